Context: an optimization exercise on an open-source flow, tuned for small area, a short achievable clock period and few clock cycles per item. The choices shown serve that exercise and are no tape-out recipe.
Function was checked by simulation only, so behaviour that the tests miss may differ from the original.
The runs stand in the order in which they began. Some may have run side by side, so a run need not build on the results above it, and the first need not be the original design.
Not every run is shown, and edits may drop behaviour that the tests do not exercise.

`design/flow/design.v`:
```
module controller(input clk,rst,start,co,
		    output reg done, zx,initx,ldx, zt,initt,ldt, zr,initr,ldr, zc,ldc,enc, s);
	reg [2:0] ps, ns;
	parameter [2:0]
	Idle = 0, Initialization = 1, Begin = 2, Mult1 = 3, Mult2 = 4, Add=5;
	always@(ps,co,start)begin
		ns = Idle;
		case(ps)
			Idle:
				ns = (start)? Initialization : Idle;
			Initialization:
				ns = (start)? Initialization : Begin;
			Begin:
				ns = Mult1;
			Mult1:
				ns = Mult2;
			Mult2:
				ns = Add;
			Add:
				ns = (co)? Idle : Mult1;
		endcase
	end
	always@(ps,co,start)begin
	done = 1'b0; zx = 1'b0; initx = 1'b0; ldx = 1'b0; zt = 1'b0; initt = 1'b0; ldt = 1'b0; 
	zr = 1'b0; initr = 1'b0; ldr = 1'b0;  zc = 1'b0; ldc = 1'b0; enc = 1'b0; s = 1'b0;
		case(ps)
			Idle:begin
				zx = 1'b1;
				zt = 1'b1;
				zc = 1'b1;
				done = 1'b1;
			end
			Initialization: begin
				ldx = 1'b1;
			end
			Begin:begin
				initr = 1'b1;
				initt = 1'b1;
			end
			Mult1:begin
				s = 1'b0;
				ldt = 1'b1;
			end
			Mult2:begin
				s = 1'b1;
				ldt = 1'b1;
			end
			Add:begin
				enc =1'b1;
				ldr = 1'b1;
			end
		endcase
	end
	always@(posedge clk,posedge rst)begin
		if(rst == 1'b1)
			ps <= Idle;
		else
			ps <= ns;
	end
endmodule
module counter (input clk,rst,zero,ld,enb, input [2:0] in ,output reg [3:0] out, output  co);
	always@(posedge clk, posedge rst)begin
		if(rst == 1'b1)
			out <= 0;
		else
			if(zero == 1'b1)
				out <= 0;
			else if(ld == 1'b1)
				out <= in;
			else if(enb == 1'b1)
				out <= out + 1'b1;
	end
	assign co = (out >= 4'b1000)? 1'b1: 1'b0;
endmodule 
module LUT (input [3:0] adr, output [15:0] data);
reg [15:0] datat;
	always @(adr) begin
		case(adr)
			0: datat = 16'hFFFF;
			1: datat = 16'h8000; 
			2: datat = 16'h5555; 
			3: datat = 16'h4000; 
			4: datat = 16'h3333; 
			5: datat = 16'h2AAA; 
			6: datat = 16'h2492; 
			7: datat = 16'h2000; 
			default: datat = 16'h2000;
		endcase
	end
assign data = datat;
endmodule
module adder(input [17:0] a,b, output [17:0] s);
assign s = a+b;
endmodule
module multiplier(input [15:0] a,b, output [15:0] c);
wire [31:0]temp;
	assign temp = a*b;
	assign c = temp[31:16];
endmodule
module mux2to1(input [15:0] a,b, input s, output [15:0] y);
	assign y = (~s)? a:b;
endmodule 
module register (input clk,rst,zero,init,ld, input [15:0] r_in, output reg [15:0] r_out);
	always@(posedge clk, posedge rst)begin
		if(rst == 1'b1)
			r_out <= 0;
		else
			if(zero == 1'b1)
				r_out <= 0;
			else if (init == 1'b1)
				r_out <= 16'hFFFF;
			else if(ld == 1'b1)
				r_out <= r_in;
	end
 endmodule
module register18 (input clk,rst,zero,init,ld, input [17:0] r_in, output reg [17:0] r_out);
	always@(posedge clk, posedge rst)begin
		if(rst == 1'b1)
			r_out <= 0;
		else
			if(zero == 1'b1)
				r_out <= 0;
			else if (init == 1'b1)
				r_out <= 16'hFFFF;
			else if(ld == 1'b1)
				r_out <= r_in;
	end
 endmodule
module datapath(input clk,rst, zx,initx,ldx, zt,initt,ldt, zr,initr,ldr, zc,ldc,enc, s,
		 input [15:0] x, output co,output [17:0]result);
	wire [15:0] xptwo;
	wire [2:0] c_in = 0;
	wire [15:0] data,m_out,temp_in,ymux;
	wire [15:0] xptwor,temp_out, xr;
	wire [17:0] res_in;
	wire [3:0] adr;
	register regx(clk,rst,zx,initx,ldx,x,xr);
	counter count(clk,rst,zc,ldc,enc,c_in,adr,co);
	LUT lut(adr,data);
	mux2to1 mux(xr,data,s,m_out);
	multiplier mult(m_out,temp_out,temp_in);
	register rtemp(clk,rst,zt,initt,ldt,temp_in,temp_out);
	adder add(result,{2'b00,temp_out},res_in);
	register18 rres(clk,rst,zr,initr,ldr,res_in,result);
endmodule
module exponential(input clk,rst,start, input [15:0] _x, output done, output[1:0] intpart, output [15:0]fracpart);
	wire co,zx,initx,ldx,zt,initt,ldt,zr,initr,ldr,zc,ldc,enc,s;
	controller control(clk,rst,start,co,done, zx,initx,ldx, 
			  zt,initt,ldt, zr,initr,ldr, zc,ldc,enc, s);
	datapath dP(clk,rst, zx,initx,ldx, zt,initt,ldt,
		    zr,initr,ldr, zc,ldc,enc, s,_x,co,{intpart,fracpart});
endmodule
```
`design/flow/run.sh`:
```
#!/bin/bash
# synth_recipe.tcl (not shown) runs the flow's synth.tcl, then flattens the netlist and writes it again
# the make line also repeats each setting of config.mk as NAME=value (left out here)
make -C /OpenROAD-flow-scripts/flow DESIGN_CONFIG=/design/flow/config.mk WORK_HOME=/design/flow/orfs CLKGATE_MAP_FILE= SYNTH_SCRIPT=/design/flow/synth_recipe.tcl finish
```
`design/flow/config.mk`:
```
export PLATFORM = sky130hd
export DESIGN_NAME = exponential
export DESIGN_NICKNAME = exponential
export VERILOG_FILES = /design/flow/design.v
export SDC_FILE = /design/flow/constraint.sdc
export NUM_CORES = 4
export LEC_CHECK = 0
export CAP_MARGIN = 20
export CORE_MARGIN = 2
export CORE_UTILIZATION = 40
export PLACE_DENSITY = 0.6
export SLEW_MARGIN = 20
```
`design/flow/constraint.sdc`:
```
create_clock -name core_clock -period 9.0 [get_ports {clk}]
set_input_delay 1.8000 -clock core_clock [delete_from_list [all_inputs] [get_ports {clk}]]
set_output_delay 1.8000 -clock core_clock [all_outputs]
set_load 0.01 [all_outputs]
```
==> summary.md, run 1 <==
| Metric | Value |
|---|---|
| Crit share post-route | 0.9201 |
| Clock Pin Slew Worst Setup and Hold Paths | 0.06 ns |
| Post-Syn Area | 0.01155 sq mm |
| CTS root buf | clkbuf_16 |
| CTS tree | yes |
| Largest family of logic cells by synthesized area | adder cells |
| Clk Latency, worst-skew pair | 0.33 ns |
| Iter 0 DRT Violations | 502 |
| Synth Area in Compound Gates | 0.1116 |
| Primary flip-flop cell chosen by synthesis mapping | dfrtp_1 |
| Register area | 0.001426 sq mm |
| Initial antenna violation count | 0 |
| DRC viols | 0 |
| Final ANT Viol Nets | 0 |
| RePlAce Congestion | 0.8445 |
| Row count | 62 |
| Max Clock Skew | 0.005712 ns |
| Critical Path AT | 8.46 ns |
| Die Width | 173.9 um |
| Worst min path class | reg -> reg |
| Yosys top cell area share | 0.3363 |
| Mapped Cells | 1312 |
| Relative slew slack | 0.3788 |
| Placeable Area | 0.02855 sq mm |
| Inserted Diodes | 0 |
| Post-cts resize count | 0 |
| WL final | 29230 um |
| Cell with the most instances after synthesis | inv_1 |
| # Max-Cap Violations | 0 |
| Distinct cells, synth | 59 |
| Via Count | 8884 |
| Global-route wire length before repair | 49810 um |
| Via density | 5.204 |
| # setup viols final | 0 |
| YS warnings | 5 |
| FILL cells | 2881 |
| DP Wirelength | 22180 um |
| H-Tree Depth | 3 |
| Buffers on Ports | 37 |
| Worst path required time | 9.18 ns |
| Number of synthesized register bits | 57 |
| Synth top area cells | fa_1 34%, ha_1 13%, dfrtp_1 12% |
| Synthesized area per cell | 8.801 sq um |
| DRT Pass-1 Iters | 5 |
| Share of cells above drive strength 1 | 0.04233 |
| Sequential element share of the synthesized area | 0.1235 |
| FMAX | 120.8 MHz |
| WS Path Type | reg -> reg |
| Fin crit period | 8.281 ns |
| Adder-cell share of the synthesized area | 0.4685 |
| Synth top cells by count | 242 x inv_1, 200 x nand2_1, 194 x fa_1, 122 x ha_1, 115 x and2_1 |
| Deepest clock path buffer count | 2 |
| Vias in the first global route | 9483 |
| Die Y | 173.9 um |
| Largest net degree at the start of global routing | 58 |
| Unrepaired setup endpoints after global routing | false |
| Number of enable flip-flop cells after synthesis | 0 |
| Slew @ Worst Pin | 0.9217 ns |
| Fin. max-slew vios | 0 |
| Clock sinks | 57 |
| Synth-to-layout area growth | 9.058% |
| Crit-path max FO | 22 |
| Hold_buf cts | 0 |
| Count of final hold-check violations | 0 |
| Wire per inst | 17.12 um |
| CP Launch Type | flip-flop |
| CP endpoint kind | flip-flop |
| Status | timing/DRC/antenna clean |
| Ports | 38 |
| Post-Layout Cell Count | 1707 |
| Post-CTS Setup Inserts | 0 |
| Area of the multi-input gates | 0.009030 sq mm |
| Mux cell area share after synthesis | 0.003576 |
| Synth async-reset ratio | 1.000 |
| Remaining global-route overflow | 0 |
| GRT Overall Usage | 0.2066 |
| Nets | 1653 |
| Starting Density | 0.4045 |
| Placed cell count | 1691 |
| Post-synthesis xor/xnor area fraction | 0.01820 |
| Yosys top cell by area | fa_1 |
| Inserted Clock Buffers | 9 |
| Simple-Gate Fraction of Synth Area | 0.1773 |
| Die area | 0.03024 sq mm |
| Fin Setup TNS | 0 ns |
-- layer usage --
metal  GRT usage  part of all wire  vias up
met2      0.3576              0.50      178
met5           0                 0        -
met4     0.04167             0.015        0
li1            -                 -     4153
met3     0.01662             0.037       28
met1      0.2854              0.45     4525
-- critical path, stage by stage, from the launching register on --
cell and delay, ns:
dfrtp_1 0.55, or3b_1 0.77, buf_4 0.30, nor3_1 0.24, a21o_1 0.57, nand2_1 0.17, fa_1 0.54, fa_1 0.52
inv_1 0.06, fa_1 0.55, fa_1 0.42, fa_1 0.50, inv_1 0.05, fa_1 0.49, inv_1 0.05, ha_1 0.33
a2111oi_0 0.43, o21a_1 0.20, o211ai_1 0.15, o22ai_1 0.35, or3_4 0.23, a21boi_2 0.06, or3_1 0.33, a21oi_1 0.18
a211oi_2 0.06
-- cell families after synthesis --
kind of cell / count (synthesis)
xor+xnor: 24
flops: 57
compound gates: 193
buf+inv: 297
simple gates: 421
fa+ha+maj: 316
mux: 4
-- stage by stage --
stage	area [sq um]	worst slack, ns	hold slack [ns]	utilization
6_report	12590	0.7191	0.4785	0.4411
5_1_grt	12590	0.2446	0.5150	0.4411
4_1_cts	12590	0.7849	0.4874	0.4411
3_5_place_dp	12310	0.8027	0.4716	0.4312
3_3_place_gp	12310	0.9988	0.4651	0.4312
2_1_floorplan	11550	1.763	0.4659	-
-- layout make-up --
cell class,count,area share
Tap cell,384,0.03815
Clock inverter,7,0.004372
Clock buffer,9,0.01788
Sequential cell,57,0.1133
Timing Repair Buffer,50,0.03716
Inverter,242,0.07213
Multi-Input combinational cell,958,0.7170
-- sequential cells by signal, indices dropped and copies added (netlist names) --
signal,count
dP.count.out,4
dP.regx.r_out,16
dP.rtemp.r_out,16
control.ps,3
dP.rres.r_out,18
-- path summary, 6_finish.rpt --
path | cells after the start | end | start | slack (ns)
setup reg to reg | 24 | dP.rtemp.r_out[13]$_DFFE_PP0P_ | control.ps[1]$_DFF_PP0_ | 0.72
hold reg to reg | 1 | dP.rres.r_out[17]$_DFFE_PP0P_ | dP.rres.r_out[17]$_DFFE_PP0P_ | 0.48
hold / removal | 1 | dP.rres.r_out[17]$_DFFE_PP0P_ | dP.rres.r_out[17]$_DFFE_PP0P_ | 0.48
max in group asynchronous | 3 | dP.rtemp.r_out[1]$_DFFE_PP0P_ | rst | 6.50
min in group asynchronous | 3 | dP.rres.r_out[3]$_DFFE_PP0P_ | rst | 2.01
setup / recovery | 24 | dP.rtemp.r_out[13]$_DFFE_PP0P_ | control.ps[1]$_DFF_PP0_ | 0.72
-- placed cells by master, fill, tap and decap left out, types with 6 or more instances in the layout --
master / n
a21o_1: 13
nor2_1: 35
a211oi_1: 7
nand4_1: 7
or3_1: 7
clkbuf_16: 9
nand2b_1: 6
a21oi_1: 55
a22o_1: 16
nand2_1: 200
o21a_1: 11
clkdlybuf4s50_1: 37
buf_4: 13
and2_1: 115
dfrtp_1: 57
nor3_1: 15
xnor2_1: 14
o21ai_0: 33
o211ai_1: 11
xor2_1: 10
nor2b_1: 6
nand3_1: 12
ha_1: 122
inv_1: 241
fa_1: 194
or2_2: 6
Testbench counts, summed over its fixed seeds: cycles 36,006, items 1,200.
Power of run 1 is left out: the tool's default activity adds up to more than one toggle a clock period on the data nets, which glitch-free logic cannot reach.
==> inputs of run 2 (changes only) <==
==> design/flow/design.v (replaced) <==
module exponential(input clk, rst, start, input [15:0] _x, output done,
                   output [1:0] intpart, output [15:0] fracpart);
	reg [3:0] st;           
	reg [15:0] xr, t;
	reg [17:0] r;
	wire cst   = (st == 4'd3) | (st == 4'd6) | (st == 4'd8) | (st == 4'd10);
	wire sh1   = (st == 4'd1);
	wire sh2   = (st == 4'd4);
	wire sh3   = (st == 4'd11) | (st == 4'd12);
	wire term  = (st != 4'd0) & ~cst;    
	reg [15:0] c;
	always @(*) begin
		case (st)
			4'd3:    c = 16'h5555;
			4'd6:    c = 16'h3333;
			4'd8:    c = 16'h2AAA;
			default: c = 16'h2492;
		endcase
	end
	wire [15:0] b = cst ? c : xr;
	wire [31:0] p = t * b;
	wire [15:0] tn = sh1 ? {1'b0,   p[31:17]} :
	                 sh2 ? {2'b00,  p[31:18]} :
	                 sh3 ? {3'b000, p[31:19]} : p[31:16];
	wire idle = (st == 4'd0);
	wire go = idle & start;
	wire [15:0] t1 = (_x[15:1] == 15'd0) ? 16'd0 : _x - 16'd2;
	always @(posedge clk or posedge rst) begin
		if (rst)
			st <= 4'd0;
		else if (go)
			st <= 4'd1;
		else if (st == 4'd12)
			st <= 4'd0;
		else if (!idle)
			st <= st + 4'd1;
	end
	always @(posedge clk) begin
		if (go) begin
			xr <= _x;
			t  <= t1;
			r  <= 18'h0FFFF;
		end else if (!idle) begin
			t <= tn;
			if (term)
				r <= r + {2'b00, t};
		end
	end
	assign done = idle;
	assign {intpart, fracpart} = r + {2'b00, t};
endmodule
==> run 2 against run 1 <==
Maximum frequency is 3.4% lower. Routed wire length grew 5.5%. First-iteration DRC count up 40%. Global-route usage increased by 0.40 points. Sequential cell count is 3 lower. Largest cell class unchanged. Sequential share of layout area down 0.14 points.
==> summary.md, run 2 <==
| Metric | Value |
|---|---|
| RePlAce Congestion | 0.9105 |
| Number of enable flip-flop cells after synthesis | 32 |
| Vias in the first global route | 9659 |
| Synth-to-layout area growth | 8.181% |
| Clk Latency, worst-skew pair | 0.30 ns |
| Yosys top cell by area | fa_1 |
| Post-Layout Inst Area | 0.01271 sq mm |
| Fin crit period | 8.570 ns |
| H-Tree Depth | 2 |
| Clock Pin Slew Worst Setup and Hold Paths | 0.07 ns |
| CTS tree | yes |
| Starting Density | 0.4081 |
| Largest delay share family, worst path | adder cells |
| Post-Syn Area | 0.01175 sq mm |
| YS warnings | 1 |
| WL final | 30840 um |
| FMAX | 116.7 MHz |
| Die Y | 175.4 um |
| Commonest cells after routing, fill and taps aside | 255 x inv_1, 207 x nand2_1, 194 x fa_1 |
| Count of final hold-check violations | 0 |
| GRT Overall Usage | 0.2106 |
| Yosys top cell area share | 0.3307 |
| Remaining global-route overflow | 0 |
| Sequential element share of the synthesized area | 0.1210 |
| Via Count | 9242 |
| Deepest clock path buffer count | 2 |
| Die Width | 175.4 um |
| Nets | 1698 |
| Slowest CP cell | fa_1 |
| WS Path Type | reg -> reg |
| Ports | 38 |
| Relative slew slack | 0.3129 |
| Crit share post-route | 0.9522 |
| Share of cells above drive strength 1 | 0.03666 |
| Max Clock Skew | 0.004416 ns |
| DRT Pass-1 Iters | 5 |
| DP Wirelength | 23630 um |
| CP Launch Type | flip-flop |
| Largest Register | r |
| Worst min path class | reg -> reg |
| Unrepaired setup endpoints after global routing | false |
| Row count | 62 |
| Worst path required time | 9.05 ns |
| Number of synthesized register bits | 54 |
| FILL cells | 2849 |
| Status | timing/DRC/antenna clean |
| Post-Layout Cell Count | 1750 |
| Primary flip-flop cell chosen by synthesis mapping | edfxtp_1 |
| Post-CTS Setup Inserts | 0 |
| Global-route wire length before repair | 51230 um |
| Wire per inst | 17.62 um |
| Largest net degree at the start of global routing | 39 |
| Iter 0 DRT Violations | 702 |
| Critical path's most frequent cell | fa_1 |
| Fin Setup TNS | 0 ns |
| # Max-Cap Violations | 0 |
| Crit-path max FO | 16 |
| Placed cell count | 1740 |
| Inserted Clock Buffers | 5 |
| Final ANT Viol Nets | 0 |
| Mapped Cells | 1346 |
| Max reg flops | 18 |
| DRC viols | 0 |
| Cell with the most instances after synthesis | inv_1 |
| Placeable Area | 0.02878 sq mm |
| Critical Path AT | 8.62 ns |
| Commonest non-fill, non-tap cell in the layout | inv_1 |
| CTS root buf | clkbuf_16 |
| Critical path's largest stage delay | 0.52 ns |
| Synth top area cells | fa_1 33%, ha_1 13%, edfxtp_1 8.2% |
| CP endpoint kind | flip-flop |
| Placed cell areas | 0.01255 sq mm |
| Via density | 5.281 |
| Synth top cells by count | 255 x inv_1, 207 x nand2_1, 194 x fa_1, 122 x ha_1, 114 x and2_1 |
| CP bufs+invs | 5 |
| Hold_buf cts | 0 |
| Initial antenna violation count | 2 |
| Distinct cells, synth | 66 |
| Buffers on Ports | 37 |
| Biggest regs | r (18), t (16), xr (16) |
| # setup viols final | 0 |
| Clock sinks | 54 |
| Slew @ Worst Pin | 1.031 ns |
| Synth async-reset ratio | 0.07407 |
| Synthesized area per cell | 8.726 sq um |
| Fin. max-slew vios | 0 |
| Die area | 0.03075 sq mm |
run 2: cell types whose count changed in the layout (fill, tap and decap cells not counted), sizes merged, moves of 7 or more:
cell | before | now
a21oi | 58 | 50
a22o | 16 | 1
dfrtp | 57 | 4
dfxtp | 0 | 18
edfxtp | 0 | 32
inv | 244 | 258
nor2 | 36 | 52
o21ai | 37 | 54
o221ai | 1 | 8
xnor2 | 14 | 25
xor2 | 10 | 17
run 2: per-stage QoR:
stage	hold WS (ns)	setup slack, ns	utilization
floorplan	0.4492	1.053	-
global placement	0.4633	0.5623	0.4360
detailed placement	0.4740	0.3411	0.4360
CTS	0.4892	0.2912	0.4411
global route	0.5043	0.03677	0.4413
finish	0.4866	0.4303	0.4415
run 2: logic make-up (layout without fill, tap and decap cells):
family | after synthesis | count (layout) | synth area share
AO/OA/AOI/OAI | 197 | 197 | 0.1123
other | 0 | 2 | 0
multiplexers | 3 | 3 | 0.002557
adder cells (fa/ha/maj) | 316 | 316 | 0.4606
AND/OR/NAND/NOR | 431 | 431 | 0.1725
buffers and inverters | 303 | 321 | 0.09907
flip-flops | 54 | 54 | 0.1210
XOR/XNOR | 42 | 42 | 0.03196
run 2: final cells by class:
type / instances / area [sq um] / area share
Antenna cell: 2 / 5.005 / 0.0003939
Clock buffer: 5 / 125.1 / 0.009847
Clock inverter: 3 / 20.02 / 0.001576
Inverter: 257 / 964.7 / 0.07592
Multi-Input combinational cell: 989 / 9176 / 0.7222
Sequential cell: 54 / 1421 / 0.1119
Tap cell: 384 / 480.5 / 0.03781
Timing Repair Buffer: 56 / 513.0 / 0.04037
run 2: metal layers:
metal,wire length (um),up-vias,GRT usage
met5,0,-,0
li1,-,4292,-
met3,1859,41,0.02381
met2,14670,296,0.3529
met1,13630,4613,0.2915
met4,684,0,0.05243
run 2: what timing repair did:
item,in CTS,in global routing
endpoints found under the setup margin,0,14
gates resized for setup,0,2
endpoints found under the hold margin,0,0
run 2: worst paths after layout:
kind                                       to  depth (start not counted)          startpoint  slack, ns
max                            t[4]$_DFFE_PP_                         26   st[0]$_DFFE_PP0P_       0.43
min                        r[17]$_SDFFE_PP0P_                          1  r[17]$_SDFFE_PP0P_       0.49
max reg2reg                    t[4]$_DFFE_PP_                         26   st[0]$_DFFE_PP0P_       0.43
min reg2reg                r[17]$_SDFFE_PP0P_                          1  r[17]$_SDFFE_PP0P_       0.49
max in group asynchronous   st[1]$_DFFE_PP0P_                          2                 rst       7.15
min in group asynchronous   st[3]$_DFFE_PP0P_                          2                 rst       1.70
run 2: worst reg2reg max path: stages (launching register included):
cell,delay (ns)
dfrtp_1,0.44
inv_1,0.15
ha_1,0.36
inv_1,0.23
nor3_1,0.48
a21o_2,0.44
nand2_1,0.14
fa_1,0.50
fa_1,0.51
fa_1,0.52
inv_1,0.06
fa_1,0.49
fa_1,0.50
inv_1,0.05
fa_1,0.48
inv_1,0.06
ha_1,0.31
a211oi_1,0.21
o21ai_0,0.14
a211o_1,0.28
a311o_2,0.35
a311o_2,0.52
a21o_1,0.25
a21oi_2,0.18
xor2_2,0.25
o21ai_1,0.09
a221o_1,0.36
Testbench counts for the RTL of run 2, summed over its fixed seeds: cycles 15,606, items 1,200.
Power of run 2 is left out for the same reason.
==> inputs of run 3 (changes only) <==
==> design/flow/design.v (replaced) <==
module exponential(input clk, rst, start, input [15:0] _x, output done,
                   output [1:0] intpart, output [15:0] fracpart);
	reg [3:0] st;           
	reg idle;               
	reg sh1, sh2, term;     
	reg [15:0] b, t;
	reg [17:0] r;
	wire go = idle & start;
	wire [3:0] nst = go ? 4'd1 : (idle | st == 4'd9) ? 4'd0 : st + 4'd1;
	always @(posedge clk or posedge rst) begin
		if (rst) begin
			st   <= 4'd0;
			idle <= 1'b1;
		end else begin
			st   <= nst;
			idle <= (nst == 4'd0);
		end
	end
	always @(posedge clk) begin
		sh1  <= (nst == 4'd1);                                
		sh2  <= (nst == 4'd4);                                
		term <= (nst == 4'd1) | (nst == 4'd2) | (nst == 4'd4) |
		        (nst == 4'd5) | (nst == 4'd7) | (nst == 4'd9);  
	end
	reg [15:0] bn;
	always @(*) begin
		case (nst)
			4'd3:    bn = 16'h5555;
			4'd6:    bn = 16'h3333;
			4'd8:    bn = 16'h2AAA;
			default: bn = _x;
		endcase
	end
	wire [31:0] p = t * b;
	wire [15:0] tn = sh1 ? {1'b0,  p[31:17]} :
	                 sh2 ? {2'b00, p[31:18]} : p[31:16];
	wire [15:0] t1 = (_x[15:1] == 15'd0) ? 16'd0 : _x - 16'd2;
	wire [22:0] p7 = t[6:0] * 16'h2492;
	wire [3:0]  t7 = p7[19:16];
	reg t8;                 
	always @(*) begin
		case (t7)
			4'd9:    t8 = b >= 16'd58255;
			4'd10:   t8 = b >= 16'd52429;
			4'd11:   t8 = b >= 16'd47663;
			4'd12:   t8 = b >= 16'd43691;
			4'd13:   t8 = b >= 16'd40330;
			4'd14:   t8 = b >= 16'd37450;
			4'd15:   t8 = b >= 16'd34953;
			default: t8 = 1'b0;
		endcase
	end
	wire [15:0] addb = idle ? {12'd0, t7} : t;
	wire [17:0] sum  = r + {2'b00, addb} + {17'd0, idle & t8};
	always @(posedge clk) begin
		if (go) begin
			b <= bn;
			t <= t1;
			r <= 18'h0FFFF;
		end else if (!idle) begin
			b <= bn;
			t <= tn;
			if (term)
				r <= sum;
		end
	end
	assign done = idle;
	assign {intpart, fracpart} = sum;
endmodule
==> run 3 against run 2 <==
Maximum frequency down 1.2%. Critical path depth shrank 2. Sequential share of layout area down 0.078 points. Final cell count grew 4.3%. Count of clock-buffer cells in the layout increased by 5. Routed wire length rose by 5.1%. Synthesized cell count increased by 5.2%. Worst hold slack worse by 0.011 ns. Clock skew is 0.0038 ns higher. Register-to-register slack gained 0.95 ns. Non-clock buffer count stayed put.
==> summary.md, run 3 <==
| Metric | Value |
|---|---|
| Crit share post-route | 0.9638 |
| Clock Pin Slew Worst Setup and Hold Paths | 0.06 ns |
| Placed cell areas | 0.01325 sq mm |
| CP endpoint kind | output port |
| Unrepaired setup endpoints after global routing | false |
| Wire per inst | 17.74 um |
| CTS root buf | clkbuf_16 |
| FILL cells | 3043 |
| Starting Density | 0.4068 |
| DRC viols | 0 |
| H-Tree Depth | 3 |
| Post-Layout Inst Area | 0.01357 sq mm |
| Pre-CTS setup slack | 0.3696 ns |
| Hold_buf cts | 0 |
| Max reg flops | 18 |
| Layout Utilization | 0.4425 |
| Synth async-reset ratio | 0.08621 |
| Final ANT Viol Nets | 0 |
| Number of enable flip-flop cells after synthesis | 32 |
| Synth top area cells | fa_1 31%, ha_1 14%, inv_1 7.9% |
| Relative slew slack | 0.2601 |
| Cell with the most instances after synthesis | inv_1 |
| Buffers on Ports | 37 |
| Simple-Gate Fraction of Synth Area | 0.1823 |
| Crit-path max FO | 5 |
| Via density | 5.350 |
| Final worst setup slack | 0.3259 ns |
| Largest family of logic cells by synthesized area | adder cells |
| DRT Pass-1 Iters | 7 |
| RePlAce Congestion | 0.8888 |
| Ports | 38 |
| Count of final hold-check violations | 0 |
| YS warnings | 1 |
| Inserted Diodes | 0 |
| Distinct cells, synth | 75 |
| Inserted Clock Buffers | 9 |
| Fin crit period | 8.674 ns |
| Initial antenna violation count | 5 |
| Largest Register | r |
| Register area | 0.001508 sq mm |
| Status | timing/DRC/antenna clean |
| Yosys top cell by area | fa_1 |
| Die area | 0.03262 sq mm |
| Row count | 64 |
| Area of the multi-input gates | 0.009774 sq mm |
| Iter 0 DRT Violations | 584 |
| Largest net degree at the start of global routing | 33 |
| Commonest non-fill, non-tap cell in the layout | inv_1 |
| Slew @ Worst Pin | 1.110 ns |
| Mux cell area share after synthesis | 0.004313 |
| Critical Path AT | 6.87 ns |
| CP Launch Type | flip-flop |
| Synthesized area per cell | 8.811 sq um |
| Die Width | 180.6 um |
| DP Wirelength | 24810 um |
| GRT Overall Usage | 0.2078 |
| HP Start | r[7]$_SDFFE_PP1P_ |
| Die Y | 180.6 um |
| FMAX | 115.3 MHz |
| Adder-cell share of the synthesized area | 0.4529 |
| Biggest regs | r (18), b (16), t (16) |
| Synth Area in Compound Gates | 0.1089 |
| Synth top cells by count | 261 x inv_1, 199 x nand2_1, 196 x fa_1, 138 x ha_1, 117 x and2_1 |
| Global-route wire length before repair | 54020 um |
| Clk Latency, worst-skew pair | 0.33 ns |
| WS Path Type | reg -> out |
| Remaining global-route overflow | 0 |
| Number of synthesized register bits | 58 |
| Sequential element share of the synthesized area | 0.1209 |
| # Max-Cap Violations | 0 |
| Worst path required time | 7.20 ns |
| Mapped Cells | 1416 |
| Vias in the first global route | 10231 |
| Nets | 1778 |
| Placeable Area | 0.03067 sq mm |
| Worst R2R Start | b[5]$_DFFE_PP_ |
| Worst min path class | reg -> reg |
| Yosys top cell area share | 0.3145 |
| # setup viols final | 0 |
| Max Clock Skew | 0.008247 ns |
| Clock sinks | 58 |
| Share of cells above drive strength 1 | 0.04476 |
| Post-synthesis xor/xnor area fraction | 0.03430 |
| Post-Syn Area | 0.01248 sq mm |
| Fin. max-slew vios | 0 |
| Synth-to-layout area growth | 8.786% |
| Deepest clock path buffer count | 2 |
| Commonest cells after routing, fill and taps aside | 261 x inv_1, 199 x nand2_1, 196 x fa_1 |
| Critical path startpoint | t[6]$_DFFE_PP_ |
| Via Count | 9769 |
| WL final | 32400 um |
| Fin Setup TNS | 0 ns |
| Primary flip-flop cell chosen by synthesis mapping | edfxtp_1 |
| CTS tree | yes |
==> run 3: worst paths after layout <==
path | slack [ns] | end | depth (start not counted)
max in group asynchronous | 7.11 | idle$_DFF_PP1_ | 2
worst min-delay path | 0.48 | r[7]$_SDFFE_PP1P_ | 1
worst max register to register | 1.38 | t[1]$_DFFE_PP_ | 20
worst max-delay path | 0.33 | fracpart[10] | 24
worst min register to register | 0.48 | r[7]$_SDFFE_PP1P_ | 1
min in group asynchronous | 1.66 | st[2]$_DFF_PP0_ | 2
==> run 3: worst max-delay path, stage by stage (launching register included) <==
cell and delay (ns):
edfxtp_1 0.40, ha_1 0.29, ha_1 0.34, fa_1 0.43, ha_1 0.38, a21o_1 0.23, a21o_2 0.24, o21ai_1 0.17
a31oi_2 0.09, a211oi_4 0.30, a41o_1 0.21, a22oi_1 0.10, a2111oi_2 0.44, a41oi_1 0.10, fa_1 0.43, fa_1 0.42
nor2b_1 0.13, o21ai_1 0.08, a21boi_1 0.20, o21ai_1 0.12, a21oi_2 0.27, a2111oi_0 0.14, nor3_1 0.24, xor2_1 0.23
clkdlybuf4s50_1 0.57
==> run 3: cells by family (layout without fill, tap and decap cells) <==
family,count (synthesis),count (layout)
AO/OA/AOI/OAI,191,191
buffers and inverters,320,334
adder cells (fa/ha/maj),334,334
flip-flops,58,58
XOR/XNOR,48,48
AND/OR/NAND/NOR,460,460
multiplexers,5,5
==> run 3: final cells by class <==
| class | count | share of cell area |
|---|---|---|
| clock buffer | 10 | 0.01844 |
| clock inverter | 6 | 0.003503 |
| inverter | 262 | 0.07246 |
| multi-input combinational | 1038 | 0.7202 |
| sequential | 58 | 0.1111 |
| tap | 396 | 0.03651 |
| timing repair buffer | 56 | 0.03780 |
==> run 3: routing by layer <==
| metal | up-vias | global-route usage | part of all wire |
|---|---|---|---|
| met1 | 4882 | 0.2811 | 0.44 |
| met3 | 54 | 0.03153 | 0.062 |
| met4 | 8 | 0.05581 | 0.023 |
| met2 | 299 | 0.3478 | 0.47 |
| met5 | - | 0 | 0.0016 |
| li1 | 4526 | - | - |
==> run 3: stage by stage <==
step,std cells,hold WS [ns]
after global placement,1808,0.4531
final,1826,0.4757
after detailed placement,1808,0.4584
after global routing,1826,0.4949
after floorplan,1416,0.4432
after CTS,1826,0.4741
==> run 3: timing repair <==
item / CTS / global route
pin swaps: 1 / 0
setup buffers: 2 / 0
endpoints found under the setup margin: 1 / 3
gates resized for setup: 0 / 2
Testbench counts for the RTL of run 3, summed over its fixed seeds: cycles 12,006, items 1,200.
Power of run 3 is left out for the same reason.
==> inputs of run 4 (changes only) <==
--- a/design/flow/design.v
+++ b/design/flow/design.v
@@ -1,2 +1,428 @@
+module mul16(input [15:0] a, input [15:0] b, output [15:0] hi);
+	wire s1 = (a[0] & b[13]) ^ (a[1] & b[12]);
+	wire c2 = (a[0] & b[13]) & (a[1] & b[12]);
+	wire s3 = (a[0] & b[14]) ^ (a[1] & b[13]) ^ (a[2] & b[12]);
+	wire c4 = ((a[0] & b[14]) & (a[1] & b[13])) | ((a[0] & b[14]) & (a[2] & b[12])) | ((a[1] & b[13]) & (a[2] & b[12]));
+	wire s5 = (a[3] & b[11]) ^ (a[4] & b[10]);
+	wire c6 = (a[3] & b[11]) & (a[4] & b[10]);
+	wire s7 = (a[0] & b[15]) ^ (a[1] & b[14]) ^ (a[2] & b[13]);
+	wire c8 = ((a[0] & b[15]) & (a[1] & b[14])) | ((a[0] & b[15]) & (a[2] & b[13])) | ((a[1] & b[14]) & (a[2] & b[13]));
+	wire s9 = (a[3] & b[12]) ^ (a[4] & b[11]) ^ (a[5] & b[10]);
+	wire c10 = ((a[3] & b[12]) & (a[4] & b[11])) | ((a[3] & b[12]) & (a[5] & b[10])) | ((a[4] & b[11]) & (a[5] & b[10]));
+	wire s11 = (a[6] & b[9]) ^ (a[7] & b[8]);
+	wire c12 = (a[6] & b[9]) & (a[7] & b[8]);
+	wire s13 = (a[1] & b[15]) ^ (a[2] & b[14]) ^ (a[3] & b[13]);
+	wire c14 = ((a[1] & b[15]) & (a[2] & b[14])) | ((a[1] & b[15]) & (a[3] & b[13])) | ((a[2] & b[14]) & (a[3] & b[13]));
+	wire s15 = (a[4] & b[12]) ^ (a[5] & b[11]) ^ (a[6] & b[10]);
+	wire c16 = ((a[4] & b[12]) & (a[5] & b[11])) | ((a[4] & b[12]) & (a[6] & b[10])) | ((a[5] & b[11]) & (a[6] & b[10]));
+	wire s17 = (a[7] & b[9]) ^ (a[8] & b[8]);
+	wire c18 = (a[7] & b[9]) & (a[8] & b[8]);
+	wire s19 = (a[2] & b[15]) ^ (a[3] & b[14]) ^ (a[4] & b[13]);
+	wire c20 = ((a[2] & b[15]) & (a[3] & b[14])) | ((a[2] & b[15]) & (a[4] & b[13])) | ((a[3] & b[14]) & (a[4] & b[13]));
+	wire s21 = (a[5] & b[12]) ^ (a[6] & b[11]) ^ (a[7] & b[10]);
+	wire c22 = ((a[5] & b[12]) & (a[6] & b[11])) | ((a[5] & b[12]) & (a[7] & b[10])) | ((a[6] & b[11]) & (a[7] & b[10]));
+	wire s23 = (a[3] & b[15]) ^ (a[4] & b[14]) ^ (a[5] & b[13]);
+	wire c24 = ((a[3] & b[15]) & (a[4] & b[14])) | ((a[3] & b[15]) & (a[5] & b[13])) | ((a[4] & b[14]) & (a[5] & b[13]));
+	wire s25 = (a[0] & b[9]) ^ (a[1] & b[8]);
+	wire c26 = (a[0] & b[9]) & (a[1] & b[8]);
+	wire s27 = (a[0] & b[10]) ^ (a[1] & b[9]) ^ (a[2] & b[8]);
+	wire c28 = ((a[0] & b[10]) & (a[1] & b[9])) | ((a[0] & b[10]) & (a[2] & b[8])) | ((a[1] & b[9]) & (a[2] & b[8]));
+	wire s29 = (a[3] & b[7]) ^ (a[4] & b[6]);
+	wire c30 = (a[3] & b[7]) & (a[4] & b[6]);
+	wire s31 = (a[0] & b[11]) ^ (a[1] & b[10]) ^ (a[2] & b[9]);
+	wire c32 = ((a[0] & b[11]) & (a[1] & b[10])) | ((a[0] & b[11]) & (a[2] & b[9])) | ((a[1] & b[10]) & (a[2] & b[9]));
+	wire s33 = (a[3] & b[8]) ^ (a[4] & b[7]) ^ (a[5] & b[6]);
+	wire c34 = ((a[3] & b[8]) & (a[4] & b[7])) | ((a[3] & b[8]) & (a[5] & b[6])) | ((a[4] & b[7]) & (a[5] & b[6]));
+	wire s35 = (a[6] & b[5]) ^ (a[7] & b[4]);
+	wire c36 = (a[6] & b[5]) & (a[7] & b[4]);
+	wire s37 = (a[0] & b[12]) ^ (a[1] & b[11]) ^ (a[2] & b[10]);
+	wire c38 = ((a[0] & b[12]) & (a[1] & b[11])) | ((a[0] & b[12]) & (a[2] & b[10])) | ((a[1] & b[11]) & (a[2] & b[10]));
+	wire s39 = (a[3] & b[9]) ^ (a[4] & b[8]) ^ (a[5] & b[7]);
+	wire c40 = ((a[3] & b[9]) & (a[4] & b[8])) | ((a[3] & b[9]) & (a[5] & b[7])) | ((a[4] & b[8]) & (a[5] & b[7]));
+	wire s41 = (a[6] & b[6]) ^ (a[7] & b[5]) ^ (a[8] & b[4]);
+	wire c42 = ((a[6] & b[6]) & (a[7] & b[5])) | ((a[6] & b[6]) & (a[8] & b[4])) | ((a[7] & b[5]) & (a[8] & b[4]));
+	wire s43 = (a[9] & b[3]) ^ (a[10] & b[2]);
+	wire c44 = (a[9] & b[3]) & (a[10] & b[2]);
+	wire s45 = s1 ^ (a[2] & b[11]) ^ (a[3] & b[10]);
+	wire c46 = (s1 & (a[2] & b[11])) | (s1 & (a[3] & b[10])) | ((a[2] & b[11]) & (a[3] & b[10]));
+	wire s47 = (a[4] & b[9]) ^ (a[5] & b[8]) ^ (a[6] & b[7]);
+	wire c48 = ((a[4] & b[9]) & (a[5] & b[8])) | ((a[4] & b[9]) & (a[6] & b[7])) | ((a[5] & b[8]) & (a[6] & b[7]));
+	wire s49 = (a[7] & b[6]) ^ (a[8] & b[5]) ^ (a[9] & b[4]);
+	wire c50 = ((a[7] & b[6]) & (a[8] & b[5])) | ((a[7] & b[6]) & (a[9] & b[4])) | ((a[8] & b[5]) & (a[9] & b[4]));
+	wire s51 = (a[10] & b[3]) ^ (a[11] & b[2]) ^ (a[12] & b[1]);
+	wire c52 = ((a[10] & b[3]) & (a[11] & b[2])) | ((a[10] & b[3]) & (a[12] & b[1])) | ((a[11] & b[2]) & (a[12] & b[1]));
+	wire s53 = c2 ^ s3 ^ s5;
+	wire c54 = (c2 & s3) | (c2 & s5) | (s3 & s5);
+	wire s55 = (a[5] & b[9]) ^ (a[6] & b[8]) ^ (a[7] & b[7]);
+	wire c56 = ((a[5] & b[9]) & (a[6] & b[8])) | ((a[5] & b[9]) & (a[7] & b[7])) | ((a[6] & b[8]) & (a[7] & b[7]));
+	wire s57 = (a[8] & b[6]) ^ (a[9] & b[5]) ^ (a[10] & b[4]);
+	wire c58 = ((a[8] & b[6]) & (a[9] & b[5])) | ((a[8] & b[6]) & (a[10] & b[4])) | ((a[9] & b[5]) & (a[10] & b[4]));
+	wire s59 = (a[11] & b[3]) ^ (a[12] & b[2]) ^ (a[13] & b[1]);
+	wire c60 = ((a[11] & b[3]) & (a[12] & b[2])) | ((a[11] & b[3]) & (a[13] & b[1])) | ((a[12] & b[2]) & (a[13] & b[1]));
+	wire s61 = c4 ^ c6 ^ s7;
+	wire c62 = (c4 & c6) | (c4 & s7) | (c6 & s7);
+	wire s63 = s9 ^ s11 ^ (a[8] & b[7]);
+	wire c64 = (s9 & s11) | (s9 & (a[8] & b[7])) | (s11 & (a[8] & b[7]));
+	wire s65 = (a[9] & b[6]) ^ (a[10] & b[5]) ^ (a[11] & b[4]);
+	wire c66 = ((a[9] & b[6]) & (a[10] & b[5])) | ((a[9] & b[6]) & (a[11] & b[4])) | ((a[10] & b[5]) & (a[11] & b[4]));
+	wire s67 = (a[12] & b[3]) ^ (a[13] & b[2]) ^ (a[14] & b[1]);
+	wire c68 = ((a[12] & b[3]) & (a[13] & b[2])) | ((a[12] & b[3]) & (a[14] & b[1])) | ((a[13] & b[2]) & (a[14] & b[1]));
+	wire s69 = c8 ^ c10 ^ c12;
+	wire c70 = (c8 & c10) | (c8 & c12) | (c10 & c12);
+	wire s71 = s13 ^ s15 ^ s17;
+	wire c72 = (s13 & s15) | (s13 & s17) | (s15 & s17);
+	wire s73 = (a[9] & b[7]) ^ (a[10] & b[6]) ^ (a[11] & b[5]);
+	wire c74 = ((a[9] & b[7]) & (a[10] & b[6])) | ((a[9] & b[7]) & (a[11] & b[5])) | ((a[10] & b[6]) & (a[11] & b[5]));
+	wire s75 = (a[12] & b[4]) ^ (a[13] & b[3]) ^ (a[14] & b[2]);
+	wire c76 = ((a[12] & b[4]) & (a[13] & b[3])) | ((a[12] & b[4]) & (a[14] & b[2])) | ((a[13] & b[3]) & (a[14] & b[2]));
+	wire s77 = c14 ^ c16 ^ c18;
+	wire c78 = (c14 & c16) | (c14 & c18) | (c16 & c18);
+	wire s79 = s19 ^ s21 ^ (a[8] & b[9]);
+	wire c80 = (s19 & s21) | (s19 & (a[8] & b[9])) | (s21 & (a[8] & b[9]));
+	wire s81 = (a[9] & b[8]) ^ (a[10] & b[7]) ^ (a[11] & b[6]);
+	wire c82 = ((a[9] & b[8]) & (a[10] & b[7])) | ((a[9] & b[8]) & (a[11] & b[6])) | ((a[10] & b[7]) & (a[11] & b[6]));
+	wire s83 = (a[12] & b[5]) ^ (a[13] & b[4]) ^ (a[14] & b[3]);
+	wire c84 = ((a[12] & b[5]) & (a[13] & b[4])) | ((a[12] & b[5]) & (a[14] & b[3])) | ((a[13] & b[4]) & (a[14] & b[3]));
+	wire s85 = c20 ^ c22 ^ s23;
+	wire c86 = (c20 & c22) | (c20 & s23) | (c22 & s23);
+	wire s87 = (a[6] & b[12]) ^ (a[7] & b[11]) ^ (a[8] & b[10]);
+	wire c88 = ((a[6] & b[12]) & (a[7] & b[11])) | ((a[6] & b[12]) & (a[8] & b[10])) | ((a[7] & b[11]) & (a[8] & b[10]));
+	wire s89 = (a[9] & b[9]) ^ (a[10] & b[8]) ^ (a[11] & b[7]);
+	wire c90 = ((a[9] & b[9]) & (a[10] & b[8])) | ((a[9] & b[9]) & (a[11] & b[7])) | ((a[10] & b[8]) & (a[11] & b[7]));
+	wire s91 = (a[12] & b[6]) ^ (a[13] & b[5]) ^ (a[14] & b[4]);
+	wire c92 = ((a[12] & b[6]) & (a[13] & b[5])) | ((a[12] & b[6]) & (a[14] & b[4])) | ((a[13] & b[5]) & (a[14] & b[4]));
+	wire s93 = c24 ^ (a[4] & b[15]) ^ (a[5] & b[14]);
+	wire c94 = (c24 & (a[4] & b[15])) | (c24 & (a[5] & b[14])) | ((a[4] & b[15]) & (a[5] & b[14]));
+	wire s95 = (a[6] & b[13]) ^ (a[7] & b[12]) ^ (a[8] & b[11]);
+	wire c96 = ((a[6] & b[13]) & (a[7] & b[12])) | ((a[6] & b[13]) & (a[8] & b[11])) | ((a[7] & b[12]) & (a[8] & b[11]));
+	wire s97 = (a[9] & b[10]) ^ (a[10] & b[9]) ^ (a[11] & b[8]);
+	wire c98 = ((a[9] & b[10]) & (a[10] & b[9])) | ((a[9] & b[10]) & (a[11] & b[8])) | ((a[10] & b[9]) & (a[11] & b[8]));
+	wire s99 = (a[12] & b[7]) ^ (a[13] & b[6]) ^ (a[14] & b[5]);
+	wire c100 = ((a[12] & b[7]) & (a[13] & b[6])) | ((a[12] & b[7]) & (a[14] & b[5])) | ((a[13] & b[6]) & (a[14] & b[5]));
+	wire s101 = (a[5] & b[15]) ^ (a[6] & b[14]) ^ (a[7] & b[13]);
+	wire c102 = ((a[5] & b[15]) & (a[6] & b[14])) | ((a[5] & b[15]) & (a[7] & b[13])) | ((a[6] & b[14]) & (a[7] & b[13]));
+	wire s103 = (a[8] & b[12]) ^ (a[9] & b[11]) ^ (a[10] & b[10]);
+	wire c104 = ((a[8] & b[12]) & (a[9] & b[11])) | ((a[8] & b[12]) & (a[10] & b[10])) | ((a[9] & b[11]) & (a[10] & b[10]));
+	wire s105 = (a[11] & b[9]) ^ (a[12] & b[8]) ^ (a[13] & b[7]);
+	wire c106 = ((a[11] & b[9]) & (a[12] & b[8])) | ((a[11] & b[9]) & (a[13] & b[7])) | ((a[12] & b[8]) & (a[13] & b[7]));
+	wire s107 = (a[6] & b[15]) ^ (a[7] & b[14]) ^ (a[8] & b[13]);
+	wire c108 = ((a[6] & b[15]) & (a[7] & b[14])) | ((a[6] & b[15]) & (a[8] & b[13])) | ((a[7] & b[14]) & (a[8] & b[13]));
+	wire s109 = (a[9] & b[12]) ^ (a[10] & b[11]) ^ (a[11] & b[10]);
+	wire c110 = ((a[9] & b[12]) & (a[10] & b[11])) | ((a[9] & b[12]) & (a[11] & b[10])) | ((a[10] & b[11]) & (a[11] & b[10]));
+	wire s111 = (a[7] & b[15]) ^ (a[8] & b[14]) ^ (a[9] & b[13]);
+	wire c112 = ((a[7] & b[15]) & (a[8] & b[14])) | ((a[7] & b[15]) & (a[9] & b[13])) | ((a[8] & b[14]) & (a[9] & b[13]));
+	wire s113 = (a[0] & b[6]) ^ (a[1] & b[5]);
+	wire c114 = (a[0] & b[6]) & (a[1] & b[5]);
+	wire s115 = (a[0] & b[7]) ^ (a[1] & b[6]) ^ (a[2] & b[5]);
+	wire c116 = ((a[0] & b[7]) & (a[1] & b[6])) | ((a[0] & b[7]) & (a[2] & b[5])) | ((a[1] & b[6]) & (a[2] & b[5]));
+	wire s117 = (a[3] & b[4]) ^ (a[4] & b[3]);
+	wire c118 = (a[3] & b[4]) & (a[4] & b[3]);
+	wire s119 = (a[0] & b[8]) ^ (a[1] & b[7]) ^ (a[2] & b[6]);
+	wire c120 = ((a[0] & b[8]) & (a[1] & b[7])) | ((a[0] & b[8]) & (a[2] & b[6])) | ((a[1] & b[7]) & (a[2] & b[6]));
+	wire s121 = (a[3] & b[5]) ^ (a[4] & b[4]) ^ (a[5] & b[3]);
+	wire c122 = ((a[3] & b[5]) & (a[4] & b[4])) | ((a[3] & b[5]) & (a[5] & b[3])) | ((a[4] & b[4]) & (a[5] & b[3]));
+	wire s123 = (a[6] & b[2]) ^ (a[7] & b[1]);
+	wire c124 = (a[6] & b[2]) & (a[7] & b[1]);
+	wire s125 = s25 ^ (a[2] & b[7]) ^ (a[3] & b[6]);
+	wire c126 = (s25 & (a[2] & b[7])) | (s25 & (a[3] & b[6])) | ((a[2] & b[7]) & (a[3] & b[6]));
+	wire s127 = (a[4] & b[5]) ^ (a[5] & b[4]) ^ (a[6] & b[3]);
+	wire c128 = ((a[4] & b[5]) & (a[5] & b[4])) | ((a[4] & b[5]) & (a[6] & b[3])) | ((a[5] & b[4]) & (a[6] & b[3]));
+	wire s129 = (a[7] & b[2]) ^ (a[8] & b[1]) ^ (a[9] & b[0]);
+	wire c130 = ((a[7] & b[2]) & (a[8] & b[1])) | ((a[7] & b[2]) & (a[9] & b[0])) | ((a[8] & b[1]) & (a[9] & b[0]));
+	wire s131 = c26 ^ s27 ^ s29;
+	wire c132 = (c26 & s27) | (c26 & s29) | (s27 & s29);
+	wire s133 = (a[5] & b[5]) ^ (a[6] & b[4]) ^ (a[7] & b[3]);
+	wire c134 = ((a[5] & b[5]) & (a[6] & b[4])) | ((a[5] & b[5]) & (a[7] & b[3])) | ((a[6] & b[4]) & (a[7] & b[3]));
+	wire s135 = (a[8] & b[2]) ^ (a[9] & b[1]) ^ (a[10] & b[0]);
+	wire c136 = ((a[8] & b[2]) & (a[9] & b[1])) | ((a[8] & b[2]) & (a[10] & b[0])) | ((a[9] & b[1]) & (a[10] & b[0]));
+	wire s137 = c28 ^ c30 ^ s31;
+	wire c138 = (c28 & c30) | (c28 & s31) | (c30 & s31);
+	wire s139 = s33 ^ s35 ^ (a[8] & b[3]);
+	wire c140 = (s33 & s35) | (s33 & (a[8] & b[3])) | (s35 & (a[8] & b[3]));
+	wire s141 = (a[9] & b[2]) ^ (a[10] & b[1]) ^ (a[11] & b[0]);
+	wire c142 = ((a[9] & b[2]) & (a[10] & b[1])) | ((a[9] & b[2]) & (a[11] & b[0])) | ((a[10] & b[1]) & (a[11] & b[0]));
+	wire s143 = c32 ^ c34 ^ c36;
+	wire c144 = (c32 & c34) | (c32 & c36) | (c34 & c36);
+	wire s145 = s37 ^ s39 ^ s41;
+	wire c146 = (s37 & s39) | (s37 & s41) | (s39 & s41);
+	wire s147 = s43 ^ (a[11] & b[1]) ^ (a[12] & b[0]);
+	wire c148 = (s43 & (a[11] & b[1])) | (s43 & (a[12] & b[0])) | ((a[11] & b[1]) & (a[12] & b[0]));
+	wire s149 = c38 ^ c40 ^ c42;
+	wire c150 = (c38 & c40) | (c38 & c42) | (c40 & c42);
+	wire s151 = c44 ^ s45 ^ s47;
+	wire c152 = (c44 & s45) | (c44 & s47) | (s45 & s47);
+	wire s153 = s49 ^ s51 ^ (a[13] & b[0]);
+	wire c154 = (s49 & s51) | (s49 & (a[13] & b[0])) | (s51 & (a[13] & b[0]));
+	wire s155 = c46 ^ c48 ^ c50;
+	wire c156 = (c46 & c48) | (c46 & c50) | (c48 & c50);
+	wire s157 = c52 ^ s53 ^ s55;
+	wire c158 = (c52 & s53) | (c52 & s55) | (s53 & s55);
+	wire s159 = s57 ^ s59 ^ (a[14] & b[0]);
+	wire c160 = (s57 & s59) | (s57 & (a[14] & b[0])) | (s59 & (a[14] & b[0]));
+	wire s161 = c54 ^ c56 ^ c58;
+	wire c162 = (c54 & c56) | (c54 & c58) | (c56 & c58);
+	wire s163 = c60 ^ s61 ^ s63;
+	wire c164 = (c60 & s61) | (c60 & s63) | (s61 & s63);
+	wire s165 = s65 ^ s67 ^ (a[15] & b[0]);
+	wire c166 = (s65 & s67) | (s65 & (a[15] & b[0])) | (s67 & (a[15] & b[0]));
+	wire s167 = c62 ^ c64 ^ c66;
+	wire c168 = (c62 & c64) | (c62 & c66) | (c64 & c66);
+	wire s169 = c68 ^ s69 ^ s71;
+	wire c170 = (c68 & s69) | (c68 & s71) | (s69 & s71);
+	wire s171 = s73 ^ s75 ^ (a[15] & b[1]);
+	wire c172 = (s73 & s75) | (s73 & (a[15] & b[1])) | (s75 & (a[15] & b[1]));
+	wire s173 = c70 ^ c72 ^ c74;
+	wire c174 = (c70 & c72) | (c70 & c74) | (c72 & c74);
+	wire s175 = c76 ^ s77 ^ s79;
+	wire c176 = (c76 & s77) | (c76 & s79) | (s77 & s79);
+	wire s177 = s81 ^ s83 ^ (a[15] & b[2]);
+	wire c178 = (s81 & s83) | (s81 & (a[15] & b[2])) | (s83 & (a[15] & b[2]));
+	wire s179 = c78 ^ c80 ^ c82;
+	wire c180 = (c78 & c80) | (c78 & c82) | (c80 & c82);
+	wire s181 = c84 ^ s85 ^ s87;
+	wire c182 = (c84 & s85) | (c84 & s87) | (s85 & s87);
+	wire s183 = s89 ^ s91 ^ (a[15] & b[3]);
+	wire c184 = (s89 & s91) | (s89 & (a[15] & b[3])) | (s91 & (a[15] & b[3]));
+	wire s185 = c86 ^ c88 ^ c90;
+	wire c186 = (c86 & c88) | (c86 & c90) | (c88 & c90);
+	wire s187 = c92 ^ s93 ^ s95;
+	wire c188 = (c92 & s93) | (c92 & s95) | (s93 & s95);
+	wire s189 = s97 ^ s99 ^ (a[15] & b[4]);
+	wire c190 = (s97 & s99) | (s97 & (a[15] & b[4])) | (s99 & (a[15] & b[4]));
+	wire s191 = c94 ^ c96 ^ c98;
+	wire c192 = (c94 & c96) | (c94 & c98) | (c96 & c98);
+	wire s193 = c100 ^ s101 ^ s103;
+	wire c194 = (c100 & s101) | (c100 & s103) | (s101 & s103);
+	wire s195 = s105 ^ (a[14] & b[6]) ^ (a[15] & b[5]);
+	wire c196 = (s105 & (a[14] & b[6])) | (s105 & (a[15] & b[5])) | ((a[14] & b[6]) & (a[15] & b[5]));
+	wire s197 = c102 ^ c104 ^ c106;
+	wire c198 = (c102 & c104) | (c102 & c106) | (c104 & c106);
+	wire s199 = s107 ^ s109 ^ (a[12] & b[9]);
+	wire c200 = (s107 & s109) | (s107 & (a[12] & b[9])) | (s109 & (a[12] & b[9]));
+	wire s201 = (a[13] & b[8]) ^ (a[14] & b[7]) ^ (a[15] & b[6]);
+	wire c202 = ((a[13] & b[8]) & (a[14] & b[7])) | ((a[13] & b[8]) & (a[15] & b[6])) | ((a[14] & b[7]) & (a[15] & b[6]));
+	wire s203 = c108 ^ c110 ^ s111;
+	wire c204 = (c108 & c110) | (c108 & s111) | (c110 & s111);
+	wire s205 = (a[10] & b[12]) ^ (a[11] & b[11]) ^ (a[12] & b[10]);
+	wire c206 = ((a[10] & b[12]) & (a[11] & b[11])) | ((a[10] & b[12]) & (a[12] & b[10])) | ((a[11] & b[11]) & (a[12] & b[10]));
+	wire s207 = (a[13] & b[9]) ^ (a[14] & b[8]) ^ (a[15] & b[7]);
+	wire c208 = ((a[13] & b[9]) & (a[14] & b[8])) | ((a[13] & b[9]) & (a[15] & b[7])) | ((a[14] & b[8]) & (a[15] & b[7]));
+	wire s209 = c112 ^ (a[8] & b[15]) ^ (a[9] & b[14]);
+	wire c210 = (c112 & (a[8] & b[15])) | (c112 & (a[9] & b[14])) | ((a[8] & b[15]) & (a[9] & b[14]));
+	wire s211 = (a[10] & b[13]) ^ (a[11] & b[12]) ^ (a[12] & b[11]);
+	wire c212 = ((a[10] & b[13]) & (a[11] & b[12])) | ((a[10] & b[13]) & (a[12] & b[11])) | ((a[11] & b[12]) & (a[12] & b[11]));
+	wire s213 = (a[13] & b[10]) ^ (a[14] & b[9]) ^ (a[15] & b[8]);
+	wire c214 = ((a[13] & b[10]) & (a[14] & b[9])) | ((a[13] & b[10]) & (a[15] & b[8])) | ((a[14] & b[9]) & (a[15] & b[8]));
+	wire s215 = (a[9] & b[15]) ^ (a[10] & b[14]) ^ (a[11] & b[13]);
+	wire c216 = ((a[9] & b[15]) & (a[10] & b[14])) | ((a[9] & b[15]) & (a[11] & b[13])) | ((a[10] & b[14]) & (a[11] & b[13]));
+	wire s217 = (a[12] & b[12]) ^ (a[13] & b[11]) ^ (a[14] & b[10]);
+	wire c218 = ((a[12] & b[12]) & (a[13] & b[11])) | ((a[12] & b[12]) & (a[14] & b[10])) | ((a[13] & b[11]) & (a[14] & b[10]));
+	wire s219 = (a[10] & b[15]) ^ (a[11] & b[14]) ^ (a[12] & b[13]);
+	wire c220 = ((a[10] & b[15]) & (a[11] & b[14])) | ((a[10] & b[15]) & (a[12] & b[13])) | ((a[11] & b[14]) & (a[12] & b[13]));
+	wire s221 = (a[0] & b[4]) ^ (a[1] & b[3]);
+	wire c222 = (a[0] & b[4]) & (a[1] & b[3]);
+	wire s223 = (a[0] & b[5]) ^ (a[1] & b[4]) ^ (a[2] & b[3]);
+	wire c224 = ((a[0] & b[5]) & (a[1] & b[4])) | ((a[0] & b[5]) & (a[2] & b[3])) | ((a[1] & b[4]) & (a[2] & b[3]));
+	wire s225 = (a[3] & b[2]) ^ (a[4] & b[1]);
+	wire c226 = (a[3] & b[2]) & (a[4] & b[1]);
+	wire s227 = s113 ^ (a[2] & b[4]) ^ (a[3] & b[3]);
+	wire c228 = (s113 & (a[2] & b[4])) | (s113 & (a[3] & b[3])) | ((a[2] & b[4]) & (a[3] & b[3]));
+	wire s229 = (a[4] & b[2]) ^ (a[5] & b[1]) ^ (a[6] & b[0]);
+	wire c230 = ((a[4] & b[2]) & (a[5] & b[1])) | ((a[4] & b[2]) & (a[6] & b[0])) | ((a[5] & b[1]) & (a[6] & b[0]));
+	wire s231 = c114 ^ s115 ^ s117;
+	wire c232 = (c114 & s115) | (c114 & s117) | (s115 & s117);
+	wire s233 = (a[5] & b[2]) ^ (a[6] & b[1]) ^ (a[7] & b[0]);
+	wire c234 = ((a[5] & b[2]) & (a[6] & b[1])) | ((a[5] & b[2]) & (a[7] & b[0])) | ((a[6] & b[1]) & (a[7] & b[0]));
+	wire s235 = c116 ^ c118 ^ s119;
+	wire c236 = (c116 & c118) | (c116 & s119) | (c118 & s119);
+	wire s237 = s121 ^ s123 ^ (a[8] & b[0]);
+	wire c238 = (s121 & s123) | (s121 & (a[8] & b[0])) | (s123 & (a[8] & b[0]));
+	wire s239 = c120 ^ c122 ^ c124;
+	wire c240 = (c120 & c122) | (c120 & c124) | (c122 & c124);
+	wire s241 = s125 ^ s127 ^ s129;
+	wire c242 = (s125 & s127) | (s125 & s129) | (s127 & s129);
+	wire s243 = c126 ^ c128 ^ c130;
+	wire c244 = (c126 & c128) | (c126 & c130) | (c128 & c130);
+	wire s245 = s131 ^ s133 ^ s135;
+	wire c246 = (s131 & s133) | (s131 & s135) | (s133 & s135);
+	wire s247 = c132 ^ c134 ^ c136;
+	wire c248 = (c132 & c134) | (c132 & c136) | (c134 & c136);
+	wire s249 = s137 ^ s139 ^ s141;
+	wire c250 = (s137 & s139) | (s137 & s141) | (s139 & s141);
+	wire s251 = c138 ^ c140 ^ c142;
+	wire c252 = (c138 & c140) | (c138 & c142) | (c140 & c142);
+	wire s253 = s143 ^ s145 ^ s147;
+	wire c254 = (s143 & s145) | (s143 & s147) | (s145 & s147);
+	wire s255 = c144 ^ c146 ^ c148;
+	wire c256 = (c144 & c146) | (c144 & c148) | (c146 & c148);
+	wire s257 = s149 ^ s151 ^ s153;
+	wire c258 = (s149 & s151) | (s149 & s153) | (s151 & s153);
+	wire s259 = c150 ^ c152 ^ c154;
+	wire c260 = (c150 & c152) | (c150 & c154) | (c152 & c154);
+	wire s261 = s155 ^ s157 ^ s159;
+	wire c262 = (s155 & s157) | (s155 & s159) | (s157 & s159);
+	wire s263 = c156 ^ c158 ^ c160;
+	wire c264 = (c156 & c158) | (c156 & c160) | (c158 & c160);
+	wire s265 = s161 ^ s163 ^ s165;
+	wire c266 = (s161 & s163) | (s161 & s165) | (s163 & s165);
+	wire s267 = c162 ^ c164 ^ c166;
+	wire c268 = (c162 & c164) | (c162 & c166) | (c164 & c166);
+	wire s269 = s167 ^ s169 ^ s171;
+	wire c270 = (s167 & s169) | (s167 & s171) | (s169 & s171);
+	wire s271 = c168 ^ c170 ^ c172;
+	wire c272 = (c168 & c170) | (c168 & c172) | (c170 & c172);
+	wire s273 = s173 ^ s175 ^ s177;
+	wire c274 = (s173 & s175) | (s173 & s177) | (s175 & s177);
+	wire s275 = c174 ^ c176 ^ c178;
+	wire c276 = (c174 & c176) | (c174 & c178) | (c176 & c178);
+	wire s277 = s179 ^ s181 ^ s183;
+	wire c278 = (s179 & s181) | (s179 & s183) | (s181 & s183);
+	wire s279 = c180 ^ c182 ^ c184;
+	wire c280 = (c180 & c182) | (c180 & c184) | (c182 & c184);
+	wire s281 = s185 ^ s187 ^ s189;
+	wire c282 = (s185 & s187) | (s185 & s189) | (s187 & s189);
+	wire s283 = c186 ^ c188 ^ c190;
+	wire c284 = (c186 & c188) | (c186 & c190) | (c188 & c190);
+	wire s285 = s191 ^ s193 ^ s195;
+	wire c286 = (s191 & s193) | (s191 & s195) | (s193 & s195);
+	wire s287 = c192 ^ c194 ^ c196;
+	wire c288 = (c192 & c194) | (c192 & c196) | (c194 & c196);
+	wire s289 = s197 ^ s199 ^ s201;
+	wire c290 = (s197 & s199) | (s197 & s201) | (s199 & s201);
+	wire s291 = c198 ^ c200 ^ c202;
+	wire c292 = (c198 & c200) | (c198 & c202) | (c200 & c202);
+	wire s293 = s203 ^ s205 ^ s207;
+	wire c294 = (s203 & s205) | (s203 & s207) | (s205 & s207);
+	wire s295 = c204 ^ c206 ^ c208;
+	wire c296 = (c204 & c206) | (c204 & c208) | (c206 & c208);
+	wire s297 = s209 ^ s211 ^ s213;
+	wire c298 = (s209 & s211) | (s209 & s213) | (s211 & s213);
+	wire s299 = c210 ^ c212 ^ c214;
+	wire c300 = (c210 & c212) | (c210 & c214) | (c212 & c214);
+	wire s301 = s215 ^ s217 ^ (a[15] & b[9]);
+	wire c302 = (s215 & s217) | (s215 & (a[15] & b[9])) | (s217 & (a[15] & b[9]));
+	wire s303 = c216 ^ c218 ^ s219;
+	wire c304 = (c216 & c218) | (c216 & s219) | (c218 & s219);
+	wire s305 = (a[13] & b[12]) ^ (a[14] & b[11]) ^ (a[15] & b[10]);
+	wire c306 = ((a[13] & b[12]) & (a[14] & b[11])) | ((a[13] & b[12]) & (a[15] & b[10])) | ((a[14] & b[11]) & (a[15] & b[10]));
+	wire s307 = c220 ^ (a[11] & b[15]) ^ (a[12] & b[14]);
+	wire c308 = (c220 & (a[11] & b[15])) | (c220 & (a[12] & b[14])) | ((a[11] & b[15]) & (a[12] & b[14]));
+	wire s309 = (a[13] & b[13]) ^ (a[14] & b[12]) ^ (a[15] & b[11]);
+	wire c310 = ((a[13] & b[13]) & (a[14] & b[12])) | ((a[13] & b[13]) & (a[15] & b[11])) | ((a[14] & b[12]) & (a[15] & b[11]));
+	wire s311 = (a[12] & b[15]) ^ (a[13] & b[14]) ^ (a[14] & b[13]);
+	wire c312 = ((a[12] & b[15]) & (a[13] & b[14])) | ((a[12] & b[15]) & (a[14] & b[13])) | ((a[13] & b[14]) & (a[14] & b[13]));
+	wire s313 = (a[0] & b[3]) ^ (a[1] & b[2]);
+	wire c314 = (a[0] & b[3]) & (a[1] & b[2]);
+	wire s315 = s221 ^ (a[2] & b[2]) ^ (a[3] & b[1]);
+	wire c316 = (s221 & (a[2] & b[2])) | (s221 & (a[3] & b[1])) | ((a[2] & b[2]) & (a[3] & b[1]));
+	wire s317 = c222 ^ s223 ^ s225;
+	wire c318 = (c222 & s223) | (c222 & s225) | (s223 & s225);
+	wire s319 = c224 ^ c226 ^ s227;
+	wire c320 = (c224 & c226) | (c224 & s227) | (c226 & s227);
+	wire s321 = c228 ^ c230 ^ s231;
+	wire c322 = (c228 & c230) | (c228 & s231) | (c230 & s231);
+	wire s323 = c232 ^ c234 ^ s235;
+	wire c324 = (c232 & c234) | (c232 & s235) | (c234 & s235);
+	wire s325 = c236 ^ c238 ^ s239;
+	wire c326 = (c236 & c238) | (c236 & s239) | (c238 & s239);
+	wire s327 = c240 ^ c242 ^ s243;
+	wire c328 = (c240 & c242) | (c240 & s243) | (c242 & s243);
+	wire s329 = c244 ^ c246 ^ s247;
+	wire c330 = (c244 & c246) | (c244 & s247) | (c246 & s247);
+	wire s331 = c248 ^ c250 ^ s251;
+	wire c332 = (c248 & c250) | (c248 & s251) | (c250 & s251);
+	wire s333 = c252 ^ c254 ^ s255;
+	wire c334 = (c252 & c254) | (c252 & s255) | (c254 & s255);
+	wire s335 = c256 ^ c258 ^ s259;
+	wire c336 = (c256 & c258) | (c256 & s259) | (c258 & s259);
+	wire s337 = c260 ^ c262 ^ s263;
+	wire c338 = (c260 & c262) | (c260 & s263) | (c262 & s263);
+	wire s339 = c264 ^ c266 ^ s267;
+	wire c340 = (c264 & c266) | (c264 & s267) | (c266 & s267);
+	wire s341 = c268 ^ c270 ^ s271;
+	wire c342 = (c268 & c270) | (c268 & s271) | (c270 & s271);
+	wire s343 = c272 ^ c274 ^ s275;
+	wire c344 = (c272 & c274) | (c272 & s275) | (c274 & s275);
+	wire s345 = c276 ^ c278 ^ s279;
+	wire c346 = (c276 & c278) | (c276 & s279) | (c278 & s279);
+	wire s347 = c280 ^ c282 ^ s283;
+	wire c348 = (c280 & c282) | (c280 & s283) | (c282 & s283);
+	wire s349 = c284 ^ c286 ^ s287;
+	wire c350 = (c284 & c286) | (c284 & s287) | (c286 & s287);
+	wire s351 = c288 ^ c290 ^ s291;
+	wire c352 = (c288 & c290) | (c288 & s291) | (c290 & s291);
+	wire s353 = c292 ^ c294 ^ s295;
+	wire c354 = (c292 & c294) | (c292 & s295) | (c294 & s295);
+	wire s355 = c296 ^ c298 ^ s299;
+	wire c356 = (c296 & c298) | (c296 & s299) | (c298 & s299);
+	wire s357 = c300 ^ c302 ^ s303;
+	wire c358 = (c300 & c302) | (c300 & s303) | (c302 & s303);
+	wire s359 = c304 ^ c306 ^ s307;
+	wire c360 = (c304 & c306) | (c304 & s307) | (c306 & s307);
+	wire s361 = c308 ^ c310 ^ s311;
+	wire c362 = (c308 & c310) | (c308 & s311) | (c310 & s311);
+	wire s363 = c312 ^ (a[13] & b[15]) ^ (a[14] & b[14]);
+	wire c364 = (c312 & (a[13] & b[15])) | (c312 & (a[14] & b[14])) | ((a[13] & b[15]) & (a[14] & b[14]));
+	wire s365 = (a[0] & b[2]) ^ (a[1] & b[1]);
+	wire c366 = (a[0] & b[2]) & (a[1] & b[1]);
+	wire s367 = s313 ^ (a[2] & b[1]) ^ (a[3] & b[0]);
+	wire c368 = (s313 & (a[2] & b[1])) | (s313 & (a[3] & b[0])) | ((a[2] & b[1]) & (a[3] & b[0]));
+	wire s369 = c314 ^ s315 ^ (a[4] & b[0]);
+	wire c370 = (c314 & s315) | (c314 & (a[4] & b[0])) | (s315 & (a[4] & b[0]));
+	wire s371 = c316 ^ s317 ^ (a[5] & b[0]);
+	wire c372 = (c316 & s317) | (c316 & (a[5] & b[0])) | (s317 & (a[5] & b[0]));
+	wire s373 = c318 ^ s319 ^ s229;
+	wire c374 = (c318 & s319) | (c318 & s229) | (s319 & s229);
+	wire s375 = c320 ^ s321 ^ s233;
+	wire c376 = (c320 & s321) | (c320 & s233) | (s321 & s233);
+	wire s377 = c322 ^ s323 ^ s237;
+	wire c378 = (c322 & s323) | (c322 & s237) | (s323 & s237);
+	wire s379 = c324 ^ s325 ^ s241;
+	wire c380 = (c324 & s325) | (c324 & s241) | (s325 & s241);
+	wire s381 = c326 ^ s327 ^ s245;
+	wire c382 = (c326 & s327) | (c326 & s245) | (s327 & s245);
+	wire s383 = c328 ^ s329 ^ s249;
+	wire c384 = (c328 & s329) | (c328 & s249) | (s329 & s249);
+	wire s385 = c330 ^ s331 ^ s253;
+	wire c386 = (c330 & s331) | (c330 & s253) | (s331 & s253);
+	wire s387 = c332 ^ s333 ^ s257;
+	wire c388 = (c332 & s333) | (c332 & s257) | (s333 & s257);
+	wire s389 = c334 ^ s335 ^ s261;
+	wire c390 = (c334 & s335) | (c334 & s261) | (s335 & s261);
+	wire s391 = c336 ^ s337 ^ s265;
+	wire c392 = (c336 & s337) | (c336 & s265) | (s337 & s265);
+	wire s393 = c338 ^ s339 ^ s269;
+	wire c394 = (c338 & s339) | (c338 & s269) | (s339 & s269);
+	wire s395 = c340 ^ s341 ^ s273;
+	wire c396 = (c340 & s341) | (c340 & s273) | (s341 & s273);
+	wire s397 = c342 ^ s343 ^ s277;
+	wire c398 = (c342 & s343) | (c342 & s277) | (s343 & s277);
+	wire s399 = c344 ^ s345 ^ s281;
+	wire c400 = (c344 & s345) | (c344 & s281) | (s345 & s281);
+	wire s401 = c346 ^ s347 ^ s285;
+	wire c402 = (c346 & s347) | (c346 & s285) | (s347 & s285);
+	wire s403 = c348 ^ s349 ^ s289;
+	wire c404 = (c348 & s349) | (c348 & s289) | (s349 & s289);
+	wire s405 = c350 ^ s351 ^ s293;
+	wire c406 = (c350 & s351) | (c350 & s293) | (s351 & s293);
+	wire s407 = c352 ^ s353 ^ s297;
+	wire c408 = (c352 & s353) | (c352 & s297) | (s353 & s297);
+	wire s409 = c354 ^ s355 ^ s301;
+	wire c410 = (c354 & s355) | (c354 & s301) | (s355 & s301);
+	wire s411 = c356 ^ s357 ^ s305;
+	wire c412 = (c356 & s357) | (c356 & s305) | (s357 & s305);
+	wire s413 = c358 ^ s359 ^ s309;
+	wire c414 = (c358 & s359) | (c358 & s309) | (s359 & s309);
+	wire s415 = c360 ^ s361 ^ (a[15] & b[12]);
+	wire c416 = (c360 & s361) | (c360 & (a[15] & b[12])) | (s361 & (a[15] & b[12]));
+	wire s417 = c362 ^ s363 ^ (a[15] & b[13]);
+	wire c418 = (c362 & s363) | (c362 & (a[15] & b[13])) | (s363 & (a[15] & b[13]));
+	wire s419 = c364 ^ (a[14] & b[15]) ^ (a[15] & b[14]);
+	wire c420 = (c364 & (a[14] & b[15])) | (c364 & (a[15] & b[14])) | ((a[14] & b[15]) & (a[15] & b[14]));
+	wire [31:0] ra = {1'b0, c420, c418, c416, c414, c412, c410, c408, c406, c404, c402, c400, c398, c396, c394, c392, c390, c388, c386, c384, c382, c380, c378, c376, c374, c372, c370, c368, c366, s365, (a[0] & b[1]), (a[0] & b[0])};
+	wire [31:0] rb = {1'b0, (a[15] & b[15]), s419, s417, s415, s413, s411, s409, s407, s405, s403, s401, s399, s397, s395, s393, s391, s389, s387, s385, s383, s381, s379, s377, s375, s373, s371, s369, s367, (a[2] & b[0]), (a[1] & b[0]), 1'b0};
+	wire [31:0] p = ra + rb;
+	assign hi = p[31:16];
+endmodule
 module exponential(input clk, rst, start, input [15:0] _x, output done,
                    output [1:0] intpart, output [15:0] fracpart);
@@ -32,10 +458,26 @@
 		endcase
 	end
-	wire [31:0] p = t * b;
-	wire [15:0] tn = sh1 ? {1'b0,  p[31:17]} :
-	                 sh2 ? {2'b00, p[31:18]} : p[31:16];
+	wire [15:0] ph;                      
+	mul16 mul(.a(t), .b(b), .hi(ph));
+	wire [15:0] tn = sh1 ? {1'b0,  ph[15:1]} :
+	                 sh2 ? {2'b00, ph[15:2]} : ph;
 	wire [15:0] t1 = (_x[15:1] == 15'd0) ? 16'd0 : _x - 16'd2;
-	wire [22:0] p7 = t[6:0] * 16'h2492;
-	wire [3:0]  t7 = p7[19:16];
+	wire [6:0] u6 = t[6:0];
+	reg [3:0] t7;
+	always @(*) begin
+		if (u6 >= 7'd85) t7 = 4'd12;
+		else if (u6 >= 7'd78) t7 = 4'd11;
+		else if (u6 >= 7'd71) t7 = 4'd10;
+		else if (u6 >= 7'd64) t7 = 4'd9;
+		else if (u6 >= 7'd57) t7 = 4'd8;
+		else if (u6 >= 7'd50) t7 = 4'd7;
+		else if (u6 >= 7'd43) t7 = 4'd6;
+		else if (u6 >= 7'd36) t7 = 4'd5;
+		else if (u6 >= 7'd29) t7 = 4'd4;
+		else if (u6 >= 7'd22) t7 = 4'd3;
+		else if (u6 >= 7'd15) t7 = 4'd2;
+		else if (u6 >= 7'd8) t7 = 4'd1;
+		else t7 = 4'd0;
+	end
 	reg t8;                 
 	always @(*) begin
@@ -51,6 +493,4 @@
 		endcase
 	end
-	wire [15:0] addb = idle ? {12'd0, t7} : t;
-	wire [17:0] sum  = r + {2'b00, addb} + {17'd0, idle & t8};
 	always @(posedge clk) begin
 		if (go) begin
@@ -62,8 +502,10 @@
 			t <= tn;
 			if (term)
-				r <= sum;
+				r <= r + {2'b00, t};
 		end
 	end
+	wire [4:0]  lo = {1'b0, r[3:0]} + {1'b0, t7} + {4'd0, t8};
+	wire [13:0] hi = lo[4] ? r[17:4] + 14'd1 : r[17:4];
 	assign done = idle;
-	assign {intpart, fracpart} = sum;
+	assign {intpart, fracpart} = {hi, lo[3:0]};
 endmodule
==> run 4 against run 3 <==
Clock skew about the same. Routed wire length down 5.0%. Count of clock-buffer cells in the layout up 5. Setup slack better by 1.4 ns. First-iteration DRC count down 23%. Maximum frequency up 19%. Synthesized cell count down 7.7%. Non-clock buffer count down 2. Via count down 8.6%. Critical path type unchanged. Critical endpoint is now fracpart[15].
==> summary.md, run 4 <==
| Metric | Value |
|---|---|
| Status | timing/DRC/antenna clean |
| Largest net degree at the start of global routing | 33 |
| Placed cell areas | 0.01219 sq mm |
| Synth top area cells | fa_1 34%, and2_1 8.5%, edfxtp_1 8.4% |
| Wire per inst | 18.22 um |
| WL final | 30770 um |
| Relative slew slack | 0.2860 |
| Deepest clock path buffer count | 2 |
| Via Count | 8927 |
| Placeable Area | 0.02801 sq mm |
| Layout Utilization | 0.4460 |
| YS warnings | 1 |
| Distinct cells, synth | 67 |
| Mapped Cells | 1307 |
| Die Width | 173.3 um |
| # setup viols final | 0 |
| H-Tree Depth | 3 |
| Crit-path max FO | 27 |
| CP endpoint kind | output port |
| Fin Setup TNS | 0 ns |
| Nets | 1590 |
| CTS tree | yes |
| Via density | 5.285 |
| Biggest regs | r (18), b (16), t (16) |
| Slew @ Worst Pin | 1.064 ns |
| Synth top cells by count | 208 x inv_1, 197 x fa_1, 174 x nand2_1, 155 x and2_1, 68 x ha_1 |
| DRT Pass-1 Iters | 5 |
| Post-Syn Area | 0.01147 sq mm |
| Commonest cells after routing, fill and taps aside | 208 x inv_1, 197 x fa_1, 174 x nand2_1 |
| Worst min path class | reg -> reg |
| Unrepaired setup endpoints after global routing | false |
| Synthesized area per cell | 8.777 sq um |
| Initial antenna violation count | 0 |
| GRT Overall Usage | 0.2128 |
| Critical Path AT | 5.50 ns |
| Primary flip-flop cell chosen by synthesis mapping | edfxtp_1 |
| Sequential element share of the synthesized area | 0.1314 |
| DP Wirelength | 23420 um |
| Global-route wire length before repair | 50940 um |
| DRC viols | 0 |
| Max reg flops | 18 |
| Buffers on Ports | 37 |
| Fin. max-slew vios | 0 |
| Largest Register | r |
| Yosys top cell area share | 0.3438 |
| Cell with the most instances after synthesis | inv_1 |
| Share of cells above drive strength 1 | 0.03509 |
| RePlAce Congestion | 0.8790 |
| Count of final hold-check violations | 0 |
| Post-Layout Inst Area | 0.01249 sq mm |
| Ports | 38 |
| Hold_buf cts | 0 |
| Vias in the first global route | 9411 |
| Iter 0 DRT Violations | 451 |
| Commonest non-fill, non-tap cell in the layout | inv_1 |
| # Max-Cap Violations | 0 |
| CTS root buf | clkbuf_16 |
| Worst path required time | 7.20 ns |
| Final ANT Viol Nets | 0 |
| WS Path Type | reg -> out |
| CP Launch Type | flip-flop |
| Synth-to-layout area growth | 8.911% |
| Clk Latency, worst-skew pair | 0.32 ns |
| Starting Density | 0.4095 |
| Die area | 0.03005 sq mm |
| Remaining global-route overflow | 0 |
| Post-CTS Setup Inserts | 0 |
| Inserted Diodes | 0 |
| Clock sinks | 58 |
| Post-cts resize count | 0 |
| Clock Pin Slew Worst Setup and Hold Paths | 0.05 ns |
| Die Y | 173.3 um |
| Max Clock Skew | 0.007922 ns |
| Number of synthesized register bits | 58 |
| Crit share post-route | 0.8116 |
| Synth async-reset ratio | 0.08621 |
| Row count | 61 |
| Yosys top cell by area | fa_1 |
| Fin crit period | 7.304 ns |
| FMAX | 136.9 MHz |
| Number of enable flip-flop cells after synthesis | 32 |
| Inserted Clock Buffers | 9 |
run 4: cell count changes in the layout (fill, tap and decap cells not counted), moves of 6 or more:
cell	previous run	this run
a31oi_1	10	2
and2_1	117	155
ha_1	138	68
inv_1	261	208
nand2_1	199	174
nand3_1	11	21
nor2b_1	19	6
o21a_1	2	10
o21ai_0	15	23
o21ai_1	20	5
o22a_1	13	1
xnor2_1	29	35
run 4: area by class of cell:
cell class,count,area [sq um]
clock inverters,1,5.005
clock buffers,15,289.0
fillers,2789,15520
multi-input cells,975,8940
flip-flops and latches,58,1508
inverters,208,780.7
repair buffers,54,498.0
well taps,378,473.0
run 4: critical path, stage by stage (launching register included):
cell	delay [ns]
edfxtp_1	1.00
nand3_1	0.19
nor2_1	0.18
or2_2	0.19
a21oi_1	0.06
o21a_1	0.25
nand2b_1	0.17
a22oi_1	0.20
o311ai_1	0.13
fa_1	0.42
fa_1	0.42
a21o_1	0.20
a21oi_1	0.41
nor2_1	0.14
and2_1	0.22
nor2b_1	0.18
nand3_1	0.11
xnor2_1	0.12
clkdlybuf4s50_1	0.57
run 4: through the flow:
| step | worst slack [ns] | std cells | hold WS, ns |
|---|---|---|---|
| after floorplan | 2.566 | 1307 | 0.4722 |
| after global placement | 2.149 | 1673 | 0.4945 |
| after detailed placement | 2.106 | 1673 | 0.5017 |
| after CTS | 1.730 | 1689 | 0.5162 |
| after global routing | 1.339 | 1689 | 0.5471 |
| final | 1.696 | 1689 | 0.5092 |
run 4: cell families after synthesis:
| kind of cell | share of synthesized area |
|---|---|
| and+or+nand+nor | 0.2057 |
| buffers and inverters | 0.08988 |
| adders and majority gates | 0.4180 |
| AOI/OAI and AO/OA | 0.1101 |
| DFF | 0.1314 |
| xor gates and xnor gates | 0.04047 |
| muxes | 0.004472 |
run 4: metal layers:
layer  global-route usage  vias to the layer above  part of all wire
met3              0.02939                       59             0.051
met4              0.06250                        0             0.027
met2               0.3450                      245              0.46
met1               0.2973                     4478              0.46
li1                     -                     4145                 -
met5                    0                        -                 0
run 4: final timing paths:
| check | cells past startpoint | to | slack (ns) | start |
|---|---|---|---|---|
| min in group asynchronous | 2 | st[3]$_DFF_PP0_ | 1.70 | rst |
| max in group asynchronous | 2 | idle$_DFF_PP1_ | 7.07 | rst |
| setup / recovery | 18 | fracpart[15] | 1.70 | t[5]$_DFFE_PP_ |
| hold / removal | 1 | r[16]$_SDFFE_PP0P_ | 0.51 | r[16]$_SDFFE_PP0P_ |
| setup reg to reg | 21 | t[8]$_DFFE_PP_ | 2.10 | b[13]$_DFFE_PP_ |
| hold reg to reg | 1 | r[16]$_SDFFE_PP0P_ | 0.51 | r[16]$_SDFFE_PP0P_ |
Testbench counts for the RTL of run 4, summed over its fixed seeds: cycles 12,006, items 1,200.
Power of run 4 is left out for the same reason.
==> inputs of run 5 (changes only) <==
==> design/flow/design.v (replaced) <==
module mul16(input [15:0] a, input [15:0] b, input [17:0] b3, output [15:0] hi);
	wire [16:0] b2 = {b, 1'b0};
	wire d0_1 = a[1:0] == 2'd1;
	wire d0_2 = a[1:0] == 2'd2;
	wire d0_3 = a[1:0] == 2'd3;
	wire pp1 = (d0_1 & b[0]) | (d0_2 & b2[0]) | (d0_3 & b3[0]);
	wire pp2 = (d0_1 & b[1]) | (d0_2 & b2[1]) | (d0_3 & b3[1]);
	wire pp3 = (d0_1 & b[2]) | (d0_2 & b2[2]) | (d0_3 & b3[2]);
	wire pp4 = (d0_1 & b[3]) | (d0_2 & b2[3]) | (d0_3 & b3[3]);
	wire pp5 = (d0_1 & b[4]) | (d0_2 & b2[4]) | (d0_3 & b3[4]);
	wire pp6 = (d0_1 & b[5]) | (d0_2 & b2[5]) | (d0_3 & b3[5]);
	wire pp7 = (d0_1 & b[6]) | (d0_2 & b2[6]) | (d0_3 & b3[6]);
	wire pp8 = (d0_1 & b[7]) | (d0_2 & b2[7]) | (d0_3 & b3[7]);
	wire pp9 = (d0_1 & b[8]) | (d0_2 & b2[8]) | (d0_3 & b3[8]);
	wire pp10 = (d0_1 & b[9]) | (d0_2 & b2[9]) | (d0_3 & b3[9]);
	wire pp11 = (d0_1 & b[10]) | (d0_2 & b2[10]) | (d0_3 & b3[10]);
	wire pp12 = (d0_1 & b[11]) | (d0_2 & b2[11]) | (d0_3 & b3[11]);
	wire pp13 = (d0_1 & b[12]) | (d0_2 & b2[12]) | (d0_3 & b3[12]);
	wire pp14 = (d0_1 & b[13]) | (d0_2 & b2[13]) | (d0_3 & b3[13]);
	wire pp15 = (d0_1 & b[14]) | (d0_2 & b2[14]) | (d0_3 & b3[14]);
	wire pp16 = (d0_1 & b[15]) | (d0_2 & b2[15]) | (d0_3 & b3[15]);
	wire pp17 = (d0_2 & b2[16]) | (d0_3 & b3[16]);
	wire pp18 = (d0_3 & b3[17]);
	wire d1_1 = a[3:2] == 2'd1;
	wire d1_2 = a[3:2] == 2'd2;
	wire d1_3 = a[3:2] == 2'd3;
	wire pp19 = (d1_1 & b[0]) | (d1_2 & b2[0]) | (d1_3 & b3[0]);
	wire pp20 = (d1_1 & b[1]) | (d1_2 & b2[1]) | (d1_3 & b3[1]);
	wire pp21 = (d1_1 & b[2]) | (d1_2 & b2[2]) | (d1_3 & b3[2]);
	wire pp22 = (d1_1 & b[3]) | (d1_2 & b2[3]) | (d1_3 & b3[3]);
	wire pp23 = (d1_1 & b[4]) | (d1_2 & b2[4]) | (d1_3 & b3[4]);
	wire pp24 = (d1_1 & b[5]) | (d1_2 & b2[5]) | (d1_3 & b3[5]);
	wire pp25 = (d1_1 & b[6]) | (d1_2 & b2[6]) | (d1_3 & b3[6]);
	wire pp26 = (d1_1 & b[7]) | (d1_2 & b2[7]) | (d1_3 & b3[7]);
	wire pp27 = (d1_1 & b[8]) | (d1_2 & b2[8]) | (d1_3 & b3[8]);
	wire pp28 = (d1_1 & b[9]) | (d1_2 & b2[9]) | (d1_3 & b3[9]);
	wire pp29 = (d1_1 & b[10]) | (d1_2 & b2[10]) | (d1_3 & b3[10]);
	wire pp30 = (d1_1 & b[11]) | (d1_2 & b2[11]) | (d1_3 & b3[11]);
	wire pp31 = (d1_1 & b[12]) | (d1_2 & b2[12]) | (d1_3 & b3[12]);
	wire pp32 = (d1_1 & b[13]) | (d1_2 & b2[13]) | (d1_3 & b3[13]);
	wire pp33 = (d1_1 & b[14]) | (d1_2 & b2[14]) | (d1_3 & b3[14]);
	wire pp34 = (d1_1 & b[15]) | (d1_2 & b2[15]) | (d1_3 & b3[15]);
	wire pp35 = (d1_2 & b2[16]) | (d1_3 & b3[16]);
	wire pp36 = (d1_3 & b3[17]);
	wire d2_1 = a[5:4] == 2'd1;
	wire d2_2 = a[5:4] == 2'd2;
	wire d2_3 = a[5:4] == 2'd3;
	wire pp37 = (d2_1 & b[0]) | (d2_2 & b2[0]) | (d2_3 & b3[0]);
	wire pp38 = (d2_1 & b[1]) | (d2_2 & b2[1]) | (d2_3 & b3[1]);
	wire pp39 = (d2_1 & b[2]) | (d2_2 & b2[2]) | (d2_3 & b3[2]);
	wire pp40 = (d2_1 & b[3]) | (d2_2 & b2[3]) | (d2_3 & b3[3]);
	wire pp41 = (d2_1 & b[4]) | (d2_2 & b2[4]) | (d2_3 & b3[4]);
	wire pp42 = (d2_1 & b[5]) | (d2_2 & b2[5]) | (d2_3 & b3[5]);
	wire pp43 = (d2_1 & b[6]) | (d2_2 & b2[6]) | (d2_3 & b3[6]);
	wire pp44 = (d2_1 & b[7]) | (d2_2 & b2[7]) | (d2_3 & b3[7]);
	wire pp45 = (d2_1 & b[8]) | (d2_2 & b2[8]) | (d2_3 & b3[8]);
	wire pp46 = (d2_1 & b[9]) | (d2_2 & b2[9]) | (d2_3 & b3[9]);
	wire pp47 = (d2_1 & b[10]) | (d2_2 & b2[10]) | (d2_3 & b3[10]);
	wire pp48 = (d2_1 & b[11]) | (d2_2 & b2[11]) | (d2_3 & b3[11]);
	wire pp49 = (d2_1 & b[12]) | (d2_2 & b2[12]) | (d2_3 & b3[12]);
	wire pp50 = (d2_1 & b[13]) | (d2_2 & b2[13]) | (d2_3 & b3[13]);
	wire pp51 = (d2_1 & b[14]) | (d2_2 & b2[14]) | (d2_3 & b3[14]);
	wire pp52 = (d2_1 & b[15]) | (d2_2 & b2[15]) | (d2_3 & b3[15]);
	wire pp53 = (d2_2 & b2[16]) | (d2_3 & b3[16]);
	wire pp54 = (d2_3 & b3[17]);
	wire d3_1 = a[7:6] == 2'd1;
	wire d3_2 = a[7:6] == 2'd2;
	wire d3_3 = a[7:6] == 2'd3;
	wire pp55 = (d3_1 & b[0]) | (d3_2 & b2[0]) | (d3_3 & b3[0]);
	wire pp56 = (d3_1 & b[1]) | (d3_2 & b2[1]) | (d3_3 & b3[1]);
	wire pp57 = (d3_1 & b[2]) | (d3_2 & b2[2]) | (d3_3 & b3[2]);
	wire pp58 = (d3_1 & b[3]) | (d3_2 & b2[3]) | (d3_3 & b3[3]);
	wire pp59 = (d3_1 & b[4]) | (d3_2 & b2[4]) | (d3_3 & b3[4]);
	wire pp60 = (d3_1 & b[5]) | (d3_2 & b2[5]) | (d3_3 & b3[5]);
	wire pp61 = (d3_1 & b[6]) | (d3_2 & b2[6]) | (d3_3 & b3[6]);
	wire pp62 = (d3_1 & b[7]) | (d3_2 & b2[7]) | (d3_3 & b3[7]);
	wire pp63 = (d3_1 & b[8]) | (d3_2 & b2[8]) | (d3_3 & b3[8]);
	wire pp64 = (d3_1 & b[9]) | (d3_2 & b2[9]) | (d3_3 & b3[9]);
	wire pp65 = (d3_1 & b[10]) | (d3_2 & b2[10]) | (d3_3 & b3[10]);
	wire pp66 = (d3_1 & b[11]) | (d3_2 & b2[11]) | (d3_3 & b3[11]);
	wire pp67 = (d3_1 & b[12]) | (d3_2 & b2[12]) | (d3_3 & b3[12]);
	wire pp68 = (d3_1 & b[13]) | (d3_2 & b2[13]) | (d3_3 & b3[13]);
	wire pp69 = (d3_1 & b[14]) | (d3_2 & b2[14]) | (d3_3 & b3[14]);
	wire pp70 = (d3_1 & b[15]) | (d3_2 & b2[15]) | (d3_3 & b3[15]);
	wire pp71 = (d3_2 & b2[16]) | (d3_3 & b3[16]);
	wire pp72 = (d3_3 & b3[17]);
	wire d4_1 = a[9:8] == 2'd1;
	wire d4_2 = a[9:8] == 2'd2;
	wire d4_3 = a[9:8] == 2'd3;
	wire pp73 = (d4_1 & b[0]) | (d4_2 & b2[0]) | (d4_3 & b3[0]);
	wire pp74 = (d4_1 & b[1]) | (d4_2 & b2[1]) | (d4_3 & b3[1]);
	wire pp75 = (d4_1 & b[2]) | (d4_2 & b2[2]) | (d4_3 & b3[2]);
	wire pp76 = (d4_1 & b[3]) | (d4_2 & b2[3]) | (d4_3 & b3[3]);
	wire pp77 = (d4_1 & b[4]) | (d4_2 & b2[4]) | (d4_3 & b3[4]);
	wire pp78 = (d4_1 & b[5]) | (d4_2 & b2[5]) | (d4_3 & b3[5]);
	wire pp79 = (d4_1 & b[6]) | (d4_2 & b2[6]) | (d4_3 & b3[6]);
	wire pp80 = (d4_1 & b[7]) | (d4_2 & b2[7]) | (d4_3 & b3[7]);
	wire pp81 = (d4_1 & b[8]) | (d4_2 & b2[8]) | (d4_3 & b3[8]);
	wire pp82 = (d4_1 & b[9]) | (d4_2 & b2[9]) | (d4_3 & b3[9]);
	wire pp83 = (d4_1 & b[10]) | (d4_2 & b2[10]) | (d4_3 & b3[10]);
	wire pp84 = (d4_1 & b[11]) | (d4_2 & b2[11]) | (d4_3 & b3[11]);
	wire pp85 = (d4_1 & b[12]) | (d4_2 & b2[12]) | (d4_3 & b3[12]);
	wire pp86 = (d4_1 & b[13]) | (d4_2 & b2[13]) | (d4_3 & b3[13]);
	wire pp87 = (d4_1 & b[14]) | (d4_2 & b2[14]) | (d4_3 & b3[14]);
	wire pp88 = (d4_1 & b[15]) | (d4_2 & b2[15]) | (d4_3 & b3[15]);
	wire pp89 = (d4_2 & b2[16]) | (d4_3 & b3[16]);
	wire pp90 = (d4_3 & b3[17]);
	wire d5_1 = a[11:10] == 2'd1;
	wire d5_2 = a[11:10] == 2'd2;
	wire d5_3 = a[11:10] == 2'd3;
	wire pp91 = (d5_1 & b[0]) | (d5_2 & b2[0]) | (d5_3 & b3[0]);
	wire pp92 = (d5_1 & b[1]) | (d5_2 & b2[1]) | (d5_3 & b3[1]);
	wire pp93 = (d5_1 & b[2]) | (d5_2 & b2[2]) | (d5_3 & b3[2]);
	wire pp94 = (d5_1 & b[3]) | (d5_2 & b2[3]) | (d5_3 & b3[3]);
	wire pp95 = (d5_1 & b[4]) | (d5_2 & b2[4]) | (d5_3 & b3[4]);
	wire pp96 = (d5_1 & b[5]) | (d5_2 & b2[5]) | (d5_3 & b3[5]);
	wire pp97 = (d5_1 & b[6]) | (d5_2 & b2[6]) | (d5_3 & b3[6]);
	wire pp98 = (d5_1 & b[7]) | (d5_2 & b2[7]) | (d5_3 & b3[7]);
	wire pp99 = (d5_1 & b[8]) | (d5_2 & b2[8]) | (d5_3 & b3[8]);
	wire pp100 = (d5_1 & b[9]) | (d5_2 & b2[9]) | (d5_3 & b3[9]);
	wire pp101 = (d5_1 & b[10]) | (d5_2 & b2[10]) | (d5_3 & b3[10]);
	wire pp102 = (d5_1 & b[11]) | (d5_2 & b2[11]) | (d5_3 & b3[11]);
	wire pp103 = (d5_1 & b[12]) | (d5_2 & b2[12]) | (d5_3 & b3[12]);
	wire pp104 = (d5_1 & b[13]) | (d5_2 & b2[13]) | (d5_3 & b3[13]);
	wire pp105 = (d5_1 & b[14]) | (d5_2 & b2[14]) | (d5_3 & b3[14]);
	wire pp106 = (d5_1 & b[15]) | (d5_2 & b2[15]) | (d5_3 & b3[15]);
	wire pp107 = (d5_2 & b2[16]) | (d5_3 & b3[16]);
	wire pp108 = (d5_3 & b3[17]);
	wire d6_1 = a[13:12] == 2'd1;
	wire d6_2 = a[13:12] == 2'd2;
	wire d6_3 = a[13:12] == 2'd3;
	wire pp109 = (d6_1 & b[0]) | (d6_2 & b2[0]) | (d6_3 & b3[0]);
	wire pp110 = (d6_1 & b[1]) | (d6_2 & b2[1]) | (d6_3 & b3[1]);
	wire pp111 = (d6_1 & b[2]) | (d6_2 & b2[2]) | (d6_3 & b3[2]);
	wire pp112 = (d6_1 & b[3]) | (d6_2 & b2[3]) | (d6_3 & b3[3]);
	wire pp113 = (d6_1 & b[4]) | (d6_2 & b2[4]) | (d6_3 & b3[4]);
	wire pp114 = (d6_1 & b[5]) | (d6_2 & b2[5]) | (d6_3 & b3[5]);
	wire pp115 = (d6_1 & b[6]) | (d6_2 & b2[6]) | (d6_3 & b3[6]);
	wire pp116 = (d6_1 & b[7]) | (d6_2 & b2[7]) | (d6_3 & b3[7]);
	wire pp117 = (d6_1 & b[8]) | (d6_2 & b2[8]) | (d6_3 & b3[8]);
	wire pp118 = (d6_1 & b[9]) | (d6_2 & b2[9]) | (d6_3 & b3[9]);
	wire pp119 = (d6_1 & b[10]) | (d6_2 & b2[10]) | (d6_3 & b3[10]);
	wire pp120 = (d6_1 & b[11]) | (d6_2 & b2[11]) | (d6_3 & b3[11]);
	wire pp121 = (d6_1 & b[12]) | (d6_2 & b2[12]) | (d6_3 & b3[12]);
	wire pp122 = (d6_1 & b[13]) | (d6_2 & b2[13]) | (d6_3 & b3[13]);
	wire pp123 = (d6_1 & b[14]) | (d6_2 & b2[14]) | (d6_3 & b3[14]);
	wire pp124 = (d6_1 & b[15]) | (d6_2 & b2[15]) | (d6_3 & b3[15]);
	wire pp125 = (d6_2 & b2[16]) | (d6_3 & b3[16]);
	wire pp126 = (d6_3 & b3[17]);
	wire d7_1 = a[15:14] == 2'd1;
	wire d7_2 = a[15:14] == 2'd2;
	wire d7_3 = a[15:14] == 2'd3;
	wire pp127 = (d7_1 & b[0]) | (d7_2 & b2[0]) | (d7_3 & b3[0]);
	wire pp128 = (d7_1 & b[1]) | (d7_2 & b2[1]) | (d7_3 & b3[1]);
	wire pp129 = (d7_1 & b[2]) | (d7_2 & b2[2]) | (d7_3 & b3[2]);
	wire pp130 = (d7_1 & b[3]) | (d7_2 & b2[3]) | (d7_3 & b3[3]);
	wire pp131 = (d7_1 & b[4]) | (d7_2 & b2[4]) | (d7_3 & b3[4]);
	wire pp132 = (d7_1 & b[5]) | (d7_2 & b2[5]) | (d7_3 & b3[5]);
	wire pp133 = (d7_1 & b[6]) | (d7_2 & b2[6]) | (d7_3 & b3[6]);
	wire pp134 = (d7_1 & b[7]) | (d7_2 & b2[7]) | (d7_3 & b3[7]);
	wire pp135 = (d7_1 & b[8]) | (d7_2 & b2[8]) | (d7_3 & b3[8]);
	wire pp136 = (d7_1 & b[9]) | (d7_2 & b2[9]) | (d7_3 & b3[9]);
	wire pp137 = (d7_1 & b[10]) | (d7_2 & b2[10]) | (d7_3 & b3[10]);
	wire pp138 = (d7_1 & b[11]) | (d7_2 & b2[11]) | (d7_3 & b3[11]);
	wire pp139 = (d7_1 & b[12]) | (d7_2 & b2[12]) | (d7_3 & b3[12]);
	wire pp140 = (d7_1 & b[13]) | (d7_2 & b2[13]) | (d7_3 & b3[13]);
	wire pp141 = (d7_1 & b[14]) | (d7_2 & b2[14]) | (d7_3 & b3[14]);
	wire pp142 = (d7_1 & b[15]) | (d7_2 & b2[15]) | (d7_3 & b3[15]);
	wire pp143 = (d7_2 & b2[16]) | (d7_3 & b3[16]);
	wire pp144 = (d7_3 & b3[17]);
	wire s145 = pp13 ^ pp29;
	wire c146 = pp13 & pp29;
	wire s147 = pp14 ^ pp30 ^ pp46;
	wire c148 = (pp14 & pp30) | (pp14 & pp46) | (pp30 & pp46);
	wire s149 = pp15 ^ pp31 ^ pp47;
	wire c150 = (pp15 & pp31) | (pp15 & pp47) | (pp31 & pp47);
	wire s151 = pp63 ^ pp79;
	wire c152 = pp63 & pp79;
	wire s153 = pp16 ^ pp32 ^ pp48;
	wire c154 = (pp16 & pp32) | (pp16 & pp48) | (pp32 & pp48);
	wire s155 = pp64 ^ pp80 ^ pp96;
	wire c156 = (pp64 & pp80) | (pp64 & pp96) | (pp80 & pp96);
	wire s157 = pp17 ^ pp33 ^ pp49;
	wire c158 = (pp17 & pp33) | (pp17 & pp49) | (pp33 & pp49);
	wire s159 = pp65 ^ pp81 ^ pp97;
	wire c160 = (pp65 & pp81) | (pp65 & pp97) | (pp81 & pp97);
	wire s161 = pp18 ^ pp34 ^ pp50;
	wire c162 = (pp18 & pp34) | (pp18 & pp50) | (pp34 & pp50);
	wire s163 = pp66 ^ pp82 ^ pp98;
	wire c164 = (pp66 & pp82) | (pp66 & pp98) | (pp82 & pp98);
	wire s165 = pp35 ^ pp51 ^ pp67;
	wire c166 = (pp35 & pp51) | (pp35 & pp67) | (pp51 & pp67);
	wire s167 = pp83 ^ pp99;
	wire c168 = pp83 & pp99;
	wire s169 = pp36 ^ pp52 ^ pp68;
	wire c170 = (pp36 & pp52) | (pp36 & pp68) | (pp52 & pp68);
	wire s171 = pp84 ^ pp100;
	wire c172 = pp84 & pp100;
	wire s173 = pp53 ^ pp69 ^ pp85;
	wire c174 = (pp53 & pp69) | (pp53 & pp85) | (pp69 & pp85);
	wire s175 = pp54 ^ pp70;
	wire c176 = pp54 & pp70;
	wire s177 = pp9 ^ pp25;
	wire c178 = pp9 & pp25;
	wire s179 = pp10 ^ pp26 ^ pp42;
	wire c180 = (pp10 & pp26) | (pp10 & pp42) | (pp26 & pp42);
	wire s181 = pp11 ^ pp27 ^ pp43;
	wire c182 = (pp11 & pp27) | (pp11 & pp43) | (pp27 & pp43);
	wire s183 = pp59 ^ pp75;
	wire c184 = pp59 & pp75;
	wire s185 = pp12 ^ pp28 ^ pp44;
	wire c186 = (pp12 & pp28) | (pp12 & pp44) | (pp28 & pp44);
	wire s187 = pp60 ^ pp76 ^ pp92;
	wire c188 = (pp60 & pp76) | (pp60 & pp92) | (pp76 & pp92);
	wire s189 = s145 ^ pp45 ^ pp61;
	wire c190 = (s145 & pp45) | (s145 & pp61) | (pp45 & pp61);
	wire s191 = pp77 ^ pp93 ^ pp109;
	wire c192 = (pp77 & pp93) | (pp77 & pp109) | (pp93 & pp109);
	wire s193 = c146 ^ s147 ^ pp62;
	wire c194 = (c146 & s147) | (c146 & pp62) | (s147 & pp62);
	wire s195 = pp78 ^ pp94 ^ pp110;
	wire c196 = (pp78 & pp94) | (pp78 & pp110) | (pp94 & pp110);
	wire s197 = c148 ^ s149 ^ s151;
	wire c198 = (c148 & s149) | (c148 & s151) | (s149 & s151);
	wire s199 = pp95 ^ pp111 ^ pp127;
	wire c200 = (pp95 & pp111) | (pp95 & pp127) | (pp111 & pp127);
	wire s201 = c150 ^ c152 ^ s153;
	wire c202 = (c150 & c152) | (c150 & s153) | (c152 & s153);
	wire s203 = s155 ^ pp112 ^ pp128;
	wire c204 = (s155 & pp112) | (s155 & pp128) | (pp112 & pp128);
	wire s205 = c154 ^ c156 ^ s157;
	wire c206 = (c154 & c156) | (c154 & s157) | (c156 & s157);
	wire s207 = s159 ^ pp113 ^ pp129;
	wire c208 = (s159 & pp113) | (s159 & pp129) | (pp113 & pp129);
	wire s209 = c158 ^ c160 ^ s161;
	wire c210 = (c158 & c160) | (c158 & s161) | (c160 & s161);
	wire s211 = s163 ^ pp114 ^ pp130;
	wire c212 = (s163 & pp114) | (s163 & pp130) | (pp114 & pp130);
	wire s213 = c162 ^ c164 ^ s165;
	wire c214 = (c162 & c164) | (c162 & s165) | (c164 & s165);
	wire s215 = s167 ^ pp115 ^ pp131;
	wire c216 = (s167 & pp115) | (s167 & pp131) | (pp115 & pp131);
	wire s217 = c166 ^ c168 ^ s169;
	wire c218 = (c166 & c168) | (c166 & s169) | (c168 & s169);
	wire s219 = s171 ^ pp116 ^ pp132;
	wire c220 = (s171 & pp116) | (s171 & pp132) | (pp116 & pp132);
	wire s221 = c170 ^ c172 ^ s173;
	wire c222 = (c170 & c172) | (c170 & s173) | (c172 & s173);
	wire s223 = pp101 ^ pp117 ^ pp133;
	wire c224 = (pp101 & pp117) | (pp101 & pp133) | (pp117 & pp133);
	wire s225 = c174 ^ s175 ^ pp86;
	wire c226 = (c174 & s175) | (c174 & pp86) | (s175 & pp86);
	wire s227 = pp102 ^ pp118 ^ pp134;
	wire c228 = (pp102 & pp118) | (pp102 & pp134) | (pp118 & pp134);
	wire s229 = c176 ^ pp71 ^ pp87;
	wire c230 = (c176 & pp71) | (c176 & pp87) | (pp71 & pp87);
	wire s231 = pp103 ^ pp119 ^ pp135;
	wire c232 = (pp103 & pp119) | (pp103 & pp135) | (pp119 & pp135);
	wire s233 = pp72 ^ pp88 ^ pp104;
	wire c234 = (pp72 & pp88) | (pp72 & pp104) | (pp88 & pp104);
	wire s235 = pp120 ^ pp136;
	wire c236 = pp120 & pp136;
	wire s237 = pp89 ^ pp105 ^ pp121;
	wire c238 = (pp89 & pp105) | (pp89 & pp121) | (pp105 & pp121);
	wire s239 = pp90 ^ pp106;
	wire c240 = pp90 & pp106;
	wire s241 = pp7 ^ pp23;
	wire c242 = pp7 & pp23;
	wire s243 = pp8 ^ pp24 ^ pp40;
	wire c244 = (pp8 & pp24) | (pp8 & pp40) | (pp24 & pp40);
	wire s245 = s177 ^ pp41 ^ pp57;
	wire c246 = (s177 & pp41) | (s177 & pp57) | (pp41 & pp57);
	wire s247 = c178 ^ s179 ^ pp58;
	wire c248 = (c178 & s179) | (c178 & pp58) | (s179 & pp58);
	wire s249 = c180 ^ s181 ^ s183;
	wire c250 = (c180 & s181) | (c180 & s183) | (s181 & s183);
	wire s251 = c182 ^ c184 ^ s185;
	wire c252 = (c182 & c184) | (c182 & s185) | (c184 & s185);
	wire s253 = c186 ^ c188 ^ s189;
	wire c254 = (c186 & c188) | (c186 & s189) | (c188 & s189);
	wire s255 = c190 ^ c192 ^ s193;
	wire c256 = (c190 & c192) | (c190 & s193) | (c192 & s193);
	wire s257 = c194 ^ c196 ^ s197;
	wire c258 = (c194 & c196) | (c194 & s197) | (c196 & s197);
	wire s259 = c198 ^ c200 ^ s201;
	wire c260 = (c198 & c200) | (c198 & s201) | (c200 & s201);
	wire s261 = c202 ^ c204 ^ s205;
	wire c262 = (c202 & c204) | (c202 & s205) | (c204 & s205);
	wire s263 = c206 ^ c208 ^ s209;
	wire c264 = (c206 & c208) | (c206 & s209) | (c208 & s209);
	wire s265 = c210 ^ c212 ^ s213;
	wire c266 = (c210 & c212) | (c210 & s213) | (c212 & s213);
	wire s267 = c214 ^ c216 ^ s217;
	wire c268 = (c214 & c216) | (c214 & s217) | (c216 & s217);
	wire s269 = c218 ^ c220 ^ s221;
	wire c270 = (c218 & c220) | (c218 & s221) | (c220 & s221);
	wire s271 = c222 ^ c224 ^ s225;
	wire c272 = (c222 & c224) | (c222 & s225) | (c224 & s225);
	wire s273 = c226 ^ c228 ^ s229;
	wire c274 = (c226 & c228) | (c226 & s229) | (c228 & s229);
	wire s275 = c230 ^ c232 ^ s233;
	wire c276 = (c230 & c232) | (c230 & s233) | (c232 & s233);
	wire s277 = c234 ^ c236 ^ s237;
	wire c278 = (c234 & c236) | (c234 & s237) | (c236 & s237);
	wire s279 = c238 ^ s239 ^ pp122;
	wire c280 = (c238 & s239) | (c238 & pp122) | (s239 & pp122);
	wire s281 = c240 ^ pp107 ^ pp123;
	wire c282 = (c240 & pp107) | (c240 & pp123) | (pp107 & pp123);
	wire s283 = pp108 ^ pp124;
	wire c284 = pp108 & pp124;
	wire s285 = pp5 ^ pp21;
	wire c286 = pp5 & pp21;
	wire s287 = pp6 ^ pp22 ^ pp38;
	wire c288 = (pp6 & pp22) | (pp6 & pp38) | (pp22 & pp38);
	wire s289 = s241 ^ pp39 ^ pp55;
	wire c290 = (s241 & pp39) | (s241 & pp55) | (pp39 & pp55);
	wire s291 = c242 ^ s243 ^ pp56;
	wire c292 = (c242 & s243) | (c242 & pp56) | (s243 & pp56);
	wire s293 = c244 ^ s245 ^ pp73;
	wire c294 = (c244 & s245) | (c244 & pp73) | (s245 & pp73);
	wire s295 = c246 ^ s247 ^ pp74;
	wire c296 = (c246 & s247) | (c246 & pp74) | (s247 & pp74);
	wire s297 = c248 ^ s249 ^ pp91;
	wire c298 = (c248 & s249) | (c248 & pp91) | (s249 & pp91);
	wire s299 = c250 ^ s251 ^ s187;
	wire c300 = (c250 & s251) | (c250 & s187) | (s251 & s187);
	wire s301 = c252 ^ s253 ^ s191;
	wire c302 = (c252 & s253) | (c252 & s191) | (s253 & s191);
	wire s303 = c254 ^ s255 ^ s195;
	wire c304 = (c254 & s255) | (c254 & s195) | (s255 & s195);
	wire s305 = c256 ^ s257 ^ s199;
	wire c306 = (c256 & s257) | (c256 & s199) | (s257 & s199);
	wire s307 = c258 ^ s259 ^ s203;
	wire c308 = (c258 & s259) | (c258 & s203) | (s259 & s203);
	wire s309 = c260 ^ s261 ^ s207;
	wire c310 = (c260 & s261) | (c260 & s207) | (s261 & s207);
	wire s311 = c262 ^ s263 ^ s211;
	wire c312 = (c262 & s263) | (c262 & s211) | (s263 & s211);
	wire s313 = c264 ^ s265 ^ s215;
	wire c314 = (c264 & s265) | (c264 & s215) | (s265 & s215);
	wire s315 = c266 ^ s267 ^ s219;
	wire c316 = (c266 & s267) | (c266 & s219) | (s267 & s219);
	wire s317 = c268 ^ s269 ^ s223;
	wire c318 = (c268 & s269) | (c268 & s223) | (s269 & s223);
	wire s319 = c270 ^ s271 ^ s227;
	wire c320 = (c270 & s271) | (c270 & s227) | (s271 & s227);
	wire s321 = c272 ^ s273 ^ s231;
	wire c322 = (c272 & s273) | (c272 & s231) | (s273 & s231);
	wire s323 = c274 ^ s275 ^ s235;
	wire c324 = (c274 & s275) | (c274 & s235) | (s275 & s235);
	wire s325 = c276 ^ s277 ^ pp137;
	wire c326 = (c276 & s277) | (c276 & pp137) | (s277 & pp137);
	wire s327 = c278 ^ s279 ^ pp138;
	wire c328 = (c278 & s279) | (c278 & pp138) | (s279 & pp138);
	wire s329 = c280 ^ s281 ^ pp139;
	wire c330 = (c280 & s281) | (c280 & pp139) | (s281 & pp139);
	wire s331 = c282 ^ s283 ^ pp140;
	wire c332 = (c282 & s283) | (c282 & pp140) | (s283 & pp140);
	wire s333 = c284 ^ pp125 ^ pp141;
	wire c334 = (c284 & pp125) | (c284 & pp141) | (pp125 & pp141);
	wire s335 = pp126 ^ pp142;
	wire c336 = pp126 & pp142;
	wire [31:0] ra = {pp144, c336, c334, c332, c330, c328, c326, c324, c322, c320, c318, c316, c314, c312, c310, c308, c306, c304, c302, c300, c298, c296, c294, c292, c290, c288, c286, s285, pp4, pp3, pp2, pp1};
	wire [31:0] rb = {1'b0, pp143, s335, s333, s331, s329, s327, s325, s323, s321, s319, s317, s315, s313, s311, s309, s307, s305, s303, s301, s299, s297, s295, s293, s291, s289, s287, pp37, pp20, pp19, 1'b0, 1'b0};
	wire [31:0] p = ra + rb;
	assign hi = p[31:16];
endmodule
module exponential(input clk, rst, start, input [15:0] _x, output done,
                   output [1:0] intpart, output [15:0] fracpart);
	reg [3:0] st;           
	reg idle;               
	reg sh1, sh2, term;     
	reg [15:0] b, t;
	reg [17:0] b3;          
	reg [17:0] r;
	wire go = idle & start;
	wire [3:0] nst = go ? 4'd1 : (idle | st == 4'd9) ? 4'd0 : st + 4'd1;
	always @(posedge clk or posedge rst) begin
		if (rst) begin
			st   <= 4'd0;
			idle <= 1'b1;
		end else begin
			st   <= nst;
			idle <= (nst == 4'd0);
		end
	end
	always @(posedge clk) begin
		sh1  <= (nst == 4'd1);                                
		sh2  <= (nst == 4'd4);                                
		term <= (nst == 4'd1) | (nst == 4'd2) | (nst == 4'd4) |
		        (nst == 4'd5) | (nst == 4'd7) | (nst == 4'd9);  
	end
	reg [15:0] bn;
	always @(*) begin
		case (nst)
			4'd3:    bn = 16'h5555;
			4'd6:    bn = 16'h3333;
			4'd8:    bn = 16'h2AAA;
			default: bn = _x;
		endcase
	end
	reg [17:0] bn3;
	always @(*) begin
		case (nst)
			4'd3:    bn3 = 18'h0FFFF;    
			4'd6:    bn3 = 18'h09999;    
			4'd8:    bn3 = 18'h07FFE;    
			default: bn3 = {2'b00, _x} + {1'b0, _x, 1'b0};
		endcase
	end
	always @(posedge clk)
		b3 <= bn3;
	wire [15:0] ph;                      
	mul16 mul(.a(t), .b(b), .b3(b3), .hi(ph));
	wire [15:0] tn = sh1 ? {1'b0,  ph[15:1]} :
	                 sh2 ? {2'b00, ph[15:2]} : ph;
	wire [15:0] t1 = (_x[15:1] == 15'd0) ? 16'd0 : _x - 16'd2;
	wire [6:0] u6 = t[6:0];
	reg [3:0] t7;
	always @(*) begin
		if (u6 >= 7'd85) t7 = 4'd12;
		else if (u6 >= 7'd78) t7 = 4'd11;
		else if (u6 >= 7'd71) t7 = 4'd10;
		else if (u6 >= 7'd64) t7 = 4'd9;
		else if (u6 >= 7'd57) t7 = 4'd8;
		else if (u6 >= 7'd50) t7 = 4'd7;
		else if (u6 >= 7'd43) t7 = 4'd6;
		else if (u6 >= 7'd36) t7 = 4'd5;
		else if (u6 >= 7'd29) t7 = 4'd4;
		else if (u6 >= 7'd22) t7 = 4'd3;
		else if (u6 >= 7'd15) t7 = 4'd2;
		else if (u6 >= 7'd8) t7 = 4'd1;
		else t7 = 4'd0;
	end
	reg t8;                 
	always @(*) begin
		case (t7)
			4'd9:    t8 = b >= 16'd58255;
			4'd10:   t8 = b >= 16'd52429;
			4'd11:   t8 = b >= 16'd47663;
			4'd12:   t8 = b >= 16'd43691;
			4'd13:   t8 = b >= 16'd40330;
			4'd14:   t8 = b >= 16'd37450;
			4'd15:   t8 = b >= 16'd34953;
			default: t8 = 1'b0;
		endcase
	end
	always @(posedge clk) begin
		if (go) begin
			b <= bn;
			t <= t1;
			r <= 18'h0FFFF;
		end else if (!idle) begin
			b <= bn;
			t <= tn;
			if (term)
				r <= r + {2'b00, t};
		end
	end
	wire [4:0]  lo = {1'b0, r[3:0]} + {1'b0, t7} + {4'd0, t8};
	wire [13:0] hi = lo[4] ? r[17:4] + 14'd1 : r[17:4];
	assign done = idle;
	assign {intpart, fracpart} = {hi, lo[3:0]};
endmodule
==> run 5 against run 4 <==
Worst hold slack improved by 0.028 ns. Critical endpoint is now intpart[0]. Global-route usage rose by 3.2 points. Highest routed layer unchanged. Critical path type unchanged. Critical path depth down 2. Utilization down 0.074 points. Maximum frequency grew 6.2%. Still clean.
==> summary.md, run 5 <==
| Metric | Value |
|---|---|
| Slew @ Worst Pin | 1.120 ns |
| Die Y | 175.6 um |
| Sequential element share of the synthesized area | 0.1586 |
| Via Count | 10503 |
| Mapped Cells | 1394 |
| CP bufs+invs | 2 |
| Vias in the first global route | 10239 |
| DRT Pass-1 Iters | 5 |
| Number of enable flip-flop cells after synthesis | 32 |
| Global-route wire length before repair | 58570 um |
| Die Width | 175.6 um |
| Layout Utilization | 0.4453 |
| DP Wirelength | 27050 um |
| Synth top area cells | fa_1 15%, ha_1 9.9%, mux2_2 9.1% |
| CTS tree | yes |
| CTS root buf | clkbuf_16 |
| Row count | 62 |
| Final ANT Viol Nets | 0 |
| Synth async-reset ratio | 0.06579 |
| Worst min path class | reg -> reg |
| Largest delay share family, worst path | compound AO/OA/AOI/OAI gates |
| Iter 0 DRT Violations | 1110 |
| DRC viols | 0 |
| Post-CTS Setup Inserts | 0 |
| Placeable Area | 0.02886 sq mm |
| Fin Setup TNS | 0 ns |
| # Max-Cap Violations | 0 |
| Remaining global-route overflow | 0 |
| Number of synthesized register bits | 76 |
| Critical Path AT | 5.08 ns |
| Commonest cells after routing, fill and taps aside | 166 x inv_1, 112 x nand2_1, 95 x mux2_2 |
| Fin crit period | 6.880 ns |
| Starting Density | 0.4081 |
| Worst path required time | 7.20 ns |
| Synth top cells by count | 166 x inv_1, 112 x nand2_1, 95 x mux2_2, 93 x ha_1, 87 x fa_1 |
| WL final | 37260 um |
| Cell Chain, Critical Path | buf_4, and3_1, o41ai_1, a21oi_1, o21ai_0, o31ai_1, fa_1, fa_1, a21o_1, a21oi_1, nor2b_1, nand3_1, nor2_1, nand4_1, xnor2_1, clkdlybuf4s50_1 |
| Post-Syn Area | 0.01178 sq mm |
| Via density | 5.921 |
| Crit share post-route | 0.7644 |
| Post-cts resize count | 0 |
| Slowest CP cell | o41ai_1 |
| Count of final hold-check violations | 0 |
| RePlAce Congestion | 0.9338 |
| GRT Overall Usage | 0.2448 |
| Ports | 38 |
| Cell with the most instances after synthesis | inv_1 |
| Inserted Clock Buffers | 9 |
| Hold_buf cts | 0 |
| Max Clock Skew | 0.007654 ns |
| Share of cells above drive strength 1 | 0.1180 |
| Distinct cells, synth | 76 |
| Buffers on Ports | 37 |
| Yosys top cell by area | fa_1 |
| Inserted Diodes | 0 |
| # setup viols final | 0 |
| Primary flip-flop cell chosen by synthesis mapping | dfxtp_1 |
| CP Launch Type | flip-flop |
| Wire per inst | 21.01 um |
| FMAX | 145.4 MHz |
| Relative slew slack | 0.2533 |
| Nets | 1584 |
| Synthesized area per cell | 8.448 sq um |
| Clk Latency, worst-skew pair | 0.35 ns |
| Clock Pin Slew Worst Setup and Hold Paths | 0.06 ns |
| Fin. max-slew vios | 0 |
| WS Path Type | reg -> out |
| Deepest clock path buffer count | 2 |
| Die area | 0.03083 sq mm |
| Largest net degree at the start of global routing | 43 |
| Initial antenna violation count | 0 |
| H-Tree Depth | 3 |
| Crit-path max FO | 42 |
| Status | timing/DRC/antenna clean |
| Commonest non-fill, non-tap cell in the layout | inv_1 |
| Yosys top cell area share | 0.1479 |
| CP endpoint kind | output port |
| Synth-to-layout area growth | 9.116% |
| Critical path's largest stage delay | 0.62 ns |
| Biggest regs | b3 (18), r (18) |
| Clock sinks | 76 |
| Unrepaired setup endpoints after global routing | false |
| YS warnings | 1 |
-- run 5: cell types whose count changed after synthesis, moves of 54 or more --
cell,delta
mux2_2,+94
nand2_1,-62
o21ai_0,+54
a22o_1,+63
and2_1,-152
fa_1,-110
-- run 5: logic make-up (layout without fill, tap and decap cells) --
group	count (synthesis)	count (layout)	share of synthesized area
muxes	127	127	0.1180
adders and majority gates	180	180	0.2467
DFF	76	76	0.1586
AOI/OAI and AO/OA	361	361	0.2120
buffers and inverters	258	254	0.08287
xor gates and xnor gates	68	68	0.05057
and+or+nand+nor	324	324	0.1312
-- run 5: metrics by stage --
step,setup slack (ns),std cells,hold WS [ns],area [sq um]
floorplan,3.078,1394,0.4763,11780
global placement,2.336,1757,0.5233,12530
detailed placement,2.287,1757,0.5266,12530
CTS,2.055,1773,0.5482,12840
global route,1.604,1774,0.5620,12850
finish,2.120,1774,0.5373,12850
-- run 5: final cells by class --
cell class / instances / area, sq um
clock inverters: 5 / 58.81
multi-input cells: 1060 / 8932
fillers: 2921 / 16010
well taps: 384 / 480.5
flip-flops and latches: 76 / 1868
clock buffers: 11 / 254.0
repair buffers: 72 / 633.1
inverters: 166 / 623.1
-- run 5: worst paths after layout --
path,start,end,slack (ns),depth (start not counted)
max,t[1]$_DFFE_PP_,intpart[0],2.12,16
min,r[17]$_SDFFE_PP0P_,r[17]$_SDFFE_PP0P_,0.54,2
max reg2reg,t[9]$_DFFE_PP_,t[12]$_DFFE_PP_,2.19,21
min reg2reg,r[17]$_SDFFE_PP0P_,r[17]$_SDFFE_PP0P_,0.54,2
max in group asynchronous,rst,idle$_DFF_PP1_,7.13,2
min in group asynchronous,rst,st[0]$_DFF_PP0_,1.64,2
-- run 5: routing by layer --
metal  up-vias  routed length [um]  global-route usage
met5         -                   0                   0
met4         0                1421             0.09504
met3        84                3113             0.05152
met2       431               16510              0.3829
met1      5118               16210              0.3314
li1       4870                   -                   -
-- run 5: worst register-to-register path: stages (launching register included) --
cell      delay (ns)
edfxtp_1        0.81
nor2b_1         0.76
buf_4           0.32
a22oi_1         0.13
fa_1            0.58
inv_1           0.07
fa_1            0.45
fa_1            0.51
inv_1           0.05
fa_1            0.49
inv_1           0.04
ha_1            0.36
a211oi_2        0.26
o211ai_1        0.14
a221oi_2        0.28
nand2_1         0.12
o211ai_2        0.23
a21oi_1         0.13
nor2_2          0.17
xnor2_1         0.12
a222oi_1        0.38
o211ai_1        0.14
Testbench counts for the RTL of run 5, summed over its fixed seeds: cycles 12,006, items 1,200.
Power of run 5 is left out for the same reason.
==> inputs of run 6 (changes only) <==
==> design/flow/design.v: back to that of run 4 <==
--- a/design/flow/config.mk
+++ b/design/flow/config.mk
@@ -10,3 +10,4 @@
 export CORE_UTILIZATION = 40
 export PLACE_DENSITY = 0.6
+export SETUP_SLACK_MARGIN = 3
 export SLEW_MARGIN = 20
==> run 6 against run 5 <==
Register-to-register slack improved by 0.51 ns. Still clean on timing, DRC and antenna. Routed wire length fell by 13%. Clock skew rose by 0.0024 ns. Maximum frequency up 9.2%. Non-clock buffer count grew 77. Via count shrank 10%.
==> summary.md, run 6 <==
| Metric | Value |
|---|---|
| Max Clock Skew | 0.01002 ns |
| Count of final hold-check violations | 0 |
| Number of synthesized register bits | 58 |
| Fin. max-slew vios | 0 |
| Post-Syn Area | 0.01147 sq mm |
| Via density | 5.277 |
| Clk Latency, worst-skew pair | 0.32 ns |
| Largest net degree at the start of global routing | 33 |
| Nets | 1685 |
| FILL cells | 2705 |
| Critical path startpoint | t[2]$_DFFE_PP_ |
| Fin crit period | 6.302 ns |
| Synth top area cells | fa_1 34%, and2_1 8.5%, edfxtp_1 8.4% |
| Wire per inst | 18.14 um |
| # Max-Cap Violations | 0 |
| Critical Path AT | 6.37 ns |
| Min-Delay Endpoint | r[3]$_SDFFE_PP1P_ |
| Final ANT Viol Nets | 0 |
| Synthesized area per cell | 8.777 sq um |
| FMAX | 158.7 MHz |
| DP Wirelength | 22480 um |
| Inserted Clock Buffers | 9 |
| DRT Pass-1 Iters | 6 |
| Largest Register | r |
| Worst Reg-to-Reg Cells | 24 |
| Global-route wire length before repair | 52100 um |
| CTS root buf | clkbuf_16 |
| Yosys top cell area share | 0.3438 |
| Synth async-reset ratio | 0.08621 |
| Fin Setup TNS | 0 ns |
| Commonest cells after routing, fill and taps aside | 202 x inv_1, 185 x fa_1, 171 x nand2_1 |
| YS warnings | 1 |
| Remaining global-route overflow | 0 |
| WL final | 32370 um |
| Slew @ Worst Pin | 1.051 ns |
| Die area | 0.03005 sq mm |
| HP Start | r[3]$_SDFFE_PP1P_ |
| Clock sinks | 58 |
| Commonest non-fill, non-tap cell in the layout | inv_1 |
| Inserted Diodes | 0 |
| Synth-to-layout area growth | 19.26% |
| Worst min path class | reg -> reg |
| Via Count | 9414 |
| Share of cells above drive strength 1 | 0.1607 |
| Biggest regs | r (18), b (16), t (16) |
| Relative slew slack | 0.2948 |
| Placeable Area | 0.02801 sq mm |
| Die Y | 173.3 um |
| Crit share post-route | 0.7002 |
| Primary flip-flop cell chosen by synthesis mapping | edfxtp_1 |
| Ports | 38 |
| Hold depth | 2 |
| Synth top cells by count | 208 x inv_1, 197 x fa_1, 174 x nand2_1, 155 x and2_1, 68 x ha_1 |
| Buffers on Ports | 37 |
| WS Path Type | reg -> reg |
| CTS tree | yes |
| Number of enable flip-flop cells after synthesis | 32 |
| CP endpoint kind | flip-flop |
| Mapped Cells | 1307 |
| Row count | 61 |
| Worst r2r dst | t[12]$_DFFE_PP_ |
| Starting Density | 0.4095 |
| Unrepaired setup endpoints after global routing | true |
| Iter 0 DRT Violations | 633 |
| # setup viols final | 0 |
| GRT Overall Usage | 0.2190 |
| Hold_buf cts | 0 |
| Worst path required time | 9.06 ns |
| CP Launch Type | flip-flop |
| Initial antenna violation count | 0 |
| Hold_ws | 0.5344 ns |
| Clock Pin Slew Worst Setup and Hold Paths | 0.05 ns |
| Distinct cells, synth | 67 |
| Crit-path max FO | 13 |
| H-Tree Depth | 3 |
| Vias in the first global route | 9808 |
| Status | timing/DRC/antenna clean |
| Yosys top cell by area | fa_1 |
| RePlAce Congestion | 0.8505 |
| Worst R2R Start | t[2]$_DFFE_PP_ |
| Max reg flops | 18 |
| Die Width | 173.3 um |
| Deepest clock path buffer count | 2 |
| DRC viols | 0 |
| Cell with the most instances after synthesis | inv_1 |
| Sequential element share of the synthesized area | 0.1314 |
| R2R Setup Slk | 2.70 ns |
-- run 6: cell families (layout without fill, tap and decap cells) --
kind of cell               count (synthesis)  after routing  synth area share
AOI/OAI and AO/OA                        184            184            0.1101
xor gates and xnor gates                  53             53           0.04047
adders and majority gates                265            265            0.4180
buffers and inverters                    274            373           0.08988
DFF                                       58             58            0.1314
muxes                                      5              5          0.004472
and+or+nand+nor                          468            468            0.2057
-- run 6: cell type report --
class	instances	area (sq um)	area share
clock buffers	16	271.5	0.01985
inverters	208	780.7	0.05707
multi-input cells	975	9413	0.6880
flip-flops and latches	58	1508	0.1102
well taps	378	473.0	0.03457
repair buffers	149	1235	0.09027
-- run 6: routing by layer --
| metal | GRT usage | wire length [um] | vias to the layer above |
|---|---|---|---|
| li1 | - | - | 4326 |
| met1 | 0.2945 | 14060 | 4753 |
| met2 | 0.3707 | 15660 | 281 |
| met3 | 0.03509 | 1892 | 54 |
| met4 | 0.05261 | 753 | 0 |
| met5 | 0 | 0 | - |
-- run 6: timing repair --
| item | in CTS | in global routing |
|---|---|---|
| endpoints found under the setup margin | 31 | 30 |
| pin swaps | 34 | 57 |
| setup buffers | 74 | 27 |
| resized for setup | 68 | 87 |
-- run 6: metrics by stage --
step	area (sq um)	std cells	setup slack (ns)	utilization
after floorplan	11580	1307	3.002	-
after global placement	12190	1667	2.388	0.4353
after detailed placement	12190	1667	2.240	0.4353
after CTS	13240	1757	2.705	0.4726
after global routing	13680	1784	2.538	0.4884
final	13680	1784	2.698	0.4884
-- run 6: worst max-delay path, cell delays in order, from the launching register on --
cell,delay (ns)
edfxtp_1,0.46
buf_6,0.17
buf_8,0.14
and2_4,0.16
fa_1,0.48
inv_1,0.05
fa_2,0.51
inv_1,0.05
fa_2,0.38
inv_2,0.06
fa_1,0.41
inv_2,0.07
fa_1,0.41
ha_1,0.30
a21o_1,0.18
or4_4,0.52
a211oi_4,0.33
nor3_4,0.12
buf_4,0.15
buf_4,0.12
a211o_1,0.30
nand2_1,0.11
xnor2_2,0.10
o2bb2ai_1,0.14
a221o_1,0.31
-- run 6: worst max-delay path by stage --
| stage | endpoint | depth (start not counted) |
|---|---|---|
| 2_1_floorplan | t[8]$_DFFE_PP_ | 23 |
| 3_3_place_gp | fracpart[15] | 18 |
| 3_5_place_dp | fracpart[15] | 18 |
| 4_1_cts | t[7]$_DFFE_PP_ | 21 |
| 5_1_grt | t[12]$_DFFE_PP_ | 25 |
| 6_report | t[12]$_DFFE_PP_ | 24 |
Testbench counts for the RTL of run 6, summed over its fixed seeds: cycles 12,006, items 1,200.
Power of run 6 is left out for the same reason.
==> inputs of run 7 (changes only) <==
==> design/flow/design.v: back to that of run 5 <==
==> run 7 against run 6 <==
Count of clock-buffer cells in the layout decreased by 5. Die area increased by 2.6%. Critical path depth decreased by 4. Sequential share of layout area increased by 2.5 points. Cell area increased by 0.89%. Critical endpoint is now fracpart[10].
==> summary.md, run 7 <==
| Metric | Value |
|---|---|
| Status | timing/DRC/antenna clean |
| Starting Density | 0.4081 |
| Row count | 62 |
| Fin. max-slew vios | 0 |
| Nets | 1642 |
| H-Tree Depth | 3 |
| Share of cells above drive strength 1 | 0.1858 |
| Post-synthesis xor/xnor area fraction | 0.05057 |
| Largest net degree at the start of global routing | 33 |
| Hold_buf cts | 0 |
| Cell with the most instances after synthesis | inv_1 |
| YS warnings | 1 |
| Distinct cells, synth | 76 |
| RePlAce Congestion | 0.9338 |
| Register area | 0.001869 sq mm |
| Inserted Clock Buffers | 9 |
| Metal2 WL | 17510 um |
| Inserted Diodes | 0 |
| Sequential element share of the synthesized area | 0.1586 |
| Count of final hold-check violations | 0 |
| DR WL met3 | 3938 um |
| Unrepaired setup endpoints after global routing | true |
| Simple-Gate Fraction of Synth Area | 0.1312 |
| Global-route wire length before repair | 61330 um |
| Post-Syn Area | 0.01178 sq mm |
| Number of enable flip-flop cells after synthesis | 32 |
| Synth top cells by count | 166 x inv_1, 112 x nand2_1, 95 x mux2_2, 93 x ha_1, 87 x fa_1 |
| FILL cells | 2819 |
| # setup viols final | 0 |
| DRC viols | 0 |
| Synth async-reset ratio | 0.06579 |
| Final worst setup slack | 3.118 ns |
| Cell Chain, Critical Path | buf_8, a21o_1, a21oi_1, nor2_1, nor2_1, nand2_1, o21ai_0, nand2_1, a21oi_2, o21ai_2, o31ai_2, fa_2, fa_2, a21o_1, a21oi_4, nor2b_4, nand3_2, nor2_2, xor2_1, clkdlybuf4s50_1 |
| Via Count | 10884 |
| WS Path Type | reg -> out |
| CTS tree | yes |
| Clock Pin Slew Worst Setup and Hold Paths | 0.06 ns |
| CTS root buf | clkbuf_16 |
| Worst path required time | 7.20 ns |
| Ports | 38 |
| M1 WL | 16540 um |
| Crit-path max FO | 29 |
| Die area | 0.03083 sq mm |
| Critical Path AT | 4.08 ns |
| Placeable Area | 0.02886 sq mm |
| Crit share post-route | 0.6535 |
| Yosys top cell area share | 0.1479 |
| Vias in the first global route | 10622 |
| Deepest clock path buffer count | 2 |
| Slowest CP cell | clkdlybuf4s50_1 |
| Iter 0 DRT Violations | 995 |
| Mapped Cells | 1394 |
| Clock sinks | 76 |
| # Max-Cap Violations | 0 |
| CP endpoint kind | output port |
| Commonest cells after routing, fill and taps aside | 162 x inv_1, 112 x nand2_1, 95 x mux2_2 |
| Die Y | 175.6 um |
| Adder-cell share of the synthesized area | 0.2467 |
| Remaining global-route overflow | 0 |
| Number of synthesized register bits | 76 |
| Commonest non-fill, non-tap cell in the layout | inv_1 |
| Synthesized area per cell | 8.448 sq um |
| Relative slew slack | 0.3587 |
| Biggest regs | b3 (18), r (18) |
| FMAX | 170.0 MHz |
| CP Launch Type | flip-flop |
| Final ANT Viol Nets | 0 |
| Largest family of logic cells by synthesized area | adder cells |
| Fin crit period | 5.882 ns |
| Synth Area in Compound Gates | 0.2120 |
| GRT Overall Usage | 0.2584 |
| Initial antenna violation count | 0 |
| Synth-to-layout area growth | 17.20% |
| Clk Latency, worst-skew pair | 0.35 ns |
| Mux cell area share after synthesis | 0.1180 |
| WL final | 39930 um |
| Pre-CTS setup slack | 2.287 ns |
| Hold_ws | 0.5365 ns |
| Via density | 5.941 |
| Area of the multi-input gates | 0.009141 sq mm |
| Fin Setup TNS | 0 ns |
| Synth top area cells | fa_1 15%, ha_1 9.9%, mux2_2 9.1% |
| Wire per inst | 21.80 um |
| Max Clock Skew | 0.009112 ns |
| DP Wirelength | 27050 um |
| Buffers on Ports | 37 |
| Critical path's largest stage delay | 0.55 ns |
| Primary flip-flop cell chosen by synthesis mapping | dfxtp_1 |
| DRT Pass-1 Iters | 6 |
| Uppermost layer routed | met4 |
| Slew @ Worst Pin | 0.9546 ns |
| Yosys top cell by area | fa_1 |
| Worst min path class | reg -> reg |
| Die Width | 175.6 um |
run 7: area by class of cell:
class                           count  share of cell area
Tap cell                          384             0.03481
Multi-Input combinational cell   1060              0.6623
Clock buffer                       11             0.01840
Inverter                          166             0.04623
Sequential cell                    76              0.1354
Clock inverter                      5            0.004261
Timing Repair Buffer              130             0.09854
run 7: metrics by stage:
stage	std cells	cell area [sq um]	utilization
floorplan	1394	11780	-
global placement	1757	12530	0.4342
detailed placement	1757	12530	0.4342
CTS	1812	13370	0.4634
global route	1832	13800	0.4783
finish	1832	13800	0.4783
run 7: path summary, 6_finish.rpt:
check | slack (ns) | from | depth (start not counted) | to
max in group asynchronous | 7.13 | rst | 2 | idle$_DFF_PP1_
hold / removal | 0.54 | r[17]$_SDFFE_PP0P_ | 2 | r[17]$_SDFFE_PP0P_
hold reg to reg | 0.54 | r[17]$_SDFFE_PP0P_ | 2 | r[17]$_SDFFE_PP0P_
setup reg to reg | 3.17 | b3[16]$_DFF_P_ | 19 | t[12]$_DFFE_PP_
setup / recovery | 3.12 | t[2]$_DFFE_PP_ | 20 | fracpart[10]
min in group asynchronous | 1.64 | rst | 2 | st[0]$_DFF_PP0_
run 7: logic make-up (layout without fill, tap and decap cells):
group / after synthesis / after routing
adders and majority gates: 180 / 180
xor gates and xnor gates: 68 / 68
muxes: 127 / 127
and+or+nand+nor: 324 / 324
DFF: 76 / 76
AOI/OAI and AO/OA: 361 / 361
buffers and inverters: 258 / 312
run 7: what timing repair did:
| item | in CTS | in global routing |
|---|---|---|
| pin swaps | 9 | 13 |
| setup endpoints to repair | 30 | 30 |
| buffers inserted | 36 | 17 |
| gates cloned | 3 | 3 |
| gates resized for setup | 38 | 64 |
run 7: per-layer routing:
metal  global-route usage  up-vias
li1                     -     4983
met5                    0        -
met1               0.3379     5298
met3              0.07143      111
met4               0.1198        0
met2               0.3965      492
run 7: worst max-delay path, delay by kind of cell (launching register included):
kind,cells,cell delay (ns)
AOI/OAI and AO/OA,8,1.11
xor gates and xnor gates,1,0.15
adders and majority gates,2,0.47
buffers and inverters,2,0.76
DFF,1,0.40
and+or+nand+nor,7,0.82
Testbench counts for the RTL of run 7, summed over its fixed seeds: cycles 12,006, items 1,200.
Power of run 7 is left out for the same reason.
==> inputs of run 8 (changes only) <==
--- a/design/flow/config.mk
+++ b/design/flow/config.mk
@@ -8,6 +8,6 @@
 export CAP_MARGIN = 20
 export CORE_MARGIN = 2
-export CORE_UTILIZATION = 40
-export PLACE_DENSITY = 0.6
+export CORE_UTILIZATION = 65
+export PLACE_DENSITY = 0.85
 export SETUP_SLACK_MARGIN = 3
 export SLEW_MARGIN = 20
==> run 8 against run 7 <==
Still clean on timing, DRC and antenna. Worst hold slack gained 0.010 ns. Global-route usage up 12 points. Final cell count is 8.5% lower. Sequential cell count is the same. Cell area decreased by 1.0%. Routed wire length up 0.10%. Critical path depth rose by 1. Die area fell by 38%. Setup slack lost 0.55 ns. Register-to-register slack worse by 0.60 ns. Synthesized cell count did not move. Area after synthesis unchanged.
==> summary.md, run 8 <==
| Metric | Value |
|---|---|
| Status | timing/DRC/antenna clean |
| Row count | 49 |
| CP bufs+invs | 4 |
| R2R Setup Slk | 2.57 ns |
| DRT Pass-1 Iters | 7 |
| Critical path's most frequent cell | fa_1 |
| Global-route wire length before repair | 58640 um |
| Inserted Diodes | 0 |
| Synth top area cells | fa_1 15%, ha_1 9.9%, mux2_2 9.1% |
| Initial antenna violation count | 2 |
| Crit share post-route | 0.7146 |
| Clock Pin Slew Worst Setup and Hold Paths | 0.07 ns |
| Remaining global-route overflow | 0 |
| Largest delay share family, worst path | adder cells |
| Nets | 1642 |
| FILL cells | 1117 |
| CP endpoint kind | flip-flop |
| Buffers on Ports | 37 |
| Slowest CP cell | edfxtp_1 |
| Mux cell area share after synthesis | 0.1180 |
| Simple-Gate Fraction of Synth Area | 0.1312 |
| Largest net degree at the start of global routing | 35 |
| Inserted Clock Buffers | 9 |
| Mapped Cells | 1394 |
| Deepest clock path buffer count | 2 |
| Vias in the first global route | 11222 |
| Synth top cells by count | 166 x inv_1, 112 x nand2_1, 95 x mux2_2, 93 x ha_1, 87 x fa_1 |
| Yosys top cell area share | 0.1479 |
| CTS root buf | clkbuf_16 |
| Clk Latency, worst-skew pair | 0.35 ns |
| Synth-to-layout area growth | 15.98% |
| YS warnings | 1 |
| Yosys top cell by area | fa_1 |
| Worst path required time | 9.08 ns |
| Distinct cells, synth | 76 |
| FMAX | 155.5 MHz |
| WS Path Type | reg -> reg |
| DRC viols | 0 |
| Hold depth | 2 |
| Min-Delay Endpoint | r[17]$_SDFFE_PP0P_ |
| Via density | 7.008 |
| Adder-cell share of the synthesized area | 0.2467 |
| H-Tree Depth | 3 |
| Starting Density | 0.6601 |
| Synth async-reset ratio | 0.06579 |
| Worst R2R Start | b[13]$_DFFE_PP_ |
| Sequential element share of the synthesized area | 0.1586 |
| Unrepaired setup endpoints after global routing | true |
| Relative slew slack | 0.3972 |
| Cell with the most instances after synthesis | inv_1 |
| HP Start | r[17]$_SDFFE_PP0P_ |
| Synthesized area per cell | 8.448 sq um |
| Final ANT Viol Nets | 0 |
| Primary flip-flop cell chosen by synthesis mapping | dfxtp_1 |
| Number of synthesized register bits | 76 |
| Register area | 0.001868 sq mm |
| Largest family of logic cells by synthesized area | adder cells |
| Die area | 0.01921 sq mm |
| Post-synthesis xor/xnor area fraction | 0.05057 |
| Worst r2r dst | t[12]$_DFFE_PP_ |
| Cell Chain, Critical Path | mux2_2, a22oi_1, fa_1, fa_1, inv_1, fa_1, inv_1, fa_1, inv_1, ha_1, nand3_2, nor4_4, o2111ai_2, a21oi_2, buf_6, o211ai_4, a21oi_2, nor2_2, xnor2_2, a222oi_1, o211ai_1 |
| Share of cells above drive strength 1 | 0.2023 |
| Area of the multi-input gates | 0.009316 sq mm |
| Max Clock Skew | 0.01255 ns |
| Hold_buf cts | 0 |
| Iter 0 DRT Violations | 1895 |
| Placeable Area | 0.01784 sq mm |
| Count of final hold-check violations | 0 |
| Critical Path AT | 6.52 ns |
| Post-Syn Area | 0.01178 sq mm |
| CP Launch Type | flip-flop |
| DP Wirelength | 24360 um |
| RePlAce Congestion | 1.008 |
| Critical path's largest stage delay | 0.65 ns |
| Fin. max-slew vios | 0 |
| Die Y | 138.6 um |
| Commonest non-fill, non-tap cell in the layout | inv_1 |
| GRT Overall Usage | 0.3799 |
| Biggest regs | b3 (18), r (18) |
| Commonest cells after routing, fill and taps aside | 162 x inv_1, 109 x nand2_1, 94 x mux2_2 |
| Number of enable flip-flop cells after synthesis | 32 |
| Fin Setup TNS | 0 ns |
| Ports | 38 |
| Crit-path max FO | 11 |
| Die Width | 138.6 um |
| Via Count | 11753 |
| Fin crit period | 6.431 ns |
| # setup viols final | 0 |
| Synth Area in Compound Gates | 0.2120 |
| CTS tree | yes |
| WL final | 39970 um |
| # Max-Cap Violations | 0 |
| Worst Reg-to-Reg Cells | 21 |
| Worst min path class | reg -> reg |
| Slew @ Worst Pin | 0.8972 ns |
| Clock sinks | 76 |
| Wire per inst | 23.83 um |
run 8: changes by cell type in the layout (fill, tap and decap cells not counted), moves of 4 or more:
cell / delta
buf_2: +4
buf_4: +10
xnor2_2: +5
buf_6: -5
a21oi_1: -4
buf_12: -4
xnor2_1: -5
run 8: repair_timing:
item                                    4_1_cts  5_1_grt
setup buffers                                37       23
gates cloned                                  5        1
resized for setup                            48      100
pin swaps                                     6       36
endpoints found under the setup margin       30       30
run 8: logic make-up after synthesis:
logic type / count (synthesis)
fa+ha+maj: 180
flops: 76
simple gates: 324
buf+inv: 258
compound gates: 361
mux: 127
xor+xnor: 68
run 8: worst max path at each step:
stage | start | to | slack [ns] | cells after the start
2_1_floorplan | t[1]$_DFFE_PP_ | t[14]$_DFFE_PP_ | 3.08 | 22
3_3_place_gp | t[4]$_DFFE_PP_ | t[13]$_DFFE_PP_ | 2.33 | 21
5_1_grt | t[5]$_DFFE_PP_ | t[12]$_DFFE_PP_ | 2.46 | 23
6_report | b[13]$_DFFE_PP_ | t[12]$_DFFE_PP_ | 2.57 | 21
3_5_place_dp | t[3]$_DFFE_PP_ | t[12]$_DFFE_PP_ | 2.26 | 21
4_1_cts | t[2]$_DFFE_PP_ | fracpart[11] | 2.95 | 23
run 8: layer usage:
metal	vias up	GRT usage	routed length (um)
li1	4986	-	-
met1	5409	0.4800	13780
met2	1038	0.6019	17370
met3	320	0.09669	5710
met4	0	0.2035	3106
met5	-	0	0
run 8: cell type report:
cell class / count / share of cell area
clock inverters: 6 / 0.003664
clock buffers: 10 / 0.01832
well taps: 229 / 0.02098
multi-input cells: 1060 / 0.6821
flip-flops and latches: 76 / 0.1368
repair inverters: 1 / 0.0005497
repair buffers: 129 / 0.09170
inverters: 166 / 0.04590
run 8: stage by stage:
step                      setup slack, ns  cell area, sq um  std cells  hold WS, ns  utilization
after floorplan                     3.078             11780       1394       0.4763            -
after global placement              2.330             12280       1595       0.5290       0.6885
after detailed placement            2.255             12280       1595       0.5303       0.6885
after CTS                           2.954             13140       1653       0.5504       0.7366
after global routing                2.461             13660       1677       0.5884       0.7656
final                               2.569             13660       1677       0.5469       0.7656
run 8: worst register-to-register path, stage by stage, from the launching register on:
cell and delay, ns:
edfxtp_1 0.65, mux2_2 0.38, a22oi_1 0.50, fa_1 0.58
fa_1 0.51, inv_1 0.05, fa_1 0.49, inv_1 0.06
fa_1 0.50, inv_1 0.05, ha_1 0.36, nand3_2 0.14
nor4_4 0.32, o2111ai_2 0.17, a21oi_2 0.15, buf_6 0.16
o211ai_4 0.11, a21oi_2 0.25, nor2_2 0.09, xnor2_2 0.17
a222oi_1 0.33, o211ai_1 0.15
Power of run 8 is left out for the same reason.
==> inputs of run 9 (changes only) <==
--- a/design/flow/config.mk
+++ b/design/flow/config.mk
@@ -8,6 +8,6 @@
 export CAP_MARGIN = 20
 export CORE_MARGIN = 2
-export CORE_UTILIZATION = 65
-export PLACE_DENSITY = 0.85
-export SETUP_SLACK_MARGIN = 3
+export CORE_UTILIZATION = 40
+export PLACE_DENSITY = 0.6
+export SETUP_SLACK_MARGIN = 4
 export SLEW_MARGIN = 20
==> run 9 against run 8 <==
Sequential share of layout area down 0.81 points. Highest routed layer unchanged. Via count down 5.5%. Largest cell class unchanged. Critical endpoint is now t[10]$_DFFE_PP_. Worst hold slack worse by 0.0091 ns.
==> summary.md, run 9 <==
| Metric | Value |
|---|---|
| Status | timing/DRC/antenna clean |
| CP bufs+invs | 5 |
| # setup viols final | 0 |
| CTS tree | yes |
| Nets | 1684 |
| Row count | 62 |
| YS warnings | 1 |
| Placeable Area | 0.02886 sq mm |
| Synth top cells by count | 166 x inv_1, 112 x nand2_1, 95 x mux2_2, 93 x ha_1, 87 x fa_1 |
| Fin. max-slew vios | 0 |
| HP Start | r[17]$_SDFFE_PP0P_ |
| DP Wirelength | 26460 um |
| Post-Syn Area | 0.01178 sq mm |
| Wire per inst | 21.12 um |
| Max Clock Skew | 0.006193 ns |
| Hold depth | 2 |
| Clock sinks | 76 |
| Count of final hold-check violations | 0 |
| Worst path required time | 9.06 ns |
| Cell with the most instances after synthesis | inv_1 |
| Clk Latency, worst-skew pair | 0.34 ns |
| CP Launch Type | flip-flop |
| Number of synthesized register bits | 76 |
| Synth top area cells | fa_1 15%, ha_1 9.9%, mux2_2 9.1% |
| GRT Overall Usage | 0.2599 |
| Slew @ Worst Pin | 0.8338 ns |
| RePlAce Congestion | 0.8953 |
| Crit-path max FO | 6 |
| Yosys top cell by area | fa_1 |
| Buffers on Ports | 37 |
| Deepest clock path buffer count | 2 |
| Largest delay share family, worst path | adder cells |
| Commonest cells after routing, fill and taps aside | 154 x inv_1, 106 x nand2_1, 91 x mux2_2 |
| H-Tree Depth | 3 |
| Min-Delay Endpoint | r[17]$_SDFFE_PP0P_ |
| WS Path Type | reg -> reg |
| Critical path's largest stage delay | 0.52 ns |
| Critical Path AT | 5.83 ns |
| Fin Setup TNS | 0 ns |
| Clock Pin Slew Worst Setup and Hold Paths | 0.06 ns |
| Sequential element share of the synthesized area | 0.1586 |
| Fin crit period | 5.769 ns |
| Primary flip-flop cell chosen by synthesis mapping | dfxtp_1 |
| FMAX | 173.3 MHz |
| Starting Density | 0.4081 |
| Worst min path class | reg -> reg |
| Critical path's most frequent cell | fa_1 |
| Worst Reg-to-Reg Cells | 22 |
| Hold_buf cts | 0 |
| Global-route wire length before repair | 62330 um |
| Synth async-reset ratio | 0.06579 |
| Slowest CP cell | fa_2 |
| Largest net degree at the start of global routing | 35 |
| WL final | 39580 um |
| Relative slew slack | 0.4398 |
| Worst R2R Start | t[3]$_DFFE_PP_ |
| Via density | 5.928 |
| Via Count | 11110 |
| Ports | 38 |
| Inserted Diodes | 0 |
| Vias in the first global route | 10963 |
| Final ANT Viol Nets | 0 |
| Unrepaired setup endpoints after global routing | true |
| Initial antenna violation count | 0 |
| Synthesized area per cell | 8.448 sq um |
| Commonest non-fill, non-tap cell in the layout | inv_1 |
| DRT Pass-1 Iters | 5 |
| Distinct cells, synth | 76 |
| Synth-to-layout area growth | 23.29% |
| R2R Setup Slk | 3.23 ns |
| DRC viols | 0 |
| Biggest regs | b3 (18), r (18) |
| Mapped Cells | 1394 |
| Worst r2r dst | t[10]$_DFFE_PP_ |
| Yosys top cell area share | 0.1479 |
| CP endpoint kind | flip-flop |
| Die area | 0.03083 sq mm |
| Share of cells above drive strength 1 | 0.2577 |
| Die Width | 175.6 um |
| Die Y | 175.6 um |
| Crit share post-route | 0.6410 |
| CTS root buf | clkbuf_16 |
| Number of enable flip-flop cells after synthesis | 32 |
| Cell Chain, Critical Path | buf_6, buf_8, mux2_4, a22oi_2, fa_2, fa_1, inv_1, fa_1, inv_1, fa_1, inv_2, ha_4, a211oi_2, o211ai_1, a221oi_2, nand2_2, o211ai_4, a21boi_4, nor4_2, nor3_2, xnor2_1, o221ai_1 |
| Remaining global-route overflow | 0 |
| Inserted Clock Buffers | 9 |
| Iter 0 DRT Violations | 874 |
| FILL cells | 2734 |
| # Max-Cap Violations | 0 |
run 9: cell count changes in the layout (fill, tap and decap cells not counted), moves of 5 or more:
cell / change
buf_6: +27
clkinvlp_4: +6
inv_1: -8
ha_4: +5
inv_2: +6
buf_2: +10
buf_4: +14
clkdlybuf4s50_1: -6
run 9: worst max path at each step:
stage	endpoint	from	cells after the start	slack [ns]
floorplan	t[13]$_DFFE_PP_	t[5]$_DFFE_PP_	23	3.60
global placement	intpart[0]	t[2]$_DFFE_PP_	15	2.30
detailed placement	intpart[0]	t[2]$_DFFE_PP_	15	2.19
CTS	intpart[0]	t[1]$_DFFE_PP_	22	3.30
global route	fracpart[15]	t[2]$_DFFE_PP_	23	3.03
finish	t[10]$_DFFE_PP_	t[3]$_DFFE_PP_	22	3.23
run 9: worst reg2reg max path: stages, from the launching register on:
cell and delay (ns):
edfxtp_1 0.37, buf_6 0.15, buf_8 0.13, mux2_4 0.29, a22oi_2 0.18, fa_2 0.52, fa_1 0.51, inv_1 0.05
fa_1 0.50, inv_1 0.05, fa_1 0.49, inv_2 0.05, ha_4 0.23, a211oi_2 0.21, o211ai_1 0.13, a221oi_2 0.29
nand2_2 0.15, o211ai_4 0.32, a21boi_4 0.13, nor4_2 0.22, nor3_2 0.10, xnor2_1 0.28, o221ai_1 0.16
run 9: area by class of cell:
class,instances,area [sq um],share of cell area
Clock buffer,10,229.0,0.01577
Timing Repair Buffer,170,1629,0.1122
Multi-Input combinational cell,1060,9615,0.6623
Timing Repair inverter,2,15.01,0.001034
Inverter,166,634.4,0.04369
Sequential cell,76,1868,0.1287
Tap cell,384,480.5,0.03309
Clock inverter,6,47.55,0.003275
run 9: timing repair:
action,4_1_cts,5_1_grt
setup endpoints to repair,34,38
cloned,6,0
buffers inserted,90,15
resized for setup,175,47
pin swaps,61,45
run 9: cells by family (layout without fill, tap and decap cells):
group	after synthesis	in the layout	share of synthesized area
flip-flops	76	76	0.1586
XOR/XNOR	68	68	0.05057
adder cells (fa/ha/maj)	180	180	0.2467
AND/OR/NAND/NOR	324	324	0.1312
AO/OA/AOI/OAI	361	361	0.2120
multiplexers	127	127	0.1180
buffers and inverters	258	354	0.08287
run 9: metal layers:
metal	vias up	global-route usage	share of wire
li1	5072	-	-
met1	5397	0.3499	0.42
met2	536	0.4067	0.44
met3	105	0.06797	0.10
met4	0	0.08506	0.032
met5	-	0	0
run 9: per-stage QoR:
step | hold WS [ns] | instances | area (sq um) | util | setup slack [ns]
3_3_place_gp | 0.5213 | 1747 | 12650 | 0.4385 | 2.298
3_5_place_dp | 0.5257 | 1747 | 12650 | 0.4385 | 2.193
2_1_floorplan | 0.4763 | 1394 | 12100 | - | 3.599
6_report | 0.5379 | 1874 | 14520 | 0.5031 | 3.231
5_1_grt | 0.5943 | 1874 | 14520 | 0.5031 | 3.035
4_1_cts | 0.5449 | 1859 | 14260 | 0.4941 | 3.296
Power of run 9 is left out for the same reason.
==> inputs of run 10 (changes only) <==
--- a/design/flow/design.v
+++ b/design/flow/design.v
@@ -171,192 +171,192 @@
 	wire s145 = pp13 ^ pp29;
 	wire c146 = pp13 & pp29;
-	wire s147 = pp14 ^ pp30 ^ pp46;
-	wire c148 = (pp14 & pp30) | (pp14 & pp46) | (pp30 & pp46);
-	wire s149 = pp15 ^ pp31 ^ pp47;
-	wire c150 = (pp15 & pp31) | (pp15 & pp47) | (pp31 & pp47);
+	wire s147, c148;
+	fa us147(pp14, pp30, pp46, s147, c148);
+	wire s149, c150;
+	fa us149(pp15, pp31, pp47, s149, c150);
 	wire s151 = pp63 ^ pp79;
 	wire c152 = pp63 & pp79;
-	wire s153 = pp16 ^ pp32 ^ pp48;
-	wire c154 = (pp16 & pp32) | (pp16 & pp48) | (pp32 & pp48);
-	wire s155 = pp64 ^ pp80 ^ pp96;
-	wire c156 = (pp64 & pp80) | (pp64 & pp96) | (pp80 & pp96);
-	wire s157 = pp17 ^ pp33 ^ pp49;
-	wire c158 = (pp17 & pp33) | (pp17 & pp49) | (pp33 & pp49);
-	wire s159 = pp65 ^ pp81 ^ pp97;
-	wire c160 = (pp65 & pp81) | (pp65 & pp97) | (pp81 & pp97);
-	wire s161 = pp18 ^ pp34 ^ pp50;
-	wire c162 = (pp18 & pp34) | (pp18 & pp50) | (pp34 & pp50);
-	wire s163 = pp66 ^ pp82 ^ pp98;
-	wire c164 = (pp66 & pp82) | (pp66 & pp98) | (pp82 & pp98);
-	wire s165 = pp35 ^ pp51 ^ pp67;
-	wire c166 = (pp35 & pp51) | (pp35 & pp67) | (pp51 & pp67);
+	wire s153, c154;
+	fa us153(pp16, pp32, pp48, s153, c154);
+	wire s155, c156;
+	fa us155(pp64, pp80, pp96, s155, c156);
+	wire s157, c158;
+	fa us157(pp17, pp33, pp49, s157, c158);
+	wire s159, c160;
+	fa us159(pp65, pp81, pp97, s159, c160);
+	wire s161, c162;
+	fa us161(pp18, pp34, pp50, s161, c162);
+	wire s163, c164;
+	fa us163(pp66, pp82, pp98, s163, c164);
+	wire s165, c166;
+	fa us165(pp35, pp51, pp67, s165, c166);
 	wire s167 = pp83 ^ pp99;
 	wire c168 = pp83 & pp99;
-	wire s169 = pp36 ^ pp52 ^ pp68;
-	wire c170 = (pp36 & pp52) | (pp36 & pp68) | (pp52 & pp68);
+	wire s169, c170;
+	fa us169(pp36, pp52, pp68, s169, c170);
 	wire s171 = pp84 ^ pp100;
 	wire c172 = pp84 & pp100;
-	wire s173 = pp53 ^ pp69 ^ pp85;
-	wire c174 = (pp53 & pp69) | (pp53 & pp85) | (pp69 & pp85);
+	wire s173, c174;
+	fa us173(pp53, pp69, pp85, s173, c174);
 	wire s175 = pp54 ^ pp70;
 	wire c176 = pp54 & pp70;
 	wire s177 = pp9 ^ pp25;
 	wire c178 = pp9 & pp25;
-	wire s179 = pp10 ^ pp26 ^ pp42;
-	wire c180 = (pp10 & pp26) | (pp10 & pp42) | (pp26 & pp42);
-	wire s181 = pp11 ^ pp27 ^ pp43;
-	wire c182 = (pp11 & pp27) | (pp11 & pp43) | (pp27 & pp43);
+	wire s179, c180;
+	fa us179(pp10, pp26, pp42, s179, c180);
+	wire s181, c182;
+	fa us181(pp11, pp27, pp43, s181, c182);
 	wire s183 = pp59 ^ pp75;
 	wire c184 = pp59 & pp75;
-	wire s185 = pp12 ^ pp28 ^ pp44;
-	wire c186 = (pp12 & pp28) | (pp12 & pp44) | (pp28 & pp44);
-	wire s187 = pp60 ^ pp76 ^ pp92;
-	wire c188 = (pp60 & pp76) | (pp60 & pp92) | (pp76 & pp92);
-	wire s189 = s145 ^ pp45 ^ pp61;
-	wire c190 = (s145 & pp45) | (s145 & pp61) | (pp45 & pp61);
-	wire s191 = pp77 ^ pp93 ^ pp109;
-	wire c192 = (pp77 & pp93) | (pp77 & pp109) | (pp93 & pp109);
-	wire s193 = c146 ^ s147 ^ pp62;
-	wire c194 = (c146 & s147) | (c146 & pp62) | (s147 & pp62);
-	wire s195 = pp78 ^ pp94 ^ pp110;
-	wire c196 = (pp78 & pp94) | (pp78 & pp110) | (pp94 & pp110);
-	wire s197 = c148 ^ s149 ^ s151;
-	wire c198 = (c148 & s149) | (c148 & s151) | (s149 & s151);
-	wire s199 = pp95 ^ pp111 ^ pp127;
-	wire c200 = (pp95 & pp111) | (pp95 & pp127) | (pp111 & pp127);
-	wire s201 = c150 ^ c152 ^ s153;
-	wire c202 = (c150 & c152) | (c150 & s153) | (c152 & s153);
-	wire s203 = s155 ^ pp112 ^ pp128;
-	wire c204 = (s155 & pp112) | (s155 & pp128) | (pp112 & pp128);
-	wire s205 = c154 ^ c156 ^ s157;
-	wire c206 = (c154 & c156) | (c154 & s157) | (c156 & s157);
-	wire s207 = s159 ^ pp113 ^ pp129;
-	wire c208 = (s159 & pp113) | (s159 & pp129) | (pp113 & pp129);
-	wire s209 = c158 ^ c160 ^ s161;
-	wire c210 = (c158 & c160) | (c158 & s161) | (c160 & s161);
-	wire s211 = s163 ^ pp114 ^ pp130;
-	wire c212 = (s163 & pp114) | (s163 & pp130) | (pp114 & pp130);
-	wire s213 = c162 ^ c164 ^ s165;
-	wire c214 = (c162 & c164) | (c162 & s165) | (c164 & s165);
-	wire s215 = s167 ^ pp115 ^ pp131;
-	wire c216 = (s167 & pp115) | (s167 & pp131) | (pp115 & pp131);
-	wire s217 = c166 ^ c168 ^ s169;
-	wire c218 = (c166 & c168) | (c166 & s169) | (c168 & s169);
-	wire s219 = s171 ^ pp116 ^ pp132;
-	wire c220 = (s171 & pp116) | (s171 & pp132) | (pp116 & pp132);
-	wire s221 = c170 ^ c172 ^ s173;
-	wire c222 = (c170 & c172) | (c170 & s173) | (c172 & s173);
-	wire s223 = pp101 ^ pp117 ^ pp133;
-	wire c224 = (pp101 & pp117) | (pp101 & pp133) | (pp117 & pp133);
-	wire s225 = c174 ^ s175 ^ pp86;
-	wire c226 = (c174 & s175) | (c174 & pp86) | (s175 & pp86);
-	wire s227 = pp102 ^ pp118 ^ pp134;
-	wire c228 = (pp102 & pp118) | (pp102 & pp134) | (pp118 & pp134);
-	wire s229 = c176 ^ pp71 ^ pp87;
-	wire c230 = (c176 & pp71) | (c176 & pp87) | (pp71 & pp87);
-	wire s231 = pp103 ^ pp119 ^ pp135;
-	wire c232 = (pp103 & pp119) | (pp103 & pp135) | (pp119 & pp135);
-	wire s233 = pp72 ^ pp88 ^ pp104;
-	wire c234 = (pp72 & pp88) | (pp72 & pp104) | (pp88 & pp104);
+	wire s185, c186;
+	fa us185(pp12, pp28, pp44, s185, c186);
+	wire s187, c188;
+	fa us187(pp60, pp76, pp92, s187, c188);
+	wire s189, c190;
+	fa us189(s145, pp45, pp61, s189, c190);
+	wire s191, c192;
+	fa us191(pp77, pp93, pp109, s191, c192);
+	wire s193, c194;
+	fa us193(c146, s147, pp62, s193, c194);
+	wire s195, c196;
+	fa us195(pp78, pp94, pp110, s195, c196);
+	wire s197, c198;
+	fa us197(c148, s149, s151, s197, c198);
+	wire s199, c200;
+	fa us199(pp95, pp111, pp127, s199, c200);
+	wire s201, c202;
+	fa us201(c150, c152, s153, s201, c202);
+	wire s203, c204;
+	fa us203(s155, pp112, pp128, s203, c204);
+	wire s205, c206;
+	fa us205(c154, c156, s157, s205, c206);
+	wire s207, c208;
+	fa us207(s159, pp113, pp129, s207, c208);
+	wire s209, c210;
+	fa us209(c158, c160, s161, s209, c210);
+	wire s211, c212;
+	fa us211(s163, pp114, pp130, s211, c212);
+	wire s213, c214;
+	fa us213(c162, c164, s165, s213, c214);
+	wire s215, c216;
+	fa us215(s167, pp115, pp131, s215, c216);
+	wire s217, c218;
+	fa us217(c166, c168, s169, s217, c218);
+	wire s219, c220;
+	fa us219(s171, pp116, pp132, s219, c220);
+	wire s221, c222;
+	fa us221(c170, c172, s173, s221, c222);
+	wire s223, c224;
+	fa us223(pp101, pp117, pp133, s223, c224);
+	wire s225, c226;
+	fa us225(c174, s175, pp86, s225, c226);
+	wire s227, c228;
+	fa us227(pp102, pp118, pp134, s227, c228);
+	wire s229, c230;
+	fa us229(c176, pp71, pp87, s229, c230);
+	wire s231, c232;
+	fa us231(pp103, pp119, pp135, s231, c232);
+	wire s233, c234;
+	fa us233(pp72, pp88, pp104, s233, c234);
 	wire s235 = pp120 ^ pp136;
 	wire c236 = pp120 & pp136;
-	wire s237 = pp89 ^ pp105 ^ pp121;
-	wire c238 = (pp89 & pp105) | (pp89 & pp121) | (pp105 & pp121);
+	wire s237, c238;
+	fa us237(pp89, pp105, pp121, s237, c238);
 	wire s239 = pp90 ^ pp106;
 	wire c240 = pp90 & pp106;
 	wire s241 = pp7 ^ pp23;
 	wire c242 = pp7 & pp23;
-	wire s243 = pp8 ^ pp24 ^ pp40;
-	wire c244 = (pp8 & pp24) | (pp8 & pp40) | (pp24 & pp40);
-	wire s245 = s177 ^ pp41 ^ pp57;
-	wire c246 = (s177 & pp41) | (s177 & pp57) | (pp41 & pp57);
-	wire s247 = c178 ^ s179 ^ pp58;
-	wire c248 = (c178 & s179) | (c178 & pp58) | (s179 & pp58);
-	wire s249 = c180 ^ s181 ^ s183;
-	wire c250 = (c180 & s181) | (c180 & s183) | (s181 & s183);
-	wire s251 = c182 ^ c184 ^ s185;
-	wire c252 = (c182 & c184) | (c182 & s185) | (c184 & s185);
-	wire s253 = c186 ^ c188 ^ s189;
-	wire c254 = (c186 & c188) | (c186 & s189) | (c188 & s189);
-	wire s255 = c190 ^ c192 ^ s193;
-	wire c256 = (c190 & c192) | (c190 & s193) | (c192 & s193);
-	wire s257 = c194 ^ c196 ^ s197;
-	wire c258 = (c194 & c196) | (c194 & s197) | (c196 & s197);
-	wire s259 = c198 ^ c200 ^ s201;
-	wire c260 = (c198 & c200) | (c198 & s201) | (c200 & s201);
-	wire s261 = c202 ^ c204 ^ s205;
-	wire c262 = (c202 & c204) | (c202 & s205) | (c204 & s205);
-	wire s263 = c206 ^ c208 ^ s209;
-	wire c264 = (c206 & c208) | (c206 & s209) | (c208 & s209);
-	wire s265 = c210 ^ c212 ^ s213;
-	wire c266 = (c210 & c212) | (c210 & s213) | (c212 & s213);
-	wire s267 = c214 ^ c216 ^ s217;
-	wire c268 = (c214 & c216) | (c214 & s217) | (c216 & s217);
-	wire s269 = c218 ^ c220 ^ s221;
-	wire c270 = (c218 & c220) | (c218 & s221) | (c220 & s221);
-	wire s271 = c222 ^ c224 ^ s225;
-	wire c272 = (c222 & c224) | (c222 & s225) | (c224 & s225);
-	wire s273 = c226 ^ c228 ^ s229;
-	wire c274 = (c226 & c228) | (c226 & s229) | (c228 & s229);
-	wire s275 = c230 ^ c232 ^ s233;
-	wire c276 = (c230 & c232) | (c230 & s233) | (c232 & s233);
-	wire s277 = c234 ^ c236 ^ s237;
-	wire c278 = (c234 & c236) | (c234 & s237) | (c236 & s237);
-	wire s279 = c238 ^ s239 ^ pp122;
-	wire c280 = (c238 & s239) | (c238 & pp122) | (s239 & pp122);
-	wire s281 = c240 ^ pp107 ^ pp123;
-	wire c282 = (c240 & pp107) | (c240 & pp123) | (pp107 & pp123);
+	wire s243, c244;
+	fa us243(pp8, pp24, pp40, s243, c244);
+	wire s245, c246;
+	fa us245(s177, pp41, pp57, s245, c246);
+	wire s247, c248;
+	fa us247(c178, s179, pp58, s247, c248);
+	wire s249, c250;
+	fa us249(c180, s181, s183, s249, c250);
+	wire s251, c252;
+	fa us251(c182, c184, s185, s251, c252);
+	wire s253, c254;
+	fa us253(c186, c188, s189, s253, c254);
+	wire s255, c256;
+	fa us255(c190, c192, s193, s255, c256);
+	wire s257, c258;
+	fa us257(c194, c196, s197, s257, c258);
+	wire s259, c260;
+	fa us259(c198, c200, s201, s259, c260);
+	wire s261, c262;
+	fa us261(c202, c204, s205, s261, c262);
+	wire s263, c264;
+	fa us263(c206, c208, s209, s263, c264);
+	wire s265, c266;
+	fa us265(c210, c212, s213, s265, c266);
+	wire s267, c268;
+	fa us267(c214, c216, s217, s267, c268);
+	wire s269, c270;
+	fa us269(c218, c220, s221, s269, c270);
+	wire s271, c272;
+	fa us271(c222, c224, s225, s271, c272);
+	wire s273, c274;
+	fa us273(c226, c228, s229, s273, c274);
+	wire s275, c276;
+	fa us275(c230, c232, s233, s275, c276);
+	wire s277, c278;
+	fa us277(c234, c236, s237, s277, c278);
+	wire s279, c280;
+	fa us279(c238, s239, pp122, s279, c280);
+	wire s281, c282;
+	fa us281(c240, pp107, pp123, s281, c282);
 	wire s283 = pp108 ^ pp124;
 	wire c284 = pp108 & pp124;
 	wire s285 = pp5 ^ pp21;
 	wire c286 = pp5 & pp21;
-	wire s287 = pp6 ^ pp22 ^ pp38;
-	wire c288 = (pp6 & pp22) | (pp6 & pp38) | (pp22 & pp38);
-	wire s289 = s241 ^ pp39 ^ pp55;
-	wire c290 = (s241 & pp39) | (s241 & pp55) | (pp39 & pp55);
-	wire s291 = c242 ^ s243 ^ pp56;
-	wire c292 = (c242 & s243) | (c242 & pp56) | (s243 & pp56);
-	wire s293 = c244 ^ s245 ^ pp73;
-	wire c294 = (c244 & s245) | (c244 & pp73) | (s245 & pp73);
-	wire s295 = c246 ^ s247 ^ pp74;
-	wire c296 = (c246 & s247) | (c246 & pp74) | (s247 & pp74);
-	wire s297 = c248 ^ s249 ^ pp91;
-	wire c298 = (c248 & s249) | (c248 & pp91) | (s249 & pp91);
-	wire s299 = c250 ^ s251 ^ s187;
-	wire c300 = (c250 & s251) | (c250 & s187) | (s251 & s187);
-	wire s301 = c252 ^ s253 ^ s191;
-	wire c302 = (c252 & s253) | (c252 & s191) | (s253 & s191);
-	wire s303 = c254 ^ s255 ^ s195;
-	wire c304 = (c254 & s255) | (c254 & s195) | (s255 & s195);
-	wire s305 = c256 ^ s257 ^ s199;
-	wire c306 = (c256 & s257) | (c256 & s199) | (s257 & s199);
-	wire s307 = c258 ^ s259 ^ s203;
-	wire c308 = (c258 & s259) | (c258 & s203) | (s259 & s203);
-	wire s309 = c260 ^ s261 ^ s207;
-	wire c310 = (c260 & s261) | (c260 & s207) | (s261 & s207);
-	wire s311 = c262 ^ s263 ^ s211;
-	wire c312 = (c262 & s263) | (c262 & s211) | (s263 & s211);
-	wire s313 = c264 ^ s265 ^ s215;
-	wire c314 = (c264 & s265) | (c264 & s215) | (s265 & s215);
-	wire s315 = c266 ^ s267 ^ s219;
-	wire c316 = (c266 & s267) | (c266 & s219) | (s267 & s219);
-	wire s317 = c268 ^ s269 ^ s223;
-	wire c318 = (c268 & s269) | (c268 & s223) | (s269 & s223);
-	wire s319 = c270 ^ s271 ^ s227;
-	wire c320 = (c270 & s271) | (c270 & s227) | (s271 & s227);
-	wire s321 = c272 ^ s273 ^ s231;
-	wire c322 = (c272 & s273) | (c272 & s231) | (s273 & s231);
-	wire s323 = c274 ^ s275 ^ s235;
-	wire c324 = (c274 & s275) | (c274 & s235) | (s275 & s235);
-	wire s325 = c276 ^ s277 ^ pp137;
-	wire c326 = (c276 & s277) | (c276 & pp137) | (s277 & pp137);
-	wire s327 = c278 ^ s279 ^ pp138;
-	wire c328 = (c278 & s279) | (c278 & pp138) | (s279 & pp138);
-	wire s329 = c280 ^ s281 ^ pp139;
-	wire c330 = (c280 & s281) | (c280 & pp139) | (s281 & pp139);
-	wire s331 = c282 ^ s283 ^ pp140;
-	wire c332 = (c282 & s283) | (c282 & pp140) | (s283 & pp140);
-	wire s333 = c284 ^ pp125 ^ pp141;
-	wire c334 = (c284 & pp125) | (c284 & pp141) | (pp125 & pp141);
+	wire s287, c288;
+	fa us287(pp6, pp22, pp38, s287, c288);
+	wire s289, c290;
+	fa us289(s241, pp39, pp55, s289, c290);
+	wire s291, c292;
+	fa us291(c242, s243, pp56, s291, c292);
+	wire s293, c294;
+	fa us293(c244, s245, pp73, s293, c294);
+	wire s295, c296;
+	fa us295(c246, s247, pp74, s295, c296);
+	wire s297, c298;
+	fa us297(c248, s249, pp91, s297, c298);
+	wire s299, c300;
+	fa us299(c250, s251, s187, s299, c300);
+	wire s301, c302;
+	fa us301(c252, s253, s191, s301, c302);
+	wire s303, c304;
+	fa us303(c254, s255, s195, s303, c304);
+	wire s305, c306;
+	fa us305(c256, s257, s199, s305, c306);
+	wire s307, c308;
+	fa us307(c258, s259, s203, s307, c308);
+	wire s309, c310;
+	fa us309(c260, s261, s207, s309, c310);
+	wire s311, c312;
+	fa us311(c262, s263, s211, s311, c312);
+	wire s313, c314;
+	fa us313(c264, s265, s215, s313, c314);
+	wire s315, c316;
+	fa us315(c266, s267, s219, s315, c316);
+	wire s317, c318;
+	fa us317(c268, s269, s223, s317, c318);
+	wire s319, c320;
+	fa us319(c270, s271, s227, s319, c320);
+	wire s321, c322;
+	fa us321(c272, s273, s231, s321, c322);
+	wire s323, c324;
+	fa us323(c274, s275, s235, s323, c324);
+	wire s325, c326;
+	fa us325(c276, s277, pp137, s325, c326);
+	wire s327, c328;
+	fa us327(c278, s279, pp138, s327, c328);
+	wire s329, c330;
+	fa us329(c280, s281, pp139, s329, c330);
+	wire s331, c332;
+	fa us331(c282, s283, pp140, s331, c332);
+	wire s333, c334;
+	fa us333(c284, pp125, pp141, s333, c334);
 	wire s335 = pp126 ^ pp142;
 	wire c336 = pp126 & pp142;
@@ -366,4 +366,8 @@
 	assign hi = p[31:16];
 endmodule
+module fa(input a, b, c, output s, co);
+	assign s = a ^ b ^ c;
+	assign co = (a & b) | (a & c) | (b & c);
+endmodule
 module exponential(input clk, rst, start, input [15:0] _x, output done,
                    output [1:0] intpart, output [15:0] fracpart);
@@ -440,10 +444,9 @@
 			4'd11:   t8 = b >= 16'd47663;
 			4'd12:   t8 = b >= 16'd43691;
-			4'd13:   t8 = b >= 16'd40330;
-			4'd14:   t8 = b >= 16'd37450;
-			4'd15:   t8 = b >= 16'd34953;
 			default: t8 = 1'b0;
 		endcase
 	end
+	wire [15:0] addb = idle ? {12'd0, t7} : t;
+	wire [17:0] sum  = r + {2'b00, addb} + {17'd0, idle & t8};
 	always @(posedge clk) begin
 		if (go) begin
@@ -455,10 +458,8 @@
 			t <= tn;
 			if (term)
-				r <= r + {2'b00, t};
+				r <= sum;
 		end
 	end
-	wire [4:0]  lo = {1'b0, r[3:0]} + {1'b0, t7} + {4'd0, t8};
-	wire [13:0] hi = lo[4] ? r[17:4] + 14'd1 : r[17:4];
 	assign done = idle;
-	assign {intpart, fracpart} = {hi, lo[3:0]};
+	assign {intpart, fracpart} = sum;
 endmodule
--- a/design/flow/config.mk
+++ b/design/flow/config.mk
@@ -10,4 +10,6 @@
 export CORE_UTILIZATION = 40
 export PLACE_DENSITY = 0.6
-export SETUP_SLACK_MARGIN = 4
+export SETUP_SLACK_MARGIN = 3
 export SLEW_MARGIN = 20
+export SYNTH_HIERARCHICAL = 1
+export SYNTH_MINIMUM_KEEP_SIZE = 0
==> run 10 against run 9 <==
Setup slack worse by 0.61 ns. Synthesized cell count down 12%. Utilization down 2.6 points. Sequential cell count unchanged. Die area down 2.1%. First-iteration DRC count down 11%. Count of clock-buffer cells in the layout up 6. Critical path depth down 3. Register-to-register slack worse by 0.19 ns. Critical endpoint is now intpart[0]. Highest routed layer unchanged.
==> summary.md, run 10 <==
| Metric | Value |
|---|---|
| H-Tree Depth | 3 |
| WS Path Type | reg -> out |
| # Max-Cap Violations | 0 |
| Max Clock Skew | 0.007016 ns |
| Crit-path max FO | 4 |
| Clk Latency, worst-skew pair | 0.35 ns |
| Pre-CTS setup slack | 2.033 ns |
| Fin crit period | 6.377 ns |
| YS warnings | 7 |
| Synth-to-layout area growth | 18.13% |
| Global-route wire length before repair | 57240 um |
| Via density | 6.170 |
| Distinct cells, synth | 79 |
| Post-synthesis xor/xnor area fraction | 0.04258 |
| Status | timing/DRC/antenna clean |
| Critical path startpoint | t[1]$_DFFE_PP_ |
| Synth top cells by count | 120 x a22o_1, 119 x mux2_2, 88 x ha_1, 86 x fa_1, 77 x a21oi_1 |
| Via Count | 10280 |
| Wire per inst | 22.49 um |
| Slew @ Worst Pin | 1.012 ns |
| Clock sinks | 76 |
| DP Wirelength | 25650 um |
| CP Launch Type | flip-flop |
| CTS root buf | clkbuf_16 |
| FILL cells | 2748 |
| Synthesized area per cell | 9.419 sq um |
| Commonest non-fill, non-tap cell in the layout | a22o_1 |
| DRC viols | 0 |
| Iter 0 DRT Violations | 776 |
| Adder-cell share of the synthesized area | 0.2450 |
| Simple-Gate Fraction of Synth Area | 0.1149 |
| Relative slew slack | 0.3254 |
| Worst Reg-to-Reg Cells | 22 |
| CTS tree | yes |
| Row count | 62 |
| Post-Syn Area | 0.01152 sq mm |
| CP endpoint kind | output port |
| Worst R2R Start | t[4]$_DFFE_PP_ |
| Synth Area in Compound Gates | 0.2469 |
| Die Y | 173.7 um |
| Hold_buf cts | 0 |
| Worst path required time | 7.20 ns |
| Die area | 0.03017 sq mm |
| Synth top area cells | fa_1 15%, mux2_2 12%, ha_1 9.6% |
| Number of enable flip-flop cells after synthesis | 32 |
| Count of final hold-check violations | 0 |
| Worst min path class | reg -> reg |
| Critical Path AT | 4.58 ns |
| Starting Density | 0.4035 |
| Cell with the most instances after synthesis | a22o_1 |
| Largest family of logic cells by synthesized area | compound AO/OA/AOI/OAI gates |
| Initial antenna violation count | 0 |
| # setup viols final | 0 |
| Number of synthesized register bits | 76 |
| Final ANT Viol Nets | 0 |
| Nets | 1470 |
| RePlAce Congestion | 0.8845 |
| Biggest regs | b3 (18), r (18) |
| Clock Pin Slew Worst Setup and Hold Paths | 0.06 ns |
| DRT Pass-1 Iters | 5 |
| Unrepaired setup endpoints after global routing | true |
| Worst r2r dst | t[13]$_DFFE_PP_ |
| Placeable Area | 0.02855 sq mm |
| Inserted Diodes | 0 |
| Inserted Clock Buffers | 9 |
| Share of cells above drive strength 1 | 0.2621 |
| Mapped Cells | 1223 |
| Deepest clock path buffer count | 2 |
| Hold depth | 1 |
| Hold_ws | 0.4731 ns |
| Ports | 38 |
| Buffers on Ports | 37 |
| R2R Setup Slk | 3.04 ns |
| Remaining global-route overflow | 0 |
| Largest net degree at the start of global routing | 33 |
| Yosys top cell area share | 0.1495 |
| Fin. max-slew vios | 0 |
| Final worst setup slack | 2.623 ns |
| Crit path capture | intpart[0] |
| Commonest cells after routing, fill and taps aside | 120 x a22o_1, 119 x mux2_2, 79 x fa_1 |
| Yosys top cell by area | fa_1 |
| Crit share post-route | 0.7085 |
| Synth async-reset ratio | 0.06579 |
| WL final | 37460 um |
| FMAX | 156.8 MHz |
| Die Width | 173.7 um |
| Primary flip-flop cell chosen by synthesis mapping | dfxtp_1 |
| Vias in the first global route | 9989 |
| GRT Overall Usage | 0.2397 |
| Sequential element share of the synthesized area | 0.1622 |
| Fin Setup TNS | 0 ns |
| Mux cell area share after synthesis | 0.1442 |
## run 10: changes by cell type in the layout (fill, tap and decap cells not counted), moves of 10 or more
cell / before / now
buf_4: 89 / 77
nor3_1: 21 / 10
o22ai_1: 4 / 14
mux2_2: 91 / 119
o22a_1: 1 / 15
inv_1: 154 / 34
nor2_1: 61 / 46
buf_6: 32 / 8
nand2_1: 106 / 55
a22o_1: 63 / 120
a22oi_1: 28 / 0
nor2b_1: 23 / 37
## run 10: worst min path at each step
stage / from / to / slack [ns]
6_report: r[4]$_SDFFE_PP1P_ / r[4]$_SDFFE_PP1P_ / 0.47
4_1_cts: r[4]$_SDFFE_PP1P_ / r[4]$_SDFFE_PP1P_ / 0.48
3_5_place_dp: r[4]$_SDFFE_PP1P_ / r[4]$_SDFFE_PP1P_ / 0.46
3_3_place_gp: r[9]$_SDFFE_PP1P_ / r[9]$_SDFFE_PP1P_ / 0.45
2_1_floorplan: r[10]$_SDFFE_PP1P_ / r[10]$_SDFFE_PP1P_ / 0.44
5_1_grt: r[15]$_SDFFE_PP1P_ / r[15]$_SDFFE_PP1P_ / 0.50
## run 10: metrics by stage
step | utilization | std cells | cell area [sq um]
global route | 0.4767 | 1666 | 13610
detailed placement | 0.4254 | 1578 | 12140
floorplan | - | 1223 | 11520
finish | 0.4767 | 1666 | 13610
CTS | 0.4535 | 1633 | 12940
global placement | 0.4254 | 1578 | 12140
## run 10: Yosys stat by module, one instance, submodules excluded
module / cell area, sq um / flip-flops and latches / cells inside
exponential: 5391 / 76 / 589
mul16: 4467 / 0 / 551
fa: 20.02 / 0 / 1
## run 10: cells by family (layout without fill, tap and decap cells)
group                      Yosys count  after routing
DFF                                 76             76
buffers and inverters              121            180
AOI/OAI and AO/OA                  400            400
xor gates and xnor gates            56             56
and+or+nand+nor                    245            245
adders and majority gates          174            174
muxes                              151            151
## run 10: layer usage
metal | routed length, um | part of all wire | GRT usage
met2 | 17770 | 0.47 | 0.3977
met4 | 1117 | 0.030 | 0.07528
met1 | 16180 | 0.43 | 0.3222
met5 | 0 | 0 | 0
met3 | 2400 | 0.064 | 0.03618
## run 10: area by class of cell
type,count,area [sq um],share of cell area
Clock buffer,16,314.1,0.02308
Inverter,35,131.4,0.009654
Multi-Input combinational cell,1026,9662,0.7100
Tap cell,384,480.5,0.03531
Sequential cell,76,1868,0.1373
Timing Repair Buffer,129,1152,0.08468
## run 10: repair_timing
action / in CTS / in global routing
setup buffers: 37 / 33
cloned: 2 / 0
gates resized for setup: 59 / 105
pin swaps: 21 / 49
endpoints found under the setup margin: 33 / 29
## run 10: critical path, cell delays in order, from the launching register on
cell and delay (ns):
edfxtp_1 0.43, buf_12 0.16, or3_4 0.38, a21oi_2 0.15
nor4b_2 0.06, a311oi_2 0.30, nand2_1 0.14, o221ai_2 0.17
o22ai_2 0.12, fa_2 0.41, fa_2 0.41, a211oi_4 0.29
o21ai_2 0.11, a31oi_2 0.24, o31a_1 0.22, buf_6 0.12
nand2b_4 0.12, a31oi_4 0.08, xor2_1 0.17, buf_2 0.14
Testbench counts for the RTL of run 10, summed over its fixed seeds: cycles 12,006, items 1,200.
Power of run 10 is left out for the same reason.
==> inputs of run 11 (changes only) <==
--- a/design/flow/design.v
+++ b/design/flow/design.v
@@ -444,9 +444,10 @@
 			4'd11:   t8 = b >= 16'd47663;
 			4'd12:   t8 = b >= 16'd43691;
+			4'd13:   t8 = b >= 16'd40330;
+			4'd14:   t8 = b >= 16'd37450;
+			4'd15:   t8 = b >= 16'd34953;
 			default: t8 = 1'b0;
 		endcase
 	end
-	wire [15:0] addb = idle ? {12'd0, t7} : t;
-	wire [17:0] sum  = r + {2'b00, addb} + {17'd0, idle & t8};
 	always @(posedge clk) begin
 		if (go) begin
@@ -458,8 +459,10 @@
 			t <= tn;
 			if (term)
-				r <= sum;
+				r <= r + {2'b00, t};
 		end
 	end
+	wire [4:0]  lo = {1'b0, r[3:0]} + {1'b0, t7} + {4'd0, t8};
+	wire [13:0] hi = lo[4] ? r[17:4] + 14'd1 : r[17:4];
 	assign done = idle;
-	assign {intpart, fracpart} = sum;
+	assign {intpart, fracpart} = {hi, lo[3:0]};
 endmodule
==> run 11 against run 10 <==
Synthesized cell count grew 3.6%. Sequential cell count is the same. Worst hold slack gained 0.015 ns. Global-route usage grew 0.77 points. Count of clock-buffer cells in the layout shrank 6. Die area grew 1.6%. Largest cell class unchanged. Utilization shrank 1.0 points. Sequential share of layout area grew 0.19 points.
==> summary.md, run 11 <==
| Metric | Value |
|---|---|
| CTS tree | yes |
| Clock sinks | 76 |
| Worst min path class | reg -> reg |
| Synth-to-layout area growth | 14.59% |
| Global-route wire length before repair | 59330 um |
| Die Width | 175.1 um |
| Mapped Cells | 1267 |
| Critical path startpoint | t[1]$_DFFE_PP_ |
| Clock Pin Slew Worst Setup and Hold Paths | 0.08 ns |
| Synth async-reset ratio | 0.06579 |
| Pre-CTS setup slack | 2.438 ns |
| Synth Area in Compound Gates | 0.2372 |
| Layout Utilization | 0.4662 |
| Crit path capture | t[8]$_DFFE_PP_ |
| Synthesized area per cell | 9.242 sq um |
| Ports | 38 |
| Buffers on Ports | 37 |
| Cell with the most instances after synthesis | a22o_1 |
| CP endpoint kind | flip-flop |
| Commonest non-fill, non-tap cell in the layout | a22o_1 |
| Inserted Clock Buffers | 9 |
| Fin crit period | 5.919 ns |
| Die area | 0.03066 sq mm |
| Unrepaired setup endpoints after global routing | true |
| Worst Reg-to-Reg Cells | 20 |
| Vias in the first global route | 10177 |
| Via density | 6.226 |
| Synth top area cells | fa_1 15%, mux2_2 11%, ha_1 9.9% |
| Worst R2R Start | t[1]$_DFFE_PP_ |
| DRC viols | 0 |
| Final ANT Viol Nets | 0 |
| Fin. max-slew vios | 0 |
| WL final | 38590 um |
| WS Path Type | reg -> reg |
| Clk Latency, worst-skew pair | 0.36 ns |
| Biggest regs | b3 (18), r (18) |
| Inserted Diodes | 0 |
| Worst path required time | 9.19 ns |
| Largest family of logic cells by synthesized area | adder cells |
| Iter 0 DRT Violations | 973 |
| Worst r2r dst | t[8]$_DFFE_PP_ |
| Deepest clock path buffer count | 2 |
| FMAX | 168.9 MHz |
| Starting Density | 0.4069 |
| CP Launch Type | flip-flop |
| Critical Path AT | 6.10 ns |
| CTS root buf | clkbuf_16 |
| Synth top cells by count | 120 x a22o_1, 119 x mux2_2, 93 x ha_1, 88 x a21oi_1, 87 x fa_1 |
| Wire per inst | 22.78 um |
| Max Clock Skew | 0.01886 ns |
| Number of enable flip-flop cells after synthesis | 32 |
| Yosys top cell by area | fa_1 |
| Primary flip-flop cell chosen by synthesis mapping | dfxtp_1 |
| Crit-path max FO | 18 |
| Largest net degree at the start of global routing | 33 |
| Hold_buf cts | 0 |
| Yosys top cell area share | 0.1487 |
| Via Count | 10547 |
| Simple-Gate Fraction of Synth Area | 0.1228 |
| Post-synthesis xor/xnor area fraction | 0.04862 |
| DP Wirelength | 27240 um |
| Post-Syn Area | 0.01171 sq mm |
| Final worst setup slack | 3.081 ns |
| # Max-Cap Violations | 0 |
| Adder-cell share of the synthesized area | 0.2481 |
| RePlAce Congestion | 0.8693 |
| Sequential element share of the synthesized area | 0.1595 |
| Placeable Area | 0.02878 sq mm |
| R2R Setup Slk | 3.08 ns |
| YS warnings | 7 |
| H-Tree Depth | 3 |
| Relative slew slack | 0.3156 |
| Commonest cells after routing, fill and taps aside | 120 x a22o_1, 119 x mux2_2, 86 x ha_1 |
| Row count | 62 |
| Mux cell area share after synthesis | 0.1419 |
| Number of synthesized register bits | 76 |
| Distinct cells, synth | 80 |
| Slew @ Worst Pin | 1.025 ns |
| Share of cells above drive strength 1 | 0.2046 |
| DRT Pass-1 Iters | 5 |
| Fin Setup TNS | 0 ns |
| Status | timing/DRC/antenna clean |
| # setup viols final | 0 |
| Hold_ws | 0.4881 ns |
| Count of final hold-check violations | 0 |
| GRT Overall Usage | 0.2474 |
| Crit share post-route | 0.6577 |
| Nets | 1504 |
| Remaining global-route overflow | 0 |
| Die Y | 175.1 um |
| Initial antenna violation count | 0 |
==> run 11: cell count changes after synthesis, moves of 5 or more <==
cell     delta
nor2b_1     -9
nor2_1     +12
xor2_1      +5
nor3_1      +8
a21oi_1    +11
nand2_1    +15
o22a_1     -13
nand3_1    +10
ha_1        +5
==> run 11: worst min path at each step <==
stage / start / cells after the start / to
2_1_floorplan: r[17]$_SDFFE_PP0P_ / 1 / r[17]$_SDFFE_PP0P_
3_3_place_gp: r[17]$_SDFFE_PP0P_ / 2 / r[17]$_SDFFE_PP0P_
3_5_place_dp: r[17]$_SDFFE_PP0P_ / 2 / r[17]$_SDFFE_PP0P_
4_1_cts: r[17]$_SDFFE_PP0P_ / 2 / r[17]$_SDFFE_PP0P_
5_1_grt: r[17]$_SDFFE_PP0P_ / 2 / r[17]$_SDFFE_PP0P_
6_report: r[17]$_SDFFE_PP0P_ / 2 / r[17]$_SDFFE_PP0P_
==> run 11: layout make-up <==
class	instances	area, sq um
Timing Repair Buffer	109	1003
Clock buffer	10	250.2
Inverter	38	142.6
Multi-Input combinational cell	1071	9575
Tap cell	384	480.5
Sequential cell	76	1868
Fill cell	2787	15360
Clock inverter	6	97.59
==> run 11: critical path, stage by stage, from the launching register on <==
cell and delay, ns:
edfxtp_1 0.56, buf_4 0.32, nor2b_4 0.08, buf_4 0.16, a22o_1 0.26, fa_1 0.57
fa_1 0.43, fa_1 0.52, fa_1 0.46, ha_4 0.30, nand4_1 0.16, nor4_1 0.34
o211ai_1 0.21, a21o_1 0.26, nand2_1 0.12, a21oi_1 0.10, xnor2_1 0.34, mux2i_1 0.12
nor2_1 0.12, a21oi_1 0.08, o22ai_1 0.24
==> run 11: kinds of logic (layout without fill, tap and decap cells) <==
family                     count (synthesis)  count (layout)
AOI/OAI and AO/OA                        398             398
buffers and inverters                    120             163
DFF                                       76              76
xor gates and xnor gates                  65              65
adders and majority gates                180             180
and+or+nand+nor                          277             277
muxes                                    151             151
==> run 11: Yosys stat by module (local to each module, per instance) <==
module / flip-flops and latches / times used / area (sq um) / cells inside
fa: 0 / 83 / 20.02 / 1
exponential: 76 / 1 / 5582 / 633
mul16: 0 / 1 / 4467 / 551
==> run 11: timing repair <==
item / CTS / global route
gates resized for setup: 26 / 67
cloned: 0 / 1
pin swaps: 1 / 20
endpoints found under the setup margin: 28 / 27
buffers inserted: 22 / 21
==> run 11: metal layers <==
metal / share of wire / track usage
met1: 0.43 / 0.3313
met3: 0.057 / 0.02785
met2: 0.46 / 0.4006
met5: 0 / 0
met4: 0.052 / 0.1132
==> run 11: through the flow <==
stage	cells	cell area, sq um
after CTS	1672	13010
final	1694	13420
after global placement	1634	12420
after floorplan	1267	11710
after global routing	1694	13420
after detailed placement	1634	12420
Testbench counts for the RTL of run 11, summed over its fixed seeds: cycles 12,006, items 1,200.
Power of run 11 is left out for the same reason.
==> inputs of run 12 (changes only) <==
--- a/design/flow/config.mk
+++ b/design/flow/config.mk
@@ -6,4 +6,5 @@
 export NUM_CORES = 4
 export LEC_CHECK = 0
+export ABC_AREA = 1
 export CAP_MARGIN = 20
 export CORE_MARGIN = 2
==> run 12 against run 11 <==
Still clean on timing, DRC and antenna. Sequential share of layout area rose by 0.60 points. Utilization shrank 0.57 points. Count of clock-buffer cells in the layout stayed put. Cell area is 4.1% lower. First-iteration DRC count up 52%. Critical path depth rose by 3. Synthesized cell count is 26% higher. Register-to-register slack improved by 0.14 ns.
==> summary.md, run 12 <==
| Metric | Value |
|---|---|
| Status | timing/DRC/antenna clean |
| Fin. max-slew vios | 0 |
| Pre-CTS setup slack | 2.666 ns |
| Clk Latency, worst-skew pair | 0.34 ns |
| Die area | 0.02986 sq mm |
| Synth top cells by count | 404 x nand2_1, 195 x inv_1, 122 x nor2_1, 119 x o221ai_1, 104 x o21ai_0 |
| FMAX | 173.0 MHz |
| DP Wirelength | 32220 um |
| Clock sinks | 76 |
| Hold_ws | 0.5279 ns |
| Remaining global-route overflow | 0 |
| Crit share post-route | 0.6424 |
| Worst Reg-to-Reg Cells | 23 |
| Fin Setup TNS | 0 ns |
| # Max-Cap Violations | 0 |
| H-Tree Depth | 3 |
| Slew @ Worst Pin | 0.8740 ns |
| Deepest clock path buffer count | 2 |
| Via density | 5.920 |
| Register area | 0.001868 sq mm |
| Crit-path max FO | 14 |
| Count of final hold-check violations | 0 |
| Synthesized area per cell | 7.159 sq um |
| Global-route wire length before repair | 64040 um |
| Final ANT Viol Nets | 0 |
| Synth async-reset ratio | 0.06579 |
| Iter 0 DRT Violations | 1482 |
| Unrepaired setup endpoints after global routing | true |
| Worst R2R Start | t[1]$_DFFE_PP_ |
| Cell with the most instances after synthesis | nand2_1 |
| DRT Pass-1 Iters | 6 |
| Fin crit period | 5.782 ns |
| Min-Delay Endpoint | r[17]$_SDFFE_PP0P_ |
| Nets | 1842 |
| Synth-to-layout area growth | 12.88% |
| WL final | 41390 um |
| RePlAce Congestion | 0.9447 |
| YS warnings | 7 |
| Ports | 38 |
| Inserted Clock Buffers | 9 |
| Hold depth | 2 |
| Layout Utilization | 0.4605 |
| Primary flip-flop cell chosen by synthesis mapping | dfxtp_1 |
| Commonest cells after routing, fill and taps aside | 391 x nand2_1, 193 x inv_1, 118 x o221ai_1 |
| Final worst setup slack | 3.218 ns |
| Number of synthesized register bits | 76 |
| Die Width | 172.8 um |
| WS Path Type | reg -> reg |
| DRC viols | 0 |
| Largest net degree at the start of global routing | 33 |
| GRT Overall Usage | 0.2712 |
| Buffers on Ports | 37 |
| Biggest regs | b3 (18), r (18) |
| Via Count | 11994 |
| Synth top area cells | fa_1 15%, nand2_1 13%, ha_1 10% |
| CTS root buf | clkbuf_16 |
| Area of the multi-input gates | 0.008653 sq mm |
| Number of enable flip-flop cells after synthesis | 32 |
| Share of cells above drive strength 1 | 0.07767 |
| R2R Setup Slk | 3.22 ns |
| Initial antenna violation count | 0 |
| Worst r2r dst | t[12]$_DFFE_PP_ |
| Worst min path class | reg -> reg |
| CP endpoint kind | flip-flop |
| Vias in the first global route | 11280 |
| Row count | 61 |
| Worst path required time | 9.05 ns |
| Wire per inst | 20.43 um |
| Relative slew slack | 0.4159 |
| Distinct cells, synth | 48 |
| Max Clock Skew | 0.007981 ns |
| Sequential element share of the synthesized area | 0.1639 |
| Placeable Area | 0.02793 sq mm |
| Starting Density | 0.4080 |
| Inserted Diodes | 0 |
| Commonest non-fill, non-tap cell in the layout | nand2_1 |
| Yosys top cell by area | fa_1 |
| CTS tree | yes |
| # setup viols final | 0 |
| FILL cells | 2888 |
| Clock Pin Slew Worst Setup and Hold Paths | 0.06 ns |
| Critical Path AT | 5.83 ns |
| HP Start | r[17]$_SDFFE_PP0P_ |
| Post-Syn Area | 0.01140 sq mm |
| CP Launch Type | flip-flop |
| Die Y | 172.8 um |
| Mapped Cells | 1592 |
| Yosys top cell area share | 0.1528 |
run 12: changes by cell type after synthesis, moves of 34 or more:
cell / change
a22o_1: -120
inv_1: +157
mux2_2: -119
nand2_1: +332
nand3_1: +41
nor2_1: +61
o21ai_0: +36
o221ai_1: +118
xnor2_1: -34
run 12: worst max-delay path by stage:
stage / slack, ns / from / cells after the start / end
finish: 3.22 / t[1]$_DFFE_PP_ / 23 / t[12]$_DFFE_PP_
global route: 2.93 / b[12]$_DFFE_PP_ / 19 / t[12]$_DFFE_PP_
CTS: 2.95 / t[8]$_DFFE_PP_ / 20 / t[9]$_DFFE_PP_
detailed placement: 2.67 / t[1]$_DFFE_PP_ / 20 / t[9]$_DFFE_PP_
global placement: 2.71 / t[1]$_DFFE_PP_ / 20 / t[9]$_DFFE_PP_
floorplan: 4.10 / t[1]$_DFFE_PP_ / 20 / t[8]$_DFFE_PP_
run 12: routing by layer:
| layer | up-vias | track usage | routed length, um |
|---|---|---|---|
| li1 | 5583 | - | - |
| met1 | 5616 | 0.3645 | 17400 |
| met2 | 659 | 0.4243 | 18370 |
| met3 | 136 | 0.04661 | 3518 |
| met4 | 0 | 0.1275 | 2101 |
| met5 | - | 0 | 0 |
run 12: through the flow:
step,instance area [sq um],cells
detailed placement,12070,1958
CTS,12660,2009
finish,12860,2026
global route,12860,2026
global placement,12060,1958
floorplan,11400,1592
run 12: kinds of logic (layout without fill, tap and decap cells):
family	count (synthesis)	count (layout)	synth area share
and+or+nand+nor	651	651	0.2379
DFF	76	76	0.1639
AOI/OAI and AO/OA	386	386	0.2234
buffers and inverters	253	309	0.08453
xor gates and xnor gates	46	46	0.03535
adders and majority gates	180	180	0.2549
run 12: critical path: stages, from the launching register on:
cell and delay (ns):
edfxtp_1 0.37, buf_4 0.20, buf_4 0.15, inv_1 0.06, nor2_1 0.05, inv_2 0.25
o221ai_1 0.22, fa_1 0.50, fa_1 0.56, fa_1 0.43, fa_1 0.49, ha_1 0.38
nand2_1 0.14, nor2_1 0.14, inv_1 0.09, nor2_1 0.25, and3_1 0.20, nand2_1 0.07
nand3_1 0.07, nand2_1 0.14, nand2_1 0.08, o21ai_0 0.08, o21ai_0 0.36, o21ai_0 0.19
run 12: per-module statistics from Yosys, one instance, submodules excluded:
module       flip-flops and latches  cells inside
exponential                      76           771
mul16                             0           738
fa                                0             1
run 12: layout make-up:
type,instances,share of cell area
Timing Repair Buffer,94,0.06244
Sequential cell,76,0.1452
Inverter,199,0.05826
Multi-Input combinational cell,1263,0.6726
Clock buffer,10,0.01945
Tap cell,378,0.03676
Clock inverter,6,0.005252
run 12: what timing repair did:
item | 4_1_cts | 5_1_grt
setup buffers | 35 | 17
pin swaps | 0 | 2
resized for setup | 9 | 29
endpoints found under the hold margin | 0 | 0
endpoints found under the setup margin | 10 | 15
hold buffers | 0 | 0
Power of run 12 is left out for the same reason.
==> inputs of run 13 (changes only) <==
--- a/design/flow/design.v
+++ b/design/flow/design.v
@@ -1,2 +1,82 @@
+module add18(input [17:0] a, input [17:0] b, output [17:0] s);
+	wire [17:0] p = a ^ b;
+	wire [17:0] g = a & b;
+	wire G1 = g[1] | (p[1] & g[0]);
+	wire P1 = p[1] & p[0];
+	wire G2 = g[3] | (p[3] & g[2]);
+	wire P2 = p[3] & p[2];
+	wire G3 = g[5] | (p[5] & g[4]);
+	wire P3 = p[5] & p[4];
+	wire G4 = g[7] | (p[7] & g[6]);
+	wire P4 = p[7] & p[6];
+	wire G5 = g[9] | (p[9] & g[8]);
+	wire P5 = p[9] & p[8];
+	wire G6 = g[11] | (p[11] & g[10]);
+	wire P6 = p[11] & p[10];
+	wire G7 = g[13] | (p[13] & g[12]);
+	wire P7 = p[13] & p[12];
+	wire G8 = g[15] | (p[15] & g[14]);
+	wire P8 = p[15] & p[14];
+	wire G9 = g[17] | (p[17] & g[16]);
+	wire P9 = p[17] & p[16];
+	wire G10 = G2 | (P2 & G1);
+	wire P10 = P2 & P1;
+	wire G11 = G4 | (P4 & G3);
+	wire P11 = P4 & P3;
+	wire G12 = G6 | (P6 & G5);
+	wire P12 = P6 & P5;
+	wire G13 = G8 | (P8 & G7);
+	wire P13 = P8 & P7;
+	wire G14 = G11 | (P11 & G10);
+	wire P14 = P11 & P10;
+	wire G15 = G13 | (P13 & G12);
+	wire P15 = P13 & P12;
+	wire G16 = G15 | (P15 & G14);
+	wire P16 = P15 & P14;
+	wire G17 = G12 | (P12 & G14);
+	wire P17 = P12 & P14;
+	wire G18 = G3 | (P3 & G10);
+	wire P18 = P3 & P10;
+	wire G19 = G5 | (P5 & G14);
+	wire P19 = P5 & P14;
+	wire G20 = G7 | (P7 & G17);
+	wire P20 = P7 & P17;
+	wire G21 = G9 | (P9 & G16);
+	wire P21 = P9 & P16;
+	wire G22 = g[2] | (p[2] & G1);
+	wire P22 = p[2] & P1;
+	wire G23 = g[4] | (p[4] & G10);
+	wire P23 = p[4] & P10;
+	wire G24 = g[6] | (p[6] & G18);
+	wire P24 = p[6] & P18;
+	wire G25 = g[8] | (p[8] & G14);
+	wire P25 = p[8] & P14;
+	wire G26 = g[10] | (p[10] & G19);
+	wire P26 = p[10] & P19;
+	wire G27 = g[12] | (p[12] & G17);
+	wire P27 = p[12] & P17;
+	wire G28 = g[14] | (p[14] & G20);
+	wire P28 = p[14] & P20;
+	wire G29 = g[16] | (p[16] & G16);
+	wire P29 = p[16] & P16;
+	assign s[0] = p[0];
+	assign s[1] = p[1] ^ g[0];
+	assign s[2] = p[2] ^ G1;
+	assign s[3] = p[3] ^ G22;
+	assign s[4] = p[4] ^ G10;
+	assign s[5] = p[5] ^ G23;
+	assign s[6] = p[6] ^ G18;
+	assign s[7] = p[7] ^ G24;
+	assign s[8] = p[8] ^ G14;
+	assign s[9] = p[9] ^ G25;
+	assign s[10] = p[10] ^ G19;
+	assign s[11] = p[11] ^ G26;
+	assign s[12] = p[12] ^ G17;
+	assign s[13] = p[13] ^ G27;
+	assign s[14] = p[14] ^ G20;
+	assign s[15] = p[15] ^ G28;
+	assign s[16] = p[16] ^ G16;
+	assign s[17] = p[17] ^ G29;
+endmodule
 module mul16(input [15:0] a, input [15:0] b, input [17:0] b3, output [15:0] hi);
 	wire [16:0] b2 = {b, 1'b0};
@@ -404,4 +484,6 @@
 		endcase
 	end
+	wire [17:0] x3;                      
+	add18 ax3(.a({2'b00, _x}), .b({1'b0, _x, 1'b0}), .s(x3));
 	reg [17:0] bn3;
 	always @(*) begin
@@ -410,5 +492,5 @@
 			4'd6:    bn3 = 18'h09999;    
 			4'd8:    bn3 = 18'h07FFE;    
-			default: bn3 = {2'b00, _x} + {1'b0, _x, 1'b0};
+			default: bn3 = x3;
 		endcase
 	end
@@ -419,5 +501,20 @@
 	wire [15:0] tn = sh1 ? {1'b0,  ph[15:1]} :
 	                 sh2 ? {2'b00, ph[15:2]} : ph;
-	wire [15:0] t1 = (_x[15:1] == 15'd0) ? 16'd0 : _x - 16'd2;
+	wire [15:0] t1;
+	assign t1[0] = ~g_dec[16].z & _x[0];
+	genvar k;
+	generate
+		for (k = 1; k <= 16; k = k + 1) begin : g_dec
+			wire z;
+			if (k == 1) begin : g_first
+				assign z = 1'b1;
+			end else begin : g_next
+				assign z = g_dec[k-1].z & ~_x[k-1];
+			end
+		end
+		for (k = 1; k <= 15; k = k + 1) begin : g_t1
+			assign t1[k] = ~g_dec[16].z & (_x[k] ^ g_dec[k].z);
+		end
+	endgenerate
 	wire [6:0] u6 = t[6:0];
 	reg [3:0] t7;
@@ -450,4 +547,6 @@
 		endcase
 	end
+	wire [17:0] racc;                    
+	add18 aacc(.a(r), .b({2'b00, t}), .s(racc));
 	always @(posedge clk) begin
 		if (go) begin
@@ -459,5 +558,5 @@
 			t <= tn;
 			if (term)
-				r <= r + {2'b00, t};
+				r <= racc;
 		end
 	end
==> run 13 against run 12 <==
Area after synthesis shrank 2.4%. Critical path depth shrank 3. Count of clock-buffer cells in the layout is the same. Non-clock buffer count shrank 21. Critical path type unchanged. Critical endpoint is now t[7]$_DFFE_PP_. Largest cell class unchanged.
==> summary.md, run 13 <==
| Metric | Value |
|---|---|
| Status | timing/DRC/antenna clean |
| Share of cells above drive strength 1 | 0.07304 |
| Crit share post-route | 0.6546 |
| Global-route wire length before repair | 58550 um |
| Primary flip-flop cell chosen by synthesis mapping | dfxtp_1 |
| Critical Path AT | 5.93 ns |
| DRC viols | 0 |
| Clk Latency, worst-skew pair | 0.34 ns |
| Inserted Diodes | 0 |
| Number of synthesized register bits | 76 |
| Slew @ Worst Pin | 1.119 ns |
| Ports | 38 |
| # setup viols final | 0 |
| Hold_buf cts | 0 |
| Synthesized area per cell | 7.399 sq um |
| Row count | 61 |
| Clock sinks | 76 |
| Yosys top cell by area | fa_1 |
| Starting Density | 0.4039 |
| GRT Overall Usage | 0.2614 |
| Synth top cells by count | 389 x nand2_1, 206 x inv_1, 118 x o221ai_1, 113 x nor2_1, 103 x fa_1 |
| DRT Pass-1 Iters | 8 |
| Largest net degree at the start of global routing | 33 |
| Synth top area cells | fa_1 19%, nand2_1 13%, ha_1 10% |
| WL final | 37450 um |
| Buffers on Ports | 37 |
| CP endpoint kind | flip-flop |
| Placed cell count | 1879 |
| Hold_ws | 0.5449 ns |
| Die Width | 170.8 um |
| Distinct cells, synth | 48 |
| Fin. max-slew vios | 0 |
| Deepest clock path buffer count | 2 |
| Mapped Cells | 1504 |
| Post-Layout Cell Count | 1925 |
| Count of final hold-check violations | 0 |
| Unrepaired setup endpoints after global routing | true |
| Nets | 1753 |
| Wire per inst | 19.45 um |
| CP Launch Type | flip-flop |
| YS warnings | 7 |
| Crit-path max FO | 18 |
| Post-Syn Area | 0.01113 sq mm |
| Initial antenna violation count | 1 |
| Fin Setup TNS | 0 ns |
| Commonest non-fill, non-tap cell in the layout | nand2_1 |
| R2R Setup Slk | 3.11 ns |
| Placeable Area | 0.02755 sq mm |
| Sequential element share of the synthesized area | 0.1679 |
| # Max-Cap Violations | 0 |
| Worst path required time | 9.04 ns |
| Commonest cells after routing, fill and taps aside | 383 x nand2_1, 203 x inv_1, 118 x o221ai_1 |
| Die Y | 170.8 um |
| Remaining global-route overflow | 0 |
| Final ANT Viol Nets | 0 |
| Synth-to-layout area growth | 11.65% |
| Via Count | 11134 |
| DP Wirelength | 29340 um |
| Pre-CTS setup slack | 2.893 ns |
| Iter 0 DRT Violations | 1229 |
| Synth async-reset ratio | 0.06579 |
| Cell with the most instances after synthesis | nand2_1 |
| Die area | 0.02917 sq mm |
| Max Clock Skew | 0.007439 ns |
| H-Tree Depth | 3 |
| RePlAce Congestion | 0.9659 |
| Vias in the first global route | 10587 |
| WS Path Type | reg -> reg |
| Relative slew slack | 0.2488 |
| Biggest regs | b3 (18), r (18) |
| Clock Pin Slew Worst Setup and Hold Paths | 0.06 ns |
| Number of enable flip-flop cells after synthesis | 32 |
| Inserted Clock Buffers | 9 |
| CTS tree | yes |
| Fin crit period | 5.891 ns |
| CTS root buf | clkbuf_16 |
| Yosys top cell area share | 0.1853 |
| Final worst setup slack | 3.109 ns |
| Via density | 5.784 |
| FMAX | 169.8 MHz |
| Worst min path class | reg -> reg |
-- run 13: changes by cell type after synthesis, moves of 8 or more --
cell	before	now
o21ai_0	104	55
nand3_1	68	47
a21oi_1	90	71
fa_1	87	103
nand2_1	404	389
xor2_1	37	24
inv_1	195	206
nor2_1	122	113
nand2_2	3	11
o22ai_1	15	23
-- run 13: Yosys stat by module (local to each module, per instance) --
module       cells  flip-flops and latches
exponential    501                      76
mul16          738                       0
add18           91                       0
fa               1                       0
-- run 13: worst paths after layout --
kind / startpoint / endpoint / cells past startpoint
max: t[5]$_DFFE_PP_ / t[7]$_DFFE_PP_ / 20
min: r[17]$_SDFFE_PP0P_ / r[17]$_SDFFE_PP0P_ / 2
max reg2reg: t[5]$_DFFE_PP_ / t[7]$_DFFE_PP_ / 20
min reg2reg: r[17]$_SDFFE_PP0P_ / r[17]$_SDFFE_PP0P_ / 2
max in group asynchronous: rst / idle$_DFF_PP1_ / 2
min in group asynchronous: rst / st[3]$_DFF_PP0_ / 2
-- run 13: critical path, cell delays in order (launching register included) --
cell and delay [ns]:
edfxtp_1 0.44, buf_4 0.17, nand2_1 0.46, o221ai_1 0.46, fa_1 0.48, fa_1 0.43
fa_1 0.60, fa_1 0.43, ha_1 0.37, a21oi_1 0.29, inv_1 0.07, nor2_1 0.20
o21ai_0 0.18, a211oi_1 0.30, nand2_1 0.08, nand2_1 0.06, nand2_1 0.15, nand2_1 0.11
nand2_1 0.05, a21oi_1 0.13, o22ai_1 0.10
-- run 13: area by class of cell --
class | instances | area (sq um)
clock buffer | 10 | 229.0
clock inverter | 6 | 62.56
fill | 2826 | 15130
inverter | 215 | 807.0
multi-input combinational | 1167 | 8343
sequential | 76 | 1868
tap | 378 | 473.0
timing repair buffer | 73 | 641.9
-- run 13: per-layer routing --
metal  vias up  part of all wire  global-route usage  wire (um)
met1      5285              0.42              0.3542      15790
met4         0             0.050              0.1282       1861
met2       570              0.44              0.4068      16590
met3       109             0.086             0.04048       3206
met5         -                 0                   0          0
li1       5170                 -                   -          -
-- run 13: kinds of logic (layout without fill, tap and decap cells) --
family | Yosys count | after routing | share of synthesized area
AOI/OAI and AO/OA | 319 | 319 | 0.1976
xor gates and xnor gates | 38 | 38 | 0.02991
adders and majority gates | 192 | 192 | 0.2854
buffers and inverters | 266 | 304 | 0.09096
DFF | 76 | 76 | 0.1679
other | 1 | 6 | 0.0003370
and+or+nand+nor | 612 | 612 | 0.2280
-- run 13: metrics by stage --
stage	area, sq um	utilization
2_1_floorplan	11150	-
3_3_place_gp	11830	0.4294
3_5_place_dp	11830	0.4294
4_1_cts	12280	0.4455
5_1_grt	12420	0.4509
6_report	12420	0.4509
-- run 13: what timing repair did --
item                                   CTS  global route
buffers inserted                        17            13
cloned                                   0             0
resized for setup                        8            26
pin swaps                                2             4
setup endpoints to repair                9            23
endpoints found under the hold margin    0             0
Testbench counts for the RTL of run 13, summed over its fixed seeds: cycles 12,006, items 1,200.
Power of run 13 is left out for the same reason.
==> inputs of run 14 (changes only) <==
--- a/design/flow/design.v
+++ b/design/flow/design.v
@@ -454,5 +454,6 @@
 	reg [3:0] st;           
 	reg idle;               
-	reg sh1, sh2, term;     
+	reg sh0, sh1, sh2;      
+	reg term;               
 	reg [15:0] b, t;
 	reg [17:0] b3;          
@@ -464,12 +465,16 @@
 			st   <= 4'd0;
 			idle <= 1'b1;
+			sh0  <= 1'b0;
+			sh1  <= 1'b0;
+			sh2  <= 1'b0;
 		end else begin
 			st   <= nst;
 			idle <= (nst == 4'd0);
+			sh0  <= (nst != 4'd0) & (nst != 4'd1) & (nst != 4'd4);
+			sh1  <= (nst == 4'd1);                                
+			sh2  <= (nst == 4'd4);                                
 		end
 	end
 	always @(posedge clk) begin
-		sh1  <= (nst == 4'd1);                                
-		sh2  <= (nst == 4'd4);                                
 		term <= (nst == 4'd1) | (nst == 4'd2) | (nst == 4'd4) |
 		        (nst == 4'd5) | (nst == 4'd7) | (nst == 4'd9);  
@@ -499,6 +504,6 @@
 	wire [15:0] ph;                      
 	mul16 mul(.a(t), .b(b), .b3(b3), .hi(ph));
-	wire [15:0] tn = sh1 ? {1'b0,  ph[15:1]} :
-	                 sh2 ? {2'b00, ph[15:2]} : ph;
+	wire [15:0] tn = ({16{sh0}} & ph) | ({16{sh1}} & {1'b0, ph[15:1]}) |
+	                 ({16{sh2}} & {2'b00, ph[15:2]}) | ({16{idle}} & t1);
 	wire [15:0] t1;
 	assign t1[0] = ~g_dec[16].z & _x[0];
@@ -550,14 +555,12 @@
 	add18 aacc(.a(r), .b({2'b00, t}), .s(racc));
 	always @(posedge clk) begin
-		if (go) begin
-			b <= bn;
-			t <= t1;
-			r <= 18'h0FFFF;
-		end else if (!idle) begin
+		if (go | !idle) begin
 			b <= bn;
 			t <= tn;
-			if (term)
-				r <= racc;
 		end
+		if (go)
+			r <= 18'h0FFFF;
+		else if (term)
+			r <= racc;
 	end
 	wire [4:0]  lo = {1'b0, r[3:0]} + {1'b0, t7} + {4'd0, t8};
==> run 14 against run 13 <==
Still clean. Worst hold slack got worse by 0.033 ns. Setup slack improved by 0.11 ns. Critical path depth rose by 3. Count of clock-buffer cells in the layout did not move. First-iteration DRC count fell by 0.24%. Utilization barely moved. Die area rose by 0.15%. Routed wire length rose by 3.4%. Via count rose by 0.96%. Area after synthesis rose by 0.16%.
==> summary.md, run 14 <==
| Metric | Value |
|---|---|
| Status | timing/DRC/antenna clean |
| Register area | 0.001903 sq mm |
| R2R Setup Slk | 3.28 ns |
| Clk Latency, worst-skew pair | 0.34 ns |
| CP Launch Type | flip-flop |
| RePlAce Congestion | 0.9754 |
| Hold_ws | 0.5121 ns |
| HP Start | r[3]$_SDFFE_PP1P_ |
| Ports | 38 |
| Final ANT Viol Nets | 0 |
| Crit-path max FO | 12 |
| Post-Syn Area | 0.01115 sq mm |
| Commonest cells after routing, fill and taps aside | 420 x nand2_1, 200 x inv_1, 118 x o221ai_1 |
| Starting Density | 0.4034 |
| Initial antenna violation count | 0 |
| Largest net degree at the start of global routing | 33 |
| Worst Reg-to-Reg Cells | 18 |
| Primary flip-flop cell chosen by synthesis mapping | dfxtp_1 |
| Number of enable flip-flop cells after synthesis | 32 |
| Nets | 1760 |
| YS warnings | 7 |
| Vias in the first global route | 10714 |
| Share of cells above drive strength 1 | 0.06885 |
| CTS root buf | clkbuf_16 |
| Via Count | 11241 |
| Critical Path AT | 3.98 ns |
| Iter 0 DRT Violations | 1226 |
| Layout Utilization | 0.4507 |
| Worst R2R Start | t[10]$_DFFE_PP_ |
| Clock Pin Slew Worst Setup and Hold Paths | 0.06 ns |
| H-Tree Depth | 3 |
| Inserted Diodes | 0 |
| Wire per inst | 20.05 um |
| Max Clock Skew | 0.01178 ns |
| Deepest clock path buffer count | 2 |
| Buffers on Ports | 37 |
| WS Path Type | reg -> out |
| DRC viols | 0 |
| DP Wirelength | 30500 um |
| Worst path required time | 7.20 ns |
| # Max-Cap Violations | 0 |
| Fin Setup TNS | 0 ns |
| Clock sinks | 77 |
| Yosys top cell area share | 0.1850 |
| Area of the multi-input gates | 0.008330 sq mm |
| Relative slew slack | 0.3930 |
| Via density | 5.818 |
| WL final | 38730 um |
| Synth-to-layout area growth | 11.73% |
| Synth top area cells | fa_1 19%, nand2_1 14%, ha_1 10% |
| Synth async-reset ratio | 0.1039 |
| Synth top cells by count | 428 x nand2_1, 202 x inv_1, 118 x o221ai_1, 115 x nor2_1, 103 x fa_1 |
| Count of final hold-check violations | 0 |
| Distinct cells, synth | 48 |
| FMAX | 172.9 MHz |
| Cell with the most instances after synthesis | nand2_1 |
| Worst min path class | reg -> reg |
| # setup viols final | 0 |
| Unrepaired setup endpoints after global routing | true |
| Crit share post-route | 0.6426 |
| FILL cells | 2884 |
| Die Y | 170.9 um |
| DRT Pass-1 Iters | 5 |
| Die Width | 170.9 um |
| Row count | 61 |
| Slew @ Worst Pin | 0.9083 ns |
| Fin. max-slew vios | 0 |
| Number of synthesized register bits | 77 |
| GRT Overall Usage | 0.2706 |
| Sequential element share of the synthesized area | 0.1707 |
| Commonest non-fill, non-tap cell in the layout | nand2_1 |
| Placeable Area | 0.02763 sq mm |
| Remaining global-route overflow | 0 |
| Min-Delay Endpoint | r[3]$_SDFFE_PP1P_ |
| Worst r2r dst | t[9]$_DFFE_PP_ |
| Biggest regs | b3 (18), r (18) |
| Die area | 0.02922 sq mm |
| Inserted Clock Buffers | 9 |
| Synthesized area per cell | 7.386 sq um |
| CTS tree | yes |
| Mapped Cells | 1509 |
| Hold depth | 2 |
| Fin crit period | 5.783 ns |
| Global-route wire length before repair | 60510 um |
| CP endpoint kind | output port |
| Yosys top cell by area | fa_1 |
-- run 14: cell count changes after synthesis, moves of 4 or more --
cell,change
nand2_1,+39
a21oi_1,-23
o22ai_1,-15
o2111ai_1,+14
nand3_1,+13
o21ai_0,-7
o21ai_1,-6
o22a_1,-6
nor2_2,-5
o211ai_1,+5
inv_1,-4
xnor2_1,+4
-- run 14: how the worst max path moves through the flow --
stage / startpoint / end / slack [ns] / cells after the start
5_1_grt: t[4]$_DFFE_PP_ / intpart[0] / 2.89 / 22
6_report: b[9]$_DFFE_PP_ / fracpart[15] / 3.22 / 23
3_5_place_dp: t[6]$_DFFE_PP_ / intpart[0] / 3.01 / 24
3_3_place_gp: t[3]$_DFFE_PP_ / intpart[0] / 3.03 / 27
4_1_cts: t[0]$_DFFE_PP_ / intpart[0] / 2.89 / 23
2_1_floorplan: t[3]$_DFFE_PP_ / intpart[0] / 3.93 / 28
-- run 14: timing repair --
item / 4_1_cts / 5_1_grt
gates cloned: 0 / 0
resized for setup: 12 / 21
buffers inserted: 30 / 0
pin swaps: 2 / 6
setup endpoints to repair: 7 / 15
hold buffers: 0 / 0
-- run 14: area by class of cell --
cell class | instances | area share
timing repair buffer | 75 | 0.05315
multi-input combinational | 1177 | 0.6689
clock inverter | 6 | 0.005727
sequential | 77 | 0.1528
tap | 378 | 0.03798
inverter | 209 | 0.06300
clock buffer | 10 | 0.01839
-- run 14: metal layers --
| metal | vias up | GRT usage | wire length (um) |
|---|---|---|---|
| met5 | - | 0 | 0 |
| met4 | 0 | 0.1268 | 1965 |
| met3 | 102 | 0.05367 | 3422 |
| met2 | 621 | 0.4079 | 16650 |
| met1 | 5350 | 0.3729 | 16690 |
| li1 | 5168 | - | - |
-- run 14: critical path, cell delays in order, from the launching register on --
cell           delay (ns)
edfxtp_1             0.74
nand2_1              0.14
a21oi_1              0.19
inv_1                0.07
o21ai_0              0.08
nand2_1              0.06
nand2_1              0.06
nand3_1              0.07
nand2_1              0.07
inv_1                0.04
nor2_1               0.08
nor2_1               0.05
fa_1                 0.36
inv_1                0.09
fa_1                 0.21
nand3_1              0.08
and2_4               0.18
nor2_2               0.15
nand4_1              0.16
inv_1                0.10
nand3_2              0.10
nor2_1               0.13
xor2_1               0.14
dlygate4sd2_1        0.28
-- run 14: metrics by stage --
stage | instance area (sq um) | cells | worst slack, ns
after CTS | 12410 | 1932 | 2.894
after detailed placement | 11870 | 1886 | 3.012
after floorplan | 11160 | 1514 | 3.927
after global routing | 12450 | 1932 | 2.891
final | 12450 | 1932 | 3.217
after global placement | 11870 | 1886 | 3.028
-- run 14: cell families (layout without fill, tap and decap cells) --
group,Yosys count,count (layout),synth area share
flops,77,77,0.1707
xor+xnor,39,39,0.03065
buf+inv,260,300,0.08857
compound gates,280,280,0.1817
simple gates,660,660,0.2430
other cells,1,6,0.0003365
fa+ha+maj,192,192,0.2849
-- run 14: modules after synthesis (local to each module, per instance) --
module	cell area (sq um)	flip-flops and latches	copies in the design
fa	20.02	0	83
exponential	4121	77	1
add18	695.7	0	2
mul16	3971	0	1
Testbench counts for the RTL of run 14, summed over its fixed seeds: cycles 12,006, items 1,200.
Power of run 14 is left out for the same reason.
==> inputs of run 15 (changes only) <==
--- a/design/flow/design.v
+++ b/design/flow/design.v
@@ -1,82 +1,2 @@
-module add18(input [17:0] a, input [17:0] b, output [17:0] s);
-	wire [17:0] p = a ^ b;
-	wire [17:0] g = a & b;
-	wire G1 = g[1] | (p[1] & g[0]);
-	wire P1 = p[1] & p[0];
-	wire G2 = g[3] | (p[3] & g[2]);
-	wire P2 = p[3] & p[2];
-	wire G3 = g[5] | (p[5] & g[4]);
-	wire P3 = p[5] & p[4];
-	wire G4 = g[7] | (p[7] & g[6]);
-	wire P4 = p[7] & p[6];
-	wire G5 = g[9] | (p[9] & g[8]);
-	wire P5 = p[9] & p[8];
-	wire G6 = g[11] | (p[11] & g[10]);
-	wire P6 = p[11] & p[10];
-	wire G7 = g[13] | (p[13] & g[12]);
-	wire P7 = p[13] & p[12];
-	wire G8 = g[15] | (p[15] & g[14]);
-	wire P8 = p[15] & p[14];
-	wire G9 = g[17] | (p[17] & g[16]);
-	wire P9 = p[17] & p[16];
-	wire G10 = G2 | (P2 & G1);
-	wire P10 = P2 & P1;
-	wire G11 = G4 | (P4 & G3);
-	wire P11 = P4 & P3;
-	wire G12 = G6 | (P6 & G5);
-	wire P12 = P6 & P5;
-	wire G13 = G8 | (P8 & G7);
-	wire P13 = P8 & P7;
-	wire G14 = G11 | (P11 & G10);
-	wire P14 = P11 & P10;
-	wire G15 = G13 | (P13 & G12);
-	wire P15 = P13 & P12;
-	wire G16 = G15 | (P15 & G14);
-	wire P16 = P15 & P14;
-	wire G17 = G12 | (P12 & G14);
-	wire P17 = P12 & P14;
-	wire G18 = G3 | (P3 & G10);
-	wire P18 = P3 & P10;
-	wire G19 = G5 | (P5 & G14);
-	wire P19 = P5 & P14;
-	wire G20 = G7 | (P7 & G17);
-	wire P20 = P7 & P17;
-	wire G21 = G9 | (P9 & G16);
-	wire P21 = P9 & P16;
-	wire G22 = g[2] | (p[2] & G1);
-	wire P22 = p[2] & P1;
-	wire G23 = g[4] | (p[4] & G10);
-	wire P23 = p[4] & P10;
-	wire G24 = g[6] | (p[6] & G18);
-	wire P24 = p[6] & P18;
-	wire G25 = g[8] | (p[8] & G14);
-	wire P25 = p[8] & P14;
-	wire G26 = g[10] | (p[10] & G19);
-	wire P26 = p[10] & P19;
-	wire G27 = g[12] | (p[12] & G17);
-	wire P27 = p[12] & P17;
-	wire G28 = g[14] | (p[14] & G20);
-	wire P28 = p[14] & P20;
-	wire G29 = g[16] | (p[16] & G16);
-	wire P29 = p[16] & P16;
-	assign s[0] = p[0];
-	assign s[1] = p[1] ^ g[0];
-	assign s[2] = p[2] ^ G1;
-	assign s[3] = p[3] ^ G22;
-	assign s[4] = p[4] ^ G10;
-	assign s[5] = p[5] ^ G23;
-	assign s[6] = p[6] ^ G18;
-	assign s[7] = p[7] ^ G24;
-	assign s[8] = p[8] ^ G14;
-	assign s[9] = p[9] ^ G25;
-	assign s[10] = p[10] ^ G19;
-	assign s[11] = p[11] ^ G26;
-	assign s[12] = p[12] ^ G17;
-	assign s[13] = p[13] ^ G27;
-	assign s[14] = p[14] ^ G20;
-	assign s[15] = p[15] ^ G28;
-	assign s[16] = p[16] ^ G16;
-	assign s[17] = p[17] ^ G29;
-endmodule
 module mul16(input [15:0] a, input [15:0] b, input [17:0] b3, output [15:0] hi);
 	wire [16:0] b2 = {b, 1'b0};
@@ -443,6 +363,121 @@
 	wire [31:0] ra = {pp144, c336, c334, c332, c330, c328, c326, c324, c322, c320, c318, c316, c314, c312, c310, c308, c306, c304, c302, c300, c298, c296, c294, c292, c290, c288, c286, s285, pp4, pp3, pp2, pp1};
 	wire [31:0] rb = {1'b0, pp143, s335, s333, s331, s329, s327, s325, s323, s321, s319, s317, s315, s313, s311, s309, s307, s305, s303, s301, s299, s297, s295, s293, s291, s289, s287, pp37, pp20, pp19, 1'b0, 1'b0};
-	wire [31:0] p = ra + rb;
-	assign hi = p[31:16];
+	wire [31:0] pp_ = ra ^ rb;
+	wire [31:0] gg_ = ra & rb;
+	wire G1 = gg_[1] | (pp_[1] & gg_[0]);
+	wire P1 = pp_[1] & pp_[0];
+	wire G2 = gg_[3] | (pp_[3] & gg_[2]);
+	wire P2 = pp_[3] & pp_[2];
+	wire G3 = gg_[5] | (pp_[5] & gg_[4]);
+	wire P3 = pp_[5] & pp_[4];
+	wire G4 = gg_[7] | (pp_[7] & gg_[6]);
+	wire P4 = pp_[7] & pp_[6];
+	wire G5 = gg_[9] | (pp_[9] & gg_[8]);
+	wire P5 = pp_[9] & pp_[8];
+	wire G6 = gg_[11] | (pp_[11] & gg_[10]);
+	wire P6 = pp_[11] & pp_[10];
+	wire G7 = gg_[13] | (pp_[13] & gg_[12]);
+	wire P7 = pp_[13] & pp_[12];
+	wire G8 = gg_[15] | (pp_[15] & gg_[14]);
+	wire P8 = pp_[15] & pp_[14];
+	wire G9 = gg_[17] | (pp_[17] & gg_[16]);
+	wire P9 = pp_[17] & pp_[16];
+	wire G10 = gg_[19] | (pp_[19] & gg_[18]);
+	wire P10 = pp_[19] & pp_[18];
+	wire G11 = gg_[21] | (pp_[21] & gg_[20]);
+	wire P11 = pp_[21] & pp_[20];
+	wire G12 = gg_[23] | (pp_[23] & gg_[22]);
+	wire P12 = pp_[23] & pp_[22];
+	wire G13 = gg_[25] | (pp_[25] & gg_[24]);
+	wire P13 = pp_[25] & pp_[24];
+	wire G14 = gg_[27] | (pp_[27] & gg_[26]);
+	wire P14 = pp_[27] & pp_[26];
+	wire G15 = gg_[29] | (pp_[29] & gg_[28]);
+	wire P15 = pp_[29] & pp_[28];
+	wire G16 = gg_[31] | (pp_[31] & gg_[30]);
+	wire P16 = pp_[31] & pp_[30];
+	wire G17 = G2 | (P2 & G1);
+	wire P17 = P2 & P1;
+	wire G18 = G4 | (P4 & G3);
+	wire P18 = P4 & P3;
+	wire G19 = G6 | (P6 & G5);
+	wire P19 = P6 & P5;
+	wire G20 = G8 | (P8 & G7);
+	wire P20 = P8 & P7;
+	wire G21 = G10 | (P10 & G9);
+	wire P21 = P10 & P9;
+	wire G22 = G12 | (P12 & G11);
+	wire P22 = P12 & P11;
+	wire G23 = G14 | (P14 & G13);
+	wire P23 = P14 & P13;
+	wire G24 = G16 | (P16 & G15);
+	wire P24 = P16 & P15;
+	wire G25 = G18 | (P18 & G17);
+	wire P25 = P18 & P17;
+	wire G26 = G20 | (P20 & G19);
+	wire P26 = P20 & P19;
+	wire G27 = G22 | (P22 & G21);
+	wire P27 = P22 & P21;
+	wire G28 = G24 | (P24 & G23);
+	wire P28 = P24 & P23;
+	wire G29 = G26 | (P26 & G25);
+	wire P29 = P26 & P25;
+	wire G30 = G28 | (P28 & G27);
+	wire P30 = P28 & P27;
+	wire G31 = G30 | (P30 & G29);
+	wire P31 = P30 & P29;
+	wire G32 = G27 | (P27 & G29);
+	wire P32 = P27 & P29;
+	wire G33 = G19 | (P19 & G25);
+	wire P33 = P19 & P25;
+	wire G34 = G21 | (P21 & G29);
+	wire P34 = P21 & P29;
+	wire G35 = G23 | (P23 & G32);
+	wire P35 = P23 & P32;
+	wire G36 = G3 | (P3 & G17);
+	wire P36 = P3 & P17;
+	wire G37 = G5 | (P5 & G25);
+	wire P37 = P5 & P25;
+	wire G38 = G7 | (P7 & G33);
+	wire P38 = P7 & P33;
+	wire G39 = G9 | (P9 & G29);
+	wire P39 = P9 & P29;
+	wire G40 = G11 | (P11 & G34);
+	wire P40 = P11 & P34;
+	wire G41 = G13 | (P13 & G32);
+	wire P41 = P13 & P32;
+	wire G42 = G15 | (P15 & G35);
+	wire P42 = P15 & P35;
+	wire G43 = gg_[2] | (pp_[2] & G1);
+	wire P43 = pp_[2] & P1;
+	wire G44 = gg_[4] | (pp_[4] & G17);
+	wire P44 = pp_[4] & P17;
+	wire G45 = gg_[6] | (pp_[6] & G36);
+	wire P45 = pp_[6] & P36;
+	wire G46 = gg_[8] | (pp_[8] & G25);
+	wire P46 = pp_[8] & P25;
+	wire G47 = gg_[10] | (pp_[10] & G37);
+	wire P47 = pp_[10] & P37;
+	wire G48 = gg_[12] | (pp_[12] & G33);
+	wire P48 = pp_[12] & P33;
+	wire G49 = gg_[14] | (pp_[14] & G38);
+	wire P49 = pp_[14] & P38;
+	wire G50 = gg_[16] | (pp_[16] & G29);
+	wire P50 = pp_[16] & P29;
+	wire G51 = gg_[18] | (pp_[18] & G39);
+	wire P51 = pp_[18] & P39;
+	wire G52 = gg_[20] | (pp_[20] & G34);
+	wire P52 = pp_[20] & P34;
+	wire G53 = gg_[22] | (pp_[22] & G40);
+	wire P53 = pp_[22] & P40;
+	wire G54 = gg_[24] | (pp_[24] & G32);
+	wire P54 = pp_[24] & P32;
+	wire G55 = gg_[26] | (pp_[26] & G41);
+	wire P55 = pp_[26] & P41;
+	wire G56 = gg_[28] | (pp_[28] & G35);
+	wire P56 = pp_[28] & P35;
+	wire G57 = gg_[30] | (pp_[30] & G42);
+	wire P57 = pp_[30] & P42;
+	assign hi = pp_[31:16] ^ {G57, G42, G56, G35, G55, G41, G54, G32, G53, G40, G52, G34, G51, G39, G50, G29};
 endmodule
 module fa(input a, b, c, output s, co);
@@ -489,6 +524,67 @@
 		endcase
 	end
-	wire [17:0] x3;                      
-	add18 ax3(.a({2'b00, _x}), .b({1'b0, _x, 1'b0}), .s(x3));
+	wire [17:0] x3_a = {2'b00, _x};
+	wire [17:0] x3_b = {1'b0, _x, 1'b0};
+	wire [17:0] x3_p = x3_a ^ x3_b;
+	wire [17:0] x3_g = x3_a & x3_b;
+	wire x3_G1 = x3_g[1] | (x3_p[1] & x3_g[0]);
+	wire x3_P1 = x3_p[1] & x3_p[0];
+	wire x3_G2 = x3_g[3] | (x3_p[3] & x3_g[2]);
+	wire x3_P2 = x3_p[3] & x3_p[2];
+	wire x3_G3 = x3_g[5] | (x3_p[5] & x3_g[4]);
+	wire x3_P3 = x3_p[5] & x3_p[4];
+	wire x3_G4 = x3_g[7] | (x3_p[7] & x3_g[6]);
+	wire x3_P4 = x3_p[7] & x3_p[6];
+	wire x3_G5 = x3_g[9] | (x3_p[9] & x3_g[8]);
+	wire x3_P5 = x3_p[9] & x3_p[8];
+	wire x3_G6 = x3_g[11] | (x3_p[11] & x3_g[10]);
+	wire x3_P6 = x3_p[11] & x3_p[10];
+	wire x3_G7 = x3_g[13] | (x3_p[13] & x3_g[12]);
+	wire x3_P7 = x3_p[13] & x3_p[12];
+	wire x3_G8 = x3_g[15] | (x3_p[15] & x3_g[14]);
+	wire x3_P8 = x3_p[15] & x3_p[14];
+	wire x3_G9 = x3_g[17] | (x3_p[17] & x3_g[16]);
+	wire x3_P9 = x3_p[17] & x3_p[16];
+	wire x3_G10 = x3_G2 | (x3_P2 & x3_G1);
+	wire x3_P10 = x3_P2 & x3_P1;
+	wire x3_G11 = x3_G4 | (x3_P4 & x3_G3);
+	wire x3_P11 = x3_P4 & x3_P3;
+	wire x3_G12 = x3_G6 | (x3_P6 & x3_G5);
+	wire x3_P12 = x3_P6 & x3_P5;
+	wire x3_G13 = x3_G8 | (x3_P8 & x3_G7);
+	wire x3_P13 = x3_P8 & x3_P7;
+	wire x3_G14 = x3_G11 | (x3_P11 & x3_G10);
+	wire x3_P14 = x3_P11 & x3_P10;
+	wire x3_G15 = x3_G13 | (x3_P13 & x3_G12);
+	wire x3_P15 = x3_P13 & x3_P12;
+	wire x3_G16 = x3_G15 | (x3_P15 & x3_G14);
+	wire x3_P16 = x3_P15 & x3_P14;
+	wire x3_G17 = x3_G12 | (x3_P12 & x3_G14);
+	wire x3_P17 = x3_P12 & x3_P14;
+	wire x3_G18 = x3_G3 | (x3_P3 & x3_G10);
+	wire x3_P18 = x3_P3 & x3_P10;
+	wire x3_G19 = x3_G5 | (x3_P5 & x3_G14);
+	wire x3_P19 = x3_P5 & x3_P14;
+	wire x3_G20 = x3_G7 | (x3_P7 & x3_G17);
+	wire x3_P20 = x3_P7 & x3_P17;
+	wire x3_G21 = x3_G9 | (x3_P9 & x3_G16);
+	wire x3_P21 = x3_P9 & x3_P16;
+	wire x3_G22 = x3_g[2] | (x3_p[2] & x3_G1);
+	wire x3_P22 = x3_p[2] & x3_P1;
+	wire x3_G23 = x3_g[4] | (x3_p[4] & x3_G10);
+	wire x3_P23 = x3_p[4] & x3_P10;
+	wire x3_G24 = x3_g[6] | (x3_p[6] & x3_G18);
+	wire x3_P24 = x3_p[6] & x3_P18;
+	wire x3_G25 = x3_g[8] | (x3_p[8] & x3_G14);
+	wire x3_P25 = x3_p[8] & x3_P14;
+	wire x3_G26 = x3_g[10] | (x3_p[10] & x3_G19);
+	wire x3_P26 = x3_p[10] & x3_P19;
+	wire x3_G27 = x3_g[12] | (x3_p[12] & x3_G17);
+	wire x3_P27 = x3_p[12] & x3_P17;
+	wire x3_G28 = x3_g[14] | (x3_p[14] & x3_G20);
+	wire x3_P28 = x3_p[14] & x3_P20;
+	wire x3_G29 = x3_g[16] | (x3_p[16] & x3_G16);
+	wire x3_P29 = x3_p[16] & x3_P16;
+	wire [17:0] x3 = x3_p ^ {x3_G29, x3_G16, x3_G28, x3_G20, x3_G27, x3_G17, x3_G26, x3_G19, x3_G25, x3_G14, x3_G24, x3_G18, x3_G23, x3_G10, x3_G22, x3_G1, x3_g[0], 1'b0};
 	reg [17:0] bn3;
 	always @(*) begin
@@ -552,6 +648,67 @@
 		endcase
 	end
-	wire [17:0] racc;                    
-	add18 aacc(.a(r), .b({2'b00, t}), .s(racc));
+	wire [17:0] ra_a = r;
+	wire [17:0] ra_b = {2'b00, t};
+	wire [17:0] ra_p = ra_a ^ ra_b;
+	wire [17:0] ra_g = ra_a & ra_b;
+	wire ra_G1 = ra_g[1] | (ra_p[1] & ra_g[0]);
+	wire ra_P1 = ra_p[1] & ra_p[0];
+	wire ra_G2 = ra_g[3] | (ra_p[3] & ra_g[2]);
+	wire ra_P2 = ra_p[3] & ra_p[2];
+	wire ra_G3 = ra_g[5] | (ra_p[5] & ra_g[4]);
+	wire ra_P3 = ra_p[5] & ra_p[4];
+	wire ra_G4 = ra_g[7] | (ra_p[7] & ra_g[6]);
+	wire ra_P4 = ra_p[7] & ra_p[6];
+	wire ra_G5 = ra_g[9] | (ra_p[9] & ra_g[8]);
+	wire ra_P5 = ra_p[9] & ra_p[8];
+	wire ra_G6 = ra_g[11] | (ra_p[11] & ra_g[10]);
+	wire ra_P6 = ra_p[11] & ra_p[10];
+	wire ra_G7 = ra_g[13] | (ra_p[13] & ra_g[12]);
+	wire ra_P7 = ra_p[13] & ra_p[12];
+	wire ra_G8 = ra_g[15] | (ra_p[15] & ra_g[14]);
+	wire ra_P8 = ra_p[15] & ra_p[14];
+	wire ra_G9 = ra_g[17] | (ra_p[17] & ra_g[16]);
+	wire ra_P9 = ra_p[17] & ra_p[16];
+	wire ra_G10 = ra_G2 | (ra_P2 & ra_G1);
+	wire ra_P10 = ra_P2 & ra_P1;
+	wire ra_G11 = ra_G4 | (ra_P4 & ra_G3);
+	wire ra_P11 = ra_P4 & ra_P3;
+	wire ra_G12 = ra_G6 | (ra_P6 & ra_G5);
+	wire ra_P12 = ra_P6 & ra_P5;
+	wire ra_G13 = ra_G8 | (ra_P8 & ra_G7);
+	wire ra_P13 = ra_P8 & ra_P7;
+	wire ra_G14 = ra_G11 | (ra_P11 & ra_G10);
+	wire ra_P14 = ra_P11 & ra_P10;
+	wire ra_G15 = ra_G13 | (ra_P13 & ra_G12);
+	wire ra_P15 = ra_P13 & ra_P12;
+	wire ra_G16 = ra_G15 | (ra_P15 & ra_G14);
+	wire ra_P16 = ra_P15 & ra_P14;
+	wire ra_G17 = ra_G12 | (ra_P12 & ra_G14);
+	wire ra_P17 = ra_P12 & ra_P14;
+	wire ra_G18 = ra_G3 | (ra_P3 & ra_G10);
+	wire ra_P18 = ra_P3 & ra_P10;
+	wire ra_G19 = ra_G5 | (ra_P5 & ra_G14);
+	wire ra_P19 = ra_P5 & ra_P14;
+	wire ra_G20 = ra_G7 | (ra_P7 & ra_G17);
+	wire ra_P20 = ra_P7 & ra_P17;
+	wire ra_G21 = ra_G9 | (ra_P9 & ra_G16);
+	wire ra_P21 = ra_P9 & ra_P16;
+	wire ra_G22 = ra_g[2] | (ra_p[2] & ra_G1);
+	wire ra_P22 = ra_p[2] & ra_P1;
+	wire ra_G23 = ra_g[4] | (ra_p[4] & ra_G10);
+	wire ra_P23 = ra_p[4] & ra_P10;
+	wire ra_G24 = ra_g[6] | (ra_p[6] & ra_G18);
+	wire ra_P24 = ra_p[6] & ra_P18;
+	wire ra_G25 = ra_g[8] | (ra_p[8] & ra_G14);
+	wire ra_P25 = ra_p[8] & ra_P14;
+	wire ra_G26 = ra_g[10] | (ra_p[10] & ra_G19);
+	wire ra_P26 = ra_p[10] & ra_P19;
+	wire ra_G27 = ra_g[12] | (ra_p[12] & ra_G17);
+	wire ra_P27 = ra_p[12] & ra_P17;
+	wire ra_G28 = ra_g[14] | (ra_p[14] & ra_G20);
+	wire ra_P28 = ra_p[14] & ra_P20;
+	wire ra_G29 = ra_g[16] | (ra_p[16] & ra_G16);
+	wire ra_P29 = ra_p[16] & ra_P16;
+	wire [17:0] racc = ra_p ^ {ra_G29, ra_G16, ra_G28, ra_G20, ra_G27, ra_G17, ra_G26, ra_G19, ra_G25, ra_G14, ra_G24, ra_G18, ra_G23, ra_G10, ra_G22, ra_G1, ra_g[0], 1'b0};
 	always @(posedge clk) begin
 		if (go | !idle) begin
==> run 15 against run 14 <==
Synthesized cell count shrank 20%. Die area fell by 10%. Critical path depth increased by 3. Utilization grew 3.1 points. First-iteration DRC count is 31% lower. Setup slack got worse by 0.20 ns. Sequential cell count unchanged. Final cell count fell by 17%. Largest cell class unchanged.
==> summary.md, run 15 <==
| Metric | Value |
|---|---|
| Status | timing/DRC/antenna clean |
| Global-route wire length before repair | 51050 um |
| Synth top cells by count | 302 x nand2_1, 124 x inv_1, 118 x o221ai_1, 108 x fa_1, 90 x ha_1 |
| CP bufs+invs | 3 |
| Row count | 57 |
| Crit path depth | 26 |
| Die Width | 162.1 um |
| Relative slew slack | 0.4565 |
| Critical Path AT | 4.19 ns |
| WS Path Type | reg -> out |
| Fin. max-slew vios | 0 |
| Yosys top cell by area | fa_1 |
| Critical path's most frequent cell | nand2_1 |
| Placed cell count | 1528 |
| Crit path capture | intpart[1] |
| Post-Layout Cell Count | 1612 |
| Distinct cells, synth | 49 |
| Sequential element share of the synthesized area | 0.1904 |
| Final ANT Viol Nets | 0 |
| Yosys top cell area share | 0.2164 |
| DP Wirelength | 23860 um |
| Via density | 5.857 |
| Post-Syn Area | 0.009993 sq mm |
| GRT Overall Usage | 0.2482 |
| Fin crit period | 5.987 ns |
| Fin Setup TNS | 0 ns |
| Worst path required time | 7.20 ns |
| Remaining global-route overflow | 0 |
| YS warnings | 7 |
| Clock sinks | 77 |
| Inserted Diodes | 0 |
| WL final | 32510 um |
| Primary flip-flop cell chosen by synthesis mapping | dfxtp_1 |
| Hold_buf cts | 0 |
| Iter 0 DRT Violations | 847 |
| Via Count | 9442 |
| Worst min path class | reg -> reg |
| Layout Utilization | 0.4818 |
| Critical path startpoint | t[4]$_DFFE_PP_ |
| CP Launch Type | flip-flop |
| H-Tree Depth | 3 |
| RePlAce Congestion | 0.9256 |
| Unrepaired setup endpoints after global routing | true |
| Largest net degree at the start of global routing | 33 |
| CTS root buf | clkbuf_16 |
| CTS tree | yes |
| Synth async-reset ratio | 0.1039 |
| Die Y | 162.1 um |
| Ports | 38 |
| Buffers on Ports | 37 |
| # Max-Cap Violations | 0 |
| Vias in the first global route | 9384 |
| Placeable Area | 0.02439 sq mm |
| Starting Density | 0.4097 |
| Largest delay share family, worst path | simple AND/OR/NAND/NOR gates |
| Number of enable flip-flop cells after synthesis | 32 |
| Clk Latency, worst-skew pair | 0.35 ns |
| Share of cells above drive strength 1 | 0.1498 |
| FMAX | 167.0 MHz |
| Deepest clock path buffer count | 2 |
| Slowest CP cell | edfxtp_1 |
| Synthesized area per cell | 8.293 sq um |
| Critical path's largest stage delay | 0.55 ns |
| Mapped Cells | 1205 |
| R2R Setup Slk | 3.17 ns |
| Slew @ Worst Pin | 0.8152 ns |
| Number of synthesized register bits | 77 |
| Worst r2r dst | t[13]$_DFFE_PP_ |
| Biggest regs | b3 (18), r (18) |
| Inserted Clock Buffers | 9 |
| Synth-to-layout area growth | 17.60% |
| Crit-path max FO | 6 |
| Clock Pin Slew Worst Setup and Hold Paths | 0.06 ns |
| Worst R2R Start | t[0]$_DFFE_PP_ |
| Synth top area cells | fa_1 22%, nand2_1 11%, ha_1 11% |
| Post-Layout Inst Area | 0.01175 sq mm |
| # setup viols final | 0 |
| Cell with the most instances after synthesis | nand2_1 |
| Commonest cells after routing, fill and taps aside | 286 x nand2_1, 119 x inv_1, 108 x o221ai_1 |
| Count of final hold-check violations | 0 |
| CP endpoint kind | output port |
| Nets | 1500 |
| Commonest non-fill, non-tap cell in the layout | nand2_1 |
| Crit share post-route | 0.6652 |
| Max Clock Skew | 0.008863 ns |
| DRT Pass-1 Iters | 6 |
| DRC viols | 0 |
| Worst Reg-to-Reg Cells | 25 |
| Placed cell areas | 0.01066 sq mm |
| Die area | 0.02626 sq mm |
| Wire per inst | 20.17 um |
| Initial antenna violation count | 0 |
-- run 15: layer usage --
metal,GRT usage,vias up,part of all wire
met4,0.08689,0,0.027
li1,-,4376,-
met5,0,-,0
met1,0.3377,4594,0.43
met3,0.04290,65,0.071
met2,0.3998,407,0.47
-- run 15: layout make-up --
type / instances / area [sq um]
clock inverter: 7 / 96.34
clock buffer: 9 / 225.2
sequential: 77 / 1903
tap: 324 / 405.4
fill: 2415 / 12640
inverter: 136 / 516.7
timing repair buffer: 117 / 994.7
multi-input combinational: 942 / 7611
-- run 15: modules after synthesis (local to each module, per instance) --
module / flops+latches / cells inside / times used / cell area, sq um
exponential: 77 / 614 / 1 / 5186
mul16: 0 / 508 / 1 / 3146
fa: 0 / 1 / 83 / 20.02
-- run 15: repair_timing --
item / 4_1_cts / 5_1_grt
endpoints found under the setup margin: 22 / 21
resized for setup: 26 / 54
hold endpoints to repair: 0 / 0
buffers inserted: 52 / 16
pin swaps: 5 / 15
cloned: 0 / 0
-- run 15: cells by family after synthesis --
logic type,synth area share
simple gates,0.1868
compound gates,0.1929
fa+ha+maj,0.3290
buf+inv,0.07087
flops,0.1904
xor+xnor,0.02880
mux,0.001127
-- run 15: worst min-delay path by stage --
stage,start,endpoint,cells past startpoint
3_3_place_gp,r[17]$_SDFFE_PP0P_,r[17]$_SDFFE_PP0P_,2
5_1_grt,r[17]$_SDFFE_PP0P_,r[17]$_SDFFE_PP0P_,2
4_1_cts,r[17]$_SDFFE_PP0P_,r[17]$_SDFFE_PP0P_,2
3_5_place_dp,r[17]$_SDFFE_PP0P_,r[17]$_SDFFE_PP0P_,2
6_report,r[17]$_SDFFE_PP0P_,r[17]$_SDFFE_PP0P_,2
2_1_floorplan,r[17]$_SDFFE_PP0P_,r[17]$_SDFFE_PP0P_,2
-- run 15: tightest hold or removal path: stages, from the launching register on --
cell and delay (ns):
dfxtp_1 0.30, inv_1 0.09, a21oi_1 0.07
-- run 15: metrics by stage --
stage               hold WS (ns)  worst slack, ns
floorplan                 0.4619            3.589
global placement          0.4805            2.659
detailed placement        0.4847            2.572
CTS                       0.4956            2.975
global route              0.5242            2.742
finish                    0.4945            3.013
Testbench counts for the RTL of run 15, summed over its fixed seeds: cycles 12,006, items 1,200.
Power of run 15 is left out for the same reason.
==> inputs of run 16 (changes only) <==
--- a/design/flow/design.v
+++ b/design/flow/design.v
@@ -363,121 +363,6 @@
 	wire [31:0] ra = {pp144, c336, c334, c332, c330, c328, c326, c324, c322, c320, c318, c316, c314, c312, c310, c308, c306, c304, c302, c300, c298, c296, c294, c292, c290, c288, c286, s285, pp4, pp3, pp2, pp1};
 	wire [31:0] rb = {1'b0, pp143, s335, s333, s331, s329, s327, s325, s323, s321, s319, s317, s315, s313, s311, s309, s307, s305, s303, s301, s299, s297, s295, s293, s291, s289, s287, pp37, pp20, pp19, 1'b0, 1'b0};
-	wire [31:0] pp_ = ra ^ rb;
-	wire [31:0] gg_ = ra & rb;
-	wire G1 = gg_[1] | (pp_[1] & gg_[0]);
-	wire P1 = pp_[1] & pp_[0];
-	wire G2 = gg_[3] | (pp_[3] & gg_[2]);
-	wire P2 = pp_[3] & pp_[2];
-	wire G3 = gg_[5] | (pp_[5] & gg_[4]);
-	wire P3 = pp_[5] & pp_[4];
-	wire G4 = gg_[7] | (pp_[7] & gg_[6]);
-	wire P4 = pp_[7] & pp_[6];
-	wire G5 = gg_[9] | (pp_[9] & gg_[8]);
-	wire P5 = pp_[9] & pp_[8];
-	wire G6 = gg_[11] | (pp_[11] & gg_[10]);
-	wire P6 = pp_[11] & pp_[10];
-	wire G7 = gg_[13] | (pp_[13] & gg_[12]);
-	wire P7 = pp_[13] & pp_[12];
-	wire G8 = gg_[15] | (pp_[15] & gg_[14]);
-	wire P8 = pp_[15] & pp_[14];
-	wire G9 = gg_[17] | (pp_[17] & gg_[16]);
-	wire P9 = pp_[17] & pp_[16];
-	wire G10 = gg_[19] | (pp_[19] & gg_[18]);
-	wire P10 = pp_[19] & pp_[18];
-	wire G11 = gg_[21] | (pp_[21] & gg_[20]);
-	wire P11 = pp_[21] & pp_[20];
-	wire G12 = gg_[23] | (pp_[23] & gg_[22]);
-	wire P12 = pp_[23] & pp_[22];
-	wire G13 = gg_[25] | (pp_[25] & gg_[24]);
-	wire P13 = pp_[25] & pp_[24];
-	wire G14 = gg_[27] | (pp_[27] & gg_[26]);
-	wire P14 = pp_[27] & pp_[26];
-	wire G15 = gg_[29] | (pp_[29] & gg_[28]);
-	wire P15 = pp_[29] & pp_[28];
-	wire G16 = gg_[31] | (pp_[31] & gg_[30]);
-	wire P16 = pp_[31] & pp_[30];
-	wire G17 = G2 | (P2 & G1);
-	wire P17 = P2 & P1;
-	wire G18 = G4 | (P4 & G3);
-	wire P18 = P4 & P3;
-	wire G19 = G6 | (P6 & G5);
-	wire P19 = P6 & P5;
-	wire G20 = G8 | (P8 & G7);
-	wire P20 = P8 & P7;
-	wire G21 = G10 | (P10 & G9);
-	wire P21 = P10 & P9;
-	wire G22 = G12 | (P12 & G11);
-	wire P22 = P12 & P11;
-	wire G23 = G14 | (P14 & G13);
-	wire P23 = P14 & P13;
-	wire G24 = G16 | (P16 & G15);
-	wire P24 = P16 & P15;
-	wire G25 = G18 | (P18 & G17);
-	wire P25 = P18 & P17;
-	wire G26 = G20 | (P20 & G19);
-	wire P26 = P20 & P19;
-	wire G27 = G22 | (P22 & G21);
-	wire P27 = P22 & P21;
-	wire G28 = G24 | (P24 & G23);
-	wire P28 = P24 & P23;
-	wire G29 = G26 | (P26 & G25);
-	wire P29 = P26 & P25;
-	wire G30 = G28 | (P28 & G27);
-	wire P30 = P28 & P27;
-	wire G31 = G30 | (P30 & G29);
-	wire P31 = P30 & P29;
-	wire G32 = G27 | (P27 & G29);
-	wire P32 = P27 & P29;
-	wire G33 = G19 | (P19 & G25);
-	wire P33 = P19 & P25;
-	wire G34 = G21 | (P21 & G29);
-	wire P34 = P21 & P29;
-	wire G35 = G23 | (P23 & G32);
-	wire P35 = P23 & P32;
-	wire G36 = G3 | (P3 & G17);
-	wire P36 = P3 & P17;
-	wire G37 = G5 | (P5 & G25);
-	wire P37 = P5 & P25;
-	wire G38 = G7 | (P7 & G33);
-	wire P38 = P7 & P33;
-	wire G39 = G9 | (P9 & G29);
-	wire P39 = P9 & P29;
-	wire G40 = G11 | (P11 & G34);
-	wire P40 = P11 & P34;
-	wire G41 = G13 | (P13 & G32);
-	wire P41 = P13 & P32;
-	wire G42 = G15 | (P15 & G35);
-	wire P42 = P15 & P35;
-	wire G43 = gg_[2] | (pp_[2] & G1);
-	wire P43 = pp_[2] & P1;
-	wire G44 = gg_[4] | (pp_[4] & G17);
-	wire P44 = pp_[4] & P17;
-	wire G45 = gg_[6] | (pp_[6] & G36);
-	wire P45 = pp_[6] & P36;
-	wire G46 = gg_[8] | (pp_[8] & G25);
-	wire P46 = pp_[8] & P25;
-	wire G47 = gg_[10] | (pp_[10] & G37);
-	wire P47 = pp_[10] & P37;
-	wire G48 = gg_[12] | (pp_[12] & G33);
-	wire P48 = pp_[12] & P33;
-	wire G49 = gg_[14] | (pp_[14] & G38);
-	wire P49 = pp_[14] & P38;
-	wire G50 = gg_[16] | (pp_[16] & G29);
-	wire P50 = pp_[16] & P29;
-	wire G51 = gg_[18] | (pp_[18] & G39);
-	wire P51 = pp_[18] & P39;
-	wire G52 = gg_[20] | (pp_[20] & G34);
-	wire P52 = pp_[20] & P34;
-	wire G53 = gg_[22] | (pp_[22] & G40);
-	wire P53 = pp_[22] & P40;
-	wire G54 = gg_[24] | (pp_[24] & G32);
-	wire P54 = pp_[24] & P32;
-	wire G55 = gg_[26] | (pp_[26] & G41);
-	wire P55 = pp_[26] & P41;
-	wire G56 = gg_[28] | (pp_[28] & G35);
-	wire P56 = pp_[28] & P35;
-	wire G57 = gg_[30] | (pp_[30] & G42);
-	wire P57 = pp_[30] & P42;
-	assign hi = pp_[31:16] ^ {G57, G42, G56, G35, G55, G41, G54, G32, G53, G40, G52, G34, G51, G39, G50, G29};
+	wire [31:0] p = ra + rb;
+	assign hi = p[31:16];
 endmodule
 module fa(input a, b, c, output s, co);
==> run 16 against run 15 <==
Highest routed layer unchanged. Non-clock buffer count fell by 38. Largest cell class unchanged. Final cell count up 13%. Worst hold slack gained 0.0012 ns. Cell area rose by 3.6%. Setup slack improved by 0.25 ns. Utilization is 2.7 points lower. Die area is 8.2% higher. Count of clock-buffer cells in the layout did not move. Critical path type is now reg -> reg. Area after synthesis grew 8.4%.
==> summary.md, run 16 <==
| Metric | Value |
|---|---|
| Status | timing/DRC/antenna clean |
| Commonest non-fill, non-tap cell in the layout | nand2_1 |
| Buffers on Ports | 37 |
| Count of final hold-check violations | 0 |
| Share of cells above drive strength 1 | 0.08684 |
| Clock Pin Slew Worst Setup and Hold Paths | 0.07 ns |
| Critical Path AT | 5.77 ns |
| Wire per inst | 20.84 um |
| Yosys top cell area share | 0.1849 |
| Number of synthesized register bits | 77 |
| Yosys top cell by area | fa_1 |
| Fin Setup TNS | 0 ns |
| Via density | 6.032 |
| Cell Chain, Critical Path | buf_4, buf_4, nand2_2, o221ai_1, fa_1, fa_1, fa_1, fa_1, ha_1, a21oi_1, o21ai_0, a21oi_1, nor2_1, nor3_1, nand2_1, nand2_1, nand2_1, nand2_1, o2111ai_1 |
| Inserted Clock Buffers | 9 |
| Synth-to-layout area growth | 12.47% |
| Ports | 38 |
| Post-Syn Area | 0.01083 sq mm |
| Critical path's largest stage delay | 0.58 ns |
| # setup viols final | 0 |
| CP bufs+invs | 2 |
| Iter 0 DRT Violations | 1386 |
| Final ANT Viol Nets | 0 |
| FMAX | 174.3 MHz |
| Biggest regs | b3 (18), r (18) |
| Remaining global-route overflow | 0 |
| Synth top area cells | fa_1 18%, nand2_1 13%, ha_1 11% |
| Fin crit period | 5.738 ns |
| Via Count | 10948 |
| Fin. max-slew vios | 0 |
| Relative slew slack | 0.4335 |
| DRC viols | 0 |
| RePlAce Congestion | 0.9665 |
| Simple-Gate Fraction of Synth Area | 0.2275 |
| # Max-Cap Violations | 0 |
| Crit-path max FO | 18 |
| Nets | 1679 |
| DRT Pass-1 Iters | 6 |
| R2R Setup Slk | 3.26 ns |
| Post-synthesis xor/xnor area fraction | 0.02265 |
| Worst min path class | reg -> reg |
| Synth async-reset ratio | 0.1039 |
| CTS root buf | clkbuf_16 |
| Vias in the first global route | 10477 |
| Min-Delay Endpoint | r[17]$_SDFFE_PP0P_ |
| Hold_ws | 0.4957 ns |
| Hold_buf cts | 0 |
| Global-route wire length before repair | 59220 um |
| WL final | 37820 um |
| Primary flip-flop cell chosen by synthesis mapping | dfxtp_1 |
| GRT Overall Usage | 0.2671 |
| Worst R2R Start | t[5]$_DFFE_PP_ |
| Adder-cell share of the synthesized area | 0.2900 |
| Max Clock Skew | 0.009614 ns |
| Largest family of logic cells by synthesized area | adder cells |
| Placeable Area | 0.02680 sq mm |
| Largest net degree at the start of global routing | 33 |
| Post-Layout Inst Area | 0.01218 sq mm |
| CTS tree | yes |
| Sequential element share of the synthesized area | 0.1757 |
| HP Start | r[17]$_SDFFE_PP0P_ |
| Die area | 0.02841 sq mm |
| H-Tree Depth | 3 |
| CP Launch Type | flip-flop |
| Inserted Diodes | 0 |
| Commonest cells after routing, fill and taps aside | 375 x nand2_1, 156 x inv_1, 118 x o221ai_1 |
| Number of enable flip-flop cells after synthesis | 32 |
| Worst r2r dst | t[9]$_DFFE_PP_ |
| Synth Area in Compound Gates | 0.2059 |
| Die Y | 168.5 um |
| Critical path startpoint | t[5]$_DFFE_PP_ |
| FILL cells | 2681 |
| Distinct cells, synth | 49 |
| Hold depth | 2 |
| Slowest CP cell | fa_1 |
| Placed cell areas | 0.01148 sq mm |
| Clock sinks | 77 |
| Synthesized area per cell | 7.578 sq um |
| Starting Density | 0.4041 |
| Synth top cells by count | 387 x nand2_1, 163 x inv_1, 118 x o221ai_1, 100 x fa_1, 97 x nor2_1 |
| Worst Reg-to-Reg Cells | 19 |
| Unrepaired setup endpoints after global routing | true |
| Deepest clock path buffer count | 2 |
| WS Path Type | reg -> reg |
| Die Width | 168.5 um |
| YS warnings | 7 |
| Clk Latency, worst-skew pair | 0.35 ns |
| Mapped Cells | 1429 |
| Worst path required time | 9.04 ns |
| Mux cell area share after synthesis | 0.001040 |
| Row count | 60 |
| Initial antenna violation count | 1 |
| Slew @ Worst Pin | 0.8476 ns |
| Crit share post-route | 0.6376 |
| CP endpoint kind | flip-flop |
| Largest delay share family, worst path | adder cells |
| DP Wirelength | 29720 um |
| Cell with the most instances after synthesis | nand2_1 |
## run 16: cell types whose count changed after synthesis, sizes merged, moves of 8 or more
cell   before  now
a21oi      44   64
inv       134  169
nand3      37   56
fa        108  100
nor3       10   22
nor2       71  105
nand2     310  393
o21ai      50   68
## run 16: cell families (layout without fill, tap and decap cells)
| kind of cell | Yosys count | after routing |
|---|---|---|
| AOI/OAI and AO/OA | 318 | 318 |
| xor gates and xnor gates | 28 | 28 |
| adders and majority gates | 191 | 191 |
| buffers and inverters | 220 | 265 |
| DFF | 77 | 77 |
| muxes | 1 | 1 |
| and+or+nand+nor | 594 | 594 |
## run 16: layer usage
metal  global-route usage  share of wire  vias up
li1                     -              -     5036
met1               0.3605           0.42     5178
met4               0.1049          0.042        0
met3              0.07201           0.10      104
met2               0.4085           0.44      630
met5                    0              0        -
## run 16: per-stage QoR
| step | setup slack, ns | instances | utilization |
|---|---|---|---|
| floorplan | 3.866 | 1429 | - |
| global placement | 3.040 | 1764 | 0.4284 |
| detailed placement | 2.993 | 1764 | 0.4285 |
| CTS | 3.028 | 1800 | 0.4461 |
| global route | 2.967 | 1815 | 0.4544 |
| finish | 3.262 | 1815 | 0.4544 |
## run 16: worst max path at each step
| stage | end | slack (ns) | cells after the start |
|---|---|---|---|
| 3_5_place_dp | intpart[1] | 2.99 | 28 |
| 5_1_grt | intpart[1] | 2.97 | 28 |
| 2_1_floorplan | intpart[1] | 3.87 | 27 |
| 3_3_place_gp | intpart[1] | 3.04 | 29 |
| 6_report | t[9]$_DFFE_PP_ | 3.26 | 19 |
| 4_1_cts | intpart[0] | 3.03 | 24 |
## run 16: layout make-up
cell class / count / area [sq um] / area share
clock buffer: 9 / 225.2 / 0.01849
inverter: 170 / 638.1 / 0.05239
multi-input combinational: 1132 / 8217 / 0.6746
tap: 341 / 426.7 / 0.03503
clock inverter: 7 / 86.33 / 0.007089
sequential: 77 / 1903 / 0.1563
timing repair buffer: 79 / 683.2 / 0.05609
## run 16: repair_timing
item                                    4_1_cts  5_1_grt
endpoints found under the setup margin        4       15
setup buffers                                20       15
pin swaps                                     1       12
gates resized for setup                       6       46
endpoints found under the hold margin         0        0
## run 16: Yosys stat by module (local to each module, per instance)
module,copies in the design,cells inside,area (sq um),flip-flops and latches
exponential,1,608,5196,77
fa,83,1,20.02,0
mul16,1,738,3971,0
## run 16: tightest hold or removal path, delay by kind of cell, from the launching register on
family | cells | cell delay, ns
flip-flops | 1 | 0.30
buffers and inverters | 1 | 0.08
AO/OA/AOI/OAI | 1 | 0.07
Testbench counts for the RTL of run 16, summed over its fixed seeds: cycles 12,006, items 1,200.
Power of run 16 is left out for the same reason.
==> inputs of run 17 (changes only) <==
==> design/flow/design.v: back to that of run 15 <==
--- a/design/flow/config.mk
+++ b/design/flow/config.mk
@@ -7,10 +7,10 @@
 export LEC_CHECK = 0
 export ABC_AREA = 1
-export CAP_MARGIN = 20
+export CAP_MARGIN = 0
 export CORE_MARGIN = 2
 export CORE_UTILIZATION = 40
 export PLACE_DENSITY = 0.6
 export SETUP_SLACK_MARGIN = 3
-export SLEW_MARGIN = 20
+export SLEW_MARGIN = 0
 export SYNTH_HIERARCHICAL = 1
 export SYNTH_MINIMUM_KEEP_SIZE = 0
==> run 17 against run 16 <==
Final cell count is 11% lower. Critical path depth is 7 higher. Synthesized cell count is 16% lower.
==> summary.md, run 17 <==
| Metric | Value |
|---|---|
| Status | timing/DRC/antenna clean |
| GRT Overall Usage | 0.2482 |
| H-Tree Depth | 3 |
| DRT Pass-1 Iters | 6 |
| DRC viols | 0 |
| Crit-path max FO | 6 |
| Placed cell areas | 0.01066 sq mm |
| Synth async-reset ratio | 0.1039 |
| Critical path's most frequent cell | nand2_1 |
| Deepest clock path buffer count | 2 |
| Worst path required time | 7.20 ns |
| Fin Setup TNS | 0 ns |
| FMAX | 167.0 MHz |
| Die Width | 162.1 um |
| Initial antenna violation count | 0 |
| Count of final hold-check violations | 0 |
| DP Wirelength | 23860 um |
| Iter 0 DRT Violations | 847 |
| Worst Reg-to-Reg Cells | 25 |
| Relative slew slack | 0.4565 |
| CTS tree | yes |
| Unrepaired setup endpoints after global routing | true |
| Clock sinks | 77 |
| Fin. max-slew vios | 0 |
| Pre-CTS setup slack | 2.572 ns |
| Largest delay share family, worst path | simple AND/OR/NAND/NOR gates |
| Starting Density | 0.4097 |
| Commonest cells after routing, fill and taps aside | 286 x nand2_1, 119 x inv_1, 108 x o221ai_1 |
| Yosys top cell by area | fa_1 |
| HP Start | r[17]$_SDFFE_PP0P_ |
| Post-Layout Inst Area | 0.01175 sq mm |
| Critical path's largest stage delay | 0.55 ns |
| Synthesized area per cell | 8.293 sq um |
| Inserted Diodes | 0 |
| Global-route wire length before repair | 51050 um |
| Post-Syn Area | 0.009993 sq mm |
| Worst min path class | reg -> reg |
| Crit share post-route | 0.6652 |
| Remaining global-route overflow | 0 |
| Placeable Area | 0.02439 sq mm |
| Via density | 5.857 |
| Synth-to-layout area growth | 17.60% |
| Number of synthesized register bits | 77 |
| RePlAce Congestion | 0.9256 |
| Clock Pin Slew Worst Setup and Hold Paths | 0.06 ns |
| Mapped Cells | 1205 |
| Synth top area cells | fa_1 22%, nand2_1 11%, ha_1 11% |
| Slew @ Worst Pin | 0.8152 ns |
| R2R Setup Slk | 3.17 ns |
| Buffers on Ports | 37 |
| Ports | 38 |
| Worst r2r dst | t[13]$_DFFE_PP_ |
| CTS root buf | clkbuf_16 |
| Cell with the most instances after synthesis | nand2_1 |
| Biggest regs | b3 (18), r (18) |
| Vias in the first global route | 9384 |
| CP endpoint kind | output port |
| WS Path Type | reg -> out |
| Inserted Clock Buffers | 9 |
| Primary flip-flop cell chosen by synthesis mapping | dfxtp_1 |
| Worst R2R Start | t[0]$_DFFE_PP_ |
| Wire per inst | 20.17 um |
| Min-Delay Endpoint | r[17]$_SDFFE_PP0P_ |
| Hold_buf cts | 0 |
| # Max-Cap Violations | 0 |
| Largest net degree at the start of global routing | 33 |
| Sequential element share of the synthesized area | 0.1904 |
| Fin crit period | 5.987 ns |
| Critical Path AT | 4.19 ns |
| Row count | 57 |
| Final worst setup slack | 3.013 ns |
| Slowest CP cell | edfxtp_1 |
| # setup viols final | 0 |
| Synth top cells by count | 302 x nand2_1, 124 x inv_1, 118 x o221ai_1, 108 x fa_1, 90 x ha_1 |
| Number of enable flip-flop cells after synthesis | 32 |
| Clk Latency, worst-skew pair | 0.35 ns |
| Die Y | 162.1 um |
| Distinct cells, synth | 49 |
| WL final | 32510 um |
| Via Count | 9442 |
| Max Clock Skew | 0.008863 ns |
| Die area | 0.02626 sq mm |
| Nets | 1500 |
| Commonest non-fill, non-tap cell in the layout | nand2_1 |
| YS warnings | 7 |
| CP bufs+invs | 3 |
| Share of cells above drive strength 1 | 0.1498 |
| Hold depth | 2 |
| Final ANT Viol Nets | 0 |
| Yosys top cell area share | 0.2164 |
| CP Launch Type | flip-flop |
## run 17: changes by cell type in the layout (fill, tap and decap cells not counted), sizes merged, moves of 4 or more
cell / previous run / this run
nand2: 393 / 310
buf: 43 / 82
inv: 174 / 135
nor2: 105 / 71
a21oi: 64 / 44
nand3: 56 / 37
o21ai: 68 / 50
nor3: 22 / 10
fa: 100 / 108
o21bai: 5 / 1
xnor2: 8 / 12
## run 17: final cells by class
cell class              instances  area (sq um)
fillers                      2415         12640
multi-input cells             942          7611
flip-flops and latches         77          1903
repair buffers                117         994.7
inverters                     136         516.7
well taps                     324         405.4
clock buffers                   9         225.2
clock inverters                 7         96.34
## run 17: worst max-delay path by stage
stage,to,start,depth (start not counted)
after detailed placement,intpart[1],b[13]$_DFFE_PP_,20
after global placement,intpart[1],b[13]$_DFFE_PP_,20
after global routing,intpart[1],t[4]$_DFFE_PP_,25
after CTS,intpart[1],t[3]$_DFFE_PP_,29
after floorplan,intpart[1],t[6]$_DFFE_PP_,24
final,intpart[1],t[4]$_DFFE_PP_,26
## run 17: timing repair
item	in CTS	in global routing
pin swaps	5	15
endpoints found under the hold margin	0	0
setup buffers	52	16
gates resized for setup	26	54
endpoints found under the setup margin	22	21
## run 17: routing by layer
layer | global-route usage | vias to the layer above | routed length, um
met2 | 0.3998 | 407 | 15220
met1 | 0.3377 | 4594 | 14070
met5 | 0 | - | 0
li1 | - | 4376 | -
met4 | 0.08689 | 0 | 894
met3 | 0.04290 | 65 | 2320
## run 17: logic make-up after synthesis
kind of cell             after synthesis  share of synthesized area
buffers and inverters                186                    0.07087
flip-flops                            77                     0.1904
adder cells (fa/ha/maj)              198                     0.3290
XOR/XNOR                              32                    0.02880
AND/OR/NAND/NOR                      445                     0.1868
multiplexers                           1                   0.001127
AO/OA/AOI/OAI                        266                     0.1929
## run 17: through the flow
step	hold WS, ns	utilization	cells
after floorplan	0.4619	-	1205
after global placement	0.4805	0.4372	1528
after detailed placement	0.4847	0.4372	1528
after CTS	0.4956	0.4683	1596
after global routing	0.5242	0.4818	1612
final	0.4945	0.4818	1612
## run 17: Yosys stat by module, one instance, submodules excluded
module,flops+latches,copies in the design,cell area [sq um],cells inside
exponential,77,1,5186,614
mul16,0,1,3146,508
fa,0,83,20.02,1
## run 17: tightest hold or removal path, stage by stage, from the launching register on
cell     delay [ns]
dfxtp_1        0.30
inv_1          0.09
a21oi_1        0.07
Testbench counts for the RTL of run 17, summed over its fixed seeds: cycles 12,006, items 1,200.
Power of run 17 is left out for the same reason.
==> inputs of run 18 (changes only) <==
--- a/design/flow/config.mk
+++ b/design/flow/config.mk
@@ -7,10 +7,10 @@
 export LEC_CHECK = 0
 export ABC_AREA = 1
-export CAP_MARGIN = 0
+export CAP_MARGIN = 20
 export CORE_MARGIN = 2
 export CORE_UTILIZATION = 40
 export PLACE_DENSITY = 0.6
-export SETUP_SLACK_MARGIN = 3
-export SLEW_MARGIN = 0
+export SETUP_SLACK_MARGIN = 3.5
+export SLEW_MARGIN = 20
 export SYNTH_HIERARCHICAL = 1
 export SYNTH_MINIMUM_KEEP_SIZE = 0
==> run 18 against run 17 <==
Critical path type is now reg -> reg. Setup slack better by 0.19 ns. Still clean on timing, DRC and antenna. Via count rose by 1.1%. Maximum frequency grew 3.3%. First-iteration DRC count increased by 1.5%. Highest routed layer unchanged. Utilization grew 1.1 points.
==> summary.md, run 18 <==
| Metric | Value |
|---|---|
| Biggest regs | b3 (18), r (18) |
| Critical path's most frequent cell | buf_6 |
| Largest delay share family, worst path | adder cells |
| Hold depth | 2 |
| Final ANT Viol Nets | 0 |
| Crit share post-route | 0.6437 |
| Hold_ws | 0.4924 ns |
| Simple-Gate Fraction of Synth Area | 0.1868 |
| Synth async-reset ratio | 0.1039 |
| Yosys top cell area share | 0.2164 |
| H-Tree Depth | 3 |
| Mapped Cells | 1205 |
| Mux cell area share after synthesis | 0.001127 |
| Die area | 0.02626 sq mm |
| CTS root buf | clkbuf_16 |
| Via Count | 9550 |
| Slowest CP cell | fa_1 |
| Commonest non-fill, non-tap cell in the layout | nand2_1 |
| DRC viols | 0 |
| Clock sinks | 77 |
| Clk Latency, worst-skew pair | 0.35 ns |
| Layout Utilization | 0.4926 |
| Distinct cells, synth | 49 |
| Final worst setup slack | 3.207 ns |
| Vias in the first global route | 9667 |
| Commonest cells after routing, fill and taps aside | 280 x nand2_1, 117 x inv_1, 109 x o221ai_1 |
| YS warnings | 7 |
| R2R Setup Slk | 3.21 ns |
| Critical path's largest stage delay | 0.53 ns |
| Yosys top cell by area | fa_1 |
| CTS tree | yes |
| Buffers on Ports | 37 |
| Worst Reg-to-Reg Cells | 28 |
| DRT Pass-1 Iters | 5 |
| Starting Density | 0.4097 |
| # Max-Cap Violations | 0 |
| Sequential element share of the synthesized area | 0.1904 |
| Unrepaired setup endpoints after global routing | true |
| Status | timing/DRC/antenna clean |
| Pre-CTS setup slack | 2.572 ns |
| WL final | 32920 um |
| Fin. max-slew vios | 0 |
| RePlAce Congestion | 0.9256 |
| Synth-to-layout area growth | 20.23% |
| Inserted Diodes | 0 |
| Die Width | 162.1 um |
| Worst min path class | reg -> reg |
| Fin Setup TNS | 0 ns |
| DP Wirelength | 23860 um |
| Synthesized area per cell | 8.293 sq um |
| Synth top area cells | fa_1 22%, nand2_1 11%, ha_1 11% |
| Adder-cell share of the synthesized area | 0.3290 |
| Hold_buf cts | 0 |
| Number of synthesized register bits | 77 |
| Inserted Clock Buffers | 9 |
| Max Clock Skew | 0.007707 ns |
| Crit path depth | 28 |
| Global-route wire length before repair | 52180 um |
| Synth Area in Compound Gates | 0.1929 |
| Clock Pin Slew Worst Setup and Hold Paths | 0.06 ns |
| Iter 0 DRT Violations | 860 |
| CP endpoint kind | flip-flop |
| Post-synthesis xor/xnor area fraction | 0.02880 |
| Crit-path max FO | 6 |
| Count of final hold-check violations | 0 |
| Largest family of logic cells by synthesized area | adder cells |
| Initial antenna violation count | 0 |
| Wire per inst | 20.26 um |
| Cell with the most instances after synthesis | nand2_1 |
| Largest net degree at the start of global routing | 33 |
| Via density | 5.877 |
| Ports | 38 |
| Synth top cells by count | 302 x nand2_1, 124 x inv_1, 118 x o221ai_1, 108 x fa_1, 90 x ha_1 |
| GRT Overall Usage | 0.2542 |
| Critical Path AT | 5.86 ns |
| Nets | 1513 |
| Die Y | 162.1 um |
| Number of enable flip-flop cells after synthesis | 32 |
| Share of cells above drive strength 1 | 0.1899 |
| Fin crit period | 5.793 ns |
| Primary flip-flop cell chosen by synthesis mapping | dfxtp_1 |
| WS Path Type | reg -> reg |
| # setup viols final | 0 |
| CP bufs+invs | 9 |
| Placeable Area | 0.02439 sq mm |
| Slew @ Worst Pin | 0.8086 ns |
| Worst path required time | 9.07 ns |
| Row count | 57 |
| Relative slew slack | 0.4609 |
| Deepest clock path buffer count | 2 |
| FMAX | 172.6 MHz |
| Remaining global-route overflow | 0 |
| Post-Syn Area | 0.009993 sq mm |
| CP Launch Type | flip-flop |
## run 18: cell counts after synthesis
No cell type changed its count.
## run 18: per-module statistics from Yosys, one instance, submodules excluded
module       flip-flops and latches  cells inside  area (sq um)  times used
exponential                      77           614          5186           1
mul16                             0           508          3146           1
fa                                0             1         20.02          83
## run 18: worst paths after layout
check / start / endpoint
max in group asynchronous: rst / idle$_DFF_PP1_
min in group asynchronous: rst / st[1]$_DFF_PP0_
max: t[3]$_DFFE_PP_ / t[12]$_DFFE_PP_
min reg2reg: r[17]$_SDFFE_PP0P_ / r[17]$_SDFFE_PP0P_
min: r[17]$_SDFFE_PP0P_ / r[17]$_SDFFE_PP0P_
max reg2reg: t[3]$_DFFE_PP_ / t[12]$_DFFE_PP_
## run 18: logic make-up after synthesis
logic type | count (synthesis)
AND/OR/NAND/NOR | 445
AO/OA/AOI/OAI | 266
adder cells (fa/ha/maj) | 198
buffers and inverters | 186
flip-flops | 77
XOR/XNOR | 32
multiplexers | 1
## run 18: area by class of cell
cell class | instances | area, sq um
clock buffers | 9 | 225.2
clock inverters | 7 | 96.34
fillers | 2357 | 12380
inverters | 136 | 519.2
multi-input cells | 942 | 7797
flip-flops and latches | 77 | 1903
well taps | 324 | 405.4
repair buffers | 130 | 1069
## run 18: routing by layer
metal | vias up | global-route usage | share of wire
li1 | 4400 | - | -
met1 | 4648 | 0.3404 | 0.42
met2 | 427 | 0.4126 | 0.47
met3 | 75 | 0.04239 | 0.076
met4 | 0 | 0.09895 | 0.033
met5 | - | 0 | 0
## run 18: per-stage QoR
step	area (sq um)	instances
4_1_cts	11770	1609
3_3_place_gp	10660	1528
2_1_floorplan	9993	1205
6_report	12020	1625
5_1_grt	12020	1625
3_5_place_dp	10660	1528
## run 18: worst min-delay path, delay by kind of cell (launching register included)
family,cells,cell delay [ns]
buf+inv,1,0.09
flops,1,0.30
compound gates,1,0.07
## run 18: timing repair
item | 4_1_cts | 5_1_grt
gates resized for setup | 123 | 41
gates cloned | 0 | 1
setup buffers | 65 | 15
setup endpoints to repair | 32 | 31
pin swaps | 33 | 16
Power of run 18 is left out for the same reason.
==> inputs of run 19 (changes only) <==
--- a/design/flow/design.v
+++ b/design/flow/design.v
@@ -635,17 +635,5 @@
 		else t7 = 4'd0;
 	end
-	reg t8;                 
-	always @(*) begin
-		case (t7)
-			4'd9:    t8 = b >= 16'd58255;
-			4'd10:   t8 = b >= 16'd52429;
-			4'd11:   t8 = b >= 16'd47663;
-			4'd12:   t8 = b >= 16'd43691;
-			4'd13:   t8 = b >= 16'd40330;
-			4'd14:   t8 = b >= 16'd37450;
-			4'd15:   t8 = b >= 16'd34953;
-			default: t8 = 1'b0;
-		endcase
-	end
+	wire t8 = b >= 16'd62481;
 	wire [17:0] ra_a = r;
 	wire [17:0] ra_b = {2'b00, t};
@@ -714,6 +702,7 @@
 		if (go | !idle) begin
 			b <= bn;
-			t <= tn;
+			t[6:0] <= tn[6:0];
 		end
+		t[15:7] <= tn[15:7];         
 		if (go)
 			r <= 18'h0FFFF;
==> run 19 against run 18 <==
Critical path type unchanged. Highest routed layer unchanged. Sequential share of layout area down 0.26 points. Maximum frequency up 7.8%. Routed wire length down 3.4%. Cell area down 3.1%. Synthesized cell count down 2.9%. Die area down 1.6%. Global-route usage down 1.3 points.
==> summary.md, run 19 <==
| Metric | Value |
|---|---|
| Max Clock Skew | 0.008034 ns |
| Remaining global-route overflow | 0 |
| Iter 0 DRT Violations | 720 |
| Commonest cells after routing, fill and taps aside | 273 x nand2_1, 115 x inv_1, 108 x o221ai_1 |
| Inserted Diodes | 0 |
| Die area | 0.02584 sq mm |
| Biggest regs | b3 (18), r (18) |
| Synth top cells by count | 292 x nand2_1, 118 x inv_1, 118 x o221ai_1, 108 x fa_1, 90 x ha_1 |
| Critical path's most frequent cell | nand2_2 |
| Die Y | 160.7 um |
| FMAX | 186.1 MHz |
| CP endpoint kind | flip-flop |
| Commonest non-fill, non-tap cell in the layout | nand2_1 |
| Worst r2r dst | t[5]$_DFFE_PP_ |
| H-Tree Depth | 3 |
| Clock sinks | 77 |
| Row count | 57 |
| Cell with the most instances after synthesis | nand2_1 |
| Crit share post-route | 0.5970 |
| Initial antenna violation count | 0 |
| RePlAce Congestion | 0.8985 |
| Relative slew slack | 0.4496 |
| Share of cells above drive strength 1 | 0.1698 |
| Yosys top cell area share | 0.2200 |
| Wire per inst | 20.29 um |
| Crit-path max FO | 8 |
| Number of enable flip-flop cells after synthesis | 23 |
| Primary flip-flop cell chosen by synthesis mapping | dfxtp_1 |
| Critical path startpoint | t[3]$_DFFE_PP_ |
| Fin. max-slew vios | 0 |
| Starting Density | 0.4053 |
| Placeable Area | 0.02425 sq mm |
| Critical Path AT | 5.45 ns |
| Number of synthesized register bits | 77 |
| Slowest CP cell | fa_2 |
| Hold_buf cts | 0 |
| DRT Pass-1 Iters | 5 |
| Area of the multi-input gates | 0.007729 sq mm |
| # Max-Cap Violations | 0 |
| Vias in the first global route | 8951 |
| Inserted Clock Buffers | 9 |
| Global-route wire length before repair | 48590 um |
| Largest net degree at the start of global routing | 24 |
| Clock Pin Slew Worst Setup and Hold Paths | 0.06 ns |
| R2R Setup Slk | 3.63 ns |
| CTS root buf | clkbuf_16 |
| Worst min path class | reg -> reg |
| Sequential element share of the synthesized area | 0.1845 |
| DP Wirelength | 22780 um |
| CTS tree | yes |
| Via Count | 9214 |
| Placed cell areas | 0.01046 sq mm |
| Synth async-reset ratio | 0.1039 |
| Die Width | 160.7 um |
| Post-Syn Area | 0.009827 sq mm |
| Synthesized area per cell | 8.399 sq um |
| Worst R2R Start | t[3]$_DFFE_PP_ |
| Final ANT Viol Nets | 0 |
| Fin crit period | 5.373 ns |
| Nets | 1455 |
| Unrepaired setup endpoints after global routing | true |
| WS Path Type | reg -> reg |
| Clk Latency, worst-skew pair | 0.35 ns |
| Via density | 5.880 |
| Worst Reg-to-Reg Cells | 25 |
| Post-Layout Inst Area | 0.01164 sq mm |
| Worst path required time | 9.08 ns |
| Register area | 0.001814 sq mm |
| YS warnings | 7 |
| Status | timing/DRC/antenna clean |
| Yosys top cell by area | fa_1 |
| Slew @ Worst Pin | 0.8236 ns |
| CP Launch Type | flip-flop |
| DRC viols | 0 |
| GRT Overall Usage | 0.2409 |
| Critical path's largest stage delay | 0.56 ns |
| Distinct cells, synth | 51 |
| Fin Setup TNS | 0 ns |
| Mapped Cells | 1170 |
| Buffers on Ports | 37 |
| Synth top area cells | fa_1 22%, ha_1 11%, nand2_1 11% |
| WL final | 31790 um |
| Ports | 38 |
| # setup viols final | 0 |
| Synth-to-layout area growth | 18.47% |
| FILL cells | 2359 |
| Deepest clock path buffer count | 2 |
| Count of final hold-check violations | 0 |
| Crit path capture | t[5]$_DFFE_PP_ |
## run 19: cell types whose count changed in the layout (fill, tap and decap cells not counted), moves of 8 or more
cell and delta:
buf_4 -15, a21oi_1 -13, buf_6 -11, o21ai_0 -11
buf_2 -9, clkdlybuf4s50_1 +9, edfxtp_1 -9, dfxtp_1 +8
nor2_1 -8
## run 19: critical path: cells and delay by family, from the launching register on
kind | cells | cell delay [ns]
AOI/OAI and AO/OA | 3 | 0.24
xor gates and xnor gates | 1 | 0.18
adders and majority gates | 6 | 2.61
buffers and inverters | 4 | 0.51
DFF | 1 | 0.50
and+or+nand+nor | 11 | 1.03
## run 19: what timing repair did
action	CTS	global route
buffers inserted	36	27
hold endpoints to repair	0	0
setup endpoints to repair	28	28
gates resized for setup	20	82
cloned	0	1
pin swaps	1	19
## run 19: how the worst min path moves through the flow
| stage | from | to | slack (ns) | cells past startpoint |
|---|---|---|---|---|
| finish | r[17]$_SDFFE_PP0P_ | r[17]$_SDFFE_PP0P_ | 0.50 | 2 |
| CTS | r[17]$_SDFFE_PP0P_ | r[17]$_SDFFE_PP0P_ | 0.51 | 2 |
| floorplan | r[17]$_SDFFE_PP0P_ | r[17]$_SDFFE_PP0P_ | 0.46 | 2 |
| global placement | r[17]$_SDFFE_PP0P_ | r[17]$_SDFFE_PP0P_ | 0.48 | 2 |
| global route | r[0]$_SDFFE_PP1P_ | r[0]$_SDFFE_PP1P_ | 0.55 | 2 |
| detailed placement | r[17]$_SDFFE_PP0P_ | r[17]$_SDFFE_PP0P_ | 0.50 | 2 |
## run 19: logic make-up after synthesis
logic type / count (synthesis) / share of synthesized area
compound gates: 254 / 0.1937
xor+xnor: 32 / 0.02928
fa+ha+maj: 198 / 0.3346
buf+inv: 182 / 0.07041
flops: 77 / 0.1845
simple gates: 427 / 0.1875
## run 19: metrics by stage
stage	utilization	std cells	hold slack [ns]	setup WS (ns)
after global routing	0.4801	1567	0.5481	3.443
after detailed placement	0.4314	1487	0.4953	3.225
after floorplan	-	1170	0.4618	3.936
after CTS	0.4555	1539	0.5057	3.442
final	0.4801	1567	0.5007	3.627
after global placement	0.4314	1487	0.4777	3.187
## run 19: layout make-up
cell class              count  area share
inverters                 131     0.04331
clock inverters             7    0.003332
flip-flops and latches     77      0.1558
clock buffers               9     0.01934
well taps                 324     0.03482
multi-input cells         911      0.6638
repair buffers            108     0.07953
## run 19: per-module statistics from Yosys (local to each module, per instance)
| module | copies in the design | cells inside | flops+latches | cell area (sq um) |
|---|---|---|---|---|
| exponential | 1 | 579 | 77 | 5020 |
| mul16 | 1 | 508 | 0 | 3146 |
| fa | 83 | 1 | 0 | 20.02 |
## run 19: layer usage
layer,GRT usage,part of all wire,routed length [um]
met3,0.06095,0.083,2638
met4,0.08929,0.040,1282
met5,0,0,0
met1,0.3176,0.41,12970
met2,0.3840,0.47,14900
Testbench counts for the RTL of run 19, summed over its fixed seeds: cycles 12,006, items 1,200.
Power of run 19 is left out for the same reason.
==> inputs of run 20 (changes only) <==
--- a/design/flow/design.v
+++ b/design/flow/design.v
@@ -636,8 +636,10 @@
 	end
 	wire t8 = b >= 16'd62481;
-	wire [17:0] ra_a = r;
-	wire [17:0] ra_b = {2'b00, t};
-	wire [17:0] ra_p = ra_a ^ ra_b;
-	wire [17:0] ra_g = ra_a & ra_b;
+	wire [15:0] addb = idle ? {12'd0, t7} : t;
+	wire cin = idle & t8;
+	wire [18:0] ra_a = {r, cin};
+	wire [18:0] ra_b = {2'b00, addb, cin};
+	wire [18:0] ra_p = ra_a ^ ra_b;
+	wire [18:0] ra_g = ra_a & ra_b;
 	wire ra_G1 = ra_g[1] | (ra_p[1] & ra_g[0]);
 	wire ra_P1 = ra_p[1] & ra_p[0];
@@ -698,5 +700,8 @@
 	wire ra_G29 = ra_g[16] | (ra_p[16] & ra_G16);
 	wire ra_P29 = ra_p[16] & ra_P16;
-	wire [17:0] racc = ra_p ^ {ra_G29, ra_G16, ra_G28, ra_G20, ra_G27, ra_G17, ra_G26, ra_G19, ra_G25, ra_G14, ra_G24, ra_G18, ra_G23, ra_G10, ra_G22, ra_G1, ra_g[0], 1'b0};
+	wire ra_G30 = ra_g[18] | (ra_p[18] & ra_G21);
+	wire ra_P30 = ra_p[18] & ra_P21;
+	wire [18:0] rs0 = ra_p ^ {ra_G21, ra_G29, ra_G16, ra_G28, ra_G20, ra_G27, ra_G17, ra_G26, ra_G19, ra_G25, ra_G14, ra_G24, ra_G18, ra_G23, ra_G10, ra_G22, ra_G1, ra_g[0], 1'b0};
+	wire [17:0] racc = rs0[18:1];
 	always @(posedge clk) begin
 		if (go | !idle) begin
@@ -710,7 +715,5 @@
 			r <= racc;
 	end
-	wire [4:0]  lo = {1'b0, r[3:0]} + {1'b0, t7} + {4'd0, t8};
-	wire [13:0] hi = lo[4] ? r[17:4] + 14'd1 : r[17:4];
 	assign done = idle;
-	assign {intpart, fracpart} = {hi, lo[3:0]};
+	assign {intpart, fracpart} = racc;
 endmodule
==> run 20 against run 19 <==
Highest routed layer unchanged. Non-clock buffer count grew 6. Register-to-register slack lost 0.11 ns. Setup slack lost 0.13 ns. Maximum frequency shrank 2.4%. Global-route usage grew 1.2 points. Clock skew is essentially flat. Sequential cell count is the same. Utilization grew 0.63 points. Worst hold slack lost 0.018 ns. Sequential share of layout area grew 0.28 points.
==> summary.md, run 20 <==
| Metric | Value |
|---|---|
| Status | timing/DRC/antenna clean |
| Primary flip-flop cell chosen by synthesis mapping | dfxtp_1 |
| Post-synthesis xor/xnor area fraction | 0.02275 |
| Simple-Gate Fraction of Synth Area | 0.1890 |
| Synth top area cells | fa_1 22%, nand2_1 11%, ha_1 11% |
| Unrepaired setup endpoints after global routing | true |
| Fin crit period | 5.506 ns |
| Post-Layout Cell Count | 1565 |
| Commonest cells after routing, fill and taps aside | 273 x nand2_1, 120 x inv_1, 105 x o221ai_1 |
| Inserted Clock Buffers | 9 |
| Nets | 1452 |
| Max Clock Skew | 0.008287 ns |
| Yosys top cell by area | fa_1 |
| Largest family of logic cells by synthesized area | adder cells |
| Commonest non-fill, non-tap cell in the layout | nand2_1 |
| Deepest clock path buffer count | 2 |
| Synth top cells by count | 289 x nand2_1, 130 x inv_1, 119 x o221ai_1, 107 x fa_1, 85 x ha_1 |
| Synth async-reset ratio | 0.1039 |
| Slew @ Worst Pin | 0.7509 ns |
| Count of final hold-check violations | 0 |
| Synthesized area per cell | 8.262 sq um |
| Vias in the first global route | 8838 |
| DRT Pass-1 Iters | 6 |
| Buffers on Ports | 37 |
| YS warnings | 7 |
| Remaining global-route overflow | 0 |
| Placeable Area | 0.02354 sq mm |
| WS Path Type | reg -> out |
| Worst path required time | 7.20 ns |
| CTS root buf | clkbuf_16 |
| Share of cells above drive strength 1 | 0.1742 |
| Via density | 5.847 |
| Biggest regs | b3 (18), r (18) |
| Distinct cells, synth | 51 |
| Adder-cell share of the synthesized area | 0.3330 |
| Wire per inst | 20.88 um |
| GRT Overall Usage | 0.2529 |
| Fin Setup TNS | 0 ns |
| Row count | 56 |
| Synth-to-layout area growth | 18.98% |
| Via Count | 9150 |
| Mux cell area share after synthesis | 0 |
| Number of enable flip-flop cells after synthesis | 23 |
| Placed cell count | 1476 |
| Cell with the most instances after synthesis | nand2_1 |
| FMAX | 181.6 MHz |
| Starting Density | 0.4089 |
| Grt met1 use | 0.3350 |
| DRC viols | 0 |
| Met2 Usage GRT | 0.3966 |
| Number of synthesized register bits | 77 |
| Fin. max-slew vios | 0 |
| Synth Area in Compound Gates | 0.1893 |
| Mapped Cells | 1165 |
| Worst Reg-to-Reg Cells | 25 |
| DP Wirelength | 23790 um |
| R2R Setup Slk | 3.52 ns |
| # setup viols final | 0 |
| Largest net degree at the start of global routing | 24 |
| Worst min path class | reg -> reg |
| Sequential element share of the synthesized area | 0.1884 |
| Clock Pin Slew Worst Setup and Hold Paths | 0.06 ns |
| Die Width | 159.1 um |
| Crit-path max FO | 5 |
| Initial antenna violation count | 0 |
| CP Launch Type | flip-flop |
| WL final | 32680 um |
| Inserted Diodes | 0 |
| RePlAce Congestion | 0.9709 |
| Die area | 0.02532 sq mm |
| Die Y | 159.1 um |
| CP endpoint kind | output port |
| Ports | 38 |
| H-Tree Depth | 3 |
| Yosys top cell area share | 0.2225 |
| Global-route wire length before repair | 50450 um |
| Crit share post-route | 0.6117 |
| Hold_buf cts | 0 |
| # Max-Cap Violations | 0 |
| Grt met3 use | 0.06200 |
| Grt peak-use layer | met2 |
| Clk Latency, worst-skew pair | 0.34 ns |
| Clock sinks | 77 |
| Post-Syn Area | 0.009625 sq mm |
| Iter 0 DRT Violations | 960 |
| Relative slew slack | 0.4982 |
| Hold depth | 2 |
| Critical Path AT | 3.71 ns |
| CTS tree | yes |
| Final ANT Viol Nets | 0 |
==> run 20: cell count changes after synthesis, sizes merged, moves of 6 or more <==
cell     delta
nor2       +12
o2111ai     -8
inv         +7
o211ai      -8
a21oi      +14
a21o        -8
xor2        -6
==> run 20: layout make-up <==
type / count / area (sq um)
Fill cell: 2316 / 12090
Clock inverter: 7 / 55.05
Inverter: 139 / 546.8
Clock buffer: 9 / 225.2
Multi-Input combinational cell: 899 / 7451
Timing Repair Buffer: 114 / 953.4
Tap cell: 319 / 399.1
Sequential cell: 77 / 1817
Timing Repair inverter: 1 / 5.005
==> run 20: logic make-up after synthesis <==
group           Yosys count
flops                    77
compound gates          251
buf+inv                 189
fa+ha+maj               192
simple gates            431
xor+xnor                 25
==> run 20: worst max-delay path, cell delays in order (launching register included) <==
cell	delay [ns]
edfxtp_1	0.41
buf_4	0.18
inv_2	0.10
nand2_1	0.10
o31ai_2	0.24
nand2_1	0.08
nand2_1	0.06
nand2_1	0.05
nand2_1	0.06
nand2_1	0.05
nand2_1	0.07
nand2_2	0.06
fa_2	0.40
nand3_2	0.08
nand3_2	0.10
nand2_2	0.10
a21oi_1	0.06
or2_4	0.24
a31o_2	0.22
fa_2	0.40
xor2_2	0.16
clkbuf_2	0.16
==> run 20: final timing paths <==
path,end,from
hold reg to reg,r[10]$_SDFFE_PP1P_,r[10]$_SDFFE_PP1P_
max in group asynchronous,idle$_DFF_PP1_,rst
min in group asynchronous,st[0]$_DFF_PP0_,rst
setup reg to reg,t[8]$_DFF_P_,t[6]$_DFFE_PP_
setup / recovery,fracpart[14],t[2]$_DFFE_PP_
hold / removal,r[10]$_SDFFE_PP1P_,r[10]$_SDFFE_PP1P_
==> run 20: per-layer routing <==
| metal | vias up | wire length [um] | share of wire |
|---|---|---|---|
| met5 | - | 0 | 0 |
| met4 | 0 | 1730 | 0.053 |
| met3 | 110 | 2897 | 0.089 |
| met2 | 499 | 14720 | 0.45 |
| met1 | 4366 | 13330 | 0.41 |
| li1 | 4175 | - | - |
==> run 20: repair_timing <==
action                                  CTS  global route
cloned                                    0             1
endpoints found under the setup margin   31            31
gates resized for setup                  64            62
setup buffers                            48            24
pin swaps                                 7            17
==> run 20: Yosys stat by module, one instance, submodules excluded <==
module       area (sq um)  cells
fa                  20.02      1
exponential          4818    574
mul16                3146    508
==> run 20: metrics by stage <==
stage	utilization	hold WS, ns	setup slack [ns]	cell area (sq um)
floorplan	-	0.4445	3.838	9625
global placement	0.4340	0.4614	2.843	10220
detailed placement	0.4341	0.4647	2.920	10220
CTS	0.4702	0.4843	3.363	11070
global route	0.4864	0.5047	3.238	11450
finish	0.4864	0.4829	3.494	11450
Testbench counts for the RTL of run 20, summed over its fixed seeds: cycles 12,006, items 1,200.
Power of run 20 is left out for the same reason.
==> inputs of run 21 (changes only) <==
--- a/design/flow/design.v
+++ b/design/flow/design.v
@@ -494,4 +494,5 @@
 	reg [17:0] b3;          
 	reg [17:0] r;
+	reg [6:0] u6;            
 	wire go = idle & start;
 	wire [3:0] nst = go ? 4'd1 : (idle | st == 4'd9) ? 4'd0 : st + 4'd1;
@@ -618,5 +619,4 @@
 		end
 	endgenerate
-	wire [6:0] u6 = t[6:0];
 	reg [3:0] t7;
 	always @(*) begin
@@ -636,10 +636,8 @@
 	end
 	wire t8 = b >= 16'd62481;
-	wire [15:0] addb = idle ? {12'd0, t7} : t;
-	wire cin = idle & t8;
-	wire [18:0] ra_a = {r, cin};
-	wire [18:0] ra_b = {2'b00, addb, cin};
-	wire [18:0] ra_p = ra_a ^ ra_b;
-	wire [18:0] ra_g = ra_a & ra_b;
+	wire [17:0] ra_a = r;
+	wire [17:0] ra_b = {2'b00, t};
+	wire [17:0] ra_p = ra_a ^ ra_b;
+	wire [17:0] ra_g = ra_a & ra_b;
 	wire ra_G1 = ra_g[1] | (ra_p[1] & ra_g[0]);
 	wire ra_P1 = ra_p[1] & ra_p[0];
@@ -700,14 +698,11 @@
 	wire ra_G29 = ra_g[16] | (ra_p[16] & ra_G16);
 	wire ra_P29 = ra_p[16] & ra_P16;
-	wire ra_G30 = ra_g[18] | (ra_p[18] & ra_G21);
-	wire ra_P30 = ra_p[18] & ra_P21;
-	wire [18:0] rs0 = ra_p ^ {ra_G21, ra_G29, ra_G16, ra_G28, ra_G20, ra_G27, ra_G17, ra_G26, ra_G19, ra_G25, ra_G14, ra_G24, ra_G18, ra_G23, ra_G10, ra_G22, ra_G1, ra_g[0], 1'b0};
-	wire [17:0] racc = rs0[18:1];
+	wire [17:0] racc = ra_p ^ {ra_G29, ra_G16, ra_G28, ra_G20, ra_G27, ra_G17, ra_G26, ra_G19, ra_G25, ra_G14, ra_G24, ra_G18, ra_G23, ra_G10, ra_G22, ra_G1, ra_g[0], 1'b0};
 	always @(posedge clk) begin
-		if (go | !idle) begin
+		if (go | !idle)
 			b <= bn;
-			t[6:0] <= tn[6:0];
-		end
-		t[15:7] <= tn[15:7];         
+		t <= tn;                     
+		if (st == 4'd9)
+			u6 <= tn[6:0];           
 		if (go)
 			r <= 18'h0FFFF;
@@ -715,5 +710,7 @@
 			r <= racc;
 	end
+	wire [4:0]  lo = {1'b0, r[3:0]} + {1'b0, t7} + {4'd0, t8};
+	wire [13:0] hi = lo[4] ? r[17:4] + 14'd1 : r[17:4];
 	assign done = idle;
-	assign {intpart, fracpart} = racc;
+	assign {intpart, fracpart} = {hi, lo[3:0]};
 endmodule
==> run 21 against run 20 <==
Die area grew 2.7%. Still clean. Non-clock buffer count down 15. Final cell count grew 0.19%. Cell area grew 1.1%. Critical path depth is 4 higher. Utilization decreased by 1.1 points. Global-route usage decreased by 1.1 points. Worst hold slack better by 0.0094 ns. Setup slack gained 0.16 ns. Sequential cell count is 7 higher. Highest routed layer unchanged. Synthesized cell count is 1.0% higher. Clock skew is 0.00090 ns higher.
==> summary.md, run 21 <==
| Metric | Value |
|---|---|
| Status | timing/DRC/antenna clean |
| Mapped Cells | 1177 |
| Iter 0 DRT Violations | 871 |
| Die area | 0.02600 sq mm |
| Sequential element share of the synthesized area | 0.1975 |
| DRT Pass-1 Iters | 5 |
| Crit path depth | 25 |
| YS warnings | 7 |
| GRT Overall Usage | 0.2422 |
| Commonest non-fill, non-tap cell in the layout | nand2_1 |
| R2R Setup Slk | 3.65 ns |
| Largest net degree at the start of global routing | 20 |
| Worst r2r dst | u6[4]$_DFFE_PP_ |
| Clock sinks | 84 |
| Initial antenna violation count | 0 |
| Row count | 57 |
| CTS root buf | clkbuf_16 |
| CP Launch Type | flip-flop |
| H-Tree Depth | 3 |
| Distinct cells, synth | 51 |
| Die Width | 161.2 um |
| Remaining global-route overflow | 0 |
| WS Path Type | reg -> reg |
| Vias in the first global route | 8891 |
| Fin. max-slew vios | 0 |
| Fin crit period | 5.348 ns |
| CP bufs+invs | 4 |
| Yosys top cell by area | fa_1 |
| Synthesized area per cell | 8.403 sq um |
| Unrepaired setup endpoints after global routing | true |
| CP endpoint kind | flip-flop |
| Crit path capture | u6[4]$_DFFE_PP_ |
| Number of enable flip-flop cells after synthesis | 23 |
| Inserted Diodes | 0 |
| Die Y | 161.2 um |
| Commonest cells after routing, fill and taps aside | 256 x nand2_1, 122 x inv_1, 113 x o221ai_1 |
| Crit share post-route | 0.5942 |
| Synth top area cells | fa_1 22%, ha_1 11%, dfxtp_1 11% |
| Placeable Area | 0.02432 sq mm |
| Slew @ Worst Pin | 0.8159 ns |
| Crit-path max FO | 7 |
| Yosys top cell area share | 0.2186 |
| Wire per inst | 20.38 um |
| CTS tree | yes |
| Clk Latency, worst-skew pair | 0.35 ns |
| Synth async-reset ratio | 0.09524 |
| Inserted Clock Buffers | 9 |
| FILL cells | 2337 |
| Critical path startpoint | t[4]$_DFF_P_ |
| Ports | 38 |
| Critical path's most frequent cell | nand2_1 |
| Max Clock Skew | 0.009187 ns |
| WL final | 31960 um |
| # Max-Cap Violations | 0 |
| Primary flip-flop cell chosen by synthesis mapping | dfxtp_1 |
| Global-route wire length before repair | 48890 um |
| Worst R2R Start | t[4]$_DFF_P_ |
| Deepest clock path buffer count | 2 |
| Via density | 5.825 |
| Via Count | 9134 |
| Cell with the most instances after synthesis | nand2_1 |
| DRC viols | 0 |
| Count of final hold-check violations | 0 |
| Critical Path AT | 5.44 ns |
| Largest delay share family, worst path | adder cells |
| Post-Syn Area | 0.009891 sq mm |
| Worst min path class | reg -> reg |
| Starting Density | 0.4067 |
| Biggest regs | b3 (18), r (18) |
| Worst Reg-to-Reg Cells | 25 |
| Slowest CP cell | fa_2 |
| Share of cells above drive strength 1 | 0.1447 |
| Nets | 1456 |
| DP Wirelength | 23310 um |
| Final ANT Viol Nets | 0 |
| Critical path's largest stage delay | 0.56 ns |
| Clock Pin Slew Worst Setup and Hold Paths | 0.07 ns |
| Worst path required time | 9.09 ns |
| Synth top cells by count | 268 x nand2_1, 132 x inv_1, 119 x o221ai_1, 108 x fa_1, 90 x ha_1 |
| Fin Setup TNS | 0 ns |
| Buffers on Ports | 37 |
| Number of synthesized register bits | 84 |
| RePlAce Congestion | 0.9284 |
| Synth-to-layout area growth | 17.03% |
| FMAX | 187.0 MHz |
| # setup viols final | 0 |
| Relative slew slack | 0.4548 |
-- run 21: cell types whose count changed after synthesis, sizes merged, moves of 5 or more --
| cell | change |
|---|---|
| o21ai | +12 |
| nand2 | -28 |
| or2 | -5 |
| ha | +5 |
| nor2 | -13 |
| dfxtp | +7 |
| xor2 | +5 |
| a21o | +6 |
| o211ai | +6 |
-- run 21: modules after synthesis, one instance, submodules excluded --
module	cells inside	copies in the design	area (sq um)
mul16	508	1	3146
exponential	586	1	5084
fa	1	83	20.02
-- run 21: per-stage QoR --
step                      instances  area, sq um  worst slack (ns)  hold WS [ns]  utilization
after global routing           1568        11570             3.426        0.5650       0.4759
after CTS                      1526        10950             3.519        0.4930       0.4502
after global placement         1498        10550             3.230        0.4779       0.4338
final                          1568        11570             3.652        0.4922       0.4759
after detailed placement       1498        10550             3.200        0.4849       0.4338
after floorplan                1177         9891             3.963        0.4637            -
-- run 21: cell families after synthesis --
family                   synth area share
AND/OR/NAND/NOR                    0.1700
AO/OA/AOI/OAI                      0.1999
adder cells (fa/ha/maj)            0.3324
buffers and inverters             0.07274
flip-flops                         0.1975
XOR/XNOR                          0.02745
-- run 21: cell type report --
| class | count | area, sq um | share of cell area |
|---|---|---|---|
| multi-input combinational | 904 | 7512 | 0.6490 |
| sequential | 84 | 1973 | 0.1705 |
| timing repair buffer | 99 | 855.8 | 0.07394 |
| inverter | 141 | 551.8 | 0.04767 |
| tap | 324 | 405.4 | 0.03502 |
| clock buffer | 10 | 229.0 | 0.01978 |
| clock inverter | 6 | 47.55 | 0.004108 |
-- run 21: worst min-delay path, cell delays in order (launching register included) --
cell,delay (ns)
dfxtp_1,0.30
inv_1,0.09
a21oi_1,0.06
-- run 21: timing repair --
action / CTS / global route
hold buffers: 0 / 0
resized for setup: 23 / 82
pin swaps: 1 / 11
buffers inserted: 12 / 40
gates cloned: 0 / 2
endpoints found under the setup margin: 31 / 34
-- run 21: metal layers --
layer  GRT usage  wire length [um]  up-vias
met2      0.3941             14920      470
met1      0.3187             13290     4337
met3     0.05419              2674       86
met5           0                 0        -
met4     0.08482              1071        0
li1            -                 -     4241
-- run 21: how the worst min path moves through the flow --
| stage | startpoint | depth (start not counted) | to |
|---|---|---|---|
| floorplan | r[17]$_SDFFE_PP0P_ | 2 | r[17]$_SDFFE_PP0P_ |
| global placement | r[17]$_SDFFE_PP0P_ | 2 | r[17]$_SDFFE_PP0P_ |
| detailed placement | r[17]$_SDFFE_PP0P_ | 2 | r[17]$_SDFFE_PP0P_ |
| CTS | r[17]$_SDFFE_PP0P_ | 2 | r[17]$_SDFFE_PP0P_ |
| global route | r[17]$_SDFFE_PP0P_ | 2 | r[17]$_SDFFE_PP0P_ |
| finish | r[17]$_SDFFE_PP0P_ | 2 | r[17]$_SDFFE_PP0P_ |
Testbench counts for the RTL of run 21, summed over its fixed seeds: cycles 12,006, items 1,200.
Power of run 21 is left out for the same reason.
==> inputs of run 22 (changes only) <==
--- a/design/flow/design.v
+++ b/design/flow/design.v
@@ -635,9 +635,11 @@
 		else t7 = 4'd0;
 	end
-	wire t8 = b >= 16'd62481;
-	wire [17:0] ra_a = r;
-	wire [17:0] ra_b = {2'b00, t};
-	wire [17:0] ra_p = ra_a ^ ra_b;
-	wire [17:0] ra_g = ra_a & ra_b;
+	reg t8;
+	wire [15:0] addb = idle ? {12'd0, t7} : t;
+	wire cin = idle & t8;
+	wire [18:0] ra_a = {r, cin};
+	wire [18:0] ra_b = {2'b00, addb, cin};
+	wire [18:0] ra_p = ra_a ^ ra_b;
+	wire [18:0] ra_g = ra_a & ra_b;
 	wire ra_G1 = ra_g[1] | (ra_p[1] & ra_g[0]);
 	wire ra_P1 = ra_p[1] & ra_p[0];
@@ -698,11 +700,15 @@
 	wire ra_G29 = ra_g[16] | (ra_p[16] & ra_G16);
 	wire ra_P29 = ra_p[16] & ra_P16;
-	wire [17:0] racc = ra_p ^ {ra_G29, ra_G16, ra_G28, ra_G20, ra_G27, ra_G17, ra_G26, ra_G19, ra_G25, ra_G14, ra_G24, ra_G18, ra_G23, ra_G10, ra_G22, ra_G1, ra_g[0], 1'b0};
+	wire ra_G30 = ra_g[18] | (ra_p[18] & ra_G21);
+	wire ra_P30 = ra_p[18] & ra_P21;
+	wire [18:0] rs0 = ra_p ^ {ra_G21, ra_G29, ra_G16, ra_G28, ra_G20, ra_G27, ra_G17, ra_G26, ra_G19, ra_G25, ra_G14, ra_G24, ra_G18, ra_G23, ra_G10, ra_G22, ra_G1, ra_g[0], 1'b0};
+	wire [17:0] racc = rs0[18:1];
 	always @(posedge clk) begin
-		if (go | !idle)
-			b <= bn;
+		b <= bn;
 		t <= tn;                     
-		if (st == 4'd9)
+		if (st == 4'd9) begin        
 			u6 <= tn[6:0];           
+			t8 <= b >= 16'd62481;    
+		end
 		if (go)
 			r <= 18'h0FFFF;
@@ -710,7 +716,5 @@
 			r <= racc;
 	end
-	wire [4:0]  lo = {1'b0, r[3:0]} + {1'b0, t7} + {4'd0, t8};
-	wire [13:0] hi = lo[4] ? r[17:4] + 14'd1 : r[17:4];
 	assign done = idle;
-	assign {intpart, fracpart} = {hi, lo[3:0]};
+	assign {intpart, fracpart} = racc;
 endmodule
==> run 22 against run 21 <==
Clock skew rose by 0.00078 ns. Highest routed layer unchanged. Worst hold slack got worse by 0.015 ns. Via count fell by 2.6%. Critical path type is now reg -> out.
==> summary.md, run 22 <==
| Metric | Value |
|---|---|
| Buffers on Ports | 37 |
| Biggest regs | b3 (18), r (18), t (16) |
| Primary flip-flop cell chosen by synthesis mapping | dfxtp_1 |
| Via Count | 8900 |
| Post-Syn Area | 0.009668 sq mm |
| Synth top area cells | fa_1 22%, dfxtp_1 14%, nand2_1 12% |
| Yosys top cell area share | 0.2216 |
| Critical Path AT | 3.56 ns |
| Fin. max-slew vios | 0 |
| Unrepaired setup endpoints after global routing | true |
| Clk Latency, worst-skew pair | 0.34 ns |
| Die Width | 159.5 um |
| DP Wirelength | 23750 um |
| Pre-CTS setup slack | 3.140 ns |
| Placed cell areas | 0.01026 sq mm |
| # setup viols final | 0 |
| RePlAce Congestion | 0.9216 |
| Final worst setup slack | 3.642 ns |
| GRT Overall Usage | 0.2405 |
| Synth top cells by count | 313 x nand2_1, 126 x inv_1, 118 x o221ai_1, 107 x fa_1, 85 x ha_1 |
| Yosys top cell by area | fa_1 |
| Clock Pin Slew Worst Setup and Hold Paths | 0.06 ns |
| Fin crit period | 5.358 ns |
| Mapped Cells | 1173 |
| Fin Setup TNS | 0 ns |
| CTS tree | yes |
| Via density | 5.863 |
| Slew @ Worst Pin | 0.7790 ns |
| Relative slew slack | 0.4800 |
| Synthesized area per cell | 8.242 sq um |
| Iter 0 DRT Violations | 874 |
| Global-route wire length before repair | 48470 um |
| Crit-path max FO | 4 |
| Crit share post-route | 0.5953 |
| Max Clock Skew | 0.009968 ns |
| Die Y | 159.5 um |
| Distinct cells, synth | 54 |
| Deepest clock path buffer count | 2 |
| FILL cells | 2355 |
| # Max-Cap Violations | 0 |
| Met2 Usage GRT | 0.3932 |
| Inserted Diodes | 0 |
| Final ANT Viol Nets | 0 |
| Number of enable flip-flop cells after synthesis | 8 |
| DRT Pass-1 Iters | 5 |
| Sequential element share of the synthesized area | 0.1865 |
| FMAX | 186.7 MHz |
| Clock sinks | 84 |
| Commonest cells after routing, fill and taps aside | 299 x nand2_1, 123 x inv_1, 112 x o221ai_1 |
| YS warnings | 7 |
| Worst min path class | reg -> reg |
| Vias in the first global route | 8654 |
| Grt met3 use | 0.04402 |
| Inserted Clock Buffers | 9 |
| Worst path required time | 7.20 ns |
| Post-Layout Inst Area | 0.01092 sq mm |
| Number of synthesized register bits | 84 |
| Synth async-reset ratio | 0.09524 |
| Synth-to-layout area growth | 12.99% |
| CTS root buf | clkbuf_16 |
| Placeable Area | 0.02361 sq mm |
| WS Path Type | reg -> out |
| Count of final hold-check violations | 0 |
| WL final | 30920 um |
| Grt peak-use layer | met2 |
| Starting Density | 0.4094 |
| Grt met1 use | 0.3128 |
| Share of cells above drive strength 1 | 0.1201 |
| DRC viols | 0 |
| CP endpoint kind | output port |
| Commonest non-fill, non-tap cell in the layout | nand2_1 |
| CP Launch Type | flip-flop |
| Row count | 56 |
| Remaining global-route overflow | 0 |
| Nets | 1405 |
| Die area | 0.02543 sq mm |
| Status | timing/DRC/antenna clean |
| H-Tree Depth | 3 |
| Wire per inst | 20.37 um |
| Ports | 38 |
| Cell with the most instances after synthesis | nand2_1 |
| Initial antenna violation count | 0 |
| Hold_ws | 0.4776 ns |
| Largest net degree at the start of global routing | 21 |
| Hold_buf cts | 0 |
-- run 22: per-module statistics from Yosys, one instance, submodules excluded --
module,times used,cells inside,area (sq um)
exponential,1,582,4861
mul16,1,508,3146
fa,83,1,20.02
-- run 22: routing by layer --
metal	vias up	routed length, um
met5	-	0
met3	93	2370
met1	4246	12830
met4	0	1369
met2	476	14350
li1	4085	-
-- run 22: area by class of cell --
cell class | count | area, sq um | area share
Clock buffer | 12 | 236.5 | 0.02165
Clock inverter | 4 | 25.02 | 0.002291
Inverter | 138 | 539.3 | 0.04936
Multi-Input combinational cell | 900 | 7336 | 0.6715
Sequential cell | 84 | 1821 | 0.1666
Tap cell | 319 | 399.1 | 0.03654
Timing Repair Buffer | 61 | 568.0 | 0.05200
-- run 22: timing repair --
item	4_1_cts	5_1_grt
pin swaps	3	15
buffers inserted	5	13
gates resized for setup	21	77
endpoints found under the setup margin	32	38
-- run 22: critical path: stages (launching register included) --
cell and delay, ns:
edfxtp_1 0.50, nor2_4 0.18, inv_2 0.07, a21oi_2 0.09
nand2_1 0.06, nand2_1 0.05, nand2_1 0.05, nand2_1 0.07
nand2_1 0.05, nand2_1 0.06, nand2_1 0.05, nand2_1 0.06
nand2_1 0.07, fa_2 0.36, nand3_2 0.10, nand3_2 0.09
nand2_2 0.10, buf_6 0.10, nand2_4 0.05, a31o_4 0.24
fa_2 0.41, xor2_2 0.24, buf_2 0.17
-- run 22: kinds of logic after synthesis --
family,share of synthesized area
adders and majority gates,0.3316
AOI/OAI and AO/OA,0.1847
xor gates and xnor gates,0.02174
buffers and inverters,0.07804
DFF,0.1865
and+or+nand+nor,0.1975
-- run 22: path summary, 6_finish.rpt --
path	slack [ns]	from	depth (start not counted)	end
max in group asynchronous	7.00	rst	2	idle$_DFF_PP1_
worst min-delay path	0.48	r[6]$_SDFFE_PP1P_	2	r[6]$_SDFFE_PP1P_
worst min register to register	0.48	r[6]$_SDFFE_PP1P_	2	r[6]$_SDFFE_PP1P_
min in group asynchronous	1.70	rst	2	st[2]$_DFF_PP0_
worst max-delay path	3.64	u6[6]$_DFFE_PP_	22	fracpart[10]
worst max register to register	3.70	t[5]$_DFF_P_	19	u6[5]$_DFFE_PP_
-- run 22: per-stage QoR --
stage | cells | utilization
after floorplan | 1173 | -
final | 1518 | 0.4626
after detailed placement | 1484 | 0.4347
after global routing | 1518 | 0.4626
after global placement | 1484 | 0.4347
after CTS | 1505 | 0.4484
Testbench counts for the RTL of run 22, summed over its fixed seeds: cycles 12,006, items 1,200.
Power of run 22 is left out for the same reason.
==> inputs of run 23 (changes only) <==
--- a/design/flow/design.v
+++ b/design/flow/design.v
@@ -636,10 +636,8 @@
 	end
 	reg t8;
-	wire [15:0] addb = idle ? {12'd0, t7} : t;
-	wire cin = idle & t8;
-	wire [18:0] ra_a = {r, cin};
-	wire [18:0] ra_b = {2'b00, addb, cin};
-	wire [18:0] ra_p = ra_a ^ ra_b;
-	wire [18:0] ra_g = ra_a & ra_b;
+	wire [17:0] ra_a = r;
+	wire [17:0] ra_b = {2'b00, t};
+	wire [17:0] ra_p = ra_a ^ ra_b;
+	wire [17:0] ra_g = ra_a & ra_b;
 	wire ra_G1 = ra_g[1] | (ra_p[1] & ra_g[0]);
 	wire ra_P1 = ra_p[1] & ra_p[0];
@@ -700,8 +698,5 @@
 	wire ra_G29 = ra_g[16] | (ra_p[16] & ra_G16);
 	wire ra_P29 = ra_p[16] & ra_P16;
-	wire ra_G30 = ra_g[18] | (ra_p[18] & ra_G21);
-	wire ra_P30 = ra_p[18] & ra_P21;
-	wire [18:0] rs0 = ra_p ^ {ra_G21, ra_G29, ra_G16, ra_G28, ra_G20, ra_G27, ra_G17, ra_G26, ra_G19, ra_G25, ra_G14, ra_G24, ra_G18, ra_G23, ra_G10, ra_G22, ra_G1, ra_g[0], 1'b0};
-	wire [17:0] racc = rs0[18:1];
+	wire [17:0] racc = ra_p ^ {ra_G29, ra_G16, ra_G28, ra_G20, ra_G27, ra_G17, ra_G26, ra_G19, ra_G25, ra_G14, ra_G24, ra_G18, ra_G23, ra_G10, ra_G22, ra_G1, ra_g[0], 1'b0};
 	always @(posedge clk) begin
 		b <= bn;
@@ -716,5 +711,7 @@
 			r <= racc;
 	end
+	wire [4:0]  lo = {1'b0, r[3:0]} + {1'b0, t7} + {4'd0, t8};
+	wire [13:0] hi = lo[4] ? r[17:4] + 14'd1 : r[17:4];
 	assign done = idle;
-	assign {intpart, fracpart} = racc;
+	assign {intpart, fracpart} = {hi, lo[3:0]};
 endmodule
==> run 23 against run 22 <==
Clock skew hardly changed. Critical endpoint is now intpart[0]. Synthesized cell count up 0.68%. Setup slack better by 0.078 ns. Worst hold slack better by 0.034 ns. Final cell count rose by 2.0%. Non-clock buffer count is 15 higher. First-iteration DRC count shrank 15%.
==> summary.md, run 23 <==
| Metric | Value |
|---|---|
| Worst path required time | 7.20 ns |
| Inserted Diodes | 0 |
| Max Clock Skew | 0.009815 ns |
| Cell with the most instances after synthesis | nand2_1 |
| Via Count | 9175 |
| Remaining global-route overflow | 0 |
| Die area | 0.02589 sq mm |
| Nets | 1437 |
| # Max-Cap Violations | 0 |
| Die Y | 160.9 um |
| Crit-path max FO | 5 |
| WS Path Type | reg -> out |
| Status | timing/DRC/antenna clean |
| Synth async-reset ratio | 0.09524 |
| Largest net degree at the start of global routing | 21 |
| Commonest cells after routing, fill and taps aside | 270 x nand2_1, 111 x inv_1, 109 x o221ai_1 |
| Commonest non-fill, non-tap cell in the layout | nand2_1 |
| Slew @ Worst Pin | 0.7647 ns |
| Wire per inst | 20.16 um |
| Fin Setup TNS | 0 ns |
| Placeable Area | 0.02425 sq mm |
| CP Launch Type | flip-flop |
| Fin. max-slew vios | 0 |
| Hold depth | 2 |
| Worst min path class | reg -> reg |
| CTS tree | yes |
| YS warnings | 7 |
| Ports | 38 |
| Crit path capture | intpart[0] |
| Iter 0 DRT Violations | 744 |
| Deepest clock path buffer count | 2 |
| Distinct cells, synth | 54 |
| Sequential element share of the synthesized area | 0.1831 |
| Inserted Clock Buffers | 9 |
| Layout Utilization | 0.4710 |
| Worst Reg-to-Reg Cells | 21 |
| Row count | 57 |
| Via density | 5.923 |
| Yosys top cell by area | fa_1 |
| Number of enable flip-flop cells after synthesis | 8 |
| GRT Overall Usage | 0.2397 |
| Clk Latency, worst-skew pair | 0.35 ns |
| Critical path startpoint | u6[6]$_DFFE_PP_ |
| Synth top area cells | fa_1 22%, dfxtp_1 14%, ha_1 11% |
| H-Tree Depth | 3 |
| Final ANT Viol Nets | 0 |
| Number of synthesized register bits | 84 |
| Synthesized area per cell | 8.339 sq um |
| Share of cells above drive strength 1 | 0.1371 |
| CTS root buf | clkbuf_16 |
| DRC viols | 0 |
| DP Wirelength | 23190 um |
| Starting Density | 0.4061 |
| Die Width | 160.9 um |
| Relative slew slack | 0.4890 |
| Worst r2r dst | u6[6]$_DFFE_PP_ |
| Primary flip-flop cell chosen by synthesis mapping | dfxtp_1 |
| Vias in the first global route | 8867 |
| Yosys top cell area share | 0.2195 |
| Hold_ws | 0.5114 ns |
| Initial antenna violation count | 0 |
| Post-Syn Area | 0.009848 sq mm |
| Count of final hold-check violations | 0 |
| Synth top cells by count | 283 x nand2_1, 122 x inv_1, 118 x o221ai_1, 108 x fa_1, 90 x ha_1 |
| Worst R2R Start | b[4]$_DFF_P_ |
| Mapped Cells | 1181 |
| Synth-to-layout area growth | 15.97% |
| Clock Pin Slew Worst Setup and Hold Paths | 0.06 ns |
| DRT Pass-1 Iters | 7 |
| RePlAce Congestion | 0.8957 |
| FMAX | 189.4 MHz |
| Critical Path AT | 3.48 ns |
| Unrepaired setup endpoints after global routing | true |
| Clock sinks | 84 |
| Crit share post-route | 0.5866 |
| Fin crit period | 5.280 ns |
| Biggest regs | b3 (18), r (18), t (16) |
| CP endpoint kind | output port |
| Buffers on Ports | 37 |
| # setup viols final | 0 |
| WL final | 31220 um |
| Global-route wire length before repair | 48870 um |
| R2R Setup Slk | 3.76 ns |
==> run 23: cell count changes in the layout (fill, tap and decap cells not counted), sizes merged, moves of 6 or more <==
cell           previous run  this run
buf                      27        39
nand3                    35        43
nand2                   329       295
o211ai                    3        10
clkdlybuf4s50            24        32
o21ai                    39        51
o2111ai                  14         8
inv                     135       125
a21oi                    37        43
==> run 23: Yosys stat by module (local to each module, per instance) <==
module,flops+latches,copies in the design,area [sq um],cells inside
fa,0,83,20.02,1
exponential,84,1,5041,590
mul16,0,1,3146,508
==> run 23: worst min-delay path by stage <==
stage / startpoint / to / slack [ns]
6_report: r[17]$_SDFFE_PP0P_ / r[17]$_SDFFE_PP0P_ / 0.51
5_1_grt: r[17]$_SDFFE_PP0P_ / r[17]$_SDFFE_PP0P_ / 0.54
2_1_floorplan: r[17]$_SDFFE_PP0P_ / r[17]$_SDFFE_PP0P_ / 0.46
3_3_place_gp: r[17]$_SDFFE_PP0P_ / r[17]$_SDFFE_PP0P_ / 0.48
3_5_place_dp: r[17]$_SDFFE_PP0P_ / r[17]$_SDFFE_PP0P_ / 0.50
4_1_cts: r[17]$_SDFFE_PP0P_ / r[17]$_SDFFE_PP0P_ / 0.51
==> run 23: metrics by stage <==
step | std cells | setup WS, ns | instance area, sq um
2_1_floorplan | 1181 | 3.879 | 9848
5_1_grt | 1549 | 3.427 | 11420
3_5_place_dp | 1503 | 3.190 | 10510
4_1_cts | 1521 | 3.519 | 10960
6_report | 1549 | 3.720 | 11420
3_3_place_gp | 1503 | 3.289 | 10510
==> run 23: layout make-up <==
| class | instances | area (sq um) |
|---|---|---|
| inverters | 131 | 529.3 |
| flip-flops and latches | 84 | 1857 |
| clock buffers | 11 | 254.0 |
| fillers | 2413 | 12830 |
| clock inverters | 5 | 105.1 |
| well taps | 324 | 405.4 |
| repair buffers | 76 | 693.2 |
| multi-input cells | 918 | 7577 |
==> run 23: cell families (layout without fill, tap and decap cells) <==
| logic type | Yosys count | count (layout) | share of synthesized area |
|---|---|---|---|
| simple gates | 424 | 425 | 0.1893 |
| compound gates | 265 | 265 | 0.1969 |
| fa+ha+maj | 198 | 198 | 0.3339 |
| buf+inv | 180 | 223 | 0.06988 |
| flops | 84 | 84 | 0.1831 |
| xor+xnor | 29 | 29 | 0.02579 |
| mux | 1 | 1 | 0.001143 |
==> run 23: per-layer routing <==
layer,global-route usage,wire (um)
met4,0.07549,950
met5,0,0
met1,0.3173,12740
met2,0.3958,15070
met3,0.04752,2469
==> run 23: worst max-delay path, stage by stage, from the launching register on <==
cell and delay (ns):
edfxtp_1 0.54, nor2_4 0.19, nand2_1 0.08, nand2_1 0.07
nand2_1 0.05, nand2_1 0.05, nand2_1 0.04, nand2_1 0.06
nand2_1 0.04, nand2_1 0.05, a21oi_1 0.07, fa_2 0.35
fa_2 0.35, nand3_1 0.09, nand2_2 0.12, and3_4 0.21
nand4_1 0.08, xor2_1 0.14, clkdlybuf4s50_1 0.55
==> run 23: repair_timing <==
action,in CTS,in global routing
pin swaps,1,5
setup buffers,2,26
resized for setup,30,73
endpoints found under the setup margin,30,29
hold buffers,0,0
cloned,0,2
Testbench counts for the RTL of run 23, summed over its fixed seeds: cycles 12,006, items 1,200.
Power of run 23 is left out for the same reason.
==> inputs of run 24 (changes only) <==
--- a/design/flow/design.v
+++ b/design/flow/design.v
@@ -494,5 +494,6 @@
 	reg [17:0] b3;          
 	reg [17:0] r;
-	reg [6:0] u6;            
+	reg fin;                
+	reg [6:0] u6h;          
 	wire go = idle & start;
 	wire [3:0] nst = go ? 4'd1 : (idle | st == 4'd9) ? 4'd0 : st + 4'd1;
@@ -619,4 +620,5 @@
 		end
 	endgenerate
+	wire [6:0] u6 = fin ? t[6:0] : u6h;
 	reg [3:0] t7;
 	always @(*) begin
@@ -636,8 +638,10 @@
 	end
 	reg t8;
-	wire [17:0] ra_a = r;
-	wire [17:0] ra_b = {2'b00, t};
-	wire [17:0] ra_p = ra_a ^ ra_b;
-	wire [17:0] ra_g = ra_a & ra_b;
+	wire [15:0] addb = idle ? {12'd0, t7} : t;
+	wire cin = idle & t8;
+	wire [18:0] ra_a = {r, cin};
+	wire [18:0] ra_b = {2'b00, addb, cin};
+	wire [18:0] ra_p = ra_a ^ ra_b;
+	wire [18:0] ra_g = ra_a & ra_b;
 	wire ra_G1 = ra_g[1] | (ra_p[1] & ra_g[0]);
 	wire ra_P1 = ra_p[1] & ra_p[0];
@@ -698,12 +702,16 @@
 	wire ra_G29 = ra_g[16] | (ra_p[16] & ra_G16);
 	wire ra_P29 = ra_p[16] & ra_P16;
-	wire [17:0] racc = ra_p ^ {ra_G29, ra_G16, ra_G28, ra_G20, ra_G27, ra_G17, ra_G26, ra_G19, ra_G25, ra_G14, ra_G24, ra_G18, ra_G23, ra_G10, ra_G22, ra_G1, ra_g[0], 1'b0};
+	wire ra_G30 = ra_g[18] | (ra_p[18] & ra_G21);
+	wire ra_P30 = ra_p[18] & ra_P21;
+	wire [18:0] rs0 = ra_p ^ {ra_G21, ra_G29, ra_G16, ra_G28, ra_G20, ra_G27, ra_G17, ra_G26, ra_G19, ra_G25, ra_G14, ra_G24, ra_G18, ra_G23, ra_G10, ra_G22, ra_G1, ra_g[0], 1'b0};
+	wire [17:0] racc = rs0[18:1];
 	always @(posedge clk) begin
 		b <= bn;
 		t <= tn;                     
-		if (st == 4'd9) begin        
-			u6 <= tn[6:0];           
+		fin <= (st == 4'd9);         
+		if (st == 4'd9)
 			t8 <= b >= 16'd62481;    
-		end
+		if (fin)
+			u6h <= t[6:0];           
 		if (go)
 			r <= 18'h0FFFF;
@@ -711,7 +719,5 @@
 			r <= racc;
 	end
-	wire [4:0]  lo = {1'b0, r[3:0]} + {1'b0, t7} + {4'd0, t8};
-	wire [13:0] hi = lo[4] ? r[17:4] + 14'd1 : r[17:4];
 	assign done = idle;
-	assign {intpart, fracpart} = {hi, lo[3:0]};
+	assign {intpart, fracpart} = racc;
 endmodule
--- a/design/flow/config.mk
+++ b/design/flow/config.mk
@@ -11,5 +11,5 @@
 export CORE_UTILIZATION = 40
 export PLACE_DENSITY = 0.6
-export SETUP_SLACK_MARGIN = 3.5
+export SETUP_SLACK_MARGIN = 4
 export SLEW_MARGIN = 20
 export SYNTH_HIERARCHICAL = 1
==> run 24 against run 23 <==
Largest cell class unchanged. Setup slack lost 0.21 ns. Global-route usage grew 2.0 points. Still clean. Sequential cell count grew 1. Register-to-register slack is essentially flat. Maximum frequency shrank 3.7%. Utilization grew 3.1 points. Area after synthesis shrank 2.2%. Die area shrank 2.1%. Sequential share of layout area shrank 0.80 points. Routed wire length grew 7.0%. Final cell count grew 1.5%. Synthesized cell count grew 1.0%.
==> summary.md, run 24 <==
| Metric | Value |
|---|---|
| DP Wirelength | 23930 um |
| Area of the multi-input gates | 0.007875 sq mm |
| Share of cells above drive strength 1 | 0.2380 |
| Cell Chain, Critical Path | buf_12, o21ai_4, nand2_1, a21oi_2, nor2_1, nand2_1, nand2_1, nand2_1, nand2_1, nand2_1, nand2_2, fa_2, nand2_2, nand2_1, o21a_1, nand2_1, nand3_2, nand3_2, o21bai_4, a31o_4, fa_2, xor2_2, buf_2 |
| Post-Layout Inst Area | 0.01181 sq mm |
| Commonest cells after routing, fill and taps aside | 265 x nand2_1, 110 x inv_1, 110 x o221ai_1 |
| Clock sinks | 85 |
| Sequential element share of the synthesized area | 0.1820 |
| Die area | 0.02534 sq mm |
| Nets | 1458 |
| Max Clock Skew | 0.009808 ns |
| Register area | 0.001826 sq mm |
| Critical path's largest stage delay | 0.40 ns |
| H-Tree Depth | 3 |
| DRT Pass-1 Iters | 6 |
| Crit-path max FO | 7 |
| Critical path startpoint | fin$_DFF_P_ |
| Yosys top cell by area | fa_1 |
| Largest net degree at the start of global routing | 22 |
| Number of synthesized register bits | 85 |
| WL final | 33420 um |
| Die Y | 159.2 um |
| Primary flip-flop cell chosen by synthesis mapping | dfxtp_1 |
| Mapped Cells | 1193 |
| Critical path's most frequent cell | nand2_1 |
| Via Count | 9323 |
| Placed cell areas | 0.01025 sq mm |
| Pre-CTS setup slack | 2.952 ns |
| FMAX | 182.3 MHz |
| HP Start | r[2]$_SDFFE_PP1P_ |
| Buffers on Ports | 37 |
| Commonest non-fill, non-tap cell in the layout | nand2_1 |
| Synth top cells by count | 308 x nand2_1, 129 x inv_1, 119 x o221ai_1, 107 x fa_1, 85 x ha_1 |
| # setup viols final | 0 |
| GRT Overall Usage | 0.2594 |
| Final ANT Viol Nets | 0 |
| Critical Path AT | 3.68 ns |
| Synth top area cells | fa_1 22%, dfxtp_1 16%, nand2_1 12% |
| DRC viols | 0 |
| # Max-Cap Violations | 0 |
| Placeable Area | 0.02354 sq mm |
| Clock Pin Slew Worst Setup and Hold Paths | 0.07 ns |
| Die Width | 159.2 um |
| Fin Setup TNS | 0 ns |
| CP Launch Type | flip-flop |
| Status | timing/DRC/antenna clean |
| YS warnings | 7 |
| Slowest CP cell | dfxtp_4 |
| Worst R2R Start | b[11]$_DFF_P_ |
| Row count | 56 |
| Via density | 5.931 |
| Ports | 38 |
| Crit share post-route | 0.6094 |
| Post-Syn Area | 0.009633 sq mm |
| Distinct cells, synth | 51 |
| Cell with the most instances after synthesis | nand2_1 |
| Deepest clock path buffer count | 2 |
| Number of enable flip-flop cells after synthesis | 1 |
| Starting Density | 0.4092 |
| RePlAce Congestion | 0.9112 |
| Initial antenna violation count | 1 |
| Relative slew slack | 0.4557 |
| Wire per inst | 21.26 um |
| Clk Latency, worst-skew pair | 0.34 ns |
| Worst path required time | 7.20 ns |
| Vias in the first global route | 9217 |
| Fin. max-slew vios | 0 |
| Synth async-reset ratio | 0.09412 |
| WS Path Type | reg -> out |
| Iter 0 DRT Violations | 1231 |
| Count of final hold-check violations | 0 |
| Global-route wire length before repair | 52110 um |
| CTS root buf | clkbuf_16 |
| Biggest regs | b3 (18), r (18), t (16) |
| Remaining global-route overflow | 0 |
| CTS tree | yes |
| R2R Setup Slk | 3.76 ns |
| CP endpoint kind | output port |
| Synthesized area per cell | 8.075 sq um |
| Fin crit period | 5.485 ns |
| Yosys top cell area share | 0.2224 |
| Final worst setup slack | 3.515 ns |
| Inserted Clock Buffers | 9 |
| Unrepaired setup endpoints after global routing | true |
| Worst min path class | reg -> reg |
| Slew @ Worst Pin | 0.8144 ns |
| FILL cells | 2231 |
| Synth-to-layout area growth | 22.60% |
## run 24: cells by family after synthesis
kind of cell	after synthesis	synth area share
buffers and inverters	192	0.07819
flip-flops	85	0.1820
AO/OA/AOI/OAI	252	0.1931
adder cells (fa/ha/maj)	192	0.3328
XOR/XNOR	25	0.02273
AND/OR/NAND/NOR	447	0.1912
## run 24: path summary, 6_finish.rpt
check	endpoint	depth (start not counted)
worst max register to register	t[8]$_DFF_P_	23
worst max-delay path	fracpart[14]	23
min in group asynchronous	sh2$_DFF_PP0_	2
max in group asynchronous	idle$_DFF_PP1_	2
worst min register to register	r[2]$_SDFFE_PP1P_	2
worst min-delay path	r[2]$_SDFFE_PP1P_	2
## run 24: worst max-delay path, delay by kind of cell, from the launching register on
| kind | cells | cell delay [ns] |
|---|---|---|
| buffers and inverters | 2 | 0.28 |
| and+or+nand+nor | 13 | 0.98 |
| DFF | 1 | 0.40 |
| AOI/OAI and AO/OA | 5 | 0.78 |
| xor gates and xnor gates | 1 | 0.15 |
| adders and majority gates | 2 | 0.75 |
## run 24: through the flow
| stage | utilization | cells | hold slack (ns) |
|---|---|---|---|
| 6_report | 0.5016 | 1572 | 0.4784 |
| 3_3_place_gp | 0.4356 | 1505 | 0.4626 |
| 3_5_place_dp | 0.4356 | 1505 | 0.4661 |
| 5_1_grt | 0.5015 | 1571 | 0.5169 |
| 4_1_cts | 0.4826 | 1551 | 0.4836 |
| 2_1_floorplan | - | 1193 | 0.4475 |
## run 24: modules after synthesis, one instance, submodules excluded
module       times used  cells  flip-flops and latches  cell area [sq um]
mul16                 1    508                       0               3146
fa                   83      1                       0              20.02
exponential           1    602                      85               4826
## run 24: what timing repair did
| item | CTS | global route |
|---|---|---|
| cloned | 1 | 0 |
| hold buffers | 0 | 0 |
| setup buffers | 29 | 20 |
| setup endpoints to repair | 34 | 33 |
| pin swaps | 28 | 40 |
| resized for setup | 231 | 85 |
## run 24: area by class of cell
| cell class | count | share of cell area |
|---|---|---|
| well taps | 319 | 0.03380 |
| flip-flops and latches | 85 | 0.1546 |
| clock inverters | 6 | 0.004026 |
| inverters | 141 | 0.04873 |
| repair buffers | 93 | 0.07162 |
| clock buffers | 10 | 0.02024 |
| diodes | 1 | 0.0002119 |
| multi-input cells | 917 | 0.6668 |
## run 24: per-layer routing
metal,routed length (um),track usage
met1,13770,0.3436
met2,15670,0.4223
met3,2775,0.05262
met4,1212,0.09174
met5,0,0
Testbench counts for the RTL of run 24, summed over its fixed seeds: cycles 12,006, items 1,200.
Power of run 24 is left out for the same reason.
==> inputs of run 25 (changes only) <==
--- a/design/flow/config.mk
+++ b/design/flow/config.mk
@@ -11,5 +11,5 @@
 export CORE_UTILIZATION = 40
 export PLACE_DENSITY = 0.6
-export SETUP_SLACK_MARGIN = 4
+export SETUP_SLACK_MARGIN = 3.5
 export SLEW_MARGIN = 20
 export SYNTH_HIERARCHICAL = 1
==> run 25 against run 24 <==
Still clean. Count of clock-buffer cells in the layout stayed put. Via count shrank 2.4%. First-iteration DRC count down 11%. Non-clock buffer count down 23. Sequential cell count stayed put. Critical path type unchanged.
==> summary.md, run 25 <==
| Metric | Value |
|---|---|
| Status | timing/DRC/antenna clean |
| Worst Reg-to-Reg Cells | 23 |
| WL final | 31460 um |
| Worst min path class | reg -> reg |
| Share of cells above drive strength 1 | 0.1676 |
| Clock Pin Slew Worst Setup and Hold Paths | 0.07 ns |
| Slew @ Worst Pin | 0.7721 ns |
| CTS root buf | clkbuf_16 |
| Clock sinks | 85 |
| Critical Path AT | 3.75 ns |
| Fin crit period | 5.545 ns |
| GRT Overall Usage | 0.2437 |
| Fin. max-slew vios | 0 |
| Fin Setup TNS | 0 ns |
| DRT Pass-1 Iters | 6 |
| Synth top area cells | fa_1 22%, dfxtp_1 16%, nand2_1 12% |
| Wire per inst | 20.32 um |
| Inserted Clock Buffers | 9 |
| CP Launch Type | flip-flop |
| Biggest regs | b3 (18), r (18), t (16) |
| YS warnings | 7 |
| Synth top cells by count | 308 x nand2_1, 129 x inv_1, 119 x o221ai_1, 107 x fa_1, 85 x ha_1 |
| Via density | 5.877 |
| Number of enable flip-flop cells after synthesis | 1 |
| Via Count | 9097 |
| FILL cells | 2307 |
| Post-Syn Area | 0.009633 sq mm |
| CP endpoint kind | output port |
| Yosys top cell area share | 0.2224 |
| DRC viols | 0 |
| CTS tree | yes |
| Placeable Area | 0.02354 sq mm |
| Initial antenna violation count | 1 |
| Crit-path max FO | 6 |
| Ports | 38 |
| Die Width | 159.2 um |
| WS Path Type | reg -> out |
| Hold_buf cts | 0 |
| Global-route wire length before repair | 49150 um |
| Synth-to-layout area growth | 16.92% |
| Nets | 1435 |
| Distinct cells, synth | 51 |
| # Max-Cap Violations | 0 |
| Synth async-reset ratio | 0.09412 |
| Commonest cells after routing, fill and taps aside | 281 x nand2_1, 124 x inv_1, 112 x o221ai_1 |
| Starting Density | 0.4092 |
| Row count | 56 |
| Final ANT Viol Nets | 0 |
| Vias in the first global route | 8765 |
| Yosys top cell by area | fa_1 |
| Relative slew slack | 0.4847 |
| H-Tree Depth | 3 |
| Hold depth | 2 |
| Inserted Diodes | 0 |
| Area of the multi-input gates | 0.007601 sq mm |
| Unrepaired setup endpoints after global routing | true |
| Number of synthesized register bits | 85 |
| Mapped Cells | 1193 |
| Remaining global-route overflow | 0 |
| RePlAce Congestion | 0.9054 |
| FMAX | 180.3 MHz |
| Worst path required time | 7.20 ns |
| Register area | 0.001784 sq mm |
| Clk Latency, worst-skew pair | 0.35 ns |
| Commonest non-fill, non-tap cell in the layout | nand2_1 |
| Count of final hold-check violations | 0 |
| Die Y | 159.2 um |
| Crit share post-route | 0.6161 |
| Sequential element share of the synthesized area | 0.1820 |
| Buffers on Ports | 37 |
| Deepest clock path buffer count | 2 |
| DP Wirelength | 23440 um |
| Iter 0 DRT Violations | 1101 |
| Synthesized area per cell | 8.075 sq um |
| # setup viols final | 0 |
| Max Clock Skew | 0.005775 ns |
| Largest net degree at the start of global routing | 21 |
| Die area | 0.02534 sq mm |
| Primary flip-flop cell chosen by synthesis mapping | dfxtp_1 |
| Cell with the most instances after synthesis | nand2_1 |
run 25: cell count changes in the layout (fill, tap and decap cells not counted), sizes merged:
cell,before,now
nand2,321,320
clkbuf,11,17
clkdlybuf4s15,0,1
buf,70,36
clkdlybuf4s50,18,24
clkinv,6,3
dlygate4sd2,3,1
inv,133,140
diode,1,0
bufinv,0,2
clkinvlp,8,3
run 25: cells by family after synthesis:
family          Yosys count  synth area share
fa+ha+maj               192            0.3328
compound gates          252            0.1931
xor+xnor                 25           0.02273
buf+inv                 192           0.07819
simple gates            447            0.1912
flops                    85            0.1820
run 25: timing repair:
action / 4_1_cts / 5_1_grt
buffers inserted: 9 / 16
hold endpoints to repair: 0 / 0
pin swaps: 6 / 44
setup endpoints to repair: 30 / 31
cloned: 1 / 0
resized for setup: 57 / 119
run 25: per-layer routing:
layer / vias up / track usage / share of wire / routed length [um]
met5: - / 0 / 0 / 0
met4: 0 / 0.07479 / 0.033 / 1036
met3: 94 / 0.04428 / 0.077 / 2432
met2: 469 / 0.4040 / 0.46 / 14620
met1: 4380 / 0.3244 / 0.43 / 13370
li1: 4154 / - / - / -
run 25: cell type report:
| class | instances | area share |
|---|---|---|
| Clock inverter | 6 | 0.008331 |
| Sequential cell | 85 | 0.1584 |
| Clock buffer | 10 | 0.02122 |
| Timing Repair inverter | 1 | 0.0004443 |
| Inverter | 141 | 0.04843 |
| Timing Repair Buffer | 70 | 0.05288 |
| Multi-Input combinational cell | 916 | 0.6749 |
| Tap cell | 319 | 0.03544 |
run 25: worst paths after layout:
kind                              startpoint                end  slack [ns]
max in group asynchronous                rst     idle$_DFF_PP1_        7.02
hold reg to reg            r[8]$_SDFFE_PP1P_  r[8]$_SDFFE_PP1P_        0.48
setup reg to reg                t[3]$_DFF_P_      t[10]$_DFF_P_        3.63
min in group asynchronous                rst      sh1$_DFF_PP0_        1.70
setup / recovery                 fin$_DFF_P_       fracpart[14]        3.45
hold / removal             r[8]$_SDFFE_PP1P_  r[8]$_SDFFE_PP1P_        0.48
run 25: worst max-delay path: stages, from the launching register on:
cell and delay [ns]:
dfxtp_4 0.39, buf_6 0.15, nand2_4 0.07, nand2_8 0.10
buf_4 0.12, nand2_1 0.09, a21oi_2 0.15, nor2_1 0.06
nand2_1 0.07, nand2_1 0.05, nand2_1 0.07, nand2_1 0.04
nand2_1 0.06, nand2_2 0.06, fa_2 0.36, nand2_1 0.06
nand2_1 0.05, o21a_1 0.12, nand2_1 0.08, nand3_2 0.09
nand3_2 0.11, o21bai_4 0.09, a31o_4 0.24, fa_2 0.40
xor2_2 0.15, buf_2 0.15
run 25: modules after synthesis (local to each module, per instance):
module	flip-flops and latches	times used	area [sq um]
fa	0	83	20.02
mul16	0	1	3146
exponential	85	1	4826
run 25: per-stage QoR:
| stage | utilization | setup slack [ns] | instance area [sq um] | hold WS [ns] | cells |
|---|---|---|---|---|---|
| floorplan | - | 3.868 | 9633 | 0.4475 | 1193 |
| global placement | 0.4351 | 2.921 | 10240 | 0.4607 | 1506 |
| detailed placement | 0.4352 | 2.885 | 10250 | 0.4685 | 1506 |
| CTS | 0.4563 | 3.458 | 10740 | 0.4835 | 1532 |
| global route | 0.4784 | 3.271 | 11260 | 0.5085 | 1548 |
| finish | 0.4784 | 3.455 | 11260 | 0.4822 | 1548 |
Power of run 25 is left out for the same reason.
==> inputs of run 26 (changes only) <==
--- a/design/flow/design.v
+++ b/design/flow/design.v
@@ -494,6 +494,5 @@
 	reg [17:0] b3;          
 	reg [17:0] r;
-	reg fin;                
-	reg [6:0] u6h;          
+	reg [6:0] u6;            
 	wire go = idle & start;
 	wire [3:0] nst = go ? 4'd1 : (idle | st == 4'd9) ? 4'd0 : st + 4'd1;
@@ -620,5 +619,4 @@
 		end
 	endgenerate
-	wire [6:0] u6 = fin ? t[6:0] : u6h;
 	reg [3:0] t7;
 	always @(*) begin
@@ -709,9 +707,8 @@
 		b <= bn;
 		t <= tn;                     
-		fin <= (st == 4'd9);         
-		if (st == 4'd9)
+		if (st == 4'd9) begin        
+			u6 <= tn[6:0];           
 			t8 <= b >= 16'd62481;    
-		if (fin)
-			u6h <= t[6:0];           
+		end
 		if (go)
 			r <= 18'h0FFFF;
--- a/design/flow/config.mk
+++ b/design/flow/config.mk
@@ -11,5 +11,5 @@
 export CORE_UTILIZATION = 40
 export PLACE_DENSITY = 0.6
-export SETUP_SLACK_MARGIN = 3.5
+export SETUP_SLACK_MARGIN = 3.75
 export SLEW_MARGIN = 20
 export SYNTH_HIERARCHICAL = 1
==> run 26 against run 25 <==
Largest cell class unchanged. Cell area up 2.2%. Non-clock buffer count up 22. Sequential cell count down 1. Final cell count about the same.
==> summary.md, run 26 <==
| Metric | Value |
|---|---|
| Status | timing/DRC/antenna clean |
| Ports | 38 |
| Deepest clock path buffer count | 2 |
| RePlAce Congestion | 0.9216 |
| Fin. max-slew vios | 0 |
| Commonest non-fill, non-tap cell in the layout | nand2_1 |
| Crit share post-route | 0.5961 |
| Initial antenna violation count | 0 |
| Die Y | 159.5 um |
| Share of cells above drive strength 1 | 0.1976 |
| FILL cells | 2295 |
| Hold_buf cts | 0 |
| Area of the multi-input gates | 0.007596 sq mm |
| Synth async-reset ratio | 0.09524 |
| Nets | 1436 |
| Register area | 0.001871 sq mm |
| DRT Pass-1 Iters | 5 |
| Via density | 5.855 |
| Layout Utilization | 0.4875 |
| Via Count | 9070 |
| Cell with the most instances after synthesis | nand2_1 |
| Count of final hold-check violations | 0 |
| FMAX | 186.4 MHz |
| Yosys top cell by area | fa_1 |
| CTS root buf | clkbuf_16 |
| Unrepaired setup endpoints after global routing | true |
| Remaining global-route overflow | 0 |
| CP Launch Type | flip-flop |
| Slew @ Worst Pin | 0.7546 ns |
| CTS tree | yes |
| # Max-Cap Violations | 0 |
| Yosys top cell area share | 0.2216 |
| Clock sinks | 84 |
| Die Width | 159.5 um |
| GRT Overall Usage | 0.2435 |
| DRC viols | 0 |
| Pre-CTS setup slack | 3.140 ns |
| Inserted Clock Buffers | 9 |
| WL final | 32240 um |
| Global-route wire length before repair | 48930 um |
| YS warnings | 7 |
| Inserted Diodes | 0 |
| # setup viols final | 0 |
| Placeable Area | 0.02361 sq mm |
| Row count | 56 |
| Largest net degree at the start of global routing | 21 |
| Crit-path max FO | 4 |
| R2R Setup Slk | 3.92 ns |
| Sequential element share of the synthesized area | 0.1865 |
| Number of enable flip-flop cells after synthesis | 8 |
| Primary flip-flop cell chosen by synthesis mapping | dfxtp_1 |
| Synthesized area per cell | 8.242 sq um |
| H-Tree Depth | 3 |
| Relative slew slack | 0.4963 |
| Number of synthesized register bits | 84 |
| Final worst setup slack | 3.635 ns |
| Synth-to-layout area growth | 19.08% |
| Mapped Cells | 1173 |
| Biggest regs | b3 (18), r (18), t (16) |
| Clock Pin Slew Worst Setup and Hold Paths | 0.06 ns |
| Max Clock Skew | 0.006658 ns |
| Buffers on Ports | 37 |
| WS Path Type | reg -> out |
| Fin crit period | 5.365 ns |
| Commonest cells after routing, fill and taps aside | 289 x nand2_1, 109 x inv_1, 108 x o221ai_1 |
| Worst min path class | reg -> reg |
| Starting Density | 0.4094 |
| Synth top area cells | fa_1 22%, dfxtp_1 14%, nand2_1 12% |
| Synth top cells by count | 313 x nand2_1, 126 x inv_1, 118 x o221ai_1, 107 x fa_1, 85 x ha_1 |
| Vias in the first global route | 8750 |
| DP Wirelength | 23750 um |
| Clk Latency, worst-skew pair | 0.34 ns |
| Die area | 0.02543 sq mm |
| CP endpoint kind | output port |
| Distinct cells, synth | 54 |
| Worst path required time | 7.20 ns |
| Wire per inst | 20.81 um |
| Final ANT Viol Nets | 0 |
| Critical Path AT | 3.56 ns |
| Iter 0 DRT Violations | 906 |
| Fin Setup TNS | 0 ns |
| Post-Syn Area | 0.009668 sq mm |
## run 26: cell types whose count changed in the layout (fill, tap and decap cells not counted), sizes merged, moves of 3 or more
| cell | before | now |
|---|---|---|
| buf | 36 | 60 |
| clkdlybuf4s50 | 24 | 18 |
| clkinv | 3 | 6 |
| clkinvlp | 3 | 9 |
| dfxtp | 76 | 68 |
| dlymetal6s2s | 1 | 8 |
| edfxtp | 1 | 8 |
| inv | 140 | 127 |
| nand2 | 320 | 329 |
| nor2 | 74 | 64 |
| o2111ai | 7 | 14 |
| o21ai | 51 | 39 |
## run 26: area by class of cell
type / instances / area share
multi-input combinational: 900 / 0.6598
sequential: 84 / 0.1625
timing repair buffer: 92 / 0.07054
inverter: 138 / 0.04978
tap: 319 / 0.03467
clock buffer: 12 / 0.02054
clock inverter: 4 / 0.002174
## run 26: worst paths after layout
check                                  start           endpoint  depth (start not counted)
setup / recovery             u6[6]$_DFFE_PP_       fracpart[12]                         21
hold / removal             r[6]$_SDFFE_PP1P_  r[6]$_SDFFE_PP1P_                          2
setup reg to reg                t[4]$_DFF_P_      t[12]$_DFF_P_                         24
hold reg to reg            r[6]$_SDFFE_PP1P_  r[6]$_SDFFE_PP1P_                          2
max in group asynchronous                rst     idle$_DFF_PP1_                          2
min in group asynchronous                rst    st[2]$_DFF_PP0_                          2
## run 26: what timing repair did
| item | CTS | global route |
|---|---|---|
| pin swaps | 10 | 42 |
| setup endpoints to repair | 39 | 40 |
| gates cloned | 0 | 1 |
| buffers inserted | 12 | 36 |
| gates resized for setup | 71 | 147 |
## run 26: kinds of logic after synthesis
logic type	Yosys count	share of synthesized area
adders and majority gates	192	0.3316
xor gates and xnor gates	24	0.02174
DFF	84	0.1865
AOI/OAI and AO/OA	238	0.1847
buffers and inverters	189	0.07804
and+or+nand+nor	446	0.1975
## run 26: routing by layer
layer / share of wire / GRT usage / up-vias
met5: 0 / 0 / -
met1: 0.41 / 0.3128 / 4342
met3: 0.074 / 0.04845 / 109
met2: 0.47 / 0.3969 / 468
li1: - / - / 4151
met4: 0.050 / 0.1095 / 0
## run 26: Yosys stat by module, one instance, submodules excluded
module | copies in the design | cells inside
exponential | 1 | 582
mul16 | 1 | 508
fa | 83 | 1
## run 26: worst max-delay path, stage by stage (launching register included)
cell	delay, ns
edfxtp_1	0.51
nor2_4	0.19
inv_2	0.06
a21oi_2	0.09
nand2_1	0.06
nand2_1	0.06
nand2_1	0.05
nand2_1	0.07
nand2_1	0.05
nand2_1	0.06
nand2_1	0.06
nand2_2	0.07
nand2_2	0.05
fa_2	0.37
nand3_2	0.09
nand3_2	0.08
nand2_2	0.08
a21oi_1	0.06
or2_4	0.26
fa_1	0.43
xor2_2	0.17
dlygate4sd2_1	0.29
## run 26: metrics by stage
step	instances	hold WS, ns	cell area, sq um
6_report	1549	0.4782	11510
4_1_cts	1512	0.4827	10750
5_1_grt	1549	0.5043	11510
3_3_place_gp	1484	0.4607	10260
3_5_place_dp	1484	0.4674	10260
2_1_floorplan	1173	0.4475	9668
Testbench counts for the RTL of run 26, summed over its fixed seeds: cycles 12,006, items 1,200.
Power of run 26 is left out for the same reason.
==> inputs of run 27 (changes only) <==
--- a/design/flow/config.mk
+++ b/design/flow/config.mk
@@ -10,6 +10,7 @@
 export CORE_MARGIN = 2
 export CORE_UTILIZATION = 40
+export CTS_BUF_LIST = sky130_fd_sc_hd__clkbuf_4 sky130_fd_sc_hd__clkbuf_8
 export PLACE_DENSITY = 0.6
-export SETUP_SLACK_MARGIN = 3.75
+export SETUP_SLACK_MARGIN = 3.5
 export SLEW_MARGIN = 20
 export SYNTH_HIERARCHICAL = 1
==> run 27 against run 26 <==
Sequential cell count did not move. Area after synthesis stayed put. Worst hold slack improved by 0.0047 ns. Routed wire length down 4.0%. Synthesized cell count unchanged. Die area unchanged. Critical endpoint is now fracpart[14]. Largest cell class unchanged.
==> summary.md, run 27 <==
| Metric | Value |
|---|---|
| Distinct cells, synth | 54 |
| CTS root buf | clkbuf_8 |
| Number of synthesized register bits | 84 |
| Mapped Cells | 1173 |
| Clock Pin Slew Worst Setup and Hold Paths | 0.08 ns |
| Slew @ Worst Pin | 0.7651 ns |
| Fin crit period | 5.372 ns |
| H-Tree Depth | 3 |
| Nets | 1406 |
| Status | timing/DRC/antenna clean |
| Worst path required time | 7.20 ns |
| Largest net degree at the start of global routing | 21 |
| Crit share post-route | 0.5969 |
| Sequential element share of the synthesized area | 0.1865 |
| Wire per inst | 20.38 um |
| GRT Overall Usage | 0.2416 |
| Unrepaired setup endpoints after global routing | true |
| Global-route wire length before repair | 48620 um |
| Commonest cells after routing, fill and taps aside | 299 x nand2_1, 123 x inv_1, 112 x o221ai_1 |
| DRC viols | 0 |
| Ports | 38 |
| Initial antenna violation count | 0 |
| Via Count | 8912 |
| Crit-path max FO | 4 |
| Yosys top cell by area | fa_1 |
| Number of enable flip-flop cells after synthesis | 8 |
| Share of cells above drive strength 1 | 0.1208 |
| Synth top area cells | fa_1 22%, dfxtp_1 14%, nand2_1 12% |
| Fin Setup TNS | 0 ns |
| Biggest regs | b3 (18), r (18), t (16) |
| Critical path's most frequent cell | nand2_1 |
| Synth top cells by count | 313 x nand2_1, 126 x inv_1, 118 x o221ai_1, 107 x fa_1, 85 x ha_1 |
| Post-Layout Inst Area | 0.01080 sq mm |
| Fin. max-slew vios | 0 |
| # Max-Cap Violations | 0 |
| Final ANT Viol Nets | 0 |
| Clk Latency, worst-skew pair | 0.37 ns |
| Starting Density | 0.4094 |
| CP endpoint kind | output port |
| Post-Syn Area | 0.009668 sq mm |
| Synthesized area per cell | 8.242 sq um |
| Remaining global-route overflow | 0 |
| YS warnings | 7 |
| RePlAce Congestion | 0.9216 |
| CP Launch Type | flip-flop |
| Slowest CP cell | edfxtp_1 |
| Via density | 5.867 |
| Synth async-reset ratio | 0.09524 |
| Synth-to-layout area growth | 11.74% |
| Iter 0 DRT Violations | 918 |
| DRT Pass-1 Iters | 5 |
| Row count | 56 |
| Count of final hold-check violations | 0 |
| Worst min path class | reg -> reg |
| Die Width | 159.5 um |
| Placed cell areas | 0.01026 sq mm |
| # setup viols final | 0 |
| Primary flip-flop cell chosen by synthesis mapping | dfxtp_1 |
| CTS tree | yes |
| Buffers on Ports | 37 |
| Yosys top cell area share | 0.2216 |
| Die Y | 159.5 um |
| Vias in the first global route | 8655 |
| Inserted Diodes | 0 |
| WS Path Type | reg -> out |
| Die area | 0.02543 sq mm |
| Commonest non-fill, non-tap cell in the layout | nand2_1 |
| WL final | 30960 um |
| FMAX | 186.1 MHz |
| Max Clock Skew | 0.01400 ns |
| Relative slew slack | 0.4892 |
| Critical path's largest stage delay | 0.52 ns |
| Deepest clock path buffer count | 2 |
| Hold_buf cts | 0 |
| Critical Path AT | 3.57 ns |
| Cell Chain, Critical Path | nor2_4, inv_2, a21oi_1, nand2_1, nand2_1, nand2_1, nand2_1, nand2_1, nand2_1, nand2_1, nand2_1, nand2_1, fa_2, nand3_2, nand3_2, nand2_2, a21oi_1, or2_4, a31o_2, fa_2, xor2_1, buf_2 |
| DP Wirelength | 23750 um |
| Placeable Area | 0.02361 sq mm |
| Inserted Clock Buffers | 9 |
| Cell with the most instances after synthesis | nand2_1 |
| Clock sinks | 84 |
| FILL cells | 2365 |
run 27: cell counts after synthesis:
Identical to the previous run, type by type.
run 27: through the flow:
step	util	cells	worst slack [ns]	hold WS, ns
after detailed placement	0.4347	1484	3.140	0.4674
after floorplan	-	1173	4.075	0.4475
after global routing	0.4575	1519	3.334	0.5123
final	0.4575	1519	3.628	0.4830
after global placement	0.4347	1484	3.140	0.4607
after CTS	0.4448	1507	3.347	0.4879
run 27: path summary, 6_finish.rpt:
kind	startpoint	end	slack (ns)	cells after the start
max in group asynchronous	rst	idle$_DFF_PP1_	7.03	2
min in group asynchronous	rst	st[2]$_DFF_PP0_	1.67	2
worst min register to register	r[6]$_SDFFE_PP1P_	r[6]$_SDFFE_PP1P_	0.48	2
worst max register to register	t[3]$_DFF_P_	u6[6]$_DFFE_PP_	3.71	22
worst min-delay path	r[6]$_SDFFE_PP1P_	r[6]$_SDFFE_PP1P_	0.48	2
worst max-delay path	u6[6]$_DFFE_PP_	fracpart[14]	3.63	22
run 27: kinds of logic after synthesis:
family,count (synthesis),share of synthesized area
and+or+nand+nor,446,0.1975
AOI/OAI and AO/OA,238,0.1847
adders and majority gates,192,0.3316
buffers and inverters,189,0.07804
DFF,84,0.1865
xor gates and xnor gates,24,0.02174
run 27: area by class of cell:
type	instances	area, sq um	share of cell area
well taps	319	399.1	0.03695
flip-flops and latches	84	1822	0.1686
inverters	138	539.3	0.04992
clock inverters	4	25.02	0.002316
repair buffers	62	574.3	0.05316
clock buffers	12	146.4	0.01355
multi-input cells	900	7297	0.6755
run 27: metal layers:
layer / wire (um) / vias to the layer above / track usage
met3: 2439 / 95 / 0.04454
met5: 0 / - / 0
met2: 14440 / 432 / 0.3991
met4: 1264 / 0 / 0.09339
met1: 12820 / 4303 / 0.3141
li1: - / 4082 / -
run 27: modules after synthesis, one instance, submodules excluded:
module	times used	area (sq um)	cells inside
exponential	1	4861	582
fa	83	20.02	1
mul16	1	3146	508
run 27: critical path, delay by kind of cell (launching register included):
| family | cells | cell delay, ns |
|---|---|---|
| xor gates and xnor gates | 1 | 0.16 |
| AOI/OAI and AO/OA | 3 | 0.39 |
| and+or+nand+nor | 14 | 1.20 |
| adders and majority gates | 2 | 0.72 |
| buffers and inverters | 2 | 0.23 |
| DFF | 1 | 0.52 |
run 27: timing repair:
item,CTS,global route
resized for setup,22,73
gates cloned,0,0
endpoints found under the setup margin,32,38
setup buffers,7,12
pin swaps,4,10
Power of run 27 is left out for the same reason.
==> inputs of run 28 (changes only) <==
--- a/design/flow/design.v
+++ b/design/flow/design.v
@@ -708,5 +708,5 @@
 		t <= tn;                     
 		if (st == 4'd9) begin        
-			u6 <= tn[6:0];           
+			u6 <= ph[6:0];           
 			t8 <= b >= 16'd62481;    
 		end
--- a/design/flow/config.mk
+++ b/design/flow/config.mk
@@ -12,5 +12,5 @@
 export CTS_BUF_LIST = sky130_fd_sc_hd__clkbuf_4 sky130_fd_sc_hd__clkbuf_8
 export PLACE_DENSITY = 0.6
-export SETUP_SLACK_MARGIN = 3.5
+export SETUP_SLACK_MARGIN = 3.25
 export SLEW_MARGIN = 20
 export SYNTH_HIERARCHICAL = 1
==> run 28 against run 27 <==
Register-to-register slack got worse by 0.30 ns. Synthesized cell count stayed put. Setup slack worse by 0.29 ns. Cell area is 1.4% lower. Clock skew fell by 0.0012 ns. Utilization shrank 0.66 points. Worst hold slack improved by 0.0040 ns. Sequential share of layout area grew 0.16 points. Maximum frequency down 5.2%. Routed wire length up 0.69%. Largest cell class unchanged. Via count fell by 1.1%. Sequential cell count unchanged.
==> summary.md, run 28 <==
| Metric | Value |
|---|---|
| Status | timing/DRC/antenna clean |
| Inserted Clock Buffers | 9 |
| Hold_buf cts | 0 |
| Number of synthesized register bits | 84 |
| Synth top cells by count | 313 x nand2_1, 126 x inv_1, 118 x o221ai_1, 107 x fa_1, 85 x ha_1 |
| Worst path required time | 9.21 ns |
| Wire per inst | 20.60 um |
| Share of cells above drive strength 1 | 0.08878 |
| Iter 0 DRT Violations | 1190 |
| Final worst setup slack | 3.334 ns |
| Synth-to-layout area growth | 10.13% |
| Number of enable flip-flop cells after synthesis | 8 |
| Fin crit period | 5.666 ns |
| Row count | 56 |
| Via Count | 8812 |
| Biggest regs | b3 (18), r (18), t (16) |
| CTS root buf | clkbuf_8 |
| Post-Syn Area | 0.009668 sq mm |
| CP Launch Type | primary input |
| Synth async-reset ratio | 0.09524 |
| YS warnings | 7 |
| Clock Pin Slew Worst Setup and Hold Paths | 0.09 ns |
| GRT Overall Usage | 0.2474 |
| Synth top area cells | fa_1 22%, dfxtp_1 14%, nand2_1 12% |
| Starting Density | 0.4094 |
| FMAX | 176.5 MHz |
| Fin Setup TNS | 0 ns |
| CP endpoint kind | flip-flop |
| Worst min path class | reg -> reg |
| DRC viols | 0 |
| Fin. max-slew vios | 0 |
| Die area | 0.02543 sq mm |
| Buffers on Ports | 37 |
| Cell with the most instances after synthesis | nand2_1 |
| Yosys top cell area share | 0.2216 |
| RePlAce Congestion | 0.9320 |
| Synthesized area per cell | 8.242 sq um |
| Hold_ws | 0.4870 ns |
| Pre-CTS setup slack | 3.029 ns |
| Sequential element share of the synthesized area | 0.1865 |
| Initial antenna violation count | 0 |
| Global-route wire length before repair | 49680 um |
| DP Wirelength | 24020 um |
| # Max-Cap Violations | 0 |
| Grt met1 use | 0.3395 |
| Via density | 5.824 |
| Crit-path max FO | 15 |
| Deepest clock path buffer count | 2 |
| DRT Pass-1 Iters | 6 |
| Die Width | 159.5 um |
| Clock sinks | 84 |
| WS Path Type | in -> reg |
| Slew @ Worst Pin | 0.8162 ns |
| FILL cells | 2381 |
| R2R Setup Slk | 3.41 ns |
| CTS tree | yes |
| Yosys top cell by area | fa_1 |
| Grt peak-use layer | met2 |
| Unrepaired setup endpoints after global routing | true |
| Commonest cells after routing, fill and taps aside | 307 x nand2_1, 123 x inv_1, 118 x o221ai_1 |
| Count of final hold-check violations | 0 |
| Met2 Usage GRT | 0.4046 |
| Commonest non-fill, non-tap cell in the layout | nand2_1 |
| Inserted Diodes | 0 |
| WL final | 31170 um |
| Ports | 38 |
| Max Clock Skew | 0.01277 ns |
| Primary flip-flop cell chosen by synthesis mapping | dfxtp_1 |
| Critical Path AT | 5.87 ns |
| Grt met3 use | 0.03933 |
| Vias in the first global route | 8601 |
| Mapped Cells | 1173 |
| Placeable Area | 0.02361 sq mm |
| Distinct cells, synth | 54 |
| Largest net degree at the start of global routing | 21 |
| Layout Utilization | 0.4509 |
| Relative slew slack | 0.4546 |
| Crit share post-route | 0.6295 |
| Final ANT Viol Nets | 0 |
| Remaining global-route overflow | 0 |
| Die Y | 159.5 um |
| Clk Latency, worst-skew pair | 0.37 ns |
| Nets | 1400 |
| H-Tree Depth | 3 |
| # setup viols final | 0 |
run 28: final cells by class:
class	instances	area, sq um	share of cell area
multi-input combinational	900	7169	0.6733
clock inverter	5	61.31	0.005758
inverter	138	539.3	0.05065
clock buffer	11	145.1	0.01363
timing repair buffer	56	520.5	0.04888
tap	319	399.1	0.03749
sequential	84	1813	0.1703
run 28: path summary, 6_finish.rpt:
check	from	endpoint	cells past startpoint
max in group asynchronous	rst	idle$_DFF_PP1_	2
min in group asynchronous	rst	st[3]$_DFF_PP0_	2
min	r[6]$_SDFFE_PP1P_	r[6]$_SDFFE_PP1P_	2
max	_x[1]	t[7]$_DFF_P_	19
max reg2reg	b[11]$_DFF_P_	t[7]$_DFF_P_	20
min reg2reg	r[6]$_SDFFE_PP1P_	r[6]$_SDFFE_PP1P_	2
run 28: cell families after synthesis:
family,count (synthesis),synth area share
AO/OA/AOI/OAI,238,0.1847
buffers and inverters,189,0.07804
AND/OR/NAND/NOR,446,0.1975
flip-flops,84,0.1865
XOR/XNOR,24,0.02174
adder cells (fa/ha/maj),192,0.3316
run 28: stage by stage:
step                instance area [sq um]  instances
floorplan                            9668       1173
global placement                    10290       1487
detailed placement                  10290       1487
CTS                                 10540       1509
global route                        10650       1513
finish                              10650       1513
run 28: layer usage:
metal	share of wire	vias to the layer above
met3	0.079	66
met1	0.43	4191
li1	-	4063
met2	0.47	492
met5	0	-
met4	0.026	0
run 28: worst max-delay path, stage by stage:
cell	delay [ns]
clkdlybuf4s50_1	0.57
inv_1	0.13
ha_1	0.22
ha_1	0.18
ha_1	0.19
ha_1	0.20
ha_1	0.20
ha_1	0.19
ha_1	0.18
ha_1	0.18
ha_1	0.18
ha_1	0.18
ha_1	0.18
ha_1	0.19
inv_1	0.05
nor2_1	0.06
nand2_1	0.08
nand2_1	0.32
o2111ai_1	0.62
run 28: timing repair:
action | 4_1_cts | 5_1_grt
pin swaps | 1 | 1
resized for setup | 8 | 30
setup endpoints to repair | 5 | 25
buffers inserted | 6 | 4
run 28: per-module statistics from Yosys, one instance, submodules excluded:
module	area, sq um	cells inside
fa	20.02	1
mul16	3146	508
exponential	4861	582
Testbench counts for the RTL of run 28, summed over its fixed seeds: cycles 12,006, items 1,200.
Power of run 28 is left out for the same reason.
==> inputs of run 29 (changes only) <==
--- a/design/flow/config.mk
+++ b/design/flow/config.mk
@@ -12,5 +12,5 @@
 export CTS_BUF_LIST = sky130_fd_sc_hd__clkbuf_4 sky130_fd_sc_hd__clkbuf_8
 export PLACE_DENSITY = 0.6
-export SETUP_SLACK_MARGIN = 3.25
+export SETUP_SLACK_MARGIN = 3.5
 export SLEW_MARGIN = 20
 export SYNTH_HIERARCHICAL = 1
==> run 29 against run 28 <==
Still clean. Sequential cell count stayed put. Final cell count grew 0.26%. Synthesized cell count stayed put. Worst hold slack gained 0.0014 ns.
==> summary.md, run 29 <==
| Metric | Value |
|---|---|
| FMAX | 186.4 MHz |
| Synth top cells by count | 313 x nand2_1, 126 x inv_1, 118 x o221ai_1, 107 x fa_1, 85 x ha_1 |
| Buffers on Ports | 37 |
| Synth-to-layout area growth | 12.14% |
| H-Tree Depth | 3 |
| FILL cells | 2351 |
| Commonest cells after routing, fill and taps aside | 302 x nand2_1, 121 x inv_1, 115 x o221ai_1 |
| Synth top area cells | fa_1 22%, dfxtp_1 14%, nand2_1 12% |
| Fin Setup TNS | 0 ns |
| # Max-Cap Violations | 0 |
| Yosys top cell by area | fa_1 |
| Fin crit period | 5.364 ns |
| CP endpoint kind | output port |
| Inserted Diodes | 0 |
| Remaining global-route overflow | 0 |
| Final ANT Viol Nets | 0 |
| Initial antenna violation count | 0 |
| Unrepaired setup endpoints after global routing | true |
| Synth async-reset ratio | 0.09524 |
| WS Path Type | reg -> out |
| Vias in the first global route | 8642 |
| YS warnings | 7 |
| Clk Latency, worst-skew pair | 0.37 ns |
| Placeable Area | 0.02361 sq mm |
| Primary flip-flop cell chosen by synthesis mapping | dfxtp_1 |
| Largest net degree at the start of global routing | 21 |
| DRC viols | 0 |
| Inserted Clock Buffers | 9 |
| Crit share post-route | 0.5961 |
| Status | timing/DRC/antenna clean |
| CP Launch Type | flip-flop |
| GRT Overall Usage | 0.2480 |
| Starting Density | 0.4094 |
| Clock Pin Slew Worst Setup and Hold Paths | 0.09 ns |
| Wire per inst | 20.85 um |
| Slew @ Worst Pin | 0.8232 ns |
| CTS tree | yes |
| Number of synthesized register bits | 84 |
| Count of final hold-check violations | 0 |
| # setup viols final | 0 |
| DRT Pass-1 Iters | 6 |
| Mapped Cells | 1173 |
| Post-Syn Area | 0.009668 sq mm |
| Sequential element share of the synthesized area | 0.1865 |
| Critical Path AT | 3.56 ns |
| Max Clock Skew | 0.01532 ns |
| Iter 0 DRT Violations | 985 |
| Fin. max-slew vios | 0 |
| Global-route wire length before repair | 49740 um |
| Commonest non-fill, non-tap cell in the layout | nand2_1 |
| Share of cells above drive strength 1 | 0.1210 |
| WL final | 31640 um |
| RePlAce Congestion | 0.9320 |
| Die area | 0.02543 sq mm |
| Row count | 56 |
| Synthesized area per cell | 8.242 sq um |
| Ports | 38 |
| Clock sinks | 84 |
| Worst path required time | 7.20 ns |
| Number of enable flip-flop cells after synthesis | 8 |
| Biggest regs | b3 (18), r (18), t (16) |
| Crit-path max FO | 4 |
| Cell with the most instances after synthesis | nand2_1 |
| Via density | 5.827 |
| Via Count | 8840 |
| Yosys top cell area share | 0.2216 |
| Distinct cells, synth | 54 |
| Worst min path class | reg -> reg |
| Deepest clock path buffer count | 2 |
| CTS root buf | clkbuf_8 |
| Die Width | 159.5 um |
| Nets | 1404 |
| DP Wirelength | 24020 um |
| Relative slew slack | 0.4499 |
| Die Y | 159.5 um |
run 29: metrics by stage:
stage	instance area, sq um	cells	setup slack (ns)	hold WS [ns]	utilization
floorplan	9668	1173	4.081	0.4475	-
global placement	10290	1487	3.019	0.4639	0.4356
detailed placement	10290	1487	3.029	0.4645	0.4356
CTS	10580	1511	3.410	0.4882	0.4481
global route	10840	1517	3.398	0.5234	0.4591
finish	10840	1517	3.636	0.4884	0.4591
run 29: final timing paths:
path                                    from                 to  slack (ns)  depth (start not counted)
min in group asynchronous                rst    st[3]$_DFF_PP0_        1.67                          2
max in group asynchronous                rst     idle$_DFF_PP1_        7.03                          2
hold / removal             r[6]$_SDFFE_PP1P_  r[6]$_SDFFE_PP1P_        0.49                          2
setup / recovery             u6[3]$_DFFE_PP_       fracpart[10]        3.64                         16
hold reg to reg            r[6]$_SDFFE_PP1P_  r[6]$_SDFFE_PP1P_        0.49                          2
setup reg to reg                t[3]$_DFF_P_      t[11]$_DFF_P_        3.69                         23
run 29: critical path: stages, from the launching register on:
cell,delay [ns]
edfxtp_1,0.46
buf_4,0.17
nand2_1,0.10
nor2_1,0.06
nor3_1,0.19
o21ai_0,0.12
a21boi_0,0.18
o21ai_1,0.15
ha_1,0.32
nand3_2,0.09
nand3_2,0.07
nand2_2,0.08
nand2_1,0.10
a31o_2,0.24
fa_1,0.43
xor2_2,0.20
clkdlybuf4s15_1,0.26
run 29: Yosys stat by module, one instance, submodules excluded:
module / cells inside / area (sq um) / times used / flops+latches
mul16: 508 / 3146 / 1 / 0
fa: 1 / 20.02 / 83 / 0
exponential: 582 / 4861 / 1 / 84
run 29: cells by family (layout without fill, tap and decap cells):
group | count (synthesis) | count (layout) | synth area share
xor gates and xnor gates | 24 | 24 | 0.02174
adders and majority gates | 192 | 192 | 0.3316
and+or+nand+nor | 446 | 446 | 0.1975
AOI/OAI and AO/OA | 238 | 238 | 0.1847
buffers and inverters | 189 | 214 | 0.07804
DFF | 84 | 84 | 0.1865
run 29: final cells by class:
cell class | instances | area (sq um) | area share
Clock buffer | 11 | 145.1 | 0.01339
Clock inverter | 5 | 61.31 | 0.005655
Inverter | 138 | 539.3 | 0.04974
Multi-Input combinational cell | 900 | 7315 | 0.6747
Sequential cell | 84 | 1827 | 0.1685
Tap cell | 319 | 399.1 | 0.03681
Timing Repair Buffer | 60 | 555.5 | 0.05124
run 29: layer usage:
metal,GRT usage,routed length [um]
met1,0.3386,13410
met2,0.4052,14760
met3,0.03985,2525
met4,0.07397,937
met5,0,0
run 29: what timing repair did:
item                                    CTS  global route
gates resized for setup                  23            68
endpoints found under the setup margin   20            31
pin swaps                                 1            10
hold buffers                              0             0
buffers inserted                          8             6
Power of run 29 is left out for the same reason.
==> inputs of run 30 (changes only) <==
--- a/design/flow/design.v
+++ b/design/flow/design.v
@@ -708,5 +708,5 @@
 		t <= tn;                     
 		if (st == 4'd9) begin        
-			u6 <= ph[6:0];           
+			u6 <= tn[6:0];           
 			t8 <= b >= 16'd62481;    
 		end
--- a/design/flow/config.mk
+++ b/design/flow/config.mk
@@ -11,4 +11,6 @@
 export CORE_UTILIZATION = 40
 export CTS_BUF_LIST = sky130_fd_sc_hd__clkbuf_4 sky130_fd_sc_hd__clkbuf_8
+export CTS_CLUSTER_DIAMETER = 120
+export CTS_CLUSTER_SIZE = 40
 export PLACE_DENSITY = 0.6
 export SETUP_SLACK_MARGIN = 3.5
==> run 30 against run 29 <==
Highest routed layer unchanged. First-iteration DRC count shrank 6.8%. Worst hold slack lost 0.0054 ns. Utilization down 0.16 points. Count of clock-buffer cells in the layout grew 1. Setup slack got worse by 0.0077 ns. Critical endpoint is now fracpart[14]. Still clean. Register-to-register slack improved by 0.02 ns. Sequential cell count stayed put. Via count is 0.81% higher. Sequential share of layout area barely moved.
==> summary.md, run 30 <==
| Metric | Value |
|---|---|
| Sequential element share of the synthesized area | 0.1865 |
| Starting Density | 0.4094 |
| Synthesized area per cell | 8.242 sq um |
| Fin crit period | 5.372 ns |
| FILL cells | 2365 |
| Final ANT Viol Nets | 0 |
| Deepest clock path buffer count | 2 |
| H-Tree Depth | 3 |
| Critical Path AT | 3.57 ns |
| Cell with the most instances after synthesis | nand2_1 |
| Mapped Cells | 1173 |
| Crit share post-route | 0.5969 |
| Fin Setup TNS | 0 ns |
| Yosys top cell area share | 0.2216 |
| FMAX | 186.1 MHz |
| DRT Pass-1 Iters | 5 |
| RePlAce Congestion | 0.9216 |
| YS warnings | 7 |
| Clock Pin Slew Worst Setup and Hold Paths | 0.08 ns |
| WS Path Type | reg -> out |
| Ports | 38 |
| Worst min path class | reg -> reg |
| Wire per inst | 20.38 um |
| Vias in the first global route | 8655 |
| Number of enable flip-flop cells after synthesis | 8 |
| Fin. max-slew vios | 0 |
| Yosys top cell by area | fa_1 |
| Synth top cells by count | 313 x nand2_1, 126 x inv_1, 118 x o221ai_1, 107 x fa_1, 85 x ha_1 |
| Die Width | 159.5 um |
| Crit-path max FO | 4 |
| Die Y | 159.5 um |
| Global-route wire length before repair | 48620 um |
| CTS root buf | clkbuf_8 |
| DRC viols | 0 |
| Relative slew slack | 0.4892 |
| Number of synthesized register bits | 84 |
| Clock sinks | 84 |
| Register area | 0.001822 sq mm |
| Die area | 0.02543 sq mm |
| R2R Setup Slk | 3.71 ns |
| Placeable Area | 0.02361 sq mm |
| Biggest regs | b3 (18), r (18), t (16) |
| Post-Syn Area | 0.009668 sq mm |
| Nets | 1406 |
| Commonest cells after routing, fill and taps aside | 299 x nand2_1, 123 x inv_1, 112 x o221ai_1 |
| # setup viols final | 0 |
| Primary flip-flop cell chosen by synthesis mapping | dfxtp_1 |
| Hold_buf cts | 0 |
| Via density | 5.867 |
| Clk Latency, worst-skew pair | 0.37 ns |
| WL final | 30960 um |
| Status | timing/DRC/antenna clean |
| Synth-to-layout area growth | 11.74% |
| CTS tree | yes |
| Share of cells above drive strength 1 | 0.1208 |
| CP Launch Type | flip-flop |
| # Max-Cap Violations | 0 |
| Worst path required time | 7.20 ns |
| Area of the multi-input gates | 0.007297 sq mm |
| DP Wirelength | 23750 um |
| GRT Overall Usage | 0.2416 |
| Commonest non-fill, non-tap cell in the layout | nand2_1 |
| Largest net degree at the start of global routing | 21 |
| Unrepaired setup endpoints after global routing | true |
| Remaining global-route overflow | 0 |
| Hold_ws | 0.4830 ns |
| Via Count | 8912 |
| Inserted Diodes | 0 |
| Row count | 56 |
| Count of final hold-check violations | 0 |
| Initial antenna violation count | 0 |
| CP endpoint kind | output port |
| Inserted Clock Buffers | 9 |
| Distinct cells, synth | 54 |
| Iter 0 DRT Violations | 918 |
| Synth top area cells | fa_1 22%, dfxtp_1 14%, nand2_1 12% |
| Max Clock Skew | 0.01400 ns |
| Buffers on Ports | 37 |
| Synth async-reset ratio | 0.09524 |
| Slew @ Worst Pin | 0.7651 ns |
run 30: path summary, 6_finish.rpt:
path,start,to,cells after the start
max in group asynchronous,rst,idle$_DFF_PP1_,2
max,u6[6]$_DFFE_PP_,fracpart[14],22
min,r[6]$_SDFFE_PP1P_,r[6]$_SDFFE_PP1P_,2
max reg2reg,t[3]$_DFF_P_,u6[6]$_DFFE_PP_,22
min reg2reg,r[6]$_SDFFE_PP1P_,r[6]$_SDFFE_PP1P_,2
min in group asynchronous,rst,st[2]$_DFF_PP0_,2
run 30: kinds of logic (layout without fill, tap and decap cells):
logic type / count (synthesis) / in the layout / synth area share
compound gates: 238 / 238 / 0.1847
simple gates: 446 / 446 / 0.1975
fa+ha+maj: 192 / 192 / 0.3316
xor+xnor: 24 / 24 / 0.02174
buf+inv: 189 / 216 / 0.07804
flops: 84 / 84 / 0.1865
run 30: routing by layer:
layer | part of all wire | track usage | up-vias | routed length [um]
li1 | - | - | 4082 | -
met1 | 0.41 | 0.3141 | 4303 | 12820
met2 | 0.47 | 0.3991 | 432 | 14440
met3 | 0.079 | 0.04454 | 95 | 2439
met4 | 0.041 | 0.09339 | 0 | 1264
met5 | 0 | 0 | - | 0
run 30: Yosys stat by module, one instance, submodules excluded:
module	cells	area, sq um
fa	1	20.02
mul16	508	3146
exponential	582	4861
run 30: timing repair:
item	4_1_cts	5_1_grt
endpoints found under the setup margin	32	38
pin swaps	4	10
resized for setup	22	73
gates cloned	0	0
setup buffers	7	12
run 30: critical path, cell delays in order (launching register included):
cell,delay [ns]
edfxtp_1,0.52
nor2_4,0.19
inv_2,0.07
a21oi_1,0.11
nand2_1,0.06
nand2_1,0.06
nand2_1,0.05
nand2_1,0.06
nand2_1,0.05
nand2_1,0.06
nand2_1,0.04
nand2_1,0.06
nand2_1,0.07
fa_2,0.37
nand3_2,0.10
nand3_2,0.08
nand2_2,0.08
a21oi_1,0.06
or2_4,0.24
a31o_2,0.22
fa_2,0.35
xor2_1,0.16
buf_2,0.16
run 30: final cells by class:
cell class | instances | share of cell area
Clock inverter | 4 | 0.002316
Multi-Input combinational cell | 900 | 0.6755
Inverter | 138 | 0.04992
Sequential cell | 84 | 0.1686
Clock buffer | 12 | 0.01355
Timing Repair Buffer | 62 | 0.05316
Tap cell | 319 | 0.03695
run 30: per-stage QoR:
step	cells	util	instance area, sq um	setup slack [ns]
final	1519	0.4575	10800	3.628
after global routing	1519	0.4575	10800	3.334
after CTS	1507	0.4448	10500	3.347
after detailed placement	1484	0.4347	10260	3.140
after global placement	1484	0.4347	10260	3.140
after floorplan	1173	-	9668	4.075
Testbench counts for the RTL of run 30, summed over its fixed seeds: cycles 12,006, items 1,200.
Power of run 30 is left out for the same reason.
==> inputs of run 31 (changes only) <==
--- a/design/flow/config.mk
+++ b/design/flow/config.mk
@@ -9,9 +9,7 @@
 export CAP_MARGIN = 20
 export CORE_MARGIN = 2
-export CORE_UTILIZATION = 40
+export CORE_UTILIZATION = 50
 export CTS_BUF_LIST = sky130_fd_sc_hd__clkbuf_4 sky130_fd_sc_hd__clkbuf_8
-export CTS_CLUSTER_DIAMETER = 120
-export CTS_CLUSTER_SIZE = 40
-export PLACE_DENSITY = 0.6
+export PLACE_DENSITY = 0.65
 export SETUP_SLACK_MARGIN = 3.5
 export SLEW_MARGIN = 20
==> run 31 against run 30 <==
Still clean on timing, DRC and antenna. Worst hold slack better by 0.0064 ns. Register-to-register slack about the same. Final cell count down 4.1%. Setup slack worse by 0.041 ns. Area after synthesis unchanged. Largest cell class unchanged. Highest routed layer unchanged.
==> summary.md, run 31 <==
| Metric | Value |
|---|---|
| Inserted Diodes | 0 |
| Post-Syn Area | 0.009668 sq mm |
| CP endpoint kind | output port |
| # setup viols final | 0 |
| Global-route wire length before repair | 47720 um |
| Max Clock Skew | 0.01207 ns |
| Fin crit period | 5.413 ns |
| Placed cell areas | 0.01019 sq mm |
| Crit share post-route | 0.6015 |
| Worst path required time | 7.20 ns |
| Row count | 50 |
| Synth async-reset ratio | 0.09524 |
| Synthesized area per cell | 8.242 sq um |
| Share of cells above drive strength 1 | 0.1221 |
| Primary flip-flop cell chosen by synthesis mapping | dfxtp_1 |
| Commonest non-fill, non-tap cell in the layout | nand2_1 |
| Remaining global-route overflow | 0 |
| Die Width | 143.1 um |
| HP Start | r[6]$_SDFFE_PP1P_ |
| Fin Setup TNS | 0 ns |
| Largest net degree at the start of global routing | 21 |
| Yosys top cell area share | 0.2216 |
| FMAX | 184.7 MHz |
| Unrepaired setup endpoints after global routing | true |
| Commonest cells after routing, fill and taps aside | 297 x nand2_1, 122 x inv_1, 115 x o221ai_1 |
| Ports | 38 |
| CTS tree | yes |
| Critical Path AT | 3.61 ns |
| Biggest regs | b3 (18), r (18), t (16) |
| YS warnings | 7 |
| Wire per inst | 20.89 um |
| CP Launch Type | flip-flop |
| Synth-to-layout area growth | 10.88% |
| Clock Pin Slew Worst Setup and Hold Paths | 0.09 ns |
| Clk Latency, worst-skew pair | 0.36 ns |
| RePlAce Congestion | 0.9089 |
| Cell with the most instances after synthesis | nand2_1 |
| Relative slew slack | 0.2010 |
| # Max-Cap Violations | 0 |
| Crit-path max FO | 5 |
| Clock sinks | 84 |
| Synth top area cells | fa_1 22%, dfxtp_1 14%, nand2_1 12% |
| Synth top cells by count | 313 x nand2_1, 126 x inv_1, 118 x o221ai_1, 107 x fa_1, 85 x ha_1 |
| Number of enable flip-flop cells after synthesis | 8 |
| Post-Layout Inst Area | 0.01072 sq mm |
| H-Tree Depth | 3 |
| Fin. max-slew vios | 0 |
| Number of synthesized register bits | 84 |
| Final worst setup slack | 3.587 ns |
| Buffers on Ports | 37 |
| Via Count | 8987 |
| Pre-CTS setup slack | 3.166 ns |
| Deepest clock path buffer count | 2 |
| Vias in the first global route | 8692 |
| Hold_buf cts | 0 |
| CTS root buf | clkbuf_8 |
| Yosys top cell by area | fa_1 |
| WL final | 30420 um |
| Die Y | 143.1 um |
| Critical path startpoint | u6[4]$_DFFE_PP_ |
| Mapped Cells | 1173 |
| Nets | 1402 |
| DRT Pass-1 Iters | 6 |
| Die area | 0.02046 sq mm |
| Worst R2R Start | t[3]$_DFF_P_ |
| DRC viols | 0 |
| Count of final hold-check violations | 0 |
| Worst min path class | reg -> reg |
| Iter 0 DRT Violations | 937 |
| WS Path Type | reg -> out |
| GRT Overall Usage | 0.3030 |
| Inserted Clock Buffers | 9 |
| DP Wirelength | 22880 um |
| Via density | 6.172 |
| Status | timing/DRC/antenna clean |
| Initial antenna violation count | 0 |
| Sequential element share of the synthesized area | 0.1865 |
| Starting Density | 0.5134 |
| Placeable Area | 0.01883 sq mm |
| Distinct cells, synth | 54 |
| Final ANT Viol Nets | 0 |
| Slew @ Worst Pin | 1.194 ns |
## run 31: cell count changes in the layout (fill, tap and decap cells not counted), moves of 4 or more
cell	change
dlymetal6s2s_1	-5
dfxtp_1	-8
fa_1	+4
clkdlybuf4s50_1	+5
dfxtp_2	+5
dlygate4sd2_1	+4
buf_4	-5
fa_2	-4
## run 31: critical path, stage by stage (launching register included)
cell and delay, ns:
edfxtp_1 0.48, inv_1 0.18, nand2_1 0.07, o31ai_1 0.18, nand2_1 0.08, nand2_1 0.06
nand2_1 0.04, nand2_1 0.05, nand2_1 0.05, nand2_1 0.07, nand2_2 0.07, fa_2 0.35
nand3_2 0.09, nand3_2 0.08, nand2_2 0.09, a21oi_2 0.05, or2_4 0.27, a31o_4 0.23
fa_1 0.43, xor2_1 0.17, buf_2 0.16
## run 31: path summary, 6_finish.rpt
check	to	slack, ns	cells after the start
setup / recovery	fracpart[14]	3.59	20
hold / removal	r[6]$_SDFFE_PP1P_	0.49	2
setup reg to reg	u6[6]$_DFFE_PP_	3.71	22
hold reg to reg	r[6]$_SDFFE_PP1P_	0.49	2
max in group asynchronous	idle$_DFF_PP1_	7.06	2
min in group asynchronous	st[0]$_DFF_PP0_	1.66	2
## run 31: kinds of logic after synthesis
group,share of synthesized area
AND/OR/NAND/NOR,0.1975
AO/OA/AOI/OAI,0.1847
adder cells (fa/ha/maj),0.3316
buffers and inverters,0.07804
flip-flops,0.1865
XOR/XNOR,0.02174
## run 31: layout make-up
type                       count  area [sq um]
multi-input combinational    900          7286
timing repair buffer          58         525.5
fill                        1745          8110
clock inverter                 7         81.33
sequential                    84          1839
inverter                     138         539.3
tap                          260         325.3
clock buffer                   9         123.9
## run 31: routing by layer
metal	vias to the layer above	share of wire	global-route usage
met4	0	0.044	0.1303
met5	-	0	0
met2	550	0.46	0.4722
met1	4245	0.41	0.4078
li1	4070	-	-
met3	122	0.084	0.06472
## run 31: per-module statistics from Yosys (local to each module, per instance)
module | area [sq um] | flip-flops and latches
fa | 20.02 | 0
mul16 | 3146 | 0
exponential | 4861 | 84
## run 31: repair_timing
item                                   4_1_cts  5_1_grt
setup buffers                                7        8
resized for setup                           25       71
setup endpoints to repair                   24       37
endpoints found under the hold margin        0        0
pin swaps                                    3       17
## run 31: through the flow
step / std cells / utilization / hold slack (ns)
floorplan: 1173 / - / 0.4475
CTS: 1448 / 0.5561 / 0.4918
global route: 1456 / 0.5693 / 0.5165
finish: 1456 / 0.5693 / 0.4894
global placement: 1425 / 0.5411 / 0.4574
detailed placement: 1425 / 0.5411 / 0.4688
Power of run 31 is left out for the same reason.
==> inputs of run 32 (changes only) <==
--- a/design/flow/design.v
+++ b/design/flow/design.v
@@ -603,20 +603,31 @@
 	wire [15:0] tn = ({16{sh0}} & ph) | ({16{sh1}} & {1'b0, ph[15:1]}) |
 	                 ({16{sh2}} & {2'b00, ph[15:2]}) | ({16{idle}} & t1);
-	wire [15:0] t1;
-	assign t1[0] = ~g_dec[16].z & _x[0];
-	genvar k;
-	generate
-		for (k = 1; k <= 16; k = k + 1) begin : g_dec
-			wire z;
-			if (k == 1) begin : g_first
-				assign z = 1'b1;
-			end else begin : g_next
-				assign z = g_dec[k-1].z & ~_x[k-1];
-			end
-		end
-		for (k = 1; k <= 15; k = k + 1) begin : g_t1
-			assign t1[k] = ~g_dec[16].z & (_x[k] ^ g_dec[k].z);
-		end
-	endgenerate
+	wire [15:0] nx = ~_x;
+	wire [16:1] z;
+	assign z[1] = 1'b1;
+	assign z[2] = nx[1];
+	assign z[3] = nx[2] & nx[1];
+	assign z[4] = nx[3] & z[3];
+	wire z2a = nx[6] & nx[5];
+	wire z2b = nx[7] & z2a;
+	assign z[5] = nx[4] & z[4];
+	assign z[6] = nx[5] & z[5];
+	assign z[7] = z2a & z[5];
+	assign z[8] = z2b & z[5];
+	wire z3a = nx[9] & nx[8];
+	wire z3b = nx[10] & z3a;
+	wire z3c = nx[11] & z3b;
+	wire z3d = nx[13] & nx[12];
+	wire z3e = nx[14] & z3d;
+	wire z3g = nx[15] & z3e;
+	assign z[9]  = nx[8] & z[8];
+	assign z[10] = z3a & z[8];
+	assign z[11] = z3b & z[8];
+	assign z[12] = z3c & z[8];
+	assign z[13] = nx[12] & z[12];
+	assign z[14] = z3d & z[12];
+	assign z[15] = z3e & z[12];
+	assign z[16] = z3g & z[12];
+	wire [15:0] t1 = z[16] ? 16'd0 : {_x[15:1] ^ z[15:1], _x[0]};
 	reg [3:0] t7;
 	always @(*) begin
@@ -708,5 +719,5 @@
 		t <= tn;                     
 		if (st == 4'd9) begin        
-			u6 <= tn[6:0];           
+			u6 <= ph[6:0];           
 			t8 <= b >= 16'd62481;    
 		end
--- a/design/flow/config.mk
+++ b/design/flow/config.mk
@@ -9,7 +9,7 @@
 export CAP_MARGIN = 20
 export CORE_MARGIN = 2
-export CORE_UTILIZATION = 50
+export CORE_UTILIZATION = 40
 export CTS_BUF_LIST = sky130_fd_sc_hd__clkbuf_4 sky130_fd_sc_hd__clkbuf_8
-export PLACE_DENSITY = 0.65
+export PLACE_DENSITY = 0.6
 export SETUP_SLACK_MARGIN = 3.5
 export SLEW_MARGIN = 20
==> run 32 against run 31 <==
Clock skew grew 0.0035 ns. Setup slack gained 0.066 ns. Die area grew 23%. Utilization shrank 9.4 points. Non-clock buffer count grew 22. Area after synthesis shrank 0.94%. Sequential share of layout area shrank 0.62 points. Highest routed layer unchanged. Via count shrank 1.4%. Cell area grew 4.1%.
==> summary.md, run 32 <==
| Metric | Value |
|---|---|
| Synth Area in Compound Gates | 0.1991 |
| WL final | 29950 um |
| Number of enable flip-flop cells after synthesis | 8 |
| Crit share post-route | 0.5941 |
| Cell with the most instances after synthesis | nand2_1 |
| Distinct cells, synth | 49 |
| Hold depth | 2 |
| CTS root buf | clkbuf_8 |
| Inserted Diodes | 0 |
| HP Start | r[14]$_SDFFE_PP1P_ |
| Starting Density | 0.4080 |
| Number of synthesized register bits | 84 |
| Relative slew slack | 0.4643 |
| Largest net degree at the start of global routing | 21 |
| Synthesized area per cell | 8.220 sq um |
| Clock Pin Slew Worst Setup and Hold Paths | 0.09 ns |
| Die Width | 158.7 um |
| Inserted Clock Buffers | 9 |
| Placeable Area | 0.02347 sq mm |
| Hold_ws | 0.4858 ns |
| FMAX | 187.0 MHz |
| Simple-Gate Fraction of Synth Area | 0.1821 |
| Final ANT Viol Nets | 0 |
| Fin. max-slew vios | 0 |
| Synth top cells by count | 281 x nand2_1, 124 x inv_1, 118 x o221ai_1, 107 x fa_1, 82 x ha_1 |
| Buffers on Ports | 37 |
| Synth async-reset ratio | 0.09524 |
| Count of final hold-check violations | 0 |
| Crit path depth | 19 |
| Worst Reg-to-Reg Cells | 25 |
| FILL cells | 2296 |
| Sequential element share of the synthesized area | 0.1883 |
| Biggest regs | b3 (18), r (18), t (16) |
| Mux cell area share after synthesis | 0 |
| M1 WL | 12300 um |
| Largest family of logic cells by synthesized area | adder cells |
| Wire per inst | 19.59 um |
| Deepest clock path buffer count | 2 |
| Clock sinks | 84 |
| DP Wirelength | 22400 um |
| CTS tree | yes |
| CP Launch Type | flip-flop |
| Primary flip-flop cell chosen by synthesis mapping | dfxtp_1 |
| Slowest CP cell | fa_2 |
| Row count | 56 |
| Critical Path AT | 3.55 ns |
| Status | timing/DRC/antenna clean |
| Synth top area cells | fa_1 22%, dfxtp_1 14%, nand2_1 11% |
| CP bufs+invs | 2 |
| DR WL met3 | 2211 um |
| Metal2 WL | 14120 um |
| # Max-Cap Violations | 0 |
| Unrepaired setup endpoints after global routing | true |
| YS warnings | 7 |
| Die Y | 158.7 um |
| Iter 0 DRT Violations | 1017 |
| Cell Chain, Critical Path | inv_2, nand2_2, o31ai_2, nand2_1, nand2_1, nand2_1, nand2_1, nand2_1, nand2_1, nand2_1, fa_2, nand2_2, nand2_2, nand3_2, a21oi_1, or2_4, a31o_2, fa_2, buf_6 |
| Critical path startpoint | u6[6]$_DFFE_PP_ |
| WS Path Type | reg -> out |
| Slew @ Worst Pin | 0.8016 ns |
| Worst min path class | reg -> reg |
| Fin Setup TNS | 0 ns |
| Worst r2r dst | t[12]$_DFF_P_ |
| Mapped Cells | 1165 |
| Remaining global-route overflow | 0 |
| Commonest non-fill, non-tap cell in the layout | nand2_1 |
| RePlAce Congestion | 0.9263 |
| Crit-path max FO | 5 |
| Placed cell areas | 0.01019 sq mm |
| Ports | 38 |
| Share of cells above drive strength 1 | 0.1595 |
| Yosys top cell by area | fa_1 |
| Register area | 0.001847 sq mm |
| Fin crit period | 5.347 ns |
| Synth-to-layout area growth | 16.58% |
| GRT Overall Usage | 0.2340 |
| Die area | 0.02520 sq mm |
| Critical path's largest stage delay | 0.58 ns |
| CP endpoint kind | output port |
| DRC viols | 0 |
| Worst path required time | 7.20 ns |
| Min-Delay Endpoint | r[14]$_SDFFE_PP1P_ |
| Nets | 1413 |
| Post-Syn Area | 0.009577 sq mm |
| Commonest cells after routing, fill and taps aside | 267 x nand2_1, 114 x inv_1, 111 x o221ai_1 |
| Clk Latency, worst-skew pair | 0.38 ns |
| Critical path's most frequent cell | nand2_1 |
| Worst R2R Start | t[3]$_DFF_P_ |
| Initial antenna violation count | 0 |
| R2R Setup Slk | 3.68 ns |
| Uppermost layer routed | met4 |
| Area of the multi-input gates | 0.007447 sq mm |
| Via density | 5.797 |
| Post-Layout Inst Area | 0.01116 sq mm |
| Vias in the first global route | 8560 |
| Max Clock Skew | 0.01555 ns |
| # setup viols final | 0 |
| Yosys top cell area share | 0.2237 |
| Post-synthesis xor/xnor area fraction | 0.02652 |
| Adder-cell share of the synthesized area | 0.3308 |
| H-Tree Depth | 3 |
| Via Count | 8864 |
| DRT Pass-1 Iters | 6 |
| Largest delay share family, worst path | simple AND/OR/NAND/NOR gates |
| Global-route wire length before repair | 46960 um |
## run 32: timing repair
| item | CTS | global route |
|---|---|---|
| pin swaps | 2 | 43 |
| hold buffers | 0 | 0 |
| endpoints found under the setup margin | 23 | 32 |
| gates resized for setup | 25 | 126 |
| setup buffers | 6 | 30 |
## run 32: how the worst max path moves through the flow
stage | to
final | fracpart[13]
after global routing | fracpart[14]
after CTS | fracpart[14]
after detailed placement | fracpart[14]
after global placement | fracpart[14]
after floorplan | t[6]$_DFF_P_
## run 32: final cells by class
type                    instances  share of cell area
flip-flops and latches         84              0.1654
inverters                     132             0.04539
multi-input cells             898              0.6670
repair buffers                 80             0.06433
clock buffers                  11             0.01244
well taps                     319             0.03575
clock inverters                 5            0.009638
## run 32: logic make-up (layout without fill, tap and decap cells)
group           count (synthesis)  in the layout
flops                          84             84
fa+ha+maj                     189            189
buf+inv                       183            228
xor+xnor                       29             29
simple gates                  417            417
compound gates                263            263
## run 32: routing by layer
metal / GRT usage / up-vias
met1: 0.3094 / 4232
li1: - / 4099
met4: 0.1018 / 0
met3: 0.04075 / 85
met2: 0.3763 / 448
met5: 0 / -
## run 32: stage by stage
stage	instances	setup slack [ns]	utilization
5_1_grt	1529	3.464	0.4756
6_report	1529	3.653	0.4756
3_5_place_dp	1477	3.371	0.4343
2_1_floorplan	1165	4.013	-
4_1_cts	1499	3.380	0.4478
3_3_place_gp	1477	3.380	0.4343
## run 32: tightest hold or removal path, delay by kind of cell (launching register included)
family,cells,cell delay [ns]
DFF,1,0.34
AOI/OAI and AO/OA,1,0.07
and+or+nand+nor,1,0.06
## run 32: per-module statistics from Yosys (local to each module, per instance)
module | copies in the design | cells inside | flip-flops and latches | area, sq um
fa | 83 | 1 | 0 | 20.02
mul16 | 1 | 508 | 0 | 3146
exponential | 1 | 574 | 84 | 4770
Testbench counts for the RTL of run 32, summed over its fixed seeds: cycles 12,006, items 1,200.
Power of run 32 is left out for the same reason.
==> inputs of run 33 (changes only) <==
--- a/design/flow/design.v
+++ b/design/flow/design.v
@@ -671,47 +671,61 @@
 	wire ra_G9 = ra_g[17] | (ra_p[17] & ra_g[16]);
 	wire ra_P9 = ra_p[17] & ra_p[16];
-	wire ra_G10 = ra_G2 | (ra_P2 & ra_G1);
-	wire ra_P10 = ra_P2 & ra_P1;
-	wire ra_G11 = ra_G4 | (ra_P4 & ra_G3);
-	wire ra_P11 = ra_P4 & ra_P3;
-	wire ra_G12 = ra_G6 | (ra_P6 & ra_G5);
-	wire ra_P12 = ra_P6 & ra_P5;
-	wire ra_G13 = ra_G8 | (ra_P8 & ra_G7);
-	wire ra_P13 = ra_P8 & ra_P7;
-	wire ra_G14 = ra_G11 | (ra_P11 & ra_G10);
-	wire ra_P14 = ra_P11 & ra_P10;
-	wire ra_G15 = ra_G13 | (ra_P13 & ra_G12);
-	wire ra_P15 = ra_P13 & ra_P12;
-	wire ra_G16 = ra_G15 | (ra_P15 & ra_G14);
-	wire ra_P16 = ra_P15 & ra_P14;
-	wire ra_G17 = ra_G12 | (ra_P12 & ra_G14);
-	wire ra_P17 = ra_P12 & ra_P14;
-	wire ra_G18 = ra_G3 | (ra_P3 & ra_G10);
-	wire ra_P18 = ra_P3 & ra_P10;
-	wire ra_G19 = ra_G5 | (ra_P5 & ra_G14);
-	wire ra_P19 = ra_P5 & ra_P14;
-	wire ra_G20 = ra_G7 | (ra_P7 & ra_G17);
-	wire ra_P20 = ra_P7 & ra_P17;
-	wire ra_G21 = ra_G9 | (ra_P9 & ra_G16);
-	wire ra_P21 = ra_P9 & ra_P16;
-	wire ra_G22 = ra_g[2] | (ra_p[2] & ra_G1);
-	wire ra_P22 = ra_p[2] & ra_P1;
-	wire ra_G23 = ra_g[4] | (ra_p[4] & ra_G10);
-	wire ra_P23 = ra_p[4] & ra_P10;
-	wire ra_G24 = ra_g[6] | (ra_p[6] & ra_G18);
-	wire ra_P24 = ra_p[6] & ra_P18;
-	wire ra_G25 = ra_g[8] | (ra_p[8] & ra_G14);
-	wire ra_P25 = ra_p[8] & ra_P14;
-	wire ra_G26 = ra_g[10] | (ra_p[10] & ra_G19);
-	wire ra_P26 = ra_p[10] & ra_P19;
-	wire ra_G27 = ra_g[12] | (ra_p[12] & ra_G17);
-	wire ra_P27 = ra_p[12] & ra_P17;
-	wire ra_G28 = ra_g[14] | (ra_p[14] & ra_G20);
-	wire ra_P28 = ra_p[14] & ra_P20;
-	wire ra_G29 = ra_g[16] | (ra_p[16] & ra_G16);
-	wire ra_P29 = ra_p[16] & ra_P16;
-	wire ra_G30 = ra_g[18] | (ra_p[18] & ra_G21);
-	wire ra_P30 = ra_p[18] & ra_P21;
-	wire [18:0] rs0 = ra_p ^ {ra_G21, ra_G29, ra_G16, ra_G28, ra_G20, ra_G27, ra_G17, ra_G26, ra_G19, ra_G25, ra_G14, ra_G24, ra_G18, ra_G23, ra_G10, ra_G22, ra_G1, ra_g[0], 1'b0};
+	wire ra_G10 = ra_g[2] | (ra_p[2] & ra_G1);
+	wire ra_P10 = ra_p[2] & ra_P1;
+	wire ra_G11 = ra_G2 | (ra_P2 & ra_G1);
+	wire ra_P11 = ra_P2 & ra_P1;
+	wire ra_G12 = ra_g[6] | (ra_p[6] & ra_G3);
+	wire ra_P12 = ra_p[6] & ra_P3;
+	wire ra_G13 = ra_G4 | (ra_P4 & ra_G3);
+	wire ra_P13 = ra_P4 & ra_P3;
+	wire ra_G14 = ra_g[10] | (ra_p[10] & ra_G5);
+	wire ra_P14 = ra_p[10] & ra_P5;
+	wire ra_G15 = ra_G6 | (ra_P6 & ra_G5);
+	wire ra_P15 = ra_P6 & ra_P5;
+	wire ra_G16 = ra_g[14] | (ra_p[14] & ra_G7);
+	wire ra_P16 = ra_p[14] & ra_P7;
+	wire ra_G17 = ra_G8 | (ra_P8 & ra_G7);
+	wire ra_P17 = ra_P8 & ra_P7;
+	wire ra_G18 = ra_g[18] | (ra_p[18] & ra_G9);
+	wire ra_P18 = ra_p[18] & ra_P9;
+	wire ra_G19 = ra_g[4] | (ra_p[4] & ra_G11);
+	wire ra_P19 = ra_p[4] & ra_P11;
+	wire ra_G20 = ra_G3 | (ra_P3 & ra_G11);
+	wire ra_P20 = ra_P3 & ra_P11;
+	wire ra_G21 = ra_G12 | (ra_P12 & ra_G11);
+	wire ra_P21 = ra_P12 & ra_P11;
+	wire ra_G22 = ra_G13 | (ra_P13 & ra_G11);
+	wire ra_P22 = ra_P13 & ra_P11;
+	wire ra_G23 = ra_g[12] | (ra_p[12] & ra_G15);
+	wire ra_P23 = ra_p[12] & ra_P15;
+	wire ra_G24 = ra_G7 | (ra_P7 & ra_G15);
+	wire ra_P24 = ra_P7 & ra_P15;
+	wire ra_G25 = ra_G16 | (ra_P16 & ra_G15);
+	wire ra_P25 = ra_P16 & ra_P15;
+	wire ra_G26 = ra_G17 | (ra_P17 & ra_G15);
+	wire ra_P26 = ra_P17 & ra_P15;
+	wire ra_G27 = ra_g[8] | (ra_p[8] & ra_G22);
+	wire ra_P27 = ra_p[8] & ra_P22;
+	wire ra_G28 = ra_G5 | (ra_P5 & ra_G22);
+	wire ra_P28 = ra_P5 & ra_P22;
+	wire ra_G29 = ra_G14 | (ra_P14 & ra_G22);
+	wire ra_P29 = ra_P14 & ra_P22;
+	wire ra_G30 = ra_G15 | (ra_P15 & ra_G22);
+	wire ra_P30 = ra_P15 & ra_P22;
+	wire ra_G31 = ra_G23 | (ra_P23 & ra_G22);
+	wire ra_P31 = ra_P23 & ra_P22;
+	wire ra_G32 = ra_G24 | (ra_P24 & ra_G22);
+	wire ra_P32 = ra_P24 & ra_P22;
+	wire ra_G33 = ra_G25 | (ra_P25 & ra_G22);
+	wire ra_P33 = ra_P25 & ra_P22;
+	wire ra_G34 = ra_G26 | (ra_P26 & ra_G22);
+	wire ra_P34 = ra_P26 & ra_P22;
+	wire ra_G35 = ra_g[16] | (ra_p[16] & ra_G34);
+	wire ra_P35 = ra_p[16] & ra_P34;
+	wire ra_G36 = ra_G9 | (ra_P9 & ra_G34);
+	wire ra_P36 = ra_P9 & ra_P34;
+	wire ra_G37 = ra_G18 | (ra_P18 & ra_G34);
+	wire ra_P37 = ra_P18 & ra_P34;
+	wire [18:0] rs0 = ra_p ^ {ra_G36, ra_G35, ra_G34, ra_G33, ra_G32, ra_G31, ra_G30, ra_G29, ra_G28, ra_G27, ra_G22, ra_G21, ra_G20, ra_G19, ra_G11, ra_G10, ra_G1, ra_g[0], 1'b0};
 	wire [17:0] racc = rs0[18:1];
 	always @(posedge clk) begin
==> run 33 against run 32 <==
Still clean on timing, DRC and antenna. Die area up 0.37%. Via count up 1.8%. Setup slack better by 0.010 ns. First-iteration DRC count down 12%. Utilization down 0.78 points. Cell area down 1.3%. Count of clock-buffer cells in the layout down 2. Largest cell class unchanged.
==> summary.md, run 33 <==
| Metric | Value |
|---|---|
| Yosys top cell by area | fa_1 |
| Nets | 1425 |
| Initial antenna violation count | 5 |
| Number of enable flip-flop cells after synthesis | 8 |
| Inserted Clock Buffers | 9 |
| Worst min path class | reg -> reg |
| Number of synthesized register bits | 84 |
| Final ANT Viol Nets | 0 |
| GRT Overall Usage | 0.2440 |
| Starting Density | 0.4083 |
| Clock Pin Slew Worst Setup and Hold Paths | 0.11 ns |
| Yosys top cell area share | 0.2145 |
| CP endpoint kind | output port |
| Mux cell area share after synthesis | 0 |
| Relative slew slack | 0.4623 |
| Sequential element share of the synthesized area | 0.1876 |
| Synth async-reset ratio | 0.09524 |
| Register area | 0.001846 sq mm |
| Fin Setup TNS | 0 ns |
| Die Y | 159.0 um |
| Ports | 38 |
| Primary flip-flop cell chosen by synthesis mapping | dfxtp_1 |
| Buffers on Ports | 37 |
| Deepest clock path buffer count | 2 |
| CTS root buf | clkbuf_8 |
| Iter 0 DRT Violations | 899 |
| Synth top cells by count | 293 x nand2_1, 130 x inv_1, 118 x o221ai_1, 103 x fa_1, 82 x ha_1 |
| Layout Utilization | 0.4678 |
| Biggest regs | b3 (18), r (18), t (16) |
| Synth Area in Compound Gates | 0.1980 |
| DP Wirelength | 23670 um |
| Cell Chain, Critical Path | buf_4, o41ai_2, nand2_1, nand2_1, nand2_1, nand2_1, nand2_1, fa_1, nand2_1, nand2_1, and2_1, inv_1, fa_1, inv_1, clkdlybuf4s50_1 |
| # setup viols final | 0 |
| Fin crit period | 5.337 ns |
| Critical path's largest stage delay | 0.53 ns |
| Largest family of logic cells by synthesized area | adder cells |
| Wire per inst | 20.04 um |
| Synthesized area per cell | 8.078 sq um |
| Adder-cell share of the synthesized area | 0.3212 |
| Slowest CP cell | clkdlybuf4s50_1 |
| Mapped Cells | 1190 |
| Max Clock Skew | 0.02228 ns |
| Row count | 56 |
| RePlAce Congestion | 0.9191 |
| Cell with the most instances after synthesis | nand2_1 |
| Commonest cells after routing, fill and taps aside | 279 x nand2_1, 126 x inv_1, 113 x o221ai_1 |
| Status | timing/DRC/antenna clean |
| Area of the multi-input gates | 0.007346 sq mm |
| Crit share post-route | 0.5930 |
| FMAX | 187.4 MHz |
| Simple-Gate Fraction of Synth Area | 0.1912 |
| FILL cells | 2361 |
| Via density | 5.833 |
| Count of final hold-check violations | 0 |
| YS warnings | 7 |
| Synth-to-layout area growth | 14.58% |
| Synth top area cells | fa_1 21%, dfxtp_1 14%, nand2_1 11% |
| Worst path required time | 7.20 ns |
| Unrepaired setup endpoints after global routing | true |
| DRC viols | 0 |
| Commonest non-fill, non-tap cell in the layout | nand2_1 |
| Distinct cells, synth | 50 |
| Global-route wire length before repair | 49010 um |
| Largest net degree at the start of global routing | 22 |
| CP Launch Type | flip-flop |
| Clk Latency, worst-skew pair | 0.38 ns |
| Placeable Area | 0.02354 sq mm |
| Fin. max-slew vios | 0 |
| Post-synthesis xor/xnor area fraction | 0.02733 |
| Remaining global-route overflow | 0 |
| Clock sinks | 84 |
| # Max-Cap Violations | 0 |
| DRT Pass-1 Iters | 7 |
| WL final | 31010 um |
| Crit-path max FO | 5 |
| Critical Path AT | 3.54 ns |
| H-Tree Depth | 3 |
| Via Count | 9023 |
| Post-Syn Area | 0.009613 sq mm |
| Slew @ Worst Pin | 0.8046 ns |
| WS Path Type | reg -> out |
| Die Width | 159.0 um |
| Critical path's most frequent cell | nand2_1 |
| Vias in the first global route | 8680 |
| Die area | 0.02529 sq mm |
| Share of cells above drive strength 1 | 0.1223 |
| CTS tree | yes |
[run 33: cell count changes after synthesis, sizes merged, moves of 2 or more]
| cell | delta |
|---|---|
| a21oi | +4 |
| inv | +4 |
| fa | -4 |
| a31o | -2 |
| nand2 | +10 |
| and2 | +5 |
| nor2 | +3 |
| nand3 | +4 |
| o31ai | -2 |
[run 33: final timing paths]
path	startpoint	to	slack, ns	cells after the start
max	u6[2]$_DFFE_PP_	fracpart[3]	3.66	15
min	r[8]$_SDFFE_PP1P_	r[8]$_SDFFE_PP1P_	0.49	2
max reg2reg	t[3]$_DFF_P_	t[11]$_DFF_P_	3.66	23
min reg2reg	r[8]$_SDFFE_PP1P_	r[8]$_SDFFE_PP1P_	0.49	2
max in group asynchronous	rst	idle$_DFF_PP1_	7.07	2
min in group asynchronous	rst	st[3]$_DFF_PP0_	1.65	2
[run 33: logic make-up (layout without fill, tap and decap cells)]
| logic type | after synthesis | in the layout |
|---|---|---|
| xor gates and xnor gates | 30 | 30 |
| buffers and inverters | 187 | 223 |
| adders and majority gates | 185 | 185 |
| AOI/OAI and AO/OA | 265 | 265 |
| other | 0 | 2 |
| DFF | 84 | 84 |
| and+or+nand+nor | 439 | 439 |
[run 33: layout make-up]
type / instances / area share
multi-input combinational: 919 / 0.6669
sequential: 84 / 0.1676
timing repair buffer: 72 / 0.05930
inverter: 135 / 0.04669
tap: 319 / 0.03624
clock inverter: 7 / 0.01159
clock buffer: 9 / 0.01125
antenna: 2 / 0.0004544
[run 33: timing repair]
| item | CTS | global route |
|---|---|---|
| hold buffers | 0 | 0 |
| endpoints found under the setup margin | 24 | 31 |
| pin swaps | 1 | 30 |
| gates resized for setup | 23 | 84 |
| buffers inserted | 7 | 22 |
[run 33: Yosys stat by module (local to each module, per instance)]
module / flops+latches / times used / cell area, sq um
exponential: 84 / 1 / 4806
fa: 0 / 83 / 20.02
mul16: 0 / 1 / 3146
[run 33: routing by layer]
metal	track usage	wire length, um	vias to the layer above
met3	0.05548	2651	101
met5	0	27	-
met2	0.3666	13620	420
li1	-	-	4168
met4	0.1074	1371	4
met1	0.3366	13340	4330
[run 33: metrics by stage]
step	area, sq um	cells	setup slack [ns]	hold WS (ns)
4_1_cts	10580	1523	3.503	0.4926
2_1_floorplan	9613	1190	3.989	0.4475
6_report	11010	1547	3.663	0.4887
3_5_place_dp	10220	1500	3.265	0.4659
5_1_grt	11010	1545	3.390	0.5207
3_3_place_gp	10220	1500	3.159	0.4602
[run 33: critical path: cells and delay by family, from the launching register on]
kind | cells | cell delay [ns]
buf+inv | 4 | 0.90
fa+ha+maj | 2 | 0.85
simple gates | 8 | 0.60
flops | 1 | 0.46
compound gates | 1 | 0.33
Testbench counts for the RTL of run 33, summed over its fixed seeds: cycles 12,006, items 1,200.
Power of run 33 is left out for the same reason.
==> inputs of run 34 (changes only) <==
==> design/flow/design.v: back to that of run 22 <==
--- a/design/flow/config.mk
+++ b/design/flow/config.mk
@@ -16,2 +16,3 @@
 export SYNTH_HIERARCHICAL = 1
 export SYNTH_MINIMUM_KEEP_SIZE = 0
+export TNS_END_PERCENT = 20
==> run 34 against run 33 <==
Still clean. Critical endpoint is now fracpart[6]. Highest routed layer is now met4. Largest cell class unchanged. Sequential cell count unchanged. Synthesized cell count decreased by 1.4%. Cell area decreased by 1.9%. Register-to-register slack improved by 0.05 ns.
==> summary.md, run 34 <==
| Metric | Value |
|---|---|
| Status | timing/DRC/antenna clean |
| Deepest clock path buffer count | 2 |
| Sequential element share of the synthesized area | 0.1865 |
| Final ANT Viol Nets | 0 |
| Via density | 5.842 |
| Row count | 56 |
| YS warnings | 7 |
| FMAX | 182.3 MHz |
| Die Y | 159.5 um |
| Worst min path class | reg -> reg |
| Post-Syn Area | 0.009668 sq mm |
| Synth-to-layout area growth | 11.82% |
| Worst path required time | 7.20 ns |
| Commonest non-fill, non-tap cell in the layout | nand2_1 |
| Layout Utilization | 0.4578 |
| Number of synthesized register bits | 84 |
| Fin crit period | 5.486 ns |
| Hold depth | 2 |
| # Max-Cap Violations | 0 |
| Min-Delay Endpoint | r[6]$_SDFFE_PP1P_ |
| Vias in the first global route | 8643 |
| Final worst setup slack | 3.514 ns |
| Distinct cells, synth | 54 |
| Max Clock Skew | 0.009885 ns |
| Remaining global-route overflow | 0 |
| Critical Path AT | 3.69 ns |
| Ports | 38 |
| Hold_buf cts | 0 |
| Count of final hold-check violations | 0 |
| Cell with the most instances after synthesis | nand2_1 |
| Worst Reg-to-Reg Cells | 19 |
| Crit-path max FO | 4 |
| H-Tree Depth | 3 |
| HP Start | r[6]$_SDFFE_PP1P_ |
| DRT Pass-1 Iters | 5 |
| Yosys top cell by area | fa_1 |
| RePlAce Congestion | 0.9216 |
| Share of cells above drive strength 1 | 0.1174 |
| Mapped Cells | 1173 |
| Grt met1 use | 0.3134 |
| Synth top area cells | fa_1 22%, dfxtp_1 14%, nand2_1 12% |
| Relative slew slack | 0.4936 |
| Commonest cells after routing, fill and taps aside | 299 x nand2_1, 123 x inv_1, 112 x o221ai_1 |
| Grt met3 use | 0.04454 |
| Clk Latency, worst-skew pair | 0.37 ns |
| CP endpoint kind | output port |
| Via Count | 8880 |
| Number of enable flip-flop cells after synthesis | 8 |
| Buffers on Ports | 37 |
| Synth top cells by count | 313 x nand2_1, 126 x inv_1, 118 x o221ai_1, 107 x fa_1, 85 x ha_1 |
| CTS root buf | clkbuf_8 |
| Met2 Usage GRT | 0.4000 |
| Initial antenna violation count | 0 |
| Crit share post-route | 0.6096 |
| Die Width | 159.5 um |
| Grt peak-use layer | met2 |
| Nets | 1407 |
| CP Launch Type | flip-flop |
| WL final | 31060 um |
| DRC viols | 0 |
| GRT Overall Usage | 0.2413 |
| DP Wirelength | 23750 um |
| Pre-CTS setup slack | 3.140 ns |
| Placeable Area | 0.02361 sq mm |
| Wire per inst | 20.43 um |
| Worst R2R Start | t[5]$_DFF_P_ |
| # setup viols final | 0 |
| Clock sinks | 84 |
| R2R Setup Slk | 3.71 ns |
| Fin Setup TNS | 0 ns |
| Unrepaired setup endpoints after global routing | true |
| Inserted Diodes | 0 |
| Largest net degree at the start of global routing | 21 |
| Yosys top cell area share | 0.2216 |
| Worst r2r dst | u6[5]$_DFFE_PP_ |
| CTS tree | yes |
| Iter 0 DRT Violations | 922 |
| Die area | 0.02543 sq mm |
| Starting Density | 0.4094 |
| WS Path Type | reg -> out |
| Inserted Clock Buffers | 9 |
| Biggest regs | b3 (18), r (18), t (16) |
| Clock Pin Slew Worst Setup and Hold Paths | 0.08 ns |
| Primary flip-flop cell chosen by synthesis mapping | dfxtp_1 |
| Fin. max-slew vios | 0 |
| Synth async-reset ratio | 0.09524 |
| Slew @ Worst Pin | 0.7578 ns |
| Global-route wire length before repair | 48540 um |
| Synthesized area per cell | 8.242 sq um |
run 34: changes by cell type in the layout (fill, tap and decap cells not counted), moves of 8 or more:
cell	change
buf_4	-8
a22o_1	-12
a21oi_1	-17
nand2_1	+20
o21ai_0	-13
o2111ai_1	+14
dfxtp_1	+11
nand2_2	+13
run 34: logic make-up (layout without fill, tap and decap cells):
group,Yosys count,count (layout),synth area share
compound gates,238,238,0.1847
xor+xnor,24,24,0.02174
flops,84,84,0.1865
fa+ha+maj,192,192,0.3316
buf+inv,189,217,0.07804
simple gates,446,446,0.1975
run 34: critical path, stage by stage (launching register included):
cell             delay, ns
edfxtp_1              0.51
nor2_4                0.19
inv_2                 0.07
a21oi_2               0.09
nand2_1               0.06
nand2_1               0.05
nand2_1               0.05
nand2_1               0.07
nand2_1               0.05
nand2_1               0.06
nand2_1               0.04
nand2_1               0.06
nand2_1               0.07
fa_2                  0.36
nand3_2               0.10
nand3_2               0.09
inv_1                 0.11
o21bai_1              0.09
fa_1                  0.41
xor2_1                0.20
clkdlybuf4s50_1       0.58
run 34: worst max path at each step:
stage	start	to
after floorplan	t[4]$_DFF_P_	u6[5]$_DFFE_PP_
after CTS	t[2]$_DFF_P_	u6[5]$_DFFE_PP_
final	u6[6]$_DFFE_PP_	fracpart[6]
after global routing	u6[6]$_DFFE_PP_	fracpart[6]
after detailed placement	_x[1]	u6[2]$_DFFE_PP_
after global placement	u6[2]$_DFFE_PP_	fracpart[14]
run 34: timing repair:
action                                  in CTS  in global routing
buffers inserted                             7                 13
pin swaps                                    4                 15
endpoints found under the setup margin      32                 38
gates cloned                                 0                  0
resized for setup                           17                 63
run 34: cell type report:
class | count | area, sq um
Tap cell | 319 | 399.1
Fill cell | 2365 | 12800
Clock buffer | 12 | 146.4
Sequential cell | 84 | 1822
Inverter | 138 | 539.3
Clock inverter | 4 | 25.02
Timing Repair Buffer | 63 | 580.6
Multi-Input combinational cell | 900 | 7298
run 34: per-stage QoR:
step	cell area, sq um	hold WS (ns)	cells
after CTS	10490	0.4879	1507
after global routing	10810	0.5123	1520
after global placement	10260	0.4607	1484
after detailed placement	10260	0.4674	1484
after floorplan	9668	0.4475	1173
final	10810	0.4835	1520
run 34: per-layer routing:
metal  wire, um  vias up
li1           -     4086
met1      12970     4251
met2      14520      449
met3       2296       94
met4       1268        0
met5          0        -
run 34: per-module statistics from Yosys, one instance, submodules excluded:
module / times used / cells inside / flip-flops and latches
fa: 83 / 1 / 0
mul16: 1 / 508 / 0
exponential: 1 / 582 / 84
Testbench counts for the RTL of run 34, summed over its fixed seeds: cycles 12,006, items 1,200.
Power of run 34 is left out for the same reason.
==> inputs of run 35 (changes only) <==
--- a/design/flow/config.mk
+++ b/design/flow/config.mk
@@ -16,3 +16,3 @@
 export SYNTH_HIERARCHICAL = 1
 export SYNTH_MINIMUM_KEEP_SIZE = 0
-export TNS_END_PERCENT = 20
+export TNS_END_PERCENT = 0
==> run 35 against run 34 <==
Die area did not move. Sequential cell count did not move. Via count shrank 0.98%. Area after synthesis stayed put. First-iteration DRC count fell by 1.5%. Register-to-register slack lost 0.24 ns. Maximum frequency shrank 1.1%. Global-route usage hardly changed. Synthesized cell count unchanged. Critical path depth is 1 lower. Critical path type is now in -> reg. Highest routed layer unchanged.
==> summary.md, run 35 <==
| Metric | Value |
|---|---|
| FMAX | 180.2 MHz |
| RePlAce Congestion | 0.9216 |
| Synth top area cells | fa_1 22%, dfxtp_1 14%, nand2_1 12% |
| # setup viols final | 0 |
| Number of synthesized register bits | 84 |
| DP Wirelength | 23750 um |
| Final ANT Viol Nets | 0 |
| Critical Path AT | 5.70 ns |
| Clock sinks | 84 |
| Primary flip-flop cell chosen by synthesis mapping | dfxtp_1 |
| Cell Chain, Critical Path | clkdlybuf4s50_1, inv_1, ha_1, ha_1, ha_1, ha_1, ha_1, ha_1, ha_1, ha_1, ha_1, ha_1, ha_1, ha_1, inv_1, nor2_1, nand2_1, nand2_1, o2111ai_1 |
| Slowest CP cell | clkdlybuf4s50_1 |
| Die area | 0.02543 sq mm |
| Clk Latency, worst-skew pair | 0.37 ns |
| YS warnings | 7 |
| H-Tree Depth | 3 |
| Wire per inst | 20.25 um |
| Worst R2R Start | b[8]$_DFF_P_ |
| Global-route wire length before repair | 48500 um |
| Min-Delay Endpoint | r[6]$_SDFFE_PP1P_ |
| Ports | 38 |
| Nets | 1396 |
| Hold depth | 2 |
| CP bufs+invs | 3 |
| Count of final hold-check violations | 0 |
| Inserted Diodes | 0 |
| Worst path required time | 9.15 ns |
| Biggest regs | b3 (18), r (18), t (16) |
| Status | timing/DRC/antenna clean |
| Clock Pin Slew Worst Setup and Hold Paths | 0.08 ns |
| Distinct cells, synth | 54 |
| WS Path Type | in -> reg |
| CTS tree | yes |
| Worst Reg-to-Reg Cells | 19 |
| Crit share post-route | 0.6167 |
| Vias in the first global route | 8638 |
| Fin crit period | 5.550 ns |
| Hold_buf cts | 0 |
| Unrepaired setup endpoints after global routing | true |
| Critical path's largest stage delay | 0.54 ns |
| Fin Setup TNS | 0 ns |
| Placed cell count | 1484 |
| Cell with the most instances after synthesis | nand2_1 |
| Relative slew slack | 0.4839 |
| Share of cells above drive strength 1 | 0.08908 |
| Deepest clock path buffer count | 2 |
| Commonest cells after routing, fill and taps aside | 304 x nand2_1, 123 x inv_1, 118 x o221ai_1 |
| GRT Overall Usage | 0.2409 |
| Largest delay share family, worst path | adder cells |
| Die Width | 159.5 um |
| Final worst setup slack | 3.450 ns |
| CTS root buf | clkbuf_8 |
| DRT Pass-1 Iters | 6 |
| Fin. max-slew vios | 0 |
| Starting Density | 0.4094 |
| Synth top cells by count | 313 x nand2_1, 126 x inv_1, 118 x o221ai_1, 107 x fa_1, 85 x ha_1 |
| Placeable Area | 0.02361 sq mm |
| Critical path's most frequent cell | ha_1 |
| Row count | 56 |
| Crit-path max FO | 15 |
| Sequential element share of the synthesized area | 0.1865 |
| Initial antenna violation count | 0 |
| Synth async-reset ratio | 0.09524 |
| Post-Syn Area | 0.009668 sq mm |
| DRC viols | 0 |
| WL final | 30550 um |
| Via density | 5.827 |
| CP endpoint kind | flip-flop |
| Yosys top cell area share | 0.2216 |
| # Max-Cap Violations | 0 |
| Largest net degree at the start of global routing | 21 |
| Worst r2r dst | u6[5]$_DFFE_PP_ |
| Commonest non-fill, non-tap cell in the layout | nand2_1 |
| Synthesized area per cell | 8.242 sq um |
| HP Start | r[6]$_SDFFE_PP1P_ |
| Max Clock Skew | 0.01231 ns |
| Post-Layout Cell Count | 1509 |
| Yosys top cell by area | fa_1 |
| Mapped Cells | 1173 |
| R2R Setup Slk | 3.47 ns |
| Critical path startpoint | _x[1] |
| Die Y | 159.5 um |
| Worst min path class | reg -> reg |
| Iter 0 DRT Violations | 908 |
| Synth-to-layout area growth | 9.473% |
| CP Launch Type | primary input |
| Number of enable flip-flop cells after synthesis | 8 |
| Pre-CTS setup slack | 3.140 ns |
| Remaining global-route overflow | 0 |
| Buffers on Ports | 37 |
| Slew @ Worst Pin | 0.7723 ns |
| Crit path depth | 19 |
| Via Count | 8793 |
| Inserted Clock Buffers | 9 |
-- run 35: cell types whose count changed in the layout (fill, tap and decap cells not counted), sizes merged --
cell,previous run,this run
buf,29,16
clkbuf,12,13
clkdlybuf4s50,28,29
-- run 35: modules after synthesis (local to each module, per instance) --
| module | cells | copies in the design |
|---|---|---|
| exponential | 582 | 1 |
| mul16 | 508 | 1 |
| fa | 1 | 83 |
-- run 35: kinds of logic (layout without fill, tap and decap cells) --
logic type / count (synthesis) / after routing / share of synthesized area
compound gates: 238 / 238 / 0.1847
xor+xnor: 24 / 24 / 0.02174
fa+ha+maj: 192 / 192 / 0.3316
flops: 84 / 84 / 0.1865
buf+inv: 189 / 206 / 0.07804
simple gates: 446 / 446 / 0.1975
-- run 35: worst max-delay path by stage --
stage / end / slack (ns)
final: u6[4]$_DFFE_PP_ / 3.45
after global routing: u6[6]$_DFFE_PP_ / 3.25
after global placement: fracpart[14] / 3.14
after detailed placement: u6[2]$_DFFE_PP_ / 3.14
after CTS: fracpart[14] / 3.28
after floorplan: u6[5]$_DFFE_PP_ / 4.07
-- run 35: per-layer routing --
metal,GRT usage,up-vias,part of all wire
met2,0.4000,438,0.47
met1,0.3136,4211,0.42
met4,0.09091,0,0.039
met5,0,-,0
li1,-,4059,-
met3,0.04272,85,0.077
-- run 35: layout make-up --
type,count,area (sq um)
Fill cell,2393,13030
Multi-Input combinational cell,900,7189
Sequential cell,84,1810
Inverter,138,539.3
Timing Repair Buffer,52,474.2
Tap cell,319,399.1
Clock buffer,12,146.4
Clock inverter,4,25.02
-- run 35: tightest hold or removal path, cell delays in order, from the launching register on --
cell	delay [ns]
dfxtp_1	0.34
a21oi_1	0.07
nand2_1	0.05
-- run 35: per-stage QoR --
| stage | cell area (sq um) | hold WS [ns] | util |
|---|---|---|---|
| floorplan | 9668 | 0.4475 | - |
| global placement | 10260 | 0.4607 | 0.4347 |
| global route | 10580 | 0.5123 | 0.4482 |
| finish | 10580 | 0.4830 | 0.4482 |
| CTS | 10480 | 0.4879 | 0.4438 |
| detailed placement | 10260 | 0.4674 | 0.4347 |
-- run 35: what timing repair did --
action                                  4_1_cts  5_1_grt
endpoints found under the setup margin       32       38
resized for setup                            10       32
pin swaps                                     3        4
setup buffers                                 5        4
Power of run 35 is left out for the same reason.
==> inputs of run 36 (changes only) <==
--- a/design/flow/config.mk
+++ b/design/flow/config.mk
@@ -11,4 +11,5 @@
 export CORE_UTILIZATION = 40
 export CTS_BUF_LIST = sky130_fd_sc_hd__clkbuf_4 sky130_fd_sc_hd__clkbuf_8
+export GPL_ROUTABILITY_DRIVEN = 0
 export PLACE_DENSITY = 0.6
 export SETUP_SLACK_MARGIN = 3.5
@@ -16,3 +17,2 @@
 export SYNTH_HIERARCHICAL = 1
 export SYNTH_MINIMUM_KEEP_SIZE = 0
-export TNS_END_PERCENT = 0
==> run 36 against run 35 <==
Synthesized cell count stayed put. Global-route usage is 0.43 points higher. Register-to-register slack better by 0.22 ns. Die area stayed put. First-iteration DRC count is 22% higher. Maximum frequency is 3.7% higher. Setup slack better by 0.20 ns. Routed wire length is 2.7% higher. Area after synthesis stayed put. Cell area is 2.9% higher. Sequential cell count stayed put.
==> summary.md, run 36 <==
| Metric | Value |
|---|---|
| Number of synthesized register bits | 84 |
| Commonest non-fill, non-tap cell in the layout | nand2_1 |
| Yosys top cell by area | fa_1 |
| Clock sinks | 84 |
| Mapped Cells | 1173 |
| Fin. max-slew vios | 0 |
| # setup viols final | 0 |
| CTS tree | yes |
| Share of cells above drive strength 1 | 0.1252 |
| Inserted Clock Buffers | 9 |
| Die area | 0.02543 sq mm |
| Global-route wire length before repair | 49280 um |
| Synth async-reset ratio | 0.09524 |
| FMAX | 186.8 MHz |
| YS warnings | 7 |
| Relative slew slack | 0.4917 |
| Initial antenna violation count | 0 |
| Sequential element share of the synthesized area | 0.1865 |
| Yosys top cell area share | 0.2216 |
| GRT Overall Usage | 0.2452 |
| Clk Latency, worst-skew pair | 0.37 ns |
| Placeable Area | 0.02361 sq mm |
| Unrepaired setup endpoints after global routing | true |
| Count of final hold-check violations | 0 |
| WL final | 31380 um |
| Synth top area cells | fa_1 22%, dfxtp_1 14%, nand2_1 12% |
| Largest net degree at the start of global routing | 21 |
| Clock Pin Slew Worst Setup and Hold Paths | 0.09 ns |
| WS Path Type | reg -> out |
| Wire per inst | 20.68 um |
| Fin crit period | 5.354 ns |
| Ports | 38 |
| Status | timing/DRC/antenna clean |
| Die Width | 159.5 um |
| Iter 0 DRT Violations | 1108 |
| Layout Utilization | 0.4612 |
| Distinct cells, synth | 54 |
| Slew @ Worst Pin | 0.7606 ns |
| DRT Pass-1 Iters | 7 |
| Critical Path AT | 3.55 ns |
| Number of enable flip-flop cells after synthesis | 8 |
| Max Clock Skew | 0.01305 ns |
| Nets | 1404 |
| Die Y | 159.5 um |
| DRC viols | 0 |
| # Max-Cap Violations | 0 |
| H-Tree Depth | 3 |
| Fin Setup TNS | 0 ns |
| Worst path required time | 7.20 ns |
| Final ANT Viol Nets | 0 |
| Crit share post-route | 0.5949 |
| Row count | 56 |
| Vias in the first global route | 8972 |
| Synth-to-layout area growth | 12.64% |
| DP Wirelength | 23620 um |
| Worst Reg-to-Reg Cells | 23 |
| Worst min path class | reg -> reg |
| Deepest clock path buffer count | 2 |
| Buffers on Ports | 37 |
| Cell with the most instances after synthesis | nand2_1 |
| Hold depth | 2 |
| Commonest cells after routing, fill and taps aside | 299 x nand2_1, 123 x inv_1, 115 x o221ai_1 |
| Starting Density | 0.4094 |
| Primary flip-flop cell chosen by synthesis mapping | dfxtp_1 |
| Post-Syn Area | 0.009668 sq mm |
| CP Launch Type | flip-flop |
| Crit-path max FO | 6 |
| CP endpoint kind | output port |
| Synthesized area per cell | 8.242 sq um |
| Biggest regs | b3 (18), r (18), t (16) |
| Inserted Diodes | 0 |
| Remaining global-route overflow | 0 |
| Via Count | 9021 |
| CTS root buf | clkbuf_8 |
| Via density | 5.947 |
| Synth top cells by count | 313 x nand2_1, 126 x inv_1, 118 x o221ai_1, 107 x fa_1, 85 x ha_1 |
run 36: cell types whose count changed in the layout (fill, tap and decap cells not counted), moves of 3 or more:
| cell | previous run | this run |
|---|---|---|
| dfxtp_1 | 65 | 48 |
| dfxtp_2 | 3 | 17 |
| nand2_4 | 3 | 14 |
| buf_4 | 14 | 20 |
| nand2_2 | 21 | 15 |
| nand2_1 | 304 | 299 |
| clkdlybuf4s50_1 | 29 | 26 |
| dfxtp_4 | 0 | 3 |
| o21ai_0 | 29 | 26 |
| o221ai_1 | 118 | 115 |
| o221ai_2 | 0 | 3 |
run 36: kinds of logic after synthesis:
logic type | synth area share
AOI/OAI and AO/OA | 0.1847
buffers and inverters | 0.07804
xor gates and xnor gates | 0.02174
and+or+nand+nor | 0.1975
adders and majority gates | 0.3316
DFF | 0.1865
run 36: layer usage:
layer  wire length [um]  vias up  global-route usage  share of wire
met1              12980     4374              0.3227           0.41
met2              15140      487              0.4077           0.48
met5                  0        -                   0              0
met4               1006        0             0.08678          0.032
li1                   -     4068                   -              -
met3               2247       92             0.04064          0.072
run 36: cell type report:
| class | count | area (sq um) |
|---|---|---|
| Clock inverter | 5 | 83.83 |
| Fill cell | 2362 | 12720 |
| Timing Repair Buffer | 60 | 560.5 |
| Tap cell | 319 | 399.1 |
| Sequential cell | 84 | 1839 |
| Multi-Input combinational cell | 900 | 7323 |
| Inverter | 138 | 539.3 |
| Clock buffer | 11 | 145.1 |
run 36: path summary, 6_finish.rpt:
kind / from / to / slack (ns)
worst max-delay path: u6[1]$_DFFE_PP_ / fracpart[13] / 3.65
worst min-delay path: r[12]$_SDFFE_PP1P_ / r[12]$_SDFFE_PP1P_ / 0.49
worst max register to register: t[0]$_DFF_P_ / u6[5]$_DFFE_PP_ / 3.69
worst min register to register: r[12]$_SDFFE_PP1P_ / r[12]$_SDFFE_PP1P_ / 0.49
max in group asynchronous: rst / idle$_DFF_PP1_ / 7.05
min in group asynchronous: rst / st[2]$_DFF_PP0_ / 1.66
run 36: critical path, cell delays in order (launching register included):
cell and delay [ns]:
edfxtp_1 0.48, buf_4 0.17, nor3_1 0.17, nor2_1 0.10, a21oi_2 0.18, nand2_1 0.07, a21oi_1 0.21, ha_1 0.31
nand2_1 0.10, nand3_2 0.10, nand2_2 0.09, a21oi_1 0.06, or2_4 0.25, a31o_4 0.23, fa_2 0.56, buf_2 0.13
run 36: what timing repair did:
item,4_1_cts,5_1_grt
setup endpoints to repair,34,38
hold buffers,0,0
buffers inserted,9,9
resized for setup,23,80
pin swaps,3,12
gates cloned,0,0
run 36: modules after synthesis, one instance, submodules excluded:
| module | flip-flops and latches | cells | times used |
|---|---|---|---|
| mul16 | 0 | 508 | 1 |
| exponential | 84 | 582 | 1 |
| fa | 0 | 1 | 83 |
run 36: stage by stage:
step                cells  instance area, sq um  hold WS [ns]  worst slack, ns
floorplan            1173                  9668        0.4475            4.075
global placement     1483                 10260        0.4601            3.197
detailed placement   1483                 10260        0.4648            3.196
CTS                  1508                 10580        0.4868            3.396
global route         1517                 10890        0.5166            3.447
finish               1517                 10890        0.4860            3.646
Power of run 36 is left out for the same reason.

[static timing again, ports no longer ideal]
How much do the figures lean on ideal ports? The routed layouts below were timed once more, with nothing changed but the port constraints.
Step 1 assumes that a clkbuf_16 drives the clock port and a buf_2 every other input.
Step 2, shift: input delay + t, output delay - t, t = (earliest + latest rising clock arrival at the registers) / 2. This alone moves slack from input paths to output paths.
a / b / c = no drivers / after step 1 / after step 2; a / b = the first two.
run | shift t [ns] | setup WS [ns] | worst hold slack (ns) | clock arrival spread, ns | cell pins on the clock port's net
run 1 | 0.372 | 0.719 / 0.719 / 0.719 | 0.478 / 0.478 / 0.478 | 0.005 / 0.006 | 1
run 2 | 0.329 | 0.430 / 0.430 / 0.430 | 0.487 / 0.487 / 0.487 | 0.004 / 0.004 | 1
run 3 | 0.363 | 0.326 / 0.289 / 0.652 | 0.476 / 0.476 / 0.476 | 0.008 / 0.009 | 1
run 4 | 0.353 | 1.696 / 1.661 / 2.014 | 0.509 / 0.509 / 0.509 | 0.007 / 0.008 | 1
run 5 | 0.385 | 2.120 / 2.078 / 2.186 | 0.537 / 0.537 / 0.537 | 0.008 / 0.009 | 1
run 6 | 0.348 | 2.698 / 2.698 / 2.698 | 0.534 / 0.534 / 0.534 | 0.010 / 0.010 | 1
run 7 | 0.385 | 3.118 / 3.075 / 3.167 | 0.536 / 0.536 / 0.536 | 0.009 / 0.009 | 1
run 8 | 0.386 | 2.569 / 2.569 / 2.569 | 0.547 / 0.547 / 0.547 | 0.013 / 0.013 | 1
run 9 | 0.376 | 3.231 / 3.212 / 3.231 | 0.538 / 0.538 / 0.538 | 0.006 / 0.006 | 1
run 10 | 0.386 | 2.623 / 2.582 / 2.968 | 0.473 / 0.473 / 0.473 | 0.007 / 0.007 | 1
run 11 | 0.399 | 3.081 / 3.081 / 3.081 | 0.488 / 0.488 / 0.488 | 0.019 / 0.019 | 1
run 12 | 0.378 | 3.218 / 3.218 / 3.218 | 0.528 / 0.528 / 0.528 | 0.009 / 0.009 | 1
run 13 | 0.380 | 3.109 / 3.092 / 3.109 | 0.545 / 0.545 / 0.545 | 0.007 / 0.007 | 1
run 14 | 0.380 | 3.217 / 3.175 / 3.108 | 0.512 / 0.512 / 0.512 | 0.012 / 0.012 | 1
run 15 | 0.379 | 3.013 / 2.976 / 3.043 | 0.495 / 0.495 / 0.495 | 0.009 / 0.009 | 1
run 16 | 0.392 | 3.262 / 3.220 / 2.903 | 0.496 / 0.496 / 0.496 | 0.010 / 0.010 | 1
run 17 | 0.379 | 3.013 / 2.976 / 3.043 | 0.495 / 0.495 / 0.495 | 0.009 / 0.009 | 1
run 18 | 0.378 | 3.207 / 3.207 / 3.181 | 0.492 / 0.492 / 0.492 | 0.008 / 0.008 | 1
run 19 | 0.383 | 3.627 / 3.627 / 3.347 | 0.501 / 0.501 / 0.501 | 0.008 / 0.008 | 1
run 20 | 0.371 | 3.494 / 3.459 / 3.431 | 0.483 / 0.483 / 0.483 | 0.008 / 0.008 | 1
run 21 | 0.384 | 3.652 / 3.620 / 3.383 | 0.492 / 0.492 / 0.492 | 0.009 / 0.010 | 1
run 22 | 0.378 | 3.642 / 3.600 / 3.332 | 0.478 / 0.478 / 0.478 | 0.010 / 0.010 | 1
run 23 | 0.380 | 3.720 / 3.682 / 3.383 | 0.511 / 0.511 / 0.511 | 0.011 / 0.010 | 1
run 24 | 0.386 | 3.515 / 3.466 / 3.590 | 0.478 / 0.478 / 0.478 | 0.009 / 0.009 | 1
run 25 | 0.393 | 3.455 / 3.405 / 3.333 | 0.482 / 0.482 / 0.482 | 0.006 / 0.006 | 1
run 26 | 0.373 | 3.635 / 3.597 / 3.643 | 0.478 / 0.478 / 0.478 | 0.007 / 0.007 | 1
run 27 | 0.398 | 3.628 / 3.593 / 3.274 | 0.483 / 0.483 / 0.483 | 0.014 / 0.014 | 1
run 28 | 0.400 | 3.334 / 3.348 / 2.948 | 0.487 / 0.487 / 0.487 | 0.013 / 0.013 | 1
run 29 | 0.404 | 3.636 / 3.594 / 3.299 | 0.488 / 0.488 / 0.488 | 0.015 / 0.016 | 1
run 30 | 0.398 | 3.628 / 3.593 / 3.274 | 0.483 / 0.483 / 0.483 | 0.014 / 0.014 | 1
run 31 | 0.393 | 3.587 / 3.552 / 3.378 | 0.489 / 0.489 / 0.489 | 0.012 / 0.012 | 1
run 32 | 0.411 | 3.653 / 3.616 / 3.682 | 0.486 / 0.486 / 0.486 | 0.015 / 0.016 | 1
run 33 | 0.420 | 3.663 / 3.618 / 3.664 | 0.489 / 0.489 / 0.489 | 0.025 / 0.026 | 1
run 34 | 0.397 | 3.514 / 3.479 / 3.257 | 0.484 / 0.484 / 0.484 | 0.010 / 0.009 | 1
run 35 | 0.397 | 3.450 / 3.459 / 3.062 | 0.483 / 0.483 / 0.483 | 0.012 / 0.012 | 1
run 36 | 0.399 | 3.646 / 3.612 / 3.306 | 0.486 / 0.486 / 0.486 | 0.013 / 0.013 | 1
After both steps every run listed still meets setup and hold. The setup slack of run 35, which loses most, moves by +0.009 ns with the drivers and by -0.388 ns with both steps.
